Source: an optimization exercise on an open RTL-to-GDS flow (aim: small area). Production flows keep margins and buffers that such runs may drop. Where RTL was checked, it was by simulation tests only, not by an equivalence proof against the original. Runs are listed by start time; runs that overlapped did not see each other's results, and the first one shown may already differ from the original design. Some runs may be left out. An edit can pass the tests and still lose a function that they never use. The RTL of runs 2 to 4 was laid out without a check of its function. Power figures rest on the tool's default switching activity, not on a simulated workload.

==> design/flow/design.v <==
module cic3_clkdiv
    #(parameter DECIMATION_FACTOR = 256,  
    parameter CLOCK_WIDTH = $clog2(DECIMATION_FACTOR),
    parameter NUMBITS = 3*CLOCK_WIDTH+1)
    (output logic diff_en,  
    output logic out_en,  
    input logic clk,  
    input logic reset_n);  
logic [CLOCK_WIDTH-1:0] clock_counter;
always_comb begin : clock_assign
    diff_en = (clock_counter == {1'b1, {(CLOCK_WIDTH-1){1'b0}}}); 
    out_en = (clock_counter == {CLOCK_WIDTH{1'b0}}); 
end  
always_ff @ (posedge clk or negedge reset_n) begin
    if (!reset_n)
        clock_counter <= 'b0; 
    else 
        clock_counter <= clock_counter + 1'b1;
end  
endmodule
module cic3_echip65_noclk  
    #(parameter DECIMATION_FACTOR = 256,  
    parameter CLOCK_WIDTH = $clog2(DECIMATION_FACTOR),
    parameter NUMBITS = 3*CLOCK_WIDTH+1)
    (output logic [NUMBITS-1:0] out,  
    input logic in,  
    input logic clk,  
    input logic diff_en,  
    input logic out_en,  
    input logic reset_n);  
logic [NUMBITS-1:0] in_coded;  
logic [NUMBITS-1:0] acc1;
logic [NUMBITS-1:0] acc2;
logic [NUMBITS-1:0] acc3;
logic [NUMBITS-1:0] acc3_d;
logic [NUMBITS-1:0] diff1;
logic [NUMBITS-1:0] diff2;
logic [NUMBITS-1:0] diff3;
logic [NUMBITS-1:0] diff1_d;
logic [NUMBITS-1:0] diff2_d;
always_comb begin : coder
    if (in) 
        in_coded = 1;
    else
        in_coded = 0;
end  
always_ff @ (posedge clk or negedge reset_n) begin 
    if (!reset_n) begin 
        acc1 <= 'b0; 
        acc2 <= 'b0; 
        acc3 <= 'b0; 
    end 
    else begin
        acc1 <= acc1 + in_coded; 
        acc2 <= acc2 + acc1; 
        acc3 <= acc3 + acc2;  
    end
end  
always_ff @ (posedge clk or negedge reset_n) begin 
    if(!reset_n) begin
        acc3_d <= 'b0; 
        diff1_d <= 'b0; 
        diff2_d <= 'b0; 
        diff1 <= 'b0; 
        diff2 <= 'b0; 
        diff3 <= 'b0;
    end 
    else if (diff_en) begin 
        diff1 <= acc3 - acc3_d; 
        diff2 <= diff1 - diff1_d; 
        diff3 <= diff2 - diff2_d; 
        acc3_d <= acc3; 
        diff1_d <= diff1; 
        diff2_d <= diff2; 
    end
end  
always_ff @ (posedge clk or negedge reset_n) begin
    if (!reset_n) begin  
        out <= 'b0;
    end
    else if (out_en) begin  
        out <= diff3;
    end
end  
endmodule
module cic3_echip65_2x12Row 
#(
parameter NUM_FILTERS_SUBSECTION = 12,
parameter NUM_SUBSECTIONS = 2
)
( 
output logic [(25-1):0] out0, 
output logic [(25-1):0] out1,
output logic [(25-1):0] out2, 
output logic [(25-1):0] out3,
output logic [(25-1):0] out4, 
output logic [(25-1):0] out5,
output logic [(25-1):0] out6, 
output logic [(25-1):0] out7,
output logic [(25-1):0] out8, 
output logic [(25-1):0] out9,
output logic [(25-1):0] out10, 
output logic [(25-1):0] out11,
output logic [(25-1):0] out12, 
output logic [(25-1):0] out13,
output logic [(25-1):0] out14, 
output logic [(25-1):0] out15,
output logic [(25-1):0] out16, 
output logic [(25-1):0] out17,
output logic [(25-1):0] out18, 
output logic [(25-1):0] out19,
output logic [(25-1):0] out20, 
output logic [(25-1):0] out21,
output logic [(25-1):0] out22, 
output logic [(25-1):0] out23,
input logic [(24-1):0] in,  
input logic clk,  
input logic reset_n  
);
logic [(12-1):0] diff_en;  
logic [(12-1):0] out_en;
logic [(12-1):0] diff_enL;  
logic [(12-1):0] diff_enR;  
logic [(12-1):0] out_enL;
logic [(12-1):0] out_enR;
logic [(NUM_FILTERS_SUBSECTION-1):0] inR;  
logic [(NUM_FILTERS_SUBSECTION-1):0] inL;  
logic [(NUM_FILTERS_SUBSECTION*25-1):0] outR;  
logic [(NUM_FILTERS_SUBSECTION*25-1):0] outL;  
genvar k;
generate
    for (k=0; k<NUM_FILTERS_SUBSECTION; k=k+1) begin : FILTER_INPUTS
        assign inR[k] = in[k];
        assign inL[k] = in[k+NUM_FILTERS_SUBSECTION];
    end
endgenerate
assign out0 = outR[(25*1 -1):25*0];
assign out1 = outR[(25*2 -1):25*1];
assign out2 = outR[(25*3 -1):25*2];
assign out3 = outR[(25*4 -1):25*3];
assign out4 = outR[(25*5 -1):25*4];
assign out5 = outR[(25*6 -1):25*5];
assign out6 = outR[(25*7 -1):25*6];
assign out7 = outR[(25*8 -1):25*7];
assign out8 = outR[(25*9 -1):25*8];
assign out9 = outR[(25*10 -1):25*9];
assign out10 = outR[(25*11 -1):25*10];
assign out11 = outR[(25*12 -1):25*11];
assign out12 = outL[(25*1 -1):25*0];
assign out13 = outL[(25*2 -1):25*1];
assign out14 = outL[(25*3 -1):25*2];
assign out15 = outL[(25*4 -1):25*3];
assign out16 = outL[(25*5 -1):25*4];
assign out17 = outL[(25*6 -1):25*5];
assign out18 = outL[(25*7 -1):25*6];
assign out19 = outL[(25*8 -1):25*7];
assign out20 = outL[(25*9 -1):25*8];
assign out21 = outL[(25*10 -1):25*9];
assign out22 = outL[(25*11 -1):25*10];
assign out23 = outL[(25*12 -1):25*11];
genvar m;
generate
    for (m=0; m<12; m=m+1) begin : DIVIDED_CLKS
        cic3_clkdiv
            cic3_clkdiv (
                .diff_en                (diff_en[m]),
                .out_en                 (out_en[m]),
                .clk                    (clk),  
                .reset_n                (reset_n)
        );
    end
endgenerate
assign diff_enL = {diff_en[11],diff_en[11],diff_en[10],diff_en[10],
                    diff_en[9],diff_en[9],diff_en[8],diff_en[8],
                    diff_en[7],diff_en[7],diff_en[6],diff_en[6]
                    };
assign out_enL = {out_en[11],out_en[11],out_en[10],out_en[10],
                    out_en[9],out_en[9],out_en[8],out_en[8],
                    out_en[7],out_en[7],out_en[6],out_en[6]
                    };
genvar j;
generate
    for (j=0; j<NUM_FILTERS_SUBSECTION; j=j+1) begin : FILTERS_LEFT
        cic3_echip65_noclk
            cic3_echip65_noclk (
                .out                    (outL[(j+1)*25-1:j*25]),  
                .in                     (inL[j]),
                .clk                    (clk),
                .diff_en                (diff_enL[j]),
                .out_en                 (out_enL[j]),
                .reset_n                (reset_n)
            );
    end
endgenerate
assign diff_enR = {diff_en[5],diff_en[5],diff_en[4],diff_en[4],
                    diff_en[3],diff_en[3],diff_en[2],diff_en[2],
                    diff_en[1],diff_en[1],diff_en[0],diff_en[0]
                    };
assign out_enR = {out_en[5],out_en[5],out_en[4],out_en[4],
                    out_en[3],out_en[3],out_en[2],out_en[2],
                    out_en[1],out_en[1],out_en[0],out_en[0]
                    };
genvar i;
generate
    for (i=0; i<NUM_FILTERS_SUBSECTION; i=i+1) begin : FILTERS_RIGHT
        cic3_echip65_noclk
            cic3_echip65_noclk (
                .out                    (outR[(i+1)*25-1:i*25]),  
                .in                     (inR[i]),
                .clk                    (clk),
                .diff_en                (diff_enR[i]),
                .out_en                 (out_enR[i]),
                .reset_n                (reset_n)
            );
    end
endgenerate
endmodule
==> design/flow/run.sh <==
#!/bin/bash
# synth_recipe.tcl (not shown) runs the flow's synth.tcl, then flattens the netlist and writes it again
# the make line also repeats each setting of config.mk as NAME=value (left out here)
make -C /OpenROAD-flow-scripts/flow DESIGN_CONFIG=/design/flow/config.mk WORK_HOME=/design/flow/orfs CLKGATE_MAP_FILE= SYNTH_SCRIPT=/design/flow/synth_recipe.tcl finish
==> design/flow/config.mk <==
export PLATFORM = sky130hd
export DESIGN_NAME = cic3_echip65_2x12Row
export DESIGN_NICKNAME = cic3_echip65_2x12Row
export VERILOG_FILES = /design/flow/design.v
export SDC_FILE = /design/flow/constraint.sdc
export NUM_CORES = 8
export LEC_CHECK = 0
export CAP_MARGIN = 20
export CORE_MARGIN = 2
export CORE_UTILIZATION = 40
export SLEW_MARGIN = 20
==> design/flow/constraint.sdc <==
create_clock -name core_clock -period 10.0 [get_ports {clk}]
set_input_delay 2.0000 -clock core_clock [delete_from_list [all_inputs] [get_ports {clk}]]
set_output_delay 2.0000 -clock core_clock [all_outputs]
set_load 0.01 [all_outputs]
==> impl_results.md, run 1 <==
* Sequential Area at ~0.15 mm²
* Syn avg cell area at roughly 9.8 µm²
* R2r setup slk at 5.75 ns
* Wire length on met3 at between 20000 and 25000 µm
* Dpl cells at about 46000
* RSZ-0062 raised after global routing: false
* Fin. Hold Viols at 0
* DRT met1 WL at about 340000 µm
* Req. time, crit path at approximately 8.0 ns
* Final setup fails at 0
* Post-synth top area cell: dfrtp_1
* Die area at between 0.8 and 0.9 mm²
* Post-synth EDFFs at 0
* CP bufs+invs at 1
* CP endpoint kind: primary output
* TritonCTS Buffers at 696
* Root Buffer: clkbuf_16
* Setup Skew at 0.09793 ns
* Non-filler instance count after layout at roughly 47000
* Input/output buffers at roughly 630
* CP max-delay cell: clkdlybuf4s50_1
* Worst r2r src: DIVIDED_CLKS[6].cic3_clkdiv.clock_counter[0]$_DFF_PN0_
* Worst min path class: reg -> reg
* Placed cell area at around 0.36 mm²
* Max_cap viols at 0
* Top delay family on crit path: buffers and inverters
* Total power at around 77000 µW
* TritonCTS clock tree: done
* Seq/Total Area, Yosys at between 40% and 50%
* Rows at approximately 340
* Netlist cell types at 89
* Antenna violations before repair at 17
* Post-layout instance area at approximately 0.38 mm²
* CTS sink count at 6096
* Crit path time final at roughly 4.4 ns
* Worst-Margin Slew at ~1.1 ns
* Die width at 926.0 µm
* Leakage at roughly 0.18 µW
* CP Depth at 1
* Final worst path period share at between 40% and 50%
* Grt ovf at 0
* CTS resizes at 0
* Post-CTS setup repair buffer count at 0
* Clock latency (worst-skew pair) at 1.15 ns
* Slew margin rel. at 26.33%
* Fin nets at 38380
* CP peak stage delay at about 0.68 ns
* Crit path launch type: flop
* Clk buf depth at 4
* Yosys warns at 2
* First-pass GRT wire length at 1201000 µm
* Origin of the worst setup path: FILTERS_LEFT[3].cic3_echip65_noclk.out[14]$_DFFE_PN0N_
* Area of the multi-input gates at ~0.18 mm²
* Pre-antenna DRT Iters at 5
* WL final at between 600000 and 700000 µm
* Critical path type: reg -> out
* Cell Pwr Density at 200.8 mW/mm²
* TNS Setup at 0 ns
* Synth Cell Area at roughly 0.34 mm²
* Dpl hpwl at roughly 500000 µm
* Cells after Synth at 34680
* Synth top area share at between 40% and 50%
* DR vias/cell at roughly 5
* Met2 WL at roughly 330000 µm
* Hold_buf cts at 0
* Routed WL per cell at ~15 µm
* Status: timing/DRC/antenna clean
* Async SR Flop Fraction at 100.0%
* Initial Utilization at between 40 and 50%
* I/O pins at about 630
* Critical path cell sequence: clkdlybuf4s50_1
* Top sig layer: met5
* Vias in the first global route at between 200k and 250k
* Fillcell total at ~80000
* H-Tree Depth at 6
* Util after Layout at ~45%
* Share of cells above drive strength 1 at under 10%
* First DRT Iteration DRCs at between 10000 and 15000
* Largest cells by area after synthesis: dfrtp_1, ha_1, o21ai_0, xnor2_1, nand2_1
* Area growth from synthesis to layout at 12.71%
* Vias at ~240k
* Seq cells post-synth at between 6000 and 7000
* Routability Congestion at about 0.85
* Crit path DAT at approximately 2.4 ns
* DRC Markers at 0
* Slew Limit Fails at 0
* Cells on worst reg2reg path at 8
* Critical path fanouts, max at 2
* Total Routing Usage GR at around 16%
* Critical R2R Capture: FILTERS_LEFT[0].cic3_echip65_noclk.diff2[4]$_DFFE_PN0N_
* ANT nets after route at 0
* Fmax at around 0.23 GHz
* DIE HEIGHT at between 900 and 1000 µm
* Primary FF master, synth: dfrtp_1
* Worst vdd ir at between 0.15 and 0.2 mV
* Pin count of the biggest net entering global routing at around 260
* Critical Path End: out15[14]
* Core box area at around 0.85 mm²
* Clk slew on worst S/H paths at ~0.060 ns
==> worst min path at each step <==
| stage | startpoint | end | slack, ns | cells after the start |
|---|---|---|---|---|
| 2_1_floorplan | FILTERS_LEFT[1].cic3_echip65_noclk.diff3[8]$_DFFE_PN0N_ | FILTERS_LEFT[1].cic3_echip65_noclk.diff3[8]$_DFFE_PN0N_ | 0.43 | 2 |
| 3_3_place_gp | FILTERS_LEFT[5].cic3_echip65_noclk.diff3[8]$_DFFE_PN0N_ | FILTERS_LEFT[5].cic3_echip65_noclk.diff3[8]$_DFFE_PN0N_ | 0.46 | 2 |
| 3_5_place_dp | FILTERS_RIGHT[5].cic3_echip65_noclk.diff3[8]$_DFFE_PN0N_ | FILTERS_RIGHT[5].cic3_echip65_noclk.diff3[8]$_DFFE_PN0N_ | 0.46 | 2 |
| 4_1_cts | FILTERS_RIGHT[10].cic3_echip65_noclk.diff2[23]$_DFFE_PN0N_ | FILTERS_RIGHT[10].cic3_echip65_noclk.diff2_d[23]$_DFFE_PN0N_ | 0.45 | 2 |
| 5_1_grt | FILTERS_RIGHT[9].cic3_echip65_noclk.acc1[0]$_DFF_PN0_ | FILTERS_RIGHT[9].cic3_echip65_noclk.acc2[0]$_DFF_PN0_ | 0.48 | 1 |
| 6_report | FILTERS_RIGHT[10].cic3_echip65_noclk.diff2[23]$_DFFE_PN0N_ | FILTERS_RIGHT[10].cic3_echip65_noclk.diff2_d[23]$_DFFE_PN0N_ | 0.46 | 2 |
==> synthesized netlist by cell type (394+ instances only) <==
library cell and count:
dfrtp_1 6096, nand2_1 4145, o21ai_0 3825, ha_1 2952, inv_1 2422, a21oi_1 2013, xnor2_1 1911, nor2_1 1348
xor2_1 1236, mux2_2 1219, a21o_1 951, clkbuf_1 822, nand3_1 734, nor3_1 536, nand2b_1 489, and3_1 428
nor2b_1 394
==> through the flow <==
| step | setup WS, ns | hold slack [ns] |
|---|---|---|
| final | 5.601 | 0.4578 |
| after global routing | 5.417 | 0.4830 |
| after CTS | 5.365 | 0.4518 |
| after detailed placement | 5.234 | 0.4585 |
| after global placement | 5.222 | 0.4567 |
| after floorplan | 6.270 | 0.4331 |
==> layer usage <==
metal  GRT usage (%)  vias up
met3           1.729     1020
met1           22.06   114700
met4           3.439        2
li1                -   122000
met5               0        -
met2           27.36     2594
==> logic make-up after synthesis <==
group	count (synthesis)	synth area share, %
DFF	6096	44.86
xor gates and xnor gates	3147	8.105
AOI/OAI and AO/OA	9012	15.92
and+or+nand+nor	8843	11.85
adders and majority gates	3072	11.57
buffers and inverters	3278	3.621
muxes	1233	4.078
==> layout by cell type (no fill, tap or decap), types with 151 or more instances in the layout <==
cell type and instances:
a211oi_1 151, a21o_1 951, a21oi_1 2013, a31oi_1 176
and3_1 428, clkbuf_16 698, clkbuf_8 188, clkdlybuf4s50_1 624
dfrtp_1 6096, ha_1 2952, inv_1 2422, mux2_2 1219
nand2_1 4134, nand2b_1 489, nand3_1 734, nand4_1 223
nor2_1 1347, nor2b_1 394, nor3_1 536, o21a_1 377
o21ai_0 3825, o21bai_1 304, o31ai_1 228, xnor2_1 1911
xor2_1 1236
==> power breakdown <==
group / switching [µW] / total (µW) / internal, µW
registers: 1760 / 28400 / 26700
logic: 11900 / 21900 / 10000
clock network: 10900 / 26600 / 15700
==> sequential cells by signal, summed over array words and instances (netlist names), 300 cells and up <==
name / count
FILTERS_LEFT.cic3_echip65_noclk.diff1: 300
FILTERS_RIGHT.cic3_echip65_noclk.diff2: 300
FILTERS_LEFT.cic3_echip65_noclk.diff1_d: 300
FILTERS_LEFT.cic3_echip65_noclk.acc2: 300
FILTERS_LEFT.cic3_echip65_noclk.diff3: 300
FILTERS_RIGHT.cic3_echip65_noclk.diff1_d: 300
FILTERS_RIGHT.cic3_echip65_noclk.acc2: 300
FILTERS_LEFT.cic3_echip65_noclk.diff2_d: 300
FILTERS_LEFT.cic3_echip65_noclk.acc1: 300
FILTERS_LEFT.cic3_echip65_noclk.diff2: 300
FILTERS_LEFT.cic3_echip65_noclk.acc3_d: 300
FILTERS_RIGHT.cic3_echip65_noclk.acc3: 300
FILTERS_RIGHT.cic3_echip65_noclk.acc1: 300
FILTERS_RIGHT.cic3_echip65_noclk.diff3: 300
FILTERS_RIGHT.cic3_echip65_noclk.diff1: 300
FILTERS_LEFT.cic3_echip65_noclk.out: 300
FILTERS_LEFT.cic3_echip65_noclk.acc3: 300
FILTERS_RIGHT.cic3_echip65_noclk.out: 300
FILTERS_RIGHT.cic3_echip65_noclk.acc3_d: 300
FILTERS_RIGHT.cic3_echip65_noclk.diff2_d: 300
==> layout make-up <==
cell class                 instances  share of cell area (%)
multi-input combinational      25310                   45.76
clock buffer                    1029                   5.372
inverter                        2422                   2.372
clock inverter                   247                  0.9833
antenna                            9                0.005876
sequential                      6096                   39.80
tap                            11220                   3.663
timing repair buffer             760                   2.046
==> run 2, diff against run 1 <==
==> design/flow/design.v (replaced) <==
module cic3_clkdiv
    (output logic [15:0] wo,       
     output logic [15:0] wm,       
     output logic [15:0] wn,       
     output logic        bnd,      
     output logic        first,    
     output logic        out_ld,   
     output logic        xfer,     
     output logic        xclr,     
     input  logic        clk,
     input  logic        reset_n);
logic [7:0] p;       
logic       jv;      
always_comb begin
    bnd    = (p == 8'd0);
    first  = (p == 8'd130) & ~jv;
    out_ld = (p == 8'd130) & jv;
    xfer   = (p >= 8'd131) & (p <= 8'd155) & jv;
    xclr   = (p >= 8'd131) & (p <= 8'd155) & ~jv;
end
always_ff @(posedge clk or negedge reset_n) begin
    if (!reset_n) begin
        p  <= 8'd130;
        jv <= 1'b0;
        wo <= 16'd8385;    
        wm <= 16'd49150;   
        wn <= 16'd8001;    
    end else begin
        p  <= p + 8'd1;
        if (p == 8'd129) jv <= 1'b1;
        wo <= (p == 8'd255) ? 16'd0     : wo + {8'd0, p};
        wn <= (p == 8'd255) ? 16'd32896 : wn + {8'd0, p} - 16'd256;
        wm <= (p == 8'd255) ? 16'd32640 : wm - {7'd0, p, 1'b0} + 16'd256;
    end
end
endmodule
module cic3_echip65_noclk
    (output logic [24:0] out,
     input  logic        in,
     input  logic        clk,
     input  logic        reset_n,
     input  logic [15:0] wo,
     input  logic [15:0] wm,
     input  logic [15:0] wn,
     input  logic        bnd,
     input  logic        first,
     input  logic        out_ld,
     input  logic        xfer,
     input  logic        xclr);
localparam int ROT = 16;    
logic [21:0] acc_z;
logic [23:0] acc_y;
logic [24:0] acc_x;
logic [24:0] w3, w2, w1;
function automatic logic [24:0] radd(input logic [24:0] a, input logic [15:0] b);
    logic c;
    logic [24:0] bb;
    bb = {9'd0, b};
    c = 1'b0;
    for (int i = 0; i < 25; i++) begin
        radd[i] = a[i] ^ bb[i] ^ c;
        c = (a[i] & bb[i]) | (c & (a[i] ^ bb[i]));
    end
endfunction
logic [24:0] az_in, ay_in, ax_in;
logic [24:0] az_nx, ay_nx, ax_nx;
always_comb begin
    az_in = (bnd | first) ? 25'd0 : {3'd0, acc_z};
    ay_in = bnd ? {3'd0, acc_z} : (first ? 25'd0 : {1'b0, acc_y});
    ax_in = bnd ? {1'b0, acc_y} : (first ? 25'd0 : acc_x);
    az_nx = radd(az_in, wo & {16{in}});
    ay_nx = radd(ay_in, wm & {16{in}});
    ax_nx = radd(ax_in, wn & {16{in}});
end
always_ff @(posedge clk) begin
    acc_z <= az_nx[21:0];
    acc_y <= ay_nx[23:0];
    acc_x <= ax_nx;
    w3 <= bnd ? acc_x : {w3[23:0], w3[24]};
    w2 <= {w2[23:0], xclr ? 1'b0 : (xfer ? w3[24] : w2[24])};
    w1 <= {w1[23:0], xclr ? 1'b0 : (xfer ? w2[24] : w1[24])};
end
always_ff @(posedge clk or negedge reset_n) begin
    if (!reset_n)
        out <= 25'd0;
    else if (out_ld)
        for (int i = 0; i < 25; i++) out[i] <= w1[(i + ROT) % 25];
end
endmodule
module cic3_echip65_2x12Row
(
output logic [(25-1):0] out0,
output logic [(25-1):0] out1,
output logic [(25-1):0] out2,
output logic [(25-1):0] out3,
output logic [(25-1):0] out4,
output logic [(25-1):0] out5,
output logic [(25-1):0] out6,
output logic [(25-1):0] out7,
output logic [(25-1):0] out8,
output logic [(25-1):0] out9,
output logic [(25-1):0] out10,
output logic [(25-1):0] out11,
output logic [(25-1):0] out12,
output logic [(25-1):0] out13,
output logic [(25-1):0] out14,
output logic [(25-1):0] out15,
output logic [(25-1):0] out16,
output logic [(25-1):0] out17,
output logic [(25-1):0] out18,
output logic [(25-1):0] out19,
output logic [(25-1):0] out20,
output logic [(25-1):0] out21,
output logic [(25-1):0] out22,
output logic [(25-1):0] out23,
input logic [(24-1):0] in,
input logic clk,
input logic reset_n
);
logic [15:0] wo, wm, wn;
logic bnd, first, out_ld, xfer, xclr;
logic [24:0] outs [24];
cic3_clkdiv ctrl (
    .wo(wo), .wm(wm), .wn(wn), .bnd(bnd), .first(first), .out_ld(out_ld),
    .xfer(xfer), .xclr(xclr), .clk(clk), .reset_n(reset_n));
genvar k;
generate
    for (k = 0; k < 24; k++) begin : FILTERS
        cic3_echip65_noclk ch (
            .out(outs[k]), .in(in[k]), .clk(clk), .reset_n(reset_n),
            .wo(wo), .wm(wm), .wn(wn), .bnd(bnd), .first(first),
            .out_ld(out_ld), .xfer(xfer), .xclr(xclr));
    end
endgenerate
assign out0  = outs[0];
assign out1  = outs[1];
assign out2  = outs[2];
assign out3  = outs[3];
assign out4  = outs[4];
assign out5  = outs[5];
assign out6  = outs[6];
assign out7  = outs[7];
assign out8  = outs[8];
assign out9  = outs[9];
assign out10 = outs[10];
assign out11 = outs[11];
assign out12 = outs[12];
assign out13 = outs[13];
assign out14 = outs[14];
assign out15 = outs[15];
assign out16 = outs[16];
assign out17 = outs[17];
assign out18 = outs[18];
assign out19 = outs[19];
assign out20 = outs[20];
assign out21 = outs[21];
assign out22 = outs[22];
assign out23 = outs[23];
endmodule
==> run 2 against run 1 <==
Effect of this change: still clean; maximum frequency decreased by 55%; combinational power is 66% lower; die area down 54%; sequential share of layout area increased by 7.5 points; routed wire length fell by 50%; global-route usage increased by 1.8 points; non-clock buffer count up 121; total power down 42%; core utilization increased by 2.0 points; synthesized area fell by 54%; highest routed layer unchanged.
==> impl_results.md, run 2 <==
* Status: timing/DRC/antenna clean (unchanged)
* Hold Slack at 0.2949 ns (was 0.4578 ns)
* Complex-gate fraction of the synthesized area at 6.749% (was 15.92%)
* Top cell by count, worst path: fa_1
* Req. time, crit path at 10.81 ns (was 8.00 ns)
* Cell Pwr Density at 245.4 mW/mm² (was 200.8 mW/mm²)
* Clk buf depth at 4 (unchanged)
* Seq cells post-synth at 4160 (was 6096)
* Cells on worst reg2reg path at 30 (was 8)
* Worst min path class: reg -> reg (unchanged)
* CP max-delay cell: fa_1 (was clkdlybuf4s50_1)
* Most common cell in the netlist: dfxtp_1 (was dfrtp_1)
* Xor/xnor cell area share of the yosys netlist at 0.5236% (was 8.105%)
* Die area at 0.3939 mm² (was 0.8575 mm²)
* R2r setup slk at 0.33 ns (was 5.75 ns)
* Fmax at 0.1017 GHz (was 0.2273 GHz)
* Core box area at 0.3882 mm² (was 0.8471 mm²)
* Critical Path End: FILTERS[22].ch.acc_x[24]$_DFF_P_ (was out15[14])
* H-Tree Depth at 5 (was 6)
* Top delay family on crit path: adder cells (was buffers and inverters)
* Largest cells by area after synthesis: dfxtp_1, fa_1, dfrtp_1, mux2_2, and2_1 (was dfrtp_1, ha_1, o21ai_0, xnor2_1, nand2_1)
* Routed WL per cell at 20.15 µm (was 14.84 µm)
* TritonCTS clock tree: done (unchanged)
* Cells after Synth at 11300 (was 34680)
* Clk slew on worst S/H paths at 0.06 ns (about the same)
* Crit path launch type: input port (was flop)
* Netlist cell types at 54 (was 89)
* Dpl cells at 16680 (was 45800)
* Fin. Hold Viols at 0 (unchanged)
* WL final at 352100 µm (was 698900 µm)
* Simple-gate share of the synthesized area at 7.338% (was 11.85%)
* Grt ovf at 0 (unchanged)
* First-pass GRT wire length at 548900 µm (was 1201000 µm)
* Synth top area share at 45.09% (was 44.86%)
* Clock latency (worst-skew pair) at 0.96 ns (was 1.15 ns)
* Area growth from synthesis to layout at 17.80% (was 12.71%)
* Die width at 627.6 µm (was 926.0 µm)
* DRC Markers at 0 (unchanged)
* Total power at 44970 µW (was 76940 µW)
* Routability Congestion at 0.8234 (was 0.8471)
* First DRT Iteration DRCs at 4525 (was 11790)
* Critical path fanouts, max at 8 (was 2)
* Non-filler instance count after layout at 17480 (was 47090)
* Input/output buffers at 625 (unchanged)
* CP bufs+invs at 5 (was 1)
* Post-synth EDFFs at 0 (unchanged)
* Primary FF master, synth: dfxtp_1 (was dfrtp_1)
* Slew Limit Fails at 0 (unchanged)
* Syn avg cell area at 13.77 µm² (was 9.805 µm²)
* Commonest non-fill, non-tap cell in the layout: dfxtp_1 (was dfrtp_1)
* Seq/Total Area, Yosys at 55.67% (was 44.86%)
* Critical R2R Capture: FILTERS[20].ch.acc_z[21]$_DFF_P_ (was FILTERS_LEFT[0].cic3_echip65_noclk.diff2[4]$_DFFE_PN0N_)
* Synth Cell Area at 0.1556 mm² (was 0.3400 mm²)
* Initial Utilization at 40.07% (was 40.14%)
* Max_cap viols at 0 (unchanged)
* Worst r2r src: ctrl.p[1]$_DFF_PN1_ (was DIVIDED_CLKS[6].cic3_clkdiv.clock_counter[0]$_DFF_PN0_)
* TritonCTS Buffers at 417 (was 696)
* Root Buffer: clkbuf_16 (unchanged)
* Total Routing Usage GR at 17.82% (was 16.02%)
* CTS sink count at 4160 (was 6096)
* Mux contribution to synthesized area at 8.759% (was 4.078%)
* Crit path DAT at 10.64 ns (was 2.40 ns)
* Critical path type: in -> reg (was reg -> out)
* Rows at 229 (was 338)
* CP peak stage delay at 0.45 ns (was 0.68 ns)
* Worst-Margin Slew at 1.166 ns (was 1.105 ns)
* Vias at 85170 (was 240300)
* Setup Skew at 0.05399 ns (was 0.09793 ns)
* Worst vdd ir at 0.1773 mV (was 0.1767 mV)
* ANT nets after route at 0 (unchanged)
* Pin count of the biggest net entering global routing at 168 (was 259)
* Vias in the first global route at 90960 (was 241300)
* Async SR Flop Fraction at 15.77% (was 100.0%)
* Adder-Cell Fraction of Synth Area at 18.40% (was 11.57%)
* Post-synth top cells: dfxtp_1, and2_1, fa_1, a22o_1, mux2_2 (was dfrtp_1, nand2_1, o21ai_0, ha_1, inv_1)
* Main combinational cell family by area after synthesis: adder cells (was compound AO/OA/AOI/OAI gates)
* Antenna violations before repair at 41 (was 17)
* Origin of the worst setup path: in[22] (was FILTERS_LEFT[3].cic3_echip65_noclk.out[14]$_DFFE_PN0N_)
* CP endpoint kind: flop (was primary output)
* Commonest non-fill, non-tap cells in the layout: dfxtp_1, and2_1, a22o_1, mux2_2, fa_1 (was dfrtp_1, nand2_1, o21ai_0, ha_1, inv_1)
* Pre-CTS setup slack at -0.9022 ns (was 5.234 ns)
* DR vias/cell at 4.873 (was 5.102)
* Final worst path period share at 98.33% (was 43.99%)
* I/O pins at 626 (unchanged)
* Fin nets at 13580 (was 38380)
* Final setup fails at 0 (unchanged)
* Final worst slack at 0.1674 ns (was 5.601 ns)
* Crit path time final at 9.833 ns (was 4.399 ns)
* Leakage at 0.07926 µW (was 0.1816 µW)
* Pre-antenna DRT Iters at 5 (unchanged)
* Share of cells above drive strength 1 at 19.39% (was 7.629%)
* Hold_sp: FILTERS[20].ch.w2[6]$_DFF_P_ (was FILTERS_RIGHT[10].cic3_echip65_noclk.diff2[23]$_DFFE_PN0N_)
* CP Depth at 31 (was 1)
* Yosys warns at 4 (was 2)
* DIE HEIGHT at 627.6 µm (was 926.0 µm)
* Dpl hpwl at 229700 µm (was 500700 µm)
* Post-synth top area cell: dfxtp_1 (was dfrtp_1)
* TNS Setup at 0 ns (unchanged)
* Slew margin rel. at 22.27% (was 26.33%)
[run 2: changes by cell type after synthesis, moves of 1226 or more]
| cell | previous run | this run |
|---|---|---|
| dfrtp_1 | 6096 | 629 |
| nand2_1 | 4145 | 321 |
| o21ai_0 | 3825 | 68 |
| dfxtp_1 | 0 | 3504 |
| ha_1 | 2952 | 593 |
| inv_1 | 2422 | 265 |
| a21oi_1 | 2013 | 25 |
| xnor2_1 | 1911 | 83 |
| and2_1 | 120 | 1539 |
| nor2_1 | 1348 | 38 |
| xor2_1 | 1236 | 10 |
[run 2: routing by layer]
metal | routed length, µm | track usage (%) | share of wire, %
met1 | 158000 | 23.86 | 45
met2 | 166900 | 29.75 | 47
met3 | 17720 | 2.902 | 5.0
met4 | 9452 | 5.022 | 2.7
met5 | 45 | 0 | 0.013
[run 2: repair_timing]
item / CTS / global route
gates resized for setup: 0 / 37
endpoints found under the setup margin: 0 / 106
hold buffers: 0 / 0
setup buffers: 0 / 5
[run 2: through the flow]
stage	instance area (µm²)	utilization, %
3_3_place_gp	168500	43.39
5_1_grt	183200	47.19
2_1_floorplan	156600	-
3_5_place_dp	168500	43.39
4_1_cts	183100	47.15
6_report	183300	47.20
[run 2: cell families after synthesis]
logic type,count (synthesis)
AO/OA/AOI/OAI,1255
XOR/XNOR,93
adder cells (fa/ha/maj),1652
buffers and inverters,960
flip-flops,4160
multiplexers,1211
AND/OR/NAND/NOR,1968
[run 2: report_power, final]
| group | total, µW | leakage, µW | internal (µW) | switching [µW] |
|---|---|---|---|---|
| combinational | 7440 | 0.0343 | 4040 | 3400 |
| sequential | 21100 | 0.0378 | 19600 | 1480 |
| clock | 16400 | 0.00719 | 9810 | 6590 |
[run 2: area by class of cell]
type                       count  area [µm²]
multi-input combinational   6179       66000
inverter                     265       994.7
fill                       33900      205000
sequential                  4160       86640
clock buffer                 617       12410
clock inverter               157        2190
antenna                       21       52.55
tap                         5197        6502
timing repair buffer         881        8469
[run 2: worst min-delay path by stage]
stage / to / slack (ns) / cells after the start
after global placement: FILTERS[12].ch.w2[6]$_DFF_P_ / 0.31 / 0
after detailed placement: FILTERS[22].ch.w2[24]$_DFF_P_ / 0.31 / 0
after CTS: FILTERS[12].ch.w2[3]$_DFF_P_ / 0.29 / 0
final: FILTERS[20].ch.w2[7]$_DFF_P_ / 0.29 / 0
after global routing: FILTERS[20].ch.w2[3]$_DFF_P_ / 0.30 / 0
after floorplan: FILTERS[0].ch.w2[10]$_DFF_P_ / 0.31 / 0
==> run 3, diff against run 2 <==
--- a/design/flow/design.v
+++ b/design/flow/design.v
@@ -11,10 +11,10 @@
      input  logic        reset_n);
-logic [7:0] p;       
+logic [7:0] q;       
 logic       jv;      
 always_comb begin
-    bnd    = (p == 8'd0);
-    first  = (p == 8'd130) & ~jv;
-    out_ld = (p == 8'd130) & jv;
-    xfer   = (p >= 8'd131) & (p <= 8'd155) & jv;
-    xclr   = (p >= 8'd131) & (p <= 8'd155) & ~jv;
+    bnd    = (q == 8'd0);
+    first  = (q == 8'd130) & ~jv;      
+    out_ld = (q == 8'd129) & jv;
+    xfer   = (q >= 8'd130) & (q <= 8'd154) & jv;
+    xclr   = (q >= 8'd130) & (q <= 8'd154) & ~jv;
 end
@@ -22,13 +22,13 @@
     if (!reset_n) begin
-        p  <= 8'd130;
+        q  <= 8'd129;
         jv <= 1'b0;
-        wo <= 16'd8385;    
-        wm <= 16'd49150;   
-        wn <= 16'd8001;    
+        wo <= 16'd8256;    
+        wm <= 16'd49152;   
+        wn <= 16'd8128;    
     end else begin
-        p  <= p + 8'd1;
-        if (p == 8'd129) jv <= 1'b1;
-        wo <= (p == 8'd255) ? 16'd0     : wo + {8'd0, p};
-        wn <= (p == 8'd255) ? 16'd32896 : wn + {8'd0, p} - 16'd256;
-        wm <= (p == 8'd255) ? 16'd32640 : wm - {7'd0, p, 1'b0} + 16'd256;
+        q  <= q + 8'd1;
+        if (q == 8'd128) jv <= 1'b1;
+        wo <= (q == 8'd255) ? 16'd0     : wo + {8'd0, q};
+        wn <= (q == 8'd255) ? 16'd32896 : wn + {8'd0, q} - 16'd256;
+        wm <= (q == 8'd255) ? 16'd32640 : wm - {7'd0, q, 1'b0} + 16'd256;
     end
@@ -49,3 +49,4 @@
      input  logic        xclr);
-localparam int ROT = 16;    
+localparam int ROT = 15;    
+logic        x;        
 logic [21:0] acc_z;
@@ -70,7 +71,8 @@
     ax_in = bnd ? {1'b0, acc_y} : (first ? 25'd0 : acc_x);
-    az_nx = radd(az_in, wo & {16{in}});
-    ay_nx = radd(ay_in, wm & {16{in}});
-    ax_nx = radd(ax_in, wn & {16{in}});
+    az_nx = radd(az_in, wo & {16{x}});
+    ay_nx = radd(ay_in, wm & {16{x}});
+    ax_nx = radd(ax_in, wn & {16{x}});
 end
 always_ff @(posedge clk) begin
+    x <= in;
     acc_z <= az_nx[21:0];
--- a/design/flow/config.mk
+++ b/design/flow/config.mk
@@ -10,2 +10,4 @@
 export CORE_UTILIZATION = 40
+export CTS_BUF_LIST = sky130_fd_sc_hd__clkbuf_4 sky130_fd_sc_hd__clkbuf_8
+export CTS_CLUSTER_SIZE = 40
 export SLEW_MARGIN = 20
==> run 3 against run 2 <==
Effect of this change: still clean on timing, DRC and antenna; sequential cell count grew 24; register-to-register slack lost 0.03 ns; clock-buffer cell count grew 501; die area grew 0.54%; total power shrank 0.73%; setup slack gained 0.14 ns; critical endpoint is now FILTERS[0].ch.acc_x[24]$_DFF_P_.
==> impl_results.md, run 3 <==
* Pin count of the biggest net entering global routing at 177 (was 168)
* Root Buffer: clkbuf_8 (was clkbuf_16)
* Commonest non-fill, non-tap cells in the layout: dfxtp_1, and2_1, mux2_2, a22o_1, clkbuf_8 (was dfxtp_1, and2_1, a22o_1, mux2_2, fa_1)
* Worst min path class: reg -> reg (unchanged)
* Critical path fanouts, max at 15 (was 8)
* Hold Slack at 0.3017 ns (was 0.2949 ns)
* Fin. Hold Viols at 0 (unchanged)
* Worst-Margin Slew at 1.373 ns (was 1.166 ns)
* First DRT Iteration DRCs at 4713 (was 4525)
* ANT nets after route at 0 (unchanged)
* TritonCTS Buffers at 690 (was 417)
* Cells after Synth at 11290 (was 11300)
* Seq/Total Area, Yosys at 55.66% (was 55.67%)
* DIE HEIGHT at 629.3 µm (was 627.6 µm)
* Post-synth top area cell: dfxtp_1 (unchanged)
* Complex-gate fraction of the synthesized area at 6.631% (was 6.749%)
* Commonest non-fill, non-tap cell in the layout: dfxtp_1 (unchanged)
* Total Routing Usage GR at 18.27% (was 17.82%)
* Req. time, crit path at 11.06 ns (was 10.81 ns)
* CP peak stage delay at 0.47 ns (was 0.45 ns)
* Share of cells above drive strength 1 at 23.29% (was 19.39%)
* Synth top area share at 45.15% (was 45.09%)
* Adder-Cell Fraction of Synth Area at 18.30% (was 18.40%)
* Crit path time final at 9.695 ns (was 9.833 ns)
* CP endpoint kind: flop (unchanged)
* I/O pins at 626 (unchanged)
* Most common cell in the netlist: dfxtp_1 (unchanged)
* Crit path DAT at 10.75 ns (was 10.64 ns)
* Slew margin rel. at 8.465% (was 22.27%)
* TNS Setup at 0 ns (unchanged)
* Xor/xnor cell area share of the yosys netlist at 0.6103% (was 0.5236%)
* Main combinational cell family by area after synthesis: adder cells (unchanged)
* Status: timing/DRC/antenna clean (unchanged)
* Routability Congestion at 0.8091 (was 0.8234)
* Seq cells post-synth at 4184 (was 4160)
* Mux contribution to synthesized area at 8.652% (was 8.759%)
* Leakage at 0.08065 µW (was 0.07926 µW)
* TritonCTS clock tree: done (unchanged)
* Core box area at 0.3891 mm² (was 0.3882 mm²)
* Yosys warns at 4 (unchanged)
* H-Tree Depth at 6 (was 5)
* Top delay family on crit path: adder cells (unchanged)
* CP bufs+invs at 6 (was 5)
* Post-synth EDFFs at 0 (unchanged)
* Vias at 86660 (was 85170)
* Area growth from synthesis to layout at 17.22% (was 17.80%)
* DRT met1 WL at 160500 µm (was 158000 µm)
* Final worst slack at 0.3049 ns (was 0.1674 ns)
* Async SR Flop Fraction at 15.68% (was 15.77%)
* Slew Limit Fails at 0 (unchanged)
* Rows at 229 (unchanged)
* Input/output buffers at 625 (unchanged)
* Antenna violations before repair at 51 (was 41)
* Syn avg cell area at 13.86 µm² (was 13.77 µm²)
* Placed cell area at 0.1674 mm² (was 0.1685 mm²)
* Pre-CTS setup slack at -0.2009 ns (was -0.9022 ns)
* Die width at 629.3 µm (was 627.6 µm)
* Final worst path period share at 96.95% (was 98.33%)
* Worst vdd ir at 0.1703 mV (was 0.1773 mV)
* Primary FF master, synth: dfxtp_1 (unchanged)
* Grt ovf at 0 (unchanged)
* Die area at 0.3961 mm² (was 0.3939 mm²)
* Post-layout instance area at 0.1834 mm² (was 0.1833 mm²)
* Fin nets at 13790 (was 13580)
* Util after Layout at 47.12% (was 47.20%)
* Pre-antenna DRT Iters at 5 (unchanged)
* Wire length on met3 at 18520 µm (was 17720 µm)
* Final setup fails at 0 (unchanged)
* Dpl hpwl at 229200 µm (was 229700 µm)
* DRC Markers at 0 (unchanged)
* Met2 WL at 173000 µm (was 166900 µm)
* Top sig layer: met5 (unchanged)
* Setup Skew at 0.09340 ns (was 0.05399 ns)
* First-pass GRT wire length at 565200 µm (was 548900 µm)
* Cell Pwr Density at 243.5 mW/mm² (was 245.4 mW/mm²)
* Hold_buf cts at 0 (unchanged)
* Fmax at 0.1031 GHz (was 0.1017 GHz)
* Largest cells by area after synthesis: dfxtp_1, fa_1, dfrtp_1, mux2_2, and2_1 (unchanged)
* R2r setup slk at 0.30 ns (was 0.33 ns)
* Netlist cell types at 50 (was 54)
* Clk slew on worst S/H paths at 0.06 ns (about the same)
* WL final at 363100 µm (was 352100 µm)
* CTS sink count at 4184 (was 4160)
* Routed WL per cell at 20.26 µm (was 20.15 µm)
* Critical path type: reg -> reg (was in -> reg)
* Initial Utilization at 40.20% (was 40.07%)
* Max_cap viols at 0 (unchanged)
* Simple-gate share of the synthesized area at 7.217% (was 7.338%)
* DR vias/cell at 4.835 (was 4.873)
* Synth Cell Area at 0.1564 mm² (was 0.1556 mm²)
* Crit path launch type: flop (was input port)
* Vias in the first global route at 93010 (was 90960)
* Clk buf depth at 4 (unchanged)
* Post-synth top cells: dfxtp_1, and2_1, mux2_2, fa_1, a22o_1 (was dfxtp_1, and2_1, fa_1, a22o_1, mux2_2)
* Clock latency (worst-skew pair) at 1.19 ns (was 0.96 ns)
* CP max-delay cell: fa_1 (unchanged)
[run 3: changes by cell type in the layout (fill, tap and decap cells not counted), sizes merged, moves of 24 or more]
cell,before,now
inv,278,303
clkbuf,617,1118
dfxtp,3504,3528
buf,259,198
bufinv,47,12
diode,21,65
[run 3: metrics by stage]
stage / power, µW / std cells
final: 44640 / 17920
after global placement: 28200 / 16610
after global routing: 47610 / 17870
after CTS: 45190 / 17860
after floorplan: 26740 / 11290
after detailed placement: 28920 / 16610
[run 3: repair_timing]
action | in CTS | in global routing
resized for setup | 49 | 205
pin swaps | 1 | 4
buffers inserted | 1 | 3
setup endpoints to repair | 54 | 135
gates cloned | 1 | 0
[run 3: final timing paths]
kind / endpoint / cells after the start / from
worst max-delay path: FILTERS[0].ch.acc_x[24]$_DFF_P_ / 34 / ctrl.q[1]$_DFF_PN0_
worst min-delay path: FILTERS[7].ch.w2[23]$_DFF_P_ / 0 / FILTERS[7].ch.w2[22]$_DFF_P_
worst max register to register: FILTERS[0].ch.acc_x[24]$_DFF_P_ / 34 / ctrl.q[1]$_DFF_PN0_
worst min register to register: FILTERS[7].ch.w2[23]$_DFF_P_ / 0 / FILTERS[7].ch.w2[22]$_DFF_P_
max in group asynchronous: FILTERS[7].ch.out[12]$_DFFE_PN0P_ / 3 / reset_n
min in group asynchronous: FILTERS[14].ch.out[21]$_DFFE_PN0P_ / 1 / reset_n
[run 3: power by group]
part / total (µW) / internal (µW) / switching [µW]
sequential: 21200 / 19700 / 1490
combinational: 7400 / 4000 / 3400
clock: 16000 / 9080 / 6930
[run 3: logic make-up (layout without fill, tap and decap cells)]
| group | after synthesis | after routing |
|---|---|---|
| and+or+nand+nor | 1945 | 1946 |
| DFF | 4184 | 4184 |
| AOI/OAI and AO/OA | 1242 | 1242 |
| muxes | 1202 | 1202 |
| xor gates and xnor gates | 109 | 109 |
| adders and majority gates | 1652 | 1652 |
| other | 0 | 65 |
| buffers and inverters | 951 | 2326 |
[run 3: layout make-up]
type / count / area (µm²)
Clock buffer: 1118 / 13770
Inverter: 263 / 987.2
Tap cell: 5197 / 6502
Fill cell: 34420 / 205800
Antenna cell: 65 / 162.7
Timing Repair Buffer: 822 / 7921
Multi-Input combinational cell: 6151 / 65570
Clock inverter: 123 / 1290
Sequential cell: 4184 / 87150
[run 3: layer usage]
layer  up-vias  global-route usage [%]
li1      39780                       -
met1     44180                   24.37
met2      2061                   30.20
met3       638                   2.942
met4         6                   6.189
met5         -                       0
==> run 4, diff against run 3 <==
--- a/design/flow/config.mk
+++ b/design/flow/config.mk
@@ -10,4 +10,2 @@
 export CORE_UTILIZATION = 40
-export CTS_BUF_LIST = sky130_fd_sc_hd__clkbuf_4 sky130_fd_sc_hd__clkbuf_8
-export CTS_CLUSTER_SIZE = 40
 export SLEW_MARGIN = 20
==> run 4 against run 3 <==
Effect of this change: still clean; hold slack worse by 0.019 ns; die area unchanged; total power rose by 1.2%; via count shrank 1.6%; synthesized cell count did not move; sequential power hardly changed; setup slack improved by 0.016 ns; first-iteration DRC count is 4.6% higher; non-clock buffer count fell by 2; routed wire length fell by 1.2%; sequential cell count stayed put; final area is 0.15% lower; largest cell class unchanged.
==> impl_results.md, run 4 <==
* Status: timing/DRC/antenna clean (unchanged)
* Worst vdd ir at 0.1524 mV (was 0.1703 mV)
* Yosys warns at 4 (unchanged)
* Worst-Margin Slew at 1.253 ns (was 1.373 ns)
* Post-synth top area cell: dfxtp_1 (unchanged)
* Most common cell in the netlist: dfxtp_1 (unchanged)
* Total Routing Usage GR at 18.11% (was 18.27%)
* Critical path fanouts, max at 15 (unchanged)
* Post-synth top cells: dfxtp_1, and2_1, mux2_2, fa_1, a22o_1 (unchanged)
* Fin. Hold Viols at 0 (unchanged)
* Dpl hpwl at 229200 µm (unchanged)
* Int Pwr at 33560 µW (was 32820 µW)
* Clock Power Share at 36.7% (was 35.9%)
* Antenna violations before repair at 51 (unchanged)
* H-Tree Depth at 5 (was 6)
* Seq cells post-synth at 4184 (unchanged)
* Critical path type: reg -> reg (unchanged)
* DRC Markers at 0 (unchanged)
* DR vias/cell at 4.872 (was 4.835)
* Worst r2r src: ctrl.q[1]$_DFF_PN0_ (unchanged)
* Setup Skew at 0.06518 ns (was 0.09340 ns)
* Synth top area share at 45.15% (unchanged)
* Commonest non-fill, non-tap cells in the layout: dfxtp_1, and2_1, mux2_2, a22o_1, fa_1 (was dfxtp_1, and2_1, mux2_2, a22o_1, clkbuf_8)
* Leakage at 0.07993 µW (was 0.08065 µW)
* Cells on worst reg2reg path at 33 (was 34)
* TritonCTS Buffers at 433 (was 690)
* Pin count of the biggest net entering global routing at 177 (unchanged)
* Pre-antenna DRT Iters at 5 (unchanged)
* Seq/Total Area, Yosys at 55.66% (unchanged)
* Cell Pwr Density at 246.7 mW/mm² (was 243.5 mW/mm²)
* Final setup fails at 0 (unchanged)
* Grt ovf at 0 (unchanged)
* Rows at 229 (unchanged)
* First DRT Iteration DRCs at 4932 (was 4713)
* Worst Hold Path Cells at 0 (unchanged)
* Primary FF master, synth: dfxtp_1 (unchanged)
* Hold_sp: FILTERS[0].ch.w2[6]$_DFF_P_ (was FILTERS[7].ch.w2[22]$_DFF_P_)
* Clock latency (worst-skew pair) at 0.97 ns (was 1.19 ns)
* Crit path time final at 9.679 ns (was 9.695 ns)
* Routability Congestion at 0.8091 (unchanged)
* Net switching power at 11590 µW (was 11820 µW)
* Slew margin rel. at 16.45% (was 8.465%)
* Area growth from synthesis to layout at 17.05% (was 17.22%)
* Final worst path period share at 96.79% (was 96.95%)
* Commonest non-fill, non-tap cell in the layout: dfxtp_1 (unchanged)
* Async SR Flop Fraction at 15.68% (unchanged)
* Largest cells by area after synthesis: dfxtp_1, fa_1, dfrtp_1, mux2_2, and2_1 (unchanged)
* Worst min path class: reg -> reg (unchanged)
* Root Buffer: clkbuf_16 (was clkbuf_8)
* Util after Layout at 47.05% (was 47.12%)
* Top cell by count, worst path: ha_1
* Crit path launch type: flop (unchanged)
* Crit path DAT at 10.49 ns (was 10.75 ns)
* Vias at 85250 (was 86660)
* First-pass GRT wire length at 559000 µm (was 565200 µm)
* DIE HEIGHT at 629.3 µm (unchanged)
* Critical R2R Capture: FILTERS[0].ch.acc_x[24]$_DFF_P_ (unchanged)
* Die width at 629.3 µm (unchanged)
* CP endpoint kind: flop (unchanged)
* Non-filler instance count after layout at 17500 (was 17920)
* Flop pwr share at 47.0% (was 47.6%)
* Routed WL per cell at 20.51 µm (was 20.26 µm)
* ANT nets after route at 0 (unchanged)
* Req. time, crit path at 10.81 ns (was 11.06 ns)
* CP max-delay cell: fa_1 (unchanged)
* CP peak stage delay at 0.47 ns (about the same)
* CTS sink count at 4184 (unchanged)
* Slew Limit Fails at 0 (unchanged)
* Vias in the first global route at 90530 (was 93010)
* Post-synth EDFFs at 0 (unchanged)
* WL final at 358900 µm (was 363100 µm)
* Die area at 0.3961 mm² (unchanged)
* Logic pwr share at 16.3% (was 16.6%)
* I/O pins at 626 (unchanged)
* Netlist cell types at 50 (unchanged)
* Syn avg cell area at 13.86 µm² (unchanged)
* Worst hold endpoint: FILTERS[0].ch.w2[7]$_DFF_P_ (was FILTERS[7].ch.w2[23]$_DFF_P_)
* Clk buf depth at 4 (unchanged)
* Core box area at 0.3891 mm² (unchanged)
* TritonCTS clock tree: done (unchanged)
* Fmax at 0.1033 GHz (was 0.1031 GHz)
* Share of cells above drive strength 1 at 19.48% (was 23.29%)
* Net Sw Frac at 25.67% (was 26.47%)
* R2r setup slk at 0.32 ns (was 0.30 ns)
* Clk slew on worst S/H paths at 0.06 ns (about the same)
* Synth Cell Area at 0.1564 mm² (unchanged)
* Max_cap viols at 0 (unchanged)
* Dpl cells at 16610 (unchanged)
* Fin nets at 13530 (was 13790)
* Initial Utilization at 40.20% (unchanged)
* Input/output buffers at 625 (unchanged)
* Cells after Synth at 11290 (unchanged)
## run 4: cell counts after synthesis
Identical to the previous run, type by type.
## run 4: layer usage
| layer | GRT usage, % | routed length (µm) | vias up |
|---|---|---|---|
| met5 | 0 | 38 | - |
| met4 | 5.140 | 8540 | 6 |
| met3 | 2.821 | 18300 | 504 |
| met2 | 30.18 | 172800 | 1933 |
| met1 | 24.39 | 159100 | 43640 |
| li1 | - | - | 39170 |
## run 4: worst max path at each step
| stage | startpoint | to | depth (start not counted) |
|---|---|---|---|
| global route | ctrl.q[0]$_DFF_PN1_ | FILTERS[13].ch.acc_y[23]$_DFF_P_ | 32 |
| CTS | ctrl.q[5]$_DFF_PN0_ | FILTERS[21].ch.acc_y[23]$_DFF_P_ | 34 |
| global placement | ctrl.q[0]$_DFF_PN1_ | FILTERS[17].ch.acc_x[24]$_DFF_P_ | 33 |
| detailed placement | ctrl.q[0]$_DFF_PN1_ | FILTERS[14].ch.acc_x[24]$_DFF_P_ | 33 |
| finish | ctrl.q[1]$_DFF_PN0_ | FILTERS[0].ch.acc_x[24]$_DFF_P_ | 33 |
| floorplan | ctrl.q[0]$_DFF_PN1_ | FILTERS[18].ch.acc_x[24]$_DFF_P_ | 36 |
## run 4: layout make-up
class | count | area (µm²)
antenna | 86 | 215.2
inverter | 263 | 987.2
timing repair buffer | 820 | 7915
clock buffer | 645 | 12880
fill | 34220 | 206000
tap | 5197 | 6502
multi-input combinational | 6151 | 65510
clock inverter | 151 | 1919
sequential | 4184 | 87150
## run 4: what timing repair did
action	4_1_cts	5_1_grt
hold buffers	0	0
cloned	1	0
pin swaps	1	4
setup buffers	1	1
endpoints found under the setup margin	37	135
resized for setup	28	200
## run 4: power by group through the flow
stage	logic (µW)	clock network, µW	registers [µW]
2_1_floorplan	5740	0	21000
3_3_place_gp	6730	0	21500
3_5_place_dp	7360	0	21600
4_1_cts	7490	17000	21200
5_1_grt	8800	17700	21600
6_report	7380	16600	21200
## run 4: kinds of logic after synthesis
logic type	count (synthesis)	share of synthesized area, %
AOI/OAI and AO/OA	1242	6.631
xor gates and xnor gates	109	0.6103
adders and majority gates	1652	18.30
buffers and inverters	951	2.933
DFF	4184	55.66
muxes	1202	8.652
and+or+nand+nor	1945	7.217
## run 4: worst max-delay path, delay by kind of cell, from the launching register on
kind                     cells  cell delay, ns
AO/OA/AOI/OAI                2            0.36
XOR/XNOR                     1            0.12
adder cells (fa/ha/maj)     25            7.98
buffers and inverters        4            0.40
flip-flops                   1            0.38
AND/OR/NAND/NOR              1            0.30
## run 4: metrics by stage
stage	TNS, ns	worst slack [ns]	hold slack (ns)	cell area [µm²]	total power [µW]
5_1_grt	-0.02752	-0.01469	0.3004	182900	48020
3_5_place_dp	-2.360	-0.2009	0.3121	167400	28920
6_report	0	0.3213	0.2828	183100	45160
3_3_place_gp	-0.5122	-0.1049	0.3099	167400	28200
4_1_cts	0	0.002174	0.2901	182300	45670
2_1_floorplan	0	0.04494	0.3096	156600	26740
==> run 5, diff against run 4 <==
--- a/design/flow/design.v
+++ b/design/flow/design.v
@@ -13,8 +13,7 @@
 logic       jv;      
+logic [7:0] qn;
+logic       jvn;
 always_comb begin
-    bnd    = (q == 8'd0);
-    first  = (q == 8'd130) & ~jv;      
-    out_ld = (q == 8'd129) & jv;
-    xfer   = (q >= 8'd130) & (q <= 8'd154) & jv;
-    xclr   = (q >= 8'd130) & (q <= 8'd154) & ~jv;
+    qn  = q + 8'd1;
+    jvn = jv | (q == 8'd128);
 end
@@ -24,2 +23,7 @@
         jv <= 1'b0;
+        bnd    <= 1'b0;
+        first  <= 1'b0;
+        out_ld <= 1'b0;
+        xfer   <= 1'b0;
+        xclr   <= 1'b0;
         wo <= 16'd8256;    
@@ -28,4 +32,9 @@
     end else begin
-        q  <= q + 8'd1;
-        if (q == 8'd128) jv <= 1'b1;
+        q  <= qn;
+        jv <= jvn;
+        bnd    <= (qn == 8'd0);
+        first  <= (qn == 8'd130) & ~jvn;      
+        out_ld <= (qn == 8'd129) & jvn;
+        xfer   <= (qn >= 8'd130) & (qn <= 8'd154) & jvn;
+        xclr   <= (qn >= 8'd130) & (qn <= 8'd154) & ~jvn;
         wo <= (q == 8'd255) ? 16'd0     : wo + {8'd0, q};
@@ -50,26 +59,39 @@
 localparam int ROT = 15;    
-logic        x;        
-logic [21:0] acc_z;
-logic [23:0] acc_y;
-logic [24:0] acc_x;
+logic        x;                         
+logic [15:0] lo_z, lo_y, lo_x;          
+logic [5:0]  hi_z;                      
+logic [7:0]  hi_y;
+logic [8:0]  hi_x;
+logic        c_z, c_y, c_x;             
 logic [24:0] w3, w2, w1;
-function automatic logic [24:0] radd(input logic [24:0] a, input logic [15:0] b);
+function automatic logic [16:0] radd16(input logic [15:0] a, input logic [15:0] b);
     logic c;
-    logic [24:0] bb;
-    bb = {9'd0, b};
     c = 1'b0;
-    for (int i = 0; i < 25; i++) begin
-        radd[i] = a[i] ^ bb[i] ^ c;
-        c = (a[i] & bb[i]) | (c & (a[i] ^ bb[i]));
+    for (int i = 0; i < 16; i++) begin
+        radd16[i] = a[i] ^ b[i] ^ c;
+        c = (a[i] & b[i]) | (c & (a[i] ^ b[i]));
+    end
+    radd16[16] = c;
+endfunction
+function automatic logic [8:0] rinc9(input logic [8:0] a, input logic ci);
+    logic c;
+    c = ci;
+    for (int i = 0; i < 9; i++) begin
+        rinc9[i] = a[i] ^ c;
+        c = a[i] & c;
     end
 endfunction
-logic [24:0] az_in, ay_in, ax_in;
-logic [24:0] az_nx, ay_nx, ax_nx;
+logic [15:0] lz_in, ly_in, lx_in;
+logic [16:0] lz_nx, ly_nx, lx_nx;
+logic [8:0]  hz_inc, hy_inc, hx_inc;
 always_comb begin
-    az_in = (bnd | first) ? 25'd0 : {3'd0, acc_z};
-    ay_in = bnd ? {3'd0, acc_z} : (first ? 25'd0 : {1'b0, acc_y});
-    ax_in = bnd ? {1'b0, acc_y} : (first ? 25'd0 : acc_x);
-    az_nx = radd(az_in, wo & {16{x}});
-    ay_nx = radd(ay_in, wm & {16{x}});
-    ax_nx = radd(ax_in, wn & {16{x}});
+    hz_inc = rinc9({3'd0, hi_z}, c_z);
+    hy_inc = rinc9({1'b0, hi_y}, c_y);
+    hx_inc = rinc9(hi_x, c_x);
+    lz_in = (bnd | first) ? 16'd0 : lo_z;
+    ly_in = bnd ? lo_z : (first ? 16'd0 : lo_y);
+    lx_in = bnd ? lo_y : (first ? 16'd0 : lo_x);
+    lz_nx = radd16(lz_in, wo & {16{x}});
+    ly_nx = radd16(ly_in, wm & {16{x}});
+    lx_nx = radd16(lx_in, wn & {16{x}});
 end
@@ -77,6 +99,9 @@
     x <= in;
-    acc_z <= az_nx[21:0];
-    acc_y <= ay_nx[23:0];
-    acc_x <= ax_nx;
-    w3 <= bnd ? acc_x : {w3[23:0], w3[24]};
+    {c_z, lo_z} <= lz_nx;
+    {c_y, lo_y} <= ly_nx;
+    {c_x, lo_x} <= lx_nx;
+    hi_z <= (bnd | first) ? 6'd0 : hz_inc[5:0];
+    hi_y <= bnd ? {2'd0, hz_inc[5:0]} : (first ? 8'd0 : hy_inc[7:0]);
+    hi_x <= bnd ? {1'b0, hy_inc[7:0]} : (first ? 9'd0 : hx_inc);
+    w3 <= bnd ? {hx_inc, lo_x} : {w3[23:0], w3[24]};
     w2 <= {w2[23:0], xclr ? 1'b0 : (xfer ? w3[24] : w2[24])};
==> run 5 against run 4 <==
Effect of this change: sequential power rose by 3%; first-iteration DRC count fell by 4.1%; maximum frequency rose by 16%; largest cell class unchanged.
==> impl_results.md, run 5 <==
* Total Routing Usage GR at 17.65% (was 18.11%)
* Slew margin rel. at 11.12% (was 16.45%)
* Grt ovf at 0 (unchanged)
* Clock Power Share at 36.1% (was 36.7%)
* Pre-CTS setup slack at 1.689 ns (was -0.2009 ns)
* Commonest non-fill, non-tap cells in the layout: dfxtp_1, and2_1, mux2_2, fa_1, a22o_1 (was dfxtp_1, and2_1, mux2_2, a22o_1, fa_1)
* Cells after Synth at 11930 (was 11290)
* TritonCTS clock tree: done (unchanged)
* Post-CTS setup repair buffer count at 0 (was 1)
* WL final at 354500 µm (was 358900 µm)
* Hold_sp: FILTERS[7].ch.w2[18]$_DFF_P_ (was FILTERS[0].ch.w2[6]$_DFF_P_)
* Hold Slack at 0.3045 ns (was 0.2828 ns)
* Crit path launch type: flop (unchanged)
* Syn avg cell area at 13.30 µm² (was 13.86 µm²)
* CTS sink count at 4261 (was 4184)
* First-pass GRT wire length at 551200 µm (was 559000 µm)
* Top cell by count, worst path: fa_1 (was ha_1)
* Seq cells post-synth at 4261 (was 4184)
* Worst Hold Path Cells at 0 (unchanged)
* Post-synth top cells: dfxtp_1, and2_1, mux2_2, fa_1, a22o_1 (unchanged)
* CP endpoint kind: flop (unchanged)
* Yosys warns at 4 (unchanged)
* Clk slew on worst S/H paths at 0.06 ns (about the same)
* TNS Setup at 0 ns (unchanged)
* Primary FF master, synth: dfxtp_1 (unchanged)
* TritonCTS Buffers at 429 (was 433)
* Logic pwr share at 16.9% (was 16.3%)
* Dpl hpwl at 224000 µm (was 229200 µm)
* Slew Limit Fails at 0 (unchanged)
* Net switching power at 12210 µW (was 11590 µW)
* ANT nets after route at 0 (unchanged)
* Pre-antenna DRT Iters at 5 (unchanged)
* Critical R2R Capture: FILTERS[18].ch.lo_x[15]$_DFF_P_ (was FILTERS[0].ch.acc_x[24]$_DFF_P_)
* Flop pwr share at 47.0% (about the same)
* Initial Utilization at 40.14% (was 40.20%)
* R2r setup slk at 1.62 ns (was 0.32 ns)
* Worst-Margin Slew at 1.333 ns (was 1.253 ns)
* Routed WL per cell at 19.61 µm (was 20.51 µm)
* Pin count of the biggest net entering global routing at 219 (was 177)
* Worst r2r src: ctrl.bnd$_DFF_PN0_ (was ctrl.q[1]$_DFF_PN0_)
* Setup Skew at 0.05514 ns (was 0.06518 ns)
* Req. time, crit path at 10.86 ns (was 10.81 ns)
* Int Pwr at 34190 µW (was 33560 µW)
* Die area at 0.4018 mm² (was 0.3961 mm²)
* Post-synth top area cell: dfxtp_1 (unchanged)
* Critical path type: reg -> reg (unchanged)
* Worst hold endpoint: FILTERS[7].ch.w2[19]$_DFF_P_ (was FILTERS[0].ch.w2[7]$_DFF_P_)
* Antenna violations before repair at 41 (was 51)
* Synth Cell Area at 0.1587 mm² (was 0.1564 mm²)
* Post-synth EDFFs at 0 (unchanged)
* Fin. Hold Viols at 0 (unchanged)
* CP max-delay cell: dfrtp_4 (was fa_1)
* Crit path time final at 8.380 ns (was 9.679 ns)
* Netlist cell types at 57 (was 50)
* Fillcell total at 35260 (was 34220)
* Synth top area share at 45.41% (was 45.15%)
* Util after Layout at 46.90% (was 47.05%)
* DIE HEIGHT at 633.9 µm (was 629.3 µm)
* Cells on worst reg2reg path at 26 (was 33)
* Status: timing/DRC/antenna clean (unchanged)
* Largest cells by area after synthesis: dfxtp_1, fa_1, dfrtp_1, mux2_2, and2_1 (unchanged)
* Fin nets at 14160 (was 13530)
* Die width at 633.9 µm (was 629.3 µm)
* Final worst slack at 1.620 ns (was 0.3213 ns)
* Leakage at 0.08491 µW (was 0.07993 µW)
* Cell Pwr Density at 250.2 mW/mm² (was 246.7 mW/mm²)
* RSZ-0062 raised after global routing: false
* Crit path DAT at 9.24 ns (was 10.49 ns)
* Input/output buffers at 625 (unchanged)
* Net Sw Frac at 26.32% (was 25.67%)
* Top delay family on crit path: adder cells (unchanged)
* DRC Markers at 0 (unchanged)
* Hold_buf cts at 0 (unchanged)
* Root Buffer: clkbuf_16 (unchanged)
* Vias in the first global route at 89090 (was 90530)
* I/O pins at 626 (unchanged)
* Share of cells above drive strength 1 at 16.31% (was 19.48%)
* Area growth from synthesis to layout at 16.83% (was 17.05%)
* Routability Congestion at 0.7707 (was 0.8091)
* CP bufs+invs at 8 (was 4)
* Fmax at 0.1193 GHz (was 0.1033 GHz)
* DR vias/cell at 4.785 (was 4.872)
* Critical path fanouts, max at 65 (was 15)
* Vias at 86490 (was 85250)
* First DRT Iteration DRCs at 4730 (was 4932)
* Rows at 231 (was 229)
* Core box area at 0.3954 mm² (was 0.3891 mm²)
* Most common cell in the netlist: dfxtp_1 (unchanged)
* Final worst path period share at 83.80% (was 96.79%)
* CTS resizes at 0 (was 28)
* Commonest non-fill, non-tap cell in the layout: dfxtp_1 (unchanged)
* Worst vdd ir at 0.1595 mV (was 0.1524 mV)
* Async SR Flop Fraction at 15.51% (was 15.68%)
* Max_cap viols at 0 (unchanged)
* Clk buf depth at 4 (unchanged)
* Clock latency (worst-skew pair) at 0.97 ns (about the same)
* Final setup fails at 0 (unchanged)
* Seq/Total Area, Yosys at 55.84% (was 55.66%)
* H-Tree Depth at 5 (unchanged)
* CP peak stage delay at 0.81 ns (was 0.47 ns)
* Worst min path class: reg -> reg (unchanged)
[run 5: changes by cell type after synthesis, sizes merged, moves of 50 or more]
cell | before | now
nor2 | 45 | 141
clkbuf | 304 | 618
and2 | 1542 | 1231
dfxtp | 3528 | 3600
xor2 | 19 | 69
buf | 384 | 78
nand2 | 312 | 503
a22o | 1032 | 862
o21ai | 74 | 16
inv | 263 | 820
a22oi | 72 | 241
[run 5: kinds of logic (layout without fill, tap and decap cells)]
group / after synthesis / after routing / synth area share [%]
AOI/OAI and AO/OA: 1209 / 1209 / 6.308
xor gates and xnor gates: 110 / 110 / 0.6070
adders and majority gates: 1676 / 1676 / 18.34
buffers and inverters: 1516 / 2391 / 3.638
DFF: 4261 / 4261 / 55.84
muxes: 1225 / 1225 / 8.653
other: 1 / 31 / 0.002363
and+or+nand+nor: 1931 / 1931 / 6.617
[run 5: routing by layer]
layer	part of all wire [%]	vias up	global-route usage, %
met1	45	43890	23.68
met2	48	1662	29.82
met5	0.0037	-	0
met3	4.9	461	2.864
li1	-	40470	-
met4	2.2	2	4.116
[run 5: worst max path at each step]
stage	cells past startpoint	end	slack, ns	startpoint
finish	26	FILTERS[18].ch.lo_x[15]$_DFF_P_	1.62	ctrl.bnd$_DFF_PN0_
global route	26	FILTERS[18].ch.lo_x[15]$_DFF_P_	1.13	ctrl.bnd$_DFF_PN0_
CTS	26	FILTERS[18].ch.lo_x[15]$_DFF_P_	1.59	ctrl.bnd$_DFF_PN0_
detailed placement	26	FILTERS[18].ch.lo_x[15]$_DFF_P_	1.69	ctrl.bnd$_DFF_PN0_
global placement	26	FILTERS[15].ch.lo_x[15]$_DFF_P_	1.74	ctrl.bnd$_DFF_PN0_
floorplan	27	FILTERS[10].ch.lo_x[15]$_DFF_P_	2.49	ctrl.bnd$_DFF_PN0_
[run 5: power groups by stage]
stage | logic (µW) | registers [µW] | clock network [µW]
floorplan | 6370 | 21500 | 0
global placement | 7630 | 22100 | 0
detailed placement | 7970 | 22100 | 0
CTS | 8070 | 21800 | 17200
global route | 9480 | 22100 | 17900
finish | 7850 | 21800 | 16700
[run 5: cell type report]
type	count	area [µm²]	share of cell area (%)
Multi-Input combinational cell	6175	64410	34.74
Inverter	820	3078	1.660
Sequential cell	4261	88710	47.84
Antenna cell	7	17.52	0.009447
Tap cell	5242	6559	3.537
Clock buffer	656	13130	7.080
Timing Repair Buffer	767	7565	4.080
Clock inverter	148	1952	1.053
[run 5: through the flow]
step           cells  total power (µW)  area (µm²)
6_report       18080             46400      185400
5_1_grt        18070             49520      185400
4_1_cts        18070             47070      185400
3_5_place_dp   17270             30100      170300
3_3_place_gp   17270             29780      170300
2_1_floorplan  11950             27920      158800
==> run 6, diff against run 5 <==
--- a/design/flow/config.mk
+++ b/design/flow/config.mk
@@ -9,3 +9,3 @@
 export CORE_MARGIN = 2
-export CORE_UTILIZATION = 40
+export CORE_UTILIZATION = 65
 export SLEW_MARGIN = 20
==> run 6 against run 5 <==
Effect of this change: still clean on timing, DRC and antenna; routed wire length shrank 2.3%; clock skew increased by 0.047 ns; total power is 0.48% lower; non-clock buffer count shrank 14; critical path depth fell by 2; die area down 38%; largest cell class unchanged; highest routed layer is now met4.
==> impl_results.md, run 6 <==
* Rows at 181 (was 231)
* Fin. Hold Viols at 0 (unchanged)
* Worst-Margin Slew at 1.186 ns (was 1.333 ns)
* Fillcell total at 15740 (was 35260)
* Crit path DAT at 9.29 ns (was 9.24 ns)
* DIE HEIGHT at 498.1 µm (was 633.9 µm)
* Routability Congestion at 0.8242 (was 0.7707)
* Mux contribution to synthesized area at 8.653% (unchanged)
* Commonest non-fill, non-tap cell in the layout: dfxtp_1 (unchanged)
* Primary FF master, synth: dfxtp_1 (unchanged)
* Routed WL per cell at 21.68 µm (was 19.61 µm)
* Syn avg cell area at 13.30 µm² (unchanged)
* Seq cells post-synth at 4261 (unchanged)
* Core box area at 0.2430 mm² (was 0.3954 mm²)
* Input/output buffers at 625 (unchanged)
* Top delay family on crit path: adder cells (unchanged)
* Slew margin rel. at 20.96% (was 11.12%)
* I/O pins at 626 (unchanged)
* CP bufs+invs at 7 (was 8)
* CP peak stage delay at 1.08 ns (was 0.81 ns)
* Post-synth EDFFs at 0 (unchanged)
* Main combinational cell family by area after synthesis: adder cells (unchanged)
* Seq/Total Area, Yosys at 55.84% (unchanged)
* Complex-gate fraction of the synthesized area at 6.307% (unchanged)
* Req. time, crit path at 10.90 ns (was 10.86 ns)
* Critical path cell sequence: nor2_4 -> buf_12 -> buf_4 -> a22oi_1 -> fa_1 -> fa_1 -> fa_1 -> inv_1 -> fa_1 -> fa_1 -> fa_1 -> fa_1 -> fa_1 -> fa_1 -> fa_1 -> fa_1 -> fa_1 -> inv_1 -> fa_1 -> inv_1 -> fa_1 -> inv_1 -> fa_1 -> inv_1
* Most common cell in the netlist: dfxtp_1 (unchanged)
* CP endpoint kind: flop (unchanged)
* Hold_buf cts at 0 (unchanged)
* Final worst path period share at 83.87% (was 83.80%)
* Commonest non-fill, non-tap cells in the layout: dfxtp_1, and2_1, mux2_2, fa_1, a22o_1 (unchanged)
* Pre-CTS setup slack at 1.599 ns (was 1.689 ns)
* Util after Layout at 74.86% (was 46.90%)
* Worst min path class: reg -> reg (unchanged)
* Post-synth top cells: dfxtp_1, and2_1, mux2_2, fa_1, a22o_1 (unchanged)
* Leakage at 0.08438 µW (was 0.08491 µW)
* DR vias/cell at 5.521 (was 4.785)
* Largest cells by area after synthesis: dfxtp_1, fa_1, dfrtp_1, mux2_2, and2_1 (unchanged)
* Max_cap viols at 0 (unchanged)
* Clk slew on worst S/H paths at 0.06 ns (about the same)
* CTS sink count at 4261 (unchanged)
* Setup Skew at 0.1021 ns (was 0.05514 ns)
* Vias in the first global route at 93330 (was 89090)
* Yosys warns at 4 (unchanged)
* TNS Setup at 0 ns (unchanged)
* Clock latency (worst-skew pair) at 1.03 ns (was 0.97 ns)
* WL final at 346400 µm (was 354500 µm)
* Slew Limit Fails at 0 (unchanged)
* Pre-antenna DRT Iters at 6 (was 5)
* Die width at 498.1 µm (was 633.9 µm)
* Dpl hpwl at 221700 µm (was 224000 µm)
* Status: timing/DRC/antenna clean (unchanged)
* Critical path type: reg -> reg (unchanged)
* Synth Cell Area at 0.1587 mm² (unchanged)
* H-Tree Depth at 5 (unchanged)
* Critical path fanouts, max at 83 (was 65)
* R2r setup slk at 1.61 ns (was 1.62 ns)
* Clk buf depth at 4 (unchanged)
* Fmax at 0.1192 GHz (was 0.1193 GHz)
* Grt ovf at 0 (unchanged)
* First DRT Iteration DRCs at 5260 (was 4730)
* First-pass GRT wire length at 548400 µm (was 551200 µm)
* Synth top area share at 45.41% (unchanged)
* ANT nets after route at 0 (unchanged)
* Total Routing Usage GR at 28.27% (was 17.65%)
* Root Buffer: clkbuf_16 (unchanged)
* Fin nets at 14130 (was 14160)
* Die area at 0.2481 mm² (was 0.4018 mm²)
* Initial Utilization at 65.31% (was 40.14%)
* Simple-gate share of the synthesized area at 6.617% (unchanged)
* Top cell by count, worst path: fa_1 (unchanged)
* Share of cells above drive strength 1 at 16.03% (was 16.31%)
* Xor/xnor cell area share of the yosys netlist at 0.6070% (unchanged)
* Async SR Flop Fraction at 15.51% (unchanged)
* Dpl cells at 15210 (was 17270)
* Cells after Synth at 11930 (unchanged)
* Netlist cell types at 57 (unchanged)
* Worst vdd ir at 0.2479 mV (was 0.1595 mV)
* CP max-delay cell: dfrtp_4 (unchanged)
* RSZ-0062 raised after global routing: false (unchanged)
* Final worst slack at 1.613 ns (was 1.620 ns)
* TritonCTS clock tree: done (unchanged)
* DRC Markers at 0 (unchanged)
* Post-synth top area cell: dfxtp_1 (unchanged)
* Antenna violations before repair at 25 (was 41)
* TritonCTS Buffers at 421 (was 429)
* Total power at 46170 µW (was 46400 µW)
* Area growth from synthesis to layout at 14.61% (was 16.83%)
* Pin count of the biggest net entering global routing at 189 (was 219)
* Cell Pwr Density at 253.8 mW/mm² (was 250.2 mW/mm²)
* Crit path launch type: flop (unchanged)
* Non-filler instance count after layout at 15970 (was 18080)
* Adder-Cell Fraction of Synth Area at 18.34% (unchanged)
* Crit path time final at 8.387 ns (was 8.380 ns)
* Vias at 88180 (was 86490)
* CTS resizes at 0 (unchanged)
* Post-CTS setup repair buffer count at 0 (unchanged)
* Final setup fails at 0 (unchanged)
run 6: final timing paths:
kind / from / endpoint / depth (start not counted)
setup / recovery: ctrl.bnd$_DFF_PN0_ / FILTERS[17].ch.lo_x[15]$_DFF_P_ / 24
max in group asynchronous: reset_n / FILTERS[5].ch.out[19]$_DFFE_PN0P_ / 4
hold / removal: FILTERS[14].ch.w2[7]$_DFF_P_ / FILTERS[14].ch.w2[8]$_DFF_P_ / 0
hold reg to reg: FILTERS[14].ch.w2[7]$_DFF_P_ / FILTERS[14].ch.w2[8]$_DFF_P_ / 0
setup reg to reg: ctrl.bnd$_DFF_PN0_ / FILTERS[17].ch.lo_x[15]$_DFF_P_ / 24
min in group asynchronous: reset_n / FILTERS[17].ch.out[14]$_DFFE_PN0P_ / 1
run 6: final cells by class:
type | instances | area (µm²) | share of cell area [%]
Inverter | 820 | 3078 | 1.692
Sequential cell | 4261 | 88690 | 48.76
Antenna cell | 11 | 27.53 | 0.01513
Clock buffer | 607 | 12440 | 6.836
Tap cell | 3202 | 4006 | 2.202
Multi-Input combinational cell | 6175 | 64410 | 35.41
Clock inverter | 143 | 1856 | 1.020
Timing Repair Buffer | 753 | 7405 | 4.071
run 6: cells by family after synthesis:
family / Yosys count
multiplexers: 1225
AO/OA/AOI/OAI: 1209
AND/OR/NAND/NOR: 1931
adder cells (fa/ha/maj): 1676
XOR/XNOR: 110
buffers and inverters: 1516
other: 1
flip-flops: 4261
run 6: power by group:
| part | switching, µW | internal, µW |
|---|---|---|
| registers | 1570 | 20200 |
| clock network | 6530 | 9620 |
| logic | 4060 | 4140 |
| total | 12200 | 34000 |
run 6: layer usage:
metal | share of wire, % | GRT usage, % | up-vias
met5 | 0 | 0 | -
met4 | 3.4 | 9.619 | 0
met3 | 5.1 | 4.457 | 655
met2 | 48 | 46.58 | 2129
met1 | 43 | 38.33 | 45090
li1 | - | - | 40300
run 6: metrics by stage:
step	hold slack [ns]	instance area [µm²]
after floorplan	0.3096	158800
after global placement	0.3098	167500
after detailed placement	0.3121	167500
after CTS	0.2857	181800
after global routing	0.2896	181900
final	0.2832	181900
run 6: worst reg2reg max path: stages, from the launching register on:
cell and delay, ns:
dfrtp_4 1.08, nor2_4 0.15, buf_12 0.25, buf_4 0.48, a22oi_1 0.28, fa_1 0.26, fa_1 0.23, fa_1 0.18
inv_1 0.05, fa_1 0.45, fa_1 0.46, fa_1 0.48, fa_1 0.47, fa_1 0.46, fa_1 0.46, fa_1 0.46
fa_1 0.48, fa_1 0.42, inv_1 0.08, fa_1 0.16, inv_1 0.05, fa_1 0.41, inv_1 0.09, fa_1 0.38
inv_1 0.07
==> run 7, diff against run 6 <==
--- a/design/flow/config.mk
+++ b/design/flow/config.mk
@@ -10,2 +10,4 @@
 export CORE_UTILIZATION = 65
+export CTS_CLUSTER_DIAMETER = 50
+export CTS_CLUSTER_SIZE = 22
 export SLEW_MARGIN = 20
==> run 7 against run 6 <==
Effect of this change: core utilization down 0.80 points; register-to-register slack better by 0.03 ns; synthesized area did not move; via count down 0.90%; hold slack improved by 0.011 ns; combinational power hardly changed; still clean on timing, DRC and antenna; cell count decreased by 0.66%; total power decreased by 3.5%; sequential cell count unchanged; clock-buffer cell count shrank 196; critical path depth stayed put; clock power down 9.9%.
==> impl_results.md, run 7 <==
* CP endpoint kind: flop (unchanged)
* H-Tree Depth at 5 (unchanged)
* Most common cell in the netlist: dfxtp_1 (unchanged)
* Final worst slack at 1.639 ns (was 1.613 ns)
* Vias in the first global route at 91820 (was 93330)
* CTS sink count at 4261 (unchanged)
* Share of cells above drive strength 1 at 15.70% (was 16.03%)
* Grt ovf at 0 (unchanged)
* Worst min path class: reg -> reg (unchanged)
* Origin of the worst setup path: ctrl.bnd$_DFF_PN0_ (unchanged)
* Vias at 87380 (was 88180)
* Root Buffer: clkbuf_16 (unchanged)
* Leakage at 0.08331 µW (was 0.08438 µW)
* Slew margin rel. at 20.24% (was 20.96%)
* I/O pins at 626 (unchanged)
* Int Pwr at 32060 µW (was 34010 µW)
* CTS resizes at 0 (unchanged)
* Pre-antenna DRT Iters at 5 (was 6)
* Async SR Flop Fraction at 15.51% (unchanged)
* Initial Utilization at 65.31% (unchanged)
* Slew Limit Fails at 0 (unchanged)
* Critical path fanouts, max at 83 (unchanged)
* Worst vdd ir at 0.1998 mV (was 0.2479 mV)
* Post-CTS setup repair buffer count at 0 (unchanged)
* Pin count of the biggest net entering global routing at 189 (unchanged)
* Top cell by count, worst path: fa_1 (unchanged)
* Rows at 181 (unchanged)
* Final worst path period share at 83.61% (was 83.87%)
* DIE HEIGHT at 498.1 µm (unchanged)
* ANT nets after route at 0 (unchanged)
* Fillcell total at 16020 (was 15740)
* Hold_buf cts at 0 (unchanged)
* Status: timing/DRC/antenna clean (unchanged)
* Seq/Total Area, Yosys at 55.84% (unchanged)
* WL final at 343500 µm (was 346400 µm)
* Synth top area share at 45.41% (unchanged)
* Input/output buffers at 625 (unchanged)
* Worst-Margin Slew at 1.196 ns (was 1.186 ns)
* Critical R2R Capture: FILTERS[17].ch.lo_x[15]$_DFF_P_ (unchanged)
* First-pass GRT wire length at 541800 µm (was 548400 µm)
* Primary FF master, synth: dfxtp_1 (unchanged)
* Routed WL per cell at 21.65 µm (was 21.68 µm)
* Fmax at 0.1196 GHz (was 0.1192 GHz)
* First DRT Iteration DRCs at 5279 (was 5260)
* Routability Congestion at 0.8242 (unchanged)
* Logic pwr share at 18.4% (was 17.8%)
* Setup Skew at 0.06041 ns (was 0.1021 ns)
* Net switching power at 12490 µW (was 12160 µW)
* TNS Setup at 0 ns (unchanged)
* Net Sw Frac at 28.03% (was 26.34%)
* CP max-delay cell: dfrtp_4 (unchanged)
* Critical path type: reg -> reg (unchanged)
* Worst r2r src: ctrl.bnd$_DFF_PN0_ (unchanged)
* Seq cells post-synth at 4261 (unchanged)
* Fin nets at 14070 (was 14130)
* Crit path DAT at 9.27 ns (was 9.29 ns)
* Post-synth top cells: dfxtp_1, and2_1, mux2_2, fa_1, a22o_1 (unchanged)
* Crit path time final at 8.361 ns (was 8.387 ns)
* Critical path cell sequence: nor2_4 -> buf_12 -> buf_4 -> a22oi_1 -> fa_1 -> fa_1 -> fa_1 -> inv_1 -> fa_1 -> fa_1 -> fa_1 -> fa_1 -> fa_1 -> fa_1 -> fa_1 -> fa_1 -> fa_1 -> inv_1 -> fa_1 -> inv_1 -> fa_1 -> inv_1 -> fa_1 -> inv_1 (unchanged)
* Total Routing Usage GR at 27.99% (was 28.27%)
* Max_cap viols at 0 (unchanged)
* Synth Cell Area at 0.1587 mm² (unchanged)
* Flop pwr share at 48.9% (was 47.3%)
* TritonCTS clock tree: done (unchanged)
* Die width at 498.1 µm (unchanged)
* RSZ-0062 raised after global routing: false (unchanged)
* Commonest non-fill, non-tap cell in the layout: dfxtp_1 (unchanged)
* Final setup fails at 0 (unchanged)
* Post-synth top area cell: dfxtp_1 (unchanged)
* Pre-CTS setup slack at 1.599 ns (unchanged)
* Crit path launch type: flop (unchanged)
* Cells on worst reg2reg path at 24 (unchanged)
* Critical Path End: FILTERS[17].ch.lo_x[15]$_DFF_P_ (unchanged)
* Yosys warns at 4 (unchanged)
* CP peak stage delay at 1.08 ns (about the same)
* Fin. Hold Viols at 0 (unchanged)
* Cell Pwr Density at 247.6 mW/mm² (was 253.8 mW/mm²)
* Post-synth EDFFs at 0 (unchanged)
* DR vias/cell at 5.508 (was 5.521)
* Clock Power Share at 32.6% (was 35.0%)
* Antenna violations before repair at 24 (was 25)
* Clock latency (worst-skew pair) at 0.97 ns (was 1.03 ns)
* Largest cells by area after synthesis: dfxtp_1, fa_1, dfrtp_1, mux2_2, and2_1 (unchanged)
* Clk buf depth at 4 (unchanged)
* R2r setup slk at 1.64 ns (was 1.61 ns)
* Dpl hpwl at 221700 µm (unchanged)
* Die area at 0.2481 mm² (unchanged)
* Clk slew on worst S/H paths at 0.09 ns (was 0.06 ns)
* Cells after Synth at 11930 (unchanged)
* TritonCTS Buffers at 359 (was 421)
* Netlist cell types at 57 (unchanged)
* Req. time, crit path at 10.91 ns (was 10.90 ns)
* DRC Markers at 0 (unchanged)
* Area growth from synthesis to layout at 13.39% (was 14.61%)
* Core box area at 0.2430 mm² (unchanged)
* Syn avg cell area at 13.30 µm² (unchanged)
* Commonest non-fill, non-tap cells in the layout: dfxtp_1, and2_1, mux2_2, fa_1, a22o_1 (unchanged)
[run 7: changes by cell type in the layout (fill, tap and decap cells not counted), moves of 7 or more]
cell | previous run | this run
clkinvlp_4 | 15 | 22
clkbuf_1 | 76 | 28
clkbuf_8 | 101 | 19
inv_12 | 0 | 9
inv_6 | 8 | 61
clkinv_8 | 3 | 46
clkinv_4 | 6 | 24
bufinv_16 | 39 | 21
inv_8 | 0 | 31
clkbuf_16 | 430 | 364
clkinv_2 | 70 | 18
[run 7: worst min path at each step]
stage,end,from,cells after the start,slack [ns]
2_1_floorplan,FILTERS[0].ch.w2[10]$_DFF_P_,FILTERS[0].ch.w2[9]$_DFF_P_,0,0.31
3_5_place_dp,FILTERS[11].ch.w2[14]$_DFF_P_,FILTERS[11].ch.w2[13]$_DFF_P_,0,0.31
6_report,FILTERS[17].ch.w2[18]$_DFF_P_,FILTERS[17].ch.w2[17]$_DFF_P_,0,0.29
3_3_place_gp,FILTERS[14].ch.w2[18]$_DFF_P_,FILTERS[14].ch.w2[17]$_DFF_P_,0,0.31
4_1_cts,FILTERS[17].ch.w2[18]$_DFF_P_,FILTERS[17].ch.w2[17]$_DFF_P_,0,0.30
5_1_grt,FILTERS[17].ch.w2[18]$_DFF_P_,FILTERS[17].ch.w2[17]$_DFF_P_,0,0.31
[run 7: power groups by stage]
stage | clock (µW) | sequential, µW | combinational, µW
2_1_floorplan | 0 | 21500 | 6370
3_3_place_gp | 0 | 22000 | 7540
3_5_place_dp | 0 | 22100 | 8230
4_1_cts | 14800 | 21800 | 8390
5_1_grt | 15400 | 22100 | 9760
6_report | 14500 | 21800 | 8210
[run 7: layer usage]
layer	up-vias	track usage, %	wire, µm
li1	40180	-	-
met1	44550	37.99	147800
met2	2066	46.08	165700
met3	583	4.804	18770
met4	0	8.867	11190
met5	-	0	0
[run 7: area by class of cell]
type                       count  area [µm²]  share of cell area (%)
inverter                     820        3078                   1.710
sequential                  4261       88690                   49.28
tap                         3202        4006                   2.226
clock inverter               233        2880                   1.600
timing repair buffer         753        7405                   4.114
antenna                       11       27.53                 0.01529
clock buffer                 411        9475                   5.265
multi-input combinational   6175       64410                   35.79
[run 7: critical path, delay by kind of cell (launching register included)]
family,cells,cell delay [ns]
compound gates,1,0.28
fa+ha+maj,15,5.72
flops,1,1.08
buf+inv,7,0.98
simple gates,1,0.14
[run 7: kinds of logic (layout without fill, tap and decap cells)]
| logic type | after synthesis | in the layout | share of synthesized area [%] |
|---|---|---|---|
| muxes | 1225 | 1225 | 8.653 |
| adders and majority gates | 1676 | 1676 | 18.34 |
| AOI/OAI and AO/OA | 1209 | 1209 | 6.308 |
| and+or+nand+nor | 1931 | 1931 | 6.617 |
| DFF | 4261 | 4261 | 55.84 |
| xor gates and xnor gates | 110 | 110 | 0.6070 |
| other | 1 | 35 | 0.002363 |
| buffers and inverters | 1516 | 2217 | 3.638 |
[run 7: metrics by stage]
| step | utilization (%) | power (µW) | hold slack [ns] | std cells | instance area, µm² |
|---|---|---|---|---|---|
| 3_3_place_gp | 68.94 | 29580 | 0.3098 | 15210 | 167500 |
| 4_1_cts | 74.03 | 44980 | 0.3025 | 15850 | 179900 |
| 3_5_place_dp | 68.95 | 30340 | 0.3121 | 15210 | 167500 |
| 6_report | 74.06 | 44550 | 0.2946 | 15870 | 180000 |
| 2_1_floorplan | - | 27920 | 0.3096 | 11950 | 158800 |
| 5_1_grt | 74.05 | 47320 | 0.3069 | 15860 | 179900 |
==> run 8, diff against run 7 <==
--- a/design/flow/config.mk
+++ b/design/flow/config.mk
@@ -10,4 +10,4 @@
 export CORE_UTILIZATION = 65
-export CTS_CLUSTER_DIAMETER = 50
-export CTS_CLUSTER_SIZE = 22
+export CTS_CLUSTER_DIAMETER = 60
+export CTS_CLUSTER_SIZE = 28
 export SLEW_MARGIN = 20
==> run 8 against run 7 <==
Effect of this change: synthesized area did not move; first-iteration DRC count rose by 3.8%; highest routed layer is now met5; sequential share of layout area rose by 1.4 points; still clean on timing, DRC and antenna; core utilization fell by 2.1 points.
==> impl_results.md, run 8 <==
* Total power at 40340 µW (was 44550 µW)
* RSZ-0062 raised after global routing: false (unchanged)
* H-Tree Depth at 4 (was 5)
* Top cell by count, worst path: fa_1 (unchanged)
* Leakage at 0.08088 µW (was 0.08331 µW)
* Critical R2R Capture: FILTERS[17].ch.lo_x[15]$_DFF_P_ (unchanged)
* Hold Slack at 0.3099 ns (was 0.2946 ns)
* Worst r2r src: ctrl.bnd$_DFF_PN0_ (unchanged)
* Critical path fanouts, max at 83 (unchanged)
* Final worst slack at 1.551 ns (was 1.639 ns)
* Commonest non-fill, non-tap cell in the layout: dfxtp_1 (unchanged)
* Crit path launch type: flop (unchanged)
* Worst-Margin Slew at 1.174 ns (was 1.196 ns)
* Vias in the first global route at 90650 (was 91820)
* Initial Utilization at 65.31% (unchanged)
* Seq cells post-synth at 4261 (unchanged)
* Slew margin rel. at 21.73% (was 20.24%)
* Placed cell area at 0.1675 mm² (unchanged)
* Grt ovf at 0 (unchanged)
* Post-synth top cells: dfxtp_1, and2_1, mux2_2, fa_1, a22o_1 (unchanged)
* Status: timing/DRC/antenna clean (unchanged)
* Dpl hpwl at 221700 µm (unchanged)
* WL final at 338000 µm (was 343500 µm)
* CP max-delay cell: dfrtp_4 (unchanged)
* Rows at 181 (unchanged)
* CTS sink count at 4261 (unchanged)
* Worst Hold Path Cells at 0 (unchanged)
* DIE HEIGHT at 498.1 µm (unchanged)
* Area of the multi-input gates at 0.06441 mm² (unchanged)
* Die width at 498.1 µm (unchanged)
* TritonCTS clock tree: done (unchanged)
* Routability Congestion at 0.8242 (unchanged)
* Die area at 0.2481 mm² (unchanged)
* Share of cells above drive strength 1 at 13.91% (was 15.70%)
* Post-layout instance area at 0.1749 mm² (was 0.1800 mm²)
* Total Routing Usage GR at 27.61% (was 27.99%)
* Antenna violations before repair at 28 (was 24)
* Vias at 86390 (was 87380)
* Primary FF master, synth: dfxtp_1 (unchanged)
* Fmax at 0.1184 GHz (was 0.1196 GHz)
* Routed WL per cell at 21.65 µm (about the same)
* Sequential Area at 0.08869 mm² (about the same)
* Cells after Synth at 11930 (unchanged)
* Input/output buffers at 625 (unchanged)
* Final setup fails at 0 (unchanged)
* Final worst path period share at 84.49% (was 83.61%)
* Max_cap viols at 0 (unchanged)
* Req. time, crit path at 10.85 ns (was 10.91 ns)
* Clk slew on worst S/H paths at 0.10 ns (was 0.09 ns)
* Root Buffer: clkbuf_16 (unchanged)
* Post-CTS setup repair buffer count at 0 (unchanged)
* Fillcell total at 16630 (was 16020)
* Crit path DAT at 9.30 ns (was 9.27 ns)
* Seq/Total Area, Yosys at 55.84% (unchanged)
* Pre-CTS setup slack at 1.599 ns (unchanged)
* Largest cells by area after synthesis: dfxtp_1, fa_1, dfrtp_1, mux2_2, and2_1 (unchanged)
* Crit path time final at 8.449 ns (was 8.361 ns)
* First DRT Iteration DRCs at 5480 (was 5279)
* Fin nets at 13920 (was 14070)
* Hold_sp: FILTERS[14].ch.w2[1]$_DFF_P_ (was FILTERS[17].ch.w2[17]$_DFF_P_)
* Critical path cell sequence: nor2_4 -> buf_12 -> buf_4 -> a22oi_1 -> fa_1 -> fa_1 -> fa_1 -> inv_1 -> fa_1 -> fa_1 -> fa_1 -> fa_1 -> fa_1 -> fa_1 -> fa_1 -> fa_1 -> fa_1 -> inv_1 -> fa_1 -> inv_1 -> fa_1 -> inv_1 -> fa_1 -> inv_1 (unchanged)
* CP endpoint kind: flop (unchanged)
* Setup Skew at 0.03582 ns (was 0.06041 ns)
* Post-synth EDFFs at 0 (unchanged)
* Clock latency (worst-skew pair) at 0.91 ns (was 0.97 ns)
* CP peak stage delay at 1.09 ns (was 1.08 ns)
* R2r setup slk at 1.55 ns (was 1.64 ns)
* Fin. Hold Viols at 0 (unchanged)
* Core box area at 0.2430 mm² (unchanged)
* Yosys warns at 4 (unchanged)
* Pin count of the biggest net entering global routing at 189 (unchanged)
* TNS Setup at 0 ns (unchanged)
* Commonest non-fill, non-tap cells in the layout: dfxtp_1, and2_1, mux2_2, fa_1, a22o_1 (unchanged)
* Hold_buf cts at 0 (unchanged)
* Cells on worst reg2reg path at 24 (unchanged)
* DR vias/cell at 5.535 (was 5.508)
* I/O pins at 626 (unchanged)
* First-pass GRT wire length at 534800 µm (was 541800 µm)
* Worst hold endpoint: FILTERS[14].ch.w2[2]$_DFF_P_ (was FILTERS[17].ch.w2[18]$_DFF_P_)
* Worst vdd ir at 0.1899 mV (was 0.1998 mV)
* Area growth from synthesis to layout at 10.23% (was 13.39%)
* Netlist cell types at 57 (unchanged)
* Synth Cell Area at 0.1587 mm² (unchanged)
* Async SR Flop Fraction at 15.51% (unchanged)
* Syn avg cell area at 13.30 µm² (unchanged)
* Post-synth top area cell: dfxtp_1 (unchanged)
* DRC Markers at 0 (unchanged)
* Cell Pwr Density at 230.6 mW/mm² (was 247.6 mW/mm²)
* ANT nets after route at 0 (unchanged)
* Slew Limit Fails at 0 (unchanged)
* Synth top area share at 45.41% (unchanged)
* CTS resizes at 0 (unchanged)
* Pre-antenna DRT Iters at 6 (was 5)
* Critical path type: reg -> reg (unchanged)
* Worst min path class: reg -> reg (unchanged)
* TritonCTS Buffers at 210 (was 359)
* Most common cell in the netlist: dfxtp_1 (unchanged)
* Clk buf depth at 3 (was 4)
-- run 8: cell count changes in the layout (fill, tap and decap cells not counted), sizes merged --
cell / previous run / this run
clkinvlp: 22 / 10
diode: 11 / 9
inv: 922 / 877
clkbuf: 411 / 260
clkinv: 88 / 57
bufinv: 21 / 5
buf: 129 / 128
-- run 8: power by group --
part | leakage, µW | switching (µW) | total (µW) | internal (µW)
Sequential | 0.0386 | 1570 | 21800 | 20200
Clock | 0.00355 | 5910 | 10400 | 4460
Combinational | 0.0387 | 4040 | 8180 | 4140
Total | 0.0809 | 11500 | 40300 | 28800
-- run 8: worst max-delay path by stage --
stage	start	end	slack [ns]	cells past startpoint
2_1_floorplan	ctrl.bnd$_DFF_PN0_	FILTERS[10].ch.lo_x[15]$_DFF_P_	2.49	27
3_3_place_gp	ctrl.bnd$_DFF_PN0_	FILTERS[17].ch.lo_x[15]$_DFF_P_	1.71	24
3_5_place_dp	ctrl.bnd$_DFF_PN0_	FILTERS[17].ch.lo_x[15]$_DFF_P_	1.60	24
4_1_cts	ctrl.bnd$_DFF_PN0_	FILTERS[17].ch.lo_x[15]$_DFF_P_	1.57	24
5_1_grt	ctrl.bnd$_DFF_PN0_	FILTERS[17].ch.lo_x[15]$_DFF_P_	1.21	24
6_report	ctrl.bnd$_DFF_PN0_	FILTERS[17].ch.lo_x[15]$_DFF_P_	1.55	24
-- run 8: cells by family (layout without fill, tap and decap cells) --
kind of cell / after synthesis / count (layout) / synth area share, %
simple gates: 1931 / 1931 / 6.617
mux: 1225 / 1225 / 8.653
compound gates: 1209 / 1209 / 6.308
fa+ha+maj: 1676 / 1676 / 18.34
buf+inv: 1516 / 1961 / 3.638
other cells: 1 / 33 / 0.002363
flops: 4261 / 4261 / 55.84
xor+xnor: 110 / 110 / 0.6070
-- run 8: stage by stage --
step,instances,utilization (%)
floorplan,11950,-
global placement,15210,68.94
detailed placement,15210,68.95
CTS,15600,71.97
global route,15600,71.99
finish,15610,71.99
-- run 8: metal layers --
layer  vias to the layer above  share of wire (%)  GRT usage (%)
li1                      39740                  -              -
met2                      1853                 48          45.79
met4                         2                3.0          8.069
met5                         -             0.0033              0
met1                     44320                 44          38.02
met3                       481                4.8          3.928
-- run 8: final cells by class --
cell class | instances | share of cell area (%)
tap | 3202 | 2.290
multi-input combinational | 6175 | 36.82
clock inverter | 129 | 0.9534
inverter | 820 | 1.759
sequential | 4261 | 50.70
timing repair buffer | 752 | 4.221
clock buffer | 260 | 3.248
antenna | 9 | 0.01287
-- run 8: critical path: cells and delay by family, from the launching register on --
| family | cells | cell delay (ns) |
|---|---|---|
| compound gates | 1 | 0.28 |
| flops | 1 | 1.09 |
| buf+inv | 7 | 0.99 |
| fa+ha+maj | 15 | 5.75 |
| simple gates | 1 | 0.14 |
==> run 9, diff against run 8 <==
==> design/flow/flow/run.sh (new file) <==
#!/bin/bash
# Own layout flow: the standard ORFS flow (standard.sh) with two changes:
#  - the port buffers that buffer_ports inserts are sky130_fd_sc_hd__buf_1
#  - CTS clusters up to 28 sinks within 60 um and inserts no dummy loads
# Every tool's output goes to the ORFS logs under orfs/logs; make's own output
# goes to flow_make.log in this folder.
set -euo pipefail
export BUFFER_PORTS_ARGS="-buffer_cell sky130_fd_sc_hd__buf_1"
export CTS_ARGS="-sink_clustering_enable -repair_clock_nets -sink_clustering_size 28 -sink_clustering_max_diameter 60 -dont_use_dummy_load"
bash standard.sh finish > flow_make.log 2>&1
==> design/flow/standard.sh (new file) <==
#!/bin/bash
# synth_recipe.tcl (not shown) runs the flow's synth.tcl, then flattens the netlist and writes it again
# the make line also repeats each setting of config.mk as NAME=value (left out here)
make -C /OpenROAD-flow-scripts/flow DESIGN_CONFIG=/design/flow/config.mk WORK_HOME=/design/flow/orfs CLKGATE_MAP_FILE= SYNTH_SCRIPT=/design/flow/synth_recipe.tcl "${@:-finish}"
removed: design/flow/run.sh
==> run 9 against run 8 <==
Effect of this change: first-iteration DRC count rose by 8.9%; global-route usage about the same; via count fell by 0.37%; setup slack improved by 0.096 ns; core utilization shrank 2.4 points; clock skew is 0.090 ns higher; non-clock buffer count grew 5.
==> impl_results.md, run 9 <==
* H-Tree Depth at 4 (unchanged)
* I/O pins at 626 (unchanged)
* Crit path time final at 8.353 ns (was 8.449 ns)
* CTS resizes at 0 (unchanged)
* Post-synth EDFFs at 0 (unchanged)
* Grt ovf at 0 (unchanged)
* Post-synth top cells: dfxtp_1, and2_1, mux2_2, fa_1, a22o_1 (unchanged)
* Root Buffer: clkbuf_16 (unchanged)
* Cells after Synth at 11930 (unchanged)
* Post-CTS setup repair buffer count at 0 (unchanged)
* Crit path launch type: flop (unchanged)
* Dpl hpwl at 221600 µm (was 221700 µm)
* Fmax at 0.1197 GHz (was 0.1184 GHz)
* Routed WL per cell at 21.93 µm (was 21.65 µm)
* Yosys warns at 4 (unchanged)
* First-pass GRT wire length at 534500 µm (was 534800 µm)
* Cell Pwr Density at 229.9 mW/mm² (was 230.6 mW/mm²)
* Worst min path class: reg -> reg (unchanged)
* Area of the multi-input gates at 0.06441 mm² (unchanged)
* TNS Setup at 0 ns (unchanged)
* Routability Congestion at 0.8443 (was 0.8242)
* Fillcell total at 17370 (was 16630)
* Sequential Area at 0.08870 mm² (was 0.08869 mm²)
* Final worst slack at 1.647 ns (was 1.551 ns)
* Commonest non-fill, non-tap cells in the layout: dfxtp_1, and2_1, mux2_2, fa_1, a22o_1 (unchanged)
* Hold_buf cts at 0 (unchanged)
* Input/output buffers at 625 (unchanged)
* Status: timing/DRC/antenna clean (unchanged)
* Rows at 181 (unchanged)
* Fin nets at 13940 (was 13920)
* Max_cap viols at 0 (unchanged)
* Async SR Flop Fraction at 15.51% (unchanged)
* Pre-CTS setup slack at 1.661 ns (was 1.599 ns)
* First DRT Iteration DRCs at 5967 (was 5480)
* Clk buf depth at 3 (unchanged)
* Worst vdd ir at 0.1755 mV (was 0.1899 mV)
* Req. time, crit path at 10.80 ns (was 10.85 ns)
* Critical path type: reg -> reg (unchanged)
* Die width at 498.1 µm (unchanged)
* Fin. Hold Viols at 0 (unchanged)
* TritonCTS clock tree: done (unchanged)
* Setup Skew at 0.1256 ns (was 0.03582 ns)
* Most common cell in the netlist: dfxtp_1 (unchanged)
* DR vias/cell at 5.571 (was 5.535)
* CTS sink count at 4261 (unchanged)
* Seq/Total Area, Yosys at 55.84% (unchanged)
* Netlist cell types at 57 (unchanged)
* Crit path DAT at 9.15 ns (was 9.30 ns)
* Pin count of the biggest net entering global routing at 214 (was 189)
* Leakage at 0.07865 µW (was 0.08088 µW)
* TritonCTS Buffers at 218 (was 210)
* Die area at 0.2481 mm² (unchanged)
* Worst-Margin Slew at 1.266 ns (was 1.174 ns)
* Slew margin rel. at 15.61% (was 21.73%)
* RSZ-0062 raised after global routing: false (unchanged)
* Total Routing Usage GR at 27.66% (was 27.61%)
* DRC Markers at 0 (unchanged)
* Core box area at 0.2430 mm² (unchanged)
* Vias at 86070 (was 86390)
* Antenna violations before repair at 42 (was 28)
* Post-synth top area cell: dfxtp_1 (unchanged)
* Final setup fails at 0 (unchanged)
* Seq cells post-synth at 4261 (unchanged)
* Syn avg cell area at 13.30 µm² (unchanged)
* CP endpoint kind: flop (unchanged)
* Vias in the first global route at 89900 (was 90650)
* Clk slew on worst S/H paths at 0.10 ns (about the same)
* Share of cells above drive strength 1 at 13.03% (was 13.91%)
* Primary FF master, synth: dfxtp_1 (unchanged)
* Slew Limit Fails at 0 (unchanged)
* DIE HEIGHT at 498.1 µm (unchanged)
* Critical path fanouts, max at 213 (was 83)
* Synth top area share at 45.41% (unchanged)
* Pre-antenna DRT Iters at 6 (unchanged)
* Final worst path period share at 83.53% (was 84.49%)
* Initial Utilization at 65.31% (unchanged)
* Synth Cell Area at 0.1587 mm² (unchanged)
* ANT nets after route at 0 (unchanged)
* Area growth from synthesis to layout at 6.602% (was 10.23%)
* Clock latency (worst-skew pair) at 0.90 ns (was 0.91 ns)
* WL final at 338800 µm (was 338000 µm)
* Commonest non-fill, non-tap cell in the layout: dfxtp_1 (unchanged)
* Largest cells by area after synthesis: dfxtp_1, fa_1, dfrtp_1, mux2_2, and2_1 (unchanged)
run 9: cell counts after synthesis:
No cell type changed its count.
run 9: power by group:
group / switching, µW / internal [µW]
sequential: 1570 / 20200
combinational: 4000 / 4120
clock: 5120 / 3860
total: 10700 / 28200
run 9: final timing paths:
path | slack (ns) | from | end | cells past startpoint
max in group asynchronous | 6.69 | reset_n | FILTERS[6].ch.out[14]$_DFFE_PN0P_ | 3
max reg2reg | 1.65 | ctrl.bnd$_DFF_PN0_ | FILTERS[10].ch.lo_z[15]$_DFF_P_ | 20
max | 1.65 | ctrl.bnd$_DFF_PN0_ | FILTERS[10].ch.lo_z[15]$_DFF_P_ | 20
min in group asynchronous | 1.27 | reset_n | FILTERS[16].ch.out[12]$_DFFE_PN0P_ | 1
min | 0.27 | FILTERS[4].ch.w2[11]$_DFF_P_ | FILTERS[4].ch.w2[12]$_DFF_P_ | 0
min reg2reg | 0.27 | FILTERS[4].ch.w2[11]$_DFF_P_ | FILTERS[4].ch.w2[12]$_DFF_P_ | 0
run 9: worst max-delay path, cell delays in order (launching register included):
cell     delay [ns]
dfrtp_4        0.89
nor2_4         0.36
buf_12         0.31
buf_12         0.24
and2_1         0.50
fa_1           0.41
fa_1           0.47
fa_1           0.47
fa_1           0.48
fa_1           0.48
fa_1           0.48
fa_1           0.47
fa_1           0.46
fa_1           0.42
inv_1          0.14
fa_1           0.20
inv_1          0.06
fa_1           0.43
inv_1          0.11
fa_1           0.39
inv_1          0.06
run 9: cell families after synthesis:
| logic type | share of synthesized area, % |
|---|---|
| xor+xnor | 0.6070 |
| compound gates | 6.308 |
| buf+inv | 3.638 |
| simple gates | 6.617 |
| mux | 8.653 |
| flops | 55.84 |
| fa+ha+maj | 18.34 |
| other cells | 0.002363 |
run 9: metrics by stage:
stage	instances	util [%]	cell area (µm²)	hold WS [ns]	total power [µW]
CTS	15430	69.61	169200	0.2826	39280
finish	15450	69.63	169200	0.2746	38890
floorplan	11950	-	158800	0.3096	27920
global route	15430	69.61	169200	0.2829	41560
detailed placement	15220	67.36	163700	0.3121	30280
global placement	15220	67.36	163700	0.3096	29600
run 9: cell type report:
| class | count | share of cell area [%] |
|---|---|---|
| antenna | 16 | 0.02366 |
| multi-input combinational | 6175 | 38.07 |
| inverter | 820 | 1.819 |
| clock buffer | 218 | 3.224 |
| timing repair buffer | 757 | 2.071 |
| sequential | 4261 | 52.43 |
| tap | 3202 | 2.368 |
run 9: routing by layer:
layer	share of wire [%]	global-route usage [%]	wire, µm
met5	0.022	0	75
met1	44	38.28	147700
met3	5.8	4.650	19790
met2	48	45.64	162100
met4	2.7	6.905	9102
==> run 10, diff against run 9 <==
==> design/flow/flow/run.sh (replaced) <==
#!/bin/bash
# Own layout flow: the standard ORFS flow (standard.sh) with two changes:
#  - the port buffers that buffer_ports inserts are sky130_fd_sc_hd__buf_1
#  - CTS clusters up to 40 sinks within 50 um and inserts no dummy loads
# Every tool's output goes to the ORFS logs under orfs/logs; make's own output
# goes to flow_make.log in this folder.
set -euo pipefail
export BUFFER_PORTS_ARGS="-buffer_cell sky130_fd_sc_hd__buf_1"
export CTS_ARGS="-sink_clustering_enable -repair_clock_nets -sink_clustering_size 40 -sink_clustering_max_diameter 50 -dont_use_dummy_load"
bash standard.sh finish > flow_make.log 2>&1
--- a/design/flow/config.mk
+++ b/design/flow/config.mk
@@ -10,4 +10,2 @@
 export CORE_UTILIZATION = 65
-export CTS_CLUSTER_DIAMETER = 60
-export CTS_CLUSTER_SIZE = 28
 export SLEW_MARGIN = 20
==> run 10 against run 9 <==
Effect of this change: still clean; non-clock buffer count unchanged; hold slack worse by 0.022 ns; clock skew down 0.051 ns; combinational power about the same; sequential power about the same; synthesized cell count unchanged; critical path depth unchanged; synthesized area unchanged; register-to-register slack better by 0.02 ns; cell count up 0.87%.
==> impl_results.md, run 10 <==
* Total power at 41830 µW (was 38890 µW)
* TritonCTS clock tree: done (unchanged)
* Simple-gate share of the synthesized area at 6.617% (unchanged)
* Post-synth EDFFs at 0 (unchanged)
* Yosys warns at 4 (unchanged)
* TritonCTS Buffers at 355 (was 218)
* Antenna violations before repair at 39 (was 42)
* Dpl cells at 15220 (unchanged)
* Clk slew on worst S/H paths at 0.10 ns (about the same)
* Core box area at 0.2430 mm² (unchanged)
* R2r setup slk at 1.67 ns (was 1.65 ns)
* CP Depth at 20 (unchanged)
* Routability Congestion at 0.8443 (unchanged)
* Status: timing/DRC/antenna clean (unchanged)
* CP bufs+invs at 6 (unchanged)
* Vias at 87140 (was 86070)
* Leakage at 0.08034 µW (was 0.07865 µW)
* I/O pins at 626 (unchanged)
* Total Routing Usage GR at 28.03% (was 27.66%)
* Adder-Cell Fraction of Synth Area at 18.34% (unchanged)
* Critical path fanouts, max at 213 (unchanged)
* Max_cap viols at 0 (unchanged)
* DIE HEIGHT at 498.1 µm (unchanged)
* Critical path type: reg -> reg (unchanged)
* Area of the multi-input gates at 0.06441 mm² (unchanged)
* CTS resizes at 0 (unchanged)
* Vias in the first global route at 91430 (was 89900)
* Die width at 498.1 µm (unchanged)
* Primary FF master, synth: dfxtp_1 (unchanged)
* Syn avg cell area at 13.30 µm² (unchanged)
* Async SR Flop Fraction at 15.51% (unchanged)
* Routed WL per cell at 22.04 µm (was 21.93 µm)
* Placed cell area at 0.1637 mm² (unchanged)
* TNS Setup at 0 ns (unchanged)
* CP max-delay cell: dfrtp_4 (unchanged)
* Fmax at 0.1201 GHz (was 0.1197 GHz)
* Post-layout instance area at 0.1726 mm² (was 0.1692 mm²)
* Seq/Total Area, Yosys at 55.84% (unchanged)
* Dpl hpwl at 221600 µm (unchanged)
* Final setup fails at 0 (unchanged)
* Rows at 181 (unchanged)
* Critical path cell sequence: nor2_4 -> buf_12 -> buf_12 -> and2_1 -> fa_1 -> fa_1 -> fa_1 -> fa_1 -> fa_1 -> fa_1 -> fa_1 -> fa_1 -> fa_1 -> inv_1 -> fa_1 -> inv_1 -> fa_1 -> inv_1 -> fa_1 -> inv_1 (unchanged)
* CP endpoint kind: flop (unchanged)
* Non-filler instance count after layout at 15580 (was 15450)
* Netlist cell types at 57 (unchanged)
* Pin count of the biggest net entering global routing at 214 (unchanged)
* Slew Limit Fails at 0 (unchanged)
* Xor/xnor cell area share of the yosys netlist at 0.6070% (unchanged)
* WL final at 343500 µm (was 338800 µm)
* Fillcell total at 16900 (was 17370)
* Top delay family on crit path: adder cells (unchanged)
* Final worst path period share at 83.29% (was 83.53%)
* DRC Markers at 0 (unchanged)
* Input/output buffers at 625 (unchanged)
* Top cell by count, worst path: fa_1 (unchanged)
* Post-CTS setup repair buffer count at 0 (unchanged)
* Critical Path End: FILTERS[10].ch.lo_z[15]$_DFF_P_ (unchanged)
* Initial Utilization at 65.31% (unchanged)
* Worst-Margin Slew at 1.264 ns (was 1.266 ns)
* Share of cells above drive strength 1 at 14.00% (was 13.03%)
* Worst r2r src: ctrl.bnd$_DFF_PN0_ (unchanged)
* ANT nets after route at 0 (unchanged)
* Worst vdd ir at 0.1713 mV (was 0.1755 mV)
* CP peak stage delay at 0.88 ns (was 0.89 ns)
* Crit path DAT at 9.20 ns (was 9.15 ns)
* Root Buffer: clkbuf_16 (unchanged)
* Critical R2R Capture: FILTERS[10].ch.lo_z[15]$_DFF_P_ (unchanged)
* Seq cells post-synth at 4261 (unchanged)
* Pre-antenna DRT Iters at 6 (unchanged)
* Fin. Hold Viols at 0 (unchanged)
* Largest cells by area after synthesis: dfxtp_1, fa_1, dfrtp_1, mux2_2, and2_1 (unchanged)
* Cell Pwr Density at 242.3 mW/mm² (was 229.9 mW/mm²)
* Post-synth top cells: dfxtp_1, and2_1, mux2_2, fa_1, a22o_1 (unchanged)
* Clock latency (worst-skew pair) at 0.98 ns (was 0.90 ns)
* Synth top area share at 45.41% (unchanged)
* Complex-gate fraction of the synthesized area at 6.307% (unchanged)
* Setup Skew at 0.07508 ns (was 0.1256 ns)
* Crit path time final at 8.329 ns (was 8.353 ns)
* Post-synth top area cell: dfxtp_1 (unchanged)
* Synth Cell Area at 0.1587 mm² (unchanged)
* Commonest non-fill, non-tap cell in the layout: dfxtp_1 (unchanged)
* H-Tree Depth at 5 (was 4)
* CTS sink count at 4261 (unchanged)
* Worst min path class: reg -> reg (unchanged)
* Main combinational cell family by area after synthesis: adder cells (unchanged)
* Clk buf depth at 4 (was 3)
* Slew margin rel. at 15.73% (was 15.61%)
* DR vias/cell at 5.591 (was 5.571)
* Area growth from synthesis to layout at 8.758% (was 6.602%)
* Fin nets at 14070 (was 13940)
* Die area at 0.2481 mm² (unchanged)
* First DRT Iteration DRCs at 6246 (was 5967)
* Crit path launch type: flop (unchanged)
* Mux contribution to synthesized area at 8.653% (unchanged)
* Commonest non-fill, non-tap cells in the layout: dfxtp_1, and2_1, mux2_2, fa_1, a22o_1 (unchanged)
* RSZ-0062 raised after global routing: false (unchanged)
* Cells after Synth at 11930 (unchanged)
* Req. time, crit path at 10.87 ns (was 10.80 ns)
* Grt ovf at 0 (unchanged)
* First-pass GRT wire length at 541800 µm (was 534500 µm)
* Most common cell in the netlist: dfxtp_1 (unchanged)
* Hold_buf cts at 0 (unchanged)
* Cells on worst reg2reg path at 20 (unchanged)
* Origin of the worst setup path: ctrl.bnd$_DFF_PN0_ (unchanged)
* Sequential Area at 0.08870 mm² (unchanged)
## run 10: layer usage
layer	vias to the layer above	global-route usage, %	share of wire, %
met5	-	0	0.012
met3	604	4.670	5.8
met4	6	7.991	3.1
met1	44530	38.32	43
met2	2203	46.37	48
li1	39790	-	-
## run 10: layout make-up
type / count / area share [%]
Clock buffer: 355 / 5.146
Tap cell: 3202 / 2.321
Multi-Input combinational cell: 6175 / 37.31
Inverter: 820 / 1.783
Antenna cell: 14 / 0.02030
Sequential cell: 4261 / 51.39
Timing Repair Buffer: 757 / 2.030
## run 10: how the worst min path moves through the flow
stage / slack (ns) / cells after the start / to / startpoint
finish: 0.25 / 0 / FILTERS[11].ch.w2[6]$_DFF_P_ / FILTERS[11].ch.w2[5]$_DFF_P_
global route: 0.27 / 0 / FILTERS[11].ch.w2[6]$_DFF_P_ / FILTERS[11].ch.w2[5]$_DFF_P_
CTS: 0.26 / 0 / FILTERS[11].ch.w2[6]$_DFF_P_ / FILTERS[11].ch.w2[5]$_DFF_P_
detailed placement: 0.31 / 0 / FILTERS[16].ch.w2[22]$_DFF_P_ / FILTERS[16].ch.w2[21]$_DFF_P_
global placement: 0.31 / 0 / FILTERS[8].ch.w2[2]$_DFF_P_ / FILTERS[8].ch.w2[1]$_DFF_P_
floorplan: 0.31 / 0 / FILTERS[0].ch.w2[10]$_DFF_P_ / FILTERS[0].ch.w2[9]$_DFF_P_
## run 10: worst reg2reg max path: cells and delay by family, from the launching register on
| family | cells | cell delay, ns |
|---|---|---|
| DFF | 1 | 0.88 |
| buffers and inverters | 6 | 0.92 |
| and+or+nand+nor | 2 | 1.30 |
| adders and majority gates | 12 | 5.18 |
## run 10: cells by family after synthesis
| logic type | count (synthesis) |
|---|---|
| simple gates | 1931 |
| mux | 1225 |
| fa+ha+maj | 1676 |
| flops | 4261 |
| other cells | 1 |
| compound gates | 1209 |
| buf+inv | 1516 |
| xor+xnor | 110 |
## run 10: metrics by stage
stage / hold WS (ns) / util [%] / setup WS (ns)
final: 0.2528 / 71.03 / 1.671
after global routing: 0.2659 / 71.02 / 1.324
after CTS: 0.2604 / 71.02 / 1.670
after detailed placement: 0.3121 / 67.36 / 1.661
after global placement: 0.3096 / 67.36 / 1.843
after floorplan: 0.3096 / - / 2.492
## run 10: where the power goes
part / total [µW] / internal [µW] / switching, µW
registers: 21800 / 20200 / 1580
clock network: 11900 / 6240 / 5640
logic: 8130 / 4120 / 4010
total: 41800 / 30600 / 11200
==> run 11, diff against run 10 <==
==> design/flow/flow/run.sh (replaced) <==
#!/bin/bash
# Own layout flow: the standard ORFS flow (standard.sh) with two changes:
#  - the port buffers that buffer_ports inserts are sky130_fd_sc_hd__buf_1
#  - CTS clusters up to 36 sinks within 60 um and inserts no dummy loads
# Every tool's output goes to the ORFS logs under orfs/logs; make's own output
# goes to flow_make.log in this folder.
set -euo pipefail
export BUFFER_PORTS_ARGS="-buffer_cell sky130_fd_sc_hd__buf_1"
export CTS_ARGS="-sink_clustering_enable -repair_clock_nets -sink_clustering_size 36 -sink_clustering_max_diameter 60 -dont_use_dummy_load"
bash standard.sh finish > flow_make.log 2>&1
--- a/design/flow/config.mk
+++ b/design/flow/config.mk
@@ -9,3 +9,3 @@
 export CORE_MARGIN = 2
-export CORE_UTILIZATION = 65
+export CORE_UTILIZATION = 75
 export SLEW_MARGIN = 20
==> run 11 against run 10 <==
Effect of this change: critical path type unchanged; non-clock buffer count down 17; still clean on timing, DRC and antenna; sequential power is essentially flat; highest routed layer unchanged; clock power down 29%; hold slack better by 0.028 ns; clock-buffer cell count fell by 160; critical path depth grew 6; final area fell by 2.7%; sequential share of layout area increased by 1.4 points.
==> impl_results.md, run 11 <==
* Status: timing/DRC/antenna clean (unchanged)
* Clock latency (worst-skew pair) at 0.88 ns (was 0.98 ns)
* Synth Cell Area at 0.1587 mm² (unchanged)
* Final worst path period share at 82.41% (was 83.29%)
* Commonest non-fill, non-tap cell in the layout: dfxtp_1 (unchanged)
* Input/output buffers at 625 (unchanged)
* I/O pins at 626 (unchanged)
* Fin nets at 13900 (was 14070)
* RSZ-0062 raised after global routing: false (unchanged)
* Pin count of the biggest net entering global routing at 194 (was 214)
* Largest cells by area after synthesis: dfxtp_1, fa_1, dfrtp_1, mux2_2, and2_1 (unchanged)
* Vias in the first global route at 90770 (was 91430)
* Pre-CTS setup slack at 1.717 ns (was 1.661 ns)
* Routed WL per cell at 22.43 µm (was 22.04 µm)
* Primary FF master, synth: dfxtp_1 (unchanged)
* CP peak stage delay at 0.88 ns (about the same)
* DRC Markers at 0 (unchanged)
* Commonest non-fill, non-tap cells in the layout: dfxtp_1, and2_1, mux2_2, fa_1, a22o_1 (unchanged)
* CP max-delay cell: dfrtp_4 (unchanged)
* CP bufs+invs at 8 (was 6)
* Clk buf depth at 3 (was 4)
* CTS resizes at 0 (unchanged)
* Share of cells above drive strength 1 at 12.76% (was 14.00%)
* First DRT Iteration DRCs at 6723 (was 6246)
* Final setup fails at 0 (unchanged)
* Final worst slack at 1.759 ns (was 1.671 ns)
* Seq cells post-synth at 4261 (unchanged)
* Leakage at 0.07829 µW (was 0.08034 µW)
* Die width at 464.0 µm (was 498.1 µm)
* Worst vdd ir at 0.1987 mV (was 0.1713 mV)
* Post-layout instance area at 0.1680 mm² (was 0.1726 mm²)
* Crit path time final at 8.241 ns (was 8.329 ns)
* Antenna violations before repair at 32 (was 39)
* DIE HEIGHT at 464.0 µm (was 498.1 µm)
* CP endpoint kind: flop (unchanged)
* Core box area at 0.2100 mm² (was 0.2430 mm²)
* DR vias/cell at 5.789 (was 5.591)
* Slew Limit Fails at 0 (unchanged)
* TritonCTS Buffers at 195 (was 355)
* Int Pwr at 27830 µW (was 30600 µW)
* Die area at 0.2153 mm² (was 0.2481 mm²)
* Critical path type: reg -> reg (unchanged)
* Cell Pwr Density at 229.1 mW/mm² (was 242.3 mW/mm²)
* Fin. Hold Viols at 0 (unchanged)
* Most common cell in the netlist: dfxtp_1 (unchanged)
* Net Sw Frac at 27.71% (was 26.85%)
* Max_cap viols at 0 (unchanged)
* Crit path launch type: flop (unchanged)
* Pre-antenna DRT Iters at 9 (was 6)
* Initial Utilization at 75.58% (was 65.31%)
* Top cell by count, worst path: fa_1 (unchanged)
* Syn avg cell area at 13.30 µm² (unchanged)
* Flop pwr share at 56.8% (was 52.2%)
* Worst-Margin Slew at 1.193 ns (was 1.264 ns)
* ANT nets after route at 0 (unchanged)
* Vias at 86880 (was 87140)
* Placed cell area at 0.1631 mm² (was 0.1637 mm²)
* Root Buffer: clkbuf_16 (unchanged)
* Fillcell total at 12480 (was 16900)
* Post-synth top cells: dfxtp_1, and2_1, mux2_2, fa_1, a22o_1 (unchanged)
* Dpl hpwl at 218500 µm (was 221600 µm)
* Net switching power at 10670 µW (was 11230 µW)
* Cells after Synth at 11930 (unchanged)
* Post-synth EDFFs at 0 (unchanged)
* Synth top area share at 45.41% (unchanged)
* Async SR Flop Fraction at 15.51% (unchanged)
* TNS Setup at 0 ns (unchanged)
* Post-synth top area cell: dfxtp_1 (unchanged)
* H-Tree Depth at 4 (was 5)
* Clock Power Share at 22.1% (was 28.4%)
* First-pass GRT wire length at 532200 µm (was 541800 µm)
* Yosys warns at 4 (unchanged)
* Crit path DAT at 9.04 ns (was 9.20 ns)
* Netlist cell types at 57 (unchanged)
* Worst min path class: reg -> reg (unchanged)
* Routability Congestion at 0.8780 (was 0.8443)
* TritonCTS clock tree: done (unchanged)
* Setup Skew at 0.06613 ns (was 0.07508 ns)
* WL final at 336600 µm (was 343500 µm)
* Rows at 168 (was 181)
* CTS sink count at 4261 (unchanged)
* Hold_buf cts at 0 (unchanged)
* Slew margin rel. at 20.49% (was 15.73%)
* Logic pwr share at 21.2% (was 19.4%)
* Post-CTS setup repair buffer count at 0 (unchanged)
* Clk slew on worst S/H paths at 0.12 ns (was 0.10 ns)
* Area growth from synthesis to layout at 5.857% (was 8.758%)
* Req. time, crit path at 10.80 ns (was 10.87 ns)
* Fmax at 0.1213 GHz (was 0.1201 GHz)
* Total Routing Usage GR at 31.73% (was 28.03%)
* Top delay family on crit path: adder cells (unchanged)
* Grt ovf at 0 (unchanged)
* Seq/Total Area, Yosys at 55.84% (unchanged)
* Critical path fanouts, max at 60 (was 213)
-- run 11: cell types whose count changed in the layout (fill, tap and decap cells not counted), moves of 3 or more --
cell / delta
clkbuf_16: -160
buf_4: -20
dfrtp_2: +4
buf_12: +3
dfrtp_4: -3
diode_2: -3
-- run 11: cells by family after synthesis --
logic type,share of synthesized area [%]
DFF,55.84
and+or+nand+nor,6.617
adders and majority gates,18.34
buffers and inverters,3.638
muxes,8.653
AOI/OAI and AO/OA,6.308
xor gates and xnor gates,0.6070
other,0.002363
-- run 11: layer usage --
metal | vias to the layer above | part of all wire (%) | track usage (%)
met1 | 44440 | 42 | 43.65
met2 | 2407 | 48 | 51.82
met3 | 596 | 6.1 | 5.012
met5 | - | 0.0039 | 0
met4 | 2 | 3.8 | 10.91
li1 | 39440 | - | -
-- run 11: through the flow --
stage	instances	power, µW	util (%)	hold slack, ns
6_report	15010	38500	80.01	0.2809
5_1_grt	15000	40980	80.00	0.2772
4_1_cts	15000	38710	79.99	0.2974
3_5_place_dp	14800	30330	77.66	0.3121
3_3_place_gp	14800	29420	77.66	0.3100
2_1_floorplan	11950	27920	-	0.3096
-- run 11: power groups by stage --
stage | logic [µW] | registers [µW] | clock network (µW)
4_1_cts | 8300 | 21800 | 8590
6_report | 8160 | 21800 | 8490
3_3_place_gp | 7360 | 22100 | 0
3_5_place_dp | 8180 | 22100 | 0
5_1_grt | 9660 | 22200 | 9160
2_1_floorplan | 6370 | 21500 | 0
-- run 11: layout make-up --
cell class,instances,area [µm²],share of cell area [%]
diodes,11,27.53,0.01638
inverters,820,3078,1.832
multi-input cells,6175,64410,38.34
flip-flops and latches,4261,88690,52.79
repair buffers,740,3413,2.032
well taps,2805,3510,2.089
clock buffers,195,4880,2.904
-- run 11: final timing paths --
kind                                                startpoint                            endpoint  slack (ns)  cells past startpoint
min in group asynchronous                              reset_n  FILTERS[22].ch.out[22]$_DFFE_PN0P_        1.14                      1
max in group asynchronous                              reset_n   FILTERS[19].ch.out[6]$_DFFE_PN0P_        6.57                      4
worst max-delay path                        ctrl.bnd$_DFF_PN0_      FILTERS[3].ch.lo_z[15]$_DFF_P_        1.76                     26
worst min register to register  FILTERS[5].ch.w2[0]$_SDFF_PP0_         FILTERS[5].ch.w2[1]$_DFF_P_        0.28                      0
worst min-delay path            FILTERS[5].ch.w2[0]$_SDFF_PP0_         FILTERS[5].ch.w2[1]$_DFF_P_        0.28                      0
worst max register to register              ctrl.bnd$_DFF_PN0_      FILTERS[3].ch.lo_z[15]$_DFF_P_        1.76                     26
==> run 12, diff against run 11 <==
--- a/design/flow/design.v
+++ b/design/flow/design.v
@@ -5,4 +5,6 @@
      output logic        bnd,      
-     output logic        first,    
+     output logic        nbnd,     
+     output logic        keep,     
      output logic        out_ld,   
+     output logic        nout_ld,  
      output logic        xfer,     
@@ -21,23 +23,36 @@
     if (!reset_n) begin
-        q  <= 8'd129;
-        jv <= 1'b0;
-        bnd    <= 1'b0;
-        first  <= 1'b0;
-        out_ld <= 1'b0;
-        xfer   <= 1'b0;
-        xclr   <= 1'b0;
-        wo <= 16'd8256;    
-        wm <= 16'd49152;   
-        wn <= 16'd8128;    
+        q       <= 8'd129;
+        jv      <= 1'b0;
+        bnd     <= 1'b0;
+        nbnd    <= 1'b1;
+        keep    <= 1'b1;
+        out_ld  <= 1'b0;
+        nout_ld <= 1'b1;
+        xfer    <= 1'b0;
+        xclr    <= 1'b0;
     end else begin
-        q  <= qn;
-        jv <= jvn;
-        bnd    <= (qn == 8'd0);
-        first  <= (qn == 8'd130) & ~jvn;      
-        out_ld <= (qn == 8'd129) & jvn;
-        xfer   <= (qn >= 8'd130) & (qn <= 8'd154) & jvn;
-        xclr   <= (qn >= 8'd130) & (qn <= 8'd154) & ~jvn;
-        wo <= (q == 8'd255) ? 16'd0     : wo + {8'd0, q};
-        wn <= (q == 8'd255) ? 16'd32896 : wn + {8'd0, q} - 16'd256;
-        wm <= (q == 8'd255) ? 16'd32640 : wm - {7'd0, q, 1'b0} + 16'd256;
+        q       <= qn;
+        jv      <= jvn;
+        bnd     <= (qn == 8'd0);
+        nbnd    <= (qn != 8'd0);
+        keep    <= (qn != 8'd0) & ~((qn == 8'd130) & ~jvn);
+        out_ld  <= (qn == 8'd129) & jvn;
+        nout_ld <= ~((qn == 8'd129) & jvn);
+        xfer    <= (qn >= 8'd130) & (qn <= 8'd154) & jvn;
+        xclr    <= (qn >= 8'd130) & (qn <= 8'd154) & ~jvn;
+    end
+end
+always_ff @(posedge clk) begin
+    if (q == 8'd129) begin
+        wo <= 16'd8385;    
+        wn <= 16'd8001;    
+        wm <= 16'd49150;   
+    end else if (q == 8'd255) begin
+        wo <= 16'd0;
+        wn <= 16'd32896;
+        wm <= 16'd32640;
+    end else begin
+        wo <= wo + {8'd0, q};
+        wn <= wn + {8'd0, q} - 16'd256;
+        wm <= wm - {7'd0, q, 1'b0} + 16'd256;
     end
@@ -54,4 +69,6 @@
      input  logic        bnd,
-     input  logic        first,
+     input  logic        nbnd,
+     input  logic        keep,
      input  logic        out_ld,
+     input  logic        nout_ld,
      input  logic        xfer,
@@ -86,2 +103,3 @@
 logic [8:0]  hz_inc, hy_inc, hx_inc;
+logic [24:0] w1_rot;
 always_comb begin
@@ -90,5 +108,5 @@
     hx_inc = rinc9(hi_x, c_x);
-    lz_in = (bnd | first) ? 16'd0 : lo_z;
-    ly_in = bnd ? lo_z : (first ? 16'd0 : lo_y);
-    lx_in = bnd ? lo_y : (first ? 16'd0 : lo_x);
+    lz_in = {16{keep}} & lo_z;
+    ly_in = ({16{bnd}} & lo_z) | ({16{keep}} & lo_y);
+    lx_in = ({16{bnd}} & lo_y) | ({16{keep}} & lo_x);
     lz_nx = radd16(lz_in, wo & {16{x}});
@@ -96,2 +114,3 @@
     lx_nx = radd16(lx_in, wn & {16{x}});
+    for (int i = 0; i < 25; i++) w1_rot[i] = w1[(i + ROT) % 25];
 end
@@ -102,6 +121,6 @@
     {c_x, lo_x} <= lx_nx;
-    hi_z <= (bnd | first) ? 6'd0 : hz_inc[5:0];
-    hi_y <= bnd ? {2'd0, hz_inc[5:0]} : (first ? 8'd0 : hy_inc[7:0]);
-    hi_x <= bnd ? {1'b0, hy_inc[7:0]} : (first ? 9'd0 : hx_inc);
-    w3 <= bnd ? {hx_inc, lo_x} : {w3[23:0], w3[24]};
+    hi_z <= {6{keep}} & hz_inc[5:0];
+    hi_y <= ({8{bnd}} & {2'd0, hz_inc[5:0]}) | ({8{keep}} & hy_inc[7:0]);
+    hi_x <= ({9{bnd}} & {1'b0, hy_inc[7:0]}) | ({9{keep}} & hx_inc);
+    w3 <= ({25{bnd}} & {hx_inc, lo_x}) | ({25{nbnd}} & {w3[23:0], w3[24]});
     w2 <= {w2[23:0], xclr ? 1'b0 : (xfer ? w3[24] : w2[24])};
@@ -112,4 +131,4 @@
         out <= 25'd0;
-    else if (out_ld)
-        for (int i = 0; i < 25; i++) out[i] <= w1[(i + ROT) % 25];
+    else
+        out <= ({25{out_ld}} & w1_rot) | ({25{nout_ld}} & out);
 end
@@ -147,7 +166,7 @@
 logic [15:0] wo, wm, wn;
-logic bnd, first, out_ld, xfer, xclr;
+logic bnd, nbnd, keep, out_ld, nout_ld, xfer, xclr;
 logic [24:0] outs [24];
 cic3_clkdiv ctrl (
-    .wo(wo), .wm(wm), .wn(wn), .bnd(bnd), .first(first), .out_ld(out_ld),
-    .xfer(xfer), .xclr(xclr), .clk(clk), .reset_n(reset_n));
+    .wo(wo), .wm(wm), .wn(wn), .bnd(bnd), .nbnd(nbnd), .keep(keep), .out_ld(out_ld),
+    .nout_ld(nout_ld), .xfer(xfer), .xclr(xclr), .clk(clk), .reset_n(reset_n));
 genvar k;
@@ -157,4 +176,4 @@
             .out(outs[k]), .in(in[k]), .clk(clk), .reset_n(reset_n),
-            .wo(wo), .wm(wm), .wn(wn), .bnd(bnd), .first(first),
-            .out_ld(out_ld), .xfer(xfer), .xclr(xclr));
+            .wo(wo), .wm(wm), .wn(wn), .bnd(bnd), .nbnd(nbnd), .keep(keep),
+            .out_ld(out_ld), .nout_ld(nout_ld), .xfer(xfer), .xclr(xclr));
     end
==> design/flow/run.sh (new file) <==
#!/bin/bash
# synth_recipe.tcl (not shown) runs the flow's synth.tcl, then flattens the netlist and writes it again
# the make line also repeats each setting of config.mk as NAME=value (left out here)
make -C /OpenROAD-flow-scripts/flow DESIGN_CONFIG=/design/flow/config.mk WORK_HOME=/design/flow/orfs CLKGATE_MAP_FILE= SYNTH_SCRIPT=/design/flow/synth_recipe.tcl finish
--- a/design/flow/config.mk
+++ b/design/flow/config.mk
@@ -9,3 +9,5 @@
 export CORE_MARGIN = 2
-export CORE_UTILIZATION = 75
+export CORE_UTILIZATION = 65
+export CTS_CLUSTER_DIAMETER = 60
+export CTS_CLUSTER_SIZE = 28
 export SLEW_MARGIN = 20
removed: design/flow/flow/run.sh
removed: design/flow/standard.sh
==> run 12 against run 11 <==
Effect of this change: maximum frequency fell by 7.1%; largest cell class unchanged; total power rose by 9.8%; routed wire length rose by 5.9%; synthesized area shrank 1.7%; still clean on timing, DRC and antenna; cell count rose by 5.8%.
==> impl_results.md, run 12 <==
* Worst Hold Path Cells at 0 (unchanged)
* Critical Path End: FILTERS[13].ch.lo_y[15]$_DFF_P_ (was FILTERS[3].ch.lo_z[15]$_DFF_P_)
* Die width at 493.8 µm (was 464.0 µm)
* Worst r2r src: ctrl.keep$_DFF_PN1_ (was ctrl.bnd$_DFF_PN0_)
* Critical path type: reg -> reg (unchanged)
* RSZ-0062 raised after global routing: false (unchanged)
* CTS resizes at 0 (unchanged)
* Final worst path period share at 88.75% (was 82.41%)
* Status: timing/DRC/antenna clean (unchanged)
* Routed WL per cell at 22.45 µm (was 22.43 µm)
* First DRT Iteration DRCs at 7315 (was 6723)
* Pin count of the biggest net entering global routing at 222 (was 194)
* Grt ovf at 0 (unchanged)
* Async SR Flop Fraction at 14.45% (was 15.51%)
* Rows at 179 (was 168)
* Worst-Margin Slew at 1.145 ns (was 1.193 ns)
* TNS Setup at 0 ns (unchanged)
* Post-CTS setup repair buffer count at 0 (unchanged)
* ANT nets after route at 0 (unchanged)
* Netlist cell types at 61 (was 57)
* Root Buffer: clkbuf_16 (unchanged)
* H-Tree Depth at 4 (unchanged)
* Most common cell in the netlist: dfxtp_1 (unchanged)
* Commonest non-fill, non-tap cell in the layout: dfxtp_1 (unchanged)
* Leakage at 0.07797 µW (was 0.07829 µW)
* Post-synth EDFFs at 0 (unchanged)
* Worst vdd ir at 0.1877 mV (was 0.1987 mV)
* Primary FF master, synth: dfxtp_1 (unchanged)
* Largest cells by area after synthesis: dfxtp_1, fa_1, dfrtp_1, a22o_1, ha_1 (was dfxtp_1, fa_1, dfrtp_1, mux2_2, and2_1)
* Fmax at 0.1127 GHz (was 0.1213 GHz)
* Critical R2R Capture: FILTERS[13].ch.lo_y[15]$_DFF_P_ (was FILTERS[3].ch.lo_z[15]$_DFF_P_)
* Clk slew on worst S/H paths at 0.11 ns (was 0.12 ns)
* TritonCTS Buffers at 208 (was 195)
* Area growth from synthesis to layout at 10.23% (was 5.857%)
* Input/output buffers at 625 (unchanged)
* Final setup fails at 0 (unchanged)
* CTS sink count at 4263 (was 4261)
* WL final at 356500 µm (was 336600 µm)
* DIE HEIGHT at 493.8 µm (was 464.0 µm)
* Pre-antenna DRT Iters at 8 (was 9)
* Grt met3 use at 4.507% (was 5.012%)
* Routability Congestion at 0.8709 (was 0.8780)
* Cells on worst reg2reg path at 20 (was 26)
* Seq cells post-synth at 4263 (was 4261)
* Crit path launch type: flop (unchanged)
* Synth Cell Area at 0.1559 mm² (was 0.1587 mm²)
* Dpl hpwl at 233200 µm (was 218500 µm)
* DR vias/cell at 5.759 (was 5.789)
* CP endpoint kind: flop (unchanged)
* R2r setup slk at 1.13 ns (was 1.76 ns)
* Worst min path class: reg -> reg (unchanged)
* Vias at 91450 (was 86880)
* Initial Utilization at 65.44% (was 75.58%)
* Slew Limit Fails at 0 (unchanged)
* First-pass GRT wire length at 559900 µm (was 532200 µm)
* DRC Markers at 0 (unchanged)
* Yosys warns at 4 (unchanged)
* Slew margin rel. at 23.70% (was 20.49%)
* Req. time, crit path at 10.82 ns (was 10.80 ns)
* Post-synth top area cell: dfxtp_1 (unchanged)
* Setup Skew at 0.06201 ns (was 0.06613 ns)
* Non-filler instance count after layout at 15880 (was 15010)
* Met1 Track Usage GR at 40.24% (was 43.65%)
* Fin. Hold Viols at 0 (unchanged)
* TritonCTS clock tree: done (unchanged)
* Pre-CTS setup slack at 1.070 ns (was 1.717 ns)
* Seq/Total Area, Yosys at 56.71% (was 55.84%)
* Dpl cells at 15490 (was 14800)
* Final worst slack at 1.125 ns (was 1.759 ns)
* Max_cap viols at 0 (unchanged)
* Fillcell total at 16710 (was 12480)
* Busiest grt layer: met2 (unchanged)
* Share of cells above drive strength 1 at 4.566% (was 12.76%)
* Antenna violations before repair at 17 (was 32)
* Fin nets at 14230 (was 13900)
* Crit path time final at 8.875 ns (was 8.241 ns)
* Origin of the worst setup path: ctrl.keep$_DFF_PN1_ (was ctrl.bnd$_DFF_PN0_)
* Critical path fanouts, max at 72 (was 60)
* Die area at 0.2439 mm² (was 0.2153 mm²)
* Vias in the first global route at 93800 (was 90770)
* Commonest non-fill, non-tap cells in the layout: dfxtp_1, a22o_1, inv_1, fa_1, and2_1 (was dfxtp_1, and2_1, mux2_2, fa_1, a22o_1)
* Post-synth top cells: dfxtp_1, a22o_1, inv_1, fa_1, and2_1 (was dfxtp_1, and2_1, mux2_2, fa_1, a22o_1)
* Hold_buf cts at 0 (unchanged)
* Syn avg cell area at 12.64 µm² (was 13.30 µm²)
* Hold_sp: FILTERS[19].ch.w2[9]$_DFF_P_ (was FILTERS[5].ch.w2[0]$_SDFF_PP0_)
* Clk buf depth at 3 (unchanged)
* Cell Pwr Density at 246.0 mW/mm² (was 229.1 mW/mm²)
* Cells after Synth at 12340 (was 11930)
* Clock latency (worst-skew pair) at 0.93 ns (was 0.88 ns)
* Total Routing Usage GR at 29.41% (was 31.73%)
* Met2 usage at 48.54% (was 51.82%)
* I/O pins at 626 (unchanged)
* Crit path DAT at 9.70 ns (was 9.04 ns)
* Core box area at 0.2383 mm² (was 0.2100 mm²)
* Synth top area share at 46.82% (was 45.41%)
[run 12: logic make-up (layout without fill, tap and decap cells)]
logic type / Yosys count / in the layout / synth area share [%]
adder cells (fa/ha/maj): 1675 / 1675 / 18.65
multiplexers: 50 / 50 / 0.3217
other: 1 / 33 / 0.002405
buffers and inverters: 1922 / 2265 / 4.640
AND/OR/NAND/NOR: 1906 / 1906 / 6.195
flip-flops: 4263 / 4263 / 56.71
XOR/XNOR: 93 / 93 / 0.5223
AO/OA/AOI/OAI: 2427 / 2427 / 12.96
[run 12: where the power goes]
group          internal (µW)  switching, µW
Sequential             20500           1730
Combinational           4950           4890
Clock                   4350           5880
[run 12: worst min path at each step]
stage | slack, ns | to
2_1_floorplan | 0.31 | FILTERS[0].ch.w2[10]$_DFF_P_
3_3_place_gp | 0.31 | FILTERS[20].ch.w2[5]$_DFF_P_
3_5_place_dp | 0.31 | FILTERS[12].ch.w2[22]$_DFF_P_
4_1_cts | 0.30 | FILTERS[14].ch.w2[23]$_DFF_P_
5_1_grt | 0.33 | FILTERS[14].ch.w2[23]$_DFF_P_
6_report | 0.30 | FILTERS[19].ch.w2[10]$_DFF_P_
[run 12: final cells by class]
class                           instances  area [µm²]  area share (%)
Sequential cell                      4263       88530           51.50
Multi-Input combinational cell       6175       60370           35.12
Timing Repair Buffer                  798        7784           4.528
Clock buffer                          254        5607           3.262
Inverter                             1085        4073           2.369
Tap cell                             3167        3963           2.305
Clock inverter                        128        1555          0.9048
Antenna cell                            9       22.52         0.01310
[run 12: critical path, stage by stage, from the launching register on]
cell and delay [ns]:
dfstp_4 1.14, buf_4 0.70, a22oi_1 0.17, fa_1 0.43
fa_1 0.46, fa_1 0.46, fa_1 0.48, fa_1 0.46
fa_1 0.47, fa_1 0.47, fa_1 0.48, fa_1 0.47
fa_1 0.48, fa_1 0.47, fa_1 0.42, inv_1 0.08
fa_1 0.17, inv_1 0.06, fa_1 0.41, inv_1 0.09
fa_1 0.38
[run 12: per-stage QoR]
stage | hold WS, ns | instance area, µm² | util (%) | power, µW
4_1_cts | 0.3032 | 171800 | 72.10 | 42640
6_report | 0.3028 | 171900 | 72.13 | 42280
3_5_place_dp | 0.3121 | 164700 | 69.10 | 32470
5_1_grt | 0.3276 | 171900 | 72.13 | 45290
2_1_floorplan | 0.3096 | 156000 | - | 29720
3_3_place_gp | 0.3100 | 164600 | 69.09 | 31560
[run 12: per-layer routing]
layer | vias to the layer above | share of wire [%]
met4 | 2 | 3.5
met5 | - | 0.0036
met1 | 46780 | 43
li1 | 41680 | -
met2 | 2407 | 48
met3 | 584 | 5.8
==> run 13, diff against run 12 <==
==> design/flow/flow/run.sh (new file) <==
#!/bin/bash
# Own layout flow: the standard ORFS flow (standard.sh) with two changes:
#  - the port buffers that buffer_ports inserts are sky130_fd_sc_hd__buf_1
#  - CTS clusters up to 28 sinks within 60 um and inserts no dummy loads
# Every tool's output goes to the ORFS logs under orfs/logs; make's own output
# goes to flow_make.log in this folder.
set -euo pipefail
export BUFFER_PORTS_ARGS="-buffer_cell sky130_fd_sc_hd__buf_1"
export CTS_ARGS="-sink_clustering_enable -repair_clock_nets -sink_clustering_size 28 -sink_clustering_max_diameter 60 -dont_use_dummy_load"
bash standard.sh finish > flow_make.log 2>&1
==> design/flow/standard.sh (new file) <==
#!/bin/bash
# synth_recipe.tcl (not shown) runs the flow's synth.tcl, then flattens the netlist and writes it again
# the make line also repeats each setting of config.mk as NAME=value (left out here)
make -C /OpenROAD-flow-scripts/flow DESIGN_CONFIG=/design/flow/config.mk WORK_HOME=/design/flow/orfs CLKGATE_MAP_FILE= SYNTH_SCRIPT=/design/flow/synth_recipe.tcl "${@:-finish}"
removed: design/flow/run.sh
==> run 13 against run 12 <==
Effect of this change: setup slack improved by 0.061 ns; critical endpoint is now FILTERS[4].ch.lo_x[15]$_DFF_P_; routed wire length down 1.0%; clock power down 14%; clock skew increased by 0.038 ns; still clean; largest cell class unchanged; maximum frequency grew 0.69%; synthesized area unchanged.
==> impl_results.md, run 13 <==
* Worst min path class: reg -> reg (unchanged)
* I/O pins at 626 (unchanged)
* Xor/xnor cell area share of the yosys netlist at 0.5223% (unchanged)
* Fin nets at 14240 (was 14230)
* Adder-Cell Fraction of Synth Area at 18.65% (unchanged)
* Area growth from synthesis to layout at 6.496% (was 10.23%)
* Origin of the worst setup path: ctrl.keep$_DFF_PN1_ (unchanged)
* Core box area at 0.2383 mm² (unchanged)
* Die width at 493.8 µm (unchanged)
* Placed cell area at 0.1608 mm² (was 0.1647 mm²)
* Vias in the first global route at 93120 (was 93800)
* Seq/Total Area, Yosys at 56.71% (unchanged)
* WL final at 352900 µm (was 356500 µm)
* Syn avg cell area at 12.64 µm² (unchanged)
* Slew margin rel. at 15.47% (was 23.70%)
* DRC Markers at 0 (unchanged)
* Max_cap viols at 0 (unchanged)
* Critical Path End: FILTERS[4].ch.lo_x[15]$_DFF_P_ (was FILTERS[13].ch.lo_y[15]$_DFF_P_)
* Input/output buffers at 625 (unchanged)
* Worst r2r src: ctrl.keep$_DFF_PN1_ (unchanged)
* Grt ovf at 0 (unchanged)
* Seq cells post-synth at 4263 (unchanged)
* Top cell by count, worst path: fa_1 (unchanged)
* Clk buf depth at 3 (unchanged)
* TritonCTS Buffers at 209 (was 208)
* Clk slew on worst S/H paths at 0.10 ns (was 0.11 ns)
* Largest cells by area after synthesis: dfxtp_1, fa_1, dfrtp_1, a22o_1, ha_1 (unchanged)
* Die area at 0.2439 mm² (unchanged)
* Final worst path period share at 88.14% (was 88.75%)
* Area of the multi-input gates at 0.06037 mm² (unchanged)
* Cells after Synth at 12340 (unchanged)
* Worst-Margin Slew at 1.268 ns (was 1.145 ns)
* Mux contribution to synthesized area at 0.3217% (unchanged)
* Fillcell total at 17370 (was 16710)
* Routed WL per cell at 22.46 µm (was 22.45 µm)
* Status: timing/DRC/antenna clean (unchanged)
* First DRT Iteration DRCs at 7051 (was 7315)
* Crit path DAT at 9.52 ns (was 9.70 ns)
* Util after Layout at 69.69% (was 72.13%)
* Critical path fanouts, max at 97 (was 72)
* Routability Congestion at 0.8653 (was 0.8709)
* Most common cell in the netlist: dfxtp_1 (unchanged)
* Leakage at 0.07570 µW (was 0.07797 µW)
* Post-synth EDFFs at 0 (unchanged)
* Main combinational cell family by area after synthesis: adder cells (unchanged)
* Post-CTS setup repair buffer count at 0 (unchanged)
* Vias at 91130 (was 91450)
* CP endpoint kind: flop (unchanged)
* Slew Limit Fails at 0 (unchanged)
* R2r setup slk at 1.19 ns (was 1.13 ns)
* DIE HEIGHT at 493.8 µm (unchanged)
* Critical path type: reg -> reg (unchanged)
* Total power at 40810 µW (was 42280 µW)
* First-pass GRT wire length at 553400 µm (was 559900 µm)
* Share of cells above drive strength 1 at 3.526% (was 4.566%)
* Simple-gate share of the synthesized area at 6.195% (unchanged)
* Setup Skew at 0.1003 ns (was 0.06201 ns)
* Antenna violations before repair at 28 (was 17)
* TritonCTS clock tree: done (unchanged)
* CP peak stage delay at 1.04 ns (was 1.14 ns)
* CTS resizes at 0 (unchanged)
* H-Tree Depth at 4 (unchanged)
* Cell Pwr Density at 245.7 mW/mm² (was 246.0 mW/mm²)
* Synth top area share at 46.82% (unchanged)
* Crit path time final at 8.814 ns (was 8.875 ns)
* CTS sink count at 4263 (unchanged)
* Complex-gate fraction of the synthesized area at 12.96% (unchanged)
* Commonest non-fill, non-tap cells in the layout: dfxtp_1, a22o_1, inv_1, fa_1, and2_1 (unchanged)
* Root Buffer: clkbuf_16 (unchanged)
* Primary FF master, synth: dfxtp_1 (unchanged)
* ANT nets after route at 0 (unchanged)
* Sequential Area at 0.08851 mm² (was 0.08853 mm²)
* Fmax at 0.1135 GHz (was 0.1127 GHz)
* Critical R2R Capture: FILTERS[4].ch.lo_x[15]$_DFF_P_ (was FILTERS[13].ch.lo_y[15]$_DFF_P_)
* Async SR Flop Fraction at 14.45% (unchanged)
* Total Routing Usage GR at 29.13% (was 29.41%)
* RSZ-0062 raised after global routing: false (unchanged)
* TNS Setup at 0 ns (unchanged)
* Worst vdd ir at 0.1994 mV (was 0.1877 mV)
* Critical path cell sequence: buf_12 -> buf_4 -> a22oi_1 -> fa_1 -> fa_1 -> fa_1 -> fa_1 -> fa_1 -> fa_1 -> fa_1 -> fa_1 -> fa_1 -> fa_1 -> fa_1 -> inv_1 -> fa_1 -> inv_1 -> fa_1 -> inv_1 -> fa_1 (was buf_4 -> a22oi_1 -> fa_1 -> fa_1 -> fa_1 -> fa_1 -> fa_1 -> fa_1 -> fa_1 -> fa_1 -> fa_1 -> fa_1 -> fa_1 -> fa_1 -> inv_1 -> fa_1 -> inv_1 -> fa_1 -> inv_1 -> fa_1)
* Rows at 179 (unchanged)
* Pin count of the biggest net entering global routing at 236 (was 222)
* Post-layout instance area at 0.1661 mm² (was 0.1719 mm²)
* DR vias/cell at 5.801 (was 5.759)
* Final setup fails at 0 (unchanged)
* Commonest non-fill, non-tap cell in the layout: dfxtp_1 (unchanged)
* Synth Cell Area at 0.1559 mm² (unchanged)
* Post-synth top area cell: dfxtp_1 (unchanged)
* Fin. Hold Viols at 0 (unchanged)
* CP max-delay cell: dfstp_4 (unchanged)
* Clock latency (worst-skew pair) at 0.89 ns (was 0.93 ns)
* Req. time, crit path at 10.71 ns (was 10.82 ns)
* Crit path launch type: flop (unchanged)
* Initial Utilization at 65.44% (unchanged)
* Yosys warns at 4 (unchanged)
* Cells on worst reg2reg path at 20 (unchanged)
* Dpl hpwl at 231500 µm (was 233200 µm)
* Post-synth top cells: dfxtp_1, a22o_1, inv_1, fa_1, and2_1 (unchanged)
* Hold_buf cts at 0 (unchanged)
* Pre-antenna DRT Iters at 5 (was 8)
* Netlist cell types at 61 (unchanged)
==> run 13: changes by cell type in the layout (fill, tap and decap cells not counted), moves of 7 or more <==
cell	previous run	this run
buf_1	0	624
clkbuf_1	31	0
clkbuf_8	8	0
clkdlybuf4s50_1	624	0
clkinv_2	14	0
clkinv_4	9	0
clkinv_8	26	0
clkinvlp_4	10	0
dfxtp_2	31	38
dfxtp_4	8	1
inv_12	10	0
inv_6	22	0
inv_8	20	0
==> run 13: worst min path at each step <==
stage	depth (start not counted)	slack, ns	end	from
after global routing	0	0.29	FILTERS[23].ch.w2[21]$_DFF_P_	FILTERS[23].ch.w2[20]$_DFF_P_
after floorplan	0	0.31	FILTERS[0].ch.w2[10]$_DFF_P_	FILTERS[0].ch.w2[9]$_DFF_P_
after detailed placement	0	0.31	FILTERS[16].ch.w2[13]$_DFF_P_	FILTERS[16].ch.w2[12]$_DFF_P_
final	0	0.29	FILTERS[23].ch.w2[6]$_DFF_P_	FILTERS[23].ch.w2[5]$_DFF_P_
after global placement	0	0.31	FILTERS[6].ch.w2[4]$_DFF_P_	FILTERS[6].ch.w2[3]$_DFF_P_
after CTS	0	0.28	FILTERS[21].ch.w2[5]$_DFF_P_	FILTERS[21].ch.w2[4]$_DFF_P_
==> run 13: layout make-up <==
type / count / area share, %
antenna: 9 / 0.01356
clock buffer: 209 / 3.149
inverter: 1085 / 2.452
multi-input combinational: 6175 / 36.35
sequential: 4263 / 53.29
tap: 3167 / 2.386
timing repair buffer: 802 / 2.357
==> run 13: layer usage <==
metal,GRT usage (%),up-vias,share of wire (%)
met4,9.270,2,3.6
met1,40.40,46560,43
met2,47.18,2434,47
met3,4.823,564,6.3
met5,0,-,0.0037
li1,-,41570,-
==> run 13: critical path, delay by kind of cell (launching register included) <==
kind / cells / cell delay (ns)
compound gates: 1 / 0.25
buf+inv: 5 / 1.33
flops: 1 / 1.04
fa+ha+maj: 14 / 6.04
==> run 13: cells by family (layout without fill, tap and decap cells) <==
logic type      after synthesis  after routing
buf+inv                    1922           2096
flops                      4263           4263
simple gates               1906           1906
compound gates             2427           2427
fa+ha+maj                  1675           1675
mux                          50             50
other cells                   1             33
xor+xnor                     93             93
==> run 13: metrics by stage <==
stage / cells / worst slack, ns / hold slack, ns
floorplan: 12360 / 1.666 / 0.3096
global placement: 15490 / 1.185 / 0.3096
detailed placement: 15490 / 1.120 / 0.3121
CTS: 15700 / 1.112 / 0.2832
global route: 15700 / 0.7583 / 0.2903
finish: 15710 / 1.186 / 0.2858
==> run 13: where the power goes <==
group | leakage [µW] | total, µW | internal [µW] | switching (µW)
Clock | 0.00258 | 8810 | 3710 | 5100
Sequential | 0.0385 | 22200 | 20500 | 1740
Combinational | 0.0346 | 9770 | 4920 | 4850
==> run 14, diff against run 13 <==
--- a/design/flow/design.v
+++ b/design/flow/design.v
@@ -1,5 +1,5 @@
 module cic3_clkdiv
-    (output logic [15:0] wo,       
-     output logic [15:0] wm,       
-     output logic [15:0] wn,       
+    (output logic [14:0] bz,       
+     output logic [15:0] by,       
+     output logic [15:0] bx,       
      output logic        bnd,      
@@ -27,3 +27,3 @@
         nbnd    <= 1'b1;
-        keep    <= 1'b1;
+        keep    <= 1'b0;
         out_ld  <= 1'b0;
@@ -32,2 +32,5 @@
         xclr    <= 1'b0;
+        bz      <= 15'd8256;    
+        by      <= 16'd49152;   
+        bx      <= 16'd8128;    
     end else begin
@@ -37,3 +40,3 @@
         nbnd    <= (qn != 8'd0);
-        keep    <= (qn != 8'd0) & ~((qn == 8'd130) & ~jvn);
+        keep    <= (qn != 8'd0);
         out_ld  <= (qn == 8'd129) & jvn;
@@ -42,17 +45,15 @@
         xclr    <= (qn >= 8'd130) & (qn <= 8'd154) & ~jvn;
-    end
-end
-always_ff @(posedge clk) begin
-    if (q == 8'd129) begin
-        wo <= 16'd8385;    
-        wn <= 16'd8001;    
-        wm <= 16'd49150;   
-    end else if (q == 8'd255) begin
-        wo <= 16'd0;
-        wn <= 16'd32896;
-        wm <= 16'd32640;
-    end else begin
-        wo <= wo + {8'd0, q};
-        wn <= wn + {8'd0, q} - 16'd256;
-        wm <= wm - {7'd0, q, 1'b0} + 16'd256;
+        if (q == 8'd255) begin
+            bz <= 15'd32640;        
+            by <= 16'd32896;        
+            bx <= 16'd32896;        
+        end else if (q == 8'd0) begin
+            bz <= 15'd0;            
+            by <= 16'd32896;        
+            bx <= 16'd32640;        
+        end else begin
+            bz <= bz + {7'd0, q};
+            by <= by - {7'd0, q, 1'b0} + 16'd256;
+            bx <= bx + {8'd0, q} - 16'd256;
+        end
     end
@@ -65,5 +66,5 @@
      input  logic        reset_n,
-     input  logic [15:0] wo,
-     input  logic [15:0] wm,
-     input  logic [15:0] wn,
+     input  logic [14:0] bz,
+     input  logic [15:0] by,
+     input  logic [15:0] bx,
      input  logic        bnd,
@@ -76,40 +77,23 @@
 localparam int ROT = 15;    
-logic        x;                         
-logic [15:0] lo_z, lo_y, lo_x;          
-logic [5:0]  hi_z;                      
-logic [7:0]  hi_y;
-logic [8:0]  hi_x;
-logic        c_z, c_y, c_x;             
+logic        x;             
+logic [21:0] acc_z;
+logic [23:0] acc_y;
+logic [24:0] acc_x;
 logic [24:0] w3, w2, w1;
-function automatic logic [16:0] radd16(input logic [15:0] a, input logic [15:0] b);
+function automatic logic [24:0] radd(input logic [24:0] a, input logic [15:0] b);
     logic c;
+    logic [24:0] bb;
+    bb = {9'd0, b};
     c = 1'b0;
-    for (int i = 0; i < 16; i++) begin
-        radd16[i] = a[i] ^ b[i] ^ c;
-        c = (a[i] & b[i]) | (c & (a[i] ^ b[i]));
-    end
-    radd16[16] = c;
-endfunction
-function automatic logic [8:0] rinc9(input logic [8:0] a, input logic ci);
-    logic c;
-    c = ci;
-    for (int i = 0; i < 9; i++) begin
-        rinc9[i] = a[i] ^ c;
-        c = a[i] & c;
+    for (int i = 0; i < 25; i++) begin
+        radd[i] = a[i] ^ bb[i] ^ c;
+        c = (a[i] & bb[i]) | (c & (a[i] ^ bb[i]));
     end
 endfunction
-logic [15:0] lz_in, ly_in, lx_in;
-logic [16:0] lz_nx, ly_nx, lx_nx;
-logic [8:0]  hz_inc, hy_inc, hx_inc;
+logic [24:0] sz, sy, sx;
 logic [24:0] w1_rot;
 always_comb begin
-    hz_inc = rinc9({3'd0, hi_z}, c_z);
-    hy_inc = rinc9({1'b0, hi_y}, c_y);
-    hx_inc = rinc9(hi_x, c_x);
-    lz_in = {16{keep}} & lo_z;
-    ly_in = ({16{bnd}} & lo_z) | ({16{keep}} & lo_y);
-    lx_in = ({16{bnd}} & lo_y) | ({16{keep}} & lo_x);
-    lz_nx = radd16(lz_in, wo & {16{x}});
-    ly_nx = radd16(ly_in, wm & {16{x}});
-    lx_nx = radd16(lx_in, wn & {16{x}});
+    sz = radd({3'd0, acc_z}, {1'b0, bz} & {16{x}});
+    sy = radd({1'b0, acc_y}, by & {16{x}});
+    sx = radd(acc_x, bx & {16{x}});
     for (int i = 0; i < 25; i++) w1_rot[i] = w1[(i + ROT) % 25];
@@ -118,9 +102,6 @@
     x <= in;
-    {c_z, lo_z} <= lz_nx;
-    {c_y, lo_y} <= ly_nx;
-    {c_x, lo_x} <= lx_nx;
-    hi_z <= {6{keep}} & hz_inc[5:0];
-    hi_y <= ({8{bnd}} & {2'd0, hz_inc[5:0]}) | ({8{keep}} & hy_inc[7:0]);
-    hi_x <= ({9{bnd}} & {1'b0, hy_inc[7:0]}) | ({9{keep}} & hx_inc);
-    w3 <= ({25{bnd}} & {hx_inc, lo_x}) | ({25{nbnd}} & {w3[23:0], w3[24]});
+    acc_z <= {22{keep}} & sz[21:0];
+    acc_y <= ({24{bnd}} & {2'd0, sz[21:0]}) | ({24{keep}} & sy[23:0]);
+    acc_x <= ({25{bnd}} & {1'b0, sy[23:0]}) | ({25{keep}} & sx);
+    w3 <= ({25{bnd}} & acc_x) | ({25{nbnd}} & {w3[23:0], w3[24]});
     w2 <= {w2[23:0], xclr ? 1'b0 : (xfer ? w3[24] : w2[24])};
@@ -165,3 +146,4 @@
 );
-logic [15:0] wo, wm, wn;
+logic [14:0] bz;
+logic [15:0] by, bx;
 logic bnd, nbnd, keep, out_ld, nout_ld, xfer, xclr;
@@ -169,3 +151,3 @@
 cic3_clkdiv ctrl (
-    .wo(wo), .wm(wm), .wn(wn), .bnd(bnd), .nbnd(nbnd), .keep(keep), .out_ld(out_ld),
+    .bz(bz), .by(by), .bx(bx), .bnd(bnd), .nbnd(nbnd), .keep(keep), .out_ld(out_ld),
     .nout_ld(nout_ld), .xfer(xfer), .xclr(xclr), .clk(clk), .reset_n(reset_n));
@@ -176,3 +158,3 @@
             .out(outs[k]), .in(in[k]), .clk(clk), .reset_n(reset_n),
-            .wo(wo), .wm(wm), .wn(wn), .bnd(bnd), .nbnd(nbnd), .keep(keep),
+            .bz(bz), .by(by), .bx(bx), .bnd(bnd), .nbnd(nbnd), .keep(keep),
             .out_ld(out_ld), .nout_ld(nout_ld), .xfer(xfer), .xclr(xclr));
==> run 14 against run 13 <==
Effect of this change: clock skew hardly changed; synthesized cell count is 2.5% higher; largest power group unchanged; critical path depth is 7 higher; sequential power is 6% lower; global-route usage is 0.35 points lower; sequential cell count is 73 lower; total power is 1.9% lower; routed wire length is 4.4% lower; clock power is 2% lower; setup slack worse by 0.35 ns; non-clock buffer count is 59 lower.
==> impl_results.md, run 14 <==
* Status: timing/DRC/antenna clean (unchanged)
* Yosys warns at 4 (unchanged)
* Leakage at 0.07168 µW (was 0.07570 µW)
* Post-synth top cells: dfxtp_1, nand2_1, a22o_1, inv_1, fa_1 (was dfxtp_1, a22o_1, inv_1, fa_1, and2_1)
* Non-filler instance count after layout at 15950 (was 15710)
* Cells after Synth at 12650 (was 12340)
* Fin. Hold Viols at 0 (unchanged)
* Area of the multi-input gates at 0.05780 mm² (was 0.06037 mm²)
* Total Routing Usage GR at 28.78% (was 29.13%)
* Clk slew on worst S/H paths at 0.10 ns (about the same)
* Routed WL per cell at 21.15 µm (was 22.46 µm)
* Pre-CTS setup slack at 0.8266 ns (was 1.120 ns)
* First-pass GRT wire length at 537400 µm (was 553400 µm)
* Req. time, crit path at 10.75 ns (was 10.71 ns)
* TritonCTS clock tree: done (unchanged)
* Root Buffer: clkbuf_16 (unchanged)
* ANT nets after route at 0 (unchanged)
* First DRT Iteration DRCs at 7224 (was 7051)
* TNS Setup at 0 ns (unchanged)
* Rows at 177 (was 179)
* Dpl cells at 15720 (was 15490)
* H-Tree Depth at 4 (unchanged)
* Fin nets at 14500 (was 14240)
* Final worst slack at 0.8339 ns (was 1.186 ns)
* Critical path fanouts, max at 8 (was 97)
* Primary FF master, synth: dfxtp_1 (unchanged)
* TritonCTS Buffers at 206 (was 209)
* Netlist cell types at 58 (was 61)
* Area growth from synthesis to layout at 6.337% (was 6.496%)
* Vias in the first global route at 92880 (was 93120)
* Pre-antenna DRT Iters at 6 (was 5)
* Worst r2r src: ctrl.bx[1]$_DFF_PN0_ (was ctrl.keep$_DFF_PN1_)
* Die width at 488.2 µm (was 493.8 µm)
* Final worst path period share at 91.66% (was 88.14%)
* Async SR Flop Fraction at 15.80% (was 14.45%)
* Worst-Margin Slew at 1.335 ns (was 1.268 ns)
* Grt ovf at 0 (unchanged)
* Fillcell total at 17330 (was 17370)
* Die area at 0.2384 mm² (was 0.2439 mm²)
* Initial Utilization at 65.48% (was 65.44%)
* Worst vdd ir at 0.1812 mV (was 0.1994 mV)
* Dpl hpwl at 209100 µm (was 231500 µm)
* Fmax at 0.1091 GHz (was 0.1135 GHz)
* Routability Congestion at 0.8468 (was 0.8653)
* Sequential Area at 0.08731 mm² (was 0.08851 mm²)
* Max_cap viols at 0 (unchanged)
* DRC Markers at 0 (unchanged)
* Seq/Total Area, Yosys at 57.23% (was 56.71%)
* Origin of the worst setup path: ctrl.bx[1]$_DFF_PN0_ (was ctrl.keep$_DFF_PN1_)
* Critical path type: reg -> reg (unchanged)
* Syn avg cell area at 12.05 µm² (was 12.64 µm²)
* Core box area at 0.2328 mm² (was 0.2383 mm²)
* Pin count of the biggest net entering global routing at 244 (was 236)
* Clk buf depth at 3 (unchanged)
* Final setup fails at 0 (unchanged)
* Synth Cell Area at 0.1524 mm² (was 0.1559 mm²)
* Crit path DAT at 9.91 ns (was 9.52 ns)
* DIE HEIGHT at 488.2 µm (was 493.8 µm)
* Antenna violations before repair at 23 (was 28)
* Util after Layout at 69.63% (was 69.69%)
* Vias at 90960 (was 91130)
* CTS sink count at 4190 (was 4263)
* Hold_buf cts at 0 (unchanged)
* Input/output buffers at 625 (unchanged)
* CTS resizes at 0 (unchanged)
* R2r setup slk at 0.83 ns (was 1.19 ns)
* Hold_sp: FILTERS[19].ch.w2[3]$_DFF_P_ (was FILTERS[23].ch.w2[5]$_DFF_P_)
* RSZ-0062 raised after global routing: false (unchanged)
* I/O pins at 626 (unchanged)
* Worst min path class: reg -> reg (unchanged)
* Commonest non-fill, non-tap cells in the layout: dfxtp_1, nand2_1, a22o_1, inv_1, fa_1 (was dfxtp_1, a22o_1, inv_1, fa_1, and2_1)
* DR vias/cell at 5.703 (was 5.801)
* CP endpoint kind: flop (unchanged)
* Clock latency (worst-skew pair) at 0.87 ns (was 0.89 ns)
* Crit path time final at 9.166 ns (was 8.814 ns)
* Crit path launch type: flop (unchanged)
* Largest cells by area after synthesis: dfxtp_1, fa_1, dfrtp_1, a22o_1, ha_1 (unchanged)
* WL final at 337400 µm (was 352900 µm)
* Post-CTS setup repair buffer count at 0 (unchanged)
* Setup Skew at 0.1005 ns (was 0.1003 ns)
* Synth top area share at 46.34% (was 46.82%)
* Slew Limit Fails at 0 (unchanged)
* Cell Pwr Density at 246.9 mW/mm² (was 245.7 mW/mm²)
* Slew margin rel. at 10.98% (was 15.47%)
* Seq cells post-synth at 4190 (was 4263)
* Post-synth EDFFs at 0 (unchanged)
* Commonest non-fill, non-tap cell in the layout: dfxtp_1 (unchanged)
* Post-synth top area cell: dfxtp_1 (unchanged)
* Most common cell in the netlist: dfxtp_1 (unchanged)
* Share of cells above drive strength 1 at 2.955% (was 3.526%)
[run 14: cell count changes in the layout (fill, tap and decap cells not counted), sizes merged, moves of 74 or more]
cell / delta
o22ai: +647
a22oi: -624
and2: -526
nand2: +525
a22o: -384
o21ai: +351
nor2: +347
dfxtp: -119
inv: +74
[run 14: worst paths after layout]
| path | endpoint | depth (start not counted) |
|---|---|---|
| worst max-delay path | FILTERS[11].ch.acc_x[23]$_DFF_P_ | 27 |
| worst min-delay path | FILTERS[19].ch.w2[4]$_DFF_P_ | 0 |
| worst max register to register | FILTERS[11].ch.acc_x[23]$_DFF_P_ | 27 |
| worst min register to register | FILTERS[19].ch.w2[4]$_DFF_P_ | 0 |
| max in group asynchronous | FILTERS[7].ch.out[11]$_DFF_PN0_ | 3 |
| min in group asynchronous | FILTERS[21].ch.out[23]$_DFF_PN0_ | 1 |
[run 14: critical path: stages (launching register included)]
cell	delay (ns)
dfrtp_1	0.75
buf_4	0.33
nand2_1	0.10
fa_1	0.41
fa_1	0.44
fa_1	0.43
fa_1	0.43
fa_1	0.44
fa_1	0.45
fa_1	0.44
fa_1	0.43
fa_1	0.44
fa_1	0.43
fa_1	0.44
fa_1	0.44
fa_1	0.44
fa_1	0.40
inv_1	0.09
fa_1	0.20
ha_1	0.18
ha_1	0.17
ha_1	0.17
ha_1	0.15
ha_1	0.14
ha_1	0.14
ha_1	0.14
ha_1	0.22
a22o_1	0.22
[run 14: logic make-up (layout without fill, tap and decap cells)]
logic type / Yosys count / in the layout / share of synthesized area (%)
buf+inv: 1989 / 2108 / 4.907
flops: 4190 / 4190 / 57.23
simple gates: 2238 / 2238 / 6.267
compound gates: 2410 / 2410 / 11.75
fa+ha+maj: 1676 / 1676 / 18.98
other cells: 1 / 49 / 0.002461
xor+xnor: 97 / 97 / 0.5575
mux: 48 / 48 / 0.3153
[run 14: final cells by class]
type	instances	share of cell area (%)
sequential	4190	53.88
multi-input combinational	6493	35.67
clock buffer	206	3.181
inverter	1159	2.694
tap	3132	2.418
timing repair buffer	743	2.125
antenna	25	0.03860
[run 14: power breakdown]
group	internal, µW	switching [µW]	leakage, µW
clock network	3660	4990	0.00254
registers	19900	935	0.0380
logic	4970	5590	0.0311
total	28500	11500	0.0717
[run 14: metal layers]
metal / GRT usage, % / vias up / wire, µm
met4: 8.395 / 8 / 10640
met5: 0 / - / 40
met3: 4.909 / 520 / 22060
met2: 45.29 / 2389 / 157000
li1: - / 41860 / -
met1: 41.31 / 46180 / 147600
[run 14: per-stage QoR]
stage	hold slack, ns	total power [µW]	area (µm²)
after CTS	0.2646	40320	162000
after global placement	0.3099	31050	156800
after floorplan	0.3096	29170	152500
after global routing	0.2828	42930	162000
after detailed placement	0.3121	31710	156800
final	0.2762	40020	162100
==> run 15, diff against run 14 <==
==> design/flow/flow/run.sh (replaced) <==
#!/bin/bash
# Own layout flow: the standard ORFS flow (standard.sh) with two changes:
#  - the port buffers that buffer_ports inserts are sky130_fd_sc_hd__buf_1
#  - CTS clusters up to 36 sinks within 60 um and inserts no dummy loads
# Every tool's output goes to the ORFS logs under orfs/logs; make's own output
# goes to flow_make.log in this folder.
set -euo pipefail
export BUFFER_PORTS_ARGS="-buffer_cell sky130_fd_sc_hd__buf_1"
export CTS_ARGS="-sink_clustering_enable -repair_clock_nets -sink_clustering_size 36 -sink_clustering_max_diameter 60 -dont_use_dummy_load"
bash standard.sh finish > flow_make.log 2>&1
==> run 15 against run 14 <==
Effect of this change: via count is 0.20% lower; total power is 0.57% lower; largest cell class unchanged; critical path type unchanged; synthesized cell count stayed put; critical endpoint unchanged.
==> impl_results.md, run 15 <==
* Fin. Hold Viols at 0 (unchanged)
* Commonest non-fill, non-tap cells in the layout: dfxtp_1, nand2_1, a22o_1, inv_1, fa_1 (unchanged)
* Cell Pwr Density at 245.9 mW/mm² (was 246.9 mW/mm²)
* Crit path DAT at 9.91 ns (about the same)
* Total power at 39790 µW (was 40020 µW)
* Root Buffer: clkbuf_16 (unchanged)
* Post-synth EDFFs at 0 (unchanged)
* Fin nets at 14490 (was 14500)
* Cells after Synth at 12650 (unchanged)
* Pin count of the biggest net entering global routing at 244 (unchanged)
* Input/output buffers at 625 (unchanged)
* TNS Setup at 0 ns (unchanged)
* Post-CTS setup repair buffer count at 0 (unchanged)
* Seq/Total Area, Yosys at 57.23% (unchanged)
* Commonest non-fill, non-tap cell in the layout: dfxtp_1 (unchanged)
* Crit path time final at 9.162 ns (was 9.166 ns)
* Clock Power Share at 21.2% (was 21.6%)
* Critical path type: reg -> reg (unchanged)
* TritonCTS Buffers at 195 (was 206)
* Seq cells post-synth at 4190 (unchanged)
* Clk buf depth at 3 (unchanged)
* I/O pins at 626 (unchanged)
* Total Routing Usage GR at 28.76% (was 28.78%)
* Netlist cell types at 58 (unchanged)
* Slew margin rel. at 24.70% (was 10.98%)
* Primary FF master, synth: dfxtp_1 (unchanged)
* Max_cap viols at 0 (unchanged)
* Initial Utilization at 65.48% (unchanged)
* Logic pwr share at 26.5% (was 26.4%)
* Int Pwr at 28330 µW (was 28510 µW)
* Flop pwr share at 52.3% (was 52.0%)
* Async SR Flop Fraction at 15.80% (unchanged)
* Final setup fails at 0 (unchanged)
* Die area at 0.2384 mm² (unchanged)
* Net Sw Frac at 28.81% (was 28.77%)
* CTS resizes at 0 (unchanged)
* RSZ-0062 raised after global routing: false (unchanged)
* Area growth from synthesis to layout at 6.172% (was 6.337%)
* Synth top area share at 46.34% (unchanged)
* Clock latency (worst-skew pair) at 0.88 ns (was 0.87 ns)
* H-Tree Depth at 4 (unchanged)
* Antenna violations before repair at 22 (was 23)
* Hold Slack at 0.2354 ns (was 0.2762 ns)
* Crit path launch type: flop (unchanged)
* Clk slew on worst S/H paths at 0.12 ns (was 0.10 ns)
* Worst min path class: reg -> reg (unchanged)
* ANT nets after route at 0 (unchanged)
* Rows at 177 (unchanged)
* Synth Cell Area at 0.1524 mm² (unchanged)
* DIE HEIGHT at 488.2 µm (unchanged)
* Hold_buf cts at 0 (unchanged)
* DRC Markers at 0 (unchanged)
* Die width at 488.2 µm (unchanged)
* Post-layout instance area at 0.1618 mm² (was 0.1621 mm²)
* Post-synth top cells: dfxtp_1, nand2_1, a22o_1, inv_1, fa_1 (unchanged)
* Fmax at 0.1091 GHz (about the same)
* Yosys warns at 4 (unchanged)
* Grt ovf at 0 (unchanged)
* Core box area at 0.2328 mm² (unchanged)
* First-pass GRT wire length at 536600 µm (was 537400 µm)
* Largest cells by area after synthesis: dfxtp_1, fa_1, dfrtp_1, a22o_1, ha_1 (unchanged)
* Placed cell area at 0.1568 mm² (unchanged)
* Post-synth top area cell: dfxtp_1 (unchanged)
* Critical path fanouts, max at 8 (unchanged)
* Vias in the first global route at 92690 (was 92880)
* Pre-antenna DRT Iters at 8 (was 6)
* Final worst path period share at 91.62% (was 91.66%)
* Dpl hpwl at 209100 µm (unchanged)
* Worst-Margin Slew at 1.130 ns (was 1.335 ns)
* Share of cells above drive strength 1 at 2.879% (was 2.955%)
* Setup Skew at 0.1126 ns (was 0.1005 ns)
* Leakage at 0.07155 µW (was 0.07168 µW)
* CP endpoint kind: flop (unchanged)
* Syn avg cell area at 12.05 µm² (unchanged)
* Slew Limit Fails at 0 (unchanged)
* First DRT Iteration DRCs at 7101 (was 7224)
* Net switching power at 11460 µW (was 11510 µW)
* Routed WL per cell at 21.15 µm (about the same)
* Req. time, crit path at 10.75 ns (about the same)
* Most common cell in the netlist: dfxtp_1 (unchanged)
* WL final at 337000 µm (was 337400 µm)
* Vias at 90770 (was 90960)
* Routability Congestion at 0.8468 (unchanged)
* TritonCTS clock tree: done (unchanged)
* DR vias/cell at 5.696 (was 5.703)
* Worst vdd ir at 0.2215 mV (was 0.1812 mV)
* CTS sink count at 4190 (unchanged)
* Status: timing/DRC/antenna clean (unchanged)
==> run 15: logic make-up after synthesis <==
family                     Yosys count  synth area share, %
DFF                               4190                57.23
other                                1             0.002461
xor gates and xnor gates            97               0.5575
and+or+nand+nor                   2238                6.267
AOI/OAI and AO/OA                 2410                11.75
buffers and inverters             1989                4.907
adders and majority gates         1676                18.98
muxes                               48               0.3153
==> run 15: stage by stage <==
step                      cells  utilization, %  setup WS [ns]
final                     15940           69.52         0.8375
after global routing      15920           69.50         0.4956
after CTS                 15910           69.47         0.8247
after detailed placement  15720           67.37         0.8266
after global placement    15720           67.37         0.9934
after floorplan           12670               -          1.586
==> run 15: power by group through the flow <==
stage	combinational, µW	sequential (µW)	clock (µW)
floorplan	8240	20900	0
global placement	9980	21100	0
detailed placement	10500	21200	0
CTS	10700	20800	8600
global route	12400	21100	9190
finish	10600	20800	8420
==> run 15: worst paths after layout <==
check | start | endpoint | slack, ns | cells past startpoint
min in group asynchronous | reset_n | FILTERS[21].ch.out[23]$_DFF_PN0_ | 1.14 | 1
setup reg to reg | ctrl.bx[1]$_DFF_PN0_ | FILTERS[11].ch.acc_x[23]$_DFF_P_ | 0.84 | 27
hold reg to reg | FILTERS[3].ch.w2[5]$_DFF_P_ | FILTERS[3].ch.w2[6]$_DFF_P_ | 0.24 | 0
max in group asynchronous | reset_n | FILTERS[8].ch.out[10]$_DFF_PN0_ | 6.57 | 4
hold / removal | FILTERS[3].ch.w2[5]$_DFF_P_ | FILTERS[3].ch.w2[6]$_DFF_P_ | 0.24 | 0
setup / recovery | ctrl.bx[1]$_DFF_PN0_ | FILTERS[11].ch.acc_x[23]$_DFF_P_ | 0.84 | 27
==> run 15: area by class of cell <==
cell class,instances,area (µm²)
inverters,1159,4365
clock buffers,195,4880
repair buffers,744,3471
well taps,3132,3919
flip-flops and latches,4190,87310
fillers,17350,70950
diodes,23,57.56
multi-input cells,6493,57800
==> run 15: worst max-delay path: stages, from the launching register on <==
cell and delay (ns):
dfrtp_1 0.74, buf_4 0.33, nand2_1 0.10, fa_1 0.41, fa_1 0.44, fa_1 0.43
fa_1 0.43, fa_1 0.44, fa_1 0.45, fa_1 0.44, fa_1 0.43, fa_1 0.45
fa_1 0.43, fa_1 0.43, fa_1 0.44, fa_1 0.44, fa_1 0.40, inv_1 0.09
fa_1 0.20, ha_1 0.18, ha_1 0.17, ha_1 0.17, ha_1 0.15, ha_1 0.14
ha_1 0.14, ha_1 0.14, ha_1 0.22, a22o_1 0.22
==> run 15: metal layers <==
layer	vias up	global-route usage [%]	part of all wire (%)
met2	2328	45.12	47
li1	41820	-	-
met4	6	8.583	3.2
met3	503	4.939	6.4
met1	46120	41.30	44
met5	-	0	0.010
==> run 16, diff against run 15 <==
==> design/flow/flow/run.sh (replaced) <==
#!/bin/bash
# Own layout flow: the standard ORFS flow (standard.sh) with two changes:
#  - the port buffers that buffer_ports inserts are sky130_fd_sc_hd__buf_1
#  - CTS clusters up to 20 sinks within 50 um, with clkbuf_8 buffers, and inserts no dummy loads
# Every tool's output goes to the ORFS logs under orfs/logs; make's own output
# goes to flow_make.log in this folder.
set -euo pipefail
export BUFFER_PORTS_ARGS="-buffer_cell sky130_fd_sc_hd__buf_1"
export CTS_ARGS="-sink_clustering_enable -repair_clock_nets -sink_clustering_size 20 -sink_clustering_max_diameter 50 -buf_list sky130_fd_sc_hd__clkbuf_8 -dont_use_dummy_load"
bash standard.sh finish > flow_make.log 2>&1
==> run 16 against run 15 <==
Effect of this change: critical path type unchanged; largest power group unchanged; final area is 0.14% lower; routed wire length is 0.64% higher; hold slack better by 0.023 ns; clock power is 3.3% lower.
==> impl_results.md, run 16 <==
* Seq cells post-synth at 4190 (unchanged)
* Die width at 488.2 µm (unchanged)
* Total Routing Usage GR at 28.95% (was 28.76%)
* Crit path DAT at 10.07 ns (was 9.91 ns)
* Antenna violations before repair at 23 (was 22)
* Clk slew on worst S/H paths at 0.11 ns (was 0.12 ns)
* Netlist cell types at 58 (unchanged)
* Cell Pwr Density at 244.4 mW/mm² (was 245.9 mW/mm²)
* Largest cells by area after synthesis: dfxtp_1, fa_1, dfrtp_1, a22o_1, ha_1 (unchanged)
* TritonCTS Buffers at 343 (was 195)
* Fin nets at 14630 (was 14490)
* Pre-CTS setup slack at 0.8266 ns (unchanged)
* Slew margin rel. at 16.17% (was 24.70%)
* Final worst slack at 0.8730 ns (was 0.8375 ns)
* Input/output buffers at 625 (unchanged)
* Hold_buf cts at 0 (unchanged)
* Non-filler instance count after layout at 16080 (was 15940)
* Yosys warns at 4 (unchanged)
* Commonest non-fill, non-tap cell in the layout: dfxtp_1 (unchanged)
* Vias at 91490 (was 90770)
* Max_cap viols at 0 (unchanged)
* Critical path fanouts, max at 8 (unchanged)
* Synth Cell Area at 0.1524 mm² (unchanged)
* Share of cells above drive strength 1 at 3.976% (was 2.879%)
* I/O pins at 626 (unchanged)
* Setup Skew at 0.1022 ns (was 0.1126 ns)
* Die area at 0.2384 mm² (unchanged)
* Net Sw Frac at 29.29% (was 28.81%)
* Crit path time final at 9.127 ns (was 9.162 ns)
* CP endpoint kind: flop (unchanged)
* Core box area at 0.2328 mm² (unchanged)
* Net switching power at 11570 µW (was 11460 µW)
* Vias in the first global route at 93920 (was 92690)
* Area growth from synthesis to layout at 6.028% (was 6.172%)
* Routability Congestion at 0.8468 (unchanged)
* Async SR Flop Fraction at 15.80% (unchanged)
* Req. time, crit path at 10.95 ns (was 10.75 ns)
* Crit path launch type: flop (unchanged)
* WL final at 339100 µm (was 337000 µm)
* Total power at 39500 µW (was 39790 µW)
* Synth top area share at 46.34% (unchanged)
* Leakage at 0.07159 µW (was 0.07155 µW)
* CTS sink count at 4190 (unchanged)
* Dpl cells at 15720 (unchanged)
* Critical path type: reg -> reg (unchanged)
* Worst-Margin Slew at 1.257 ns (was 1.130 ns)
* Pin count of the biggest net entering global routing at 244 (unchanged)
* TritonCTS clock tree: done (unchanged)
* Final setup fails at 0 (unchanged)
* Clock latency (worst-skew pair) at 1.07 ns (was 0.88 ns)
* Int Pwr at 27930 µW (was 28330 µW)
* DRC Markers at 0 (unchanged)
* Clock Power Share at 20.6% (was 21.2%)
* Fillcell total at 17410 (was 17350)
* Routed WL per cell at 21.09 µm (was 21.15 µm)
* Rows at 177 (unchanged)
* Slew Limit Fails at 0 (unchanged)
* Status: timing/DRC/antenna clean (unchanged)
* Initial Utilization at 65.48% (unchanged)
* DR vias/cell at 5.690 (was 5.696)
* Worst min path class: reg -> reg (unchanged)
* DIE HEIGHT at 488.2 µm (unchanged)
* Root Buffer: clkbuf_8 (was clkbuf_16)
* Flop pwr share at 52.7% (was 52.3%)
* Post-CTS setup repair buffer count at 0 (unchanged)
* Post-synth EDFFs at 0 (unchanged)
* Grt ovf at 0 (unchanged)
* RSZ-0062 raised after global routing: false (unchanged)
* ANT nets after route at 0 (unchanged)
* Cells after Synth at 12650 (unchanged)
* Pre-antenna DRT Iters at 7 (was 8)
* First DRT Iteration DRCs at 6875 (was 7101)
* Syn avg cell area at 12.05 µm² (unchanged)
* Post-synth top cells: dfxtp_1, nand2_1, a22o_1, inv_1, fa_1 (unchanged)
* Post-synth top area cell: dfxtp_1 (unchanged)
* Clk buf depth at 4 (was 3)
* TNS Setup at 0 ns (unchanged)
* Worst vdd ir at 0.1657 mV (was 0.2215 mV)
* Primary FF master, synth: dfxtp_1 (unchanged)
* Logic pwr share at 26.7% (was 26.5%)
* Fmax at 0.1096 GHz (was 0.1091 GHz)
* Fin. Hold Viols at 0 (unchanged)
* Most common cell in the netlist: dfxtp_1 (unchanged)
* Seq/Total Area, Yosys at 57.23% (unchanged)
* CTS resizes at 0 (unchanged)
* Dpl hpwl at 209100 µm (unchanged)
* Final worst path period share at 91.27% (was 91.62%)
* Commonest non-fill, non-tap cells in the layout: dfxtp_1, nand2_1, a22o_1, inv_1, fa_1 (unchanged)
* First-pass GRT wire length at 540200 µm (was 536600 µm)
* H-Tree Depth at 5 (was 4)
* Util after Layout at 69.42% (was 69.52%)
## run 16: changes by cell type in the layout (fill, tap and decap cells not counted), sizes merged
cell    before  now
clkbuf     196  344
buf        743  741
diode       23   21
## run 16: path summary, 6_finish.rpt
path                                              from  depth (start not counted)                                to  slack (ns)
max in group asynchronous                      reset_n                          3   FILTERS[7].ch.out[12]$_DFF_PN0_        6.73
setup / recovery                  ctrl.bx[1]$_DFF_PN0_                         27  FILTERS[11].ch.acc_x[23]$_DFF_P_        0.87
hold reg to reg            FILTERS[3].ch.w2[2]$_DFF_P_                          0       FILTERS[3].ch.w2[3]$_DFF_P_        0.26
min in group asynchronous                      reset_n                          1   FILTERS[21].ch.out[6]$_DFF_PN0_        0.94
setup reg to reg                  ctrl.bx[1]$_DFF_PN0_                         27  FILTERS[11].ch.acc_x[23]$_DFF_P_        0.87
hold / removal             FILTERS[3].ch.w2[2]$_DFF_P_                          0       FILTERS[3].ch.w2[3]$_DFF_P_        0.26
## run 16: worst max-delay path: stages (launching register included)
cell and delay (ns):
dfrtp_1 0.72, buf_4 0.33, nand2_1 0.10, fa_1 0.41, fa_1 0.43, fa_1 0.43, fa_1 0.43, fa_1 0.44
fa_1 0.45, fa_1 0.45, fa_1 0.43, fa_1 0.44, fa_1 0.43, fa_1 0.43, fa_1 0.44, fa_1 0.44
fa_1 0.40, inv_1 0.09, fa_1 0.21, ha_1 0.17, ha_1 0.16, ha_1 0.17, ha_1 0.15, ha_1 0.14
ha_1 0.14, ha_1 0.14, ha_1 0.22, a22o_1 0.22
## run 16: logic make-up after synthesis
logic type	Yosys count	share of synthesized area [%]
DFF	4190	57.23
other	1	0.002461
adders and majority gates	1676	18.98
xor gates and xnor gates	97	0.5575
muxes	48	0.3153
and+or+nand+nor	2238	6.267
buffers and inverters	1989	4.907
AOI/OAI and AO/OA	2410	11.75
## run 16: per-layer routing
| metal | share of wire [%] | up-vias | global-route usage (%) |
|---|---|---|---|
| met2 | 46 | 2583 | 45.24 |
| li1 | - | 42060 | - |
| met4 | 3.5 | 6 | 9.530 |
| met5 | 0.012 | - | 0 |
| met3 | 6.6 | 637 | 4.974 |
| met1 | 44 | 46210 | 41.36 |
## run 16: power groups by stage
| stage | clock [µW] | sequential [µW] | combinational (µW) |
|---|---|---|---|
| 6_report | 8140 | 20800 | 10500 |
| 5_1_grt | 8960 | 21100 | 12400 |
| 4_1_cts | 8350 | 20800 | 10600 |
| 3_5_place_dp | 0 | 21200 | 10500 |
| 3_3_place_gp | 0 | 21100 | 9980 |
| 2_1_floorplan | 0 | 20900 | 8240 |
## run 16: through the flow
stage	hold slack, ns	instance area [µm²]
CTS	0.2606	161500
finish	0.2583	161600
global route	0.2748	161600
detailed placement	0.3121	156800
floorplan	0.3096	152500
global placement	0.3099	156800
## run 16: final cells by class
class / instances / area (µm²) / area share [%]
multi-input combinational: 6493 / 57800 / 35.77
antenna: 21 / 52.55 / 0.03252
timing repair buffer: 742 / 3416 / 2.114
clock buffer: 343 / 4721 / 2.921
sequential: 4190 / 87310 / 54.03
tap: 3132 / 3919 / 2.425
inverter: 1159 / 4365 / 2.702
==> run 17, diff against run 16 <==
--- a/design/flow/design.v
+++ b/design/flow/design.v
@@ -15,5 +15,21 @@
 logic       jv;      
-logic [7:0] qn;
-logic       jvn;
+function automatic logic [15:0] radd16(input logic [15:0] a, input logic [15:0] b);
+    logic c;
+    c = 1'b0;
+    for (int i = 0; i < 16; i++) begin
+        radd16[i] = a[i] ^ b[i] ^ c;
+        c = (a[i] & b[i]) | (c & (a[i] ^ b[i]));
+    end
+endfunction
+logic [7:0]  qn;
+logic        jvn;
+logic [15:0] dz, dy, dx;    
+logic [15:0] bz_nx, by_nx, bx_nx;
 always_comb begin
+    dz = {8'd0, q};
+    dx = {8'hff, q};
+    dy = 16'd256 - {7'd0, q, 1'b0};
+    bz_nx = radd16({1'b0, bz}, dz);
+    by_nx = radd16(by, dy);
+    bx_nx = radd16(bx, dx);
     qn  = q + 8'd1;
@@ -32,5 +48,2 @@
         xclr    <= 1'b0;
-        bz      <= 15'd8256;    
-        by      <= 16'd49152;   
-        bx      <= 16'd8128;    
     end else begin
@@ -45,15 +58,21 @@
         xclr    <= (qn >= 8'd130) & (qn <= 8'd154) & ~jvn;
-        if (q == 8'd255) begin
-            bz <= 15'd32640;        
-            by <= 16'd32896;        
-            bx <= 16'd32896;        
-        end else if (q == 8'd0) begin
-            bz <= 15'd0;            
-            by <= 16'd32896;        
-            bx <= 16'd32640;        
-        end else begin
-            bz <= bz + {7'd0, q};
-            by <= by - {7'd0, q, 1'b0} + 16'd256;
-            bx <= bx + {8'd0, q} - 16'd256;
-        end
+    end
+end
+always_ff @(posedge clk) begin
+    if (q == 8'd129) begin
+        bz <= 15'd8385;         
+        by <= 16'd49150;        
+        bx <= 16'd8001;         
+    end else if (q == 8'd255) begin
+        bz <= 15'd32640;        
+        by <= 16'd32896;        
+        bx <= 16'd32896;        
+    end else if (q == 8'd0) begin
+        bz <= 15'd0;            
+        by <= 16'd32896;        
+        bx <= 16'd32640;        
+    end else begin
+        bz <= bz_nx[14:0];
+        by <= by_nx;
+        bx <= bx_nx;
     end
==> design/flow/run.sh (new file) <==
#!/bin/bash
# synth_recipe.tcl (not shown) runs the flow's synth.tcl, then flattens the netlist and writes it again
# the make line also repeats each setting of config.mk as NAME=value (left out here)
make -C /OpenROAD-flow-scripts/flow DESIGN_CONFIG=/design/flow/config.mk WORK_HOME=/design/flow/orfs CLKGATE_MAP_FILE= SYNTH_SCRIPT=/design/flow/synth_recipe.tcl finish
removed: design/flow/flow/run.sh
removed: design/flow/standard.sh
==> run 17 against run 16 <==
Effect of this change: global-route usage grew 1.4 points; total power grew 4.1%; register-to-register slack lost 0.18 ns; still clean; clock skew shrank 0.061 ns; sequential share of layout area shrank 1.8 points; non-clock buffer count grew 4; clock power grew 25%; setup slack lost 0.18 ns; synthesized cell count shrank 0.92%; combinational power is essentially flat; first-iteration DRC count grew 2.0%; clock-buffer cell count shrank 88.
==> impl_results.md, run 17 <==
* Post-synth top area cell: dfxtp_1 (unchanged)
* Worst min path class: reg -> reg (unchanged)
* DRC Markers at 0 (unchanged)
* Synth top area share at 47.26% (was 46.34%)
* Largest cells by area after synthesis: dfxtp_1, fa_1, dfrtp_1, a22o_1, ha_1 (unchanged)
* TNS Setup at 0 ns (unchanged)
* ANT nets after route at 0 (unchanged)
* Routed WL per cell at 22.37 µm (was 21.09 µm)
* Slew margin rel. at 20.03% (was 16.17%)
* Final setup fails at 0 (unchanged)
* Int Pwr at 28980 µW (was 27930 µW)
* Seq/Total Area, Yosys at 57.45% (was 57.23%)
* First DRT Iteration DRCs at 7012 (was 6875)
* R2r setup slk at 0.70 ns (was 0.87 ns)
* Flop pwr share at 50.4% (was 52.7%)
* Hold Slack at 0.3182 ns (was 0.2583 ns)
* Slew Limit Fails at 0 (unchanged)
* Fmax at 0.1075 GHz (was 0.1096 GHz)
* Net Sw Frac at 29.50% (was 29.29%)
* Setup Skew at 0.04122 ns (was 0.1022 ns)
* Req. time, crit path at 10.80 ns (was 10.95 ns)
* Most common cell in the netlist: dfxtp_1 (unchanged)
* Worst r2r src: ctrl.bx[0]$_SDFF_PP1_ (was ctrl.bx[1]$_DFF_PN0_)
* Antenna violations before repair at 30 (was 23)
* Vias at 91070 (was 91490)
* Commonest non-fill, non-tap cell in the layout: dfxtp_1 (unchanged)
* Routability Congestion at 0.8360 (was 0.8468)
* Critical path fanouts, max at 8 (unchanged)
* Root Buffer: clkbuf_16 (was clkbuf_8)
* Cells on worst reg2reg path at 30 (was 27)
* Origin of the worst setup path: ctrl.bx[0]$_SDFF_PP1_ (was ctrl.bx[1]$_DFF_PN0_)
* CP bufs+invs at 4 (was 2)
* Die area at 0.2368 mm² (was 0.2384 mm²)
* CTS resizes at 0 (unchanged)
* Cells after Synth at 12530 (was 12650)
* Pre-CTS setup slack at 0.7729 ns (was 0.8266 ns)
* Rows at 177 (unchanged)
* DR vias/cell at 5.734 (was 5.690)
* Status: timing/DRC/antenna clean (unchanged)
* TritonCTS Buffers at 206 (was 343)
* RSZ-0062 raised after global routing: false (unchanged)
* Synth Cell Area at 0.1514 mm² (was 0.1524 mm²)
* Netlist cell types at 48 (was 58)
* Top cell by count, worst path: fa_1 (unchanged)
* Logic pwr share at 24.7% (was 26.7%)
* H-Tree Depth at 4 (was 5)
* Post-synth top cells: dfxtp_1, nand2_1, a22o_1, inv_1, fa_1 (unchanged)
* Die width at 486.6 µm (was 488.2 µm)
* Critical path type: reg -> reg (unchanged)
* CP peak stage delay at 0.48 ns (was 0.72 ns)
* Initial Utilization at 65.23% (was 65.48%)
* Syn avg cell area at 12.08 µm² (was 12.05 µm²)
* CP Depth at 30 (was 27)
* Pre-antenna DRT Iters at 5 (was 7)
* Post-synth EDFFs at 0 (unchanged)
* DIE HEIGHT at 486.6 µm (was 488.2 µm)
* Max_cap viols at 0 (unchanged)
* Primary FF master, synth: dfxtp_1 (unchanged)
* Clk buf depth at 3 (was 4)
* I/O pins at 626 (unchanged)
* Cell Pwr Density at 246.5 mW/mm² (was 244.4 mW/mm²)
* Seq cells post-synth at 4190 (unchanged)
* Critical Path End: FILTERS[23].ch.acc_x[23]$_DFF_P_ (was FILTERS[11].ch.acc_x[23]$_DFF_P_)
* Async SR Flop Fraction at 14.70% (was 15.80%)
* Post-CTS setup repair buffer count at 0 (unchanged)
* Clock Power Share at 24.9% (was 20.6%)
* Final worst path period share at 93.04% (was 91.27%)
* Crit path time final at 9.304 ns (was 9.127 ns)
* Leakage at 0.07349 µW (was 0.07159 µW)
* Area growth from synthesis to layout at 10.15% (was 6.028%)
* Dpl hpwl at 225300 µm (was 209100 µm)
* Worst Hold Path Cells at 0 (unchanged)
* Vias in the first global route at 92270 (was 93920)
* Total Routing Usage GR at 30.35% (was 28.95%)
* TritonCTS clock tree: done (unchanged)
* Clock latency (worst-skew pair) at 0.92 ns (was 1.07 ns)
* Commonest non-fill, non-tap cells in the layout: dfxtp_1, nand2_1, a22o_1, inv_1, fa_1 (unchanged)
* Crit path launch type: flop (unchanged)
* First-pass GRT wire length at 556400 µm (was 540200 µm)
* Grt ovf at 0 (unchanged)
* Worst vdd ir at 0.2139 mV (was 0.1657 mV)
* Hold_buf cts at 0 (unchanged)
* Fin nets at 14340 (was 14630)
* Crit path DAT at 10.10 ns (was 10.07 ns)
* CTS sink count at 4190 (unchanged)
* Yosys warns at 4 (unchanged)
* Clk slew on worst S/H paths at 0.10 ns (was 0.11 ns)
* Fin. Hold Viols at 0 (unchanged)
* CP max-delay cell: fa_1 (was dfrtp_1)
* Core box area at 0.2321 mm² (was 0.2328 mm²)
* Net switching power at 12120 µW (was 11570 µW)
* Critical R2R Capture: FILTERS[23].ch.acc_x[23]$_DFF_P_ (was FILTERS[11].ch.acc_x[23]$_DFF_P_)
* WL final at 355300 µm (was 339100 µm)
* CP endpoint kind: flop (unchanged)
* Final worst slack at 0.6959 ns (was 0.8730 ns)
* Pin count of the biggest net entering global routing at 227 (was 244)
* Input/output buffers at 625 (unchanged)
* Worst-Margin Slew at 1.200 ns (was 1.257 ns)
* Fillcell total at 16460 (was 17410)
* Share of cells above drive strength 1 at 4.357% (was 3.976%)
* Top delay family on crit path: adder cells (unchanged)
## run 17: how the worst min path moves through the flow
stage,startpoint,end
floorplan,FILTERS[0].ch.w2[9]$_DFF_P_,FILTERS[0].ch.w2[10]$_DFF_P_
global route,FILTERS[17].ch.w2[8]$_DFF_P_,FILTERS[17].ch.w2[9]$_DFF_P_
global placement,FILTERS[5].ch.w2[8]$_DFF_P_,FILTERS[5].ch.w2[9]$_DFF_P_
finish,FILTERS[17].ch.w2[8]$_DFF_P_,FILTERS[17].ch.w2[9]$_DFF_P_
detailed placement,FILTERS[16].ch.w2[18]$_DFF_P_,FILTERS[16].ch.w2[19]$_DFF_P_
CTS,FILTERS[17].ch.w2[8]$_DFF_P_,FILTERS[17].ch.w2[9]$_DFF_P_
## run 17: power groups by stage
stage / Sequential, µW / Clock (µW) / Combinational [µW]
after floorplan: 20800 / 0 / 7890
after detailed placement: 21100 / 0 / 10100
after global routing: 21000 / 11000 / 11900
final: 20700 / 10200 / 10200
after CTS: 20700 / 10400 / 10200
after global placement: 21000 / 0 / 9560
## run 17: cell families after synthesis
group | synth area share (%)
buffers and inverters | 4.984
AND/OR/NAND/NOR | 6.285
XOR/XNOR | 0.5149
adder cells (fa/ha/maj) | 18.93
multiplexers | 0.3248
AO/OA/AOI/OAI | 11.52
flip-flops | 57.45
## run 17: worst reg2reg max path, delay by kind of cell (launching register included)
kind,cells,cell delay (ns)
AOI/OAI and AO/OA,1,0.23
adders and majority gates,24,7.79
buffers and inverters,4,0.68
DFF,1,0.34
and+or+nand+nor,1,0.17
## run 17: per-layer routing
layer	up-vias	GRT usage [%]	wire length, µm
met5	-	0	84
met4	12	9.344	12510
met3	572	5.489	24060
met2	2534	48.33	166400
met1	46430	42.64	152300
li1	41530	-	-
## run 17: layout make-up
class | count | area, µm² | share of cell area, %
clock buffer | 255 | 5628 | 3.375
clock inverter | 128 | 1590 | 0.9537
tap | 3043 | 3807 | 2.283
timing repair buffer | 746 | 7370 | 4.419
sequential | 4190 | 87130 | 52.25
antenna | 10 | 25.02 | 0.01501
multi-input combinational | 6363 | 56880 | 34.11
inverter | 1148 | 4324 | 2.593
## run 17: per-stage QoR
stage                     util (%)  cells  total power, µW  area (µm²)
final                        71.85  15880            41100      166800
after global routing         71.84  15880            43890      166700
after CTS                    71.84  15870            41380      166700
after detailed placement     68.73  15490            31210      159500
after global placement       68.73  15490            30550      159500
after floorplan                  -  12530            28740      151400
==> run 18, diff against run 17 <==
==> design/flow/flow/run.sh (new file) <==
#!/bin/bash
# Own layout flow: the standard ORFS flow (standard.sh) with two changes:
#  - the port buffers that buffer_ports inserts are sky130_fd_sc_hd__buf_1
#  - CTS clusters up to 28 sinks within 60 um and inserts no dummy loads
# Every tool's output goes to the ORFS logs under orfs/logs; make's own output
# goes to flow_make.log in this folder.
set -euo pipefail
export BUFFER_PORTS_ARGS="-buffer_cell sky130_fd_sc_hd__buf_1"
export CTS_ARGS="-sink_clustering_enable -repair_clock_nets -sink_clustering_size 28 -sink_clustering_max_diameter 60 -dont_use_dummy_load"
bash standard.sh finish > flow_make.log 2>&1
==> design/flow/standard.sh (new file) <==
#!/bin/bash
# synth_recipe.tcl (not shown) runs the flow's synth.tcl, then flattens the netlist and writes it again
# the make line also repeats each setting of config.mk as NAME=value (left out here)
make -C /OpenROAD-flow-scripts/flow DESIGN_CONFIG=/design/flow/config.mk WORK_HOME=/design/flow/orfs CLKGATE_MAP_FILE= SYNTH_SCRIPT=/design/flow/synth_recipe.tcl "${@:-finish}"
removed: design/flow/run.sh
==> run 18 against run 17 <==
Effect of this change: total power down 3.9%; first-iteration DRC count down 1.7%; clock power down 15%; non-clock buffer count up 19; highest routed layer unchanged.
==> impl_results.md, run 18 <==
* Status: timing/DRC/antenna clean (unchanged)
* Final setup fails at 0 (unchanged)
* CTS resizes at 0 (unchanged)
* H-Tree Depth at 4 (unchanged)
* Antenna violations before repair at 39 (was 30)
* Post-CTS setup repair buffer count at 0 (unchanged)
* Hold_buf cts at 0 (unchanged)
* Vias in the first global route at 91610 (was 92270)
* Fin. Hold Viols at 0 (unchanged)
* Synth top area share at 47.26% (unchanged)
* Netlist cell types at 48 (unchanged)
* Die area at 0.2368 mm² (unchanged)
* TritonCTS clock tree: done (unchanged)
* Util after Layout at 69.29% (was 71.85%)
* Dpl hpwl at 223400 µm (was 225300 µm)
* Simple-gate share of the synthesized area at 6.285% (unchanged)
* Initial Utilization at 65.23% (unchanged)
* Clock latency (worst-skew pair) at 0.90 ns (was 0.92 ns)
* Slew margin rel. at 21.82% (was 20.03%)
* Slew Limit Fails at 0 (unchanged)
* Worst min path class: reg -> reg (unchanged)
* Mux contribution to synthesized area at 0.3248% (unchanged)
* Commonest non-fill, non-tap cells in the layout: dfxtp_1, nand2_1, a22o_1, inv_1, fa_1 (unchanged)
* Post-synth top cells: dfxtp_1, nand2_1, a22o_1, inv_1, fa_1 (unchanged)
* Fin nets at 14350 (was 14340)
* Top cell by count, worst path: fa_1 (unchanged)
* Fillcell total at 17050 (was 16460)
* Cell Pwr Density at 245.7 mW/mm² (was 246.5 mW/mm²)
* Flop pwr share at 52.5% (was 50.4%)
* Rows at 177 (unchanged)
* DIE HEIGHT at 486.6 µm (unchanged)
* Seq cells post-synth at 4190 (unchanged)
* Critical path type: reg -> reg (unchanged)
* Routed WL per cell at 21.94 µm (was 22.37 µm)
* I/O pins at 626 (unchanged)
* DR vias/cell at 5.734 (about the same)
* RSZ-0062 raised after global routing: false (unchanged)
* Input/output buffers at 625 (unchanged)
* Max_cap viols at 0 (unchanged)
* Setup Skew at 0.08282 ns (was 0.04122 ns)
* DRC Markers at 0 (unchanged)
* Clock Power Share at 21.9% (was 24.9%)
* Syn avg cell area at 12.08 µm² (unchanged)
* Root Buffer: clkbuf_16 (unchanged)
* Hold Slack at 0.2953 ns (was 0.3182 ns)
* Primary FF master, synth: dfxtp_1 (unchanged)
* Crit path DAT at 9.82 ns (was 10.10 ns)
* Area growth from synthesis to layout at 6.230% (was 10.15%)
* First-pass GRT wire length at 547100 µm (was 556400 µm)
* CP max-delay cell: dfxtp_2 (was fa_1)
* ANT nets after route at 0 (unchanged)
* Crit path launch type: flop (unchanged)
* Pre-antenna DRT Iters at 6 (was 5)
* Largest cells by area after synthesis: dfxtp_1, fa_1, dfrtp_1, a22o_1, ha_1 (unchanged)
* Int Pwr at 28180 µW (was 28980 µW)
* Share of cells above drive strength 1 at 3.378% (was 4.357%)
* WL final at 345000 µm (was 355300 µm)
* Pre-CTS setup slack at 0.9459 ns (was 0.7729 ns)
* Cells after Synth at 12530 (unchanged)
* Total Routing Usage GR at 29.65% (was 30.35%)
* Vias at 90160 (was 91070)
* Core box area at 0.2321 mm² (unchanged)
* Complex-gate fraction of the synthesized area at 11.52% (unchanged)
* Main combinational cell family by area after synthesis: adder cells (unchanged)
* Logic pwr share at 25.6% (was 24.7%)
* Final worst path period share at 90.50% (was 93.04%)
* Most common cell in the netlist: dfxtp_1 (unchanged)
* TritonCTS Buffers at 204 (was 206)
* First DRT Iteration DRCs at 6895 (was 7012)
* Worst-Margin Slew at 1.173 ns (was 1.200 ns)
* Clk slew on worst S/H paths at 0.08 ns (was 0.10 ns)
* Grt ovf at 0 (unchanged)
* Net switching power at 11330 µW (was 12120 µW)
* Leakage at 0.07118 µW (was 0.07349 µW)
* Area of the multi-input gates at 0.05688 mm² (unchanged)
* Fmax at 0.1105 GHz (was 0.1075 GHz)
* Xor/xnor cell area share of the yosys netlist at 0.5149% (unchanged)
* Crit path time final at 9.050 ns (was 9.304 ns)
* Worst vdd ir at 0.1637 mV (was 0.2139 mV)
* Seq/Total Area, Yosys at 57.45% (unchanged)
* Yosys warns at 4 (unchanged)
* Post-synth EDFFs at 0 (unchanged)
* Net Sw Frac at 28.68% (was 29.50%)
* Pin count of the biggest net entering global routing at 229 (was 227)
* Critical path fanouts, max at 23 (was 8)
* Sequential Area at 0.08707 mm² (was 0.08713 mm²)
* Die width at 486.6 µm (unchanged)
* Final worst slack at 0.9500 ns (was 0.6959 ns)
* Async SR Flop Fraction at 14.70% (unchanged)
* Post-synth top area cell: dfxtp_1 (unchanged)
* Adder-Cell Fraction of Synth Area at 18.93% (unchanged)
* CP peak stage delay at 1.06 ns (was 0.48 ns)
* CTS sink count at 4190 (unchanged)
* Synth Cell Area at 0.1514 mm² (unchanged)
* Commonest non-fill, non-tap cell in the layout: dfxtp_1 (unchanged)
* Req. time, crit path at 10.77 ns (was 10.80 ns)
* Clk buf depth at 3 (unchanged)
* TNS Setup at 0 ns (unchanged)
* CP endpoint kind: flop (unchanged)
* Routability Congestion at 0.8448 (was 0.8360)
[run 18: cell count changes in the layout (fill, tap and decap cells not counted), sizes merged]
| cell | delta |
|---|---|
| clkinv | -56 |
| buf | +642 |
| clkbuf | -50 |
| inv | -64 |
| clkinvlp | -3 |
| bufinv | -5 |
| clkdlybuf4s50 | -624 |
[run 18: worst paths after layout]
check | startpoint | end | slack [ns] | cells after the start
hold / removal | FILTERS[23].ch.w2[4]$_DFF_P_ | FILTERS[23].ch.w2[5]$_DFF_P_ | 0.30 | 0
min in group asynchronous | reset_n | FILTERS[18].ch.out[13]$_DFF_PN0_ | 1.06 | 1
setup / recovery | ctrl.by[1]$_SDFF_PP1_ | FILTERS[11].ch.acc_x[23]$_DFF_P_ | 0.95 | 28
hold reg to reg | FILTERS[23].ch.w2[4]$_DFF_P_ | FILTERS[23].ch.w2[5]$_DFF_P_ | 0.30 | 0
max in group asynchronous | reset_n | FILTERS[11].ch.out[2]$_DFF_PN0_ | 6.84 | 3
setup reg to reg | ctrl.by[1]$_SDFF_PP1_ | FILTERS[11].ch.acc_x[23]$_DFF_P_ | 0.95 | 28
[run 18: power by group through the flow]
stage / Clock, µW / Sequential [µW] / Combinational [µW]
after global placement: 0 / 21000 / 9550
after detailed placement: 0 / 21100 / 10100
after global routing: 9400 / 21000 / 11900
after CTS: 8820 / 20800 / 10200
after floorplan: 0 / 20800 / 7890
final: 8650 / 20700 / 10100
[run 18: kinds of logic (layout without fill, tap and decap cells)]
family,count (synthesis),after routing
other cells,0,10
buf+inv,1979,2117
compound gates,2347,2347
flops,4190,4190
xor+xnor,89,89
simple gates,2223,2223
fa+ha+maj,1655,1655
mux,49,49
[run 18: cell type report]
class,count,area share [%]
Tap cell,3043,2.367
Timing Repair Buffer,765,2.248
Inverter,1148,2.689
Clock buffer,204,3.174
Antenna cell,10,0.01556
Multi-Input combinational cell,6363,35.37
Sequential cell,4190,54.14
[run 18: critical path, delay by kind of cell, from the launching register on]
family / cells / cell delay, ns
compound gates: 1 / 0.15
xor+xnor: 1 / 0.17
fa+ha+maj: 22 / 7.04
buf+inv: 3 / 0.41
flops: 1 / 1.06
simple gates: 1 / 0.16
[run 18: layer usage]
layer  routed length [µm]  global-route usage [%]
met1               150100                   42.53
met2               159800                   46.78
met3                23750                   5.185
met4                11230                   8.241
met5                   81                       0
[run 18: metrics by stage]
step	cell area, µm²	power, µW	instances
after floorplan	151400	28740	12530
after global placement	155600	30550	15510
after detailed placement	155600	31230	15510
after CTS	160700	39790	15710
after global routing	160800	42330	15720
final	160800	39510	15720
==> run 19, diff against run 18 <==
--- a/design/flow/config.mk
+++ b/design/flow/config.mk
@@ -10,4 +10,3 @@
 export CORE_UTILIZATION = 65
-export CTS_CLUSTER_DIAMETER = 60
-export CTS_CLUSTER_SIZE = 28
+export GPL_TIMING_DRIVEN = 0
 export SLEW_MARGIN = 20
==> run 19 against run 18 <==
Effect of this change: synthesized area stayed put; hold slack lost 0.012 ns; via count rose by 9.2%; total power grew 2.3%; global-route usage increased by 9.5 points; register-to-register slack got worse by 0.82 ns; clock-buffer cell count up 5; first-iteration DRC count is 31% higher; die area did not move; maximum frequency fell by 8.3%; sequential power hardly changed; cell count up 5.0%; critical path type unchanged; highest routed layer unchanged.
==> impl_results.md, run 19 <==
* Status: timing/DRC/antenna clean (unchanged)
* CP endpoint kind: flop (unchanged)
* Largest cells by area after synthesis: dfxtp_1, fa_1, dfrtp_1, a22o_1, ha_1 (unchanged)
* Clk slew on worst S/H paths at 0.11 ns (was 0.08 ns)
* Critical path fanouts, max at 10 (was 23)
* Post-synth EDFFs at 0 (unchanged)
* Placed cell area at 0.1593 mm² (was 0.1556 mm²)
* Antenna violations before repair at 52 (was 39)
* H-Tree Depth at 4 (unchanged)
* First DRT Iteration DRCs at 9049 (was 6895)
* I/O pins at 626 (unchanged)
* Grt ovf at 0 (unchanged)
* Seq cells post-synth at 4190 (unchanged)
* Worst-Margin Slew at 1.287 ns (was 1.173 ns)
* Hold_buf cts at 0 (unchanged)
* WL final at 462200 µm (was 345000 µm)
* ANT nets after route at 0 (unchanged)
* Pre-antenna DRT Iters at 6 (unchanged)
* Root Buffer: clkbuf_16 (unchanged)
* DIE HEIGHT at 486.6 µm (unchanged)
* Setup Skew at 0.1028 ns (was 0.08282 ns)
* Most common cell in the netlist: dfxtp_1 (unchanged)
* Req. time, crit path at 10.77 ns (about the same)
* Final setup fails at 0 (unchanged)
* CP max-delay cell: fa_1 (was dfxtp_2)
* Crit path DAT at 10.65 ns (was 9.82 ns)
* Worst vdd ir at 0.2200 mV (was 0.1637 mV)
* Core box area at 0.2321 mm² (unchanged)
* Synth Cell Area at 0.1514 mm² (unchanged)
* Critical path type: reg -> reg (unchanged)
* Final worst path period share at 98.73% (was 90.50%)
* Seq/Total Area, Yosys at 57.45% (unchanged)
* Cells after Synth at 12530 (unchanged)
* Max_cap viols at 0 (unchanged)
* Area of the multi-input gates at 0.05688 mm² (about the same)
* Area growth from synthesis to layout at 8.719% (was 6.230%)
* Netlist cell types at 48 (unchanged)
* Fmax at 0.1013 GHz (was 0.1105 GHz)
* Async SR Flop Fraction at 14.70% (unchanged)
* Commonest non-fill, non-tap cell in the layout: dfxtp_1 (unchanged)
* Crit path time final at 9.873 ns (was 9.050 ns)
* Die width at 486.6 µm (unchanged)
* Share of cells above drive strength 1 at 3.651% (was 3.378%)
* Util after Layout at 70.92% (was 69.29%)
* Top cell by count, worst path: fa_1 (unchanged)
* Total Routing Usage GR at 39.17% (was 29.65%)
* Routability Congestion at 0.9696 (was 0.8448)
* Post-synth top cells: dfxtp_1, nand2_1, a22o_1, inv_1, fa_1 (unchanged)
* First-pass GRT wire length at 670700 µm (was 547100 µm)
* Post-layout instance area at 0.1646 mm² (was 0.1608 mm²)
* Primary FF master, synth: dfxtp_1 (unchanged)
* Pin count of the biggest net entering global routing at 35 (was 229)
* Fillcell total at 16910 (was 17050)
* Clk buf depth at 3 (unchanged)
* Vias at 98470 (was 90160)
* Leakage at 0.07279 µW (was 0.07118 µW)
* Clock latency (worst-skew pair) at 0.91 ns (was 0.90 ns)
* CP peak stage delay at 0.60 ns (was 1.06 ns)
* Input/output buffers at 625 (unchanged)
* Fin. Hold Viols at 0 (unchanged)
* Die area at 0.2368 mm² (unchanged)
* Cell Pwr Density at 245.6 mW/mm² (was 245.7 mW/mm²)
* Crit path launch type: flop (unchanged)
* TritonCTS clock tree: done (unchanged)
* Synth top area share at 47.26% (unchanged)
* Vias in the first global route at 99820 (was 91610)
* Commonest non-fill, non-tap cells in the layout: dfxtp_1, nand2_1, a22o_1, inv_1, fa_1 (unchanged)
* Routed WL per cell at 27.99 µm (was 21.94 µm)
* CTS sink count at 4190 (unchanged)
* Post-synth top area cell: dfxtp_1 (unchanged)
* TritonCTS Buffers at 209 (was 204)
* Fin nets at 15110 (was 14350)
* RSZ-0062 raised after global routing: false (unchanged)
* Slew Limit Fails at 0 (unchanged)
* Slew margin rel. at 14.19% (was 21.82%)
* Sequential Area at 0.08698 mm² (was 0.08707 mm²)
* DRC Markers at 0 (unchanged)
* Initial Utilization at 65.23% (unchanged)
* DR vias/cell at 5.965 (was 5.734)
* Post-CTS setup repair buffer count at 0 (unchanged)
* Syn avg cell area at 12.08 µm² (unchanged)
* Yosys warns at 4 (unchanged)
* Dpl hpwl at 349000 µm (was 223400 µm)
* Rows at 177 (unchanged)
* Worst min path class: reg -> reg (unchanged)
## run 19: stage by stage
stage	hold WS [ns]	worst slack, ns	cells	power [µW]	TNS, ns
floorplan	0.3096	1.600	12530	28740	0
global placement	0.3096	-25.00	16200	31010	-
detailed placement	0.3121	-1.017	16270	31730	-38.48
CTS	0.2918	0.006986	16480	40440	0
global route	0.3019	0.0002398	16480	42820	0
finish	0.2832	0.1267	16510	40430	0
## run 19: kinds of logic after synthesis
group | share of synthesized area [%]
AOI/OAI and AO/OA | 11.52
and+or+nand+nor | 6.285
buffers and inverters | 4.984
xor gates and xnor gates | 0.5149
DFF | 57.45
adders and majority gates | 18.93
muxes | 0.3248
## run 19: worst paths after layout
path                                          startpoint                          endpoint  slack (ns)  depth (start not counted)
max reg2reg                        ctrl.bx[0]$_SDFF_PP1_  FILTERS[19].ch.acc_x[23]$_DFF_P_        0.13                         29
min reg2reg                FILTERS[16].ch.w2[11]$_DFF_P_     FILTERS[16].ch.w2[12]$_DFF_P_        0.28                          0
max in group asynchronous                        reset_n   FILTERS[19].ch.out[7]$_DFF_PN0_        6.80                          9
min                        FILTERS[16].ch.w2[11]$_DFF_P_     FILTERS[16].ch.w2[12]$_DFF_P_        0.28                          0
max                                ctrl.bx[0]$_SDFF_PP1_  FILTERS[19].ch.acc_x[23]$_DFF_P_        0.13                         29
min in group asynchronous                        reset_n   FILTERS[14].ch.out[5]$_DFF_PN0_        1.02                          1
## run 19: critical path, delay by kind of cell (launching register included)
kind,cells,cell delay [ns]
AOI/OAI and AO/OA,1,0.22
adders and majority gates,24,8.18
buffers and inverters,3,0.61
DFF,1,0.55
and+or+nand+nor,1,0.16
## run 19: metal layers
layer | part of all wire (%) | global-route usage, % | wire, µm | vias to the layer above
met3 | 9.6 | 9.369 | 44380 | 1244
met2 | 44 | 59.69 | 203600 | 4489
li1 | - | - | - | 42980
met5 | 0.029 | 0 | 132 | -
met4 | 8.7 | 27.46 | 40150 | 20
met1 | 38 | 49.52 | 173900 | 49740
## run 19: report_power, final
group	leakage (µW)	switching [µW]	total (µW)	internal, µW
registers	0.0379	946	20800	19800
logic	0.0323	5890	10800	4900
clock network	0.00258	5170	8880	3710
## run 19: final cells by class
cell class,instances,share of cell area (%)
plain buffers,817,2.029
repair buffers,695,2.392
inverters,1148,2.618
flip-flops and latches,4190,52.84
clock buffers,209,3.178
multi-input cells,6363,34.56
diodes,44,0.06690
well taps,3043,2.313
## run 19: timing repair
| item | 4_1_cts | 5_1_grt |
|---|---|---|
| setup endpoints to repair | 104 | 55 |
| cloned | 0 | 0 |
| resized for setup | 9 | 18 |
==> run 20, diff against run 19 <==
--- a/design/flow/config.mk
+++ b/design/flow/config.mk
@@ -9,4 +9,3 @@
 export CORE_MARGIN = 2
-export CORE_UTILIZATION = 65
-export GPL_TIMING_DRIVEN = 0
+export CORE_UTILIZATION = 72
 export SLEW_MARGIN = 20
==> run 20 against run 19 <==
Effect of this change: register-to-register slack better by 0.84 ns; core utilization grew 5.7 points; still clean on timing, DRC and antenna; cell count decreased by 6.3%; via count decreased by 8.1%; final area down 2.6%; hold slack better by 0.0081 ns; critical endpoint is now FILTERS[23].ch.acc_x[23]$_DFF_P_; clock power down 3.7%.
==> impl_results.md, run 20 <==
* DR vias/cell at 5.854 (was 5.965)
* Vias at 90520 (was 98470)
* Root Buffer: clkbuf_16 (unchanged)
* Fin. Hold Viols at 0 (unchanged)
* Post-synth top cells: dfxtp_1, nand2_1, a22o_1, inv_1, fa_1 (unchanged)
* Pre-CTS setup slack at 0.9831 ns (was -1.017 ns)
* DRC Markers at 0 (unchanged)
* Pin count of the biggest net entering global routing at 248 (was 35)
* Util after Layout at 76.59% (was 70.92%)
* ANT nets after route at 0 (unchanged)
* Synth top area share at 47.26% (unchanged)
* Cell Pwr Density at 246.1 mW/mm² (was 245.6 mW/mm²)
* RSZ-0062 raised after global routing: false (unchanged)
* Fin nets at 14330 (was 15110)
* CTS sink count at 4190 (unchanged)
* Yosys warns at 4 (unchanged)
* Status: timing/DRC/antenna clean (unchanged)
* Final worst path period share at 90.32% (was 98.73%)
* Antenna violations before repair at 24 (was 52)
* Final worst slack at 0.9677 ns (was 0.1267 ns)
* TritonCTS Buffers at 202 (was 209)
* Critical path fanouts, max at 18 (was 10)
* R2r setup slk at 0.97 ns (was 0.13 ns)
* First DRT Iteration DRCs at 7434 (was 9049)
* Slew Limit Fails at 0 (unchanged)
* Top cell by count, worst path: fa_1 (unchanged)
* CP max-delay cell: fa_1 (unchanged)
* Commonest non-fill, non-tap cells in the layout: dfxtp_1, nand2_1, a22o_1, inv_1, fa_1 (unchanged)
* WL final at 336800 µm (was 462200 µm)
* Clock latency (worst-skew pair) at 0.89 ns (was 0.91 ns)
* Initial Utilization at 72.31% (was 65.23%)
* Post-synth EDFFs at 0 (unchanged)
* Crit path time final at 9.032 ns (was 9.873 ns)
* Primary FF master, synth: dfxtp_1 (unchanged)
* Met1 Track Usage GR at 44.17% (was 49.52%)
* Worst vdd ir at 0.2264 mV (was 0.2200 mV)
* Placed cell area at 0.1552 mm² (was 0.1593 mm²)
* Cells after Synth at 12530 (unchanged)
* Hold_buf cts at 0 (unchanged)
* Grt met3 use at 6.837% (was 9.369%)
* Worst Hold Path Cells at 0 (unchanged)
* Req. time, crit path at 10.74 ns (was 10.77 ns)
* Clk buf depth at 3 (unchanged)
* Post-synth top area cell: dfxtp_1 (unchanged)
* Die area at 0.2139 mm² (was 0.2368 mm²)
* Fmax at 0.1107 GHz (was 0.1013 GHz)
* Rows at 168 (was 177)
* Worst min path class: reg -> reg (unchanged)
* Critical path type: reg -> reg (unchanged)
* Pre-antenna DRT Iters at 6 (unchanged)
* Netlist cell types at 48 (unchanged)
* Total power at 39460 µW (was 40430 µW)
* Leakage at 0.07108 µW (was 0.07279 µW)
* H-Tree Depth at 4 (unchanged)
* Grt ovf at 0 (unchanged)
* Die width at 462.5 µm (was 486.6 µm)
* Async SR Flop Fraction at 14.70% (unchanged)
* Largest cells by area after synthesis: dfxtp_1, fa_1, dfrtp_1, a22o_1, ha_1 (unchanged)
* First-pass GRT wire length at 535500 µm (was 670700 µm)
* TritonCTS clock tree: done (unchanged)
* Synth Cell Area at 0.1514 mm² (unchanged)
* Core box area at 0.2094 mm² (was 0.2321 mm²)
* Total Routing Usage GR at 31.87% (was 39.17%)
* Commonest non-fill, non-tap cell in the layout: dfxtp_1 (unchanged)
* Hold_sp: FILTERS[17].ch.w2[7]$_DFF_P_ (was FILTERS[16].ch.w2[11]$_DFF_P_)
* Crit path DAT at 9.78 ns (was 10.65 ns)
* Critical R2R Capture: FILTERS[23].ch.acc_x[23]$_DFF_P_ (was FILTERS[19].ch.acc_x[23]$_DFF_P_)
* Most common cell in the netlist: dfxtp_1 (unchanged)
* Routability Congestion at 0.8631 (was 0.9696)
* Share of cells above drive strength 1 at 3.225% (was 3.651%)
* Final setup fails at 0 (unchanged)
* Busiest grt layer: met2 (unchanged)
* CTS resizes at 0 (was 9)
* DIE HEIGHT at 462.5 µm (was 486.6 µm)
* Routed WL per cell at 21.78 µm (was 27.99 µm)
* Crit path launch type: flop (unchanged)
* CP peak stage delay at 0.51 ns (was 0.60 ns)
* Met2 usage at 50.06% (was 59.69%)
* Syn avg cell area at 12.08 µm² (unchanged)
* Vias in the first global route at 92590 (was 99820)
* Worst-Margin Slew at 1.236 ns (was 1.287 ns)
* Slew margin rel. at 17.63% (was 14.19%)
* CP endpoint kind: flop (unchanged)
* Max_cap viols at 0 (unchanged)
* Clk slew on worst S/H paths at 0.10 ns (was 0.11 ns)
* Setup Skew at 0.07013 ns (was 0.1028 ns)
* Seq/Total Area, Yosys at 57.45% (unchanged)
* Cells on worst reg2reg path at 29 (unchanged)
* Input/output buffers at 625 (unchanged)
* Post-CTS setup repair buffer count at 0 (unchanged)
* Post-layout instance area at 0.1603 mm² (was 0.1646 mm²)
* Area growth from synthesis to layout at 5.914% (was 8.719%)
* TNS Setup at 0 ns (unchanged)
* Worst r2r src: ctrl.bx[0]$_SDFF_PP1_ (unchanged)
* I/O pins at 626 (unchanged)
* Worst hold endpoint: FILTERS[17].ch.w2[8]$_DFF_P_ (was FILTERS[16].ch.w2[12]$_DFF_P_)
* Seq cells post-synth at 4190 (unchanged)
* Dpl hpwl at 219100 µm (was 349000 µm)
run 20: cell type report:
class / count / area, µm²
clock buffer: 202 / 5055
fill: 13870 / 49020
multi-input combinational: 6363 / 56880
timing repair buffer: 748 / 3493
antenna: 7 / 17.52
sequential: 4190 / 87070
inverter: 1148 / 4324
tap: 2805 / 3510
run 20: kinds of logic after synthesis:
family | after synthesis | synth area share, %
AO/OA/AOI/OAI | 2347 | 11.52
flip-flops | 4190 | 57.45
buffers and inverters | 1979 | 4.984
XOR/XNOR | 89 | 0.5149
multiplexers | 49 | 0.3248
adder cells (fa/ha/maj) | 1655 | 18.93
AND/OR/NAND/NOR | 2223 | 6.285
run 20: how the worst max path moves through the flow:
stage | start | endpoint | cells after the start
global placement | ctrl.bx[0]$_SDFF_PP1_ | FILTERS[23].ch.acc_x[23]$_DFF_P_ | 29
floorplan | ctrl.bx[0]$_SDFF_PP1_ | FILTERS[9].ch.acc_x[23]$_DFF_P_ | 29
CTS | ctrl.bx[0]$_SDFF_PP1_ | FILTERS[23].ch.acc_x[23]$_DFF_P_ | 29
detailed placement | ctrl.bx[0]$_SDFF_PP1_ | FILTERS[23].ch.acc_x[23]$_DFF_P_ | 29
global route | ctrl.bx[0]$_SDFF_PP1_ | FILTERS[14].ch.acc_x[23]$_DFF_P_ | 29
finish | ctrl.bx[0]$_SDFF_PP1_ | FILTERS[23].ch.acc_x[23]$_DFF_P_ | 29
run 20: per-layer routing:
layer | routed length [µm] | part of all wire [%]
met5 | 134 | 0.040
met4 | 14110 | 4.2
met3 | 26410 | 7.8
met2 | 156400 | 46
met1 | 139700 | 41
run 20: critical path, delay by kind of cell, from the launching register on:
family	cells	cell delay (ns)
and+or+nand+nor	1	0.15
adders and majority gates	24	7.75
DFF	1	0.39
buffers and inverters	3	0.38
AOI/OAI and AO/OA	1	0.22
run 20: through the flow:
stage / std cells / hold WS [ns]
5_1_grt: 15460 / 0.2983
3_3_place_gp: 15250 / 0.3097
2_1_floorplan: 12530 / 0.3096
3_5_place_dp: 15250 / 0.3121
4_1_cts: 15460 / 0.2887
6_report: 15460 / 0.2913
run 20: where the power goes:
part	switching [µW]	internal, µW	leakage (µW)
Sequential	934	19800	0.0379
Combinational	5420	4750	0.0307
Clock	4960	3590	0.00249
Total	11300	28200	0.0711
==> run 21, diff against run 20 <==
==> design/flow/flow/run.sh (replaced) <==
#!/bin/bash
# Own layout flow: the standard ORFS flow (standard.sh) with two changes:
#  - the port buffers that buffer_ports inserts are sky130_fd_sc_hd__buf_1
#  - CTS clusters up to 30 sinks within 70 um and inserts no dummy loads
# Every tool's output goes to the ORFS logs under orfs/logs; make's own output
# goes to flow_make.log in this folder.
set -euo pipefail
export BUFFER_PORTS_ARGS="-buffer_cell sky130_fd_sc_hd__buf_1"
export CTS_ARGS="-sink_clustering_enable -repair_clock_nets -sink_clustering_size 30 -sink_clustering_max_diameter 70 -dont_use_dummy_load"
bash standard.sh finish > flow_make.log 2>&1
--- a/design/flow/config.mk
+++ b/design/flow/config.mk
@@ -9,3 +9,5 @@
 export CORE_MARGIN = 2
-export CORE_UTILIZATION = 72
+export CORE_UTILIZATION = 65
+export CTS_CLUSTER_DIAMETER = 60
+export CTS_CLUSTER_SIZE = 28
 export SLEW_MARGIN = 20
==> run 21 against run 20 <==
Effect of this change: critical path type unchanged; non-clock buffer count grew 17; total power shrank 1.0%; setup slack gained 0.014 ns; clock skew grew 0.0034 ns; cell count grew 1.6%; critical endpoint is now FILTERS[11].ch.acc_x[23]$_DFF_P_; sequential share of layout area is essentially flat.
==> impl_results.md, run 21 <==
* WL final at 344800 µm (was 336800 µm)
* CP endpoint kind: flop (unchanged)
* Commonest non-fill, non-tap cells in the layout: dfxtp_1, nand2_1, a22o_1, inv_1, fa_1 (unchanged)
* Top cell by count, worst path: fa_1 (unchanged)
* Worst Hold Path Cells at 0 (unchanged)
* Hold_sp: FILTERS[10].ch.w2[3]$_DFF_P_ (was FILTERS[17].ch.w2[7]$_DFF_P_)
* Initial Utilization at 65.23% (was 72.31%)
* Commonest non-fill, non-tap cell in the layout: dfxtp_1 (unchanged)
* Mux contribution to synthesized area at 0.3248% (unchanged)
* Vias at 89910 (was 90520)
* CP max-delay cell: dfxtp_2 (was fa_1)
* Worst vdd ir at 0.1593 mV (was 0.2264 mV)
* Placed cell area at 0.1556 mm² (was 0.1552 mm²)
* CP bufs+invs at 3 (unchanged)
* Routed WL per cell at 21.94 µm (was 21.78 µm)
* Fmax at 0.1109 GHz (was 0.1107 GHz)
* Post-CTS setup repair buffer count at 0 (unchanged)
* Fin nets at 14330 (about the same)
* Top delay family on crit path: adder cells (unchanged)
* Vias in the first global route at 91610 (was 92590)
* Netlist cell types at 48 (unchanged)
* Leakage at 0.07089 µW (was 0.07108 µW)
* Clk buf depth at 3 (unchanged)
* Share of cells above drive strength 1 at 3.202% (was 3.225%)
* Crit path time final at 9.018 ns (was 9.032 ns)
* Complex-gate fraction of the synthesized area at 11.52% (unchanged)
* Cells after Synth at 12530 (unchanged)
* Core box area at 0.2321 mm² (was 0.2094 mm²)
* Main combinational cell family by area after synthesis: adder cells (unchanged)
* Seq cells post-synth at 4190 (unchanged)
* CP Depth at 28 (was 29)
* Grt ovf at 0 (unchanged)
* Util after Layout at 69.05% (was 76.59%)
* First DRT Iteration DRCs at 6993 (was 7434)
* Crit path launch type: flop (unchanged)
* Max_cap viols at 0 (unchanged)
* Post-layout instance area at 0.1603 mm² (about the same)
* DRC Markers at 0 (unchanged)
* Xor/xnor cell area share of the yosys netlist at 0.5149% (unchanged)
* Post-synth EDFFs at 0 (unchanged)
* Final setup fails at 0 (unchanged)
* Die width at 486.6 µm (was 462.5 µm)
* RSZ-0062 raised after global routing: false (unchanged)
* Rows at 177 (was 168)
* Largest cells by area after synthesis: dfxtp_1, fa_1, dfrtp_1, a22o_1, ha_1 (unchanged)
* Cells on worst reg2reg path at 28 (was 29)
* Area of the multi-input gates at 0.05688 mm² (unchanged)
* Post-synth top area cell: dfxtp_1 (unchanged)
* Pin count of the biggest net entering global routing at 229 (was 248)
* Most common cell in the netlist: dfxtp_1 (unchanged)
* TritonCTS Buffers at 181 (was 202)
* Root Buffer: clkbuf_16 (unchanged)
* CP peak stage delay at 1.04 ns (was 0.51 ns)
* H-Tree Depth at 4 (unchanged)
* Routability Congestion at 0.8448 (was 0.8631)
* Fin. Hold Viols at 0 (unchanged)
* Final worst path period share at 90.18% (was 90.32%)
* Worst min path class: reg -> reg (unchanged)
* Total Routing Usage GR at 29.67% (was 31.87%)
* Primary FF master, synth: dfxtp_1 (unchanged)
* TritonCTS clock tree: done (unchanged)
* Worst r2r src: ctrl.by[1]$_SDFF_PP1_ (was ctrl.bx[0]$_SDFF_PP1_)
* Sequential Area at 0.08707 mm² (about the same)
* DR vias/cell at 5.722 (was 5.854)
* Post-synth top cells: dfxtp_1, nand2_1, a22o_1, inv_1, fa_1 (unchanged)
* Yosys warns at 4 (unchanged)
* Crit path DAT at 9.80 ns (was 9.78 ns)
* Critical path fanouts, max at 23 (was 18)
* Dpl hpwl at 223400 µm (was 219100 µm)
* Pre-antenna DRT Iters at 6 (unchanged)
* Slew Limit Fails at 0 (unchanged)
* Worst-Margin Slew at 1.149 ns (was 1.236 ns)
* Critical path type: reg -> reg (unchanged)
* Hold Slack at 0.2840 ns (was 0.2913 ns)
* TNS Setup at 0 ns (unchanged)
* Synth top area share at 47.26% (unchanged)
* Seq/Total Area, Yosys at 57.45% (unchanged)
* Async SR Flop Fraction at 14.70% (unchanged)
* DIE HEIGHT at 486.6 µm (was 462.5 µm)
* Setup Skew at 0.07356 ns (was 0.07013 ns)
* Req. time, crit path at 10.79 ns (was 10.74 ns)
* CTS sink count at 4190 (unchanged)
* Slew margin rel. at 23.42% (was 17.63%)
* Hold_buf cts at 0 (unchanged)
* CTS resizes at 0 (unchanged)
* Status: timing/DRC/antenna clean (unchanged)
* Simple-gate share of the synthesized area at 6.285% (unchanged)
* Syn avg cell area at 12.08 µm² (unchanged)
* Clock latency (worst-skew pair) at 0.90 ns (was 0.89 ns)
* ANT nets after route at 0 (unchanged)
* Input/output buffers at 625 (unchanged)
* Total power at 39050 µW (was 39460 µW)
* Synth Cell Area at 0.1514 mm² (unchanged)
* Origin of the worst setup path: ctrl.by[1]$_SDFF_PP1_ (was ctrl.bx[0]$_SDFF_PP1_)
* Fillcell total at 17140 (was 13870)
* Area growth from synthesis to layout at 5.865% (was 5.914%)
* I/O pins at 626 (unchanged)
* First-pass GRT wire length at 547000 µm (was 535500 µm)
* Adder-Cell Fraction of Synth Area at 18.93% (unchanged)
* Antenna violations before repair at 34 (was 24)
* Die area at 0.2368 mm² (was 0.2139 mm²)
* Cell Pwr Density at 243.6 mW/mm² (was 246.1 mW/mm²)
* Clk slew on worst S/H paths at 0.10 ns (about the same)
-- run 21: through the flow --
step | worst slack (ns) | std cells
floorplan | 1.600 | 12530
global placement | 0.9998 | 15510
detailed placement | 0.9459 | 15510
CTS | 0.9342 | 15690
global route | 0.5265 | 15690
finish | 0.9819 | 15710
-- run 21: path summary, 6_finish.rpt --
path	endpoint	slack, ns
max	FILTERS[11].ch.acc_x[23]$_DFF_P_	0.98
min in group asynchronous	FILTERS[18].ch.out[7]$_DFF_PN0_	1.05
min reg2reg	FILTERS[10].ch.w2[4]$_DFF_P_	0.28
max in group asynchronous	FILTERS[3].ch.out[5]$_DFF_PN0_	6.85
min	FILTERS[10].ch.w2[4]$_DFF_P_	0.28
max reg2reg	FILTERS[11].ch.acc_x[23]$_DFF_P_	0.98
-- run 21: cell type report --
| class | instances | share of cell area [%] |
|---|---|---|
| flip-flops and latches | 4190 | 54.33 |
| diodes | 22 | 0.03435 |
| well taps | 3043 | 2.376 |
| multi-input cells | 6363 | 35.49 |
| inverters | 1148 | 2.698 |
| clock buffers | 181 | 2.826 |
| repair buffers | 765 | 2.251 |
-- run 21: logic make-up after synthesis --
kind of cell	Yosys count
DFF	4190
and+or+nand+nor	2223
xor gates and xnor gates	89
adders and majority gates	1655
muxes	49
buffers and inverters	1979
AOI/OAI and AO/OA	2347
-- run 21: power breakdown --
| part | internal, µW | leakage (µW) | switching, µW |
|---|---|---|---|
| clock | 3250 | 0.00223 | 4930 |
| combinational | 4750 | 0.0308 | 5400 |
| sequential | 19800 | 0.0379 | 918 |
| total | 27800 | 0.0709 | 11200 |
-- run 21: per-layer routing --
metal | GRT usage [%] | up-vias | routed length (µm)
met3 | 5.193 | 521 | 23150
li1 | - | 41300 | -
met1 | 42.64 | 45590 | 150900
met4 | 7.840 | 10 | 10460
met2 | 46.92 | 2483 | 160200
met5 | 0 | - | 60
==> run 22, diff against run 21 <==
==> design/flow/flow/run.sh (replaced) <==
#!/bin/bash
# Own layout flow: the standard ORFS flow (standard.sh) with two changes:
#  - the port buffers that buffer_ports inserts are sky130_fd_sc_hd__buf_1
#  - CTS clusters up to 32 sinks within 60 um and inserts no dummy loads
# Every tool's output goes to the ORFS logs under orfs/logs; make's own output
# goes to flow_make.log in this folder.
set -euo pipefail
export BUFFER_PORTS_ARGS="-buffer_cell sky130_fd_sc_hd__buf_1"
export CTS_ARGS="-sink_clustering_enable -repair_clock_nets -sink_clustering_size 32 -sink_clustering_max_diameter 60 -dont_use_dummy_load"
bash standard.sh finish > flow_make.log 2>&1
==> run 22 against run 21 <==
Effect of this change: die area unchanged; total power up 1.0%; synthesized cell count unchanged; setup slack got worse by 0.043 ns; sequential power barely moved; combinational power is essentially flat; sequential cell count unchanged; clock skew is 0.0021 ns lower; largest cell class unchanged; largest power group unchanged; highest routed layer unchanged.
==> impl_results.md, run 22 <==
* Clock latency (worst-skew pair) at 0.87 ns (was 0.90 ns)
* Synth top area share at 47.26% (unchanged)
* Placed cell area at 0.1556 mm² (unchanged)
* Routed WL per cell at 21.95 µm (was 21.94 µm)
* Final worst slack at 0.9389 ns (was 0.9819 ns)
* Sequential Area at 0.08707 mm² (unchanged)
* Crit path DAT at 9.83 ns (was 9.80 ns)
* Hold_buf cts at 0 (unchanged)
* Worst vdd ir at 0.1640 mV (was 0.1593 mV)
* Seq cells post-synth at 4190 (unchanged)
* Antenna violations before repair at 37 (was 34)
* R2r setup slk at 0.94 ns (was 0.98 ns)
* Pin count of the biggest net entering global routing at 229 (unchanged)
* Core box area at 0.2321 mm² (unchanged)
* First DRT Iteration DRCs at 6930 (was 6993)
* CTS sink count at 4190 (unchanged)
* Input/output buffers at 625 (unchanged)
* Worst-Margin Slew at 1.214 ns (was 1.149 ns)
* Primary FF master, synth: dfxtp_1 (unchanged)
* TritonCTS Buffers at 201 (was 181)
* Post-synth top cells: dfxtp_1, nand2_1, a22o_1, inv_1, fa_1 (unchanged)
* Rows at 177 (unchanged)
* RSZ-0062 raised after global routing: false (unchanged)
* Final worst path period share at 90.61% (was 90.18%)
* Vias at 90080 (was 89910)
* Critical path fanouts, max at 23 (unchanged)
* Vias in the first global route at 91530 (was 91610)
* Post-layout instance area at 0.1608 mm² (was 0.1603 mm²)
* Routability Congestion at 0.8448 (unchanged)
* H-Tree Depth at 4 (unchanged)
* Cells after Synth at 12530 (unchanged)
* First-pass GRT wire length at 547100 µm (was 547000 µm)
* Status: timing/DRC/antenna clean (unchanged)
* Initial Utilization at 65.23% (unchanged)
* Synth Cell Area at 0.1514 mm² (unchanged)
* Final setup fails at 0 (unchanged)
* Yosys warns at 4 (unchanged)
* Top cell by count, worst path: fa_1 (unchanged)
* Post-CTS setup repair buffer count at 0 (unchanged)
* Commonest non-fill, non-tap cell in the layout: dfxtp_1 (unchanged)
* Clk buf depth at 3 (unchanged)
* Slew Limit Fails at 0 (unchanged)
* Fin nets at 14350 (was 14330)
* Setup Skew at 0.07150 ns (was 0.07356 ns)
* Pre-CTS setup slack at 0.9459 ns (unchanged)
* Commonest non-fill, non-tap cells in the layout: dfxtp_1, nand2_1, a22o_1, inv_1, fa_1 (unchanged)
* Async SR Flop Fraction at 14.70% (unchanged)
* Fin. Hold Viols at 0 (unchanged)
* DIE HEIGHT at 486.6 µm (unchanged)
* Dpl hpwl at 223400 µm (unchanged)
* Area of the multi-input gates at 0.05688 mm² (unchanged)
* Post-synth EDFFs at 0 (unchanged)
* TNS Setup at 0 ns (unchanged)
* DRC Markers at 0 (unchanged)
* Die width at 486.6 µm (unchanged)
* Crit path time final at 9.061 ns (was 9.018 ns)
* Largest cells by area after synthesis: dfxtp_1, fa_1, dfrtp_1, a22o_1, ha_1 (unchanged)
* Root Buffer: clkbuf_16 (unchanged)
* CP endpoint kind: flop (unchanged)
* DR vias/cell at 5.728 (was 5.722)
* Die area at 0.2368 mm² (unchanged)
* Crit path launch type: flop (unchanged)
* Slew margin rel. at 19.06% (was 23.42%)
* Worst min path class: reg -> reg (unchanged)
* Seq/Total Area, Yosys at 57.45% (unchanged)
* Total Routing Usage GR at 29.64% (was 29.67%)
* Netlist cell types at 48 (unchanged)
* Fillcell total at 17080 (was 17140)
* Leakage at 0.07114 µW (was 0.07089 µW)
* Pre-antenna DRT Iters at 5 (was 6)
* CTS resizes at 0 (unchanged)
* WL final at 345200 µm (was 344800 µm)
* CP max-delay cell: dfxtp_2 (unchanged)
* Area growth from synthesis to layout at 6.194% (was 5.865%)
* TritonCTS clock tree: done (unchanged)
* Grt ovf at 0 (unchanged)
* Most common cell in the netlist: dfxtp_1 (unchanged)
* Fmax at 0.1104 GHz (was 0.1109 GHz)
* Max_cap viols at 0 (unchanged)
* Post-synth top area cell: dfxtp_1 (unchanged)
* Syn avg cell area at 12.08 µm² (unchanged)
* Req. time, crit path at 10.77 ns (was 10.79 ns)
* Share of cells above drive strength 1 at 3.355% (was 3.202%)
* Clk slew on worst S/H paths at 0.10 ns (about the same)
* Critical path type: reg -> reg (unchanged)
* Cell Pwr Density at 245.4 mW/mm² (was 243.6 mW/mm²)
* CP peak stage delay at 1.06 ns (was 1.04 ns)
* Util after Layout at 69.27% (was 69.05%)
* ANT nets after route at 0 (unchanged)
* I/O pins at 626 (unchanged)
run 22: cell families (layout without fill, tap and decap cells):
family / count (synthesis) / in the layout / share of synthesized area (%)
DFF: 4190 / 4190 / 57.45
AOI/OAI and AO/OA: 2347 / 2347 / 11.52
and+or+nand+nor: 2223 / 2223 / 6.285
buffers and inverters: 1979 / 2114 / 4.984
adders and majority gates: 1655 / 1655 / 18.93
xor gates and xnor gates: 89 / 89 / 0.5149
muxes: 49 / 49 / 0.3248
other: 0 / 18 / 0
run 22: critical path: cells and delay by family, from the launching register on:
kind,cells,cell delay [ns]
fa+ha+maj,22,7.03
buf+inv,3,0.43
compound gates,1,0.14
flops,1,1.06
xor+xnor,1,0.17
simple gates,1,0.15
run 22: per-stage QoR:
step / cells / power (µW) / hold slack [ns]
2_1_floorplan: 12530 / 28740 / 0.3096
3_3_place_gp: 15510 / 30550 / 0.3095
3_5_place_dp: 15510 / 31230 / 0.3121
4_1_cts: 15710 / 39730 / 0.2887
5_1_grt: 15710 / 42280 / 0.3002
6_report: 15730 / 39450 / 0.2854
run 22: layout make-up:
cell class                 count  area share [%]
sequential                  4190           54.16
antenna                       18         0.02802
multi-input combinational   6363           35.38
timing repair buffer         765           2.249
tap                         3043           2.368
inverter                    1148           2.690
clock buffer                 201           3.129
run 22: routing by layer:
metal	part of all wire, %	track usage (%)
met3	6.8	5.296
met1	44	42.59
met5	0.025	0
met2	46	46.58
met4	3.2	8.345
run 22: power by group:
| part | internal (µW) | switching [µW] |
|---|---|---|
| Clock | 3580 | 5020 |
| Sequential | 19800 | 918 |
| Combinational | 4740 | 5390 |
run 22: worst paths after layout:
path	startpoint	to	cells past startpoint
max	ctrl.by[1]$_SDFF_PP1_	FILTERS[11].ch.acc_x[23]$_DFF_P_	28
min	FILTERS[10].ch.w2[3]$_DFF_P_	FILTERS[10].ch.w2[4]$_DFF_P_	0
max reg2reg	ctrl.by[1]$_SDFF_PP1_	FILTERS[11].ch.acc_x[23]$_DFF_P_	28
min reg2reg	FILTERS[10].ch.w2[3]$_DFF_P_	FILTERS[10].ch.w2[4]$_DFF_P_	0
max in group asynchronous	reset_n	FILTERS[1].ch.out[23]$_DFF_PN0_	3
min in group asynchronous	reset_n	FILTERS[14].ch.out[5]$_DFF_PN0_	1
==> run 23, diff against run 22 <==
--- a/design/flow/design.v
+++ b/design/flow/design.v
@@ -10,3 +10,3 @@
      output logic        xfer,     
-     output logic        xclr,     
+     output logic        nxfer,    
      input  logic        clk,
@@ -14,3 +14,3 @@
 logic [7:0] q;       
-logic       jv;      
+logic [1:0] pc;      
 function automatic logic [15:0] radd16(input logic [15:0] a, input logic [15:0] b);
@@ -24,3 +24,3 @@
 logic [7:0]  qn;
-logic        jvn;
+logic [1:0]  pcn;
 logic [15:0] dz, dy, dx;    
@@ -35,3 +35,3 @@
     qn  = q + 8'd1;
-    jvn = jv | (q == 8'd128);
+    pcn = ((q == 8'd128) && (pc != 2'd3)) ? pc + 2'd1 : pc;
 end
@@ -40,3 +40,3 @@
         q       <= 8'd129;
-        jv      <= 1'b0;
+        pc      <= 2'd0;
         bnd     <= 1'b0;
@@ -47,6 +47,6 @@
         xfer    <= 1'b0;
-        xclr    <= 1'b0;
+        nxfer   <= 1'b1;
     end else begin
         q       <= qn;
-        jv      <= jvn;
+        pc      <= pcn;
         bnd     <= (qn == 8'd0);
@@ -54,6 +54,6 @@
         keep    <= (qn != 8'd0);
-        out_ld  <= (qn == 8'd129) & jvn;
-        nout_ld <= ~((qn == 8'd129) & jvn);
-        xfer    <= (qn >= 8'd130) & (qn <= 8'd154) & jvn;
-        xclr    <= (qn >= 8'd130) & (qn <= 8'd154) & ~jvn;
+        out_ld  <= (qn == 8'd129) & (pcn == 2'd3);
+        nout_ld <= ~((qn == 8'd129) & (pcn == 2'd3));
+        xfer    <= (qn >= 8'd130) & (qn <= 8'd154);
+        nxfer   <= ~((qn >= 8'd130) & (qn <= 8'd154));
     end
@@ -94,4 +94,5 @@
      input  logic        xfer,
-     input  logic        xclr);
+     input  logic        nxfer);
 localparam int ROT = 15;    
+localparam logic [24:0] INV = 25'b1010010101010101010101010;   
 logic        x;             
@@ -124,5 +125,5 @@
     acc_x <= ({25{bnd}} & {1'b0, sy[23:0]}) | ({25{keep}} & sx);
-    w3 <= ({25{bnd}} & acc_x) | ({25{nbnd}} & {w3[23:0], w3[24]});
-    w2 <= {w2[23:0], xclr ? 1'b0 : (xfer ? w3[24] : w2[24])};
-    w1 <= {w1[23:0], xclr ? 1'b0 : (xfer ? w2[24] : w1[24])};
+    w3 <= ~(({25{bnd}} & acc_x) | ({25{nbnd}} & {w3[23:0], w3[24]}));
+    w2 <= {w2[23:0], (xfer & w3[24]) | (nxfer & w2[24])};
+    w1 <= {w1[23:0], (xfer & w2[24]) | (nxfer & w1[24])};
 end
@@ -132,3 +133,3 @@
     else
-        out <= ({25{out_ld}} & w1_rot) | ({25{nout_ld}} & out);
+        out <= ({25{out_ld}} & (w1_rot ^ INV)) | ({25{nout_ld}} & out);
 end
@@ -167,3 +168,3 @@
 logic [15:0] by, bx;
-logic bnd, nbnd, keep, out_ld, nout_ld, xfer, xclr;
+logic bnd, nbnd, keep, out_ld, nout_ld, xfer, nxfer;
 logic [24:0] outs [24];
@@ -171,3 +172,3 @@
     .bz(bz), .by(by), .bx(bx), .bnd(bnd), .nbnd(nbnd), .keep(keep), .out_ld(out_ld),
-    .nout_ld(nout_ld), .xfer(xfer), .xclr(xclr), .clk(clk), .reset_n(reset_n));
+    .nout_ld(nout_ld), .xfer(xfer), .nxfer(nxfer), .clk(clk), .reset_n(reset_n));
 genvar k;
@@ -178,3 +179,3 @@
             .bz(bz), .by(by), .bx(bx), .bnd(bnd), .nbnd(nbnd), .keep(keep),
-            .out_ld(out_ld), .nout_ld(nout_ld), .xfer(xfer), .xclr(xclr));
+            .out_ld(out_ld), .nout_ld(nout_ld), .xfer(xfer), .nxfer(nxfer));
     end
==> design/flow/flow/run.sh (replaced) <==
#!/bin/bash
# Own layout flow: the standard ORFS flow (standard.sh) with two changes:
#  - the port buffers that buffer_ports inserts are sky130_fd_sc_hd__buf_1
#  - CTS clusters up to 30 sinks within 70 um and inserts no dummy loads
# Every tool's output goes to the ORFS logs under orfs/logs; make's own output
# goes to flow_make.log in this folder.
set -euo pipefail
export BUFFER_PORTS_ARGS="-buffer_cell sky130_fd_sc_hd__buf_1"
export CTS_ARGS="-sink_clustering_enable -repair_clock_nets -sink_clustering_size 30 -sink_clustering_max_diameter 70 -dont_use_dummy_load"
bash standard.sh finish > flow_make.log 2>&1
--- a/design/flow/config.mk
+++ b/design/flow/config.mk
@@ -10,4 +10,2 @@
 export CORE_UTILIZATION = 65
-export CTS_CLUSTER_DIAMETER = 60
-export CTS_CLUSTER_SIZE = 28
 export SLEW_MARGIN = 20
==> run 23 against run 22 <==
Effect of this change: clock skew shrank 0.0044 ns; synthesized cell count shrank 0.71%; sequential share of layout area grew 0.57 points; synthesized area shrank 0.67%; global-route usage shrank 0.16 points; sequential cell count grew 1; total power shrank 0.86%; hold slack lost 0.0027 ns; cell count shrank 0.97%; sequential power is essentially flat; non-clock buffer count shrank 25.
==> impl_results.md, run 23 <==
* Status: timing/DRC/antenna clean (unchanged)
* Core box area at 0.2301 mm² (was 0.2321 mm²)
* Final setup fails at 0 (unchanged)
* Synth Cell Area at 0.1504 mm² (was 0.1514 mm²)
* CP endpoint kind: flop (unchanged)
* Async SR Flop Fraction at 14.72% (was 14.70%)
* Origin of the worst setup path: ctrl.bx[0]$_SDFF_PP1_ (was ctrl.by[1]$_SDFF_PP1_)
* CP max-delay cell: fa_1 (was dfxtp_2)
* Crit path launch type: flop (unchanged)
* Clk slew on worst S/H paths at 0.10 ns (about the same)
* Top cell by count, worst path: fa_1 (unchanged)
* Total Routing Usage GR at 29.48% (was 29.64%)
* Pre-CTS setup slack at 0.8944 ns (was 0.9459 ns)
* Hold_buf cts at 0 (unchanged)
* Post-synth EDFFs at 0 (unchanged)
* First DRT Iteration DRCs at 7101 (was 6930)
* Critical path type: reg -> reg (unchanged)
* Non-filler instance count after layout at 15580 (was 15730)
* Syn avg cell area at 12.09 µm² (was 12.08 µm²)
* Yosys warns at 4 (unchanged)
* Clock latency (worst-skew pair) at 0.86 ns (was 0.87 ns)
* Vias at 90180 (was 90080)
* CTS sink count at 4191 (was 4190)
* Post-synth top area cell: dfxtp_1 (unchanged)
* Clk buf depth at 3 (unchanged)
* Cells after Synth at 12440 (was 12530)
* DR vias/cell at 5.790 (was 5.728)
* Area growth from synthesis to layout at 5.852% (was 6.194%)
* Commonest non-fill, non-tap cells in the layout: dfxtp_1, nand2_1, inv_1, fa_1, a22o_1 (was dfxtp_1, nand2_1, a22o_1, inv_1, fa_1)
* Critical path fanouts, max at 14 (was 23)
* Pre-antenna DRT Iters at 6 (was 5)
* Input/output buffers at 625 (unchanged)
* Seq cells post-synth at 4191 (was 4190)
* ANT nets after route at 0 (unchanged)
* Routability Congestion at 0.8559 (was 0.8448)
* Primary FF master, synth: dfxtp_1 (unchanged)
* WL final at 341400 µm (was 345200 µm)
* Worst min path class: reg -> reg (unchanged)
* Fin. Hold Viols at 0 (unchanged)
* Crit path time final at 9.116 ns (was 9.061 ns)
* Worst r2r src: ctrl.bx[0]$_SDFF_PP1_ (was ctrl.by[1]$_SDFF_PP1_)
* TritonCTS clock tree: done (unchanged)
* CP peak stage delay at 0.44 ns (was 1.06 ns)
* Pin count of the biggest net entering global routing at 232 (was 229)
* Post-synth top cells: dfxtp_1, nand2_1, inv_1, fa_1, a22o_1 (was dfxtp_1, nand2_1, a22o_1, inv_1, fa_1)
* Post-CTS setup repair buffer count at 0 (unchanged)
* Placed cell area at 0.1545 mm² (was 0.1556 mm²)
* Final worst slack at 0.8839 ns (was 0.9389 ns)
* Dpl cells at 15380 (was 15510)
* Fin nets at 14220 (was 14350)
* TritonCTS Buffers at 186 (was 201)
* I/O pins at 626 (unchanged)
* Worst-Margin Slew at 1.319 ns (was 1.214 ns)
* Leakage at 0.07366 µW (was 0.07114 µW)
* Die width at 485 µm (was 486.6 µm)
* Antenna violations before repair at 17 (was 37)
* Seq/Total Area, Yosys at 57.85% (was 57.45%)
* Grt ovf at 0 (unchanged)
* Largest cells by area after synthesis: dfxtp_1, fa_1, dfrtp_1, ha_1, a22o_1 (was dfxtp_1, fa_1, dfrtp_1, a22o_1, ha_1)
* Req. time, crit path at 10.72 ns (was 10.77 ns)
* H-Tree Depth at 4 (unchanged)
* Die area at 0.2352 mm² (was 0.2368 mm²)
* Root Buffer: clkbuf_16 (unchanged)
* Setup Skew at 0.06715 ns (was 0.07150 ns)
* R2r setup slk at 0.88 ns (was 0.94 ns)
* Max_cap viols at 0 (unchanged)
* DRC Markers at 0 (unchanged)
* DIE HEIGHT at 485 µm (was 486.6 µm)
* Cells on worst reg2reg path at 29 (was 28)
* Netlist cell types at 51 (was 48)
* Hold Slack at 0.2828 ns (was 0.2854 ns)
* RSZ-0062 raised after global routing: false (unchanged)
* Rows at 176 (was 177)
* Share of cells above drive strength 1 at 2.967% (was 3.355%)
* TNS Setup at 0 ns (unchanged)
* Synth top area share at 47.58% (was 47.26%)
* Most common cell in the netlist: dfxtp_1 (unchanged)
* Worst vdd ir at 0.1457 mV (was 0.1640 mV)
* Critical R2R Capture: FILTERS[23].ch.acc_x[23]$_DFF_P_ (was FILTERS[11].ch.acc_x[23]$_DFF_P_)
* Post-layout instance area at 0.1592 mm² (was 0.1608 mm²)
* First-pass GRT wire length at 544200 µm (was 547100 µm)
* Slew Limit Fails at 0 (unchanged)
* Commonest non-fill, non-tap cell in the layout: dfxtp_1 (unchanged)
* Crit path DAT at 9.84 ns (was 9.83 ns)
* Slew margin rel. at 12.09% (was 19.06%)
* Final worst path period share at 91.16% (was 90.61%)
* CTS resizes at 0 (unchanged)
* Vias in the first global route at 92200 (was 91530)
* Critical Path End: FILTERS[23].ch.acc_x[23]$_DFF_P_ (was FILTERS[11].ch.acc_x[23]$_DFF_P_)
* Routed WL per cell at 21.92 µm (was 21.95 µm)
* Initial Utilization at 65.35% (was 65.23%)
* Cell Pwr Density at 245.7 mW/mm² (was 245.4 mW/mm²)
* Dpl hpwl at 213200 µm (was 223400 µm)
* Fmax at 0.1097 GHz (was 0.1104 GHz)
[run 23: cell types whose count changed after synthesis, moves of 43 or more]
cell     change
buf_2       -46
nand2_1     -49
nor2_1      -43
o21ai_0     -55
a22o_1     -504
a22oi_1    +600
mux2i_1     -47
[run 23: cells by family (layout without fill, tap and decap cells)]
| kind of cell | count (synthesis) | count (layout) | share of synthesized area, % |
|---|---|---|---|
| buffers and inverters | 1978 | 2073 | 4.969 |
| adder cells (fa/ha/maj) | 1656 | 1656 | 19.06 |
| XOR/XNOR | 88 | 88 | 0.5125 |
| flip-flops | 4191 | 4191 | 57.85 |
| AO/OA/AOI/OAI | 2396 | 2396 | 11.50 |
| other | 0 | 12 | 0 |
| AND/OR/NAND/NOR | 2132 | 2132 | 6.094 |
| multiplexers | 2 | 2 | 0.01414 |
[run 23: metal layers]
metal / GRT usage (%) / wire [µm] / up-vias
met5: 0 / 57 / -
met4: 8.904 / 11640 / 8
met3: 4.763 / 22420 / 506
met2: 47.21 / 160300 / 2531
met1: 41.69 / 147000 / 46070
li1: - / - / 41070
[run 23: critical path, delay by kind of cell, from the launching register on]
family,cells,cell delay (ns)
adder cells (fa/ha/maj),24,7.68
buffers and inverters,3,0.53
flip-flops,1,0.36
AO/OA/AOI/OAI,1,0.22
AND/OR/NAND/NOR,1,0.19
[run 23: area by class of cell]
| class | count | area (µm²) |
|---|---|---|
| inverters | 1147 | 4328 |
| fillers | 17030 | 70940 |
| multi-input cells | 6274 | 55920 |
| diodes | 12 | 30.03 |
| clock buffers | 186 | 4654 |
| repair buffers | 740 | 3354 |
| well taps | 3026 | 3786 |
| flip-flops and latches | 4191 | 87110 |
[run 23: per-stage QoR]
step / total power, µW / util [%]
after floorplan: 28780 / -
final: 39110 / 69.17
after global routing: 41910 / 69.16
after CTS: 39400 / 69.16
after global placement: 30560 / 67.14
after detailed placement: 31220 / 67.14
[run 23: worst min path at each step]
stage / cells past startpoint / slack, ns / from / endpoint
2_1_floorplan: 0 / 0.31 / FILTERS[0].ch.w2[9]$_DFF_P_ / FILTERS[0].ch.w2[10]$_DFF_P_
5_1_grt: 0 / 0.28 / FILTERS[19].ch.w2[4]$_DFF_P_ / FILTERS[19].ch.w2[5]$_DFF_P_
3_5_place_dp: 0 / 0.31 / FILTERS[0].ch.w2[3]$_DFF_P_ / FILTERS[0].ch.w2[4]$_DFF_P_
4_1_cts: 0 / 0.27 / FILTERS[19].ch.w2[14]$_DFF_P_ / FILTERS[19].ch.w2[15]$_DFF_P_
6_report: 0 / 0.28 / FILTERS[15].ch.w2[3]$_DFF_P_ / FILTERS[15].ch.w2[4]$_DFF_P_
3_3_place_gp: 0 / 0.31 / FILTERS[3].ch.w2[11]$_DFF_P_ / FILTERS[3].ch.w2[12]$_DFF_P_
[run 23: where the power goes]
group	internal [µW]	switching [µW]	total, µW	leakage, µW
Combinational	4730	5200	9930	0.0332
Clock	3330	4910	8240	0.00229
Sequential	19800	1110	20900	0.0381
Total	27900	11200	39100	0.0737
==> run 24, diff against run 23 <==
==> design/flow/flow/run.sh (replaced) <==
#!/bin/bash
# Own layout flow: the standard ORFS flow (standard.sh) with two changes:
#  - the port buffers that buffer_ports inserts are sky130_fd_sc_hd__buf_1
#  - CTS clusters up to 26 sinks within 80 um and inserts no dummy loads
# Every tool's output goes to the ORFS logs under orfs/logs; make's own output
# goes to flow_make.log in this folder.
set -euo pipefail
export BUFFER_PORTS_ARGS="-buffer_cell sky130_fd_sc_hd__buf_1"
export CTS_ARGS="-sink_clustering_enable -repair_clock_nets -sink_clustering_size 26 -sink_clustering_max_diameter 80 -dont_use_dummy_load"
bash standard.sh finish > flow_make.log 2>&1
==> run 24 against run 23 <==
Effect of this change: combinational power about the same; final area about the same; register-to-register slack about the same; synthesized cell count unchanged; first-iteration DRC count decreased by 6.4%; maximum frequency about the same; sequential cell count unchanged; cell count about the same; die area unchanged; clock skew increased by 0.022 ns; critical endpoint unchanged; core utilization about the same.
==> impl_results.md, run 24 <==
* Fillcell total at 17040 (was 17030)
* Pin count of the biggest net entering global routing at 232 (unchanged)
* CP endpoint kind: flop (unchanged)
* Post-synth top area cell: dfxtp_1 (unchanged)
* Top cell by count, worst path: fa_1 (unchanged)
* Area of the multi-input gates at 0.05592 mm² (unchanged)
* Input/output buffers at 625 (unchanged)
* Hold Slack at 0.2713 ns (was 0.2828 ns)
* Slew Limit Fails at 0 (unchanged)
* Initial Utilization at 65.35% (unchanged)
* Worst min path class: reg -> reg (unchanged)
* H-Tree Depth at 4 (unchanged)
* Hold_buf cts at 0 (unchanged)
* TritonCTS clock tree: done (unchanged)
* Crit path launch type: flop (unchanged)
* Dpl cells at 15380 (unchanged)
* First-pass GRT wire length at 545300 µm (was 544200 µm)
* CP peak stage delay at 0.45 ns (was 0.44 ns)
* Routability Congestion at 0.8559 (unchanged)
* Cell Pwr Density at 245.7 mW/mm² (about the same)
* Setup Skew at 0.08937 ns (was 0.06715 ns)
* Async SR Flop Fraction at 14.72% (unchanged)
* CP max-delay cell: fa_1 (unchanged)
* Commonest non-fill, non-tap cell in the layout: dfxtp_1 (unchanged)
* Crit path time final at 9.112 ns (was 9.116 ns)
* WL final at 342300 µm (was 341400 µm)
* Clk slew on worst S/H paths at 0.10 ns (about the same)
* Max_cap viols at 0 (unchanged)
* Share of cells above drive strength 1 at 2.975% (was 2.967%)
* Die width at 485 µm (unchanged)
* Cells after Synth at 12440 (unchanged)
* Fin. Hold Viols at 0 (unchanged)
* Critical path fanouts, max at 14 (unchanged)
* Largest cells by area after synthesis: dfxtp_1, fa_1, dfrtp_1, ha_1, a22o_1 (unchanged)
* Primary FF master, synth: dfxtp_1 (unchanged)
* Area growth from synthesis to layout at 5.875% (was 5.852%)
* TNS Setup at 0 ns (unchanged)
* I/O pins at 626 (unchanged)
* Final setup fails at 0 (unchanged)
* Dpl hpwl at 213200 µm (unchanged)
* Sequential Area at 0.08711 mm² (unchanged)
* Vias in the first global route at 92510 (was 92200)
* Cells on worst reg2reg path at 29 (unchanged)
* Leakage at 0.07367 µW (was 0.07366 µW)
* Crit path DAT at 9.86 ns (was 9.84 ns)
* Seq cells post-synth at 4191 (unchanged)
* ANT nets after route at 0 (unchanged)
* Clock latency (worst-skew pair) at 0.89 ns (was 0.86 ns)
* Status: timing/DRC/antenna clean (unchanged)
* Yosys warns at 4 (unchanged)
* Worst Hold Path Cells at 0 (unchanged)
* Root Buffer: clkbuf_16 (unchanged)
* Worst-Margin Slew at 1.258 ns (was 1.319 ns)
* Antenna violations before repair at 20 (was 17)
* Final worst path period share at 91.12% (was 91.16%)
* Post-synth EDFFs at 0 (unchanged)
* Pre-CTS setup slack at 0.8944 ns (unchanged)
* TritonCTS Buffers at 186 (unchanged)
* Critical path type: reg -> reg (unchanged)
* Seq/Total Area, Yosys at 57.85% (unchanged)
* Core box area at 0.2301 mm² (unchanged)
* Synth top area share at 47.58% (unchanged)
* CTS resizes at 0 (unchanged)
* Syn avg cell area at 12.09 µm² (unchanged)
* RSZ-0062 raised after global routing: false (unchanged)
* Pre-antenna DRT Iters at 6 (unchanged)
* Fmax at 0.1097 GHz (about the same)
* Routed WL per cell at 21.97 µm (was 21.92 µm)
* Util after Layout at 69.19% (was 69.17%)
* Vias at 90180 (about the same)
* CTS sink count at 4191 (unchanged)
* Post-CTS setup repair buffer count at 0 (unchanged)
* Post-synth top cells: dfxtp_1, nand2_1, inv_1, fa_1, a22o_1 (unchanged)
* Grt ovf at 0 (unchanged)
* Total Routing Usage GR at 29.57% (was 29.48%)
* DIE HEIGHT at 485 µm (unchanged)
* Commonest non-fill, non-tap cells in the layout: dfxtp_1, nand2_1, inv_1, fa_1, a22o_1 (unchanged)
* DR vias/cell at 5.788 (was 5.790)
* Worst vdd ir at 0.1614 mV (was 0.1457 mV)
* Clk buf depth at 3 (unchanged)
* Most common cell in the netlist: dfxtp_1 (unchanged)
* Final worst slack at 0.8881 ns (was 0.8839 ns)
* Non-filler instance count after layout at 15580 (about the same)
* Synth Cell Area at 0.1504 mm² (unchanged)
* Rows at 176 (unchanged)
* DRC Markers at 0 (unchanged)
* Fin nets at 14220 (about the same)
* First DRT Iteration DRCs at 6644 (was 7101)
* Req. time, crit path at 10.75 ns (was 10.72 ns)
* Die area at 0.2352 mm² (unchanged)
* Slew margin rel. at 16.15% (was 12.09%)
* Netlist cell types at 51 (unchanged)
-- run 24: layer usage --
layer	routed length, µm	track usage, %
met1	146700	41.67
met2	161000	47.22
met3	23070	4.987
met4	11430	9.239
met5	49	0
-- run 24: layout make-up --
class                   instances  area share (%)
repair buffers                741           2.124
diodes                         15         0.02357
clock buffers                 186           2.923
multi-input cells            6274           35.12
inverters                    1147           2.718
flip-flops and latches       4191           54.71
well taps                    3026           2.378
-- run 24: report_power, final --
group	internal, µW	switching (µW)	total, µW	leakage (µW)
combinational	4730	5210	9940	0.0332
sequential	19800	1110	20900	0.0381
clock	3330	4920	8250	0.00229
-- run 24: worst paths after layout --
check / slack, ns / endpoint / start
min in group asynchronous: 1.16 / FILTERS[14].ch.out[3]$_DFF_PN0_ / reset_n
worst min-delay path: 0.27 / FILTERS[14].ch.w2[8]$_DFF_P_ / FILTERS[14].ch.w2[7]$_DFF_P_
worst min register to register: 0.27 / FILTERS[14].ch.w2[8]$_DFF_P_ / FILTERS[14].ch.w2[7]$_DFF_P_
worst max register to register: 0.89 / FILTERS[23].ch.acc_x[23]$_DFF_P_ / ctrl.bx[0]$_SDFF_PP1_
max in group asynchronous: 6.81 / FILTERS[7].ch.out[1]$_DFF_PN0_ / reset_n
worst max-delay path: 0.89 / FILTERS[23].ch.acc_x[23]$_DFF_P_ / ctrl.bx[0]$_SDFF_PP1_
-- run 24: cell families (layout without fill, tap and decap cells) --
kind of cell / count (synthesis) / after routing / synth area share [%]
multiplexers: 2 / 2 / 0.01414
flip-flops: 4191 / 4191 / 57.85
buffers and inverters: 1978 / 2074 / 4.969
other: 0 / 15 / 0
XOR/XNOR: 88 / 88 / 0.5125
AO/OA/AOI/OAI: 2396 / 2396 / 11.50
AND/OR/NAND/NOR: 2132 / 2132 / 6.094
adder cells (fa/ha/maj): 1656 / 1656 / 19.06
-- run 24: critical path, delay by kind of cell, from the launching register on --
family	cells	cell delay, ns
adder cells (fa/ha/maj)	24	7.71
buffers and inverters	3	0.52
flip-flops	1	0.36
AO/OA/AOI/OAI	1	0.22
AND/OR/NAND/NOR	1	0.19
-- run 24: metrics by stage --
stage	cell area [µm²]	total power [µW]
2_1_floorplan	150400	28780
3_3_place_gp	154500	30560
3_5_place_dp	154500	31220
4_1_cts	159200	39420
5_1_grt	159200	41940
6_report	159200	39130
==> run 25, diff against run 24 <==
==> design/flow/flow/run.sh (replaced) <==
#!/bin/bash
# Own layout flow: the standard ORFS flow (standard.sh) with two changes:
#  - the port buffers that buffer_ports inserts are sky130_fd_sc_hd__buf_1
#  - CTS clusters up to 30 sinks within 70 um and inserts no dummy loads
# Every tool's output goes to the ORFS logs under orfs/logs; make's own output
# goes to flow_make.log in this folder.
set -euo pipefail
export BUFFER_PORTS_ARGS="-buffer_cell sky130_fd_sc_hd__buf_1"
export CTS_ARGS="-sink_clustering_enable -repair_clock_nets -sink_clustering_size 30 -sink_clustering_max_diameter 70 -dont_use_dummy_load"
bash standard.sh finish > flow_make.log 2>&1
--- a/design/flow/config.mk
+++ b/design/flow/config.mk
@@ -9,3 +9,3 @@
 export CORE_MARGIN = 2
-export CORE_UTILIZATION = 65
+export CORE_UTILIZATION = 70
 export SLEW_MARGIN = 20
==> run 25 against run 24 <==
Effect of this change: non-clock buffer count is 7 higher; still clean on timing, DRC and antenna; synthesized area did not move; clock power down 1%; hold slack gained 0.0071 ns; final area down 0.20%; first-iteration DRC count grew 12%; sequential cell count unchanged; total power fell by 0.21%; clock-buffer cell count is 6 lower; core utilization up 5.1 points; register-to-register slack worse by 0.03 ns; routed wire length is 0.51% lower.
==> impl_results.md, run 25 <==
* CP max-delay cell: fa_1 (unchanged)
* Vias at 90550 (was 90180)
* Pin count of the biggest net entering global routing at 246 (was 232)
* Die width at 467.5 µm (was 485 µm)
* Post-synth EDFFs at 0 (unchanged)
* Netlist cell types at 51 (unchanged)
* Synth top area share at 47.58% (unchanged)
* Net switching power at 11260 µW (was 11250 µW)
* TritonCTS Buffers at 180 (was 186)
* Routability Congestion at 0.8572 (was 0.8559)
* First-pass GRT wire length at 535300 µm (was 545300 µm)
* Largest cells by area after synthesis: dfxtp_1, fa_1, dfrtp_1, ha_1, a22o_1 (unchanged)
* Max_cap viols at 0 (unchanged)
* Clk slew on worst S/H paths at 0.11 ns (was 0.10 ns)
* Crit path DAT at 9.86 ns (about the same)
* Antenna violations before repair at 24 (was 20)
* H-Tree Depth at 4 (unchanged)
* Initial Utilization at 70.28% (was 65.35%)
* CTS sink count at 4191 (unchanged)
* Dpl hpwl at 216000 µm (was 213200 µm)
* Post-synth top area cell: dfxtp_1 (unchanged)
* Fillcell total at 14740 (was 17040)
* Seq cells post-synth at 4191 (unchanged)
* Async SR Flop Fraction at 14.72% (unchanged)
* Slew Limit Fails at 0 (unchanged)
* DR vias/cell at 5.882 (was 5.788)
* Crit path time final at 9.140 ns (was 9.112 ns)
* Critical path fanouts, max at 14 (unchanged)
* Leakage at 0.07365 µW (was 0.07367 µW)
* Flop pwr share at 53.6% (was 53.5%)
* Cell Pwr Density at 245.7 mW/mm² (about the same)
* Yosys warns at 4 (unchanged)
* Synth Cell Area at 0.1504 mm² (unchanged)
* Final worst path period share at 91.40% (was 91.12%)
* Top cell by count, worst path: fa_1 (unchanged)
* Slew margin rel. at 19.60% (was 16.15%)
* CTS resizes at 0 (unchanged)
* Req. time, crit path at 10.72 ns (was 10.75 ns)
* Final setup fails at 0 (unchanged)
* DIE HEIGHT at 467.5 µm (was 485 µm)
* ANT nets after route at 0 (unchanged)
* CP peak stage delay at 0.45 ns (about the same)
* Area growth from synthesis to layout at 5.664% (was 5.875%)
* Status: timing/DRC/antenna clean (unchanged)
* Die area at 0.2186 mm² (was 0.2352 mm²)
* Vias in the first global route at 92120 (was 92510)
* Root Buffer: clkbuf_16 (unchanged)
* Seq/Total Area, Yosys at 57.85% (unchanged)
* Core box area at 0.2140 mm² (was 0.2301 mm²)
* I/O pins at 626 (unchanged)
* Total Routing Usage GR at 31.49% (was 29.57%)
* TNS Setup at 0 ns (unchanged)
* Commonest non-fill, non-tap cell in the layout: dfxtp_1 (unchanged)
* First DRT Iteration DRCs at 7459 (was 6644)
* TritonCTS clock tree: done (unchanged)
* Syn avg cell area at 12.09 µm² (unchanged)
* Critical path type: reg -> reg (unchanged)
* Most common cell in the netlist: dfxtp_1 (unchanged)
* Post-synth top cells: dfxtp_1, nand2_1, inv_1, fa_1, a22o_1 (unchanged)
* Fin. Hold Viols at 0 (unchanged)
* Hold_buf cts at 0 (unchanged)
* Fmax at 0.1094 GHz (was 0.1097 GHz)
* Setup Skew at 0.07204 ns (was 0.08937 ns)
* Primary FF master, synth: dfxtp_1 (unchanged)
* Int Pwr at 27790 µW (was 27880 µW)
* Clock Power Share at 20.8% (was 21.1%)
* Worst min path class: reg -> reg (unchanged)
* Input/output buffers at 625 (unchanged)
* Fin nets at 14220 (about the same)
* Cells after Synth at 12440 (unchanged)
* Clock latency (worst-skew pair) at 0.88 ns (was 0.89 ns)
* Routed WL per cell at 22.12 µm (was 21.97 µm)
* Rows at 170 (was 176)
* Crit path launch type: flop (unchanged)
* Net Sw Frac at 28.84% (was 28.74%)
* Post-CTS setup repair buffer count at 0 (unchanged)
* CP endpoint kind: flop (unchanged)
* DRC Markers at 0 (unchanged)
* Grt ovf at 0 (unchanged)
* Worst vdd ir at 0.2162 mV (was 0.1614 mV)
* Pre-antenna DRT Iters at 6 (unchanged)
* Logic pwr share at 25.5% (was 25.4%)
* WL final at 340500 µm (was 342300 µm)
* Clk buf depth at 3 (unchanged)
* RSZ-0062 raised after global routing: false (unchanged)
* Total power at 39040 µW (was 39130 µW)
* Share of cells above drive strength 1 at 2.943% (was 2.975%)
* Worst-Margin Slew at 1.206 ns (was 1.258 ns)
* Commonest non-fill, non-tap cells in the layout: dfxtp_1, nand2_1, inv_1, fa_1, a22o_1 (unchanged)
[run 25: cell count changes in the layout (fill, tap and decap cells not counted)]
| cell | before | now |
|---|---|---|
| dfxtp_4 | 12 | 7 |
| buf_4 | 103 | 107 |
| buf_16 | 1 | 4 |
| clkbuf_16 | 186 | 180 |
| dfxtp_1 | 3523 | 3528 |
| buf_6 | 1 | 4 |
| buf_12 | 11 | 8 |
[run 25: routing by layer]
metal | global-route usage [%] | share of wire (%) | wire, µm | vias up
met5 | 0 | 0.016 | 54 | -
met4 | 12.25 | 4.5 | 15210 | 6
met3 | 5.996 | 7.3 | 24920 | 635
met2 | 49.93 | 47 | 158600 | 2842
met1 | 43.32 | 42 | 141700 | 46000
li1 | - | - | - | 41070
[run 25: per-stage QoR]
stage / setup slack (ns) / instance area, µm² / util, % / instances / hold WS, ns
after detailed placement: 0.8694 / 154200 / 72.08 / 15190 / 0.3121
after global placement: 0.9581 / 154200 / 72.08 / 15190 / 0.3098
after global routing: 0.5199 / 158900 / 74.25 / 15390 / 0.2864
final: 0.8595 / 158900 / 74.26 / 15390 / 0.2784
after floorplan: 1.600 / 150400 / - / 12440 / 0.3096
after CTS: 0.8264 / 158700 / 74.18 / 15370 / 0.2758
[run 25: path summary, 6_finish.rpt]
kind	slack [ns]	startpoint	to	cells after the start
max	0.86	ctrl.bx[0]$_SDFF_PP1_	FILTERS[20].ch.acc_x[23]$_DFF_P_	29
min	0.28	FILTERS[5].ch.w2[8]$_DFF_P_	FILTERS[5].ch.w2[9]$_DFF_P_	0
max reg2reg	0.86	ctrl.bx[0]$_SDFF_PP1_	FILTERS[20].ch.acc_x[23]$_DFF_P_	29
min reg2reg	0.28	FILTERS[5].ch.w2[8]$_DFF_P_	FILTERS[5].ch.w2[9]$_DFF_P_	0
max in group asynchronous	6.90	reset_n	FILTERS[6].ch.out[19]$_DFF_PN0_	3
min in group asynchronous	1.14	reset_n	ctrl.q[5]$_DFF_PN0_	1
[run 25: layout make-up]
class	instances	area [µm²]	area share, %
multi-input cells	6274	55920	35.19
inverters	1147	4328	2.724
well taps	2838	3551	2.235
clock buffers	180	4504	2.835
diodes	15	37.54	0.02362
repair buffers	748	3468	2.183
flip-flops and latches	4191	87100	54.81
[run 25: kinds of logic after synthesis]
logic type	count (synthesis)	share of synthesized area [%]
AO/OA/AOI/OAI	2396	11.50
buffers and inverters	1978	4.969
AND/OR/NAND/NOR	2132	6.094
adder cells (fa/ha/maj)	1656	19.06
flip-flops	4191	57.85
multiplexers	2	0.01414
XOR/XNOR	88	0.5125
[run 25: critical path: cells and delay by family, from the launching register on]
kind	cells	cell delay [ns]
buffers and inverters	3	0.52
flip-flops	1	0.35
adder cells (fa/ha/maj)	24	7.75
AND/OR/NAND/NOR	1	0.20
AO/OA/AOI/OAI	1	0.22
[run 25: power by group through the flow]
stage	clock network [µW]	registers, µW	logic (µW)
floorplan	0	21000	7780
global placement	0	21200	9330
detailed placement	0	21300	9900
CTS	8250	21000	10100
global route	8830	21200	11700
finish	8130	20900	9970
==> run 26, diff against run 25 <==
==> design/flow/run.sh (new file) <==
#!/bin/bash
# synth_recipe.tcl (not shown) runs the flow's synth.tcl, then flattens the netlist and writes it again
# the make line also repeats each setting of config.mk as NAME=value (left out here)
make -C /OpenROAD-flow-scripts/flow DESIGN_CONFIG=/design/flow/config.mk WORK_HOME=/design/flow/orfs CLKGATE_MAP_FILE= SYNTH_SCRIPT=/design/flow/synth_recipe.tcl finish
--- a/design/flow/config.mk
+++ b/design/flow/config.mk
@@ -9,3 +9,5 @@
 export CORE_MARGIN = 2
-export CORE_UTILIZATION = 70
+export CORE_UTILIZATION = 65
+export CTS_CLUSTER_DIAMETER = 60
+export CTS_CLUSTER_SIZE = 28
 export SLEW_MARGIN = 20
removed: design/flow/flow/run.sh
removed: design/flow/standard.sh
==> run 26 against run 25 <==
Effect of this change: clock skew down 0.035 ns; sequential cell count unchanged; synthesized area unchanged; register-to-register slack better by 0.03 ns; routed wire length up 2.7%; maximum frequency up 0.38%; die area up 7.6%; clock-buffer cell count up 74; critical endpoint is now FILTERS[11].ch.acc_x[23]$_DFF_P_; highest routed layer unchanged.
==> impl_results.md, run 26 <==
* Slew margin rel. at 19.35% (was 19.60%)
* Routed WL per cell at 22.17 µm (was 22.12 µm)
* Final setup fails at 0 (unchanged)
* Netlist cell types at 51 (unchanged)
* Leakage at 0.07621 µW (was 0.07365 µW)
* Die width at 485 µm (was 467.5 µm)
* Vias in the first global route at 92840 (was 92120)
* Crit path launch type: flop (unchanged)
* Grt ovf at 0 (unchanged)
* TritonCTS clock tree: done (unchanged)
* Post-CTS setup repair buffer count at 0 (unchanged)
* R2r setup slk at 0.89 ns (was 0.86 ns)
* I/O pins at 626 (unchanged)
* Simple-gate share of the synthesized area at 6.094% (unchanged)
* RSZ-0062 raised after global routing: false (unchanged)
* Net Sw Frac at 29.58% (was 28.84%)
* DIE HEIGHT at 485 µm (was 467.5 µm)
* TritonCTS Buffers at 207 (was 180)
* Slew Limit Fails at 0 (unchanged)
* Adder-Cell Fraction of Synth Area at 19.06% (unchanged)
* Total Routing Usage GR at 30.06% (was 31.49%)
* Complex-gate fraction of the synthesized area at 11.50% (unchanged)
* Mux contribution to synthesized area at 0.01414% (unchanged)
* Clk slew on worst S/H paths at 0.09 ns (was 0.11 ns)
* Status: timing/DRC/antenna clean (unchanged)
* Yosys warns at 4 (unchanged)
* Most common cell in the netlist: dfxtp_1 (unchanged)
* Net switching power at 12160 µW (was 11260 µW)
* Post-layout instance area at 0.1656 mm² (was 0.1589 mm²)
* CP bufs+invs at 3 (unchanged)
* Critical path type: reg -> reg (unchanged)
* TNS Setup at 0 ns (unchanged)
* Hold_buf cts at 0 (unchanged)
* Logic pwr share at 24.3% (was 25.5%)
* Post-synth top area cell: dfxtp_1 (unchanged)
* Initial Utilization at 65.35% (was 70.28%)
* Rows at 176 (was 170)
* Fillcell total at 16200 (was 14740)
* Syn avg cell area at 12.09 µm² (unchanged)
* Setup Skew at 0.03735 ns (was 0.07204 ns)
* CP max-delay cell: fa_1 (unchanged)
* CP Depth at 29 (unchanged)
* Commonest non-fill, non-tap cells in the layout: dfxtp_1, nand2_1, inv_1, fa_1, a22o_1 (unchanged)
* Routability Congestion at 0.8459 (was 0.8572)
* Seq/Total Area, Yosys at 57.85% (unchanged)
* Worst vdd ir at 0.2238 mV (was 0.2162 mV)
* Fin. Hold Viols at 0 (unchanged)
* Largest cells by area after synthesis: dfxtp_1, fa_1, dfrtp_1, ha_1, a22o_1 (unchanged)
* Die area at 0.2352 mm² (was 0.2186 mm²)
* Fin nets at 14240 (was 14220)
* Area growth from synthesis to layout at 10.13% (was 5.664%)
* DRC Markers at 0 (unchanged)
* Cell Pwr Density at 248.1 mW/mm² (was 245.7 mW/mm²)
* Root Buffer: clkbuf_16 (unchanged)
* Clock latency (worst-skew pair) at 0.90 ns (was 0.88 ns)
* Async SR Flop Fraction at 14.72% (unchanged)
* Main combinational cell family by area after synthesis: adder cells (unchanged)
* Primary FF master, synth: dfxtp_1 (unchanged)
* Worst min path class: reg -> reg (unchanged)
* Core box area at 0.2301 mm² (was 0.2140 mm²)
* Vias at 90950 (was 90550)
* Commonest non-fill, non-tap cell in the layout: dfxtp_1 (unchanged)
* Int Pwr at 28940 µW (was 27790 µW)
* Post-synth top cells: dfxtp_1, nand2_1, inv_1, fa_1, a22o_1 (unchanged)
* Clock Power Share at 24.8% (was 20.8%)
* Hold Slack at 0.3156 ns (was 0.2784 ns)
* Seq cells post-synth at 4191 (unchanged)
* Dpl hpwl at 217700 µm (was 216000 µm)
* First DRT Iteration DRCs at 7233 (was 7459)
* Synth Cell Area at 0.1504 mm² (unchanged)
* Clk buf depth at 3 (unchanged)
* Share of cells above drive strength 1 at 4.109% (was 2.943%)
* Fmax at 0.1098 GHz (was 0.1094 GHz)
* Pre-antenna DRT Iters at 6 (unchanged)
* Xor/xnor cell area share of the yosys netlist at 0.5125% (unchanged)
* Top delay family on crit path: adder cells (unchanged)
* Post-synth EDFFs at 0 (unchanged)
* First-pass GRT wire length at 552400 µm (was 535300 µm)
* CP peak stage delay at 0.47 ns (was 0.45 ns)
* Worst-Margin Slew at 1.210 ns (was 1.206 ns)
* WL final at 349700 µm (was 340500 µm)
* Cells on worst reg2reg path at 29 (unchanged)
* Crit path DAT at 9.90 ns (was 9.86 ns)
* Input/output buffers at 625 (unchanged)
* Worst Hold Path Cells at 0 (unchanged)
* Flop pwr share at 50.9% (was 53.6%)
* Pin count of the biggest net entering global routing at 242 (was 246)
* Crit path time final at 9.106 ns (was 9.140 ns)
* Util after Layout at 71.97% (was 74.26%)
* Placed cell area at 0.1584 mm² (was 0.1542 mm²)
* ANT nets after route at 0 (unchanged)
* Top cell by count, worst path: fa_1 (unchanged)
* CP endpoint kind: flop (unchanged)
* H-Tree Depth at 4 (unchanged)
* CTS sink count at 4191 (unchanged)
* Max_cap viols at 0 (unchanged)
* CTS resizes at 0 (unchanged)
* Req. time, crit path at 10.79 ns (was 10.72 ns)
* Synth top area share at 47.58% (unchanged)
* Critical path fanouts, max at 14 (unchanged)
* DR vias/cell at 5.767 (was 5.882)
* Final worst path period share at 91.06% (was 91.40%)
* Cells after Synth at 12440 (unchanged)
* Antenna violations before repair at 32 (was 24)
[run 26: cell counts after synthesis]
Identical to the previous run, type by type.
[run 26: per-layer routing]
metal	vias up	share of wire, %	routed length [µm]	GRT usage [%]
met2	2735	47	164500	48.07
met4	6	3.4	11970	9.420
met1	46320	42	147500	41.81
li1	41360	-	-	-
met3	533	7.4	25730	5.673
met5	-	0.016	56	0.4491
[run 26: final timing paths]
check | start | to
setup / recovery | ctrl.bx[0]$_SDFF_PP1_ | FILTERS[11].ch.acc_x[23]$_DFF_P_
setup reg to reg | ctrl.bx[0]$_SDFF_PP1_ | FILTERS[11].ch.acc_x[23]$_DFF_P_
max in group asynchronous | reset_n | FILTERS[16].ch.out[24]$_DFF_PN0_
hold reg to reg | FILTERS[14].ch.w2[20]$_DFF_P_ | FILTERS[14].ch.w2[21]$_DFF_P_
hold / removal | FILTERS[14].ch.w2[20]$_DFF_P_ | FILTERS[14].ch.w2[21]$_DFF_P_
min in group asynchronous | reset_n | FILTERS[13].ch.out[20]$_DFF_PN0_
[run 26: power by group through the flow]
stage          Combinational, µW  Sequential (µW)  Clock [µW]
6_report                    9970            20900       10200
5_1_grt                    11700            21200       11000
4_1_cts                    10000            21000       10400
3_5_place_dp                9900            21300           0
3_3_place_gp                9370            21200           0
2_1_floorplan               7780            21000           0
[run 26: stage by stage]
| step | std cells | setup WS, ns | total power [µW] |
|---|---|---|---|
| after detailed placement | 15370 | 0.8499 | 31210 |
| after global routing | 15770 | 0.4561 | 43890 |
| after CTS | 15750 | 0.8316 | 41370 |
| final | 15770 | 0.8945 | 41100 |
| after floorplan | 12440 | 1.600 | 28780 |
| after global placement | 15370 | 0.9859 | 30550 |
[run 26: worst register-to-register path: cells and delay by family (launching register included)]
kind,cells,cell delay (ns)
fa+ha+maj,24,7.70
buf+inv,3,0.51
compound gates,1,0.22
simple gates,1,0.23
flops,1,0.34
[run 26: area by class of cell]
type,instances,area (µm²),share of cell area [%]
sequential,4191,87130,52.61
multi-input combinational,6274,55920,33.76
timing repair buffer,733,7237,4.370
clock buffer,254,5535,3.342
inverter,1147,4328,2.613
tap,3026,3786,2.286
clock inverter,128,1638,0.9889
antenna,17,42.54,0.02569
[run 26: logic make-up after synthesis]
| family | after synthesis |
|---|---|
| buffers and inverters | 1978 |
| AO/OA/AOI/OAI | 2396 |
| AND/OR/NAND/NOR | 2132 |
| flip-flops | 4191 |
| multiplexers | 2 |
| adder cells (fa/ha/maj) | 1656 |
| XOR/XNOR | 88 |
==> run 27, diff against run 26 <==
==> design/flow/design.v (replaced) <==
module cic3_clkdiv
    (output logic [14:0] z1,       
     output logic [15:0] z2,
     output logic [16:0] z12,
     output logic [15:0] y1,       
     output logic [15:0] y2,
     output logic [16:0] y12,
     output logic [14:0] x1,       
     output logic [14:0] x2,
     output logic [15:0] x12,
     output logic        nexta,    
     output logic        bnd,      
     output logic        nbnd,
     output logic        keep,     
     output logic        nkeep,
     output logic        lda,      
     output logic        nlda,
     output logic        ldb,      
     output logic        nldb,
     output logic        out_ld,   
     output logic        nout_ld,
     output logic        xfer,     
     output logic        nxfer,
     input  logic        clk,
     input  logic        reset_n);
logic [7:0] c;       
logic [1:0] pc;      
logic       st;      
function automatic logic [16:0] radd17(input logic [16:0] a, input logic [16:0] b);
    logic k;
    k = 1'b0;
    for (int i = 0; i < 17; i++) begin
        radd17[i] = a[i] ^ b[i] ^ k;
        k = (a[i] & b[i]) | (k & (a[i] ^ b[i]));
    end
endfunction
logic [7:0]  cn;     
logic [1:0]  pcn;
logic [7:0]  bn;     
logic [16:0] tz1, tz2, tz12, ty1, ty2, ty12, tx1, tx2, tx12;
logic [16:0] nz1, nz2, nz12, ny1, ny2, ny12, nx1, nx2, nx12;
always_comb begin
    cn  = c + 8'd1;
    pcn = ((c == 8'd255) && (pc != 2'd3)) ? pc + 2'd1 : pc;
    bn  = {cn[7:1], 1'b0} + 8'd128;
    tz1  = {9'd0, bn} - 17'd1;
    tz2  = {8'd0, bn, 1'b0} - 17'd1;
    tz12 = tz1 + tz2;
    ty1  = 17'd258 - {8'd0, bn, 1'b0};
    ty2  = 17'd514 - {7'd0, bn, 2'b0};
    ty12 = ty1 + ty2;
    tx1  = {9'd0, bn} - 17'd257;
    tx2  = {8'd0, bn, 1'b0} - 17'd513;
    tx12 = tx1 + tx2;
    nz1  = radd17({1'b0, z2}, tz1);
    nz2  = radd17({1'b0, z2}, tz2);
    nz12 = radd17({z2, 1'b0}, tz12);
    ny1  = radd17({1'b0, y2}, ty1);
    ny2  = radd17({1'b0, y2}, ty2);
    ny12 = radd17({y2, 1'b0}, ty12);
    nx1  = radd17({2'b0, x2}, tx1);
    nx2  = radd17({2'b0, x2}, tx2);
    nx12 = radd17({1'b0, x2, 1'b0}, tx12);
end
always_ff @(posedge clk or negedge reset_n) begin
    if (!reset_n) begin
        c       <= 8'd0;
        pc      <= 2'd0;
        st      <= 1'b0;
        nexta   <= 1'b0;
        bnd     <= 1'b0;
        nbnd    <= 1'b1;
        keep    <= 1'b0;
        nkeep   <= 1'b1;
        lda     <= 1'b0;
        nlda    <= 1'b1;
        ldb     <= 1'b0;
        nldb    <= 1'b1;
        out_ld  <= 1'b0;
        nout_ld <= 1'b1;
        xfer    <= 1'b0;
        nxfer   <= 1'b1;
    end else begin
        c       <= cn;
        pc      <= pcn;
        st      <= 1'b1;
        nexta   <= cn[0];                     
        bnd     <= (cn == 8'd128) | (cn == 8'd129);
        nbnd    <= ~((cn == 8'd128) | (cn == 8'd129));
        keep    <= st & ~((cn == 8'd128) | (cn == 8'd129));
        nkeep   <= ~(st & ~((cn == 8'd128) | (cn == 8'd129)));
        lda     <= (cn == 8'd128);
        nlda    <= (cn != 8'd128);
        ldb     <= (cn == 8'd129);
        nldb    <= (cn != 8'd129);
        out_ld  <= (cn == 8'd0) & (pcn == 2'd3);
        nout_ld <= ~((cn == 8'd0) & (pcn == 2'd3));
        xfer    <= (cn >= 8'd1) & (cn <= 8'd25);
        nxfer   <= ~((cn >= 8'd1) & (cn <= 8'd25));
    end
end
always_ff @(posedge clk) begin
    if (!cn[0]) begin                         
        if (bn == 8'd0) begin                 
            z1 <= 15'd32640;  z2 <= 16'd32896;  z12 <= 17'd65536;    
            y1 <= 16'd32896;  y2 <= 16'd32640;  y12 <= 17'd65536;    
            x1 <= 15'd0;      x2 <= 15'd0;      x12 <= 16'd0;
        end else if (bn == 8'd2) begin
            z1 <= 15'd1;      z2 <= 16'd3;      z12 <= 17'd4;        
            y1 <= 16'd33150;  y2 <= 16'd33402;  y12 <= 17'd66552;    
            x1 <= 15'd32385;  x2 <= 15'd32131;  x12 <= 16'd64516;    
        end else if (bn == 8'd130) begin
            z1 <= 15'd8385;   z2 <= 16'd8515;   z12 <= 17'd16900;    
            y1 <= 16'd49150;  y2 <= 16'd49146;  y12 <= 17'd98296;    
            x1 <= 15'd8001;   x2 <= 15'd7875;   x12 <= 16'd15876;    
        end else begin
            z1 <= nz1[14:0];  z2 <= nz2[15:0];  z12 <= nz12;
            y1 <= ny1[15:0];  y2 <= ny2[15:0];  y12 <= ny12;
            x1 <= nx1[14:0];  x2 <= nx2[14:0];  x12 <= nx12[15:0];
        end
    end
end
endmodule
module cic3_echip65_noclk
    (output logic [24:0] outa,
     output logic [24:0] outb,
     input  logic        ina,
     input  logic        inb,
     input  logic        clk,
     input  logic        reset_n,
     input  logic [14:0] z1,
     input  logic [15:0] z2,
     input  logic [16:0] z12,
     input  logic [15:0] y1,
     input  logic [15:0] y2,
     input  logic [16:0] y12,
     input  logic [14:0] x1,
     input  logic [14:0] x2,
     input  logic [15:0] x12,
     input  logic        nexta,
     input  logic        bnd,
     input  logic        nbnd,
     input  logic        keep,
     input  logic        nkeep,
     input  logic        lda,
     input  logic        nlda,
     input  logic        ldb,
     input  logic        nldb,
     input  logic        out_ld,
     input  logic        nout_ld,
     input  logic        xfer,
     input  logic        nxfer);
localparam int ROTA = 14;
localparam int ROTB = 13;
localparam logic [24:0] INVA = 25'b1011010101010101010101010 ^ 25'h1ffff;
localparam logic [24:0] INVB = 25'b1001010101010101010101010 ^ 25'h1ffff;
function automatic logic [17:0] nadd17(input logic [16:0] na, input logic [16:0] nb);
    logic nk;
    nk = 1'b1;
    for (int i = 0; i < 17; i++) begin
        nadd17[i] = na[i] ^ nb[i] ^ nk;
        nk = (na[i] & nb[i]) | (nk & (na[i] ^ nb[i]));
    end
    nadd17[17] = nk;
endfunction
function automatic logic [7:0] rinc8(input logic [7:0] a, input logic ci);
    logic k;
    k = ci;
    for (int i = 0; i < 8; i++) begin
        rinc8[i] = a[i] ^ k;
        k = a[i] & k;
    end
endfunction
logic       xa, xb, xb2;         
logic [2:0] sel;                 
logic [22:0] z_r1, z_r2;         
logic [24:0] y_r1, y_r2;         
logic [25:0] x_r1, x_r2;         
logic [24:0] w3a, w2a, w1a, w3b, w2b, w1b;
logic [16:0] nopz, nopy, nopx;     
logic [17:0] lz, ly, lx;
logic [7:0]  hz, hy, hx;
logic [22:0] z_nx;
logic [24:0] y_nx;
logic [25:0] x_nx;
logic [24:0] xdone;              
logic [24:0] w1a_rot, w1b_rot;
logic        f, s;
always_comb begin
    f = nexta ? xa : xb2;
    s = nexta ? ina : xb;
    nopz = ~(({17{sel[0]}} & {2'd0, z1}) | ({17{sel[1]}} & {1'b0, z2}) | ({17{sel[2]}} & z12));
    nopy = ~(({17{sel[0]}} & {1'b0, y1}) | ({17{sel[1]}} & {1'b0, y2}) | ({17{sel[2]}} & y12));
    nopx = ~(({17{sel[0]}} & {2'd0, x1}) | ({17{sel[1]}} & {2'd0, x2}) | ({17{sel[2]}} & {1'b0, x12}));
    lz = nadd17(z_r2[16:0], nopz);
    ly = nadd17(y_r2[16:0], nopy);
    lx = nadd17(x_r2[16:0], nopx);
    hz = rinc8({3'd0, z_r2[22:18]}, ~z_r2[17]);
    hy = rinc8({1'b0, y_r2[24:18]}, ~y_r2[17]);
    hx = rinc8(x_r2[25:18], ~x_r2[17]);
    z_nx = {hz[4:0], lz};
    y_nx = {hy[6:0], ly};
    x_nx = {hx, lx};
    xdone = {hx, x_r2[16:0]};
    for (int i = 0; i < 25; i++) begin
        w1a_rot[i] = w1a[(i + ROTA) % 25];
        w1b_rot[i] = w1b[(i + ROTB) % 25];
    end
end
always_ff @(posedge clk) begin
    xa  <= ina;
    xb  <= inb;
    xb2 <= xb;
    sel <= {f & s, ~f & s, f & ~s};
    z_r1[17:0]  <= {18{nkeep}} | z_nx[17:0];
    z_r1[22:18] <= {5{keep}} & z_nx[22:18];
    y_r1[17:0]  <= ({18{nbnd}} | z_nx[17:0]) & ({18{nkeep}} | y_nx[17:0]);
    y_r1[24:18] <= ({7{bnd}} & {2'd0, z_nx[22:18]}) | ({7{keep}} & y_nx[24:18]);
    x_r1[17:0]  <= ({18{nbnd}} | y_nx[17:0]) & ({18{nkeep}} | x_nx[17:0]);
    x_r1[25:18] <= ({8{bnd}} & {1'b0, y_nx[24:18]}) | ({8{keep}} & x_nx[25:18]);
    z_r2 <= z_r1;
    y_r2 <= y_r1;
    x_r2 <= x_r1;
    w3a <= ~(({25{lda}} & xdone) | ({25{nlda}} & {w3a[23:0], w3a[24]}));
    w3b <= ~(({25{ldb}} & xdone) | ({25{nldb}} & {w3b[23:0], w3b[24]}));
    w2a <= {w2a[23:0], (xfer & w3a[24]) | (nxfer & w2a[24])};
    w1a <= {w1a[23:0], (xfer & w2a[24]) | (nxfer & w1a[24])};
    w2b <= {w2b[23:0], (xfer & w3b[24]) | (nxfer & w2b[24])};
    w1b <= {w1b[23:0], (xfer & w2b[24]) | (nxfer & w1b[24])};
end
always_ff @(posedge clk or negedge reset_n) begin
    if (!reset_n) begin
        outa <= 25'd0;
        outb <= 25'd0;
    end else begin
        outa <= ({25{out_ld}} & (w1a_rot ^ INVA)) | ({25{nout_ld}} & outa);
        outb <= ({25{out_ld}} & (w1b_rot ^ INVB)) | ({25{nout_ld}} & outb);
    end
end
endmodule
module cic3_echip65_2x12Row
(
output logic [(25-1):0] out0,
output logic [(25-1):0] out1,
output logic [(25-1):0] out2,
output logic [(25-1):0] out3,
output logic [(25-1):0] out4,
output logic [(25-1):0] out5,
output logic [(25-1):0] out6,
output logic [(25-1):0] out7,
output logic [(25-1):0] out8,
output logic [(25-1):0] out9,
output logic [(25-1):0] out10,
output logic [(25-1):0] out11,
output logic [(25-1):0] out12,
output logic [(25-1):0] out13,
output logic [(25-1):0] out14,
output logic [(25-1):0] out15,
output logic [(25-1):0] out16,
output logic [(25-1):0] out17,
output logic [(25-1):0] out18,
output logic [(25-1):0] out19,
output logic [(25-1):0] out20,
output logic [(25-1):0] out21,
output logic [(25-1):0] out22,
output logic [(25-1):0] out23,
input logic [(24-1):0] in,
input logic clk,
input logic reset_n
);
logic [14:0] z1, x1, x2;
logic [15:0] z2, y1, y2, x12;
logic [16:0] z12, y12;
logic nexta, bnd, nbnd, keep, nkeep, lda, nlda, ldb, nldb, out_ld, nout_ld, xfer, nxfer;
logic [24:0] outs [24];
cic3_clkdiv ctrl (
    .z1(z1), .z2(z2), .z12(z12), .y1(y1), .y2(y2), .y12(y12),
    .x1(x1), .x2(x2), .x12(x12), .nexta(nexta), .bnd(bnd), .nbnd(nbnd), .keep(keep), .nkeep(nkeep),
    .lda(lda), .nlda(nlda), .ldb(ldb), .nldb(nldb), .out_ld(out_ld),
    .nout_ld(nout_ld), .xfer(xfer), .nxfer(nxfer), .clk(clk), .reset_n(reset_n));
genvar k;
generate
    for (k = 0; k < 12; k++) begin : PAIRS
        cic3_echip65_noclk pair (
            .outa(outs[2*k]), .outb(outs[2*k+1]), .ina(in[2*k]), .inb(in[2*k+1]),
            .clk(clk), .reset_n(reset_n),
            .z1(z1), .z2(z2), .z12(z12), .y1(y1), .y2(y2), .y12(y12),
            .x1(x1), .x2(x2), .x12(x12), .nexta(nexta), .bnd(bnd), .nbnd(nbnd), .keep(keep), .nkeep(nkeep),
            .lda(lda), .nlda(nlda), .ldb(ldb), .nldb(nldb), .out_ld(out_ld),
            .nout_ld(nout_ld), .xfer(xfer), .nxfer(nxfer));
    end
endgenerate
assign out0  = outs[0];
assign out1  = outs[1];
assign out2  = outs[2];
assign out3  = outs[3];
assign out4  = outs[4];
assign out5  = outs[5];
assign out6  = outs[6];
assign out7  = outs[7];
assign out8  = outs[8];
assign out9  = outs[9];
assign out10 = outs[10];
assign out11 = outs[11];
assign out12 = outs[12];
assign out13 = outs[13];
assign out14 = outs[14];
assign out15 = outs[15];
assign out16 = outs[16];
assign out17 = outs[17];
assign out18 = outs[18];
assign out19 = outs[19];
assign out20 = outs[20];
assign out21 = outs[21];
assign out22 = outs[22];
assign out23 = outs[23];
endmodule
==> design/flow/flow/run.sh (new file) <==
#!/bin/bash
# Own layout flow: the standard ORFS flow (standard.sh) with two changes:
#  - the port buffers that buffer_ports inserts are sky130_fd_sc_hd__buf_1
#  - CTS clusters up to 30 sinks within 70 um and inserts no dummy loads
# Every tool's output goes to the ORFS logs under orfs/logs; make's own output
# goes to flow_make.log in this folder.
set -euo pipefail
export BUFFER_PORTS_ARGS="-buffer_cell sky130_fd_sc_hd__buf_1"
export CTS_ARGS="-sink_clustering_enable -repair_clock_nets -sink_clustering_size 30 -sink_clustering_max_diameter 70 -dont_use_dummy_load"
bash standard.sh finish > flow_make.log 2>&1
==> design/flow/standard.sh (new file) <==
#!/bin/bash
# synth_recipe.tcl (not shown) runs the flow's synth.tcl, then flattens the netlist and writes it again
# the make line also repeats each setting of config.mk as NAME=value (left out here)
make -C /OpenROAD-flow-scripts/flow DESIGN_CONFIG=/design/flow/config.mk WORK_HOME=/design/flow/orfs CLKGATE_MAP_FILE= SYNTH_SCRIPT=/design/flow/synth_recipe.tcl "${@:-finish}"
--- a/design/flow/config.mk
+++ b/design/flow/config.mk
@@ -10,4 +10,2 @@
 export CORE_UTILIZATION = 65
-export CTS_CLUSTER_DIAMETER = 60
-export CTS_CLUSTER_SIZE = 28
 export SLEW_MARGIN = 20
removed: design/flow/run.sh
==> run 27 against run 26 <==
Effect of this change: critical path depth shrank 6; cell count is 16% lower; sequential share of layout area is 9.9 points higher; sequential power down 9%; total power shrank 28%; synthesized area shrank 7.3%; setup slack better by 0.49 ns; largest power group unchanged.
==> impl_results.md, run 27 <==
* Status: timing/DRC/antenna clean (unchanged)
* Fin. Hold Viols at 0 (unchanged)
* CTS resizes at 0 (unchanged)
* Dpl hpwl at 243000 µm (was 217700 µm)
* Post-synth top cells: dfxtp_1, clkbuf_1, fa_1, a22oi_1, dfrtp_1 (was dfxtp_1, nand2_1, inv_1, fa_1, a22o_1)
* Final worst slack at 1.382 ns (was 0.8945 ns)
* WL final at 371300 µm (was 349700 µm)
* Critical R2R Capture: PAIRS[5].pair.z_r1[16]$_DFF_P_ (was FILTERS[11].ch.acc_x[23]$_DFF_P_)
* ANT nets after route at 0 (unchanged)
* Netlist cell types at 61 (was 51)
* Commonest non-fill, non-tap cell in the layout: dfxtp_1 (unchanged)
* Root Buffer: clkbuf_16 (unchanged)
* Critical path fanouts, max at 44 (was 14)
* R2r setup slk at 1.38 ns (was 0.89 ns)
* Grt ovf at 0 (unchanged)
* CTS sink count at 4405 (was 4191)
* Pin count of the biggest net entering global routing at 192 (was 242)
* Most common cell in the netlist: dfxtp_1 (unchanged)
* Post-synth top area cell: dfxtp_1 (unchanged)
* Worst-Margin Slew at 1.376 ns (was 1.210 ns)
* Core box area at 0.2125 mm² (was 0.2301 mm²)
* Final setup fails at 0 (unchanged)
* Slew margin rel. at 8.285% (was 19.35%)
* Antenna violations before repair at 18 (was 32)
* Die area at 0.2181 mm² (was 0.2352 mm²)
* Fmax at 0.1160 GHz (was 0.1098 GHz)
* Primary FF master, synth: dfxtp_1 (unchanged)
* Xor/xnor cell area share of the yosys netlist at 0.4885% (was 0.5125%)
* Post-layout instance area at 0.1484 mm² (was 0.1656 mm²)
* First-pass GRT wire length at 551100 µm (was 552400 µm)
* First DRT Iteration DRCs at 12790 (was 7233)
* Net Sw Frac at 22.75% (was 29.58%)
* Share of cells above drive strength 1 at 5.610% (was 4.109%)
* Worst min path class: reg -> reg (unchanged)
* Clk buf depth at 3 (unchanged)
* Rows at 169 (was 176)
* RSZ-0062 raised after global routing: false (unchanged)
* Setup Skew at 0.08459 ns (was 0.03735 ns)
* Mux contribution to synthesized area at 0.01527% (was 0.01414%)
* Placed cell area at 0.1437 mm² (was 0.1584 mm²)
* Req. time, crit path at 10.75 ns (was 10.79 ns)
* Commonest non-fill, non-tap cells in the layout: dfxtp_1, fa_1, a22oi_1, buf_1, dfrtp_1 (was dfxtp_1, nand2_1, inv_1, fa_1, a22o_1)
* Fin nets at 11390 (was 14240)
* Clock latency (worst-skew pair) at 0.87 ns (was 0.90 ns)
* Vias in the first global route at 82300 (was 92840)
* Slew Limit Fails at 0 (unchanged)
* Clock Power Share at 28.0% (was 24.8%)
* Worst vdd ir at 0.1949 mV (was 0.2238 mV)
* Worst hold endpoint: PAIRS[7].pair.z_r2[1]$_DFF_P_ (was FILTERS[14].ch.w2[21]$_DFF_P_)
* Crit path time final at 8.618 ns (was 9.106 ns)
* H-Tree Depth at 4 (unchanged)
* Net switching power at 6766 µW (was 12160 µW)
* Routability Congestion at 0.9473 (was 0.8459)
* Cell Pwr Density at 200.5 mW/mm² (was 248.1 mW/mm²)
* Cells on worst reg2reg path at 23 (was 29)
* Hold_sp: PAIRS[7].pair.z_r1[1]$_DFF_P_ (was FILTERS[14].ch.w2[20]$_DFF_P_)
* Max_cap viols at 0 (unchanged)
* Yosys warns at 4 (unchanged)
* Hold_buf cts at 0 (unchanged)
* TritonCTS clock tree: done (unchanged)
* Logic pwr share at 7.6% (was 24.3%)
* Area growth from synthesis to layout at 6.470% (was 10.13%)
* Total Routing Usage GR at 33.89% (was 30.06%)
* I/O pins at 626 (unchanged)
* Cells after Synth at 10220 (was 12440)
* Non-filler instance count after layout at 13240 (was 15770)
* Sequential Area at 0.09274 mm² (was 0.08713 mm²)
* Crit path launch type: flop (unchanged)
* TritonCTS Buffers at 182 (was 207)
* Critical path type: reg -> reg (unchanged)
* Syn avg cell area at 13.63 µm² (was 12.09 µm²)
* Synth Cell Area at 0.1393 mm² (was 0.1504 mm²)
* Adder-Cell Fraction of Synth Area at 12.05% (was 19.06%)
* Input/output buffers at 625 (unchanged)
* Die width at 467.0 µm (was 485 µm)
* Final worst path period share at 86.18% (was 91.06%)
* Async SR Flop Fraction at 14.14% (was 14.72%)
* Pre-CTS setup slack at 1.442 ns (was 0.8499 ns)
* CP endpoint kind: flop (unchanged)
* Worst Hold Path Cells at 0 (unchanged)
* Biggest regs: PAIRS.pair.x_r1: 312 flops, PAIRS.pair.x_r2: 312 flops
* Dpl cells at 13050 (was 15370)
* Crit path DAT at 9.37 ns (was 9.90 ns)
* Synth top area share at 52.41% (was 47.58%)
* Seq/Total Area, Yosys at 66.49% (was 57.85%)
* Post-synth EDFFs at 134 (was 0)
* Complex-gate fraction of the synthesized area at 14.06% (was 11.50%)
* DRC Markers at 0 (unchanged)
* Pre-antenna DRT Iters at 19 (was 6)
* Vias at 82890 (was 90950)
* Routed WL per cell at 28.04 µm (was 22.17 µm)
* Flop pwr share at 64.3% (was 50.9%)
* TNS Setup at 0 ns (unchanged)
* Simple-gate share of the synthesized area at 3.436% (was 6.094%)
* Leakage at 0.06463 µW (was 0.07621 µW)
* DIE HEIGHT at 467.0 µm (was 485 µm)
* Int Pwr at 22970 µW (was 28940 µW)
* Main combinational cell family by area after synthesis: compound AO/OA/AOI/OAI gates (was adder cells)
* Clk slew on worst S/H paths at 0.11 ns (was 0.09 ns)
* Largest cells by area after synthesis: dfxtp_1, dfrtp_1, fa_1, a222oi_1, a22oi_1 (was dfxtp_1, fa_1, dfrtp_1, ha_1, a22o_1)
* DR vias/cell at 6.260 (was 5.767)
* Seq cells post-synth at 4405 (was 4191)
* Initial Utilization at 65.57% (was 65.35%)
* Fillcell total at 14970 (was 16200)
* Area of the multi-input gates at 0.04188 mm² (was 0.05592 mm²)
* Worst r2r src: PAIRS[5].pair.sel[1]$_DFF_P_ (was ctrl.bx[0]$_SDFF_PP1_)
* Post-CTS setup repair buffer count at 0 (unchanged)
==> run 27: per-stage QoR <==
stage          total power, µW  utilization, %  hold slack, ns
2_1_floorplan            20920               -          0.3096
3_3_place_gp             21650           67.60          0.3095
3_5_place_dp             21740           67.63          0.3121
4_1_cts                  29830           69.78          0.2473
5_1_grt                  30830           69.80          0.2522
6_report                 29740           69.81          0.2622
==> run 27: kinds of logic (layout without fill, tap and decap cells) <==
| logic type | after synthesis | count (layout) |
|---|---|---|
| DFF | 4405 | 4405 |
| buffers and inverters | 1275 | 1461 |
| other | 1 | 11 |
| and+or+nand+nor | 1027 | 1027 |
| muxes | 2 | 2 |
| AOI/OAI and AO/OA | 2489 | 2489 |
| adders and majority gates | 949 | 949 |
| xor gates and xnor gates | 76 | 76 |
==> run 27: per-layer routing <==
layer	part of all wire, %	track usage (%)	vias up
li1	-	-	36060
met1	40	46.85	41380
met2	42	48.29	4447
met3	12	10.94	999
met4	6.0	16.88	8
met5	0.014	0.1098	-
==> run 27: how the worst max path moves through the flow <==
stage          slack, ns                              to                    startpoint
2_1_floorplan       0.72      ctrl.z12[16]$_SDFFCE_PP1P_           ctrl.c[0]$_DFF_PN0_
3_3_place_gp        1.52  PAIRS[3].pair.z_r1[16]$_DFF_P_  PAIRS[3].pair.sel[1]$_DFF_P_
3_5_place_dp        1.44  PAIRS[3].pair.z_r1[16]$_DFF_P_  PAIRS[3].pair.sel[0]$_DFF_P_
4_1_cts             1.44  PAIRS[5].pair.z_r1[16]$_DFF_P_  PAIRS[5].pair.sel[1]$_DFF_P_
5_1_grt             1.04  PAIRS[3].pair.z_r1[16]$_DFF_P_  PAIRS[3].pair.sel[1]$_DFF_P_
6_report            1.38  PAIRS[5].pair.z_r1[16]$_DFF_P_  PAIRS[5].pair.sel[1]$_DFF_P_
==> run 27: cell type report <==
cell class	count	area share [%]
timing repair buffer	792	2.552
inverter	487	1.240
sequential	4405	62.51
multi-input combinational	4544	28.23
antenna	10	0.01687
clock buffer	182	3.070
tap	2821	2.379
==> run 27: power by group through the flow <==
stage,logic (µW),registers (µW),clock network [µW]
finish,2270,19100,8330
global route,2520,19300,9060
CTS,2230,19100,8450
detailed placement,2200,19500,0
global placement,2160,19500,0
floorplan,1550,19400,0
==> run 27: critical path, stage by stage, from the launching register on <==
cell and delay [ns]:
dfxtp_2 1.10, nor2_1 0.21, nor2_1 0.17, ha_1 0.20, fa_1 0.21, fa_1 0.17, inv_1 0.05, fa_1 0.44
fa_1 0.44, fa_1 0.45, fa_1 0.43, fa_1 0.45, fa_1 0.43, fa_1 0.44, fa_1 0.43, fa_1 0.48
fa_1 0.44, fa_1 0.40, inv_1 0.08, fa_1 0.22, inv_1 0.08, fa_1 0.42, fa_1 0.48, or2_2 0.28
==> run 28, diff against run 27 <==
==> design/flow/run.sh (new file) <==
#!/bin/bash
# synth_recipe.tcl (not shown) runs the flow's synth.tcl, then flattens the netlist and writes it again
# the make line also repeats each setting of config.mk as NAME=value (left out here)
make -C /OpenROAD-flow-scripts/flow DESIGN_CONFIG=/design/flow/config.mk WORK_HOME=/design/flow/orfs CLKGATE_MAP_FILE= SYNTH_SCRIPT=/design/flow/synth_recipe.tcl finish
--- a/design/flow/config.mk
+++ b/design/flow/config.mk
@@ -10,2 +10,4 @@
 export CORE_UTILIZATION = 65
+export CTS_CLUSTER_DIAMETER = 60
+export CTS_CLUSTER_SIZE = 28
 export SLEW_MARGIN = 20
removed: design/flow/flow/run.sh
removed: design/flow/standard.sh
==> run 28 against run 27 <==
Effect of this change: combinational power about the same; first-iteration DRC count grew 7.5%; still clean; hold slack improved by 0.029 ns; clock power rose by 24%; sequential power barely moved; maximum frequency grew 0.72%; total power is 6.7% higher; register-to-register slack better by 0.06 ns; non-clock buffer count rose by 47.
==> impl_results.md, run 28 <==
* Routed WL per cell at 28.54 µm (was 28.04 µm)
* Hold_buf cts at 0 (unchanged)
* Final worst path period share at 85.57% (was 86.18%)
* Seq/Total Area, Yosys at 66.49% (unchanged)
* Input/output buffers at 625 (unchanged)
* Clock Power Share at 32.4% (was 28.0%)
* Antenna violations before repair at 12 (was 18)
* Synth Cell Area at 0.1393 mm² (unchanged)
* Post-synth EDFFs at 134 (unchanged)
* Net Sw Frac at 23.65% (was 22.75%)
* Clock latency (worst-skew pair) at 0.92 ns (was 0.87 ns)
* Rows at 169 (unchanged)
* Setup Skew at 0.05209 ns (was 0.08459 ns)
* Commonest non-fill, non-tap cells in the layout: dfxtp_1, fa_1, a22oi_1, clkdlybuf4s50_1, dfrtp_1 (was dfxtp_1, fa_1, a22oi_1, buf_1, dfrtp_1)
* Slew Limit Fails at 0 (unchanged)
* Leakage at 0.06745 µW (was 0.06463 µW)
* Status: timing/DRC/antenna clean (unchanged)
* RSZ-0062 raised after global routing: false (unchanged)
* Slew margin rel. at 8.975% (was 8.285%)
* DIE HEIGHT at 467.0 µm (unchanged)
* Worst-Margin Slew at 1.365 ns (was 1.376 ns)
* Syn avg cell area at 13.63 µm² (unchanged)
* CTS resizes at 0 (unchanged)
* WL final at 384500 µm (was 371300 µm)
* Grt ovf at 0 (unchanged)
* Crit path DAT at 9.37 ns (about the same)
* Pre-antenna DRT Iters at 20 (was 19)
* I/O pins at 626 (unchanged)
* TNS Setup at 0 ns (unchanged)
* Fmax at 0.1169 GHz (was 0.1160 GHz)
* H-Tree Depth at 4 (unchanged)
* Post-CTS setup repair buffer count at 0 (unchanged)
* Post-synth top area cell: dfxtp_1 (unchanged)
* Vias in the first global route at 83630 (was 82300)
* Area growth from synthesis to layout at 11.37% (was 6.470%)
* First DRT Iteration DRCs at 13750 (was 12790)
* Post-layout instance area at 0.1552 mm² (was 0.1484 mm²)
* Largest cells by area after synthesis: dfxtp_1, dfrtp_1, fa_1, a222oi_1, a22oi_1 (unchanged)
* Async SR Flop Fraction at 14.14% (unchanged)
* Req. time, crit path at 10.81 ns (was 10.75 ns)
* ANT nets after route at 0 (unchanged)
* Core box area at 0.2125 mm² (unchanged)
* Commonest non-fill, non-tap cell in the layout: dfxtp_1 (unchanged)
* DR vias/cell at 6.273 (was 6.260)
* Placed cell area at 0.1479 mm² (was 0.1437 mm²)
* Int Pwr at 24220 µW (was 22970 µW)
* Crit path launch type: flop (unchanged)
* Post-synth top cells: dfxtp_1, clkbuf_1, fa_1, a22oi_1, dfrtp_1 (unchanged)
* Most common cell in the netlist: dfxtp_1 (unchanged)
* DRC Markers at 0 (unchanged)
* Primary FF master, synth: dfxtp_1 (unchanged)
* TritonCTS Buffers at 206 (was 182)
* Dpl hpwl at 253700 µm (was 243000 µm)
* Cell Pwr Density at 204.5 mW/mm² (was 200.5 mW/mm²)
* CP endpoint kind: flop (unchanged)
* Final setup fails at 0 (unchanged)
* Netlist cell types at 61 (unchanged)
* Cells after Synth at 10220 (unchanged)
* Yosys warns at 4 (unchanged)
* Total Routing Usage GR at 35.08% (was 33.89%)
* Logic pwr share at 7.2% (was 7.6%)
* Seq cells post-synth at 4405 (unchanged)
* TritonCTS clock tree: done (unchanged)
* Routability Congestion at 0.9883 (was 0.9473)
* Share of cells above drive strength 1 at 7.347% (was 5.610%)
* Net switching power at 7505 µW (was 6766 µW)
* Max_cap viols at 0 (unchanged)
* Critical path type: reg -> reg (unchanged)
* Critical path fanouts, max at 43 (was 44)
* Flop pwr share at 60.4% (was 64.3%)
* Initial Utilization at 65.57% (unchanged)
* Worst min path class: reg -> reg (unchanged)
* Biggest regs: PAIRS.pair.x_r1: 312 flops, PAIRS.pair.x_r2: 312 flops (unchanged)
* Die area at 0.2181 mm² (unchanged)
* Crit path time final at 8.557 ns (was 8.618 ns)
* Vias at 84530 (was 82890)
* Worst vdd ir at 0.2301 mV (was 0.1949 mV)
* Fin nets at 11460 (was 11390)
* Pin count of the biggest net entering global routing at 218 (was 192)
* Clk buf depth at 3 (unchanged)
* First-pass GRT wire length at 565200 µm (was 551100 µm)
* Fillcell total at 14200 (was 14970)
* Fin. Hold Viols at 0 (unchanged)
* CTS sink count at 4405 (unchanged)
* Clk slew on worst S/H paths at 0.10 ns (was 0.11 ns)
* Die width at 467.0 µm (unchanged)
* Synth top area share at 52.41% (unchanged)
* Root Buffer: clkbuf_16 (unchanged)
## run 28: cell counts after synthesis
No cell type changed its count.
## run 28: path summary, 6_finish.rpt
check / from / end / slack [ns] / cells past startpoint
hold / removal: PAIRS[6].pair.x_r1[8]$_DFF_P_ / PAIRS[6].pair.x_r2[8]$_DFF_P_ / 0.29 / 0
min in group asynchronous: reset_n / ctrl.c[0]$_DFF_PN0_ / 1.10 / 1
setup reg to reg: PAIRS[2].pair.sel[0]$_DFF_P_ / PAIRS[2].pair.z_r1[16]$_DFF_P_ / 1.44 / 23
hold reg to reg: PAIRS[6].pair.x_r1[8]$_DFF_P_ / PAIRS[6].pair.x_r2[8]$_DFF_P_ / 0.29 / 0
max in group asynchronous: reset_n / ctrl.out_ld$_DFF_PN0_ / 6.77 / 3
setup / recovery: PAIRS[2].pair.sel[0]$_DFF_P_ / PAIRS[2].pair.z_r1[16]$_DFF_P_ / 1.44 / 23
## run 28: kinds of logic (layout without fill, tap and decap cells)
logic type | count (synthesis) | after routing | synth area share, %
DFF | 4405 | 4405 | 66.49
AOI/OAI and AO/OA | 2489 | 2489 | 14.06
buffers and inverters | 1275 | 1695 | 3.453
and+or+nand+nor | 1027 | 1027 | 3.436
adders and majority gates | 949 | 949 | 12.05
xor gates and xnor gates | 76 | 76 | 0.4885
muxes | 2 | 2 | 0.01527
other | 1 | 11 | 0.002691
## run 28: cell type report
type / instances / area [µm²] / area share [%]
Antenna cell: 10 / 25.02 / 0.01613
Clock buffer: 260 / 5647 / 3.639
Clock inverter: 109 / 1429 / 0.9208
Inverter: 487 / 1839 / 1.185
Multi-Input combinational cell: 4544 / 41900 / 27.00
Sequential cell: 4405 / 92730 / 59.76
Tap cell: 2821 / 3530 / 2.275
Timing Repair Buffer: 839 / 8084 / 5.209
## run 28: critical path, cell delays in order (launching register included)
cell	delay [ns]
dfxtp_2	1.03
nor2_1	0.18
nor2_1	0.15
ha_1	0.18
fa_1	0.22
fa_1	0.17
inv_1	0.05
fa_1	0.52
fa_1	0.50
fa_1	0.44
fa_1	0.43
fa_1	0.44
fa_1	0.43
fa_1	0.44
fa_1	0.44
fa_1	0.43
fa_1	0.43
fa_1	0.39
inv_1	0.10
fa_1	0.17
inv_1	0.05
fa_1	0.42
fa_1	0.49
or2_2	0.28
## run 28: per-stage QoR
step	hold WS (ns)	std cells	setup WS, ns	util [%]	power, µW
3_5_place_dp	0.3121	13090	1.462	69.61	21770
4_1_cts	0.2984	13460	1.502	72.94	31810
3_3_place_gp	0.3095	13080	1.572	69.58	21680
5_1_grt	0.2988	13470	1.179	73.01	32850
6_report	0.2908	13480	1.443	73.02	31730
2_1_floorplan	0.3096	10220	0.7202	-	20920
## run 28: power groups by stage
stage / clock, µW / combinational [µW] / sequential (µW)
after floorplan: 0 / 1550 / 19400
after global placement: 0 / 2180 / 19500
after detailed placement: 0 / 2220 / 19600
after CTS: 10400 / 2250 / 19200
after global routing: 11100 / 2520 / 19300
final: 10300 / 2290 / 19200
## run 28: metal layers
| metal | share of wire, % | up-vias | track usage, % |
|---|---|---|---|
| met1 | 40 | 42230 | 48.51 |
| met2 | 42 | 4755 | 49.67 |
| met4 | 5.9 | 14 | 17.29 |
| li1 | - | 36440 | - |
| met3 | 12 | 1095 | 11.82 |
| met5 | 0.043 | - | 0.2635 |

-- re-timing with driven ports --
How much do the figures lean on ideal ports? The routed layouts below were timed once more, with nothing changed but the port constraints.
Step 1 assumes that a clkbuf_16 drives the clock port and a buf_2 every other input.
Step 2 adds t to the input delays and takes it off the output delays; t is the mean of the earliest and latest rising clock arrival at the registers after step 1. Input paths then give back, and output paths get back, about the clock's delay inside the block.
a / b / c = ideal ports / drivers / drivers and shift; a / b = the first two.
| run | shift t [ns] | setup WS [ns] | latest minus earliest clock arrival (ns) | worst data-port slew with drivers (ns) |
|---|---|---|---|---|
| run 1 | 1.237 | 5.601 / 5.455 / 5.204 | 0.122 / 0.122 | 0.34 |
| run 2 | 1.033 | 0.167 / 0.239 / -0.794 | 0.069 / 0.070 | 0.34 |
| run 3 | 1.232 | 0.305 / 0.305 / 0.305 | 0.110 / 0.111 | 0.09 |
| run 4 | 1.038 | 0.321 / 0.321 / 0.321 | 0.072 / 0.073 | 0.10 |
| run 5 | 1.058 | 1.620 / 1.620 / 1.620 | 0.059 / 0.059 | 0.24 |
| run 6 | 1.071 | 1.613 / 1.613 / 1.613 | 0.115 / 0.115 | 0.17 |
| run 7 | 1.035 | 1.639 / 1.639 / 1.639 | 0.064 / 0.064 | 0.18 |
| run 8 | 0.989 | 1.551 / 1.551 / 1.551 | 0.047 / 0.046 | 0.17 |
| run 9 | 0.932 | 1.647 / 1.647 / 1.647 | 0.126 / 0.126 | 0.15 |
| run 10 | 1.016 | 1.671 / 1.671 / 1.671 | 0.110 / 0.109 | 0.14 |
| run 11 | 0.934 | 1.759 / 1.759 / 1.759 | 0.072 / 0.072 | 0.19 |
| run 12 | 0.986 | 1.125 / 1.125 / 1.125 | 0.062 / 0.062 | 0.15 |
| run 13 | 0.930 | 1.186 / 1.186 / 1.186 | 0.102 / 0.102 | 0.25 |
| run 14 | 0.918 | 0.834 / 0.834 / 0.834 | 0.104 / 0.104 | 0.19 |
| run 15 | 0.934 | 0.838 / 0.838 / 0.838 | 0.113 / 0.113 | 0.19 |
| run 16 | 1.110 | 0.873 / 0.873 / 0.873 | 0.119 / 0.119 | 0.19 |
| run 17 | 1.007 | 0.696 / 0.696 / 0.696 | 0.043 / 0.043 | 0.22 |
| run 18 | 0.948 | 0.950 / 0.950 / 0.950 | 0.095 / 0.095 | 0.33 |
| run 19 | 0.964 | 0.127 / 0.127 / 0.127 | 0.107 / 0.106 | 0.09 |
| run 20 | 0.946 | 0.968 / 0.968 / 0.968 | 0.072 / 0.073 | 0.29 |
| run 21 | 0.965 | 0.982 / 0.982 / 0.982 | 0.083 / 0.082 | 0.33 |
| run 22 | 0.943 | 0.939 / 0.939 / 0.939 | 0.098 / 0.098 | 0.34 |
| run 23 | 0.930 | 0.884 / 0.884 / 0.884 | 0.107 / 0.107 | 0.09 |
| run 24 | 0.925 | 0.888 / 0.888 / 0.888 | 0.102 / 0.102 | 0.10 |
| run 25 | 0.933 | 0.860 / 0.860 / 0.860 | 0.084 / 0.085 | 0.19 |
| run 26 | 0.978 | 0.894 / 0.894 / 0.894 | 0.044 / 0.044 | 0.26 |
| run 27 | 0.939 | 1.382 / 1.382 / 1.382 | 0.092 / 0.093 | 0.11 |
| run 28 | 0.996 | 1.443 / 1.443 / 1.443 | 0.052 / 0.052 | 0.10 |
Met with ideal ports but missed after step 2: setup timing in run 2. For run 2, which loses most, drivers alone change the setup slack by +0.072 ns; drivers and shift together by -0.961 ns.
